What follows belongs to an exercise in optimizing a design on an open flow for small area and a short achievable clock period; a production flow would make more cautious choices.
Where RTL was checked, it was by simulation tests only, not by an equivalence proof against the original.
Order is by start time. A run may have started before the one above it ended, and the first run may already hold edits.
Not every run is shown, and edits may drop behaviour that the tests do not exercise.
Function not checked in runs 2, 3, 10, 15, 18 to 20, 22, 23 and 27 to 30: the RTL went through the layout flow alone.
The clock cells of runs 6 to 30 come from the design's own scripts or RTL, not from TritonCTS.
No driver is modelled on the clock port, so clock power and skew are understated where the tree is cut down; a real chip needs a root buffer or a tree.
Power figures rest on the tool's default switching activity, not on a simulated workload.

<file path="config.mk">
export PLATFORM = sky130hd
export DESIGN_NAME = alu4_top
export DESIGN_NICKNAME = alu4_top
export VERILOG_FILES = /design/flow/design.v
export SDC_FILE = /design/flow/constraint.sdc
export NUM_CORES = 4
export LEC_CHECK = 0
export CAP_MARGIN = 20
export CORE_MARGIN = 2
export CORE_UTILIZATION = 20
export SLEW_MARGIN = 20
</file>
<file path="constraint.sdc">
create_clock -name core_clock -period 5.0 [get_ports {clk}]
set_input_delay 1.0000 -clock core_clock [delete_from_list [all_inputs] [get_ports {clk}]]
set_output_delay 1.0000 -clock core_clock [all_outputs]
set_load 0.01 [all_outputs]
</file>
<file path="design.v">
module alu4_top (
  input  wire        clk,
  input  wire [13:0] i,
  output wire [7:0]  o
);
  reg  [13:0] a_q;
  reg  [7:0]  y_q;
  wire [7:0]  y_c;
  alu4 u_alu4 (
    .i_0_(a_q[0]),
    .i_1_(a_q[1]),
    .i_2_(a_q[2]),
    .i_3_(a_q[3]),
    .i_4_(a_q[4]),
    .i_5_(a_q[5]),
    .i_6_(a_q[6]),
    .i_7_(a_q[7]),
    .i_8_(a_q[8]),
    .i_9_(a_q[9]),
    .i_10_(a_q[10]),
    .i_11_(a_q[11]),
    .i_12_(a_q[12]),
    .i_13_(a_q[13]),
    .o_0_(y_c[0]),
    .o_1_(y_c[1]),
    .o_2_(y_c[2]),
    .o_3_(y_c[3]),
    .o_4_(y_c[4]),
    .o_5_(y_c[5]),
    .o_6_(y_c[6]),
    .o_7_(y_c[7])
  );
  always @(posedge clk) begin
    a_q <= i;
    y_q <= y_c;
  end
  assign o = y_q;
endmodule

module alu4 (
	i_9_, i_10_, i_7_, i_8_, i_5_, i_6_, i_3_, i_13_, 
	i_4_, i_12_, i_1_, i_11_, i_2_, i_0_, o_1_, o_2_, o_0_, o_7_, 
	o_5_, o_6_, o_3_, o_4_);
input i_9_;
input i_10_;
input i_7_;
input i_8_;
input i_5_;
input i_6_;
input i_3_;
input i_13_;
input i_4_;
input i_12_;
input i_1_;
input i_11_;
input i_2_;
input i_0_;
output o_1_;
output o_2_;
output o_0_;
output o_7_;
output o_5_;
output o_6_;
output o_3_;
output o_4_;
wire n_n637;
wire n_n860;
wire n_n861;
wire wire8;
wire wire21;
wire wire23;
wire wire414;
wire n_n877;
wire n_n876;
wire n_n878;
wire n_n874;
wire wire18;
wire wire55;
wire wire126;
wire wire278;
wire wire283;
wire wire327;
wire wire343;
wire wire348;
wire wire386;
wire n_n1240;
wire n_n1241;
wire n_n1221;
wire n_n1236;
wire n_n1222;
wire n_n1121;
wire n_n1120;
wire n_n1108;
wire n_n1189;
wire n_n1187;
wire n_n658;
wire n_n741;
wire n_n566;
wire n_n764;
wire n_n701;
wire wire323;
wire wire325;
wire wire326;
wire n_n970;
wire n_n972;
wire n_n978;
wire n_n976;
wire n_n962;
wire n_n955;
wire n_n957;
wire n_n816;
wire n_n853;
wire n_n779;
wire n_n795;
wire wire17;
wire wire33;
wire wire35;
wire wire37;
wire wire68;
wire wire288;
wire wire313;
wire wire322;
wire wire336;
wire wire420;
wire n_n833;
wire n_n538;
wire n_n850;
wire n_n498;
wire n_n838;
wire n_n835;
wire n_n748;
wire n_n725;
wire wire341;
wire n_n665;
wire wire425;
wire wire337;
wire wire430;
wire n_n1245;
wire wire435;
wire wire434;
wire n_n716;
wire n_n849;
wire n_n36;
wire wire438;
wire n_n545;
wire n_n675;
wire wire29;
wire wire289;
wire wire443;
wire wire442;
wire n_n570;
wire n_n787;
wire n_n769;
wire n_n819;
wire n_n273;
wire wire381;
wire wire12;
wire wire377;
wire n_n847;
wire wire27;
wire n_n581;
wire wire264;
wire n_n638;
wire wire15;
wire n_n814;
wire n_n541;
wire wire28;
wire n_n746;
wire wire333;
wire n_n830;
wire n_n453;
wire n_n761;
wire n_n213;
wire n_n421;
wire n_n415;
wire wire344;
wire n_n369;
wire wire25;
wire n_n358;
wire wire14;
wire n_n412;
wire wire279;
wire n_n773;
wire n_n844;
wire wire13;
wire n_n639;
wire wire286;
wire n_n185;
wire n_n432;
wire n_n826;
wire n_n183;
wire wire96;
wire n_n818;
wire n_n153;
wire n_n316;
wire n_n197;
wire n_n843;
wire n_n699;
wire wire293;
wire n_n678;
wire n_n671;
wire wire26;
wire n_n176;
wire n_n712;
wire n_n751;
wire wire265;
wire n_n719;
wire wire31;
wire n_n687;
wire wire34;
wire n_n827;
wire n_n685;
wire wire309;
wire wire267;
wire n_n683;
wire n_n275;
wire n_n792;
wire n_n35;
wire wire69;
wire wire70;
wire wire106;
wire wire450;
wire n_n1261;
wire wire454;
wire wire453;
wire n_n1248;
wire n_n752;
wire wire307;
wire n_n635;
wire n_n592;
wire n_n832;
wire n_n852;
wire n_n1243;
wire n_n609;
wire wire465;
wire n_n598;
wire n_n575;
wire wire19;
wire wire9;
wire n_n672;
wire n_n810;
wire wire32;
wire wire370;
wire wire371;
wire wire295;
wire wire301;
wire wire346;
wire wire11;
wire n_n633;
wire n_n653;
wire n_n526;
wire n_n534;
wire n_n242;
wire n_n656;
wire n_n194;
wire n_n346;
wire n_n842;
wire wire281;
wire n_n791;
wire n_n755;
wire n_n846;
wire n_n1258;
wire n_n670;
wire wire113;
wire n_n756;
wire n_n550;
wire n_n732;
wire wire284;
wire wire483;
wire wire482;
wire wire118;
wire wire487;
wire wire486;
wire wire485;
wire n_n1126;
wire wire22;
wire wire38;
wire wire297;
wire n_n1127;
wire wire493;
wire wire491;
wire n_n1112;
wire wire268;
wire n_n274;
wire n_n837;
wire n_n240;
wire wire330;
wire n_n771;
wire n_n606;
wire n_n813;
wire wire290;
wire wire308;
wire wire318;
wire wire494;
wire wire360;
wire wire497;
wire n_n1250;
wire wire294;
wire wire296;
wire wire502;
wire wire501;
wire wire272;
wire wire298;
wire wire311;
wire wire363;
wire n_n1129;
wire wire104;
wire wire270;
wire wire379;
wire wire507;
wire n_n1123;
wire n_n623;
wire wire181;
wire wire364;
wire wire512;
wire wire516;
wire wire513;
wire wire300;
wire wire269;
wire n_n822;
wire n_n840;
wire n_n631;
wire n_n710;
wire n_n729;
wire wire519;
wire wire518;
wire wire517;
wire n_n1256;
wire n_n735;
wire wire523;
wire wire521;
wire n_n1231;
wire wire350;
wire wire529;
wire wire16;
wire wire533;
wire wire536;
wire wire277;
wire n_n597;
wire n_n651;
wire n_n1255;
wire wire405;
wire wire545;
wire wire544;
wire wire543;
wire n_n1253;
wire wire120;
wire n_n1229;
wire wire553;
wire wire552;
wire n_n1128;
wire wire30;
wire wire352;
wire wire557;
wire wire338;
wire wire560;
wire wire558;
wire n_n1000;
wire wire565;
wire wire564;
wire n_n503;
wire wire73;
wire wire121;
wire wire571;
wire n_n1233;
wire wire574;
wire n_n624;
wire wire20;
wire wire579;
wire wire578;
wire n_n619;
wire wire583;
wire wire581;
wire n_n1234;
wire wire591;
wire n_n851;
wire wire594;
wire wire593;
wire wire123;
wire wire276;
wire wire291;
wire wire354;
wire wire596;
wire n_n277;
wire wire115;
wire wire410;
wire wire604;
wire wire606;
wire n_n1264;
wire n_n1265;
wire wire292;
wire wire340;
wire wire359;
wire wire402;
wire wire612;
wire n_n1191;
wire n_n1185;
wire wire351;
wire wire369;
wire wire617;
wire wire616;
wire wire314;
wire wire365;
wire wire619;
wire n_n612;
wire wire275;
wire wire626;
wire wire628;
wire n_n768;
wire wire632;
wire wire639;
wire wire638;
wire wire637;
wire wire41;
wire wire382;
wire wire641;
wire wire324;
wire n_n910;
wire wire648;
wire wire299;
wire wire316;
wire wire376;
wire wire395;
wire wire36;
wire wire304;
wire wire384;
wire wire385;
wire wire347;
wire wire356;
wire wire655;
wire n_n991;
wire wire660;
wire n_n879;
wire wire287;
wire wire388;
wire n_n881;
wire wire668;
wire wire667;
wire wire666;
wire wire669;
wire wire671;
wire wire406;
wire wire676;
wire wire403;
wire wire334;
wire wire380;
wire wire686;
wire wire685;
wire n_n993;
wire n_n913;
wire wire696;
wire n_n906;
wire wire397;
wire wire701;
wire wire700;
wire wire321;
wire wire704;
wire wire703;
wire wire706;
wire wire705;
wire wire708;
wire n_n987;
wire wire366;
wire wire717;
wire wire716;
wire n_n965;
wire n_n981;
wire n_n984;
wire n_n983;
wire wire725;
wire wire724;
wire wire723;
wire wire374;
wire n_n986;
wire wire24;
wire wire735;
wire wire737;
wire wire736;
wire wire342;
wire wire738;
wire wire744;
wire wire747;
wire wire746;
wire wire751;
wire wire752;
wire wire263;
wire wire762;
wire wire761;
wire wire54;
wire wire10;
wire wire42;
wire wire51;
wire wire317;
wire wire319;
wire wire329;
wire wire335;
wire wire375;
wire wire393;
wire wire424;
wire wire423;
wire wire427;
wire wire426;
wire wire429;
wire wire428;
wire wire436;
wire wire440;
wire wire439;
wire wire447;
wire wire451;
wire wire452;
wire wire459;
wire wire469;
wire wire468;
wire wire479;
wire wire484;
wire wire503;
wire wire515;
wire wire520;
wire wire525;
wire wire524;
wire wire530;
wire wire531;
wire wire541;
wire wire546;
wire wire551;
wire wire562;
wire wire561;
wire wire569;
wire wire573;
wire wire572;
wire wire576;
wire wire584;
wire wire615;
wire wire622;
wire wire633;
wire wire636;
wire wire635;
wire wire644;
wire wire643;
wire wire646;
wire wire649;
wire wire653;
wire wire657;
wire wire673;
wire wire677;
wire wire680;
wire wire683;
wire wire684;
wire wire689;
wire wire698;
wire wire707;
wire wire712;
wire wire719;
wire wire718;
wire wire726;
wire wire728;
wire wire734;
wire wire741;
wire wire763;
wire wire40;
wire wire50;
wire wire52;
wire wire57;
wire wire59;
wire wire60;
wire wire62;
wire wire63;
wire wire64;
wire wire65;
wire wire80;
wire wire81;
wire wire82;
wire wire83;
wire wire84;
wire wire86;
wire wire89;
wire wire95;
wire wire97;
wire wire98;
wire wire103;
wire wire107;
wire wire112;
wire wire127;
wire wire128;
wire wire129;
wire wire130;
wire wire136;
wire wire139;
wire wire141;
wire wire142;
wire wire143;
wire wire144;
wire wire145;
wire wire150;
wire wire154;
wire wire156;
wire wire163;
wire wire166;
wire wire170;
wire wire171;
wire wire172;
wire wire176;
wire wire180;
wire wire182;
wire wire190;
wire wire192;
wire wire194;
wire wire198;
wire wire200;
wire wire201;
wire wire206;
wire wire207;
wire wire208;
wire wire212;
wire wire213;
wire wire215;
wire wire222;
wire wire223;
wire wire224;
wire wire225;
wire wire230;
wire wire231;
wire wire235;
wire wire236;
wire wire237;
wire wire238;
wire wire241;
wire wire245;
wire wire246;
wire wire247;
wire wire249;
wire wire252;
wire wire253;
wire wire255;
wire wire256;
wire wire258;
wire wire362;
wire wire373;
wire wire411;
wire wire768;
wire wire769;
wire wire772;
wire wire773;
wire wire777;
wire wire779;
wire wire784;
wire wire785;
wire wire788;
wire wire790;
wire wire791;
wire wire795;
wire wire798;
wire wire800;
wire wire801;
wire wire802;
wire wire808;
wire wire809;
wire wire814;
wire wire824;
wire wire825;
wire wire834;
wire wire835;
wire wire836;
wire wire837;
wire wire840;
wire wire841;
wire wire842;
wire wire843;
wire wire844;
wire wire845;
wire wire846;
wire wire850;
wire wire852;
wire wire853;
wire wire854;
wire wire855;
wire wire856;
wire wire857;
wire wire859;
wire wire863;
wire wire864;
wire wire879;
wire wire881;
wire wire882;
wire wire883;
wire wire884;
wire wire885;
wire wire887;
wire wire891;
wire wire895;
wire wire896;
wire wire901;
wire wire903;
wire wire905;
wire wire907;
wire wire909;
wire wire912;
wire wire917;
wire wire925;
wire wire927;
wire wire931;
wire wire932;
wire wire934;
wire wire937;
wire wire939;
wire wire947;
wire wire948;
wire wire949;
wire wire951;
wire wire954;
wire wire957;
wire wire958;
wire wire960;
wire wire961;
wire wire962;
wire wire970;
wire wire971;
wire wire972;
wire wire979;
wire wire981;
wire wire987;
wire wire988;
wire wire993;
wire wire995;
wire wire1003;
wire wire1005;
wire wire1009;
wire wire1011;
wire wire1012;
wire wire1017;
wire wire1019;
wire wire1021;
wire wire1023;
wire wire1024;
wire wire1026;
wire wire1027;
wire wire1030;
wire wire1033;
wire wire1040;
wire wire1041;
wire wire1042;
wire wire1043;
wire wire1044;
wire wire1047;
wire wire1064;
wire wire1067;
wire wire1074;
wire wire1076;
wire wire1082;
wire wire1083;
wire wire1087;
wire wire1089;
wire wire1092;
wire wire1093;
wire wire1094;
wire wire1096;
wire wire1097;
wire wire1103;
wire wire1108;
wire wire1109;
wire wire1110;
wire wire1115;
wire wire1116;
wire wire1117;
wire wire1119;
wire wire1121;
wire wire1122;
wire wire1123;
wire wire1130;
wire wire1132;
wire wire1133;
wire wire1134;
wire wire1135;
wire wire1139;
wire wire1143;
wire wire1152;
wire wire1154;
wire wire1156;
wire wire1160;
wire wire1162;
wire wire1165;
wire wire1166;
wire wire1168;
wire wire1169;
wire wire1171;
wire wire1173;
wire wire1175;
wire wire1180;
wire wire1181;
wire wire1182;
wire wire1183;
wire wire1186;
wire wire1194;
wire wire1195;
wire wire1196;
wire wire1198;
wire wire1199;
wire wire1200;
wire wire1202;
wire wire1203;
wire wire1204;
wire wire1213;
wire wire1214;
wire wire1215;
wire wire1216;
wire wire1217;
wire wire1218;
wire wire1221;
wire wire1228;
wire wire1229;
wire wire1230;
wire wire1234;
wire wire1235;
wire wire1239;
wire wire1245;
wire wire1246;
wire wire1247;
wire wire1248;
wire wire1249;
wire wire1250;
wire wire1252;
wire wire1255;
wire wire1263;
wire wire1266;
wire wire1267;
wire wire1272;
wire wire1274;
wire wire1277;
wire wire1279;
wire wire1283;
wire wire1290;
wire wire1293;
wire wire1294;
wire wire1295;
wire wire1296;
wire wire1297;
wire wire1298;
wire wire1299;
wire wire1300;
wire wire1301;
wire wire1302;
wire wire1307;
wire wire1308;
wire wire1314;
wire wire1315;
wire wire1316;
wire wire1317;
wire wire1321;
wire wire1324;
wire wire1326;
wire wire1327;
wire wire1328;
wire wire1329;
wire wire1331;
wire wire1332;
wire wire1333;
wire wire1334;
wire wire1336;
wire wire1337;
wire wire1338;
wire wire1339;
wire wire1340;
wire wire1341;
wire wire1343;
wire wire1344;
wire wire1346;
wire wire1348;
wire wire1350;
wire wire1351;
wire wire1352;
wire wire1353;
wire wire1354;
wire wire1355;
wire wire1361;
wire wire1362;
wire wire1363;
wire wire1366;
wire wire1372;
wire wire1373;
wire wire1375;
wire wire1376;
wire wire1377;
wire wire1383;
wire wire1385;
wire wire1388;
wire wire1390;
wire wire1391;
wire wire1392;
wire wire1393;
wire wire1394;
wire wire1396;
wire wire1397;
wire wire1400;
wire wire1402;
wire wire1403;
wire wire1406;
wire wire1408;
wire wire1409;
wire wire1410;
wire wire1412;
wire wire1414;
wire wire1416;
wire wire1418;
wire wire1419;
wire wire1423;
wire wire1425;
wire wire1432;
wire wire1433;
wire wire1436;
wire wire1437;
wire wire1438;
wire wire1440;
wire wire1441;
wire wire1444;
wire wire1446;
wire wire1447;
wire wire1450;
wire wire1453;
wire wire1454;
wire wire1462;
wire wire1463;
wire wire1464;
wire wire1466;
wire wire1472;
wire wire1474;
wire wire1480;
wire wire1481;
wire wire1488;
wire wire1490;
wire wire1493;
wire wire1500;
wire wire1501;
wire wire1502;
wire wire1503;
wire wire1504;
wire wire1506;
wire wire1511;
wire wire1517;
wire wire1524;
wire wire1525;
wire wire1526;
wire wire1527;
wire wire1528;
wire wire1529;
wire wire1530;
wire wire1534;
wire wire1535;
wire wire1537;
wire wire1538;
wire wire1539;
wire wire1542;
wire wire1543;
wire wire1547;
wire wire1552;
wire wire1553;
wire wire1554;
wire wire1555;
wire wire1558;
wire wire1562;
wire wire1563;
wire wire1564;
wire wire1565;
wire wire1569;
wire wire1571;
wire wire1572;
wire wire1574;
wire wire1575;
wire wire1582;
wire wire1583;
wire wire1584;
wire wire1585;
wire wire1587;
wire wire1588;
wire wire1596;
wire wire1603;
wire wire1605;
wire wire1609;
wire wire1610;
wire wire1611;
wire wire1612;
wire wire1613;
wire wire1614;
wire wire1620;
wire wire1624;
wire wire1629;
wire wire1630;
wire wire1634;
wire wire1635;
wire wire1637;
wire wire1639;
wire wire1640;
wire wire1643;
wire wire1644;
wire wire1647;
wire wire1648;
wire wire1652;
wire wire1656;
wire wire1661;
wire wire1663;
wire wire1669;
wire wire1672;
wire wire1673;
wire wire1675;
wire wire1679;
wire wire1681;
wire wire1684;
wire wire1685;
wire wire1686;
wire wire1689;
wire wire1691;
wire wire1692;
wire wire1694;
wire wire1699;
wire wire1702;
wire wire1703;
wire wire1704;
wire wire1705;
wire wire1708;
wire wire1709;
wire wire1712;
wire wire1713;
wire wire1720;
wire wire1721;
wire wire1722;
wire wire1723;
wire wire1724;
wire wire1725;
wire wire1726;
wire wire1729;
wire wire1732;
wire wire1740;
wire wire1741;
wire wire1744;
wire wire1746;
wire wire1748;
wire wire1750;
wire wire1756;
wire wire1763;
wire wire1764;
wire wire1765;
wire wire1766;
wire wire1767;
wire wire1768;
wire wire1770;
wire wire1776;
wire wire1778;
wire wire1779;
wire wire1780;
wire wire1781;
wire wire1789;
wire wire1792;
wire wire1794;
wire wire1796;
wire wire1797;
wire wire1798;
wire wire1799;
wire wire1803;
wire wire1804;
wire wire1805;
wire wire1806;
wire wire1808;
wire wire1810;
wire wire1814;
wire wire1816;
wire wire1817;
wire wire1820;
wire wire1821;
wire wire1823;
wire wire1825;
wire wire1829;
wire wire1832;
wire wire1833;
wire wire1838;
wire wire1839;
wire wire1841;
wire wire1844;
wire wire1845;
wire wire1848;
wire wire1849;
wire wire1850;
wire wire1852;
wire wire1853;
wire wire1856;
wire wire1857;
wire wire1861;
wire wire1863;
wire wire1867;
wire wire1869;
wire wire6473;
wire wire6474;
wire wire6475;
wire wire6478;
wire wire6479;
wire wire6485;
wire wire6488;
wire wire6491;
wire wire6493;
wire wire6494;
wire wire6495;
wire wire6496;
wire wire6499;
wire wire6500;
wire wire6501;
wire wire6504;
wire wire6506;
wire wire6507;
wire wire6509;
wire wire6510;
wire wire6512;
wire wire6515;
wire wire6516;
wire wire6517;
wire wire6520;
wire wire6522;
wire wire6523;
wire wire6524;
wire wire6526;
wire wire6527;
wire wire6528;
wire wire6530;
wire wire6536;
wire wire6537;
wire wire6538;
wire wire6549;
wire wire6550;
wire wire6551;
wire wire6553;
wire wire6554;
wire wire6555;
wire wire6557;
wire wire6558;
wire wire6559;
wire wire6561;
wire wire6562;
wire wire6563;
wire wire6567;
wire wire6573;
wire wire6575;
wire wire6577;
wire wire6578;
wire wire6579;
wire wire6582;
wire wire6584;
wire wire6585;
wire wire6587;
wire wire6588;
wire wire6589;
wire wire6591;
wire wire6593;
wire wire6594;
wire wire6595;
wire wire6598;
wire wire6600;
wire wire6603;
wire wire6604;
wire wire6605;
wire wire6615;
wire wire6616;
wire wire6618;
wire wire6620;
wire wire6621;
wire wire6622;
wire wire6623;
wire wire6624;
wire wire6627;
wire wire6628;
wire wire6629;
wire wire6630;
wire wire6631;
wire wire6632;
wire wire6633;
wire wire6636;
wire wire6637;
wire wire6638;
wire wire6640;
wire wire6642;
wire wire6643;
wire wire6644;
wire wire6645;
wire wire6647;
wire wire6651;
wire wire6653;
wire wire6654;
wire wire6658;
wire wire6660;
wire wire6661;
wire wire6665;
wire wire6667;
wire wire6669;
wire wire6670;
wire wire6672;
wire wire6673;
wire wire6674;
wire wire6675;
wire wire6678;
wire wire6683;
wire wire6686;
wire wire6687;
wire wire6688;
wire wire6693;
wire wire6694;
wire wire6698;
wire wire6702;
wire wire6704;
wire wire6708;
wire wire6709;
wire wire6712;
wire wire6713;
wire wire6714;
wire wire6715;
wire wire6719;
wire wire6725;
wire wire6730;
wire wire6731;
wire wire6735;
wire wire6737;
wire wire6745;
wire wire6748;
wire wire6749;
wire wire6750;
wire wire6752;
wire wire6755;
wire wire6756;
wire wire6757;
wire wire6759;
wire wire6762;
wire wire6763;
wire wire6764;
wire wire6766;
wire wire6770;
wire wire6771;
wire wire6772;
wire wire6773;
wire wire6775;
wire wire6776;
wire wire6777;
wire wire6780;
wire wire6782;
wire wire6785;
wire wire6787;
wire wire6788;
wire wire6789;
wire wire6791;
wire wire6794;
wire wire6799;
wire wire6803;
wire wire6805;
wire wire6806;
wire wire6807;
wire wire6811;
wire wire6812;
wire wire6814;
wire wire6816;
wire wire6819;
wire wire6820;
wire wire6821;
wire wire6823;
wire wire6824;
wire wire6825;
wire wire6827;
wire wire6828;
wire wire6831;
wire wire6834;
wire wire6835;
wire wire6837;
wire wire6838;
wire wire6840;
wire wire6842;
wire wire6843;
wire wire6846;
wire wire6848;
wire wire6850;
wire wire6852;
wire wire6853;
wire wire6854;
wire wire6857;
wire wire6858;
wire wire6860;
wire wire6864;
wire wire6865;
wire wire6868;
wire wire6869;
wire wire6870;
wire wire6871;
wire wire6872;
wire wire6873;
wire wire6875;
wire wire6876;
wire wire6879;
wire wire6884;
wire wire6885;
wire wire6886;
wire wire6887;
wire wire6888;
wire wire6890;
wire wire6893;
wire wire6894;
wire wire6896;
wire wire6897;
wire wire6899;
wire wire6900;
wire wire6901;
wire wire6902;
wire wire6904;
wire wire6905;
wire wire6906;
wire wire6908;
wire wire6911;
wire wire6913;
wire wire6914;
wire wire6915;
wire wire6916;
wire wire6918;
wire wire6919;
wire wire6920;
wire wire6921;
wire wire6922;
wire wire6923;
wire wire6924;
wire wire6925;
wire wire6926;
wire wire6929;
wire wire6930;
wire wire6931;
wire wire6934;
wire wire6937;
wire wire6938;
wire wire6941;
wire wire6942;
wire wire6943;
wire wire6944;
wire wire6945;
wire wire6946;
wire wire6949;
wire wire6950;
wire wire6952;
wire wire6954;
wire wire6955;
wire wire6956;
wire wire6958;
wire wire6959;
wire wire6961;
wire wire6963;
wire wire6964;
wire wire6965;
wire wire6966;
wire wire6967;
wire wire6968;
wire wire6969;
wire wire6970;
wire wire6972;
wire wire6973;
wire wire6975;
wire wire6976;
wire wire6978;
wire wire6979;
wire wire6982;
wire wire6983;
wire wire6984;
wire wire6985;
wire wire6987;
wire wire6991;
wire wire6992;
wire wire6994;
wire wire6995;
wire wire6996;
wire wire6997;
wire wire6999;
wire wire7001;
wire wire7003;
wire wire7004;
wire wire7005;
wire wire7007;
wire wire7008;
wire wire7009;
wire wire7010;
wire wire7011;
wire wire7013;
wire wire7015;
wire wire7017;
wire wire7018;
wire wire7019;
wire wire7021;
wire wire7022;
wire wire7023;
wire wire7024;
wire wire7027;
wire wire7028;
wire wire7029;
wire wire7030;
wire wire7032;
wire wire7033;
wire wire7035;
wire wire7037;
wire wire7038;
wire wire7039;
wire wire7040;
wire wire7041;
wire wire7042;
wire wire7043;
wire wire7045;
wire wire7046;
wire wire7047;
wire wire7050;
wire wire7051;
wire wire7054;
wire wire7057;
wire wire7058;
wire wire7059;
wire wire7060;
wire wire7062;
wire wire7063;
wire wire7065;
wire wire7066;
wire wire7067;
wire wire7068;
wire wire7070;
wire wire7071;
wire wire7074;
wire wire7076;
wire wire7077;
wire wire7078;
wire wire7079;
wire wire7080;
wire wire7082;
wire wire7083;
wire wire7084;
wire wire7085;
wire wire7086;
wire wire7087;
wire wire7088;
wire wire7091;
wire wire7092;
wire wire7093;
wire wire7094;
wire wire7100;
wire wire7102;
wire wire7104;
wire wire7105;
wire wire7107;
wire wire7108;
wire wire7109;
wire wire7110;
wire wire7111;
wire wire7113;
wire wire7114;
wire wire7115;
wire wire7117;
wire wire7118;
wire wire7119;
wire wire7121;
wire wire7122;
wire wire7126;
wire wire7127;
wire wire7128;
wire wire7129;
wire wire7130;
wire wire7132;
wire wire7133;
wire wire7134;
wire wire7136;
wire wire7138;
wire wire7140;
wire wire7144;
wire wire7146;
wire wire7149;
wire wire7151;
wire wire7155;
wire wire7157;
wire wire7161;
wire wire7163;
wire wire7164;
wire wire7165;
wire wire7167;
wire wire7168;
wire wire7174;
wire wire7175;
wire wire7177;
wire wire7178;
wire wire7181;
wire wire7182;
wire wire7183;
wire wire7184;
wire wire7185;
wire wire7188;
wire wire7190;
wire wire7191;
wire wire7194;
wire wire7196;
wire wire7199;
wire wire7200;
wire wire7202;
wire wire7203;
wire wire7205;
wire wire7208;
wire wire7211;
wire wire7214;
wire wire7215;
wire wire7218;
wire wire7219;
wire wire7222;
wire wire7223;
wire wire7226;
wire wire7227;
wire wire7228;
wire wire7229;
wire wire7231;
wire wire7232;
wire wire7233;
wire wire7234;
wire wire7235;
wire wire7237;
wire wire7239;
wire wire7241;
wire wire7244;
wire wire7246;
wire wire7248;
wire wire7249;
wire wire7250;
wire wire7251;
wire wire7253;
wire wire7254;
wire wire7255;
wire wire7257;
wire wire7260;
wire wire7261;
wire wire7262;
wire wire7263;
wire wire7264;
wire wire7266;
wire wire7267;
wire wire7268;
wire wire7269;
wire wire7271;
wire wire7272;
wire wire7273;
wire wire7275;
wire wire7277;
wire wire7278;
wire wire7279;
wire wire7280;
wire wire7282;
wire wire7286;
wire wire7287;
wire wire7288;
wire wire7289;
wire wire7292;
wire wire7293;
wire wire7294;
wire wire7295;
wire wire7296;
wire wire7297;
wire wire7300;
wire wire7302;
wire wire7303;
wire wire7304;
wire wire7307;
wire wire7308;
wire wire7309;
wire wire7310;
wire wire7311;
wire wire7312;
wire wire7313;
wire wire7314;
wire wire7317;
wire wire7318;
wire wire7319;
wire wire7321;
wire wire7322;
wire wire7324;
wire wire7325;
wire wire7326;
wire wire7327;
wire wire7329;
wire wire7335;
wire wire7336;
wire wire7337;
wire wire7338;
wire wire7339;
assign o_1_ = ( n_n860 ) | ( n_n861 ) | ( wire1852 ) | ( wire6485 ) ;
 assign o_2_ = ( n_n874 ) | ( wire1789 ) | ( wire6528 ) | ( wire6530 ) ;
 assign o_0_ = ( wire6536 ) | ( wire6537 ) | ( wire6538 ) ;
 assign o_7_ = ( n_n1221 ) | ( n_n1222 ) | ( wire6827 ) | ( wire6828 ) ;
 assign o_5_ = ( wire6937 ) | ( wire6938 ) | ( wire6949 ) | ( wire6950 ) ;
 assign o_6_ = ( n_n1185 ) | ( wire6975 ) | ( wire7001 ) ;
 assign o_3_ = ( n_n906 ) | ( wire7065 ) | ( wire7076 ) ;
 assign o_4_ = ( n_n955 ) | ( wire7337 ) | ( wire7338 ) | ( wire7339 ) ;
 assign n_n637 = ( i_13_  &  (~ i_11_) ) ;
 assign n_n860 = ( wire1867 ) | ( wire1869 ) | ( wire6474 ) | ( wire6475 ) ;
 assign n_n861 = ( wire1861 ) | ( wire6479 ) | ( (~ i_3_)  &  wire747 ) ;
 assign wire8 = ( i_9_  &  i_10_ ) ;
 assign wire21 = ( i_3_  &  (~ i_4_) ) ;
 assign wire23 = ( (~ i_8_)  &  (~ i_3_) ) ;
 assign wire414 = ( i_9_  &  i_10_ ) | ( i_9_  &  i_8_ ) | ( i_10_  &  (~ i_8_) ) ;
 assign n_n877 = ( wire1841 ) | ( wire6491 ) | ( (~ i_5_)  &  wire648 ) ;
 assign n_n876 = ( wire1832 ) | ( wire1833 ) | ( wire6495 ) | ( wire6496 ) ;
 assign n_n878 = ( wire1823 ) | ( wire1825 ) | ( wire6500 ) | ( wire6501 ) ;
 assign n_n874 = ( n_n879 ) | ( n_n881 ) | ( wire6520 ) ;
 assign wire18 = ( i_9_  &  i_8_ ) ;
 assign wire55 = ( i_3_ ) | ( i_2_ ) ;
 assign wire126 = ( i_10_  &  (~ i_8_)  &  i_3_ ) ;
 assign wire278 = ( i_10_  &  (~ i_8_) ) ;
 assign wire283 = ( i_9_  &  i_1_ ) ;
 assign wire327 = ( (~ i_6_)  &  i_3_  &  i_2_  &  i_0_ ) ;
 assign wire343 = ( i_9_  &  i_5_  &  i_0_ ) ;
 assign wire348 = ( i_10_  &  (~ i_5_)  &  i_0_ ) ;
 assign wire386 = ( i_9_  &  i_7_  &  i_2_ ) ;
 assign n_n1240 = ( wire6615 ) | ( wire6616 ) | ( wire284  &  wire483 ) ;
 assign n_n1241 = ( wire6627 ) | ( wire344  &  wire502  &  wire6594 ) ;
 assign n_n1221 = ( n_n1248 ) | ( n_n1229 ) | ( wire1547 ) | ( wire6704 ) ;
 assign n_n1236 = ( wire1535 ) | ( wire1537 ) | ( wire6715 ) ;
 assign n_n1222 = ( n_n1261 ) | ( n_n1231 ) | ( n_n1233 ) | ( wire6791 ) ;
 assign n_n1121 = ( wire1375 ) | ( wire1376 ) | ( wire6834 ) ;
 assign n_n1120 = ( wire1362 ) | ( wire1363 ) | ( wire1366 ) | ( wire6840 ) ;
 assign n_n1108 = ( wire1186 ) | ( wire1195 ) | ( wire6941 ) | ( wire6946 ) ;
 assign n_n1189 = ( wire6956 ) | ( wire14  &  wire6954 ) | ( wire14  &  wire6955 ) ;
 assign n_n1187 = ( wire1096 ) | ( wire1097 ) | ( wire6997 ) ;
 assign n_n658 = ( i_5_  &  i_6_  &  (~ i_3_) ) ;
 assign n_n741 = ( (~ i_9_)  &  (~ i_10_)  &  (~ i_11_) ) ;
 assign n_n566 = ( (~ i_9_)  &  (~ i_10_)  &  (~ i_12_) ) ;
 assign n_n764 = ( (~ i_9_)  &  i_7_  &  i_8_ ) ;
 assign n_n701 = ( (~ i_10_)  &  (~ i_12_)  &  (~ i_11_) ) ;
 assign wire323 = ( (~ i_5_)  &  (~ i_1_) ) ;
 assign wire325 = ( i_6_  &  (~ i_1_) ) ;
 assign wire326 = ( (~ i_6_)  &  (~ i_1_) ) ;
 assign n_n970 = ( wire947 ) | ( wire949 ) | ( wire7088 ) ;
 assign n_n972 = ( wire937 ) | ( i_0_  &  wire939 ) | ( i_0_  &  wire7093 ) ;
 assign n_n978 = ( wire925 ) | ( wire7102 ) | ( wire20  &  wire578 ) ;
 assign n_n976 = ( wire881 ) | ( wire882 ) | ( wire883 ) | ( wire884 ) ;
 assign n_n962 = ( n_n984 ) | ( n_n983 ) | ( wire7167 ) | ( wire7168 ) ;
 assign n_n955 = ( n_n965 ) | ( wire7232 ) | ( wire7233 ) | ( wire7244 ) ;
 assign n_n957 = ( wire40 ) | ( wire50 ) | ( wire52 ) | ( wire7329 ) ;
 assign n_n816 = ( (~ i_10_)  &  (~ i_13_)  &  i_11_ ) ;
 assign n_n853 = ( (~ i_13_)  &  i_12_  &  i_11_ ) ;
 assign n_n779 = ( i_4_  &  (~ i_1_)  &  (~ i_2_) ) ;
 assign n_n795 = ( (~ i_9_)  &  (~ i_7_)  &  (~ i_8_) ) ;
 assign wire17 = ( (~ i_13_)  &  i_4_  &  i_12_  &  i_11_ ) ;
 assign wire33 = ( i_1_  &  i_2_ ) ;
 assign wire35 = ( (~ i_5_)  &  i_4_ ) ;
 assign wire37 = ( (~ i_10_)  &  (~ i_13_)  &  i_4_  &  i_12_ ) ;
 assign wire68 = ( (~ i_10_)  &  (~ i_8_)  &  wire17  &  n_n835 ) ;
 assign wire288 = ( (~ i_8_)  &  (~ i_5_) ) ;
 assign wire313 = ( (~ i_10_)  &  (~ i_13_)  &  i_12_  &  i_11_ ) ;
 assign wire322 = ( (~ i_9_)  &  i_8_  &  i_5_  &  i_6_ ) ;
 assign wire336 = ( (~ i_10_)  &  (~ i_8_)  &  (~ i_6_)  &  (~ i_2_) ) ;
 assign wire420 = ( (~ i_6_)  &  (~ i_2_)  &  i_0_ ) | ( (~ i_1_)  &  (~ i_2_)  &  i_0_ ) ;
 assign n_n833 = ( i_1_  &  (~ i_2_)  &  i_0_ ) ;
 assign n_n538 = ( i_5_  &  i_3_  &  (~ i_4_) ) ;
 assign n_n850 = ( (~ i_7_)  &  (~ i_8_)  &  i_6_ ) ;
 assign n_n498 = ( i_10_  &  (~ i_13_)  &  i_12_  &  (~ i_11_) ) ;
 assign n_n838 = ( (~ i_1_)  &  (~ i_2_)  &  i_0_ ) ;
 assign n_n835 = ( (~ i_1_)  &  (~ i_2_)  &  (~ i_0_) ) ;
 assign n_n748 = ( (~ i_7_)  &  i_8_  &  i_6_ ) ;
 assign n_n725 = ( (~ i_10_)  &  (~ i_13_)  &  i_12_  &  (~ i_11_) ) ;
 assign wire341 = ( i_9_  &  (~ i_5_)  &  i_3_  &  (~ i_4_) ) ;
 assign n_n665 = ( i_13_  &  (~ i_12_) ) ;
 assign wire425 = ( wire1756 ) | ( wire6555 ) | ( i_7_  &  wire427 ) ;
 assign wire337 = ( i_9_  &  i_10_  &  wire6557 ) ;
 assign wire430 = ( wire1746 ) | ( n_n609  &  wire6561 ) | ( n_n609  &  wire6562 ) ;
 assign n_n1245 = ( wire1744 ) | ( i_13_  &  (~ i_12_)  &  wire430 ) ;
 assign wire435 = ( n_n619  &  wire376 ) | ( n_n623  &  wire436 ) ;
 assign wire434 = ( n_n833  &  n_n633 ) | ( n_n830  &  n_n631 ) ;
 assign n_n716 = ( (~ i_13_)  &  i_12_  &  (~ i_11_) ) ;
 assign n_n849 = ( (~ i_10_)  &  (~ i_13_)  &  i_12_ ) ;
 assign n_n36 = ( (~ i_8_)  &  i_11_ ) ;
 assign wire438 = ( n_n779  &  wire309 ) | ( n_n685  &  wire439 ) ;
 assign n_n545 = ( (~ i_13_)  &  (~ i_12_)  &  i_11_ ) ;
 assign n_n675 = ( (~ i_3_)  &  (~ i_1_)  &  (~ i_2_) ) ;
 assign wire29 = ( i_7_  &  (~ i_2_) ) ;
 assign wire289 = ( (~ i_8_)  &  i_6_ ) ;
 assign wire443 = ( n_n675  &  wire295 ) | ( n_n792  &  wire6837 ) ;
 assign wire442 = ( n_n779  &  wire289 ) | ( n_n685  &  wire269 ) ;
 assign n_n570 = ( (~ i_13_)  &  (~ i_12_) ) ;
 assign n_n787 = ( (~ i_13_)  &  i_11_ ) ;
 assign n_n769 = ( (~ i_9_)  &  i_8_  &  i_6_ ) ;
 assign n_n819 = ( (~ i_9_)  &  i_7_  &  i_6_ ) ;
 assign n_n273 = ( (~ i_3_)  &  i_1_  &  (~ i_2_) ) ;
 assign wire381 = ( (~ i_13_)  &  (~ i_12_)  &  (~ i_11_) ) ;
 assign wire12 = ( i_5_  &  i_6_ ) ;
 assign wire377 = ( (~ i_1_)  &  (~ i_0_) ) ;
 assign n_n847 = ( (~ i_1_)  &  i_2_  &  (~ i_0_) ) ;
 assign wire27 = ( (~ i_7_)  &  (~ i_8_) ) ;
 assign n_n581 = ( i_9_  &  (~ i_7_)  &  (~ i_8_) ) ;
 assign wire264 = ( i_1_  &  i_0_ ) ;
 assign n_n638 = ( i_9_  &  i_7_  &  i_8_ ) ;
 assign wire15 = ( i_3_  &  i_1_ ) ;
 assign n_n814 = ( i_3_  &  i_1_  &  i_2_ ) ;
 assign n_n541 = ( (~ i_5_)  &  i_3_  &  (~ i_4_) ) ;
 assign wire28 = ( (~ i_7_)  &  (~ i_6_) ) ;
 assign n_n746 = ( (~ i_7_)  &  i_8_  &  (~ i_6_) ) ;
 assign wire333 = ( i_1_  &  (~ i_0_) ) ;
 assign n_n830 = ( i_1_  &  (~ i_2_)  &  (~ i_0_) ) ;
 assign n_n453 = ( i_10_  &  (~ i_11_) ) ;
 assign n_n761 = ( (~ i_13_)  &  i_12_ ) ;
 assign n_n213 = ( i_10_  &  i_11_ ) ;
 assign n_n421 = ( i_9_  &  i_10_  &  i_11_ ) ;
 assign n_n415 = ( i_10_  &  i_12_  &  i_11_ ) ;
 assign wire344 = ( (~ i_9_)  &  (~ i_10_) ) ;
 assign n_n369 = ( i_3_  &  (~ i_4_)  &  i_1_ ) ;
 assign wire25 = ( i_9_  &  i_7_ ) ;
 assign n_n358 = ( i_9_  &  i_7_  &  i_6_ ) ;
 assign wire14 = ( (~ i_4_)  &  i_2_ ) ;
 assign n_n412 = ( i_3_  &  (~ i_4_)  &  i_2_ ) ;
 assign wire279 = ( (~ i_10_)  &  (~ i_6_) ) ;
 assign n_n773 = ( (~ i_10_)  &  (~ i_8_)  &  (~ i_6_) ) ;
 assign n_n844 = ( i_1_  &  i_2_  &  i_0_ ) ;
 assign wire13 = ( i_5_  &  (~ i_6_) ) ;
 assign n_n639 = ( i_5_  &  (~ i_6_)  &  i_3_ ) ;
 assign wire286 = ( i_7_  &  i_8_ ) ;
 assign n_n185 = ( i_7_  &  i_8_  &  (~ i_5_) ) ;
 assign n_n432 = ( i_9_  &  i_10_  &  i_12_ ) ;
 assign n_n826 = ( i_3_  &  i_1_  &  i_0_ ) ;
 assign n_n183 = ( i_9_  &  i_12_ ) ;
 assign wire96 = ( (~ i_3_) ) | ( (~ i_2_) ) ;
 assign n_n818 = ( i_3_  &  i_2_  &  i_0_ ) ;
 assign n_n153 = ( i_3_  &  (~ i_4_)  &  i_0_ ) ;
 assign n_n316 = ( i_12_  &  (~ i_11_) ) ;
 assign n_n197 = ( i_9_  &  i_11_ ) ;
 assign n_n843 = ( (~ i_7_)  &  (~ i_8_)  &  (~ i_6_) ) ;
 assign n_n699 = ( (~ i_10_)  &  (~ i_7_)  &  (~ i_6_) ) ;
 assign wire293 = ( (~ i_3_)  &  i_4_ ) ;
 assign n_n678 = ( (~ i_3_)  &  i_4_  &  (~ i_0_) ) ;
 assign n_n671 = ( (~ i_3_)  &  (~ i_2_)  &  (~ i_0_) ) ;
 assign wire26 = ( (~ i_5_)  &  i_6_ ) ;
 assign n_n176 = ( i_8_  &  (~ i_5_)  &  i_6_ ) ;
 assign n_n712 = ( i_5_  &  (~ i_3_)  &  i_4_ ) ;
 assign n_n751 = ( (~ i_9_)  &  (~ i_13_) ) ;
 assign wire265 = ( (~ i_1_)  &  (~ i_2_) ) ;
 assign n_n719 = ( (~ i_9_)  &  (~ i_13_)  &  (~ i_11_) ) ;
 assign wire31 = ( (~ i_3_)  &  (~ i_1_) ) ;
 assign n_n687 = ( (~ i_3_)  &  (~ i_1_)  &  i_0_ ) ;
 assign wire34 = ( i_7_  &  i_5_ ) ;
 assign n_n827 = ( (~ i_9_)  &  i_7_  &  i_5_ ) ;
 assign n_n685 = ( (~ i_3_)  &  i_4_  &  (~ i_1_) ) ;
 assign wire309 = ( (~ i_9_)  &  i_8_ ) ;
 assign wire267 = ( (~ i_9_)  &  i_7_ ) ;
 assign n_n683 = ( (~ i_3_)  &  (~ i_1_)  &  (~ i_0_) ) ;
 assign n_n275 = ( (~ i_9_)  &  i_7_  &  (~ i_8_) ) ;
 assign n_n792 = ( (~ i_10_)  &  (~ i_7_)  &  (~ i_8_) ) ;
 assign n_n35 = ( i_8_  &  i_12_ ) ;
 assign wire69 = ( (~ i_6_)  &  (~ i_0_)  &  wire17  &  n_n792 ) ;
 assign wire70 = ( (~ i_5_)  &  (~ i_6_)  &  n_n792  &  wire370 ) ;
 assign wire106 = ( n_n853  &  n_n792  &  n_n791 ) ;
 assign wire450 = ( n_n853  &  wire6735 ) | ( i_4_  &  wire323  &  n_n853 ) ;
 assign n_n1261 = ( wire1511 ) | ( wire6737 ) | ( n_n792  &  wire450 ) ;
 assign wire454 = ( wire1652 ) | ( n_n637  &  wire1656 ) | ( n_n637  &  wire6633 ) ;
 assign wire453 = ( i_0_  &  n_n639  &  wire265 ) | ( (~ i_0_)  &  wire265  &  n_n635 ) ;
 assign n_n1248 = ( wire1647 ) | ( wire1648 ) | ( n_n638  &  wire454 ) ;
 assign n_n752 = ( i_7_  &  i_8_  &  i_6_ ) ;
 assign wire307 = ( i_9_  &  i_5_  &  i_3_  &  (~ i_4_) ) ;
 assign n_n635 = ( (~ i_5_)  &  (~ i_6_)  &  i_3_ ) ;
 assign n_n592 = ( i_10_  &  (~ i_7_)  &  (~ i_8_) ) ;
 assign n_n832 = ( i_7_  &  (~ i_8_)  &  (~ i_6_) ) ;
 assign n_n852 = ( (~ i_1_)  &  i_2_  &  i_0_ ) ;
 assign n_n1243 = ( wire6587 ) | ( n_n665  &  wire1712 ) | ( n_n665  &  wire1713 ) ;
 assign n_n609 = ( i_10_  &  (~ i_8_)  &  (~ i_11_) ) ;
 assign wire465 = ( wire388 ) | ( wire42 ) | ( wire6591 ) ;
 assign n_n598 = ( (~ i_6_)  &  i_2_  &  i_0_ ) ;
 assign n_n575 = ( (~ i_10_)  &  (~ i_13_)  &  (~ i_12_) ) ;
 assign wire19 = ( i_8_  &  (~ i_3_) ) ;
 assign wire9 = ( (~ i_9_)  &  i_4_ ) ;
 assign n_n672 = ( (~ i_3_)  &  i_4_  &  (~ i_2_) ) ;
 assign n_n810 = ( (~ i_9_)  &  i_6_  &  i_4_ ) ;
 assign wire32 = ( (~ i_13_)  &  i_1_ ) ;
 assign wire370 = ( (~ i_13_)  &  i_4_  &  i_11_ ) ;
 assign wire371 = ( (~ i_13_)  &  i_4_  &  i_1_ ) ;
 assign wire295 = ( (~ i_13_)  &  i_4_  &  i_12_ ) ;
 assign wire301 = ( (~ i_13_)  &  (~ i_12_)  &  i_11_  &  (~ i_2_) ) ;
 assign wire346 = ( (~ i_9_)  &  (~ i_3_)  &  i_4_  &  (~ i_2_) ) ;
 assign wire11 = ( (~ i_5_)  &  (~ i_6_) ) ;
 assign n_n633 = ( i_5_  &  i_6_  &  i_3_ ) ;
 assign n_n653 = ( (~ i_5_)  &  (~ i_6_)  &  (~ i_3_) ) ;
 assign n_n526 = ( (~ i_12_)  &  (~ i_11_) ) ;
 assign n_n534 = ( i_3_  &  (~ i_1_)  &  i_2_ ) ;
 assign n_n242 = ( (~ i_10_)  &  (~ i_7_)  &  (~ i_11_) ) ;
 assign n_n656 = ( i_10_  &  (~ i_7_)  &  (~ i_11_) ) ;
 assign n_n194 = ( i_9_  &  i_7_  &  i_11_ ) ;
 assign n_n346 = ( (~ i_4_)  &  i_1_  &  i_2_ ) ;
 assign n_n842 = ( (~ i_10_)  &  (~ i_13_) ) ;
 assign wire281 = ( i_4_  &  (~ i_1_) ) ;
 assign n_n791 = ( i_4_  &  (~ i_1_)  &  (~ i_0_) ) ;
 assign n_n755 = ( (~ i_9_)  &  (~ i_13_)  &  i_11_ ) ;
 assign n_n846 = ( i_5_  &  i_3_  &  i_4_ ) ;
 assign n_n1258 = ( wire1503 ) | ( wire1504 ) | ( wire6745 ) ;
 assign n_n670 = ( (~ i_3_)  &  (~ i_2_)  &  i_0_ ) ;
 assign wire113 = ( wire17  &  wire6669 ) ;
 assign n_n756 = ( i_7_  &  i_8_  &  (~ i_6_) ) ;
 assign n_n550 = ( (~ i_9_)  &  (~ i_13_)  &  (~ i_12_) ) ;
 assign n_n732 = ( i_5_  &  (~ i_3_)  &  (~ i_4_) ) ;
 assign wire284 = ( (~ i_9_)  &  (~ i_13_)  &  (~ i_12_)  &  i_11_ ) ;
 assign wire483 = ( wire1679 ) | ( wire1681 ) | ( n_n748  &  wire484 ) ;
 assign wire482 = ( n_n752  &  n_n575 ) | ( n_n756  &  n_n729 ) ;
 assign wire118 = ( i_13_  &  (~ i_12_)  &  (~ i_11_) ) ;
 assign wire487 = ( i_9_  &  i_13_  &  (~ i_12_) ) | ( i_9_  &  i_13_  &  i_1_ ) ;
 assign wire486 = ( i_9_  &  i_10_  &  i_13_ ) | ( i_10_  &  (~ i_6_)  &  i_13_ ) ;
 assign wire485 = ( i_10_  &  (~ i_6_) ) | ( (~ i_6_)  &  (~ i_1_) ) ;
 assign n_n1126 = ( wire6871 ) | ( wire6872 ) | ( wire6873 ) ;
 assign wire22 = ( (~ i_4_)  &  i_1_ ) ;
 assign wire38 = ( i_9_ ) | ( (~ i_1_) ) ;
 assign wire297 = ( (~ i_4_)  &  (~ i_12_)  &  i_11_ ) ;
 assign n_n1127 = ( wire1293 ) | ( wire1294 ) | ( wire1295 ) | ( wire1296 ) ;
 assign wire493 = ( i_10_  &  (~ i_7_)  &  i_6_ ) | ( i_10_  &  (~ i_7_)  &  (~ i_11_) ) ;
 assign wire491 = ( n_n748  &  wire342 ) | ( n_n183  &  wire393 ) ;
 assign n_n1112 = ( n_n1126 ) | ( n_n1127 ) | ( wire1283 ) | ( wire6890 ) ;
 assign wire268 = ( i_7_  &  (~ i_6_) ) ;
 assign n_n274 = ( (~ i_13_)  &  (~ i_11_) ) ;
 assign n_n837 = ( i_7_  &  (~ i_8_)  &  i_6_ ) ;
 assign n_n240 = ( (~ i_10_)  &  (~ i_7_)  &  i_8_ ) ;
 assign wire330 = ( i_4_  &  (~ i_2_) ) ;
 assign n_n771 = ( i_4_  &  (~ i_2_)  &  (~ i_0_) ) ;
 assign n_n606 = ( (~ i_5_)  &  (~ i_6_)  &  (~ i_2_) ) ;
 assign n_n813 = ( (~ i_9_)  &  i_5_  &  i_4_ ) ;
 assign wire290 = ( (~ i_6_)  &  i_0_ ) ;
 assign wire308 = ( i_9_  &  i_13_  &  (~ i_12_) ) ;
 assign wire318 = ( (~ i_9_)  &  i_8_  &  i_4_ ) ;
 assign wire494 = ( wire33  &  n_n768 ) | ( n_n769  &  wire6748 ) ;
 assign wire360 = ( i_10_  &  (~ i_5_)  &  (~ i_11_) ) ;
 assign wire497 = ( wire1637 ) | ( n_n665  &  wire1643 ) | ( n_n665  &  wire6640 ) ;
 assign n_n1250 = ( wire1634 ) | ( wire1635 ) | ( (~ i_11_)  &  wire497 ) ;
 assign wire294 = ( (~ i_10_)  &  (~ i_13_)  &  (~ i_12_)  &  i_11_ ) ;
 assign wire296 = ( (~ i_4_)  &  i_1_  &  i_2_  &  i_0_ ) ;
 assign wire502 = ( wire1669 ) | ( wire6624 ) | ( (~ i_7_)  &  wire503 ) ;
 assign wire501 = ( (~ i_5_)  &  n_n847  &  wire277 ) | ( i_5_  &  n_n852  &  wire277 ) ;
 assign wire272 = ( i_3_  &  (~ i_4_)  &  i_1_  &  i_2_ ) ;
 assign wire298 = ( i_3_  &  (~ i_4_)  &  (~ i_1_)  &  i_2_ ) ;
 assign wire311 = ( i_10_  &  (~ i_6_) ) ;
 assign wire363 = ( i_10_  &  (~ i_6_)  &  (~ i_11_) ) ;
 assign n_n1129 = ( wire6896 ) | ( i_6_  &  wire1274 ) | ( i_6_  &  wire6893 ) ;
 assign wire104 = ( i_9_  &  i_10_  &  i_12_  &  i_11_ ) ;
 assign wire270 = ( i_9_  &  i_8_  &  i_12_ ) ;
 assign wire379 = ( i_3_  &  i_1_  &  i_11_ ) ;
 assign wire507 = ( i_10_  &  (~ i_8_)  &  i_6_ ) | ( i_10_  &  (~ i_8_)  &  (~ i_11_) ) ;
 assign n_n1123 = ( wire6905 ) | ( (~ i_6_)  &  wire1263 ) | ( (~ i_6_)  &  wire6902 ) ;
 assign n_n623 = ( i_9_  &  i_8_  &  (~ i_11_) ) ;
 assign wire181 = ( (~ i_6_) ) | ( (~ i_12_) ) ;
 assign wire364 = ( i_10_  &  (~ i_7_)  &  (~ i_8_)  &  (~ i_6_) ) ;
 assign wire512 = ( i_3_  &  (~ i_12_)  &  i_2_ ) | ( i_3_  &  i_1_  &  i_2_ ) ;
 assign wire516 = ( (~ i_6_)  &  (~ i_11_) ) | ( (~ i_12_)  &  (~ i_11_) ) ;
 assign wire513 = ( (~ i_12_)  &  i_2_ ) | ( i_1_  &  i_2_ ) ;
 assign wire300 = ( (~ i_1_)  &  i_0_ ) ;
 assign wire269 = ( (~ i_7_)  &  i_6_ ) ;
 assign n_n822 = ( (~ i_10_)  &  i_12_  &  i_11_ ) ;
 assign n_n840 = ( i_1_  &  i_2_  &  (~ i_0_) ) ;
 assign n_n631 = ( (~ i_5_)  &  i_6_  &  i_3_ ) ;
 assign n_n710 = ( (~ i_5_)  &  (~ i_3_)  &  i_4_ ) ;
 assign n_n729 = ( (~ i_10_)  &  (~ i_13_)  &  (~ i_11_) ) ;
 assign wire519 = ( wire1629 ) | ( wire1630 ) | ( n_n725  &  wire520 ) ;
 assign wire518 = ( n_n837  &  wire277 ) | ( wire22  &  wire6644 ) ;
 assign wire517 = ( n_n843  &  n_n735 ) | ( n_n795  &  wire6642 ) ;
 assign n_n1256 = ( wire1624 ) | ( wire6651 ) | ( n_n732  &  wire519 ) ;
 assign n_n735 = ( (~ i_5_)  &  (~ i_3_)  &  (~ i_4_) ) ;
 assign wire523 = ( n_n746  &  wire525 ) | ( n_n748  &  wire524 ) ;
 assign wire521 = ( (~ i_13_)  &  wire296 ) | ( n_n346  &  wire6756 ) ;
 assign n_n1231 = ( n_n1258 ) | ( wire1490 ) | ( wire6752 ) | ( wire6759 ) ;
 assign wire350 = ( i_7_  &  (~ i_5_)  &  (~ i_6_)  &  (~ i_2_) ) ;
 assign wire529 = ( (~ i_6_)  &  i_0_  &  n_n741 ) | ( i_6_  &  i_0_  &  n_n566 ) ;
 assign wire16 = ( (~ i_5_)  &  i_0_ ) ;
 assign wire533 = ( n_n746  &  n_n575 ) | ( n_n843  &  n_n729 ) ;
 assign wire536 = ( (~ i_8_)  &  (~ i_3_) ) | ( (~ i_7_)  &  (~ i_2_) ) ;
 assign wire277 = ( (~ i_3_)  &  (~ i_4_) ) ;
 assign n_n597 = ( i_10_  &  i_7_  &  (~ i_8_) ) ;
 assign n_n651 = ( i_10_  &  i_7_  &  i_8_ ) ;
 assign n_n1255 = ( wire1609 ) | ( wire1610 ) | ( wire6658 ) ;
 assign wire405 = ( (~ i_13_)  &  i_11_  &  n_n835  &  n_n710 ) ;
 assign wire545 = ( wire1603 ) | ( wire1605 ) | ( wire381  &  wire546 ) ;
 assign wire544 = ( n_n833  &  n_n712 ) | ( n_n830  &  n_n710 ) ;
 assign wire543 = ( n_n847  &  n_n712 ) | ( n_n852  &  n_n710 ) ;
 assign n_n1253 = ( wire6683 ) | ( n_n849  &  wire571 ) ;
 assign wire120 = ( n_n853  &  n_n699  &  n_n678 ) ;
 assign n_n1229 = ( n_n1253 ) | ( wire1584 ) | ( wire6678 ) | ( wire6694 ) ;
 assign wire553 = ( n_n35  &  wire393 ) | ( n_n756  &  wire6922 ) ;
 assign wire552 = ( n_n638  &  (~ wire181) ) | ( n_n619  &  wire6921 ) ;
 assign n_n1128 = ( wire1221 ) | ( wire6926 ) | ( (~ i_4_)  &  wire553 ) ;
 assign wire30 = ( (~ i_7_)  &  (~ i_5_) ) ;
 assign wire352 = ( (~ i_7_)  &  i_2_ ) ;
 assign wire557 = ( n_n844  &  wire30 ) | ( wire7249  &  wire7250 ) ;
 assign wire338 = ( i_10_  &  (~ i_5_)  &  i_12_  &  i_0_ ) ;
 assign wire560 = ( n_n840  &  wire562 ) | ( wire333  &  wire561 ) ;
 assign wire558 = ( i_10_  &  i_1_  &  (~ i_11_) ) | ( i_10_  &  i_1_  &  i_0_ ) ;
 assign n_n1000 = ( wire176 ) | ( wire7255 ) | ( (~ i_12_)  &  wire560 ) ;
 assign wire565 = ( wire375 ) | ( wire170 ) | ( wire171 ) | ( wire172 ) ;
 assign wire564 = ( n_n432  &  wire36 ) | ( wire26  &  wire7257 ) ;
 assign n_n503 = ( (~ i_9_)  &  (~ i_8_)  &  i_6_ ) ;
 assign wire73 = ( (~ i_10_)  &  (~ i_7_)  &  wire17  &  n_n683 ) ;
 assign wire121 = ( (~ i_13_)  &  i_12_  &  n_n835  &  n_n712 ) ;
 assign wire571 = ( n_n712  &  wire573 ) | ( n_n710  &  wire572 ) ;
 assign n_n1233 = ( n_n1264 ) | ( n_n1265 ) | ( wire6782 ) ;
 assign wire574 = ( n_n826  &  wire9 ) | ( (~ wire38)  &  n_n851 ) ;
 assign n_n624 = ( i_5_  &  i_6_  &  (~ i_2_) ) ;
 assign wire20 = ( i_5_  &  i_0_ ) ;
 assign wire579 = ( wire24 ) | ( wire931 ) | ( wire932 ) ;
 assign wire578 = ( n_n752  &  wire24 ) | ( n_n819  &  wire6848 ) ;
 assign n_n619 = ( i_9_  &  i_10_  &  i_8_ ) ;
 assign wire583 = ( wire1418 ) | ( wire1419 ) | ( n_n843  &  wire584 ) ;
 assign wire581 = ( wire1414 ) | ( n_n832  &  wire410 ) | ( n_n832  &  wire1416 ) ;
 assign n_n1234 = ( wire115 ) | ( wire1400 ) | ( wire1402 ) | ( wire6814 ) ;
 assign wire591 = ( i_9_  &  i_7_  &  i_6_ ) | ( i_7_  &  (~ i_5_)  &  i_6_ ) ;
 assign n_n851 = ( (~ i_5_)  &  i_3_  &  i_4_ ) ;
 assign wire594 = ( i_9_  &  i_7_ ) | ( i_7_  &  (~ i_2_) ) ;
 assign wire593 = ( i_9_  &  i_10_ ) | ( i_10_  &  (~ i_7_) ) ;
 assign wire123 = ( (~ i_7_)  &  (~ i_6_)  &  i_3_  &  i_0_ ) ;
 assign wire276 = ( i_5_  &  (~ i_12_) ) ;
 assign wire291 = ( i_3_  &  i_0_ ) ;
 assign wire354 = ( (~ i_7_)  &  (~ i_12_)  &  i_11_ ) ;
 assign wire596 = ( n_n818  &  wire7287 ) | ( n_n415  &  wire7288 ) ;
 assign n_n277 = ( (~ i_9_)  &  (~ i_7_)  &  (~ i_11_) ) ;
 assign wire115 = ( i_1_  &  i_2_  &  i_0_  &  wire6807 ) ;
 assign wire410 = ( (~ i_13_)  &  (~ i_12_)  &  n_n835  &  n_n541 ) ;
 assign wire604 = ( wire1214 ) | ( wire1215 ) | ( wire1216 ) | ( wire1217 ) ;
 assign wire606 = ( wire15  &  n_n827 ) | ( n_n819  &  wire291 ) ;
 assign n_n1264 = ( wire1462 ) | ( wire1463 ) | ( wire1466 ) | ( wire6766 ) ;
 assign n_n1265 = ( wire6773 ) | ( n_n849  &  wire1453 ) | ( n_n849  &  wire1454 ) ;
 assign wire292 = ( i_3_  &  i_1_  &  i_2_  &  i_0_ ) ;
 assign wire340 = ( (~ i_9_)  &  (~ i_10_)  &  (~ i_13_)  &  i_4_ ) ;
 assign wire359 = ( (~ i_5_)  &  i_3_  &  i_1_  &  i_2_ ) ;
 assign wire402 = ( (~ i_9_)  &  (~ i_13_)  &  n_n846  &  n_n822 ) ;
 assign wire612 = ( n_n818  &  n_n810 ) | ( n_n633  &  wire6777 ) ;
 assign n_n1191 = ( wire1132 ) | ( wire1134 ) | ( wire6978 ) | ( wire6979 ) ;
 assign n_n1185 = ( wire1154 ) | ( i_2_  &  wire6965 ) | ( i_2_  &  wire6966 ) ;
 assign wire351 = ( (~ i_9_)  &  i_7_  &  i_4_ ) ;
 assign wire369 = ( (~ i_10_)  &  (~ i_13_)  &  i_4_  &  i_11_ ) ;
 assign wire617 = ( n_n816  &  wire9 ) | ( wire19  &  wire294 ) ;
 assign wire616 = ( n_n761  &  wire351 ) | ( (~ i_11_)  &  n_n761  &  n_n275 ) ;
 assign wire314 = ( i_9_  &  i_10_  &  i_7_ ) ;
 assign wire365 = ( i_3_  &  (~ i_12_) ) ;
 assign wire619 = ( n_n35  &  n_n656 ) | ( wire275  &  wire356 ) ;
 assign n_n612 = ( i_5_  &  i_1_  &  i_2_ ) ;
 assign wire275 = ( (~ i_7_)  &  (~ i_2_) ) ;
 assign wire626 = ( i_10_  &  (~ i_7_)  &  (~ i_11_) ) | ( i_10_  &  (~ i_7_)  &  i_2_ ) ;
 assign wire628 = ( (~ i_8_)  &  wire37 ) | ( (~ i_8_)  &  (~ i_3_)  &  n_n716 ) ;
 assign n_n768 = ( (~ i_9_)  &  i_8_  &  i_5_ ) ;
 assign wire632 = ( n_n566  &  wire19 ) | ( n_n741  &  wire633 ) ;
 assign wire639 = ( wire7129 ) | ( i_5_  &  wire879 ) | ( i_5_  &  wire7128 ) ;
 assign wire638 = ( n_n545  &  wire377 ) | ( n_n755  &  wire7127 ) ;
 assign wire637 = ( n_n185  &  n_n683 ) | ( n_n752  &  wire7126 ) ;
 assign wire41 = ( (~ i_6_)  &  (~ i_3_)  &  (~ i_0_) ) | ( (~ i_3_)  &  (~ i_1_)  &  (~ i_0_) ) ;
 assign wire382 = ( (~ i_10_)  &  (~ i_7_)  &  (~ i_8_)  &  (~ i_11_) ) ;
 assign wire641 = ( (~ i_6_)  &  (~ i_0_)  &  n_n242 ) | ( i_6_  &  (~ i_0_)  &  n_n277 ) ;
 assign wire324 = ( (~ i_5_)  &  (~ i_3_)  &  (~ i_1_) ) ;
 assign n_n910 = ( wire1064 ) | ( wire7019 ) | ( wire382  &  wire324 ) ;
 assign wire648 = ( wire1848 ) | ( wire1849 ) | ( wire33  &  wire649 ) ;
 assign wire299 = ( i_12_  &  i_2_ ) ;
 assign wire316 = ( i_10_  &  (~ i_7_)  &  i_12_ ) ;
 assign wire376 = ( i_7_  &  i_5_  &  i_1_ ) ;
 assign wire395 = ( i_9_  &  i_5_  &  i_6_  &  i_12_ ) ;
 assign wire36 = ( i_6_  &  i_0_ ) ;
 assign wire304 = ( i_10_  &  (~ i_5_)  &  (~ i_6_)  &  i_11_ ) ;
 assign wire384 = ( (~ i_5_)  &  (~ i_6_)  &  i_3_  &  i_2_ ) ;
 assign wire385 = ( (~ i_5_)  &  (~ i_6_)  &  i_2_ ) ;
 assign wire347 = ( i_10_  &  (~ i_5_) ) ;
 assign wire356 = ( i_8_  &  i_12_  &  (~ i_11_) ) ;
 assign wire655 = ( wire777 ) | ( wire7185 ) | ( i_8_  &  wire657 ) ;
 assign n_n991 = ( wire772 ) | ( wire773 ) | ( (~ i_4_)  &  wire655 ) ;
 assign wire660 = ( i_9_  &  i_10_  &  i_11_ ) | ( i_9_  &  i_7_  &  i_11_ ) ;
 assign n_n879 = ( wire1814 ) | ( wire6506 ) | ( wire6507 ) ;
 assign wire287 = ( i_7_  &  i_3_  &  i_1_  &  i_0_ ) ;
 assign wire388 = ( (~ i_7_)  &  (~ i_6_)  &  i_0_ ) ;
 assign n_n881 = ( wire1805 ) | ( wire1806 ) | ( wire1808 ) | ( wire6512 ) ;
 assign wire668 = ( (~ i_5_)  &  (~ i_6_)  &  (~ i_3_) ) | ( (~ i_5_)  &  (~ i_3_)  &  (~ i_1_) ) ;
 assign wire667 = ( n_n779  &  wire288 ) | ( n_n685  &  wire30 ) ;
 assign wire666 = ( n_n699  &  n_n710 ) | ( n_n792  &  wire7066 ) ;
 assign wire669 = ( wire1074 ) | ( n_n658  &  n_n275 ) | ( n_n275  &  wire7013 ) ;
 assign wire671 = ( wire35  &  n_n675 ) | ( n_n672  &  wire11 ) ;
 assign wire406 = ( i_4_  &  (~ i_1_)  &  (~ i_2_)  &  n_n768 ) ;
 assign wire676 = ( wire279  &  n_n671 ) | ( n_n792  &  wire677 ) ;
 assign wire403 = ( (~ i_9_)  &  i_7_  &  i_5_  &  n_n685 ) ;
 assign wire334 = ( i_9_  &  i_12_  &  i_11_ ) ;
 assign wire380 = ( (~ i_11_)  &  (~ i_0_) ) ;
 assign wire686 = ( n_n432  &  n_n176 ) | ( wire12  &  wire270 ) ;
 assign wire685 = ( i_5_  &  wire292 ) | ( i_5_  &  (~ i_12_)  &  n_n814 ) ;
 assign n_n993 = ( wire373 ) | ( wire7191 ) | ( wire18  &  wire685 ) ;
 assign n_n913 = ( wire1011 ) | ( wire1012 ) | ( wire7046 ) | ( wire7047 ) ;
 assign wire696 = ( wire1003 ) | ( wire1005 ) | ( wire7050 ) | ( wire7051 ) ;
 assign n_n906 = ( n_n913 ) | ( wire7054 ) | ( (~ i_12_)  &  wire696 ) ;
 assign wire397 = ( i_9_  &  i_5_  &  (~ i_6_)  &  i_11_ ) ;
 assign wire701 = ( i_9_  &  i_7_  &  i_6_ ) | ( i_9_  &  i_7_  &  i_11_ ) ;
 assign wire700 = ( n_n432  &  n_n826 ) | ( wire380  &  wire7269 ) ;
 assign wire321 = ( i_5_  &  (~ i_0_) ) ;
 assign wire704 = ( i_5_  &  (~ i_6_)  &  i_3_ ) | ( i_5_  &  i_3_  &  i_1_ ) ;
 assign wire703 = ( n_n746  &  wire366 ) | ( n_n826  &  wire7275 ) ;
 assign wire706 = ( i_10_  &  (~ i_5_) ) | ( (~ i_5_)  &  (~ i_0_) ) ;
 assign wire705 = ( wire7294  &  wire7295 ) | ( wire707  &  wire7296 ) ;
 assign wire708 = ( n_n538  &  wire333 ) | ( n_n369  &  wire7178 ) ;
 assign n_n987 = ( wire784 ) | ( wire785 ) | ( wire354  &  wire708 ) ;
 assign wire366 = ( i_5_  &  i_3_  &  i_0_ ) ;
 assign wire717 = ( wire20  &  wire334 ) | ( n_n415  &  wire718 ) ;
 assign wire716 = ( n_n176  &  wire719 ) | ( wire270  &  wire7194 ) ;
 assign n_n965 = ( n_n991 ) | ( n_n993 ) | ( wire256 ) | ( wire7196 ) ;
 assign n_n981 = ( wire857 ) | ( wire7140 ) | ( i_5_  &  wire762 ) ;
 assign n_n984 = ( wire836 ) | ( wire837 ) | ( wire7155 ) ;
 assign n_n983 = ( wire73 ) | ( wire824 ) | ( wire825 ) | ( wire7161 ) ;
 assign wire725 = ( n_n773  &  n_n671 ) | ( n_n835  &  wire726 ) ;
 assign wire724 = ( wire37 ) | ( (~ i_3_)  &  n_n725 ) ;
 assign wire723 = ( wire37  &  n_n671 ) | ( n_n771  &  wire7165 ) ;
 assign wire374 = ( i_9_  &  (~ i_4_)  &  i_11_ ) ;
 assign n_n986 = ( wire246 ) | ( wire247 ) | ( wire249 ) | ( wire7205 ) ;
 assign wire24 = ( (~ i_9_)  &  (~ i_13_)  &  i_4_ ) ;
 assign wire735 = ( wire24 ) | ( wire808 ) | ( wire809 ) ;
 assign wire737 = ( wire395 ) | ( wire397 ) | ( i_6_  &  wire10 ) ;
 assign wire736 = ( wire230 ) | ( wire231 ) | ( wire263  &  wire7219 ) ;
 assign wire342 = ( i_9_  &  (~ i_12_)  &  i_11_ ) ;
 assign wire738 = ( n_n818  &  wire304 ) | ( n_n752  &  wire7226 ) ;
 assign wire744 = ( n_n581  &  wire290 ) | ( i_2_  &  wire288  &  wire290 ) ;
 assign wire747 = ( i_13_  &  (~ i_12_)  &  (~ i_11_) ) | ( (~ i_13_)  &  i_4_  &  i_12_  &  i_11_ ) ;
 assign wire746 = ( i_13_  &  (~ i_12_) ) | ( (~ i_13_)  &  i_4_  &  i_12_ ) ;
 assign wire751 = ( (~ i_5_)  &  i_6_  &  i_3_ ) | ( (~ i_5_)  &  i_3_  &  i_1_ ) ;
 assign wire752 = ( wire80 ) | ( wire81 ) | ( n_n840  &  wire54 ) ;
 assign wire263 = ( i_6_  &  (~ i_0_) ) ;
 assign wire762 = ( wire863 ) | ( wire864 ) | ( n_n716  &  wire763 ) ;
 assign wire761 = ( n_n678  &  wire7132 ) | ( n_n716  &  wire7133 ) ;
 assign wire54 = ( (~ i_5_)  &  (~ i_11_) ) | ( (~ i_12_)  &  (~ i_11_) ) ;
 assign wire10 = ( i_9_  &  i_10_  &  i_12_ ) | ( i_10_  &  (~ i_5_)  &  i_12_ ) ;
 assign wire42 = ( (~ i_5_)  &  i_1_  &  i_2_ ) | ( i_1_  &  i_2_  &  i_0_ ) ;
 assign wire51 = ( n_n769  &  n_n771 ) | ( n_n835  &  wire318 ) ;
 assign wire317 = ( i_8_  &  (~ i_5_)  &  (~ i_6_)  &  (~ i_3_) ) ;
 assign wire319 = ( (~ i_9_)  &  i_8_  &  (~ i_13_)  &  i_4_ ) ;
 assign wire329 = ( (~ i_10_)  &  (~ i_13_)  &  (~ i_12_)  &  (~ i_11_) ) ;
 assign wire335 = ( (~ i_9_)  &  (~ i_13_)  &  (~ i_12_)  &  (~ i_11_) ) ;
 assign wire375 = ( i_5_  &  i_6_  &  (~ i_12_) ) ;
 assign wire393 = ( i_10_  &  i_7_  &  (~ i_6_)  &  (~ i_11_) ) ;
 assign wire424 = ( n_n850  &  n_n751 ) | ( n_n570  &  n_n503 ) ;
 assign wire423 = ( wire329  &  wire6549 ) | ( n_n729  &  wire6550 ) ;
 assign wire427 = ( n_n623  &  wire429 ) | ( n_n619  &  wire428 ) ;
 assign wire426 = ( i_5_  &  i_1_  &  i_2_ ) | ( i_1_  &  i_2_  &  i_0_ ) ;
 assign wire429 = ( i_6_  &  (~ i_0_) ) | ( (~ i_1_)  &  (~ i_0_) ) ;
 assign wire428 = ( i_6_  &  i_0_ ) | ( i_1_  &  i_0_ ) ;
 assign wire436 = ( n_n835 ) | ( n_n624 ) | ( wire1740 ) | ( wire1741 ) ;
 assign wire440 = ( (~ i_9_)  &  i_7_  &  i_8_ ) | ( (~ i_10_)  &  (~ i_7_)  &  (~ i_8_) ) ;
 assign wire439 = ( (~ i_9_)  &  i_7_ ) | ( (~ i_10_)  &  (~ i_7_) ) ;
 assign wire447 = ( i_1_  &  wire335 ) | ( (~ i_13_)  &  i_1_  &  n_n277 ) ;
 assign wire451 = ( n_n816  &  wire264 ) | ( n_n822  &  wire452 ) ;
 assign wire452 = ( i_5_  &  (~ i_6_)  &  (~ i_13_) ) | ( i_5_  &  (~ i_13_)  &  i_1_ ) ;
 assign wire459 = ( wire279  &  wire301 ) | ( n_n852  &  wire329 ) ;
 assign wire469 = ( n_n658  &  n_n844 ) | ( n_n847  &  n_n653 ) ;
 assign wire468 = ( i_5_  &  (~ i_6_)  &  n_n838 ) | ( (~ i_5_)  &  i_6_  &  n_n830 ) ;
 assign wire479 = ( n_n852  &  n_n846 ) | ( n_n847  &  n_n851 ) ;
 assign wire484 = ( i_5_  &  n_n833  &  wire277 ) | ( (~ i_5_)  &  n_n830  &  wire277 ) ;
 assign wire503 = ( wire22  &  wire6622 ) | ( n_n735  &  wire6623 ) ;
 assign wire515 = ( i_6_  &  (~ i_12_) ) | ( (~ i_12_)  &  (~ i_11_) ) ;
 assign wire520 = ( i_6_  &  n_n847  &  wire27 ) | ( (~ i_6_)  &  wire27  &  n_n840 ) ;
 assign wire525 = ( i_0_  &  wire265  &  n_n846 ) | ( (~ i_0_)  &  wire265  &  n_n851 ) ;
 assign wire524 = ( n_n833  &  n_n846 ) | ( n_n830  &  n_n851 ) ;
 assign wire530 = ( wire23  &  n_n729 ) | ( n_n575  &  wire531 ) ;
 assign wire531 = ( i_7_ ) | ( i_8_  &  (~ i_3_) ) ;
 assign wire541 = ( (~ i_5_)  &  n_n833  &  wire277 ) | ( i_5_  &  n_n830  &  wire277 ) ;
 assign wire546 = ( i_5_  &  n_n819  &  wire277 ) | ( (~ i_5_)  &  n_n699  &  wire277 ) ;
 assign wire551 = ( (~ i_5_)  &  i_6_  &  n_n838 ) | ( i_5_  &  (~ i_6_)  &  n_n830 ) ;
 assign wire562 = ( i_10_  &  (~ i_7_)  &  i_5_ ) | ( i_10_  &  (~ i_7_)  &  (~ i_11_) ) ;
 assign wire561 = ( i_10_  &  i_5_  &  (~ i_6_) ) | ( i_10_  &  (~ i_6_)  &  (~ i_11_) ) ;
 assign wire569 = ( n_n795  &  n_n570 ) | ( n_n843  &  n_n751 ) ;
 assign wire573 = ( n_n830  &  n_n756 ) | ( n_n746  &  n_n840 ) ;
 assign wire572 = ( n_n838  &  n_n752 ) | ( n_n833  &  n_n756 ) ;
 assign wire576 = ( i_5_  &  (~ i_6_)  &  i_2_ ) | ( i_5_  &  i_1_  &  i_2_ ) ;
 assign wire584 = ( i_0_  &  wire33  &  n_n541 ) | ( (~ i_0_)  &  wire33  &  wire6803 ) ;
 assign wire615 = ( i_10_  &  i_7_  &  (~ i_8_) ) | ( i_10_  &  (~ i_8_)  &  (~ i_11_) ) ;
 assign wire622 = ( i_2_ ) | ( (~ i_12_)  &  (~ i_11_) ) ;
 assign wire633 = ( (~ i_8_)  &  (~ i_3_) ) | ( (~ i_7_)  &  (~ i_2_) ) ;
 assign wire636 = ( (~ i_10_)  &  (~ i_7_)  &  (~ i_11_) ) | ( (~ i_10_)  &  (~ i_12_)  &  (~ i_11_) ) ;
 assign wire635 = ( (~ i_10_)  &  (~ i_7_)  &  i_8_ ) | ( (~ i_10_)  &  (~ i_7_)  &  (~ i_11_) ) ;
 assign wire644 = ( (~ i_9_)  &  (~ i_8_)  &  i_6_ ) | ( (~ i_10_)  &  (~ i_8_)  &  (~ i_6_) ) ;
 assign wire643 = ( (~ i_7_) ) | ( (~ i_8_)  &  (~ i_3_) ) ;
 assign wire646 = ( i_6_  &  (~ i_3_)  &  (~ i_0_) ) | ( (~ i_3_)  &  (~ i_1_)  &  (~ i_0_) ) ;
 assign wire649 = ( (~ i_8_)  &  i_11_ ) | ( i_9_  &  i_7_  &  i_11_ ) ;
 assign wire653 = ( i_8_  &  i_12_ ) | ( i_10_  &  (~ i_7_)  &  i_12_ ) ;
 assign wire657 = ( i_0_  &  wire33  &  wire10 ) | ( (~ i_0_)  &  wire33  &  wire7184 ) ;
 assign wire673 = ( i_8_  &  (~ i_3_) ) | ( i_7_  &  (~ i_2_) ) ;
 assign wire677 = ( (~ i_5_)  &  (~ i_6_) ) | ( (~ i_6_)  &  (~ i_0_) ) ;
 assign wire680 = ( (~ i_9_)  &  i_7_  &  i_8_ ) | ( (~ i_10_)  &  (~ i_7_)  &  i_8_ ) ;
 assign wire683 = ( n_n814 ) | ( wire1794 ) | ( i_1_  &  wire684 ) ;
 assign wire684 = ( i_9_  &  i_7_  &  i_8_ ) | ( i_9_  &  i_7_  &  i_6_ ) ;
 assign wire689 = ( (~ i_5_)  &  i_0_  &  n_n432 ) | ( (~ i_5_)  &  (~ i_0_)  &  wire7190 ) ;
 assign wire698 = ( (~ i_5_)  &  (~ i_6_)  &  (~ i_3_) ) | ( (~ i_5_)  &  (~ i_3_)  &  (~ i_1_) ) ;
 assign wire707 = ( (~ i_5_)  &  i_0_ ) | ( i_5_  &  (~ i_12_)  &  (~ i_0_) ) ;
 assign wire712 = ( n_n541  &  wire333 ) | ( n_n369  &  wire347 ) ;
 assign wire719 = ( i_10_  &  i_12_  &  (~ i_11_) ) | ( i_10_  &  i_12_  &  i_0_ ) | ( i_12_  &  (~ i_11_)  &  (~ i_0_) ) ;
 assign wire718 = ( i_9_  &  i_0_ ) | ( (~ i_5_)  &  i_0_ ) ;
 assign wire726 = ( (~ i_7_) ) | ( (~ i_8_)  &  (~ i_3_) ) ;
 assign wire728 = ( (~ i_9_)  &  i_4_ ) | ( (~ i_8_)  &  i_4_ ) ;
 assign wire734 = ( n_n819  &  wire381 ) | ( n_n752  &  n_n550 ) ;
 assign wire741 = ( i_9_  &  i_7_  &  i_8_ ) | ( i_7_  &  i_8_  &  (~ i_5_) ) ;
 assign wire763 = ( n_n683  &  n_n792 ) | ( n_n699  &  wire7136 ) ;
 assign wire40 = ( (~ i_10_)  &  (~ i_13_)  &  n_n838  &  wire7322 ) ;
 assign wire50 = ( n_n687  &  wire57 ) | ( n_n687  &  n_n729  &  wire7325 ) ;
 assign wire52 = ( wire16  &  wire59 ) | ( wire16  &  wire60 ) | ( wire16  &  wire7327 ) ;
 assign wire57 = ( (~ i_7_)  &  (~ i_5_)  &  wire1202 ) | ( (~ i_7_)  &  (~ i_5_)  &  wire1203 ) ;
 assign wire59 = ( n_n699  &  wire62 ) | ( n_n699  &  wire63 ) ;
 assign wire60 = ( (~ i_1_)  &  wire329 ) ;
 assign wire62 = ( (~ i_3_)  &  (~ i_13_)  &  (~ i_12_)  &  (~ i_11_) ) ;
 assign wire63 = ( (~ i_13_)  &  (~ i_11_)  &  (~ i_2_) ) ;
 assign wire64 = ( wire82  &  wire7312 ) | ( wire83  &  wire7312 ) ;
 assign wire65 = ( wire338  &  wire7313 ) | ( wire84  &  wire7313 ) ;
 assign wire80 = ( i_5_  &  (~ i_12_)  &  i_1_  &  i_2_ ) ;
 assign wire81 = ( i_5_  &  i_1_  &  i_2_  &  i_0_ ) ;
 assign wire82 = ( i_7_  &  i_12_  &  i_2_ ) ;
 assign wire83 = ( i_8_  &  i_3_  &  i_12_ ) ;
 assign wire84 = ( (~ i_5_)  &  i_12_  &  (~ i_11_)  &  (~ i_0_) ) ;
 assign wire86 = ( i_12_  &  (~ i_11_)  &  n_n597  &  wire751 ) ;
 assign wire89 = ( wire126  &  wire95 ) | ( wire126  &  n_n526  &  n_n840 ) ;
 assign wire95 = ( (~ i_5_)  &  i_1_  &  i_2_  &  i_0_ ) ;
 assign wire97 = ( (~ i_12_)  &  i_2_  &  n_n639  &  wire7304 ) ;
 assign wire98 = ( i_3_  &  i_2_  &  i_0_  &  wire304 ) ;
 assign wire103 = ( i_9_  &  i_10_  &  i_13_  &  i_0_ ) ;
 assign wire107 = ( i_10_  &  (~ i_5_)  &  i_13_  &  i_0_ ) ;
 assign wire112 = ( i_9_  &  i_5_  &  i_13_  &  (~ i_12_) ) ;
 assign wire127 = ( i_5_  &  (~ i_12_)  &  n_n840  &  wire7280 ) ;
 assign wire128 = ( i_10_  &  i_11_  &  n_n826  &  wire7282 ) ;
 assign wire129 = ( n_n316  &  n_n631  &  wire314 ) | ( n_n316  &  n_n631  &  wire136 ) ;
 assign wire130 = ( i_9_  &  i_10_  &  n_n639  &  wire354 ) ;
 assign wire136 = ( i_10_  &  (~ i_8_)  &  i_2_ ) ;
 assign wire139 = ( n_n194  &  wire144 ) | ( n_n194  &  wire145 ) ;
 assign wire141 = ( i_9_  &  i_5_  &  i_13_  &  i_0_ ) ;
 assign wire142 = ( i_5_  &  i_13_  &  (~ i_12_)  &  (~ i_0_) ) ;
 assign wire143 = ( i_13_  &  (~ i_12_)  &  (~ i_11_)  &  (~ i_0_) ) ;
 assign wire144 = ( i_5_  &  (~ i_6_)  &  (~ i_12_)  &  i_2_ ) ;
 assign wire145 = ( i_5_  &  (~ i_6_)  &  i_2_  &  i_0_ ) ;
 assign wire150 = ( (~ i_12_)  &  i_11_  &  n_n639  &  wire7264 ) ;
 assign wire154 = ( wire270  &  wire156 ) | ( n_n826  &  wire34  &  wire270 ) ;
 assign wire156 = ( i_5_  &  i_3_  &  i_11_  &  i_0_ ) ;
 assign wire163 = ( i_9_  &  i_10_  &  i_1_  &  i_0_ ) ;
 assign wire166 = ( i_5_  &  (~ i_6_)  &  (~ i_12_)  &  i_2_ ) ;
 assign wire170 = ( (~ i_5_)  &  i_6_  &  (~ i_11_)  &  (~ i_0_) ) ;
 assign wire171 = ( i_6_  &  (~ i_12_)  &  (~ i_11_)  &  (~ i_0_) ) ;
 assign wire172 = ( i_5_  &  i_6_  &  i_0_ ) ;
 assign wire176 = ( n_n656  &  wire180 ) | ( n_n656  &  wire182 ) ;
 assign wire180 = ( (~ i_5_)  &  i_6_  &  i_12_  &  i_2_ ) ;
 assign wire182 = ( (~ i_5_)  &  i_1_  &  i_2_ ) ;
 assign wire190 = ( i_3_  &  i_0_  &  wire104 ) | ( i_2_  &  i_0_  &  wire104 ) ;
 assign wire192 = ( i_1_  &  wire194 ) | ( i_1_  &  wire1408 ) | ( i_1_  &  wire1409 ) ;
 assign wire194 = ( i_9_  &  i_10_  &  i_5_  &  (~ i_12_) ) ;
 assign wire198 = ( i_9_  &  wire7234  &  wire7235 ) | ( (~ i_0_)  &  wire7234  &  wire7235 ) ;
 assign wire200 = ( (~ i_8_)  &  i_5_  &  n_n598  &  wire374 ) ;
 assign wire201 = ( (~ i_4_)  &  i_1_  &  wire206 ) | ( (~ i_4_)  &  i_1_  &  wire207 ) ;
 assign wire206 = ( i_9_  &  (~ i_7_)  &  (~ i_8_)  &  wire7239 ) ;
 assign wire207 = ( wire27  &  wire208 ) | ( wire27  &  wire841 ) | ( wire27  &  wire842 ) ;
 assign wire208 = ( i_9_  &  i_5_  &  i_11_  &  i_0_ ) ;
 assign wire212 = ( (~ i_6_)  &  (~ i_0_)  &  n_n538  &  wire7223 ) ;
 assign wire213 = ( i_5_  &  (~ i_6_)  &  n_n412  &  wire342 ) ;
 assign wire215 = ( (~ i_4_)  &  i_1_  &  wire222 ) | ( (~ i_4_)  &  i_1_  &  wire7229 ) ;
 assign wire222 = ( i_12_  &  (~ i_11_)  &  wire223 ) | ( i_12_  &  (~ i_11_)  &  wire224 ) ;
 assign wire223 = ( i_10_  &  i_7_  &  i_8_  &  (~ i_5_) ) ;
 assign wire224 = ( i_7_  &  i_8_  &  (~ i_5_)  &  (~ i_0_) ) ;
 assign wire225 = ( (~ i_5_)  &  i_6_  &  n_n412  &  wire7215 ) ;
 assign wire230 = ( i_1_  &  (~ i_11_)  &  i_2_  &  (~ i_0_) ) ;
 assign wire231 = ( i_10_  &  i_1_  &  i_2_  &  i_0_ ) ;
 assign wire235 = ( i_7_  &  i_6_  &  n_n541  &  wire7208 ) ;
 assign wire236 = ( i_10_  &  i_12_  &  n_n153  &  wire591 ) ;
 assign wire237 = ( wire360  &  wire272 ) | ( wire272  &  wire241 ) ;
 assign wire238 = ( i_1_  &  i_2_  &  i_0_  &  wire307 ) ;
 assign wire241 = ( i_9_  &  i_5_  &  (~ i_12_) ) ;
 assign wire245 = ( wire307  &  wire7199 ) | ( wire253  &  wire7199 ) ;
 assign wire246 = ( wire304  &  wire7200 ) | ( wire397  &  wire7200 ) ;
 assign wire247 = ( (~ i_7_)  &  i_5_  &  n_n826  &  wire374 ) ;
 assign wire249 = ( (~ i_8_)  &  i_5_  &  wire252 ) | ( (~ i_8_)  &  i_5_  &  wire7203 ) ;
 assign wire252 = ( i_9_  &  i_11_  &  wire296 ) ;
 assign wire253 = ( i_5_  &  i_3_  &  (~ i_4_)  &  (~ i_0_) ) ;
 assign wire255 = ( i_9_  &  i_12_  &  n_n752  &  wire366 ) ;
 assign wire256 = ( (~ i_4_)  &  i_2_  &  wire716 ) ;
 assign wire258 = ( i_6_  &  i_0_  &  n_n432  &  wire6976 ) ;
 assign wire362 = ( (~ i_11_)  &  (~ i_0_)  &  n_n176  &  wire7188 ) ;
 assign wire373 = ( i_3_  &  wire411 ) | ( i_3_  &  n_n752  &  wire689 ) ;
 assign wire411 = ( n_n840  &  wire768 ) | ( n_n840  &  wire769 ) ;
 assign wire768 = ( i_9_  &  i_8_  &  (~ i_12_)  &  (~ i_11_) ) ;
 assign wire769 = ( i_9_  &  i_8_  &  (~ i_5_)  &  (~ i_11_) ) ;
 assign wire772 = ( i_10_  &  (~ i_5_)  &  n_n346  &  wire356 ) ;
 assign wire773 = ( wire296  &  wire7181 ) ;
 assign wire777 = ( n_n752  &  wire338 ) | ( n_n752  &  wire779 ) ;
 assign wire779 = ( i_9_  &  i_5_  &  i_12_  &  i_0_ ) ;
 assign wire784 = ( (~ i_4_)  &  wire788 ) | ( (~ i_4_)  &  wire287  &  wire10 ) ;
 assign wire785 = ( i_7_  &  wire795 ) | ( i_7_  &  n_n316  &  wire712 ) ;
 assign wire788 = ( n_n826  &  wire790 ) | ( n_n826  &  wire791 ) ;
 assign wire790 = ( i_9_  &  i_7_  &  i_5_  &  i_12_ ) ;
 assign wire791 = ( i_10_  &  (~ i_7_)  &  (~ i_5_)  &  i_11_ ) ;
 assign wire795 = ( i_3_  &  (~ i_4_)  &  i_0_  &  wire395 ) ;
 assign wire798 = ( i_7_  &  i_0_  &  n_n658  &  wire24 ) ;
 assign wire800 = ( (~ i_9_)  &  (~ i_13_)  &  (~ i_11_)  &  wire7175 ) ;
 assign wire801 = ( wire20  &  wire802 ) | ( (~ i_3_)  &  wire20  &  wire734 ) ;
 assign wire802 = ( (~ i_1_)  &  wire335 ) | ( (~ i_1_)  &  wire286  &  wire24 ) ;
 assign wire808 = ( (~ i_9_)  &  i_8_  &  (~ i_13_)  &  (~ i_12_) ) ;
 assign wire809 = ( (~ i_9_)  &  (~ i_8_)  &  (~ i_13_)  &  (~ i_11_) ) ;
 assign wire814 = ( n_n853  &  n_n819  &  n_n678 ) ;
 assign wire824 = ( n_n853  &  wire7157 ) | ( n_n764  &  n_n853  &  n_n791 ) ;
 assign wire825 = ( (~ i_10_)  &  (~ i_6_)  &  wire17  &  n_n671 ) ;
 assign wire834 = ( i_5_  &  (~ i_6_)  &  n_n581  &  wire297 ) ;
 assign wire835 = ( i_6_  &  (~ i_0_)  &  n_n764  &  wire17 ) ;
 assign wire836 = ( n_n853  &  wire51 ) | ( n_n853  &  n_n671  &  n_n810 ) ;
 assign wire837 = ( n_n843  &  wire840 ) | ( n_n843  &  wire20  &  wire374 ) ;
 assign wire840 = ( (~ i_4_)  &  wire841 ) | ( (~ i_4_)  &  wire842 ) ;
 assign wire841 = ( i_5_  &  (~ i_12_)  &  i_11_  &  (~ i_0_) ) ;
 assign wire842 = ( i_10_  &  (~ i_5_)  &  i_11_  &  i_0_ ) ;
 assign wire843 = ( (~ i_5_)  &  (~ i_0_)  &  n_n819  &  wire301 ) ;
 assign wire844 = ( n_n671  &  n_n176  &  wire284 ) ;
 assign wire845 = ( n_n755  &  wire850 ) | ( n_n755  &  wire852 ) | ( n_n755  &  wire7146 ) ;
 assign wire846 = ( i_7_  &  n_n545  &  wire7138 ) ;
 assign wire850 = ( wire35  &  wire853 ) | ( wire35  &  wire854 ) | ( wire35  &  wire855 ) ;
 assign wire852 = ( i_7_  &  i_8_  &  (~ i_5_)  &  n_n791 ) ;
 assign wire853 = ( i_8_  &  (~ i_1_)  &  (~ i_2_)  &  (~ i_0_) ) ;
 assign wire854 = ( i_7_  &  i_8_  &  i_6_  &  (~ i_0_) ) ;
 assign wire855 = ( i_7_  &  (~ i_3_)  &  (~ i_1_)  &  (~ i_0_) ) ;
 assign wire856 = ( (~ i_7_)  &  i_5_  &  wire37  &  n_n683 ) ;
 assign wire857 = ( i_5_  &  (~ i_6_)  &  wire761 ) ;
 assign wire859 = ( i_8_  &  (~ i_3_)  &  n_n545  &  wire7138 ) ;
 assign wire863 = ( wire37  &  wire7134 ) ;
 assign wire864 = ( (~ i_7_)  &  (~ i_8_)  &  n_n849  &  n_n791 ) ;
 assign wire879 = ( i_8_  &  (~ i_3_)  &  n_n550 ) ;
 assign wire881 = ( n_n719  &  n_n837  &  wire7119 ) ;
 assign wire882 = ( (~ i_9_)  &  (~ i_13_)  &  (~ i_12_)  &  wire7121 ) ;
 assign wire883 = ( n_n716  &  wire885 ) | ( n_n716  &  n_n675  &  wire7015 ) ;
 assign wire884 = ( n_n761  &  wire406 ) | ( n_n761  &  wire887 ) | ( n_n761  &  wire7122 ) ;
 assign wire885 = ( i_5_  &  (~ i_3_)  &  (~ i_2_)  &  n_n503 ) ;
 assign wire887 = ( i_5_  &  i_6_  &  wire346 ) | ( i_5_  &  i_6_  &  wire891 ) ;
 assign wire891 = ( (~ i_9_)  &  i_7_  &  i_8_  &  i_4_ ) ;
 assign wire895 = ( (~ i_5_)  &  wire901 ) | ( (~ i_5_)  &  n_n816  &  wire9 ) ;
 assign wire896 = ( (~ i_10_)  &  wire903 ) | ( (~ i_10_)  &  wire301  &  wire317 ) ;
 assign wire901 = ( (~ i_9_)  &  (~ i_10_)  &  wire673  &  wire6594 ) ;
 assign wire903 = ( n_n545  &  wire350 ) | ( n_n545  &  wire905 ) ;
 assign wire905 = ( i_7_  &  (~ i_5_)  &  (~ i_1_)  &  (~ i_2_) ) ;
 assign wire907 = ( (~ i_10_)  &  (~ i_5_)  &  n_n675  &  wire7109 ) ;
 assign wire909 = ( n_n761  &  wire912 ) | ( n_n761  &  wire7110 ) | ( n_n761  &  wire7111 ) ;
 assign wire912 = ( i_4_  &  (~ i_2_)  &  wire322 ) ;
 assign wire917 = ( n_n545  &  n_n240  &  wire668 ) ;
 assign wire925 = ( (~ i_7_)  &  i_5_  &  n_n838  &  wire7094 ) ;
 assign wire927 = ( wire319  &  wire7100 ) | ( wire335  &  wire7100 ) | ( wire934  &  wire7100 ) ;
 assign wire931 = ( (~ i_9_)  &  i_8_  &  (~ i_13_)  &  (~ i_12_) ) ;
 assign wire932 = ( (~ i_9_)  &  (~ i_8_)  &  (~ i_13_)  &  (~ i_11_) ) ;
 assign wire934 = ( (~ i_9_)  &  (~ i_7_)  &  (~ i_13_)  &  (~ i_11_) ) ;
 assign wire937 = ( i_5_  &  n_n741  &  n_n761  &  wire536 ) ;
 assign wire939 = ( (~ i_13_)  &  wire7091 ) | ( (~ i_13_)  &  n_n741  &  wire275 ) ;
 assign wire947 = ( wire954  &  wire7085 ) | ( wire7084  &  wire7085 ) ;
 assign wire948 = ( (~ i_5_)  &  (~ i_6_)  &  n_n670  &  wire7086 ) ;
 assign wire949 = ( n_n575  &  wire951 ) | ( n_n575  &  n_n606  &  wire7087 ) ;
 assign wire951 = ( i_8_  &  (~ i_5_)  &  (~ i_6_)  &  n_n670 ) ;
 assign wire954 = ( i_0_  &  wire957 ) | ( i_0_  &  wire958 ) ;
 assign wire957 = ( (~ i_8_)  &  (~ i_5_)  &  (~ i_6_)  &  (~ i_2_) ) ;
 assign wire958 = ( (~ i_7_)  &  (~ i_5_)  &  (~ i_6_)  &  (~ i_3_) ) ;
 assign wire960 = ( wire350  &  wire7078 ) ;
 assign wire961 = ( n_n838  &  wire7080 ) | ( (~ i_5_)  &  n_n838  &  wire530 ) ;
 assign wire962 = ( (~ i_9_)  &  (~ i_13_)  &  n_n701  &  wire300 ) ;
 assign wire970 = ( (~ i_10_)  &  (~ i_5_)  &  n_n675  &  wire7067 ) ;
 assign wire971 = ( (~ i_9_)  &  i_7_  &  i_8_  &  wire7068 ) ;
 assign wire972 = ( (~ i_9_)  &  wire979 ) | ( (~ i_9_)  &  n_n526  &  n_n624 ) ;
 assign wire979 = ( (~ i_1_)  &  n_n701 ) | ( (~ i_1_)  &  wire375 ) | ( (~ i_1_)  &  wire981 ) ;
 assign wire981 = ( i_5_  &  (~ i_12_)  &  (~ i_11_) ) ;
 assign wire987 = ( n_n653  &  wire382 ) | ( n_n653  &  wire995 ) ;
 assign wire988 = ( (~ i_5_)  &  (~ i_11_)  &  (~ i_0_) ) | ( (~ i_12_)  &  (~ i_11_)  &  (~ i_0_) ) ;
 assign wire993 = ( (~ i_9_)  &  (~ i_3_) ) | ( (~ i_9_)  &  (~ i_2_) ) ;
 assign wire995 = ( (~ i_10_)  &  (~ i_7_)  &  (~ i_12_)  &  (~ i_11_) ) ;
 assign wire1003 = ( i_6_  &  (~ i_1_)  &  (~ i_0_) ) | ( i_6_  &  (~ i_0_)  &  wire1009 ) ;
 assign wire1005 = ( (~ i_10_)  &  i_8_  &  (~ i_6_)  &  n_n671 ) ;
 assign wire1009 = ( (~ i_9_)  &  i_7_  &  i_8_  &  (~ i_3_) ) ;
 assign wire1011 = ( (~ i_11_)  &  wire1017 ) | ( (~ i_11_)  &  n_n658  &  n_n275 ) ;
 assign wire1012 = ( (~ i_12_)  &  wire1019 ) | ( (~ i_12_)  &  wire265  &  n_n827 ) ;
 assign wire1017 = ( i_5_  &  (~ i_3_)  &  (~ i_2_)  &  n_n503 ) ;
 assign wire1019 = ( (~ i_10_)  &  wire350 ) | ( (~ i_10_)  &  wire1021 ) ;
 assign wire1021 = ( i_7_  &  (~ i_5_)  &  (~ i_1_)  &  (~ i_2_) ) ;
 assign wire1023 = ( n_n764  &  wire1026 ) | ( n_n764  &  wire1027 ) ;
 assign wire1024 = ( (~ i_12_)  &  wire1030 ) | ( (~ i_12_)  &  wire7042 ) | ( (~ i_12_)  &  wire7043 ) ;
 assign wire1026 = ( i_5_  &  i_6_  &  i_4_ ) | ( i_6_  &  i_4_  &  (~ i_0_) ) ;
 assign wire1027 = ( i_5_  &  (~ i_3_)  &  (~ i_12_)  &  (~ i_1_) ) ;
 assign wire1030 = ( (~ i_10_)  &  i_8_  &  (~ i_5_)  &  n_n675 ) ;
 assign wire1033 = ( (~ i_12_)  &  wire1040 ) | ( (~ i_12_)  &  wire1041 ) | ( (~ i_12_)  &  wire7035 ) ;
 assign wire1040 = ( (~ i_6_)  &  (~ i_0_)  &  wire1043 ) | ( (~ i_6_)  &  (~ i_0_)  &  wire1044 ) ;
 assign wire1041 = ( (~ i_3_)  &  (~ i_1_)  &  (~ i_0_)  &  wire680 ) ;
 assign wire1042 = ( i_7_  &  (~ i_1_)  &  (~ i_2_)  &  (~ i_0_) ) ;
 assign wire1043 = ( (~ i_10_)  &  i_7_  &  (~ i_2_) ) ;
 assign wire1044 = ( (~ i_10_)  &  (~ i_7_)  &  i_8_  &  (~ i_3_) ) ;
 assign wire1047 = ( (~ i_9_)  &  (~ i_10_)  &  i_4_ ) ;
 assign wire1064 = ( (~ i_11_)  &  wire7017 ) | ( (~ i_11_)  &  wire7018 ) ;
 assign wire1067 = ( (~ i_10_)  &  (~ i_5_)  &  (~ i_6_)  &  (~ i_1_) ) ;
 assign wire1074 = ( (~ i_9_)  &  i_5_  &  (~ i_6_)  &  (~ i_1_) ) ;
 assign wire1076 = ( (~ i_11_)  &  wire7009 ) | ( (~ i_11_)  &  n_n671  &  wire644 ) ;
 assign wire1082 = ( (~ i_6_)  &  (~ i_1_)  &  (~ i_0_) ) ;
 assign wire1083 = ( (~ i_10_)  &  wire1089 ) | ( (~ i_10_)  &  wire7004 ) | ( (~ i_10_)  &  wire7005 ) ;
 assign wire1087 = ( (~ i_5_)  &  i_6_  &  (~ i_12_)  &  (~ i_1_) ) ;
 assign wire1089 = ( (~ i_8_)  &  wire1092 ) | ( (~ i_8_)  &  wire1093 ) ;
 assign wire1092 = ( i_4_  &  (~ i_1_)  &  (~ i_2_)  &  (~ i_0_) ) ;
 assign wire1093 = ( (~ i_5_)  &  i_4_  &  (~ i_1_)  &  (~ i_2_) ) ;
 assign wire1094 = ( (~ i_9_)  &  i_7_  &  i_8_  &  wire6994 ) ;
 assign wire1096 = ( (~ i_7_)  &  wire6996 ) | ( (~ i_7_)  &  wire19  &  wire301 ) ;
 assign wire1097 = ( i_7_  &  wire1103 ) | ( i_7_  &  n_n761  &  n_n672 ) ;
 assign wire1103 = ( i_2_  &  wire319 ) | ( (~ i_3_)  &  i_2_  &  wire335 ) ;
 assign wire1108 = ( wire14  &  wire1115 ) | ( wire14  &  wire1116 ) | ( wire14  &  wire1117 ) ;
 assign wire1109 = ( i_3_  &  wire1119 ) | ( i_3_  &  wire8  &  wire622 ) ;
 assign wire1110 = ( i_3_  &  (~ i_12_)  &  wire314 ) ;
 assign wire1115 = ( i_10_  &  (~ i_7_)  &  i_8_  &  i_12_ ) ;
 assign wire1116 = ( i_9_  &  i_10_  &  (~ i_8_)  &  i_11_ ) ;
 assign wire1117 = ( i_9_  &  i_7_  &  i_8_  &  i_12_ ) ;
 assign wire1119 = ( i_9_  &  i_10_  &  (~ i_7_)  &  (~ i_11_) ) ;
 assign wire1121 = ( i_3_  &  wire1130 ) | ( i_3_  &  wire6983 ) ;
 assign wire1122 = ( i_9_  &  i_10_  &  i_13_  &  i_2_ ) ;
 assign wire1123 = ( (~ i_7_)  &  i_13_  &  (~ i_11_)  &  (~ i_2_) ) ;
 assign wire1130 = ( i_9_  &  i_7_  &  i_8_  &  (~ i_12_) ) ;
 assign wire1132 = ( (~ i_2_)  &  wire118 ) | ( (~ i_2_)  &  wire365  &  wire615 ) ;
 assign wire1133 = ( i_9_  &  i_7_  &  i_13_  &  i_2_ ) ;
 assign wire1134 = ( i_3_  &  i_2_  &  n_n592 ) ;
 assign wire1135 = ( i_7_  &  i_13_  &  (~ i_12_)  &  (~ i_2_) ) ;
 assign wire1139 = ( wire1152  &  wire6967 ) | ( wire23  &  n_n719  &  wire6967 ) ;
 assign wire1143 = ( (~ i_7_)  &  (~ i_8_)  &  wire369 ) ;
 assign wire1152 = ( (~ i_9_)  &  (~ i_3_)  &  (~ i_13_)  &  i_4_ ) ;
 assign wire1154 = ( (~ i_10_)  &  (~ i_13_)  &  i_11_  &  wire6963 ) ;
 assign wire1156 = ( (~ i_13_)  &  wire1160 ) | ( (~ i_13_)  &  n_n566  &  wire19 ) ;
 assign wire1160 = ( (~ i_10_)  &  (~ i_7_)  &  (~ i_8_)  &  i_4_ ) ;
 assign wire1162 = ( (~ i_7_)  &  wire329 ) ;
 assign wire1165 = ( (~ i_8_)  &  (~ i_3_)  &  (~ i_13_)  &  n_n741 ) ;
 assign wire1166 = ( (~ i_9_)  &  (~ i_3_)  &  (~ i_13_)  &  n_n701 ) ;
 assign wire1168 = ( n_n853  &  n_n672 ) | ( n_n853  &  wire1171 ) ;
 assign wire1169 = ( wire21  &  wire1173 ) | ( wire21  &  wire1175 ) | ( wire21  &  wire6959 ) ;
 assign wire1171 = ( (~ i_9_)  &  i_8_  &  i_4_  &  (~ i_2_) ) ;
 assign wire1173 = ( i_9_  &  i_7_  &  (~ i_12_) ) | ( i_7_  &  (~ i_12_)  &  (~ i_2_) ) ;
 assign wire1175 = ( (~ i_12_)  &  (~ i_11_)  &  (~ i_2_) ) ;
 assign wire1180 = ( i_9_  &  i_7_  &  i_12_  &  i_11_ ) ;
 assign wire1181 = ( i_10_  &  (~ i_7_)  &  (~ i_8_)  &  i_11_ ) ;
 assign wire1182 = ( i_9_  &  i_7_  &  (~ i_8_)  &  i_11_ ) ;
 assign wire1183 = ( i_10_  &  (~ i_7_)  &  i_12_  &  i_11_ ) ;
 assign wire1186 = ( (~ i_6_)  &  wire6945 ) | ( (~ i_6_)  &  wire636  &  wire6943 ) ;
 assign wire1194 = ( (~ i_13_)  &  (~ i_11_)  &  n_n273  &  n_n773 ) ;
 assign wire1195 = ( (~ i_6_)  &  wire1198 ) | ( (~ i_6_)  &  wire1199 ) ;
 assign wire1196 = ( wire336  &  wire371 ) | ( wire371  &  wire1348 ) ;
 assign wire1198 = ( n_n792  &  wire371 ) | ( n_n792  &  wire1200 ) ;
 assign wire1199 = ( n_n273  &  wire1202 ) | ( n_n273  &  wire1203 ) ;
 assign wire1200 = ( (~ i_3_)  &  (~ i_13_)  &  i_1_  &  (~ i_11_) ) ;
 assign wire1202 = ( (~ i_10_)  &  i_8_  &  (~ i_13_)  &  (~ i_12_) ) ;
 assign wire1203 = ( (~ i_10_)  &  (~ i_13_)  &  i_4_ ) ;
 assign wire1204 = ( (~ i_6_)  &  (~ i_11_)  &  wire298 ) ;
 assign wire1213 = ( i_12_  &  wire393 ) ;
 assign wire1214 = ( i_9_  &  (~ i_7_)  &  i_6_  &  i_11_ ) ;
 assign wire1215 = ( i_10_  &  i_7_  &  (~ i_6_)  &  i_12_ ) ;
 assign wire1216 = ( i_10_  &  (~ i_7_)  &  (~ i_6_)  &  i_11_ ) ;
 assign wire1217 = ( i_9_  &  i_7_  &  i_6_  &  i_12_ ) ;
 assign wire1218 = ( i_9_  &  i_8_  &  i_12_  &  wire6920 ) ;
 assign wire1221 = ( (~ i_6_)  &  wire1228 ) | ( (~ i_6_)  &  wire6925 ) ;
 assign wire1228 = ( (~ i_4_)  &  i_2_  &  wire1229 ) | ( (~ i_4_)  &  i_2_  &  wire1230 ) ;
 assign wire1229 = ( i_8_  &  i_12_  &  (~ i_1_)  &  (~ i_11_) ) ;
 assign wire1230 = ( i_10_  &  i_8_  &  i_12_  &  (~ i_11_) ) ;
 assign wire1234 = ( i_2_  &  wire1239 ) | ( i_2_  &  wire8  &  wire515 ) ;
 assign wire1235 = ( i_9_  &  i_10_  &  i_1_  &  i_2_ ) ;
 assign wire1239 = ( i_9_  &  i_10_  &  (~ i_6_)  &  (~ i_11_) ) ;
 assign wire1245 = ( (~ i_6_)  &  n_n534  &  n_n623 ) | ( (~ i_12_)  &  n_n534  &  n_n623 ) ;
 assign wire1246 = ( n_n421  &  wire1249 ) | ( n_n421  &  wire1250 ) ;
 assign wire1247 = ( n_n638  &  wire1252 ) | ( n_n638  &  n_n316  &  wire6908 ) ;
 assign wire1248 = ( i_3_  &  i_1_  &  i_11_  &  wire364 ) ;
 assign wire1249 = ( (~ i_7_)  &  i_6_  &  i_3_  &  (~ i_12_) ) ;
 assign wire1250 = ( (~ i_7_)  &  i_3_  &  i_1_ ) ;
 assign wire1252 = ( i_6_  &  i_3_  &  i_12_  &  i_1_ ) ;
 assign wire1255 = ( (~ i_12_)  &  i_11_  &  n_n592  &  wire6897 ) ;
 assign wire1263 = ( (~ i_8_)  &  wire1266 ) | ( (~ i_8_)  &  wire15  &  n_n415 ) ;
 assign wire1266 = ( i_10_  &  i_3_  &  i_1_  &  i_2_ ) ;
 assign wire1267 = ( (~ i_4_)  &  i_1_  &  wire104 ) | ( (~ i_4_)  &  i_1_  &  wire1272 ) ;
 assign wire1272 = ( i_10_  &  (~ i_6_)  &  i_12_  &  i_11_ ) ;
 assign wire1274 = ( i_9_  &  wire272 ) | ( i_9_  &  wire1277 ) ;
 assign wire1277 = ( i_3_  &  (~ i_4_)  &  (~ i_12_)  &  i_2_ ) ;
 assign wire1279 = ( (~ i_12_)  &  (~ i_1_)  &  i_2_  &  wire493 ) ;
 assign wire1283 = ( i_3_  &  i_1_  &  wire1290 ) | ( i_3_  &  i_1_  &  wire6887 ) ;
 assign wire1290 = ( i_9_  &  i_10_  &  i_7_  &  i_12_ ) ;
 assign wire1293 = ( wire6875  &  wire6876 ) ;
 assign wire1294 = ( wire364  &  wire6879 ) | ( wire1301  &  wire6879 ) | ( wire1302  &  wire6879 ) ;
 assign wire1295 = ( wire297  &  wire1297 ) | ( wire297  &  wire1298 ) ;
 assign wire1296 = ( n_n346  &  wire1299 ) | ( n_n346  &  wire1300 ) ;
 assign wire1297 = ( (~ i_7_)  &  (~ i_8_)  &  i_6_  &  (~ i_1_) ) ;
 assign wire1298 = ( i_9_  &  (~ i_7_)  &  (~ i_8_)  &  i_6_ ) ;
 assign wire1299 = ( i_10_  &  (~ i_8_)  &  (~ i_6_)  &  i_11_ ) ;
 assign wire1300 = ( i_9_  &  (~ i_8_)  &  i_6_  &  i_11_ ) ;
 assign wire1301 = ( i_9_  &  i_10_  &  (~ i_7_)  &  (~ i_8_) ) ;
 assign wire1302 = ( i_9_  &  (~ i_7_)  &  (~ i_8_)  &  i_6_ ) ;
 assign wire1307 = ( i_6_  &  i_13_  &  (~ i_12_)  &  (~ i_1_) ) ;
 assign wire1308 = ( i_13_  &  (~ i_12_)  &  (~ i_1_)  &  (~ i_11_) ) ;
 assign wire1314 = ( (~ i_10_)  &  (~ i_3_)  &  n_n545  &  n_n746 ) ;
 assign wire1315 = ( i_6_  &  (~ i_13_)  &  i_12_  &  wire346 ) ;
 assign wire1316 = ( wire301  &  wire6864 ) ;
 assign wire1317 = ( wire295  &  wire1321 ) | ( wire295  &  wire1338 ) | ( wire295  &  wire1339 ) ;
 assign wire1321 = ( (~ i_9_)  &  i_7_  &  i_8_  &  i_6_ ) ;
 assign wire1324 = ( (~ i_9_)  &  (~ i_10_)  &  wire19  &  wire6594 ) ;
 assign wire1326 = ( n_n273  &  wire1331 ) | ( n_n273  &  n_n274  &  n_n503 ) ;
 assign wire1327 = ( i_6_  &  wire1332 ) | ( i_6_  &  wire1333 ) ;
 assign wire1328 = ( (~ i_3_)  &  (~ i_2_)  &  n_n716  &  n_n503 ) ;
 assign wire1329 = ( wire371  &  wire1338 ) | ( wire371  &  wire1339 ) ;
 assign wire1331 = ( (~ i_9_)  &  i_6_  &  (~ i_13_)  &  i_4_ ) ;
 assign wire1332 = ( n_n764  &  wire371 ) | ( n_n764  &  wire1334 ) ;
 assign wire1333 = ( n_n716  &  wire1336 ) | ( n_n716  &  wire1337 ) ;
 assign wire1334 = ( (~ i_3_)  &  (~ i_13_)  &  (~ i_12_)  &  i_1_ ) ;
 assign wire1336 = ( (~ i_9_)  &  (~ i_7_)  &  (~ i_2_) ) ;
 assign wire1337 = ( (~ i_9_)  &  i_7_  &  (~ i_8_)  &  (~ i_3_) ) ;
 assign wire1338 = ( (~ i_9_)  &  i_7_  &  i_6_  &  (~ i_3_) ) ;
 assign wire1339 = ( (~ i_9_)  &  i_8_  &  i_6_  &  (~ i_2_) ) ;
 assign wire1340 = ( (~ i_9_)  &  (~ i_13_)  &  n_n701  &  wire6852 ) ;
 assign wire1341 = ( (~ i_13_)  &  i_12_  &  n_n741  &  wire6853 ) ;
 assign wire1343 = ( wire336  &  wire370 ) | ( wire370  &  wire1346 ) | ( wire370  &  wire1348 ) ;
 assign wire1344 = ( i_7_  &  (~ i_2_)  &  n_n566  &  wire32 ) ;
 assign wire1346 = ( (~ i_10_)  &  (~ i_7_)  &  (~ i_8_)  &  (~ i_6_) ) ;
 assign wire1348 = ( (~ i_10_)  &  (~ i_7_)  &  (~ i_6_)  &  (~ i_3_) ) ;
 assign wire1350 = ( wire1361  &  wire6843 ) | ( wire6842  &  wire6843 ) ;
 assign wire1351 = ( (~ i_3_)  &  i_1_  &  n_n819  &  wire381 ) ;
 assign wire1352 = ( (~ i_13_)  &  (~ i_12_)  &  n_n769  &  n_n273 ) ;
 assign wire1353 = ( i_6_  &  wire1355 ) | ( i_6_  &  (~ i_2_)  &  wire447 ) ;
 assign wire1354 = ( i_1_  &  n_n819  &  wire6848 ) ;
 assign wire1355 = ( (~ i_9_)  &  i_7_  &  (~ i_8_)  &  wire6846 ) ;
 assign wire1361 = ( (~ i_3_)  &  i_4_  &  (~ i_1_)  &  (~ i_2_) ) ;
 assign wire1362 = ( (~ i_13_)  &  (~ i_12_)  &  i_11_  &  wire6835 ) ;
 assign wire1363 = ( (~ i_8_)  &  i_6_  &  n_n716  &  n_n675 ) ;
 assign wire1366 = ( (~ i_6_)  &  wire1372 ) | ( (~ i_6_)  &  n_n675  &  wire6838 ) ;
 assign wire1372 = ( n_n764  &  wire1373 ) | ( n_n764  &  n_n545  &  wire31 ) ;
 assign wire1373 = ( (~ i_13_)  &  i_4_  &  (~ i_1_)  &  i_11_ ) ;
 assign wire1375 = ( wire1383  &  wire6831 ) | ( wire31  &  n_n792  &  wire6831 ) ;
 assign wire1376 = ( (~ i_8_)  &  i_11_  &  n_n779  &  n_n849 ) ;
 assign wire1377 = ( wire17  &  n_n675 ) | ( (~ i_1_)  &  wire17  &  wire440 ) ;
 assign wire1383 = ( (~ i_7_)  &  (~ i_1_)  &  (~ i_2_) ) ;
 assign wire1385 = ( i_9_  &  i_10_  &  wire6820 ) | ( i_9_  &  i_10_  &  wire6821 ) ;
 assign wire1388 = ( n_n665  &  wire287 ) | ( n_n665  &  wire1393 ) | ( n_n665  &  wire1394 ) ;
 assign wire1390 = ( i_13_  &  wire292 ) ;
 assign wire1391 = ( (~ i_5_)  &  i_3_  &  (~ i_4_)  &  wire6816 ) ;
 assign wire1392 = ( (~ i_6_)  &  n_n538  &  n_n716 ) ;
 assign wire1393 = ( i_5_  &  i_6_  &  i_3_  &  i_2_ ) ;
 assign wire1394 = ( i_5_  &  i_3_  &  i_1_  &  i_2_ ) ;
 assign wire1396 = ( (~ i_7_)  &  n_n826 ) | ( (~ i_7_)  &  n_n635 ) ;
 assign wire1397 = ( (~ i_7_)  &  (~ i_5_)  &  i_3_  &  i_1_ ) ;
 assign wire1400 = ( n_n498  &  n_n835  &  wire307  &  wire269 ) ;
 assign wire1402 = ( i_9_  &  i_10_  &  wire1406 ) | ( i_9_  &  i_10_  &  wire6812 ) ;
 assign wire1403 = ( wire272  &  wire1408 ) | ( wire272  &  wire1409 ) ;
 assign wire1406 = ( i_13_  &  (~ i_11_)  &  wire327 ) | ( i_13_  &  (~ i_11_)  &  wire384 ) ;
 assign wire1408 = ( i_9_  &  i_10_  &  (~ i_5_)  &  (~ i_11_) ) ;
 assign wire1409 = ( i_9_  &  i_10_  &  (~ i_12_)  &  (~ i_11_) ) ;
 assign wire1410 = ( n_n592  &  wire272  &  wire6794 ) ;
 assign wire1412 = ( i_10_  &  wire583 ) ;
 assign wire1414 = ( n_n541  &  n_n830  &  n_n550  &  n_n837 ) ;
 assign wire1416 = ( n_n538  &  n_n838  &  n_n550 ) ;
 assign wire1418 = ( n_n538  &  n_n850  &  n_n716  &  wire6799 ) ;
 assign wire1419 = ( n_n833  &  n_n538  &  n_n550  &  n_n837 ) ;
 assign wire1423 = ( n_n795  &  n_n822  &  wire6785 ) ;
 assign wire1425 = ( (~ i_8_)  &  wire1432 ) | ( (~ i_8_)  &  wire1433 ) ;
 assign wire1432 = ( n_n822  &  wire24  &  wire576 ) ;
 assign wire1433 = ( n_n816  &  wire9  &  wire42 ) | ( n_n816  &  wire9  &  wire6788 ) ;
 assign wire1436 = ( n_n751  &  n_n846  &  n_n822  &  wire6775 ) ;
 assign wire1437 = ( (~ i_9_)  &  i_4_  &  wire313  &  wire6776 ) ;
 assign wire1438 = ( (~ i_7_)  &  (~ i_6_)  &  wire402 ) | ( (~ i_7_)  &  (~ i_6_)  &  wire1444 ) ;
 assign wire1440 = ( (~ i_9_)  &  i_4_  &  n_n816  &  wire359 ) ;
 assign wire1441 = ( wire292  &  wire340 ) ;
 assign wire1444 = ( n_n816  &  wire1446 ) | ( n_n816  &  wire1447 ) ;
 assign wire1446 = ( (~ i_9_)  &  i_3_  &  i_4_  &  i_0_ ) ;
 assign wire1447 = ( (~ i_9_)  &  (~ i_5_)  &  i_3_  &  i_4_ ) ;
 assign wire1450 = ( n_n844  &  n_n843  &  n_n842  &  n_n851 ) ;
 assign wire1453 = ( n_n851  &  wire6770 ) | ( n_n833  &  n_n832  &  n_n851 ) ;
 assign wire1454 = ( n_n846  &  wire6771 ) | ( n_n846  &  wire6772 ) ;
 assign wire1462 = ( (~ i_9_)  &  i_4_  &  wire313  &  wire6762 ) ;
 assign wire1463 = ( n_n822  &  wire24  &  wire6763 ) ;
 assign wire1464 = ( wire327  &  n_n816  &  wire9 ) | ( n_n816  &  wire9  &  wire384 ) ;
 assign wire1466 = ( n_n849  &  wire6764 ) | ( n_n849  &  wire9  &  wire287 ) ;
 assign wire1472 = ( n_n850  &  n_n725  &  n_n852  &  n_n735 ) ;
 assign wire1474 = ( (~ i_8_)  &  (~ i_3_)  &  n_n741  &  wire521 ) ;
 assign wire1480 = ( (~ i_8_)  &  i_6_  &  (~ i_3_)  &  i_0_ ) ;
 assign wire1481 = ( (~ i_8_)  &  i_5_  &  i_6_  &  (~ i_3_) ) ;
 assign wire1488 = ( n_n849  &  n_n844  &  wire318 ) ;
 assign wire1490 = ( n_n764  &  wire1493 ) | ( n_n764  &  wire6749 ) | ( n_n764  &  wire6750 ) ;
 assign wire1493 = ( i_5_  &  (~ i_1_)  &  wire17 ) | ( i_5_  &  i_1_  &  wire37 ) ;
 assign wire1500 = ( n_n844  &  n_n751  &  n_n752  &  n_n846 ) ;
 assign wire1501 = ( (~ i_2_)  &  wire17  &  wire322 ) ;
 assign wire1502 = ( i_1_  &  i_0_  &  n_n764  &  wire37 ) ;
 assign wire1503 = ( n_n755  &  wire1506 ) | ( n_n755  &  n_n756  &  wire479 ) ;
 assign wire1504 = ( n_n853  &  wire51 ) | ( n_n853  &  n_n779  &  n_n768 ) ;
 assign wire1506 = ( n_n752  &  n_n840  &  n_n851 ) ;
 assign wire1511 = ( n_n795  &  wire1517 ) | ( i_4_  &  n_n795  &  wire451 ) ;
 assign wire1517 = ( (~ i_6_)  &  i_0_  &  wire369 ) ;
 assign wire1524 = ( n_n816  &  n_n795  &  wire6719 ) ;
 assign wire1525 = ( (~ i_8_)  &  wire420  &  n_n822  &  wire24 ) ;
 assign wire1526 = ( (~ i_5_)  &  wire17  &  wire336 ) ;
 assign wire1527 = ( i_2_  &  wire37  &  wire322 ) ;
 assign wire1528 = ( (~ i_8_)  &  (~ i_5_)  &  n_n779  &  wire313 ) ;
 assign wire1529 = ( (~ i_9_)  &  i_4_  &  wire313  &  wire6725 ) ;
 assign wire1530 = ( n_n853  &  n_n773  &  n_n771 ) ;
 assign wire1534 = ( n_n795  &  n_n498  &  wire13  &  wire298 ) ;
 assign wire1535 = ( wire1543  &  wire6709 ) | ( n_n453  &  wire569  &  wire6709 ) ;
 assign wire1537 = ( i_13_  &  (~ i_12_)  &  wire1542 ) | ( i_13_  &  (~ i_12_)  &  wire6714 ) ;
 assign wire1538 = ( n_n850  &  n_n570  &  n_n541  &  n_n213 ) ;
 assign wire1539 = ( n_n538  &  n_n498  &  n_n843 ) ;
 assign wire1542 = ( i_5_  &  i_6_  &  i_3_  &  wire314 ) ;
 assign wire1543 = ( (~ i_9_)  &  (~ i_13_)  &  (~ i_12_)  &  wire6708 ) ;
 assign wire1547 = ( i_13_  &  (~ i_12_)  &  wire1555 ) | ( i_13_  &  (~ i_12_)  &  wire6702 ) ;
 assign wire1552 = ( i_7_  &  i_8_  &  n_n658  &  n_n835 ) ;
 assign wire1553 = ( n_n833  &  n_n653  &  n_n651 ) ;
 assign wire1554 = ( n_n656  &  wire41 ) | ( n_n656  &  wire6698 ) ;
 assign wire1555 = ( (~ i_3_)  &  wire1558 ) | ( (~ i_3_)  &  n_n651  &  wire551 ) ;
 assign wire1558 = ( i_10_  &  i_5_  &  n_n746  &  n_n840 ) ;
 assign wire1562 = ( (~ i_9_)  &  i_7_  &  wire313  &  n_n685 ) ;
 assign wire1563 = ( n_n822  &  wire24  &  wire6686 ) ;
 assign wire1564 = ( n_n853  &  wire403 ) | ( n_n853  &  wire6687 ) | ( n_n853  &  wire6688 ) ;
 assign wire1565 = ( (~ i_10_)  &  (~ i_5_)  &  wire17  &  n_n675 ) ;
 assign wire1569 = ( n_n822  &  wire24  &  wire1574 ) | ( n_n822  &  wire24  &  wire1575 ) ;
 assign wire1571 = ( (~ i_7_)  &  (~ i_5_)  &  wire313  &  n_n685 ) ;
 assign wire1572 = ( n_n835  &  n_n761  &  n_n712  &  n_n752 ) ;
 assign wire1574 = ( (~ i_7_)  &  (~ i_6_)  &  (~ i_3_)  &  i_0_ ) ;
 assign wire1575 = ( (~ i_7_)  &  (~ i_3_)  &  (~ i_1_)  &  i_0_ ) ;
 assign wire1582 = ( wire1587  &  wire6670 ) | ( wire1588  &  wire6670 ) ;
 assign wire1583 = ( n_n822  &  wire24  &  wire6672 ) ;
 assign wire1584 = ( n_n853  &  wire6674 ) | ( n_n853  &  wire6675 ) ;
 assign wire1585 = ( (~ i_10_)  &  (~ i_6_)  &  wire17  &  n_n671 ) ;
 assign wire1587 = ( (~ i_5_)  &  (~ i_6_)  &  (~ i_3_)  &  (~ i_2_) ) ;
 assign wire1588 = ( (~ i_6_)  &  (~ i_3_)  &  (~ i_2_)  &  (~ i_0_) ) ;
 assign wire1596 = ( n_n835  &  n_n787  &  n_n843  &  n_n710 ) ;
 assign wire1603 = ( n_n849  &  n_n746  &  n_n710 ) ;
 assign wire1605 = ( (~ i_9_)  &  (~ i_13_)  &  n_n701  &  wire277 ) ;
 assign wire1609 = ( n_n837  &  wire1612 ) | ( n_n837  &  wire1613 ) ;
 assign wire1610 = ( n_n832  &  wire1614 ) | ( n_n725  &  n_n832  &  wire541 ) ;
 assign wire1611 = ( n_n835  &  n_n716  &  n_n732  &  n_n837 ) ;
 assign wire1612 = ( n_n838  &  n_n725  &  n_n735 ) ;
 assign wire1613 = ( n_n755  &  n_n840  &  n_n710 ) ;
 assign wire1614 = ( n_n847  &  n_n755  &  n_n710 ) ;
 assign wire1620 = ( (~ i_1_)  &  (~ i_2_)  &  i_0_  &  n_n843 ) ;
 assign wire1624 = ( (~ i_9_)  &  n_n716  &  n_n732  &  n_n837 ) ;
 assign wire1629 = ( (~ i_13_)  &  i_12_  &  n_n741  &  wire6647 ) ;
 assign wire1630 = ( n_n844  &  n_n719  &  n_n837 ) ;
 assign wire1634 = ( i_13_  &  (~ i_12_)  &  n_n675  &  wire360 ) ;
 assign wire1635 = ( i_13_  &  (~ i_12_)  &  (~ i_11_)  &  wire6636 ) ;
 assign wire1637 = ( wire308  &  wire1639 ) | ( wire308  &  wire1640 ) ;
 assign wire1639 = ( i_6_  &  (~ i_3_)  &  (~ i_2_)  &  (~ i_0_) ) ;
 assign wire1640 = ( i_5_  &  i_6_  &  (~ i_3_)  &  (~ i_2_) ) ;
 assign wire1643 = ( n_n658  &  wire25 ) | ( wire25  &  n_n683 ) | ( wire25  &  wire1644 ) ;
 assign wire1644 = ( i_5_  &  (~ i_3_)  &  (~ i_1_) ) ;
 assign wire1647 = ( wire6630  &  wire6631 ) | ( n_n844  &  wire317  &  wire6631 ) ;
 assign wire1648 = ( i_9_  &  i_8_  &  wire453  &  wire6563 ) ;
 assign wire1652 = ( i_5_  &  i_6_  &  i_3_  &  wire6632 ) ;
 assign wire1656 = ( (~ i_1_)  &  i_2_  &  (~ i_0_)  &  n_n635 ) ;
 assign wire1661 = ( (~ i_13_)  &  n_n566  &  wire19  &  wire296 ) ;
 assign wire1663 = ( n_n746  &  wire294  &  n_n735 ) ;
 assign wire1669 = ( (~ i_4_)  &  i_2_  &  wire317 ) ;
 assign wire1672 = ( n_n716  &  n_n847  &  wire307  &  n_n756 ) ;
 assign wire1673 = ( n_n844  &  n_n752  &  n_n550  &  n_n732 ) ;
 assign wire1675 = ( n_n835  &  n_n545  &  n_n746  &  n_n735 ) ;
 assign wire1679 = ( n_n838  &  n_n746  &  n_n732 ) ;
 assign wire1681 = ( n_n752  &  n_n840  &  n_n735 ) ;
 assign wire1684 = ( wire344  &  n_n598  &  wire6594  &  wire6595 ) ;
 assign wire1685 = ( n_n746  &  n_n844  &  n_n575  &  n_n735 ) ;
 assign wire1686 = ( i_13_  &  (~ i_11_)  &  wire1692 ) | ( i_13_  &  (~ i_11_)  &  wire6603 ) ;
 assign wire1689 = ( n_n358  &  n_n840  &  wire6598 ) ;
 assign wire1691 = ( (~ i_7_)  &  (~ i_8_)  &  n_n835  &  n_n653 ) ;
 assign wire1692 = ( n_n581  &  wire1694 ) | ( (~ i_3_)  &  n_n581  &  wire468 ) ;
 assign wire1694 = ( i_5_  &  i_6_  &  (~ i_3_)  &  n_n833 ) ;
 assign wire1699 = ( wire1704  &  wire6588 ) | ( wire1705  &  wire6588 ) ;
 assign wire1702 = ( i_10_  &  (~ i_8_)  &  (~ i_11_)  &  wire6589 ) ;
 assign wire1703 = ( n_n830  &  n_n639  &  n_n597 ) ;
 assign wire1704 = ( i_13_  &  (~ i_12_)  &  (~ i_1_)  &  (~ i_0_) ) ;
 assign wire1705 = ( (~ i_5_)  &  (~ i_6_)  &  i_13_ ) ;
 assign wire1708 = ( n_n832  &  n_n852  &  wire6578  &  wire6579 ) ;
 assign wire1709 = ( n_n635  &  n_n592  &  wire6582 ) ;
 assign wire1712 = ( n_n597  &  wire6584 ) | ( n_n833  &  n_n635  &  n_n597 ) ;
 assign wire1713 = ( n_n592  &  wire6585 ) | ( n_n847  &  n_n592  &  n_n633 ) ;
 assign wire1720 = ( (~ i_11_)  &  wire341  &  n_n752  &  n_n840 ) ;
 assign wire1721 = ( n_n844  &  n_n752  &  wire307 ) ;
 assign wire1722 = ( i_9_  &  i_11_  &  wire1724 ) | ( i_9_  &  i_11_  &  wire1725 ) ;
 assign wire1723 = ( n_n638  &  wire6575 ) | ( n_n638  &  n_n541  &  wire459 ) ;
 assign wire1724 = ( n_n570  &  n_n847  &  n_n541  &  n_n752 ) ;
 assign wire1725 = ( n_n835  &  n_n570  &  n_n541  &  n_n756 ) ;
 assign wire1726 = ( (~ i_5_)  &  i_6_  &  wire294  &  wire298 ) ;
 assign wire1729 = ( i_6_  &  n_n840  &  wire6573 ) ;
 assign wire1732 = ( i_9_  &  i_8_  &  wire434  &  wire6563 ) ;
 assign wire1740 = ( i_5_  &  (~ i_1_)  &  (~ i_2_) ) ;
 assign wire1741 = ( i_6_  &  (~ i_2_)  &  (~ i_0_) ) ;
 assign wire1744 = ( i_9_  &  i_10_  &  wire6557  &  wire6558 ) ;
 assign wire1746 = ( i_5_  &  i_6_  &  wire6559 ) | ( i_6_  &  i_0_  &  wire6559 ) ;
 assign wire1748 = ( (~ i_6_)  &  (~ i_2_)  &  (~ i_0_) ) ;
 assign wire1750 = ( (~ i_7_)  &  (~ i_6_)  &  (~ i_0_) ) ;
 assign wire1756 = ( i_9_  &  i_10_  &  i_8_  &  wire426 ) ;
 assign wire1763 = ( n_n838  &  n_n748  &  n_n725  &  wire341 ) ;
 assign wire1764 = ( n_n538  &  n_n850  &  n_n498  &  n_n835 ) ;
 assign wire1765 = ( i_9_  &  wire1767 ) | ( i_9_  &  wire1768 ) ;
 assign wire1766 = ( n_n833  &  wire6551 ) | ( n_n833  &  n_n541  &  wire423 ) ;
 assign wire1767 = ( n_n538  &  n_n725  &  n_n746  &  n_n830 ) ;
 assign wire1768 = ( n_n538  &  n_n835  &  n_n748  &  n_n716 ) ;
 assign wire1770 = ( wire341  &  n_n575  &  n_n756 ) ;
 assign wire1776 = ( i_9_  &  i_10_  &  i_1_ ) | ( i_10_  &  (~ i_6_)  &  i_1_ ) ;
 assign wire1778 = ( i_10_  &  (~ i_7_)  &  i_2_ ) ;
 assign wire1779 = ( i_9_  &  i_6_  &  i_1_ ) ;
 assign wire1780 = ( i_9_  &  i_10_  &  i_3_ ) | ( i_9_  &  i_10_  &  i_2_ ) ;
 assign wire1781 = ( i_9_  &  i_8_  &  i_3_ ) ;
 assign wire1789 = ( i_5_  &  wire1792 ) | ( i_5_  &  i_12_  &  wire683 ) ;
 assign wire1792 = ( i_9_  &  i_10_  &  i_12_  &  i_1_ ) ;
 assign wire1794 = ( i_9_  &  i_7_  &  i_6_  &  i_2_ ) ;
 assign wire1796 = ( (~ i_7_)  &  wire1803 ) | ( (~ i_7_)  &  wire1804 ) ;
 assign wire1797 = ( n_n844  &  wire6515 ) | ( n_n844  &  wire6516 ) ;
 assign wire1798 = ( i_10_  &  (~ i_6_)  &  i_1_  &  i_0_ ) ;
 assign wire1799 = ( i_8_  &  i_12_  &  i_11_  &  wire6509 ) ;
 assign wire1803 = ( (~ i_8_)  &  i_1_  &  i_11_  &  i_0_ ) ;
 assign wire1804 = ( i_3_  &  i_1_  &  i_11_  &  i_0_ ) ;
 assign wire1805 = ( n_n598  &  wire1810 ) | ( n_n598  &  wire6510 ) ;
 assign wire1806 = ( i_12_  &  i_11_ ) | ( i_11_  &  wire327 ) | ( i_11_  &  wire123 ) ;
 assign wire1808 = ( i_12_  &  wire287 ) ;
 assign wire1810 = ( i_10_  &  (~ i_7_)  &  i_11_ ) ;
 assign wire1814 = ( (~ i_7_)  &  wire1820 ) | ( (~ i_7_)  &  wire1821 ) ;
 assign wire1816 = ( i_9_  &  i_6_  &  i_1_  &  i_0_ ) ;
 assign wire1817 = ( i_9_  &  i_10_  &  i_0_ ) ;
 assign wire1820 = ( (~ i_8_)  &  (~ i_5_)  &  (~ i_6_)  &  i_11_ ) ;
 assign wire1821 = ( (~ i_5_)  &  (~ i_6_)  &  i_3_  &  i_11_ ) ;
 assign wire1823 = ( wire36  &  wire1829 ) | ( i_2_  &  wire36  &  wire653 ) ;
 assign wire1825 = ( i_11_  &  wire384 ) ;
 assign wire1829 = ( i_7_  &  i_8_  &  i_12_ ) | ( i_7_  &  i_3_  &  i_12_ ) ;
 assign wire1832 = ( wire316  &  wire6494 ) | ( wire6493  &  wire6494 ) ;
 assign wire1833 = ( i_7_  &  wire1838 ) | ( i_7_  &  wire1839 ) ;
 assign wire1838 = ( i_8_  &  i_5_  &  i_6_  &  i_12_ ) ;
 assign wire1839 = ( i_5_  &  i_6_  &  i_3_  &  i_12_ ) ;
 assign wire1841 = ( wire379  &  wire30 ) | ( wire30  &  wire1844 ) | ( wire30  &  wire1845 ) ;
 assign wire1844 = ( i_10_  &  i_1_  &  i_11_  &  i_2_ ) ;
 assign wire1845 = ( (~ i_8_)  &  i_1_  &  i_11_ ) ;
 assign wire1848 = ( i_9_  &  i_10_  &  i_1_  &  i_11_ ) ;
 assign wire1849 = ( i_3_  &  i_1_  &  i_11_  &  i_2_ ) ;
 assign wire1850 = ( i_9_  &  i_10_  &  i_3_  &  i_13_ ) ;
 assign wire1852 = ( (~ i_4_)  &  n_n609 ) | ( (~ i_4_)  &  wire1856 ) | ( (~ i_4_)  &  wire1857 ) ;
 assign wire1853 = ( (~ i_8_)  &  (~ i_3_)  &  i_13_  &  (~ i_11_) ) ;
 assign wire1856 = ( i_9_  &  i_8_  &  (~ i_12_) ) | ( i_8_  &  (~ i_3_)  &  (~ i_12_) ) ;
 assign wire1857 = ( i_9_  &  i_10_  &  (~ i_12_)  &  (~ i_11_) ) ;
 assign wire1861 = ( i_13_  &  wire1863 ) | ( i_13_  &  wire6478 ) ;
 assign wire1863 = ( i_9_  &  i_8_  &  i_3_ ) ;
 assign wire1867 = ( i_3_  &  wire319 ) | ( i_3_  &  n_n842  &  wire728 ) ;
 assign wire1869 = ( (~ i_8_)  &  wire369 ) ;
 assign wire6473 = ( (~ i_8_)  &  (~ i_11_) ) | ( (~ i_12_)  &  (~ i_11_) ) ;
 assign wire6474 = ( wire23  &  wire370 ) | ( wire277  &  wire6473 ) ;
 assign wire6475 = ( wire313  &  wire9 ) | ( i_8_  &  n_n761  &  wire9 ) ;
 assign wire6478 = ( i_10_  &  (~ i_8_)  &  i_3_ ) | ( i_10_  &  (~ i_8_)  &  (~ i_11_) ) ;
 assign wire6479 = ( n_n453  &  wire308 ) | ( wire19  &  wire746 ) ;
 assign wire6485 = ( wire1850 ) | ( wire1853 ) | ( wire21  &  wire414 ) ;
 assign wire6488 = ( i_9_  &  i_1_  &  i_11_ ) ;
 assign wire6491 = ( n_n35  &  n_n612 ) | ( wire26  &  wire6488 ) ;
 assign wire6493 = ( i_8_  &  i_12_ ) | ( i_9_  &  i_10_  &  i_12_ ) ;
 assign wire6494 = ( i_5_  &  i_6_  &  i_2_ ) ;
 assign wire6495 = ( i_1_  &  wire395 ) | ( i_1_  &  wire34  &  n_n35 ) ;
 assign wire6496 = ( n_n633  &  wire299 ) | ( n_n612  &  wire316 ) ;
 assign wire6499 = ( i_12_  &  i_2_  &  i_0_ ) ;
 assign wire6500 = ( n_n36  &  wire385 ) | ( n_n358  &  wire6499 ) ;
 assign wire6501 = ( n_n818  &  (~ wire181) ) | ( i_1_  &  wire304 ) ;
 assign wire6504 = ( i_9_  &  i_5_  &  i_0_ ) | ( i_10_  &  (~ i_5_)  &  i_0_ ) ;
 assign wire6506 = ( wire6504 ) | ( (~ i_7_)  &  i_2_  &  wire304 ) ;
 assign wire6507 = ( wire1816 ) | ( wire1817 ) | ( wire385  &  wire660 ) ;
 assign wire6509 = ( i_7_  &  i_1_  &  i_0_ ) ;
 assign wire6510 = ( (~ i_8_)  &  i_11_ ) | ( i_9_  &  i_7_  &  i_11_ ) ;
 assign wire6512 = ( n_n36  &  wire388 ) | ( n_n35  &  wire6509 ) ;
 assign wire6515 = ( i_10_  &  (~ i_7_) ) | ( (~ i_8_)  &  i_11_ ) ;
 assign wire6516 = ( i_9_  &  i_7_ ) | ( i_8_  &  i_12_ ) ;
 assign wire6517 = ( wire292 ) | ( wire1798 ) ;
 assign wire6520 = ( wire1796 ) | ( wire1797 ) | ( wire1799 ) | ( wire6517 ) ;
 assign wire6522 = ( i_7_  &  i_5_  &  i_3_  &  i_1_ ) ;
 assign wire6523 = ( i_5_  &  (~ i_6_)  &  i_1_ ) ;
 assign wire6524 = ( i_9_  &  i_7_  &  i_12_ ) ;
 assign wire6526 = ( i_12_  &  wire6522 ) | ( i_10_  &  i_12_  &  wire6523 ) ;
 assign wire6527 = ( wire376  &  wire334 ) | ( n_n612  &  wire6524 ) ;
 assign wire6528 = ( wire6527 ) | ( wire6526 ) ;
 assign wire6530 = ( n_n877 ) | ( n_n876 ) | ( n_n878 ) ;
 assign wire6536 = ( wire126 ) | ( wire343 ) | ( wire1776 ) ;
 assign wire6537 = ( wire348 ) | ( wire386 ) | ( wire1778 ) | ( wire1779 ) ;
 assign wire6538 = ( wire1780 ) | ( wire1781 ) | ( wire278  &  wire327 ) ;
 assign wire6549 = ( i_9_  &  i_8_  &  (~ i_6_) ) ;
 assign wire6550 = ( i_9_  &  (~ i_7_)  &  i_8_  &  (~ i_6_) ) ;
 assign wire6551 = ( wire1770 ) | ( n_n538  &  n_n453  &  wire424 ) ;
 assign wire6553 = ( wire1763 ) | ( wire1764 ) | ( wire1765 ) ;
 assign wire6554 = ( i_7_  &  i_5_  &  (~ i_1_) ) ;
 assign wire6555 = ( wire12  &  n_n638 ) | ( n_n623  &  wire6554 ) ;
 assign wire6557 = ( (~ i_8_)  &  i_13_  &  (~ i_11_) ) ;
 assign wire6558 = ( (~ i_7_)  &  (~ i_5_)  &  i_1_ ) | ( (~ i_7_)  &  i_1_  &  i_0_ ) ;
 assign wire6559 = ( i_9_  &  i_10_  &  i_8_  &  i_2_ ) ;
 assign wire6561 = ( wire1748 ) | ( (~ i_5_)  &  (~ i_1_)  &  (~ i_2_) ) ;
 assign wire6562 = ( n_n835 ) | ( n_n606 ) | ( wire1750 ) ;
 assign wire6563 = ( (~ i_7_)  &  i_13_  &  (~ i_11_) ) ;
 assign wire6567 = ( wire1732 ) | ( n_n665  &  wire425 ) | ( n_n665  &  wire435 ) ;
 assign wire6573 = ( i_3_  &  (~ i_4_)  &  (~ i_12_)  &  (~ i_11_) ) ;
 assign wire6575 = ( wire1726 ) | ( wire1729 ) | ( wire272  &  wire375 ) ;
 assign wire6577 = ( wire1720 ) | ( wire1721 ) | ( wire1722 ) ;
 assign wire6578 = ( i_5_  &  i_9_ ) ;
 assign wire6579 = ( (~ i_3_)  &  i_13_  &  (~ i_11_) ) ;
 assign wire6582 = ( i_13_  &  i_1_  &  i_2_  &  i_0_ ) ;
 assign wire6584 = ( (~ i_0_)  &  wire265  &  n_n633 ) | ( i_0_  &  wire265  &  n_n631 ) ;
 assign wire6585 = ( n_n639  &  n_n840 ) | ( n_n852  &  n_n631 ) ;
 assign wire6587 = ( wire1708 ) | ( wire1709 ) | ( n_n453  &  wire308 ) ;
 assign wire6588 = ( i_10_  &  (~ i_7_)  &  (~ i_8_)  &  (~ i_11_) ) ;
 assign wire6589 = ( (~ i_7_)  &  (~ i_5_)  &  (~ i_1_) ) ;
 assign wire6591 = ( (~ i_5_)  &  (~ i_6_)  &  i_2_ ) | ( (~ i_6_)  &  i_2_  &  i_0_ ) ;
 assign wire6593 = ( wire1699 ) | ( n_n665  &  wire1702 ) | ( n_n665  &  wire1703 ) ;
 assign wire6594 = ( (~ i_13_)  &  (~ i_12_)  &  i_11_ ) ;
 assign wire6595 = ( i_8_  &  (~ i_3_)  &  (~ i_4_) ) ;
 assign wire6598 = ( (~ i_8_)  &  (~ i_5_)  &  (~ i_3_) ) ;
 assign wire6600 = ( i_9_  &  i_7_  &  (~ i_8_) ) ;
 assign wire6603 = ( wire1689 ) | ( wire1691 ) | ( wire469  &  wire6600 ) ;
 assign wire6604 = ( wire1685 ) | ( wire1684 ) ;
 assign wire6605 = ( wire6593 ) | ( wire6604 ) | ( wire337  &  wire465 ) ;
 assign wire6615 = ( wire1675 ) | ( wire1673 ) ;
 assign wire6616 = ( wire1672 ) | ( wire341  &  n_n852  &  wire482 ) ;
 assign wire6618 = ( i_7_  &  i_8_  &  (~ i_6_)  &  wire284 ) ;
 assign wire6620 = ( (~ i_3_)  &  (~ i_4_)  &  i_0_ ) ;
 assign wire6621 = ( i_8_  &  (~ i_5_)  &  (~ i_3_) ) ;
 assign wire6622 = ( i_8_  &  (~ i_3_)  &  i_0_ ) ;
 assign wire6623 = ( i_1_  &  i_8_ ) ;
 assign wire6624 = ( n_n746  &  wire6620 ) | ( n_n346  &  wire6621 ) ;
 assign wire6627 = ( wire1661 ) | ( wire1663 ) | ( wire501  &  wire6618 ) ;
 assign wire6628 = ( i_8_  &  (~ i_5_)  &  i_6_  &  (~ i_3_) ) ;
 assign wire6629 = ( i_8_  &  i_5_  &  i_6_  &  (~ i_3_) ) ;
 assign wire6630 = ( n_n852  &  wire6628 ) | ( n_n847  &  wire6629 ) ;
 assign wire6631 = ( i_10_  &  (~ i_7_)  &  i_13_  &  (~ i_12_) ) ;
 assign wire6632 = ( i_13_  &  i_1_  &  i_2_  &  i_0_ ) ;
 assign wire6633 = ( n_n639  &  n_n852 ) | ( n_n840  &  n_n631 ) ;
 assign wire6636 = ( (~ i_3_)  &  (~ i_1_)  &  (~ i_2_)  &  (~ i_0_) ) ;
 assign wire6637 = ( i_5_  &  i_9_ ) ;
 assign wire6638 = ( (~ i_0_)  &  (~ i_3_) ) ;
 assign wire6640 = ( n_n675  &  wire6637 ) | ( n_n358  &  wire6638 ) ;
 assign wire6642 = ( (~ i_6_)  &  (~ i_3_)  &  (~ i_4_) ) ;
 assign wire6643 = ( (~ i_10_)  &  (~ i_13_)  &  (~ i_11_)  &  n_n844 ) ;
 assign wire6644 = ( i_7_  &  (~ i_8_)  &  (~ i_3_) ) ;
 assign wire6645 = ( (~ i_13_)  &  i_12_  &  i_0_  &  n_n741 ) ;
 assign wire6647 = ( i_7_  &  (~ i_8_)  &  i_1_ ) ;
 assign wire6651 = ( wire517  &  wire6643 ) | ( wire518  &  wire6645 ) ;
 assign wire6653 = ( n_n832  &  n_n852 ) | ( n_n844  &  n_n837 ) ;
 assign wire6654 = ( (~ i_9_)  &  (~ i_13_)  &  i_11_  &  n_n712 ) ;
 assign wire6658 = ( wire1611 ) | ( wire1620  &  wire6654 ) | ( wire6653  &  wire6654 ) ;
 assign wire6660 = ( (~ i_10_)  &  (~ i_13_)  &  i_12_  &  n_n748 ) ;
 assign wire6661 = ( (~ i_9_)  &  (~ i_13_)  &  i_11_  &  n_n850 ) ;
 assign wire6665 = ( wire543  &  wire6660 ) | ( wire544  &  wire6661 ) ;
 assign wire6667 = ( wire1596 ) | ( wire6665 ) | ( n_n844  &  wire545 ) ;
 assign wire6669 = ( (~ i_3_)  &  (~ i_1_)  &  (~ i_2_)  &  (~ i_0_) ) ;
 assign wire6670 = ( i_10_  &  i_13_  &  (~ i_12_)  &  (~ i_11_) ) ;
 assign wire6672 = ( (~ i_6_)  &  (~ i_3_)  &  (~ i_2_)  &  i_0_ ) ;
 assign wire6673 = ( (~ i_10_)  &  (~ i_5_)  &  (~ i_6_) ) ;
 assign wire6674 = ( n_n671  &  n_n810 ) | ( n_n675  &  n_n813 ) ;
 assign wire6675 = ( n_n672  &  wire6673 ) | ( (~ i_9_)  &  wire12  &  n_n672 ) ;
 assign wire6678 = ( wire113 ) | ( wire1582 ) | ( wire1583 ) | ( wire1585 ) ;
 assign wire6683 = ( wire73 ) | ( wire1569 ) | ( wire1571 ) | ( wire1572 ) ;
 assign wire6686 = ( (~ i_3_)  &  (~ i_1_)  &  (~ i_2_)  &  i_0_ ) ;
 assign wire6687 = ( n_n819  &  n_n678 ) | ( n_n819  &  n_n712 ) ;
 assign wire6688 = ( n_n699  &  n_n710 ) | ( n_n683  &  wire351 ) ;
 assign wire6693 = ( wire120 ) | ( wire1562 ) | ( wire1563 ) | ( wire1565 ) ;
 assign wire6694 = ( wire1564 ) | ( wire6693 ) ;
 assign wire6698 = ( (~ i_5_)  &  (~ i_6_)  &  (~ i_3_) ) | ( (~ i_5_)  &  (~ i_3_)  &  (~ i_1_) ) ;
 assign wire6702 = ( wire1552 ) | ( wire1553 ) | ( wire1554 ) ;
 assign wire6704 = ( n_n1250 ) | ( n_n1256 ) | ( n_n1255 ) | ( wire6667 ) ;
 assign wire6708 = ( i_10_  &  (~ i_7_)  &  (~ i_8_)  &  i_6_ ) ;
 assign wire6709 = ( (~ i_1_)  &  i_2_  &  i_0_  &  n_n538 ) ;
 assign wire6712 = ( i_10_  &  i_3_  &  i_0_ ) ;
 assign wire6713 = ( i_9_  &  i_10_  &  i_3_  &  i_1_ ) ;
 assign wire6714 = ( n_n358  &  wire6712 ) | ( wire34  &  wire6713 ) ;
 assign wire6715 = ( wire1534 ) | ( n_n847  &  wire1538 ) | ( n_n847  &  wire1539 ) ;
 assign wire6719 = ( (~ i_5_)  &  i_4_  &  i_1_ ) ;
 assign wire6725 = ( i_8_  &  i_1_  &  i_2_ ) ;
 assign wire6730 = ( wire68 ) | ( wire1524 ) | ( wire1528 ) | ( wire1530 ) ;
 assign wire6731 = ( wire1525 ) | ( wire1526 ) | ( wire1527 ) | ( wire1529 ) ;
 assign wire6735 = ( (~ i_9_)  &  i_4_  &  i_1_ ) ;
 assign wire6737 = ( wire69 ) | ( wire70 ) | ( wire106 ) ;
 assign wire6745 = ( wire1500 ) | ( wire1501 ) | ( wire1502 ) ;
 assign wire6748 = ( i_0_  &  i_2_ ) ;
 assign wire6749 = ( wire12  &  wire295 ) | ( n_n853  &  n_n791 ) ;
 assign wire6750 = ( i_6_  &  (~ i_0_)  &  wire17 ) | ( i_6_  &  i_0_  &  wire37 ) ;
 assign wire6752 = ( wire1488 ) | ( wire37  &  wire494 ) ;
 assign wire6755 = ( (~ i_13_)  &  i_12_  &  n_n741  &  wire14 ) ;
 assign wire6756 = ( i_5_  &  (~ i_13_)  &  i_12_ ) ;
 assign wire6757 = ( wire1472 ) | ( wire1480  &  wire6755 ) | ( wire1481  &  wire6755 ) ;
 assign wire6759 = ( wire1474 ) | ( wire6757 ) | ( n_n755  &  wire523 ) ;
 assign wire6762 = ( i_7_  &  i_6_  &  i_3_ ) ;
 assign wire6763 = ( i_5_  &  (~ i_6_)  &  i_3_  &  i_2_ ) ;
 assign wire6764 = ( n_n819  &  n_n846 ) | ( n_n814  &  n_n813 ) ;
 assign wire6766 = ( wire1464 ) | ( wire37  &  wire606 ) ;
 assign wire6770 = ( n_n850  &  n_n852 ) | ( n_n838  &  n_n837 ) ;
 assign wire6771 = ( n_n835  &  n_n837 ) | ( n_n843  &  n_n840 ) ;
 assign wire6772 = ( n_n850  &  n_n847 ) | ( n_n830  &  n_n832 ) ;
 assign wire6773 = ( wire1450 ) | ( (~ i_9_)  &  i_4_  &  wire313 ) ;
 assign wire6775 = ( i_1_  &  (~ i_7_) ) ;
 assign wire6776 = ( i_6_  &  i_3_  &  i_2_ ) ;
 assign wire6777 = ( (~ i_9_)  &  i_4_  &  i_2_ ) ;
 assign wire6780 = ( wire1440 ) | ( wire1441 ) | ( n_n849  &  wire612 ) ;
 assign wire6782 = ( wire1436 ) | ( wire1437 ) | ( wire1438 ) | ( wire6780 ) ;
 assign wire6785 = ( (~ i_13_)  &  i_4_  &  (~ i_1_)  &  i_0_ ) ;
 assign wire6787 = ( (~ i_10_)  &  (~ i_7_)  &  (~ i_13_)  &  i_11_ ) ;
 assign wire6788 = ( (~ i_5_)  &  (~ i_6_)  &  i_2_ ) | ( (~ i_6_)  &  i_2_  &  i_0_ ) ;
 assign wire6789 = ( wire1423 ) | ( wire574  &  wire6787 ) ;
 assign wire6791 = ( wire1425 ) | ( wire6730 ) | ( wire6731 ) | ( wire6789 ) ;
 assign wire6794 = ( (~ i_5_)  &  (~ i_6_)  &  (~ i_11_) ) ;
 assign wire6799 = ( (~ i_2_)  &  (~ i_9_) ) ;
 assign wire6803 = ( i_5_  &  i_3_  &  (~ i_4_)  &  (~ i_12_) ) ;
 assign wire6805 = ( wire1410 ) | ( wire364  &  n_n840  &  wire6573 ) ;
 assign wire6806 = ( wire6805 ) | ( i_10_  &  i_11_  &  wire581 ) ;
 assign wire6807 = ( i_9_  &  i_10_  &  i_3_  &  (~ i_4_) ) ;
 assign wire6811 = ( i_6_  &  i_13_  &  (~ i_12_) ) ;
 assign wire6812 = ( wire272  &  wire276 ) | ( n_n818  &  wire6811 ) ;
 assign wire6814 = ( wire1403 ) | ( n_n421  &  wire268  &  wire410 ) ;
 assign wire6816 = ( i_6_  &  (~ i_13_)  &  (~ i_12_)  &  i_11_ ) ;
 assign wire6819 = ( wire123 ) | ( wire359 ) | ( wire1397 ) ;
 assign wire6820 = ( wire1390 ) | ( n_n847  &  wire1391 ) | ( n_n847  &  wire1392 ) ;
 assign wire6821 = ( wire1388 ) | ( n_n637  &  wire1396 ) | ( n_n637  &  wire6819 ) ;
 assign wire6823 = ( wire1723 ) | ( wire1766 ) | ( wire6553 ) | ( wire6577 ) ;
 assign wire6824 = ( n_n1240 ) | ( n_n1241 ) | ( n_n1236 ) ;
 assign wire6825 = ( n_n1245 ) | ( wire1412 ) | ( wire6567 ) | ( wire6806 ) ;
 assign wire6827 = ( n_n1243 ) | ( wire1686 ) | ( wire6605 ) | ( wire6824 ) ;
 assign wire6828 = ( n_n1234 ) | ( wire1385 ) | ( wire6823 ) | ( wire6825 ) ;
 assign wire6831 = ( i_6_  &  (~ i_13_)  &  i_12_  &  (~ i_11_) ) ;
 assign wire6834 = ( wire1377 ) | ( n_n853  &  wire438 ) ;
 assign wire6835 = ( i_7_  &  (~ i_6_)  &  (~ i_1_)  &  (~ i_2_) ) ;
 assign wire6837 = ( (~ i_13_)  &  i_4_  &  i_12_  &  (~ i_1_) ) ;
 assign wire6838 = ( i_8_  &  (~ i_13_)  &  (~ i_12_)  &  i_11_ ) ;
 assign wire6840 = ( i_6_  &  wire443 ) | ( n_n849  &  wire442 ) ;
 assign wire6842 = ( n_n779  &  wire309 ) | ( n_n685  &  wire267 ) ;
 assign wire6843 = ( (~ i_6_)  &  (~ i_13_)  &  i_11_ ) ;
 assign wire6846 = ( (~ i_3_)  &  (~ i_13_)  &  i_1_  &  (~ i_11_) ) ;
 assign wire6848 = ( (~ i_13_)  &  (~ i_12_)  &  (~ i_2_) ) ;
 assign wire6850 = ( wire1351 ) | ( wire1352 ) | ( wire1354 ) ;
 assign wire6852 = ( (~ i_3_)  &  i_1_ ) | ( i_1_  &  (~ i_2_) ) ;
 assign wire6853 = ( (~ i_8_)  &  i_6_  &  (~ i_3_) ) ;
 assign wire6854 = ( (~ i_10_)  &  (~ i_6_)  &  (~ i_13_)  &  i_11_ ) ;
 assign wire6857 = ( wire1340 ) | ( wire1344 ) | ( n_n849  &  n_n810 ) ;
 assign wire6858 = ( wire1341 ) | ( wire1343 ) | ( n_n672  &  wire6854 ) ;
 assign wire6860 = ( wire1326 ) | ( wire1328 ) | ( wire1329 ) ;
 assign wire6864 = ( (~ i_10_)  &  i_8_  &  (~ i_6_)  &  (~ i_3_) ) ;
 assign wire6865 = ( n_n816  &  wire9 ) | ( wire29  &  wire294 ) ;
 assign wire6868 = ( wire1317 ) | ( (~ i_6_)  &  wire1324 ) | ( (~ i_6_)  &  wire6865 ) ;
 assign wire6869 = ( wire1314 ) | ( wire1315 ) | ( wire1316 ) | ( wire6868 ) ;
 assign wire6870 = ( wire1327 ) | ( wire6857 ) | ( wire6858 ) | ( wire6860 ) ;
 assign wire6871 = ( wire1307 ) | ( i_10_  &  (~ i_11_)  &  wire308 ) ;
 assign wire6872 = ( wire1308 ) | ( i_13_  &  (~ i_11_)  &  wire485 ) ;
 assign wire6873 = ( i_6_  &  wire487 ) | ( i_1_  &  wire486 ) ;
 assign wire6875 = ( (~ i_8_)  &  i_6_  &  (~ i_4_)  &  i_2_ ) ;
 assign wire6876 = ( i_9_  &  (~ i_12_)  &  i_11_ ) | ( (~ i_12_)  &  (~ i_1_)  &  i_11_ ) ;
 assign wire6879 = ( (~ i_4_)  &  i_1_  &  i_11_ ) ;
 assign wire6884 = ( i_10_  &  i_1_  &  i_2_ ) ;
 assign wire6885 = ( i_2_  &  (~ i_6_) ) ;
 assign wire6886 = ( i_10_  &  (~ i_6_)  &  i_12_ ) ;
 assign wire6887 = ( n_n748  &  n_n197 ) | ( n_n638  &  wire6886 ) ;
 assign wire6888 = ( wire28  &  wire6884 ) | ( n_n656  &  wire6885 ) ;
 assign wire6890 = ( wire1279 ) | ( wire6888 ) | ( i_3_  &  wire491 ) ;
 assign wire6893 = ( (~ i_12_)  &  wire298 ) | ( wire22  &  wire334 ) ;
 assign wire6894 = ( wire272  &  wire311 ) | ( n_n412  &  wire363 ) ;
 assign wire6896 = ( wire1267 ) | ( wire6894 ) | ( n_n526  &  wire298 ) ;
 assign wire6897 = ( i_6_  &  i_3_  &  (~ i_1_) ) ;
 assign wire6899 = ( i_3_  &  (~ i_12_)  &  (~ i_1_)  &  i_2_ ) ;
 assign wire6900 = ( i_9_  &  i_8_  &  i_6_  &  i_12_ ) ;
 assign wire6901 = ( i_3_  &  i_12_  &  i_1_ ) ;
 assign wire6902 = ( (~ wire96)  &  n_n609 ) | ( n_n597  &  wire6901 ) ;
 assign wire6904 = ( wire15  &  wire104 ) | ( i_11_  &  wire15  &  wire6900 ) ;
 assign wire6905 = ( wire1255 ) | ( wire6904 ) | ( wire507  &  wire6899 ) ;
 assign wire6906 = ( i_9_  &  i_8_  &  i_6_ ) ;
 assign wire6908 = ( (~ i_6_)  &  i_3_  &  (~ i_1_) ) ;
 assign wire6911 = ( wire1245 ) | ( wire1247 ) | ( wire512  &  wire6906 ) ;
 assign wire6913 = ( i_7_  &  (~ i_6_)  &  i_3_  &  i_12_ ) ;
 assign wire6914 = ( i_9_  &  i_7_  &  (~ i_1_)  &  i_2_ ) ;
 assign wire6915 = ( wire1235 ) | ( n_n609  &  wire6913 ) ;
 assign wire6916 = ( n_n358  &  wire513 ) | ( wire516  &  wire6914 ) ;
 assign wire6918 = ( wire1234 ) | ( wire6915 ) | ( wire6916 ) ;
 assign wire6919 = ( wire1246 ) | ( wire1248 ) | ( wire6911 ) | ( wire6918 ) ;
 assign wire6920 = ( i_6_  &  (~ i_4_)  &  i_1_  &  i_2_ ) ;
 assign wire6921 = ( i_12_  &  i_7_ ) ;
 assign wire6922 = ( i_12_  &  (~ i_1_)  &  (~ i_11_) ) ;
 assign wire6923 = ( (~ i_4_)  &  i_12_  &  i_1_ ) ;
 assign wire6924 = ( i_10_  &  i_8_  &  i_12_ ) ;
 assign wire6925 = ( n_n651  &  wire6923 ) | ( n_n346  &  wire6924 ) ;
 assign wire6926 = ( wire1218 ) | ( (~ i_4_)  &  i_1_  &  wire552 ) ;
 assign wire6929 = ( i_9_  &  (~ i_12_)  &  i_11_ ) | ( (~ i_12_)  &  (~ i_1_)  &  i_11_ ) ;
 assign wire6930 = ( i_12_  &  (~ i_1_)  &  (~ i_11_) ) ;
 assign wire6931 = ( (~ i_7_)  &  i_6_  &  wire6929 ) | ( i_7_  &  (~ i_6_)  &  wire6930 ) ;
 assign wire6934 = ( wire1204 ) | ( wire21  &  wire1213 ) | ( wire21  &  wire6931 ) ;
 assign wire6937 = ( n_n1112 ) | ( wire6934 ) | ( n_n369  &  wire604 ) ;
 assign wire6938 = ( n_n1129 ) | ( n_n1123 ) | ( n_n1128 ) | ( wire6919 ) ;
 assign wire6941 = ( wire1194 ) | ( wire1196 ) | ( wire313  &  wire9 ) ;
 assign wire6942 = ( (~ i_3_)  &  (~ i_13_)  &  (~ i_12_)  &  i_1_ ) ;
 assign wire6943 = ( (~ i_13_)  &  i_1_  &  (~ i_2_) ) ;
 assign wire6944 = ( i_7_  &  i_1_  &  (~ i_2_) ) ;
 assign wire6945 = ( wire635  &  wire6942 ) | ( n_n575  &  wire6944 ) ;
 assign wire6946 = ( i_1_  &  wire340 ) | ( (~ i_13_)  &  i_1_  &  wire632 ) ;
 assign wire6949 = ( n_n1108 ) | ( wire1350 ) | ( wire1353 ) | ( wire6850 ) ;
 assign wire6950 = ( n_n1121 ) | ( n_n1120 ) | ( wire6869 ) | ( wire6870 ) ;
 assign wire6952 = ( (~ i_8_)  &  (~ i_4_)  &  (~ i_12_)  &  i_11_ ) ;
 assign wire6954 = ( wire1182 ) | ( wire1180 ) ;
 assign wire6955 = ( wire104 ) | ( wire1181 ) | ( wire1183 ) ;
 assign wire6956 = ( n_n412  &  wire593 ) | ( wire594  &  wire6952 ) ;
 assign wire6958 = ( (~ i_8_)  &  (~ i_13_)  &  i_4_  &  (~ i_2_) ) ;
 assign wire6959 = ( i_10_  &  (~ i_7_)  &  (~ i_11_) ) | ( (~ i_7_)  &  (~ i_11_)  &  (~ i_2_) ) ;
 assign wire6961 = ( wire25  &  n_n412 ) | ( n_n822  &  wire6958 ) ;
 assign wire6963 = ( (~ i_7_)  &  (~ i_3_)  &  i_4_ ) ;
 assign wire6964 = ( n_n792  &  n_n274 ) | ( n_n570  &  n_n240 ) ;
 assign wire6965 = ( wire340 ) | ( wire1165 ) | ( wire1166 ) ;
 assign wire6966 = ( wire1156 ) | ( (~ i_3_)  &  wire1162 ) | ( (~ i_3_)  &  wire6964 ) ;
 assign wire6967 = ( i_2_  &  i_7_ ) ;
 assign wire6968 = ( (~ i_10_)  &  (~ i_3_)  &  (~ i_13_)  &  i_4_ ) ;
 assign wire6969 = ( n_n849  &  wire351 ) | ( wire352  &  wire6968 ) ;
 assign wire6970 = ( wire313  &  wire9 ) | ( n_n764  &  wire295 ) ;
 assign wire6972 = ( wire1139 ) | ( (~ i_3_)  &  wire616 ) ;
 assign wire6973 = ( wire6970 ) | ( (~ i_7_)  &  wire617 ) ;
 assign wire6975 = ( wire1143 ) | ( wire6969 ) | ( wire6972 ) | ( wire6973 ) ;
 assign wire6976 = ( i_8_  &  (~ i_4_)  &  i_2_ ) ;
 assign wire6978 = ( wire1135 ) | ( n_n432  &  wire6976 ) ;
 assign wire6979 = ( wire1133 ) | ( (~ i_8_)  &  i_3_  &  n_n656 ) ;
 assign wire6982 = ( i_9_  &  i_8_  &  (~ i_2_) ) ;
 assign wire6983 = ( n_n623  &  wire275 ) | ( n_n526  &  wire6982 ) ;
 assign wire6984 = ( wire1123 ) | ( i_10_  &  (~ i_11_)  &  wire308 ) ;
 assign wire6985 = ( wire1122 ) | ( i_3_  &  i_2_  &  n_n638 ) ;
 assign wire6987 = ( wire6984 ) | ( wire6985 ) | ( i_13_  &  wire626 ) ;
 assign wire6991 = ( n_n1191 ) | ( wire1110 ) | ( (~ i_4_)  &  wire619 ) ;
 assign wire6992 = ( wire1108 ) | ( wire1109 ) | ( wire1121 ) | ( wire6987 ) ;
 assign wire6994 = ( (~ i_3_)  &  (~ i_13_)  &  (~ i_12_)  &  i_2_ ) ;
 assign wire6995 = ( i_8_  &  i_4_  &  (~ i_2_) ) ;
 assign wire6996 = ( n_n787  &  n_n672 ) | ( n_n755  &  wire6995 ) ;
 assign wire6997 = ( wire1094 ) | ( i_7_  &  (~ i_2_)  &  wire628 ) ;
 assign wire6999 = ( n_n1189 ) | ( wire1168 ) | ( wire1169 ) | ( wire6961 ) ;
 assign wire7001 = ( n_n1187 ) | ( wire6991 ) | ( wire6992 ) | ( wire6999 ) ;
 assign wire7003 = ( i_4_  &  (~ i_7_) ) ;
 assign wire7004 = ( wire1087 ) | ( (~ i_7_)  &  (~ i_5_)  &  n_n685 ) ;
 assign wire7005 = ( wire35  &  n_n675 ) | ( n_n683  &  wire7003 ) ;
 assign wire7007 = ( n_n835  &  wire293 ) | ( n_n675  &  n_n813 ) ;
 assign wire7008 = ( wire7007 ) | ( n_n792  &  n_n791 ) ;
 assign wire7009 = ( wire1082 ) | ( n_n835  &  wire643 ) ;
 assign wire7010 = ( wire41  &  wire382 ) | ( (~ i_2_)  &  wire641 ) ;
 assign wire7011 = ( i_5_  &  (~ i_1_)  &  (~ i_2_) ) ;
 assign wire7013 = ( i_5_  &  (~ i_3_)  &  (~ i_1_) ) ;
 assign wire7015 = ( (~ i_9_)  &  (~ i_8_)  &  i_5_ ) ;
 assign wire7017 = ( wire1067 ) | ( n_n675  &  wire7015 ) ;
 assign wire7018 = ( wire1074 ) | ( n_n275  &  wire646 ) | ( n_n275  &  wire7013 ) ;
 assign wire7019 = ( (~ i_5_)  &  wire265  &  n_n242 ) | ( i_5_  &  wire265  &  n_n277 ) ;
 assign wire7021 = ( n_n819  &  n_n678 ) | ( n_n671  &  n_n810 ) ;
 assign wire7022 = ( n_n819  &  n_n712 ) | ( n_n779  &  n_n768 ) ;
 assign wire7023 = ( n_n769  &  n_n771 ) | ( n_n835  &  wire318 ) ;
 assign wire7024 = ( wire12  &  wire346 ) | ( n_n764  &  n_n791 ) ;
 assign wire7027 = ( wire7021 ) | ( wire7024 ) | ( wire322  &  wire330 ) ;
 assign wire7028 = ( wire1047 ) | ( n_n773  &  n_n771 ) ;
 assign wire7029 = ( n_n699  &  n_n710 ) | ( n_n672  &  wire6673 ) ;
 assign wire7030 = ( wire35  &  wire336 ) | ( n_n699  &  n_n678 ) ;
 assign wire7032 = ( wire7030 ) | ( i_4_  &  wire676 ) ;
 assign wire7033 = ( i_5_  &  i_4_  &  (~ i_1_) ) ;
 assign wire7035 = ( wire1042 ) | ( (~ i_2_)  &  (~ i_0_)  &  n_n819 ) ;
 assign wire7037 = ( n_n683  &  wire351 ) | ( n_n764  &  wire7033 ) ;
 assign wire7038 = ( wire7037 ) | ( n_n827  &  n_n685 ) ;
 assign wire7039 = ( wire7022 ) | ( wire7023 ) | ( wire7027 ) | ( wire7038 ) ;
 assign wire7040 = ( wire1033 ) | ( wire7028 ) | ( wire7029 ) | ( wire7032 ) ;
 assign wire7041 = ( (~ i_2_)  &  (~ i_10_) ) ;
 assign wire7042 = ( wire267  &  n_n624 ) | ( n_n675  &  n_n768 ) ;
 assign wire7043 = ( (~ wire55)  &  wire322 ) | ( wire317  &  wire7041 ) ;
 assign wire7045 = ( wire1023 ) | ( i_7_  &  (~ i_2_)  &  n_n566 ) ;
 assign wire7046 = ( n_n741  &  wire275 ) | ( (~ i_8_)  &  (~ i_3_)  &  n_n741 ) ;
 assign wire7047 = ( n_n242  &  n_n606 ) | ( n_n624  &  n_n277 ) ;
 assign wire7050 = ( wire321 ) | ( i_8_  &  (~ i_3_)  &  n_n835 ) ;
 assign wire7051 = ( n_n769  &  n_n671 ) | ( n_n240  &  wire698 ) ;
 assign wire7054 = ( wire1024 ) | ( wire7045 ) | ( n_n566  &  wire19 ) ;
 assign wire7057 = ( (~ i_5_)  &  (~ i_3_)  &  (~ i_11_)  &  (~ i_2_) ) ;
 assign wire7058 = ( (~ i_9_)  &  i_7_  &  (~ i_12_)  &  (~ i_11_) ) ;
 assign wire7059 = ( n_n773  &  wire7057 ) | ( n_n658  &  wire7058 ) ;
 assign wire7060 = ( wire988 ) | ( n_n701  &  n_n606 ) | ( n_n701  &  wire993 ) ;
 assign wire7062 = ( wire987 ) | ( wire7059 ) | ( wire7060 ) ;
 assign wire7063 = ( wire1076 ) | ( wire7010 ) | ( wire7062 ) ;
 assign wire7065 = ( n_n910 ) | ( wire7039 ) | ( wire7040 ) | ( wire7063 ) ;
 assign wire7066 = ( (~ i_5_)  &  i_4_  &  (~ i_1_) ) ;
 assign wire7067 = ( (~ i_11_)  &  (~ i_8_) ) ;
 assign wire7068 = ( i_5_  &  i_6_  &  (~ i_3_)  &  (~ i_12_) ) ;
 assign wire7070 = ( n_n741  &  wire326 ) | ( n_n792  &  wire7066 ) ;
 assign wire7071 = ( n_n701  &  wire323 ) | ( n_n566  &  wire325 ) ;
 assign wire7074 = ( wire970 ) | ( wire971 ) | ( wire7070 ) | ( wire7071 ) ;
 assign wire7076 = ( wire972 ) | ( wire1083 ) | ( wire7008 ) | ( wire7074 ) ;
 assign wire7077 = ( (~ i_1_)  &  (~ i_13_) ) ;
 assign wire7078 = ( (~ i_10_)  &  (~ i_13_)  &  (~ i_12_)  &  i_0_ ) ;
 assign wire7079 = ( (~ i_10_)  &  (~ i_13_)  &  (~ i_11_) ) ;
 assign wire7080 = ( n_n842  &  n_n710 ) | ( wire30  &  wire7079 ) ;
 assign wire7082 = ( wire960 ) | ( wire962 ) | ( wire529  &  wire7077 ) ;
 assign wire7083 = ( (~ i_5_)  &  (~ i_3_)  &  i_0_ ) ;
 assign wire7084 = ( wire11  &  n_n670 ) | ( n_n843  &  wire16 ) ;
 assign wire7085 = ( (~ i_10_)  &  (~ i_13_)  &  i_4_ ) ;
 assign wire7086 = ( (~ i_10_)  &  (~ i_8_)  &  (~ i_13_)  &  (~ i_11_) ) ;
 assign wire7087 = ( i_0_  &  (~ i_11_) ) ;
 assign wire7088 = ( wire948 ) | ( wire533  &  wire7083 ) ;
 assign wire7091 = ( n_n566  &  wire19 ) | ( i_7_  &  (~ i_2_)  &  n_n566 ) ;
 assign wire7092 = ( wire340 ) | ( (~ i_2_)  &  n_n701  &  n_n751 ) ;
 assign wire7093 = ( wire1165 ) | ( wire1166 ) | ( wire7092 ) ;
 assign wire7094 = ( (~ i_9_)  &  (~ i_13_)  &  (~ i_11_) ) ;
 assign wire7100 = ( i_5_  &  i_6_  &  (~ i_2_)  &  i_0_ ) ;
 assign wire7102 = ( wire927 ) | ( wire12  &  n_n670  &  wire579 ) ;
 assign wire7104 = ( (~ i_5_)  &  i_6_  &  (~ i_1_) ) ;
 assign wire7105 = ( n_n849  &  n_n813 ) | ( wire294  &  wire7104 ) ;
 assign wire7107 = ( wire7105 ) | ( (~ i_13_)  &  i_11_  &  wire666 ) ;
 assign wire7108 = ( wire70 ) | ( wire917 ) | ( n_n816  &  wire667 ) ;
 assign wire7109 = ( i_8_  &  (~ i_13_)  &  (~ i_12_)  &  i_11_ ) ;
 assign wire7110 = ( n_n819  &  n_n712 ) | ( n_n764  &  wire7033 ) ;
 assign wire7111 = ( n_n827  &  n_n685 ) | ( n_n624  &  n_n277 ) ;
 assign wire7113 = ( wire907 ) | ( n_n716  &  wire669 ) ;
 assign wire7114 = ( (~ i_5_)  &  (~ i_13_)  &  i_4_  &  i_11_ ) ;
 assign wire7115 = ( n_n816  &  wire671 ) | ( wire336  &  wire7114 ) ;
 assign wire7117 = ( wire896 ) | ( wire7107 ) | ( wire7108 ) ;
 assign wire7118 = ( wire895 ) | ( wire909 ) | ( wire7113 ) | ( wire7115 ) ;
 assign wire7119 = ( i_5_  &  (~ i_3_)  &  i_0_ ) ;
 assign wire7121 = ( i_5_  &  i_6_  &  (~ i_1_)  &  i_0_ ) ;
 assign wire7122 = ( n_n675  &  n_n813 ) | ( n_n277  &  wire7011 ) ;
 assign wire7126 = ( (~ i_5_)  &  (~ i_3_)  &  (~ i_0_) ) ;
 assign wire7127 = ( i_7_  &  (~ i_3_)  &  i_4_  &  (~ i_0_) ) ;
 assign wire7128 = ( wire319 ) | ( (~ i_8_)  &  (~ i_3_)  &  n_n719 ) ;
 assign wire7129 = ( n_n712  &  n_n751 ) | ( n_n570  &  n_n827 ) ;
 assign wire7130 = ( wire26  &  wire638 ) | ( wire284  &  wire637 ) ;
 assign wire7132 = ( (~ i_10_)  &  (~ i_7_)  &  (~ i_13_)  &  i_12_ ) ;
 assign wire7133 = ( (~ i_0_)  &  (~ i_1_) ) ;
 assign wire7134 = ( (~ i_8_)  &  (~ i_1_)  &  (~ i_2_)  &  (~ i_0_) ) ;
 assign wire7136 = ( (~ i_0_)  &  (~ i_2_) ) ;
 assign wire7138 = ( (~ i_5_)  &  (~ i_1_)  &  (~ i_2_)  &  (~ i_0_) ) ;
 assign wire7140 = ( wire405 ) | ( wire856 ) | ( wire859 ) ;
 assign wire7144 = ( (~ i_5_)  &  i_6_  &  i_4_ ) ;
 assign wire7146 = ( n_n176  &  n_n771 ) | ( n_n671  &  wire7144 ) ;
 assign wire7149 = ( wire843 ) | ( wire844 ) | ( wire846 ) ;
 assign wire7151 = ( wire845 ) | ( wire7130 ) | ( n_n838  &  wire639 ) ;
 assign wire7155 = ( wire834 ) | ( wire835 ) | ( wire17  &  wire6669 ) ;
 assign wire7157 = ( n_n773  &  n_n771 ) | ( n_n683  &  wire351 ) ;
 assign wire7161 = ( wire68 ) | ( wire69 ) | ( wire106 ) | ( wire120 ) ;
 assign wire7163 = ( i_5_  &  (~ i_0_)  &  n_n843 ) ;
 assign wire7164 = ( i_5_  &  (~ i_13_)  &  i_12_  &  (~ i_11_) ) ;
 assign wire7165 = ( (~ i_10_)  &  (~ i_8_)  &  (~ i_13_)  &  i_12_ ) ;
 assign wire7167 = ( wire121 ) | ( wire814 ) | ( wire725  &  wire7164 ) ;
 assign wire7168 = ( wire13  &  wire723 ) | ( wire724  &  wire7163 ) ;
 assign wire7174 = ( i_7_  &  i_5_  &  n_n687 ) ;
 assign wire7175 = ( i_5_  &  (~ i_6_)  &  (~ i_1_)  &  i_0_ ) ;
 assign wire7177 = ( wire798 ) | ( wire800 ) | ( wire735  &  wire7174 ) ;
 assign wire7178 = ( i_5_  &  i_9_ ) ;
 assign wire7181 = ( i_9_  &  i_8_  &  i_5_  &  i_12_ ) ;
 assign wire7182 = ( i_10_  &  i_6_  &  i_12_  &  i_0_ ) ;
 assign wire7183 = ( (~ i_5_)  &  i_6_  &  i_12_  &  (~ i_11_) ) ;
 assign wire7184 = ( (~ i_5_)  &  i_12_  &  (~ i_11_) ) ;
 assign wire7185 = ( n_n638  &  wire7182 ) | ( n_n651  &  wire7183 ) ;
 assign wire7188 = ( i_9_  &  i_3_  &  i_12_  &  i_2_ ) ;
 assign wire7190 = ( i_9_  &  i_12_  &  (~ i_11_) ) ;
 assign wire7191 = ( wire362 ) | ( n_n818  &  wire686 ) ;
 assign wire7194 = ( i_5_  &  i_6_  &  i_0_ ) ;
 assign wire7196 = ( wire255 ) | ( wire258 ) | ( (~ i_4_)  &  wire717 ) ;
 assign wire7199 = ( (~ i_7_)  &  (~ i_6_)  &  (~ i_12_)  &  i_11_ ) ;
 assign wire7200 = ( (~ i_7_)  &  i_3_  &  (~ i_4_)  &  i_0_ ) ;
 assign wire7202 = ( i_10_  &  (~ i_8_)  &  (~ i_5_)  &  i_11_ ) ;
 assign wire7203 = ( wire297  &  n_n840 ) | ( n_n346  &  wire342 ) ;
 assign wire7205 = ( wire245 ) | ( wire296  &  wire7202 ) ;
 assign wire7208 = ( i_10_  &  i_12_  &  (~ i_11_) ) | ( i_12_  &  (~ i_11_)  &  (~ i_0_) ) ;
 assign wire7211 = ( n_n840  &  wire6573 ) | ( n_n840  &  wire6803 ) ;
 assign wire7214 = ( wire235 ) | ( wire236 ) | ( wire7211 ) ;
 assign wire7215 = ( i_10_  &  i_12_  &  (~ i_11_) ) ;
 assign wire7218 = ( i_3_  &  (~ i_4_)  &  i_2_  &  i_0_ ) ;
 assign wire7219 = ( i_12_  &  (~ i_11_)  &  i_2_ ) ;
 assign wire7222 = ( wire115 ) | ( wire225 ) | ( wire737  &  wire7218 ) ;
 assign wire7223 = ( (~ i_12_)  &  i_11_  &  i_2_ ) ;
 assign wire7226 = ( (~ i_5_)  &  i_12_  &  (~ i_11_)  &  (~ i_0_) ) ;
 assign wire7227 = ( i_10_  &  i_12_  &  i_0_ ) ;
 assign wire7228 = ( i_7_  &  i_5_  &  i_0_ ) ;
 assign wire7229 = ( wire741  &  wire7227 ) | ( wire270  &  wire7228 ) ;
 assign wire7231 = ( wire212 ) | ( wire213 ) | ( (~ i_4_)  &  wire738 ) ;
 assign wire7232 = ( wire237 ) | ( wire238 ) | ( wire7214 ) | ( wire7231 ) ;
 assign wire7233 = ( wire215 ) | ( wire7222 ) | ( n_n541  &  wire736 ) ;
 assign wire7234 = ( (~ i_8_)  &  (~ i_4_)  &  i_2_ ) ;
 assign wire7235 = ( i_5_  &  (~ i_6_)  &  (~ i_12_)  &  i_11_ ) ;
 assign wire7237 = ( i_10_  &  (~ i_4_)  &  i_11_ ) ;
 assign wire7239 = ( i_5_  &  (~ i_12_)  &  i_11_ ) ;
 assign wire7241 = ( wire198 ) | ( wire200 ) | ( wire744  &  wire7237 ) ;
 assign wire7244 = ( n_n987 ) | ( n_n986 ) | ( wire201 ) | ( wire7241 ) ;
 assign wire7246 = ( (~ i_7_)  &  (~ i_5_)  &  i_2_  &  i_0_ ) ;
 assign wire7248 = ( i_10_  &  (~ i_7_)  &  (~ i_5_)  &  i_11_ ) ;
 assign wire7249 = ( (~ i_12_)  &  i_11_  &  (~ i_0_) ) ;
 assign wire7250 = ( (~ i_7_)  &  i_5_  &  (~ i_6_)  &  i_2_ ) ;
 assign wire7251 = ( n_n415  &  wire7246 ) | ( n_n598  &  wire7248 ) ;
 assign wire7253 = ( wire190 ) | ( wire7251 ) | ( i_10_  &  wire557 ) ;
 assign wire7254 = ( (~ i_7_)  &  i_6_  &  i_2_ ) ;
 assign wire7255 = ( wire11  &  wire558 ) | ( wire338  &  wire7254 ) ;
 assign wire7257 = ( i_9_  &  i_10_  &  i_12_  &  (~ i_11_) ) ;
 assign wire7260 = ( wire163 ) | ( n_n421  &  n_n598 ) | ( n_n421  &  wire166 ) ;
 assign wire7261 = ( wire283  &  wire565 ) | ( i_2_  &  wire564 ) ;
 assign wire7262 = ( wire7261 ) | ( wire7260 ) ;
 assign wire7263 = ( n_n1000 ) | ( wire192 ) | ( wire7253 ) ;
 assign wire7264 = ( i_9_  &  i_8_  &  i_2_ ) ;
 assign wire7266 = ( i_5_  &  i_12_  &  i_2_  &  i_0_ ) ;
 assign wire7267 = ( i_8_  &  i_3_  &  i_2_  &  i_0_ ) ;
 assign wire7268 = ( i_9_  &  i_10_  &  i_8_  &  (~ i_5_) ) ;
 assign wire7269 = ( i_9_  &  i_3_  &  i_12_  &  i_1_ ) ;
 assign wire7271 = ( wire397  &  wire7267 ) | ( wire292  &  wire7268 ) ;
 assign wire7272 = ( wire154 ) | ( n_n185  &  wire700 ) ;
 assign wire7273 = ( wire150 ) | ( wire7271 ) | ( wire701  &  wire7266 ) ;
 assign wire7275 = ( (~ i_7_)  &  i_8_  &  i_5_ ) ;
 assign wire7277 = ( wire143 ) | ( wire18  &  wire354  &  wire704 ) ;
 assign wire7278 = ( wire139 ) | ( wire141 ) | ( wire142 ) ;
 assign wire7279 = ( wire7277 ) | ( i_9_  &  i_11_  &  wire703 ) ;
 assign wire7280 = ( i_10_  &  (~ i_8_)  &  i_3_ ) ;
 assign wire7282 = ( (~ i_7_)  &  (~ i_8_)  &  (~ i_5_) ) ;
 assign wire7286 = ( i_10_  &  i_3_  &  i_12_  &  i_0_ ) ;
 assign wire7287 = ( i_10_  &  (~ i_5_)  &  i_6_  &  i_12_ ) ;
 assign wire7288 = ( (~ i_5_)  &  i_3_  &  i_0_ ) ;
 assign wire7289 = ( n_n421  &  wire123 ) | ( n_n358  &  wire7286 ) ;
 assign wire7292 = ( wire7289 ) | ( (~ i_8_)  &  wire596 ) ;
 assign wire7293 = ( wire127 ) | ( wire128 ) | ( wire129 ) | ( wire130 ) ;
 assign wire7294 = ( (~ i_7_)  &  (~ i_8_)  &  (~ i_0_) ) ;
 assign wire7295 = ( i_5_  &  i_3_  &  (~ i_12_)  &  i_1_ ) ;
 assign wire7296 = ( (~ i_7_)  &  (~ i_8_)  &  (~ i_6_)  &  i_3_ ) ;
 assign wire7297 = ( n_n453  &  wire308 ) | ( n_n637  &  wire706 ) ;
 assign wire7300 = ( wire103 ) | ( wire107 ) | ( wire112 ) | ( wire7297 ) ;
 assign wire7302 = ( i_7_  &  (~ i_8_)  &  i_6_  &  i_3_ ) ;
 assign wire7303 = ( i_10_  &  (~ i_8_)  &  (~ i_5_)  &  i_12_ ) ;
 assign wire7304 = ( i_10_  &  i_11_  &  (~ i_0_) ) ;
 assign wire7307 = ( n_n609  &  wire359 ) | ( wire287  &  wire7303 ) ;
 assign wire7308 = ( wire86 ) | ( wire89 ) | ( wire338  &  wire7302 ) ;
 assign wire7309 = ( wire7307 ) | ( (~ i_8_)  &  wire97 ) | ( (~ i_8_)  &  wire98 ) ;
 assign wire7310 = ( wire7292 ) | ( wire7293 ) | ( wire7308 ) ;
 assign wire7311 = ( wire7300 ) | ( wire7309 ) | ( n_n213  &  wire705 ) ;
 assign wire7312 = ( i_9_  &  i_10_  &  i_11_  &  i_0_ ) ;
 assign wire7313 = ( i_9_  &  i_7_  &  i_6_  &  i_2_ ) ;
 assign wire7314 = ( (~ i_5_)  &  i_1_  &  i_2_  &  i_0_ ) ;
 assign wire7317 = ( wire64 ) | ( wire65 ) | ( wire314  &  wire7314 ) ;
 assign wire7318 = ( wire7317 ) | ( i_9_  &  i_7_  &  wire752 ) ;
 assign wire7319 = ( wire7272 ) | ( wire7273 ) | ( wire7278 ) | ( wire7279 ) ;
 assign wire7321 = ( wire7262 ) | ( wire7263 ) | ( wire7310 ) | ( wire7311 ) ;
 assign wire7322 = ( (~ i_8_)  &  (~ i_5_)  &  i_4_ ) ;
 assign wire7324 = ( (~ i_5_)  &  (~ i_6_)  &  (~ i_1_)  &  i_0_ ) ;
 assign wire7325 = ( (~ i_7_)  &  (~ i_8_)  &  (~ i_5_) ) ;
 assign wire7326 = ( (~ i_10_)  &  (~ i_7_)  &  (~ i_8_)  &  (~ i_13_) ) ;
 assign wire7327 = ( wire325  &  n_n575 ) | ( wire281  &  wire7326 ) ;
 assign wire7329 = ( wire313  &  wire9 ) | ( n_n729  &  wire7324 ) ;
 assign wire7335 = ( n_n970 ) | ( n_n957 ) | ( wire961 ) | ( wire7082 ) ;
 assign wire7336 = ( n_n978 ) | ( n_n976 ) | ( wire7117 ) | ( wire7118 ) ;
 assign wire7337 = ( n_n972 ) | ( n_n962 ) | ( wire801 ) | ( wire7177 ) ;
 assign wire7338 = ( n_n981 ) | ( wire7149 ) | ( wire7151 ) | ( wire7335 ) ;
 assign wire7339 = ( wire7318 ) | ( wire7319 ) | ( wire7321 ) | ( wire7336 ) ;
endmodule
</file>
<file path="run.sh">
#!/bin/bash
# synth_recipe.tcl (not shown) runs the flow's synth.tcl, then flattens the netlist and writes it again
# the make line also repeats each setting of config.mk as NAME=value (left out here)
make -C /OpenROAD-flow-scripts/flow DESIGN_CONFIG=/design/flow/config.mk WORK_HOME=/design/flow/orfs CLKGATE_MAP_FILE= SYNTH_SCRIPT=/design/flow/synth_recipe.tcl finish
</file>
==> metrics.cfg, run 1 <==
[outcome]
status=finished clean

[worst_hold_path]
hold_path.class=reg2reg
hold_start=a_q[8]

[pwr]
p_clk_frac=0.189
internal-power_w=0.000598
switching_share=0.596
pwr-share-seq=0.184
power_density_nw_per_um2=158
p_sw_w=0.000884
power_w=0.00148
peakVddDrop_uv=109
p_leak_nw=2.79
p_comb_frac=0.627

[placement]
pre_cts_ws_ns=1.40
gp_congestion=1.19
hpwlAfterDp_um=58500
port_buffers=22

[synthesis]
synth_area_um2=8300
async_flop_share=0
synth_warnings=1
syn_inst=1286
synth_area_per_cell_um2=6.45
syn-num-nets=1301
synth_edf_count=0
ys_types=95
yosys-top-cells-area=dfxtp_1 5.3%, a21oi_1 4.9%, buf_2 4.7%
synth_area_leader_cell=dfxtp_1
synth-seq-cells=22
ys_dominant_reg_cell=dfxtp_1
synth_commonest_cells=99 x nand2_1, 85 x nor2_1, 82 x a21oi_1, 78 x buf_2
yosysMostFrequentCell=nand2_1
synth_top_cell_area_share=0.0531
ys_seq_area_frac=0.0531

[global_routing]
grt_max_degree=74
grtUsageMet2=0.515
use_met3=0.195
grt_pass1_wl_um=114000
grt_pass1_vias=13000
grt_util_all_layers=0.377
antenna_found_initial=14
grt-busiest-layer=met2
gr-total-overflow=0
met1_usage=0.443

[clock_tree]
clkSinkCount=22
post_cts_buffers=0
ctsResizeCount=0
cts_hold_buf=0
cts.path.max_buffers=2
clkLatencyLatePin_ns=0.31
htree_levels=1
clock-root-buffer=clkbuf_16
tritoncts.num_buffers=3
cts_tree=done
clk_pin_slew_ns=0.10

[detailed_routing]
vias_per_cell=7.75
drt-initial-drc-count=2799
antenna_left=0
via_count=13900
routed_wl_um=84400
firstDrtPassIters=9
routedWlPerCell_um=46.9
drc_errors=0

[run]
maxCapViolCount=0

[final_layout]
nNetsFinal=1272
num-fill-cells=4733
fin_util=0.229
drive_gt1_frac=0.152
area_delta_synth_final_pct=13.0

[timing]
fin_crit_ns=4.15
setup_viol=0
final.setup.tns_ns=0
rsz0062_at_grt=false
drv_slew=0
worstMarginPinSlew_ns=1.18
skew_ns=0.0214
hold_violations=0
fmax_mhz=241
slew-limit-headroom=0.207
setup_ws_ns=0.846
period_share=0.831

[setup_path]
r2r-end=y_q[4]
r2r-start=a_q[2]
crit_end=y_q[4]
cp_max_fo=33
worstPathRequired_ns=5.18
reg2reg_slack_ns=0.85
worstPathArrival_ns=4.34
crit_start=a_q[2]
start_kind=flip-flop
rr_worst_depth=10
cp-end-kind=flip-flop
crit_type=reg2reg

[floorplan]
fp.dieH_um=208
fp.coreArea_um2=40900
ios=23
initial_core_util=0.203
die_w_um=208
dieArea_um2=43100
rows=74

power groups by stage:
stage,registers [W],logic (W),clock network [W]
3_5_place_dp,0.000270,0.000831,0
3_3_place_gp,0.000272,0.000864,0
4_1_cts,0.000266,0.000834,0.000291
2_1_floorplan,0.000208,0.000469,0
5_1_grt,0.000270,0.000909,0.000290
6_report,0.000273,0.000929,0.000280
cells by family after synthesis:
| logic type | count (synthesis) | share of synthesized area |
|---|---|---|
| buffers and inverters | 188 | 0.132 |
| multiplexers | 4 | 0.00498 |
| AO/OA/AOI/OAI | 444 | 0.381 |
| flip-flops | 22 | 0.0531 |
| AND/OR/NAND/NOR | 621 | 0.422 |
| XOR/XNOR | 7 | 0.00829 |
per-stage QoR:
| step | hold WS [ns] | std cells | instance area (um^2) |
|---|---|---|---|
| 2_1_floorplan | 0.743 | 1286 | 8300 |
| 3_3_place_gp | 0.896 | 1781 | 9170 |
| 3_5_place_dp | 0.811 | 1783 | 9210 |
| 4_1_cts | 0.838 | 1787 | 9320 |
| 5_1_grt | 0.940 | 1788 | 9350 |
| 6_report | 0.880 | 1798 | 9380 |
flip-flops by register name, summed over array words and instances (netlist names):
name  flops
a_q      14
y_q       8
final cells by class:
| class | instances | area [um^2] | share of cell area |
|---|---|---|---|
| Clock inverter | 1 | 30.0 | 0.00320 |
| Clock buffer | 3 | 75.1 | 0.00801 |
| Timing Repair Buffer | 139 | 1180 | 0.126 |
| Sequential cell | 22 | 470 | 0.0502 |
| Multi-Input combinational cell | 1076 | 6870 | 0.733 |
| Tap cell | 532 | 666 | 0.0710 |
| Antenna cell | 10 | 25.0 | 0.00267 |
| Inverter | 15 | 56.3 | 0.00600 |
how the worst min path moves through the flow:
stage | end | cells after the start
2_1_floorplan | y_q[2] | 5
3_3_place_gp | y_q[4] | 5
3_5_place_dp | y_q[4] | 5
4_1_cts | y_q[4] | 5
5_1_grt | y_q[4] | 5
6_report | y_q[4] | 5
per-layer routing:
metal  wire, um  up-vias
met5        206        -
met4       8670       16
met3      13200      596
met2      32100     1643
met1      30200     6630
li1           -     5050
critical path, cell delays in order, from the launching register on:
cell and delay, ns:
dfxtp_4 0.64, buf_4 0.38, nor2b_2 0.22, buf_4 0.23, o21ai_1 0.79, nor2_1 0.09, nor4_1 0.89, buf_4 0.24
nand4_1 0.10, nor3_1 0.30, nand4_1 0.12
cells in the final DEF, fill, tap and decap left out, types with 10 or more instances in the layout:
master | synthesis | routed
nor3_1 | 52 | 49
nor2_1 | 85 | 84
nand3_1 | 60 | 60
nor4_1 | 53 | 52
nor2b_1 | 40 | 34
o2111ai_1 | 24 | 24
o22ai_1 | 37 | 37
a32oi_1 | 20 | 20
o211ai_1 | 14 | 14
clkdlybuf4s50_1 | 0 | 22
nand2b_1 | 32 | 32
inv_1 | 11 | 11
o21ai_0 | 58 | 58
a21oi_1 | 82 | 82
a31oi_1 | 17 | 17
buf_4 | 17 | 108
or2_2 | 17 | 17
a22oi_1 | 21 | 21
nor3b_1 | 10 | 10
nand4_1 | 60 | 60
diode_2 | 0 | 10
and3_1 | 14 | 14
a2111oi_0 | 18 | 17
o32ai_1 | 23 | 23
a211oi_1 | 19 | 19
nand2_1 | 99 | 99
and2_1 | 15 | 15
==> run 2, diff against run 1 <==
==> design.v (replaced) <==
module alu4_top (
  input  wire        clk,
  input  wire [13:0] i,
  output wire [7:0]  o
);
  reg  [13:0] a_q;
  reg  [7:0]  y_q;
  wire [7:0]  y_c;
  alu4 u_alu4 (
    .i_0_(a_q[0]),
    .i_1_(a_q[1]),
    .i_2_(a_q[2]),
    .i_3_(a_q[3]),
    .i_4_(a_q[4]),
    .i_5_(a_q[5]),
    .i_6_(a_q[6]),
    .i_7_(a_q[7]),
    .i_8_(a_q[8]),
    .i_9_(a_q[9]),
    .i_10_(a_q[10]),
    .i_11_(a_q[11]),
    .i_12_(a_q[12]),
    .i_13_(a_q[13]),
    .o_0_(y_c[0]),
    .o_1_(y_c[1]),
    .o_2_(y_c[2]),
    .o_3_(y_c[3]),
    .o_4_(y_c[4]),
    .o_5_(y_c[5]),
    .o_6_(y_c[6]),
    .o_7_(y_c[7])
  );
  always @(posedge clk) begin
    a_q <= i;
    y_q <= y_c;
  end
  assign o = y_q;
endmodule

module alu4 ( 
    i_9_, i_10_, i_7_, i_8_, i_5_, i_6_, i_3_, i_13_, i_4_, i_12_, i_1_, i_11_,
    i_2_, i_0_,
    o_1_, o_2_, o_0_, o_7_, o_5_, o_6_, o_3_, o_4_  );
  input  i_9_, i_10_, i_7_, i_8_, i_5_, i_6_, i_3_, i_13_, i_4_, i_12_,
    i_1_, i_11_, i_2_, i_0_;
  output o_1_, o_2_, o_0_, o_7_, o_5_, o_6_, o_3_, o_4_;
  wire new_n23, new_n24, new_n25, new_n26, new_n27, new_n28, new_n29,
    new_n30, new_n31, new_n32, new_n33, new_n34, new_n36, new_n37, new_n38,
    new_n39, new_n40, new_n41, new_n42, new_n43, new_n44, new_n45, new_n46,
    new_n47, new_n48, new_n49, new_n50, new_n51, new_n52, new_n53, new_n54,
    new_n55, new_n56, new_n57, new_n58, new_n59, new_n60, new_n61, new_n62,
    new_n63, new_n64, new_n66, new_n68, new_n69, new_n70, new_n71, new_n72,
    new_n73, new_n74, new_n75, new_n76, new_n77, new_n78, new_n79, new_n80,
    new_n82, new_n84, new_n86, new_n87, new_n89;
  assign new_n23 = ~i_9_ & i_8_;
  assign new_n24 = ~i_10_ & ~i_8_;
  assign new_n25 = i_3_ & ~new_n24;
  assign new_n26 = ~new_n23 & new_n25;
  assign new_n27 = i_8_ & i_12_;
  assign new_n28 = ~i_8_ & i_11_;
  assign new_n29 = ~i_3_ & ~new_n28;
  assign new_n30 = ~new_n27 & new_n29;
  assign new_n31 = ~new_n26 & ~new_n30;
  assign new_n32 = ~i_13_ & i_4_;
  assign new_n33 = ~new_n31 & new_n32;
  assign new_n34 = new_n31 & ~new_n32;
  assign o_1_ = ~new_n33 & ~new_n34;
  assign new_n36 = ~i_9_ & i_5_;
  assign new_n37 = ~i_10_ & ~i_5_;
  assign new_n38 = i_0_ & ~new_n37;
  assign new_n39 = ~new_n36 & new_n38;
  assign new_n40 = ~i_9_ & i_6_;
  assign new_n41 = ~i_10_ & ~i_6_;
  assign new_n42 = i_1_ & ~new_n41;
  assign new_n43 = ~new_n40 & new_n42;
  assign new_n44 = ~new_n39 & ~new_n43;
  assign new_n45 = ~i_9_ & i_7_;
  assign new_n46 = ~i_10_ & ~i_7_;
  assign new_n47 = i_2_ & ~new_n46;
  assign new_n48 = ~new_n45 & new_n47;
  assign new_n49 = new_n30 & ~new_n48;
  assign new_n50 = i_7_ & i_12_;
  assign new_n51 = ~i_7_ & i_11_;
  assign new_n52 = ~i_2_ & ~new_n51;
  assign new_n53 = ~new_n50 & new_n52;
  assign new_n54 = i_6_ & i_12_;
  assign new_n55 = ~i_6_ & i_11_;
  assign new_n56 = ~i_1_ & ~new_n55;
  assign new_n57 = ~new_n54 & new_n56;
  assign new_n58 = ~new_n53 & ~new_n57;
  assign new_n59 = ~new_n49 & new_n58;
  assign new_n60 = new_n44 & ~new_n59;
  assign new_n61 = i_5_ & i_12_;
  assign new_n62 = ~i_5_ & i_11_;
  assign new_n63 = ~i_0_ & ~new_n62;
  assign new_n64 = ~new_n61 & new_n63;
  assign o_2_ = ~new_n60 & ~new_n64;
  assign new_n66 = ~new_n26 & ~new_n48;
  assign o_0_ = ~new_n44 | ~new_n66;
  assign new_n68 = ~new_n39 & ~new_n64;
  assign new_n69 = ~new_n43 & ~new_n57;
  assign new_n70 = ~new_n48 & ~new_n53;
  assign new_n71 = ~i_13_ & ~new_n26;
  assign new_n72 = ~new_n34 & new_n71;
  assign new_n73 = new_n70 & ~new_n72;
  assign new_n74 = ~i_13_ & ~new_n48;
  assign new_n75 = ~new_n73 & new_n74;
  assign new_n76 = new_n69 & ~new_n75;
  assign new_n77 = ~i_13_ & ~new_n43;
  assign new_n78 = ~new_n76 & new_n77;
  assign new_n79 = new_n68 & ~new_n78;
  assign new_n80 = ~new_n68 & new_n78;
  assign o_4_ = ~new_n79 & ~new_n80;
  assign new_n82 = ~new_n69 & new_n75;
  assign o_5_ = ~new_n76 & ~new_n82;
  assign new_n84 = ~new_n70 & new_n72;
  assign o_6_ = ~new_n73 & ~new_n84;
  assign new_n86 = o_1_ & o_6_;
  assign new_n87 = o_5_ & new_n86;
  assign o_7_ = o_4_ & new_n87;
  assign new_n89 = i_4_ & ~o_0_;
  assign o_3_ = ~o_2_ | new_n89;
endmodule
==> run 2 against run 1 <==
Compared with the run above: largest cell class is now registers; sequential power is 27% lower; fmax is 71% higher; critical path type unchanged; wire length is 98% lower; combinational power is 93% lower.
==> metrics.cfg, run 2 <==
[final_layout]
num_antenna_cells=0  ; -10
largest_reg_flops=14  ; unchanged
area_delta_synth_final_pct=45.2
fin_util=0.306  ; +0.0769
drive_gt1_frac=0.124  ; -0.0285
top_register=a_q
layout_common_cells=22 x dfxtp_1, 22 x clkdlybuf4s50_1, 4 x nand2_1, 4 x nor2_1
final_cell_area_um2=1130  ; -88%
num-fill-cells=390  ; -92%
nNetsFinal=108  ; -92%
reg_top3=a_q x14, y_q x8

[detailed_routing]
routed_wl_um=1420  ; -98%
firstDrtPassIters=5  ; -4
drc_errors=0  ; unchanged
antenna_left=0  ; unchanged
drt-initial-drc-count=17  ; -99%
vias_per_cell=3.91  ; -50%
via_count=536  ; -96%
routedWlPerCell_um=10.4  ; -78%

[setup_path]
r2r-start=a_q[12]
crit_type=reg2reg
start_kind=flip-flop
worstPathArrival_ns=2.64  ; -1.70 ns
rr_worst_depth=12  ; +2
reg2reg_slack_ns=2.57  ; +1.72 ns
r2r-end=y_q[7]
worstPathRequired_ns=5.21  ; +0.03 ns
cp_max_fo=5  ; -85%
cp-end-kind=flip-flop

[floorplan]
die_w_um=66.3  ; -68%
fp.dieH_um=66.3  ; -68%
fp.coreArea_um2=3690  ; -91%
ios=23  ; unchanged
rows=22  ; -70%
dieArea_um2=4400  ; -90%
initial_core_util=0.211  ; +0.00786

[synthesis]
synth_top_cell_area_share=0.567  ; +0.514
synth-seq-cells=22  ; unchanged
ys_seq_area_frac=0.567  ; +0.514
yosys-top-cells-area=dfxtp_1 57%, ha_1 4.8%, mux2_2 4.3%
yosysMostFrequentCell=dfxtp_1
synth_area_um2=777  ; -91%
ys_types=24  ; -75%
async_flop_share=0  ; unchanged
synth_edf_count=0  ; unchanged
synth_area_leader_cell=dfxtp_1
synth_area_per_cell_um2=12.3  ; +91%
syn-num-nets=81  ; -94%
synth_commonest_cells=22 x dfxtp_1, 4 x nand2_1, 4 x nor2_1
syn_inst=63  ; -95%
synth_warnings=1  ; unchanged
ys_dominant_reg_cell=dfxtp_1

[placement]
port_buffers=22  ; unchanged
gp_congestion=0.817  ; -31%
hpwlAfterDp_um=1110  ; -98%
placed_area_um2=1060  ; -89%

[global_routing]
grt_max_degree=14  ; -81%
antenna_found_initial=0  ; -14
gr-total-overflow=0  ; unchanged
grt_pass1_vias=536  ; -96%
grt_util_all_layers=0.0718  ; -0.305
grt_pass1_wl_um=2310  ; -98%

[pwr]
power_density_nw_per_um2=376  ; +140%
p_leak_nw=0.444  ; -84%
peakVddDrop_uv=186  ; +71%

[clock_tree]
clkSinkCount=22  ; unchanged
tritoncts.num_buffers=3  ; unchanged
ctsResizeCount=0  ; unchanged
clk_pin_slew_ns=0.08  ; -0.02 ns
cts_tree=done
clock-root-buffer=clkbuf_8
post_cts_buffers=0  ; unchanged
cts_hold_buf=0  ; unchanged
htree_levels=1  ; unchanged
clkLatencyLatePin_ns=0.26  ; -0.05 ns
cts.path.max_buffers=2  ; unchanged

[timing]
fmax_mhz=411  ; +71%
setup_viol=0  ; unchanged
rsz0062_at_grt=false
fin_crit_ns=2.43  ; -1.72 ns
slew-limit-headroom=0.760  ; +0.553
final.setup.tns_ns=0  ; unchanged
skew_ns=0.00681  ; -0.0146 ns
worstMarginPinSlew_ns=0.355  ; -0.828 ns
period_share=0.486  ; -0.344
drv_slew=0  ; unchanged
hold_violations=0  ; unchanged

[worst_hold_path]
hold_path.class=reg2reg
min_path_cells=2  ; -3
hold_start=a_q[4]
min_to=y_q[3]

[outcome]
status=finished clean

[run]
maxCapViolCount=0  ; unchanged

run 2: kinds of logic after synthesis:
group                      Yosys count  synth area share
DFF                                 22             0.567
and+or+nand+nor                     18             0.122
AOI/OAI and AO/OA                    9             0.121
muxes                                8             0.121
adders and majority gates            3            0.0483
buffers and inverters                2           0.00967
xor gates and xnor gates             1            0.0113
run 2: worst max-delay path by stage:
stage / endpoint / start / slack, ns
2_1_floorplan: y_q[7] / a_q[8] / 2.75
3_3_place_gp: y_q[7] / a_q[12] / 2.62
3_5_place_dp: y_q[7] / a_q[12] / 2.56
4_1_cts: y_q[7] / a_q[12] / 2.53
5_1_grt: y_q[7] / a_q[12] / 2.38
6_report: y_q[7] / a_q[12] / 2.57
run 2: power by group:
part / internal [W] / switching [W] / leakage [nW]
Combinational: 0.0000411 / 0.0000227 / 0.223
Clock: 0.000107 / 0.0000537 / 0.0357
Sequential: 0.000191 / 0.00000915 / 0.185
Total: 0.000339 / 0.0000856 / 0.444
run 2: layout make-up:
| type | count | area [um^2] | area share |
|---|---|---|---|
| Sequential cell | 22 | 440 | 0.390 |
| Multi-Input combinational cell | 39 | 329 | 0.292 |
| Timing Repair Buffer | 22 | 220 | 0.195 |
| Tap cell | 48 | 60.1 | 0.0532 |
| Clock buffer | 3 | 41.3 | 0.0366 |
| Clock inverter | 1 | 30.0 | 0.0266 |
| Inverter | 2 | 7.51 | 0.00665 |
run 2: metrics by stage:
step	worst slack [ns]	hold slack (ns)	power, W	std cells
global placement	2.62	0.505	0.000268	133
floorplan	2.75	0.465	0.000233	63
detailed placement	2.56	0.508	0.000269	133
global route	2.38	0.555	0.000445	137
finish	2.57	0.524	0.000424	137
CTS	2.53	0.529	0.000431	137
run 2: worst max-delay path: stages, from the launching register on:
cell and delay (ns):
dfxtp_1 0.35, and2_1 0.19, nor3_1 0.18, nor2_1 0.08
ha_1 0.19, or3_1 0.35, ha_1 0.18, nor2_1 0.08
nand2_1 0.06, ha_1 0.19, a211oi_2 0.16, xnor2_1 0.16
and4_1 0.20
run 2: routing by layer:
metal / wire (um) / part of all wire / GRT usage / up-vias
li1: - / - / - / 273
met1: 677 / 0.48 / 0.0840 / 236
met2: 600 / 0.42 / 0.114 / 25
met3: 136 / 0.096 / 0.0409 / 2
met4: 6 / 0.0042 / 0.0153 / 0
met5: 0 / 0 / 0 / -
==> run 3, diff against run 2 <==
==> design.v (replaced) <==
module alu4_top (
  input  wire        clk,
  input  wire [13:0] i,
  output wire [7:0]  o
);
  reg  [13:0] a_q;
  reg  [7:0]  y_q;
  wire [7:0]  y_c;
  alu4 u_alu4 (
    .i_0_(a_q[0]),
    .i_1_(a_q[1]),
    .i_2_(a_q[2]),
    .i_3_(a_q[3]),
    .i_4_(a_q[4]),
    .i_5_(a_q[5]),
    .i_6_(a_q[6]),
    .i_7_(a_q[7]),
    .i_8_(a_q[8]),
    .i_9_(a_q[9]),
    .i_10_(a_q[10]),
    .i_11_(a_q[11]),
    .i_12_(a_q[12]),
    .i_13_(a_q[13]),
    .o_0_(y_c[0]),
    .o_1_(y_c[1]),
    .o_2_(y_c[2]),
    .o_3_(y_c[3]),
    .o_4_(y_c[4]),
    .o_5_(y_c[5]),
    .o_6_(y_c[6]),
    .o_7_(y_c[7])
  );
  always @(posedge clk) begin
    a_q <= i;
    y_q <= y_c;
  end
  assign o = y_q;
endmodule

module alu4 (
	i_9_, i_10_, i_7_, i_8_, i_5_, i_6_, i_3_, i_13_,
	i_4_, i_12_, i_1_, i_11_, i_2_, i_0_, o_1_, o_2_, o_0_, o_7_,
	o_5_, o_6_, o_3_, o_4_);
input i_9_;
input i_10_;
input i_7_;
input i_8_;
input i_5_;
input i_6_;
input i_3_;
input i_13_;
input i_4_;
input i_12_;
input i_1_;
input i_11_;
input i_2_;
input i_0_;
output o_1_;
output o_2_;
output o_0_;
output o_7_;
output o_5_;
output o_6_;
output o_3_;
output o_4_;
wire [3:0] a = {i_3_, i_2_, i_1_, i_0_};
wire [3:0] b = {i_8_, i_7_, i_6_, i_5_};
wire m = i_13_;
wire cn = i_4_;
wire [3:0] g, p, h;
genvar k;
generate
  for (k = 0; k < 4; k = k + 1) begin : gp
    assign g[k] = a[k] & (b[k] ? i_9_ : i_10_);
    assign p[k] = a[k] | (b[k] ? i_12_ : i_11_);
    assign h[k] = p[k] & ~g[k];
  end
endgenerate
wire c3 = ~cn;
wire c2 = g[3] | (p[3] & c3);
wire c1 = g[2] | (p[2] & g[3]) | (p[2] & p[3] & c3);
wire c0 = g[1] | (p[1] & g[2]) | (p[1] & p[2] & g[3]) | (p[1] & p[2] & p[3] & c3);
wire co = g[0] | (p[0] & g[1]) | (p[0] & p[1] & g[2]) | (p[0] & p[1] & p[2] & g[3])
        | (p[0] & p[1] & p[2] & p[3] & c3);
wire f3 = ~(h[3] ^ (~m & ~c3));
wire f2 = ~(h[2] ^ (~m & ~c2));
wire f1 = ~(h[1] ^ (~m & ~c1));
wire f0 = ~(h[0] ^ (~m & ~c0));
assign o_1_ = f3;
assign o_6_ = f2;
assign o_5_ = f1;
assign o_4_ = f0;
assign o_7_ = f0 & f1 & f2 & f3;
assign o_0_ = g[0] | g[1] | g[2] | g[3];
assign o_2_ = p[0] & (g[0] | g[1] | (p[1] & p[2] & (p[3] | g[2])));
assign o_3_ = ~co;
endmodule
==> flow/run.sh (new file) <==
#!/bin/bash
# Standard ORFS layout, with port buffers of a chosen cell.
export BUFFER_PORTS_ARGS="-buffer_cell sky130_fd_sc_hd__buf_1"
bash standard.sh > standard.log 2>&1
==> standard.sh (new file) <==
#!/bin/bash
# synth_recipe.tcl (not shown) runs the flow's synth.tcl, then flattens the netlist and writes it again
# the make line also repeats each setting of config.mk as NAME=value (left out here)
make -C /OpenROAD-flow-scripts/flow DESIGN_CONFIG=/design/flow/config.mk WORK_HOME=/design/flow/orfs CLKGATE_MAP_FILE= SYNTH_SCRIPT=/design/flow/synth_recipe.tcl "${@:-finish}"
removed: run.sh
==> run 3 against run 2 <==
Compared with the run above: sequential share of layout area increased by 2.9 points; global-route usage is 0.40 points lower; synthesized cell count increased by 16%; critical path type is now reg2out; largest power group unchanged.
==> metrics.cfg, run 3 <==
[global_routing]
grt_max_degree=13  ; -1
gr-total-overflow=0  ; unchanged
grt_util_all_layers=0.0677  ; -0.00404
grt_pass1_vias=615  ; +15%
antenna_found_initial=0  ; unchanged
grt_pass1_wl_um=2620  ; +13%

[setup_path]
cp.depth=1  ; -11
worstPathArrival_ns=0.73  ; -1.91 ns
cp-end-kind=output pin
path_delay_family=flip-flops
worstPathCellList=buf_1
rr_worst_depth=5  ; -7
worst-path-buf-inv=1  ; +1
cp_max_fo=1  ; -4
start_kind=flip-flop
worstPathRequired_ns=4.00  ; -1.21 ns
crit_slowest_cell=dfxtp_1
cpPeakStageDelay_ns=0.32  ; -0.03 ns
crit_type=reg2out

[detailed_routing]
met3WireLength_um=105  ; -23%
antenna_left=0  ; unchanged
firstDrtPassIters=4  ; -1
met1_length_um=718  ; +6.1%
wl_met2_um=640  ; +6.7%
routed_wl_um=1500  ; +5.8%
routedWlPerCell_um=10.1  ; -2.7%
drc_errors=0  ; unchanged
vias_per_cell=3.93  ; +0.52%
via_count=586  ; +9.3%
drt-initial-drc-count=6  ; -11
top_layer=met4

[clock_tree]
clock-root-buffer=clkbuf_8
clkSinkCount=22  ; unchanged
clkLatencyLatePin_ns=0.26  ; about the same
clk_pin_slew_ns=0.08  ; about the same
cts_hold_buf=0  ; unchanged
cts_tree=done
post_cts_buffers=0  ; unchanged
cts.path.max_buffers=2  ; unchanged
htree_levels=1  ; unchanged
tritoncts.num_buffers=3  ; unchanged
ctsResizeCount=0  ; unchanged

[final_layout]
fin_util=0.259  ; -0.0473
top_register=a_q
drive_gt1_frac=0.202  ; +0.0784
reg_top3=a_q x14, y_q x8
layout_common_cells=22 x dfxtp_1, 22 x buf_1, 6 x nor2_1
largest_reg_flops=14  ; unchanged
nNetsFinal=115  ; +6.5%
stdcell_count=149  ; +8.8%
area_delta_synth_final_pct=23.6
num_antenna_cells=0  ; unchanged

[floorplan]
die_w_um=69.2  ; +4.3%
ios=23  ; unchanged
initial_core_util=0.209  ; -0.00128
dieArea_um2=4790  ; +8.8%
fp.dieH_um=69.2  ; +4.3%
fp.coreArea_um2=4060  ; +10%
rows=23  ; +4.5%

[placement]
port_buffers=22  ; unchanged
dpl.cell_count=145  ; +9.0%
gp_congestion=0.843  ; +3.1%
hpwlAfterDp_um=1170  ; +5.2%
pre_cts_ws_ns=3.37  ; +0.814 ns

[synthesis]
ys_dominant_reg_cell=dfxtp_1
synth_commonest_cells=22 x dfxtp_1, 6 x nor2_1
synth_area_um2=850  ; +9.3%
synth_top_cell_area_share=0.518  ; -0.0484
synth_area_per_cell_um2=11.6  ; -5.6%
synth_area_leader_cell=dfxtp_1
syn-num-nets=88  ; +8.6%
syn_inst=73  ; +16%
yosysMostFrequentCell=dfxtp_1
yosys-top-cells-area=dfxtp_1 52%, mux2_2 5.3%, mux2_4 5.3%
synth-seq-cells=22  ; unchanged
async_flop_share=0  ; unchanged
ys_seq_area_frac=0.518  ; -0.0484
ys_types=27  ; +13%
synth_edf_count=0  ; unchanged
synth_warnings=1  ; unchanged

[pwr]
p_leak_nw=0.423  ; -4.7%
peakVddDrop_uv=68.7  ; -63%
power_density_nw_per_um2=364  ; -3.1%

[timing]
rsz0062_at_grt=false
final.setup.tns_ns=0  ; unchanged
skew_ns=0.00513  ; -0.00168 ns
setup_viol=0  ; unchanged
hold_violations=0  ; unchanged
drv_slew=0  ; unchanged
worstMarginPinSlew_ns=0.428  ; +0.0733 ns
fmax_mhz=578  ; +41%
fin_crit_ns=1.73  ; -0.701 ns
slew-limit-headroom=0.706  ; -0.0533
period_share=0.346  ; -0.140
setup_ws_ns=3.27  ; +0.701 ns

[worst_hold_path]
hold_path.class=reg2reg
min_path_cells=2  ; unchanged

[run]
maxCapViolCount=0  ; unchanged

[outcome]
status=finished clean

==> run 3: changes by cell type after synthesis, sizes merged, moves of 3 or more <==
| cell | before | now |
|---|---|---|
| nand2b | 3 | 0 |
| ha | 3 | 0 |
| o21bai | 0 | 3 |
| a21oi | 1 | 4 |
==> run 3: worst reg2reg max path, delay by kind of cell, from the launching register on <==
| family | cells | cell delay, ns |
|---|---|---|
| AOI/OAI and AO/OA | 3 | 0.61 |
| muxes | 1 | 0.37 |
| xor gates and xnor gates | 1 | 0.16 |
| DFF | 1 | 0.42 |
==> run 3: cells by family after synthesis <==
kind of cell,count (synthesis),synth area share
compound gates,15,0.165
xor+xnor,3,0.0309
buf+inv,4,0.0177
flops,22,0.518
mux,9,0.130
simple gates,20,0.138
==> run 3: path summary, 6_finish.rpt <==
path / startpoint / end / slack [ns]
hold reg to reg: a_q[0] / y_q[2] / 0.58
hold / removal: a_q[0] / y_q[2] / 0.58
setup / recovery: y_q[2] / o[2] / 3.27
setup reg to reg: a_q[7] / y_q[7] / 3.33
==> run 3: metal layers <==
metal,up-vias,GRT usage
met5,-,0
met4,0,0.0392
met3,5,0.0276
met2,19,0.100
met1,259,0.0821
li1,303,-
==> run 3: area by class of cell <==
cell class	instances	area, um^2
Fill cell	438	3010
Sequential cell	22	440
Timing Repair Buffer	22	82.6
Inverter	4	15.0
Tap cell	50	62.6
Multi-Input combinational cell	47	394
Clock buffer	4	55.1
==> run 3: power breakdown <==
group          internal (W)  switching [W]
registers          0.000191     0.00000903
logic             0.0000273      0.0000290
clock network     0.0000702      0.0000566
==> run 3: per-stage QoR <==
stage / instance area (um^2) / hold slack [ns] / power, W
CTS: 1050 / 0.584 / 0.000387
finish: 1050 / 0.581 / 0.000383
floorplan: 850 / 0.521 / 0.000244
global route: 1050 / 0.637 / 0.000401
global placement: 995 / 0.566 / 0.000260
detailed placement: 995 / 0.565 / 0.000260
==> run 4, diff against run 3 <==
==> design.v (replaced) <==
module alu4_top (
  input  wire        clk,
  input  wire [13:0] i,
  output wire [7:0]  o
);
  reg  [13:0] a_q;
  reg  [7:0]  y_q;
  wire [7:0]  y_c;
  alu4 u_alu4 (
    .i_0_(a_q[0]),
    .i_1_(a_q[1]),
    .i_2_(a_q[2]),
    .i_3_(a_q[3]),
    .i_4_(a_q[4]),
    .i_5_(a_q[5]),
    .i_6_(a_q[6]),
    .i_7_(a_q[7]),
    .i_8_(a_q[8]),
    .i_9_(a_q[9]),
    .i_10_(a_q[10]),
    .i_11_(a_q[11]),
    .i_12_(a_q[12]),
    .i_13_(a_q[13]),
    .o_0_(y_c[0]),
    .o_1_(y_c[1]),
    .o_2_(y_c[2]),
    .o_3_(y_c[3]),
    .o_4_(y_c[4]),
    .o_5_(y_c[5]),
    .o_6_(y_c[6]),
    .o_7_(y_c[7])
  );
  always @(posedge clk) begin
    a_q <= i;
    y_q <= y_c;
  end
  assign o = y_q;
endmodule

module alu4 (
	i_9_, i_10_, i_7_, i_8_, i_5_, i_6_, i_3_, i_13_,
	i_4_, i_12_, i_1_, i_11_, i_2_, i_0_, o_1_, o_2_, o_0_, o_7_,
	o_5_, o_6_, o_3_, o_4_);
input i_9_;
input i_10_;
input i_7_;
input i_8_;
input i_5_;
input i_6_;
input i_3_;
input i_13_;
input i_4_;
input i_12_;
input i_1_;
input i_11_;
input i_2_;
input i_0_;
output o_1_;
output o_2_;
output o_0_;
output o_7_;
output o_5_;
output o_6_;
output o_3_;
output o_4_;
wire new_n23;
wire new_n24;
wire new_n25;
wire new_n26;
wire new_n27;
wire new_n28;
wire new_n29;
wire new_n30;
wire new_n32;
wire new_n33;
wire new_n34;
wire new_n35;
wire new_n36;
wire new_n37;
wire new_n38;
wire new_n39;
wire new_n40;
wire new_n41;
wire new_n42;
wire new_n43;
wire new_n45;
wire new_n47;
wire new_n48;
wire new_n49;
wire new_n50;
wire new_n51;
wire new_n52;
wire new_n53;
wire new_n54;
wire new_n55;
wire new_n56;
wire new_n57;
wire new_n58;
wire new_n59;
wire new_n60;
  g_inv g00 (.A(i_8_), .Y(new_n23));
  g_o221a g01 (.A1(i_10_), .A2(i_8_), .B1(i_9_), .B2(new_n23), .C1(i_3_), .X(new_n24));
  g_a221oi g02 (.A1(new_n23), .A2(i_11_), .B1(i_8_), .B2(i_12_), .C1(i_3_), .Y(new_n25));
  g_nor2 g03 (.A(new_n24), .B(new_n25), .Y(new_n26));
  g_inv g04 (.A(i_4_), .Y(new_n27));
  g_or2 g05 (.A(i_13_), .B(new_n27), .X(new_n28));
  g_nand2 g06 (.A(new_n26), .B(new_n28), .Y(new_n29));
  g_o21ai g07 (.A1(new_n26), .A2(new_n28), .B1(new_n29), .Y(new_n30));
  g_inv g08 (.A(new_n30), .Y(o_1_));
  g_inv g09 (.A(i_5_), .Y(new_n32));
  g_a221oi g10 (.A1(new_n32), .A2(i_11_), .B1(i_5_), .B2(i_12_), .C1(i_0_), .Y(new_n33));
  g_o221a g11 (.A1(i_10_), .A2(i_5_), .B1(i_9_), .B2(new_n32), .C1(i_0_), .X(new_n34));
  g_inv g12 (.A(i_6_), .Y(new_n35));
  g_o221a g13 (.A1(i_10_), .A2(i_6_), .B1(i_9_), .B2(new_n35), .C1(i_1_), .X(new_n36));
  g_or2 g14 (.A(new_n34), .B(new_n36), .X(new_n37));
  g_inv g15 (.A(i_7_), .Y(new_n38));
  g_o221ai g16 (.A1(i_10_), .A2(i_7_), .B1(i_9_), .B2(new_n38), .C1(i_2_), .Y(new_n39));
  g_a221oi g17 (.A1(new_n38), .A2(i_11_), .B1(i_7_), .B2(i_12_), .C1(i_2_), .Y(new_n40));
  g_a221oi g18 (.A1(new_n35), .A2(i_11_), .B1(i_6_), .B2(i_12_), .C1(i_1_), .Y(new_n41));
  g_a211oi g19 (.A1(new_n25), .A2(new_n39), .B1(new_n40), .C1(new_n41), .Y(new_n42));
  g_nor2 g20 (.A(new_n37), .B(new_n42), .Y(new_n43));
  g_nor2 g21 (.A(new_n33), .B(new_n43), .Y(o_2_));
  g_inv g22 (.A(new_n39), .Y(new_n45));
  g_or3 g23 (.A(new_n37), .B(new_n45), .C(new_n24), .X(o_0_));
  g_nor2 g24 (.A(new_n45), .B(new_n40), .Y(new_n47));
  g_nor2 g25 (.A(i_13_), .B(new_n24), .Y(new_n48));
  g_nand2 g26 (.A(new_n29), .B(new_n48), .Y(new_n49));
  g_nand2 g27 (.A(new_n47), .B(new_n49), .Y(new_n50));
  g_o21ai g28 (.A1(new_n47), .A2(new_n49), .B1(new_n50), .Y(new_n51));
  g_nor2 g29 (.A(new_n36), .B(new_n41), .Y(new_n52));
  g_nor2 g30 (.A(i_13_), .B(new_n45), .Y(new_n53));
  g_nand2 g31 (.A(new_n50), .B(new_n53), .Y(new_n54));
  g_nand2 g32 (.A(new_n52), .B(new_n54), .Y(new_n55));
  g_o21ai g33 (.A1(new_n52), .A2(new_n54), .B1(new_n55), .Y(new_n56));
  g_nor2 g34 (.A(new_n33), .B(new_n34), .Y(new_n57));
  g_nor2 g35 (.A(i_13_), .B(new_n36), .Y(new_n58));
  g_nand2 g36 (.A(new_n55), .B(new_n58), .Y(new_n59));
  g_nor2 g37 (.A(new_n57), .B(new_n59), .Y(new_n60));
  g_a21oi g38 (.A1(new_n57), .A2(new_n59), .B1(new_n60), .Y(o_4_));
  g_nor4b g39 (.A(new_n30), .B(new_n51), .C(new_n56), .D_N(o_4_), .Y(o_7_));
  g_inv g40 (.A(new_n56), .Y(o_5_));
  g_inv g41 (.A(new_n51), .Y(o_6_));
  g_o21ai g42 (.A1(new_n27), .A2(o_0_), .B1(o_2_), .Y(o_3_));
endmodule
module g_a211oi (A1, A2, B1, C1, Y);
  input A1;
  input A2;
  input B1;
  input C1;
  output Y;
  assign Y = (~A1&~B1&~C1) | (~A2&~B1&~C1);
endmodule
module g_a21oi (A1, A2, B1, Y);
  input A1;
  input A2;
  input B1;
  output Y;
  assign Y = (~A1&~B1) | (~A2&~B1);
endmodule
module g_a221oi (A1, A2, B1, B2, C1, Y);
  input A1;
  input A2;
  input B1;
  input B2;
  input C1;
  output Y;
  assign Y = (~A1&~B1&~C1) | (~A1&~B2&~C1) | (~A2&~B1&~C1) | (~A2&~B2&~C1);
endmodule
module g_inv (A, Y);
  input A;
  output Y;
  assign Y = (~A);
endmodule
module g_nand2 (A, B, Y);
  input A;
  input B;
  output Y;
  assign Y = (~A) | (~B);
endmodule
module g_nor2 (A, B, Y);
  input A;
  input B;
  output Y;
  assign Y = (~A&~B);
endmodule
module g_nor4b (A, B, C, D_N, Y);
  input A;
  input B;
  input C;
  input D_N;
  output Y;
  assign Y = (~A&~B&~C&D_N);
endmodule
module g_o21ai (A1, A2, B1, Y);
  input A1;
  input A2;
  input B1;
  output Y;
  assign Y = (~A1&~A2) | (~B1);
endmodule
module g_o221a (A1, A2, B1, B2, C1, X);
  input A1;
  input A2;
  input B1;
  input B2;
  input C1;
  output X;
  assign X = (A1&B1&C1) | (A2&B1&C1) | (A1&B2&C1) | (A2&B2&C1);
endmodule
module g_o221ai (A1, A2, B1, B2, C1, Y);
  input A1;
  input A2;
  input B1;
  input B2;
  input C1;
  output Y;
  assign Y = (~B1&~B2) | (~A1&~A2) | (~C1);
endmodule
module g_or2 (A, B, X);
  input A;
  input B;
  output X;
  assign X = (A) | (B);
endmodule
module g_or3 (A, B, C, X);
  input A;
  input B;
  input C;
  output X;
  assign X = (A) | (B) | (C);
endmodule
--- a/config.mk
+++ b/config.mk
@@ -9,3 +9,5 @@
 export CORE_MARGIN = 2
 export CORE_UTILIZATION = 20
 export SLEW_MARGIN = 20
+export SYNTH_HIERARCHICAL = 1
+export SYNTH_MINIMUM_KEEP_SIZE = 0
==> run 4 against run 3 <==
Compared with the run above: still clean on timing, DRC and antenna; sequential share of layout area grew 8.0 points; clock power shrank 42%; worst hold slack lost 0.11 ns; cell area shrank 16%; combinational power shrank 28%; setup slack lost 0.054 ns; critical path depth grew 11; clock skew grew 0.0062 ns; largest cell class unchanged; largest power group unchanged; highest routed layer unchanged.
==> metrics.cfg, run 4 <==
[floorplan]
ios=23  ; unchanged
rows=21  ; -8.7%
dieArea_um2=4090  ; -15%
initial_core_util=0.212  ; +0.00251
fp.dieH_um=63.9  ; -7.6%
die_w_um=63.9  ; -7.6%
fp.coreArea_um2=3390  ; -16%

[final_layout]
stdcell_count=136  ; -8.7%
top_register=a_q
largest_reg_flops=14  ; unchanged
num-fill-cells=373  ; -15%
area_delta_synth_final_pct=22.6
nNetsFinal=107  ; -7.0%
layout_common_cells=22 x dfxtp_1, 22 x buf_1, 10 x nor2_1
drive_gt1_frac=0.122  ; -0.0798
num_antenna_cells=0  ; unchanged
reg_top3=a_q x14, y_q x8

[global_routing]
met1_usage=0.0745  ; -0.00763
grtUsageMet2=0.0924  ; -0.00798
grt-busiest-layer=met2
use_met3=0.0458  ; +0.0182
grt_pass1_vias=470  ; -24%
grt_pass1_wl_um=1970  ; -25%
grt_max_degree=12  ; -1
antenna_found_initial=0  ; unchanged
gr-total-overflow=0  ; unchanged
grt_util_all_layers=0.0637  ; -0.00406

[timing]
slew-limit-headroom=0.803  ; +0.0971
rsz0062_at_grt=false
fin_crit_ns=1.78  ; +0.0543 ns
period_share=0.357  ; +0.0109
skew_ns=0.0113  ; +0.00621 ns
setup_ws_ns=3.22  ; -0.0543 ns
drv_slew=0  ; unchanged
setup_viol=0  ; unchanged
worstMarginPinSlew_ns=0.295  ; -0.133 ns
fmax_mhz=560  ; -3.0%
hold_violations=0  ; unchanged
final.setup.tns_ns=0  ; unchanged
fin_hold_ws_ns=0.468  ; -0.113 ns

[setup_path]
cp-end-kind=flip-flop
reg2reg_slack_ns=3.22  ; -0.11 ns
worstPathCellList=inv_1 -> a221oi_2 -> nor2_1 -> nand2_1 -> nand2_1 -> nand2_1 -> nand2_1 -> nand2_1 -> nand2_1 -> nor2_1 -> a21oi_2 -> nor4b_2
cpPeakStageDelay_ns=0.38  ; +0.06 ns
crit_type=reg2reg
start_kind=flip-flop
crit_slowest_cell=dfxtp_1
worstPathRequired_ns=5.20  ; +1.20 ns
crit_start=a_q[8]
cp_max_fo=3  ; +2
worstPathArrival_ns=1.98  ; +1.25 ns
r2r-end=y_q[7]
crit_end=y_q[7]
rr_worst_depth=12  ; +7
cpMostUsedCell=nand2_1
r2r-start=a_q[8]

[synthesis]
synth-seq-cells=22  ; unchanged
syn_inst=65  ; -11%
synth_warnings=7  ; +6
synth_commonest_cells=22 x dfxtp_1, 10 x nor2_1, 9 x inv_1, 6 x nand2_1
synth_area_per_cell_um2=11.0  ; -5.1%
ys_types=13  ; -52%
synth_area_leader_cell=dfxtp_1
ys_seq_area_frac=0.613  ; +0.0948
async_flop_share=0  ; unchanged
syn-num-nets=80  ; -9.1%
synth_top_cell_area_share=0.613  ; +0.0948
yosysMostFrequentCell=dfxtp_1
synth_edf_count=0  ; unchanged
synth_area_um2=718  ; -15%
ys_dominant_reg_cell=dfxtp_1
yosys-top-cells-area=dfxtp_1 61%, a221oi_2 8.4%, nor2_1 5.2%

[detailed_routing]
drc_errors=0  ; unchanged
routed_wl_um=1210  ; -20%
routedWlPerCell_um=8.88  ; -12%
antenna_left=0  ; unchanged
firstDrtPassIters=2  ; -2
vias_per_cell=3.80  ; -3.3%
drt-initial-drc-count=7  ; +1
via_count=517  ; -12%

[clock_tree]
clkLatencyLatePin_ns=0.30  ; +0.04 ns
clock-root-buffer=clkbuf_4
clk_pin_slew_ns=0.11  ; +0.03 ns
htree_levels=1  ; unchanged
cts_tree=done
cts.path.max_buffers=2  ; unchanged
post_cts_buffers=0  ; unchanged
tritoncts.num_buffers=3  ; unchanged
clkSinkCount=22  ; unchanged
ctsResizeCount=0  ; unchanged
cts_hold_buf=0  ; unchanged

[outcome]
status=finished clean

[worst_hold_path]
hold_path.class=reg2reg

[placement]
pre_cts_ws_ns=3.25  ; -0.125 ns
hpwlAfterDp_um=1000  ; -14%
dpl.cell_count=133  ; -8.3%
gp_congestion=0.712  ; -16%
port_buffers=22  ; unchanged

[pwr]
p_leak_nw=0.352  ; -17%
power_w=0.000312  ; -18%
power_density_nw_per_um2=354  ; -2.8%
peakVddDrop_uv=143  ; +110%

[run]
maxCapViolCount=0  ; unchanged

==> run 4: cell count changes after synthesis, sizes merged, moves of 4 or more <==
cell / previous run / this run
mux2: 7 / 0
inv: 4 / 9
a221oi: 0 / 4
nor2: 6 / 10
==> run 4: area by class of cell <==
type,instances,area [um^2],area share
tap,46,57.6,0.0653
inverter,9,33.8,0.0384
clock buffer,3,22.5,0.0256
timing repair buffer,22,82.6,0.0937
multi-input combinational,34,244,0.277
sequential,22,440,0.500
==> run 4: Yosys stat by module, one instance, submodules excluded, excerpt <==
module	cell area, um^2	times used	cells
g_or2	6.26	2	1
alu4_top	440	1	22
g_nor4b	15.0	1	1
g_nand2	3.75	6	1
g_o221ai	15.0	1	1
g_a211oi	12.5	1	1
g_or3	6.26	1	1
g_inv	3.75	9	1
g_a221oi	15.0	4	1
g_nor2	3.75	10	1
g_a21oi	8.76	1	1
g_o221a	11.3	3	1
g_o21ai	5.00	4	1
==> run 4: logic make-up after synthesis <==
kind of cell,Yosys count,share of synthesized area
buffers and inverters,9,0.0470
AO/OA/AOI/OAI,14,0.209
AND/OR/NAND/NOR,20,0.131
flip-flops,22,0.613
==> run 4: critical path: cells and delay by family, from the launching register on <==
kind / cells / cell delay, ns
flip-flops: 1 / 0.38
buffers and inverters: 1 / 0.08
AND/OR/NAND/NOR: 9 / 0.85
AO/OA/AOI/OAI: 2 / 0.37
==> run 4: metrics by stage <==
step           utilization  instance area, um^2
2_1_floorplan            -                  718
3_3_place_gp         0.253                  858
3_5_place_dp         0.253                  858
4_1_cts              0.260                  881
5_1_grt              0.260                  881
6_report             0.260                  881
==> run 4: worst min path at each step <==
stage	start	end	slack, ns	cells after the start
after global placement	a_q[4]	y_q[3]	0.44	2
final	a_q[4]	y_q[3]	0.47	2
after global routing	a_q[4]	y_q[3]	0.50	2
after CTS	a_q[4]	y_q[3]	0.47	2
after floorplan	a_q[4]	y_q[3]	0.42	2
after detailed placement	a_q[4]	y_q[3]	0.45	2
==> run 4: metal layers <==
layer / part of all wire / up-vias
met5: 0 / -
met4: 0.0083 / 0
met3: 0.10 / 2
met2: 0.42 / 21
met1: 0.46 / 223
li1: - / 271
==> run 4: power breakdown <==
part / switching (W) / internal, W / total (W)
Clock: 0.0000459 / 0.0000281 / 0.0000740
Sequential: 0.00000766 / 0.000190 / 0.000197
Combinational: 0.0000236 / 0.0000172 / 0.0000407
==> run 5, diff against run 4 <==
--- a/config.mk
+++ b/config.mk
@@ -7,7 +7,10 @@
 export LEC_CHECK = 0
 export CAP_MARGIN = 20
 export CORE_MARGIN = 2
-export CORE_UTILIZATION = 20
+export CORE_UTILIZATION = 40
+export CTS_BUF_LIST = sky130_fd_sc_hd__clkbuf_16
+export CTS_CLUSTER_DIAMETER = 200
+export CTS_CLUSTER_SIZE = 30
 export SLEW_MARGIN = 20
 export SYNTH_HIERARCHICAL = 1
 export SYNTH_MINIMUM_KEEP_SIZE = 0
==> run 5 against run 4 <==
Compared with the run above: still clean on timing, DRC and antenna; clock skew is 0.0097 ns lower; synthesized cell count stayed put; combinational power is 2% lower; critical path type unchanged; largest cell class unchanged.
==> metrics.cfg, run 5 <==
[global_routing]
grt_pass1_vias=451  ; -4.0%
grt_pass1_wl_um=1750  ; -12%
grt_util_all_layers=0.127  ; +0.0636
antenna_found_initial=0  ; unchanged
gr-total-overflow=0  ; unchanged
grt_max_degree=13  ; +1

[detailed_routing]
routed_wl_um=1050  ; -13%
drc_errors=0  ; unchanged
via_count=503  ; -2.7%
drt-initial-drc-count=9  ; +2
antenna_left=0  ; unchanged
vias_per_cell=4.34  ; +14%
routedWlPerCell_um=9.03  ; +1.6%
firstDrtPassIters=4  ; +2

[synthesis]
synth-seq-cells=22  ; unchanged
yosysMostFrequentCell=dfxtp_1
synthSimpleGateAreaFrac=0.131  ; unchanged
ys_dominant_reg_cell=dfxtp_1
synth_xor_xnor_area_share=0  ; unchanged
synth_commonest_cells=22 x dfxtp_1, 10 x nor2_1, 9 x inv_1, 6 x nand2_1
syn_inst=65  ; unchanged
synthAdderAreaFrac=0  ; unchanged
synth_edf_count=0  ; unchanged
yosys-top-cells-area=dfxtp_1 61%, a221oi_2 8.4%, nor2_1 5.2%
synth_top_cell_area_share=0.613  ; unchanged
synth_area_per_cell_um2=11.0  ; unchanged
syn-num-nets=80  ; unchanged
muxShareOfSynthArea=0  ; unchanged
async_flop_share=0  ; unchanged
synth_compound_gate_area_share=0.209  ; unchanged
synth_area_leader_cell=dfxtp_1
synth_top_family_by_area=compound AO/OA/AOI/OAI gates
synth_warnings=7  ; unchanged
ys_types=13  ; unchanged
synth_area_um2=718  ; unchanged
ys_seq_area_frac=0.613  ; unchanged

[placement]
gp_congestion=0.766  ; +7.6%
hpwlAfterDp_um=838  ; -16%
port_buffers=22  ; unchanged

[setup_path]
cpMostUsedCell=nand2_1
cpPeakStageDelay_ns=0.36  ; -0.02 ns
cp-end-kind=flip-flop
worst-path-buf-inv=1  ; unchanged
worstPathRequired_ns=5.13  ; -0.07 ns
crit_type=reg2reg
path_delay_family=simple AND/OR/NAND/NOR gates
start_kind=flip-flop
cp_max_fo=3  ; unchanged
crit_slowest_cell=dfxtp_1
worstPathArrival_ns=1.89  ; -0.09 ns
worstPathCellList=inv_1 -> a221oi_2 -> nor2_1 -> nand2_1 -> nand2_1 -> nand2_1 -> nand2_1 -> nand2_1 -> nand2_1 -> nor2_1 -> a21oi_2 -> nor4b_2

[clock_tree]
ctsResizeCount=0  ; unchanged
post_cts_buffers=0  ; unchanged
clkSinkCount=22  ; unchanged
clk_pin_slew_ns=0.05  ; -0.06 ns
tritoncts.num_buffers=3  ; unchanged
cts.path.max_buffers=2  ; unchanged
clkLatencyLatePin_ns=0.25  ; -0.05 ns
clock-root-buffer=clkbuf_16
htree_levels=1  ; unchanged
cts_hold_buf=0  ; unchanged
cts_tree=done

[timing]
drv_slew=0  ; unchanged
final.setup.tns_ns=0  ; unchanged
period_share=0.353  ; -0.00434
setup_viol=0  ; unchanged
skew_ns=0.00164  ; -0.00969 ns
fin_hold_ws_ns=0.448  ; -0.0205 ns
slew-limit-headroom=0.814  ; +0.0101
fin_crit_ns=1.76  ; -0.0217 ns
worstMarginPinSlew_ns=0.280  ; -0.0152 ns
fmax_mhz=567  ; +1.2%
hold_violations=0  ; unchanged
rsz0062_at_grt=false

[worst_hold_path]
hold_path.class=reg2reg

[final_layout]
largest_reg_flops=14  ; unchanged
top_register=a_q
final-seq-area_um2=440  ; unchanged
num_antenna_cells=0  ; unchanged
num-fill-cells=166  ; -55%
multi_input_area_um2=244  ; unchanged
drive_gt1_frac=0.121  ; -0.00134
area_delta_synth_final_pct=26.8
layout_common_cells=22 x dfxtp_1, 22 x buf_1, 10 x nor2_1
reg_top3=a_q x14, y_q x8
nNetsFinal=107  ; unchanged

[pwr]
p_leak_nw=0.376  ; +7.0%
power_w=0.000398  ; +27%
peakVddDrop_uv=232  ; +62%
power_density_nw_per_um2=437  ; +23%

[floorplan]
ios=23  ; unchanged
die_w_um=46.4  ; -27%
fp.dieH_um=46.4  ; -27%
fp.coreArea_um2=1710  ; -50%
initial_core_util=0.421  ; +0.209
rows=15  ; -29%
dieArea_um2=2150  ; -47%

[outcome]
status=finished clean

[run]
maxCapViolCount=0  ; unchanged

run 5: cell types whose count changed in the layout (fill, tap and decap cells not counted):
cell / previous run / this run
clkbuf_16: 0 / 3
clkbuf_4: 3 / 0
clkinv_1: 0 / 1
run 5: worst paths after layout:
| kind | from | to | slack, ns | cells after the start |
|---|---|---|---|---|
| max | a_q[8] | y_q[7] | 3.24 | 12 |
| min | a_q[4] | y_q[3] | 0.45 | 2 |
| max reg2reg | a_q[8] | y_q[7] | 3.24 | 12 |
| min reg2reg | a_q[4] | y_q[3] | 0.45 | 2 |
run 5: cells by family after synthesis:
group,after synthesis
flip-flops,22
AND/OR/NAND/NOR,20
AO/OA/AOI/OAI,14
buffers and inverters,9
run 5: stage by stage:
stage           util  area, um^2  cells  worst slack, ns
4_1_cts        0.533         911    116             3.23
2_1_floorplan      -         718     65             3.39
3_3_place_gp   0.487         832    112             3.31
6_report       0.533         911    116             3.24
3_5_place_dp   0.487         832    112             3.24
5_1_grt        0.533         911    116             3.01
run 5: routing by layer:
metal / up-vias / routed length, um / track usage
met5: - / 0 / 0
met4: 0 / 53 / 0.137
met3: 5 / 80 / 0.0471
met2: 18 / 445 / 0.183
met1: 205 / 468 / 0.134
li1: 275 / - / -
run 5: power breakdown:
group	internal, W	total (W)	leakage (nW)	switching [W]
Combinational	0.0000171	0.0000398	0.152	0.0000226
Clock	0.000106	0.000160	0.0385	0.0000540
Sequential	0.000190	0.000198	0.185	0.00000761
Total	0.000314	0.000398	0.376	0.0000842
run 5: worst min-delay path, cell delays in order, from the launching register on:
cell	delay, ns
dfxtp_1	0.29
inv_1	0.06
o21ai_1	0.05
run 5: Yosys stat by module (local to each module, per instance), a selection:
module / cell area, um^2 / flip-flops and latches / cells inside
g_a211oi: 12.5 / 0 / 1
g_a221oi: 15.0 / 0 / 1
g_nand2: 3.75 / 0 / 1
g_o21ai: 5.00 / 0 / 1
g_nor4b: 15.0 / 0 / 1
g_or3: 6.26 / 0 / 1
g_a21oi: 8.76 / 0 / 1
g_inv: 3.75 / 0 / 1
g_o221ai: 15.0 / 0 / 1
g_o221a: 11.3 / 0 / 1
alu4_top: 440 / 22 / 22
g_nor2: 3.75 / 0 / 1
g_or2: 6.26 / 0 / 1
run 5: area by class of cell:
| cell class | instances | area share |
|---|---|---|
| multi-input cells | 34 | 0.268 |
| clock inverters | 1 | 0.00412 |
| well taps | 25 | 0.0343 |
| flip-flops and latches | 22 | 0.484 |
| clock buffers | 3 | 0.0824 |
| inverters | 9 | 0.0371 |
| repair buffers | 22 | 0.0907 |
==> run 6, diff against run 5 <==
==> flow/run.sh (replaced) <==
#!/bin/bash
# Standard ORFS layout with buf_1 port buffers, except clock tree synthesis:
# the clock reaches all registers through a single clock buffer (clk_tree.tcl).
set -e
export BUFFER_PORTS_ARGS="-buffer_cell sky130_fd_sc_hd__buf_1"
bash standard.sh place > standard_place.log 2>&1
RES=$(pwd)/orfs/results/$FLOW_PLATFORM/alu4_top/base
export RES
openroad -no_init -exit flow/clk_tree.tcl > clk_tree.log 2>&1
bash standard.sh > standard_finish.log 2>&1
==> flow/clk_tree.tcl (new file) <==
# Clock tree: one clkbuf_16 between the clock port and every register clock pin,
# placed at the centre of the registers, then legalised.
set plat $::env(FLOW_HOME)/platforms/$::env(FLOW_PLATFORM)
read_liberty $plat/lib/sky130_fd_sc_hd__tt_025C_1v80.lib
read_db $::env(RES)/3_place.odb
read_sdc $::env(RES)/3_place.sdc
set block [ord::get_db_block]
set clknet [$block findNet clk]
set master [[ord::get_db] findMaster sky130_fd_sc_hd__clkbuf_16]
set buf [odb::dbInst_create $block $master clkbuf_root]
set leaf [odb::dbNet_create $block clknet_root]
$leaf setSigType CLOCK
$clknet setSigType CLOCK
set sx 0; set sy 0; set n 0
foreach it [$clknet getITerms] {
  set inst [$it getInst]
  set loc [$inst getLocation]
  set sx [expr {$sx + [lindex $loc 0]}]; set sy [expr {$sy + [lindex $loc 1]}]; incr n
  set mt [$it getMTerm]
  $it disconnect
  $it connect $leaf
}
puts "moved $n clock sinks to clknet_root"
[$buf findITerm A] connect $clknet
[$buf findITerm X] connect $leaf
$buf setLocation [expr {$sx / $n}] [expr {$sy / $n}]
$buf setPlacementStatus PLACED
global_connect
set_propagated_clock [all_clocks]
detailed_placement
check_placement -verbose
source $plat/setRC.tcl
estimate_parasitics -placement
report_clock_skew
report_checks -path_delay min_max
write_db $::env(RES)/4_1_cts.odb
write_sdc -no_timestamp $::env(RES)/4_cts.sdc
--- a/config.mk
+++ b/config.mk
@@ -7,10 +7,7 @@
 export LEC_CHECK = 0
 export CAP_MARGIN = 20
 export CORE_MARGIN = 2
-export CORE_UTILIZATION = 40
-export CTS_BUF_LIST = sky130_fd_sc_hd__clkbuf_16
-export CTS_CLUSTER_DIAMETER = 200
-export CTS_CLUSTER_SIZE = 30
+export CORE_UTILIZATION = 20
 export SLEW_MARGIN = 20
 export SYNTH_HIERARCHICAL = 1
 export SYNTH_MINIMUM_KEEP_SIZE = 0
==> run 6 against run 5 <==
Compared with the run above: synthesized area unchanged; via count unchanged; clock skew about the same; sequential power about the same; global-route usage shrank 7.2 points; first-iteration DRC count decreased by 11%; register-to-register slack worse by 0.03 ns; combinational power rose by 2%; clock power shrank 52%.
==> metrics.cfg, run 6 <==
[detailed_routing]
routedWlPerCell_um=8.78  ; -2.8%
routed_wl_um=1180  ; +12%
drc_errors=0  ; unchanged
drt-initial-drc-count=8  ; -1
via_count=503  ; unchanged
antenna_left=0  ; unchanged
vias_per_cell=3.75  ; -13%
firstDrtPassIters=2  ; -2

[synthesis]
ys_types=13  ; unchanged
syn-num-nets=80  ; unchanged
synth_area_leader_cell=dfxtp_1
async_flop_share=0  ; unchanged
synth-seq-cells=22  ; unchanged
syn_inst=65  ; unchanged
yosysMostFrequentCell=dfxtp_1
yosys-top-cells-area=dfxtp_1 61%, a221oi_2 8.4%, nor2_1 5.2%
synth_area_um2=718  ; unchanged
synth_area_per_cell_um2=11.0  ; unchanged
ys_seq_area_frac=0.613  ; unchanged
synth_commonest_cells=22 x dfxtp_1, 10 x nor2_1, 9 x inv_1, 6 x nand2_1
synth_warnings=7  ; unchanged
synth_edf_count=0  ; unchanged
synth_top_cell_area_share=0.613  ; unchanged
ys_dominant_reg_cell=dfxtp_1

[placement]
gp_congestion=0.712  ; -7.1%
hpwlAfterDp_um=1000  ; +20%
port_buffers=22  ; unchanged

[global_routing]
grt_util_all_layers=0.0551  ; -0.0721
grt_pass1_wl_um=1930  ; +11%
gr-total-overflow=0  ; unchanged
antenna_found_initial=0  ; unchanged
grt_pass1_vias=454  ; +0.67%
grt_max_degree=23  ; +10

[floorplan]
die_w_um=63.9  ; +38%
ios=23  ; unchanged
initial_core_util=0.212  ; -0.209
fp.dieH_um=63.9  ; +38%
fp.coreArea_um2=3390  ; +98%
dieArea_um2=4090  ; +90%
rows=21  ; +6

[final_layout]
fin_util=0.261  ; -0.273
num_antenna_cells=0  ; unchanged
num-fill-cells=376  ; +130%
multi_input_area_um2=244  ; unchanged
area_delta_synth_final_pct=23.0
drive_gt1_frac=0.102  ; -0.0186
nNetsFinal=105  ; -1.9%
largest_reg_flops=14  ; unchanged
reg_top3=a_q x14, y_q x8
final-seq-area_um2=440  ; unchanged
layout_common_cells=22 x dfxtp_1, 22 x buf_1, 10 x nor2_1
top_register=a_q

[setup_path]
cp-end-kind=flip-flop
start_kind=flip-flop
reg2reg_slack_ns=3.21  ; -0.03 ns
rr_worst_depth=12  ; unchanged
crit_type=reg2reg
r2r-end=y_q[7]
cp_max_fo=3  ; unchanged
r2r-start=a_q[8]
worstPathRequired_ns=5.03  ; -0.10 ns
worstPathArrival_ns=1.82  ; -0.07 ns

[pwr]
pwr-share-seq=0.628  ; +0.131
peakVddDrop_uv=155  ; -33%
p_leak_nw=0.350  ; -7.0%
switching_share=0.226  ; +0.0142
p_sw_w=0.0000710  ; -16%
power_density_nw_per_um2=355  ; -19%
power_w=0.000314  ; -21%
p_comb_frac=0.129  ; +0.029
internal-power_w=0.000243  ; -22%
p_clk_frac=0.243  ; -0.160

[worst_hold_path]
hold_start=a_q[4]
hold_path.class=reg2reg
min_to=y_q[3]
min_path_cells=2  ; unchanged

[timing]
period_share=0.358  ; +0.00578
fin_hold_ws_ns=0.462  ; +0.0140 ns
hold_violations=0  ; unchanged
fin_crit_ns=1.79  ; +0.0289 ns
setup_viol=0  ; unchanged
worstMarginPinSlew_ns=0.295  ; +0.0153 ns
rsz0062_at_grt=false
final.setup.tns_ns=0  ; unchanged
slew-limit-headroom=0.803  ; -0.0102
fmax_mhz=558  ; -1.6%
skew_ns=0.00140  ; -0.000240 ns
drv_slew=0  ; unchanged

[outcome]
status=finished clean

[clock_tree]
clk_pin_slew_ns=0.08  ; +0.03 ns
clkLatencyLatePin_ns=0.14  ; -0.11 ns

[run]
maxCapViolCount=0  ; unchanged

## run 6: logic make-up (layout without fill, tap and decap cells)
family | count (synthesis) | after routing | synth area share
AOI/OAI and AO/OA | 14 | 14 | 0.209
buffers and inverters | 9 | 32 | 0.0470
DFF | 22 | 22 | 0.613
and+or+nand+nor | 20 | 20 | 0.131
## run 6: cell type report
type	count	share of cell area
sequential	22	0.499
multi-input combinational	34	0.276
timing repair buffer	22	0.0935
tap	46	0.0652
inverter	9	0.0382
buffer	1	0.0283
## run 6: power by group through the flow
stage	Sequential, W	Combinational [W]	Clock, W
floorplan	0.000205	0.0000228	0
global placement	0.000201	0.0000401	0
detailed placement	0.000202	0.0000408	0
global route	0.000199	0.0000458	0.0000872
finish	0.000197	0.0000406	0.0000762
## run 6: worst max-delay path: stages (launching register included)
cell and delay (ns):
dfxtp_1 0.38, inv_1 0.08, a221oi_2 0.33, nor2_1 0.11, nand2_1 0.09, nand2_1 0.08
nand2_1 0.07, nand2_1 0.06, nand2_1 0.07, nand2_1 0.08, nor2_1 0.13, a21oi_2 0.04
nor4b_2 0.16
## run 6: worst max path at each step
| stage | startpoint | endpoint | slack, ns | cells past startpoint |
|---|---|---|---|---|
| 2_1_floorplan | a_q[8] | y_q[7] | 3.39 | 12 |
| 3_3_place_gp | a_q[8] | y_q[7] | 3.32 | 12 |
| 3_5_place_dp | a_q[8] | y_q[7] | 3.25 | 12 |
| 5_1_grt | a_q[8] | y_q[7] | 3.06 | 12 |
| 6_report | a_q[8] | y_q[7] | 3.21 | 12 |
## run 6: modules after synthesis, one instance, submodules excluded, excerpt
module    copies in the design  flops+latches
g_or3                        1              0
g_a211oi                     1              0
g_a21oi                      1              0
g_a221oi                     4              0
alu4_top                     1             22
g_nand2                      6              0
g_o21ai                      4              0
g_o221ai                     1              0
g_nor2                      10              0
g_or2                        2              0
g_nor4b                      1              0
## run 6: stage by stage
stage / instance area (um^2) / setup slack, ns / instances
2_1_floorplan: 718 / 3.39 / 65
3_3_place_gp: 858 / 3.32 / 133
3_5_place_dp: 858 / 3.25 / 133
5_1_grt: 883 / 3.06 / 134
6_report: 883 / 3.21 / 134
## run 6: layer usage
metal  GRT usage  up-vias  wire [um]
li1            -      269          -
met1      0.0756      214        561
met2      0.0898       18        493
met3      0.0123        2        103
met4     0.00815        0         17
met5           0        -          0
==> run 7, diff against run 6 <==
--- a/config.mk
+++ b/config.mk
@@ -8,6 +8,7 @@
 export CAP_MARGIN = 20
 export CORE_MARGIN = 2
 export CORE_UTILIZATION = 20
+export SETUP_SLACK_MARGIN = 3.3
 export SLEW_MARGIN = 20
 export SYNTH_HIERARCHICAL = 1
 export SYNTH_MINIMUM_KEEP_SIZE = 0
==> run 7 against run 6 <==
Compared with the run above: still clean on timing, DRC and antenna; combinational power grew 15%; die area is the same; sequential power is essentially flat; fmax increased by 9.1%; critical path type unchanged; critical endpoint unchanged.
==> metrics.cfg, run 7 <==
[outcome]
status=finished clean

[setup_path]
cp_max_fo=3  ; unchanged
crit_type=reg2reg
worstPathRequired_ns=5.06  ; +0.03 ns
worstPathArrival_ns=1.71  ; -0.11 ns
r2r-start=a_q[8]
start_kind=flip-flop
r2r-end=y_q[7]
cpMostUsedCell=nand2_1
worstPathCellList=inv_2 -> o221a_1 -> nor2_2 -> nand2_1 -> nand2_1 -> nand2_1 -> nand2_1 -> nand2_2 -> nand2_2 -> nor2_2 -> a21oi_2 -> nor4b_4
reg2reg_slack_ns=3.36  ; +0.15 ns
crit_slowest_cell=dfxtp_2
cp-end-kind=flip-flop
rr_worst_depth=12  ; unchanged
cpPeakStageDelay_ns=0.36  ; -0.02 ns

[floorplan]
rows=21  ; unchanged
initial_core_util=0.212  ; unchanged
dieArea_um2=4090  ; unchanged
fp.dieH_um=63.9  ; unchanged
fp.coreArea_um2=3390  ; unchanged
ios=23  ; unchanged
die_w_um=63.9  ; unchanged

[synthesis]
synth-seq-cells=22  ; unchanged
syn-num-nets=80  ; unchanged
ys_types=13  ; unchanged
synth_area_leader_cell=dfxtp_1
ys_dominant_reg_cell=dfxtp_1
synth_edf_count=0  ; unchanged
synth_commonest_cells=22 x dfxtp_1, 10 x nor2_1, 9 x inv_1, 6 x nand2_1
syn_inst=65  ; unchanged
yosysMostFrequentCell=dfxtp_1
synth_top_cell_area_share=0.613  ; unchanged
synth_area_per_cell_um2=11.0  ; unchanged
yosys-top-cells-area=dfxtp_1 61%, a221oi_2 8.4%, nor2_1 5.2%
synth_area_um2=718  ; unchanged
synth_warnings=7  ; unchanged
ys_seq_area_frac=0.613  ; unchanged
async_flop_share=0  ; unchanged

[timing]
period_share=0.329  ; -0.0298
fin_hold_ws_ns=0.461  ; -0.000191 ns
slew-limit-headroom=0.791  ; -0.0129
rsz0062_at_grt=true
worstMarginPinSlew_ns=0.312  ; +0.0172 ns
fin_crit_ns=1.64  ; -0.149 ns
setup_viol=0  ; unchanged
final.setup.tns_ns=0  ; unchanged
hold_violations=0  ; unchanged
drv_slew=0  ; unchanged
fmax_mhz=609  ; +9.1%
skew_ns=0.00136  ; -0.0000354 ns

[placement]
port_buffers=22  ; unchanged
gp_congestion=0.712  ; unchanged
hpwlAfterDp_um=1000  ; unchanged
dpl.cell_count=133  ; unchanged

[final_layout]
stdcell_count=136  ; +1.5%
drive_gt1_frac=0.233  ; +0.131
largest_reg_flops=14  ; unchanged
final-seq-area_um2=444  ; +0.85%
top_register=a_q
multi_input_area_um2=268  ; +9.7%
num-fill-cells=371  ; -1.3%
num_antenna_cells=0  ; unchanged
area_delta_synth_final_pct=28.9
final_common_cell=buf_1
reg_top3=a_q x14, y_q x8
nNetsFinal=107  ; +1.9%
layout_common_cells=22 x buf_1, 19 x dfxtp_1, 8 x inv_1

[global_routing]
antenna_found_initial=0  ; unchanged
grt_pass1_vias=454  ; unchanged
grt_pass1_wl_um=1930  ; unchanged
gr-total-overflow=0  ; unchanged
grt_util_all_layers=0.0551  ; unchanged
grt_max_degree=23  ; unchanged

[worst_hold_path]
hold_start=a_q[4]
hold_path.class=reg2reg
min_to=y_q[3]
min_path_cells=2  ; unchanged

[detailed_routing]
antenna_left=0  ; unchanged
routedWlPerCell_um=8.80  ; +0.29%
routed_wl_um=1200  ; +1.8%
drc_errors=0  ; unchanged
vias_per_cell=3.83  ; +2.1%
firstDrtPassIters=4  ; +2
drt-initial-drc-count=5  ; -3
via_count=521  ; +3.6%

[pwr]
p_leak_nw=0.365  ; +4.4%
peakVddDrop_uv=156  ; +0.83%
power_density_nw_per_um2=346  ; -2.7%

[clock_tree]
clk_pin_slew_ns=0.08  ; about the same
clkLatencyLatePin_ns=0.14  ; about the same

[run]
maxCapViolCount=0  ; unchanged

## run 7: worst max path at each step
stage                 from      to  cells past startpoint
finish              a_q[8]  y_q[7]                     12
global route        a_q[8]  y_q[7]                     12
detailed placement  a_q[8]  y_q[7]                     12
global placement    a_q[8]  y_q[7]                     12
floorplan           a_q[8]  y_q[7]                     12
## run 7: final cells by class
| class | instances | area share |
|---|---|---|
| buffer | 1 | 0.0270 |
| inverter | 9 | 0.0365 |
| multi-input combinational | 34 | 0.289 |
| sequential | 22 | 0.480 |
| tap | 46 | 0.0622 |
| timing repair buffer | 24 | 0.105 |
## run 7: logic make-up (layout without fill, tap and decap cells)
group                  count (synthesis)  in the layout  share of synthesized area
and+or+nand+nor                       20             20                      0.131
DFF                                   22             22                      0.613
buffers and inverters                  9             34                     0.0470
AOI/OAI and AO/OA                     14             14                      0.209
## run 7: stage by stage
step	worst slack (ns)	power, W	utilization	cell area [um^2]
5_1_grt	3.25	0.000339	0.273	926
3_5_place_dp	3.25	0.000243	0.253	858
3_3_place_gp	3.32	0.000241	0.253	858
2_1_floorplan	3.39	0.000228	-	718
6_report	3.36	0.000320	0.273	926
## run 7: power by group
part / switching [W] / leakage (nW) / internal (W)
Sequential: 0.00000781 / 0.185 / 0.000190
Clock: 0.0000397 / 0.0123 / 0.0000363
Combinational: 0.0000263 / 0.168 / 0.0000203
## run 7: critical path, delay by kind of cell (launching register included)
kind | cells | cell delay (ns)
buffers and inverters | 1 | 0.04
and+or+nand+nor | 9 | 0.80
AOI/OAI and AO/OA | 2 | 0.35
DFF | 1 | 0.36
## run 7: per-module statistics from Yosys, one instance, submodules excluded, excerpt
module    cells  flops+latches  times used  cell area, um^2
g_a221oi      1              0           4             15.0
g_o21ai       1              0           4             5.00
g_nor2        1              0          10             3.75
g_nand2       1              0           6             3.75
g_o221ai      1              0           1             15.0
g_or2         1              0           2             6.26
alu4_top     22             22           1              440
## run 7: routing by layer
metal	wire length, um	GRT usage	up-vias
met5	0	0	-
li1	-	-	274
met4	17	0.00815	0
met2	524	0.0898	18
met1	552	0.0756	227
met3	103	0.0123	2
==> run 8, diff against run 7 <==
--- a/config.mk
+++ b/config.mk
@@ -8,7 +8,7 @@
 export CAP_MARGIN = 20
 export CORE_MARGIN = 2
 export CORE_UTILIZATION = 20
-export SETUP_SLACK_MARGIN = 3.3
+export SETUP_SLACK_MARGIN = 3.45
 export SLEW_MARGIN = 20
 export SYNTH_HIERARCHICAL = 1
 export SYNTH_MINIMUM_KEEP_SIZE = 0
==> run 8 against run 7 <==
Compared with the run above: critical path type unchanged; cell area grew 8.4%; total power grew 3.7%; sequential share of layout area shrank 2.7 points; utilization grew 2.3 points; fmax shrank 2.3%; first-iteration DRC count grew to 2.8 times the previous value; setup slack lost 0.038 ns; cell count grew 1.5%; critical endpoint unchanged; still clean on timing, DRC and antenna; clock skew grew 0.00051 ns; worst hold slack lost 0.00056 ns; clock power shrank 2%; sequential power is essentially flat.
==> metrics.cfg, run 8 <==
[final_layout]
layout_common_cells=14 x buf_1, 13 x dfxtp_1, 8 x inv_1, 8 x dfxtp_2, 7 x nor2_1
num_antenna_cells=0  ; unchanged
final_cell_area_um2=1000  ; +8.4%
reg_top3=a_q x14, y_q x8
nNetsFinal=109  ; +1.9%
stdcell_count=138  ; +1.5%
drive_gt1_frac=0.435  ; +0.201
final_common_cell=buf_1
area_delta_synth_final_pct=39.7
largest_reg_flops=14  ; unchanged
top_register=a_q

[detailed_routing]
firstDrtPassIters=4  ; unchanged
antenna_left=0  ; unchanged
vias_per_cell=3.83  ; about the same
drt-initial-drc-count=14  ; +9
routed_wl_um=1310  ; +9.8%
via_count=529  ; +1.5%
drc_errors=0  ; unchanged
routedWlPerCell_um=9.52  ; +8.2%

[placement]
port_buffers=22  ; unchanged
hpwlAfterDp_um=964  ; -3.8%
gp_congestion=0.750  ; +5.5%
placed_area_um2=860  ; +0.15%
dpl.cell_count=133  ; unchanged

[global_routing]
gr-total-overflow=0  ; unchanged
grt_pass1_vias=449  ; -1.1%
antenna_found_initial=0  ; unchanged
grt_pass1_wl_um=1970  ; +1.8%
grt_max_degree=23  ; unchanged
grt_util_all_layers=0.0553  ; +0.000123

[synthesis]
yosysMostFrequentCell=dfxtp_1
synth-seq-cells=22  ; unchanged
synth_edf_count=0  ; unchanged
syn-num-nets=80  ; unchanged
synth_commonest_cells=22 x dfxtp_1, 10 x nor2_1, 9 x inv_1, 6 x nand2_1
syn_inst=65  ; unchanged
synth_area_um2=718  ; unchanged
synth_area_leader_cell=dfxtp_1
synth_area_per_cell_um2=11.0  ; unchanged
ys_dominant_reg_cell=dfxtp_1
ys_types=13  ; unchanged
ys_seq_area_frac=0.613  ; unchanged
async_flop_share=0  ; unchanged
synth_top_cell_area_share=0.613  ; unchanged
synth_warnings=7  ; unchanged
yosys-top-cells-area=dfxtp_1 61%, a221oi_2 8.4%, nor2_1 5.2%

[setup_path]
crit_type=reg2reg
worstPathArrival_ns=1.75  ; +0.04 ns
rr_worst_depth=11  ; -1
r2r-start=a_q[8]
cpMostUsedCell=nand2_2
path_delay_family=simple AND/OR/NAND/NOR gates
worstPathRequired_ns=5.06  ; about the same
worst-path-buf-inv=2  ; +1
cpPeakStageDelay_ns=0.38  ; +0.02 ns
cp-end-kind=flip-flop
crit_slowest_cell=dfxtp_4
worstPathCellList=inv_4 -> o221a_1 -> buf_4 -> nor2_2 -> nand2_2 -> nand2_2 -> nand2_2 -> nand2_2 -> nand2_2 -> a21oi_2 -> nor4b_4
reg2reg_slack_ns=3.32  ; -0.04 ns
r2r-end=y_q[7]
cp_max_fo=3  ; unchanged
start_kind=flip-flop

[worst_hold_path]
min_to=y_q[3]
hold_path.class=reg2reg
min_path_cells=2  ; unchanged
hold_start=a_q[4]

[floorplan]
ios=23  ; unchanged
fp.coreArea_um2=3390  ; unchanged
initial_core_util=0.212  ; unchanged
rows=21  ; unchanged
die_w_um=63.9  ; unchanged
dieArea_um2=4090  ; unchanged
fp.dieH_um=63.9  ; unchanged

[pwr]
peakVddDrop_uv=138  ; -12%
p_leak_nw=0.408  ; +12%
power_density_nw_per_um2=331  ; -4.3%

[timing]
fin_crit_ns=1.68  ; +0.0382 ns
skew_ns=0.00187  ; +0.000507 ns
setup_viol=0  ; unchanged
rsz0062_at_grt=true
period_share=0.336  ; +0.00764
hold_violations=0  ; unchanged
fmax_mhz=595  ; -2.3%
worstMarginPinSlew_ns=0.323  ; +0.0113 ns
slew-limit-headroom=0.784  ; -0.00611
final.setup.tns_ns=0  ; unchanged
drv_slew=0  ; unchanged

[outcome]
status=finished clean

[run]
maxCapViolCount=0  ; unchanged

[clock_tree]
clk_pin_slew_ns=0.08  ; about the same
clkLatencyLatePin_ns=0.14  ; about the same

run 8: changes by cell type in the layout (fill, tap and decap cells not counted), moves of 2 or more:
| cell | delta |
|---|---|
| buf_1 | -8 |
| buf_2 | +4 |
| buf_4 | +2 |
| buf_6 | +3 |
| dfxtp_1 | -6 |
| dfxtp_2 | +5 |
| nand2_1 | -3 |
| nand2_2 | +3 |
run 8: cells by family (layout without fill, tap and decap cells):
| family | Yosys count | count (layout) | share of synthesized area |
|---|---|---|---|
| AO/OA/AOI/OAI | 14 | 14 | 0.209 |
| flip-flops | 22 | 22 | 0.613 |
| buffers and inverters | 9 | 36 | 0.0470 |
| AND/OR/NAND/NOR | 20 | 20 | 0.131 |
run 8: power breakdown:
part | switching [W] | internal, W
registers | 0.00000937 | 0.000191
clock network | 0.0000385 | 0.0000363
logic | 0.0000280 | 0.0000294
total | 0.0000759 | 0.000256
run 8: modules after synthesis, one instance, submodules excluded, excerpt:
module,cells inside,times used,area [um^2],flops+latches
g_a211oi,1,1,12.5,0
g_a21oi,1,1,8.76,0
g_a221oi,1,4,15.0,0
g_inv,1,9,3.75,0
g_nor4b,1,1,15.0,0
g_o21ai,1,4,5.00,0
g_o221a,1,3,11.3,0
g_o221ai,1,1,15.0,0
g_or2,1,2,6.26,0
g_or3,1,1,6.26,0
run 8: how the worst max path moves through the flow:
| stage | startpoint | end | slack (ns) | cells past startpoint |
|---|---|---|---|---|
| 2_1_floorplan | a_q[8] | y_q[7] | 3.45 | 12 |
| 3_3_place_gp | a_q[10] | y_q[7] | 3.33 | 11 |
| 3_5_place_dp | a_q[10] | y_q[7] | 3.31 | 11 |
| 5_1_grt | a_q[7] | y_q[7] | 3.21 | 11 |
| 6_report | a_q[8] | y_q[7] | 3.32 | 11 |
run 8: stage by stage:
step | hold WS, ns | util | total power, W | setup slack, ns
2_1_floorplan | 0.420 | - | 0.000228 | 3.45
6_report | 0.461 | 0.296 | 0.000332 | 3.32
3_5_place_dp | 0.444 | 0.254 | 0.000242 | 3.31
5_1_grt | 0.494 | 0.296 | 0.000353 | 3.21
3_3_place_gp | 0.450 | 0.254 | 0.000241 | 3.33
run 8: worst min-delay path: stages, from the launching register on:
cell,delay [ns]
dfxtp_1,0.31
inv_1,0.06
o21ai_1,0.05
run 8: area by class of cell:
type / count / area [um^2]
Inverter: 9 / 36.3
Buffer: 1 / 25.0
Sequential cell: 22 / 454
Timing Repair Buffer: 26 / 141
Fill cell: 355 / 2390
Tap cell: 46 / 57.6
Multi-Input combinational cell: 34 / 289
run 8: metal layers:
metal | GRT usage | wire, um | vias to the layer above
met1 | 0.0837 | 609 | 233
met5 | 0 | 0 | -
met2 | 0.0885 | 607 | 21
li1 | - | - | 275
met3 | 0.00704 | 97 | 0
met4 | 0 | 0 | 0
--- run 9: outline of the changes from run 8 ---
design.v: 231 -> 268 lines; modules unchanged: 8
  alu4: edited, 105 -> 121 lines, not shown
  g_a211o: new, 8 lines, not shown
  g_and2: new, 6 lines
  g_nand3b: new, 7 lines, not shown
  g_nand4: new, 8 lines, not shown
  g_nor3: new, 7 lines, not shown
  g_o211ai: new, 8 lines, not shown
  g_o21bai: new, 7 lines, not shown
  g_xnor2: new, 6 lines, not shown
  g_xor2: new, 6 lines
  removed: g_a221oi, g_nor4b, g_o221a, g_o221ai, g_or3
==> module g_and2 as of run 9 <==
module g_and2 (A, B, X);
  input A;
  input B;
  output X;
  assign X = (A&B);
endmodule
==> module g_xor2 as of run 9 <==
module g_xor2 (A, B, X);
  input A;
  input B;
  output X;
  assign X = (A&~B) | (~A&B);
endmodule
--- a/config.mk
+++ b/config.mk
@@ -8,7 +8,6 @@
 export CAP_MARGIN = 20
 export CORE_MARGIN = 2
 export CORE_UTILIZATION = 20
-export SETUP_SLACK_MARGIN = 3.45
 export SLEW_MARGIN = 20
 export SYNTH_HIERARCHICAL = 1
 export SYNTH_MINIMUM_KEEP_SIZE = 0
==> run 9 against run 8 <==
Compared with the run above: cell count rose by 4.3%; setup slack improved by 0.073 ns; largest power group unchanged; via count down 0.76%; cell area shrank 8.6%; still clean; clock skew is essentially flat; highest routed layer unchanged; sequential share of layout area rose by 2.8 points; utilization down 4.4 points; worst hold slack better by 0.14 ns.
==> metrics.cfg, run 9 <==
[timing]
period_share=0.322  ; -0.0145
worstMarginPinSlew_ns=0.296  ; -0.0275 ns
drv_slew=0  ; unchanged
hold_violations=0  ; unchanged
skew_ns=0.00174  ; -0.000130 ns
slew-limit-headroom=0.802  ; +0.0180
final.setup.tns_ns=0  ; unchanged
setup_ws_ns=3.39  ; +0.0726 ns
fin_hold_ws_ns=0.599  ; +0.138 ns
fin_crit_ns=1.61  ; -0.0726 ns
fmax_mhz=622  ; +4.5%
rsz0062_at_grt=false
setup_viol=0  ; unchanged

[synthesis]
synthSimpleGateAreaFrac=0.142  ; +0.0112
synth_top_cell_area_share=0.588  ; -0.0256
yosysMostFrequentCell=dfxtp_1
ys_types=17  ; +4
synth_xor_xnor_area_share=0.0351  ; +0.0351
ys_dominant_reg_cell=dfxtp_1
synth_edf_count=0  ; unchanged
synthAdderAreaFrac=0  ; unchanged
synth_compound_gate_area_share=0.205  ; -0.00372
syn-num-nets=88  ; +10%
synth-seq-cells=22  ; unchanged
async_flop_share=0  ; unchanged
synth_warnings=7  ; unchanged
synth_area_um2=749  ; +4.4%
synth_top_family_by_area=compound AO/OA/AOI/OAI gates
synth_area_per_cell_um2=10.3  ; -7.1%
yosys-top-cells-area=dfxtp_1 59%, a21oi_2 9.3%, nor2_1 5.0%
ys_seq_area_frac=0.588  ; -0.0256
synth_area_leader_cell=dfxtp_1
synth_commonest_cells=22 x dfxtp_1, 10 x nor2_1, 8 x a21oi_2, 7 x nand2_1
syn_inst=73  ; +12%
muxShareOfSynthArea=0  ; unchanged

[global_routing]
grt-busiest-layer=met2
antenna_found_initial=0  ; unchanged
grt_pass1_wl_um=1820  ; -7.4%
gr-total-overflow=0  ; unchanged
grt_max_degree=23  ; unchanged
grt_pass1_vias=439  ; -2.2%
use_met3=0.00856  ; +0.00152
grtUsageMet2=0.0829  ; -0.00563
grt_util_all_layers=0.0510  ; -0.00431
met1_usage=0.0742  ; -0.00946

[setup_path]
start_kind=flip-flop
cp_max_fo=1  ; -2
path_delay_family=flip-flops
cp-end-kind=output pin
cpPeakStageDelay_ns=0.31  ; -0.07 ns
worstPathArrival_ns=0.61  ; -1.14 ns
crit_type=reg2out
worstPathRequired_ns=4.00  ; -1.06 ns
worst-path-buf-inv=1  ; -1
crit_slowest_cell=dfxtp_1
worstPathCellList=buf_1

[run]
maxCapViolCount=0  ; unchanged

[final_layout]
final-seq-area_um2=440  ; -3.0%
num-fill-cells=397  ; +12%
drive_gt1_frac=0.135  ; -0.299
area_delta_synth_final_pct=22.4
top_register=a_q
multi_input_area_um2=287  ; -0.87%
reg_top3=a_q x14, y_q x8
fin_util=0.252  ; -0.0436
layout_common_cells=22 x dfxtp_1, 22 x buf_1, 10 x nor2_1
num_antenna_cells=0  ; unchanged
largest_reg_flops=14  ; unchanged
stdcell_count=144  ; +4.3%
nNetsFinal=113  ; +3.7%

[detailed_routing]
routedWlPerCell_um=8.42  ; -12%
via_count=525  ; -0.76%
routed_wl_um=1210  ; -7.8%
drt-initial-drc-count=11  ; -3
firstDrtPassIters=4  ; unchanged
vias_per_cell=3.65  ; -4.9%
antenna_left=0  ; unchanged
drc_errors=0  ; unchanged

[floorplan]
dieArea_um2=4250  ; +4.1%
fp.dieH_um=65.2  ; +2.0%
initial_core_util=0.206  ; -0.00562
rows=22  ; +4.8%
die_w_um=65.2  ; +2.0%
ios=23  ; unchanged
fp.coreArea_um2=3630  ; +7.2%

[placement]
pre_cts_ws_ns=3.48  ; +0.163 ns
dpl.cell_count=143  ; +7.5%
gp_congestion=0.771  ; +2.7%
port_buffers=22  ; unchanged

[pwr]
p_sw_w=0.0000718  ; -5.5%
p_comb_frac=0.142  ; -0.031
switching_share=0.226  ; -0.00245
pwr-share-seq=0.624  ; +0.022
internal-power_w=0.000246  ; -4.1%
peakVddDrop_uv=158  ; +15%
power_density_nw_per_um2=346  ; +4.6%
p_leak_nw=0.352  ; -14%
p_clk_frac=0.234  ; +0.009

[outcome]
status=finished clean

[worst_hold_path]
hold_path.class=reg2reg

[clock_tree]
clk_pin_slew_ns=0.08  ; about the same
clkLatencyLatePin_ns=0.14  ; about the same

[run 9: area by class of cell]
class | instances | area share
sequential | 22 | 0.480
buffer | 1 | 0.0273
timing repair buffer | 22 | 0.0900
tap | 48 | 0.0655
inverter | 6 | 0.0246
multi-input combinational | 45 | 0.312
[run 9: Yosys stat by module, one instance, submodules excluded, excerpt]
module    flops+latches  times used  cells
g_a21oi               0           8      1
g_and2                0           1      1
g_nor3                0           1      1
g_o211ai              0           1      1
g_o21ai               0           6      1
g_or2                 0           2      1
[run 9: metrics by stage]
| stage | power [W] | area, um^2 |
|---|---|---|
| after floorplan | 0.000233 | 749 |
| after global placement | 0.000247 | 892 |
| after detailed placement | 0.000248 | 892 |
| after global routing | 0.000336 | 917 |
| final | 0.000317 | 917 |
[run 9: power groups by stage]
| stage | Sequential [W] | Clock (W) | Combinational, W |
|---|---|---|---|
| final | 0.000198 | 0.0000742 | 0.0000452 |
| after global routing | 0.000200 | 0.0000849 | 0.0000511 |
| after detailed placement | 0.000202 | 0 | 0.0000457 |
| after global placement | 0.000202 | 0 | 0.0000453 |
| after floorplan | 0.000206 | 0 | 0.0000266 |
[run 9: kinds of logic after synthesis]
group	Yosys count
compound gates	19
xor+xnor	3
buf+inv	6
flops	22
simple gates	23
[run 9: worst paths after layout]
check	start	cells past startpoint	slack (ns)	end
setup reg to reg	a_q[12]	7	3.47	y_q[5]
setup / recovery	y_q[2]	1	3.39	o[2]
hold / removal	a_q[4]	3	0.60	y_q[1]
hold reg to reg	a_q[4]	3	0.60	y_q[1]
[run 9: worst reg2reg max path, cell delays in order, from the launching register on]
cell and delay, ns:
dfxtp_1 0.47, a21oi_2 0.09, o21ai_1 0.15, nand2_1 0.12
a21oi_2 0.14, nor3_2 0.05, or2_1 0.24, and2_1 0.15
[run 9: layer usage]
metal  part of all wire  up-vias
met5                  0        -
met4                  0        0
met3              0.091        0
met2               0.40       19
met1               0.51      218
li1                   -      288
==> run 10, diff against run 9 <==
==> design.v (replaced) <==
module alu4_top (
  input  wire        clk,
  input  wire [13:0] i,
  output wire [7:0]  o
);
  reg  [13:0] a_q;
  reg  [7:0]  y_q;
  wire [7:0]  y_c;
  alu4 u_alu4 (
    .i_0_(a_q[0]),
    .i_1_(a_q[1]),
    .i_2_(a_q[2]),
    .i_3_(a_q[3]),
    .i_4_(a_q[4]),
    .i_5_(a_q[5]),
    .i_6_(a_q[6]),
    .i_7_(a_q[7]),
    .i_8_(a_q[8]),
    .i_9_(a_q[9]),
    .i_10_(a_q[10]),
    .i_11_(a_q[11]),
    .i_12_(a_q[12]),
    .i_13_(a_q[13]),
    .o_0_(y_c[0]),
    .o_1_(y_c[1]),
    .o_2_(y_c[2]),
    .o_3_(y_c[3]),
    .o_4_(y_c[4]),
    .o_5_(y_c[5]),
    .o_6_(y_c[6]),
    .o_7_(y_c[7])
  );
  always @(posedge clk) begin
    a_q <= i;
    y_q <= y_c;
  end
  assign o = y_q;
endmodule

module alu4 (
	i_9_, i_10_, i_7_, i_8_, i_5_, i_6_, i_3_, i_13_,
	i_4_, i_12_, i_1_, i_11_, i_2_, i_0_, o_1_, o_2_, o_0_, o_7_,
	o_5_, o_6_, o_3_, o_4_);
input i_9_;
input i_10_;
input i_7_;
input i_8_;
input i_5_;
input i_6_;
input i_3_;
input i_13_;
input i_4_;
input i_12_;
input i_1_;
input i_11_;
input i_2_;
input i_0_;
output o_1_;
output o_2_;
output o_0_;
output o_7_;
output o_5_;
output o_6_;
output o_3_;
output o_4_;
wire new_n23;
wire new_n24;
wire new_n25;
wire new_n26;
wire new_n27;
wire new_n28;
wire new_n29;
wire new_n30;
wire new_n31;
wire new_n32;
wire new_n34;
wire new_n35;
wire new_n36;
wire new_n37;
wire new_n38;
wire new_n39;
wire new_n40;
wire new_n41;
wire new_n42;
wire new_n43;
wire new_n44;
wire new_n45;
wire new_n46;
wire new_n47;
wire new_n48;
wire new_n49;
wire new_n50;
wire new_n51;
wire new_n52;
wire new_n53;
wire new_n54;
wire new_n55;
wire new_n58;
wire new_n59;
wire new_n60;
wire new_n61;
wire new_n62;
wire new_n63;
wire new_n64;
wire new_n65;
wire new_n66;
wire new_n67;
wire new_n68;
wire new_n69;
wire new_n71;
wire new_n72;
wire new_n74;
wire new_n76;
  g_inv g00 (.A(i_4_), .Y(new_n23));
  g_nor2 g01 (.A(i_13_), .B(new_n23), .Y(new_n24));
  g_inv g02 (.A(i_9_), .Y(new_n25));
  g_o21ai g03 (.A1(i_10_), .A2(i_8_), .B1(i_3_), .Y(new_n26));
  g_a21oi g04 (.A1(new_n25), .A2(i_8_), .B1(new_n26), .Y(new_n27));
  g_inv g05 (.A(new_n27), .Y(new_n28));
  g_inv g06 (.A(i_11_), .Y(new_n29));
  g_a21oi g07 (.A1(i_8_), .A2(i_12_), .B1(i_3_), .Y(new_n30));
  g_o21ai g08 (.A1(i_8_), .A2(new_n29), .B1(new_n30), .Y(new_n31));
  g_nand2 g09 (.A(new_n28), .B(new_n31), .Y(new_n32));
  g_xor2 g10 (.A(new_n24), .B(new_n32), .X(o_1_));
  g_inv g11 (.A(i_7_), .Y(new_n34));
  g_inv g12 (.A(i_10_), .Y(new_n35));
  g_nand2 g13 (.A(new_n35), .B(new_n34), .Y(new_n36));
  g_o211ai g14 (.A1(i_9_), .A2(new_n34), .B1(i_2_), .C1(new_n36), .Y(new_n37));
  g_inv g15 (.A(new_n37), .Y(new_n38));
  g_a21oi g16 (.A1(i_6_), .A2(i_12_), .B1(i_1_), .Y(new_n39));
  g_o21ai g17 (.A1(i_6_), .A2(new_n29), .B1(new_n39), .Y(new_n40));
  g_a21oi g18 (.A1(i_7_), .A2(i_12_), .B1(i_2_), .Y(new_n41));
  g_o21ai g19 (.A1(i_7_), .A2(new_n29), .B1(new_n41), .Y(new_n42));
  g_and2 g20 (.A(new_n40), .B(new_n42), .X(new_n43));
  g_o21ai g21 (.A1(new_n31), .A2(new_n38), .B1(new_n43), .Y(new_n44));
  g_inv g22 (.A(i_6_), .Y(new_n45));
  g_nand2 g23 (.A(new_n35), .B(new_n45), .Y(new_n46));
  g_o211ai g24 (.A1(i_9_), .A2(new_n45), .B1(i_1_), .C1(new_n46), .Y(new_n47));
  g_inv g25 (.A(new_n47), .Y(new_n48));
  g_inv g26 (.A(i_0_), .Y(new_n49));
  g_nor2 g27 (.A(i_10_), .B(i_5_), .Y(new_n50));
  g_and2 g28 (.A(new_n25), .B(i_5_), .X(new_n51));
  g_nor3 g29 (.A(new_n49), .B(new_n50), .C(new_n51), .Y(new_n52));
  g_nor2 g30 (.A(new_n48), .B(new_n52), .Y(new_n53));
  g_a21oi g31 (.A1(i_5_), .A2(i_12_), .B1(i_0_), .Y(new_n54));
  g_o21ai g32 (.A1(i_5_), .A2(new_n29), .B1(new_n54), .Y(new_n55));
  g_a21boi g33 (.A1(new_n44), .A2(new_n53), .B1_N(new_n55), .Y(o_2_));
  g_nand3 g34 (.A(new_n53), .B(new_n28), .C(new_n37), .Y(o_0_));
  g_inv g35 (.A(new_n52), .Y(new_n58));
  g_nand2 g36 (.A(new_n58), .B(new_n55), .Y(new_n59));
  g_a21oi g37 (.A1(new_n31), .A2(new_n23), .B1(new_n27), .Y(new_n60));
  g_inv g38 (.A(new_n60), .Y(new_n61));
  g_nand2 g39 (.A(new_n61), .B(new_n43), .Y(new_n62));
  g_inv g40 (.A(i_13_), .Y(new_n63));
  g_a21oi g41 (.A1(new_n38), .A2(new_n40), .B1(new_n48), .Y(new_n64));
  g_nand3 g42 (.A(new_n62), .B(new_n63), .C(new_n64), .Y(new_n65));
  g_xor2 g43 (.A(new_n59), .B(new_n65), .X(new_n66));
  g_nand2 g44 (.A(new_n47), .B(new_n40), .Y(new_n67));
  g_nand2 g45 (.A(new_n61), .B(new_n42), .Y(new_n68));
  g_nand3 g46 (.A(new_n68), .B(new_n63), .C(new_n37), .Y(new_n69));
  g_xnor2 g47 (.A(new_n67), .B(new_n69), .Y(o_5_));
  g_nand2 g48 (.A(new_n37), .B(new_n42), .Y(new_n71));
  g_nand2 g49 (.A(new_n60), .B(new_n63), .Y(new_n72));
  g_xnor2 g50 (.A(new_n71), .B(new_n72), .Y(o_6_));
  g_nand3 g51 (.A(o_5_), .B(o_1_), .C(o_6_), .Y(new_n74));
  g_nor2 g52 (.A(new_n66), .B(new_n74), .Y(o_7_));
  g_nand3 g53 (.A(new_n62), .B(new_n58), .C(new_n64), .Y(new_n76));
  g_nand2 g54 (.A(new_n76), .B(new_n55), .Y(o_3_));
  g_inv g55 (.A(new_n66), .Y(o_4_));
endmodule
module g_a21boi (A1, A2, B1_N, Y);
  input A1;
  input A2;
  input B1_N;
  output Y;
  assign Y = (~A1&B1_N) | (~A2&B1_N);
endmodule
module g_a21oi (A1, A2, B1, Y);
  input A1;
  input A2;
  input B1;
  output Y;
  assign Y = (~A1&~B1) | (~A2&~B1);
endmodule
module g_and2 (A, B, X);
  input A;
  input B;
  output X;
  assign X = (A&B);
endmodule
module g_inv (A, Y);
  input A;
  output Y;
  assign Y = (~A);
endmodule
module g_nand2 (A, B, Y);
  input A;
  input B;
  output Y;
  assign Y = (~A) | (~B);
endmodule
module g_nand3 (A, B, C, Y);
  input A;
  input B;
  input C;
  output Y;
  assign Y = (~A) | (~B) | (~C);
endmodule
module g_nor2 (A, B, Y);
  input A;
  input B;
  output Y;
  assign Y = (~A&~B);
endmodule
module g_nor3 (A, B, C, Y);
  input A;
  input B;
  input C;
  output Y;
  assign Y = (~A&~B&~C);
endmodule
module g_o211ai (A1, A2, B1, C1, Y);
  input A1;
  input A2;
  input B1;
  input C1;
  output Y;
  assign Y = (~A1&~A2) | (~B1) | (~C1);
endmodule
module g_o21ai (A1, A2, B1, Y);
  input A1;
  input A2;
  input B1;
  output Y;
  assign Y = (~A1&~A2) | (~B1);
endmodule
module g_xnor2 (A, B, Y);
  input A;
  input B;
  output Y;
  assign Y = (~A&~B) | (A&B);
endmodule
module g_xor2 (A, B, X);
  input A;
  input B;
  output X;
  assign X = (A&~B) | (~A&B);
endmodule
==> run 10 against run 9 <==
Compared with the run above: clock power is 3.9% higher; still clean on timing, DRC and antenna; worst hold slack worse by 0.043 ns; synthesized area is 0.83% higher; sequential share of layout area is 0.33 points lower; critical path depth stayed put; largest cell class unchanged.
==> metrics.cfg, run 10 <==
[synthesis]
synth_top_cell_area_share=0.583  ; -0.00486
synthSimpleGateAreaFrac=0.132  ; -0.00945
syn_inst=78  ; +6.8%
synth_area_per_cell_um2=9.69  ; -5.6%
synth_commonest_cells=22 x dfxtp_1, 14 x inv_1, 10 x nand2_1, 7 x a21oi_2, 6 x o21ai_1
ys_seq_area_frac=0.583  ; -0.00486
synth_xor_xnor_area_share=0.0464  ; +0.0113
synthAdderAreaFrac=0  ; unchanged
ys_types=13  ; -4
ys_dominant_reg_cell=dfxtp_1
synth_compound_gate_area_share=0.169  ; -0.0365
synth_warnings=7  ; unchanged
synth-seq-cells=22  ; unchanged
synth_area_um2=756  ; +0.83%
yosysMostFrequentCell=dfxtp_1
synth_edf_count=0  ; unchanged
yosys-top-cells-area=dfxtp_1 58%, a21oi_2 8.1%, inv_1 7.0%
synth_top_family_by_area=compound AO/OA/AOI/OAI gates
async_flop_share=0  ; unchanged
syn-num-nets=93  ; +5.7%
synth_area_leader_cell=dfxtp_1
muxShareOfSynthArea=0  ; unchanged

[global_routing]
antenna_found_initial=0  ; unchanged
gr-total-overflow=0  ; unchanged
grtUsageMet2=0.106  ; +0.0230
grt_max_degree=23  ; unchanged
grt-busiest-layer=met2
grt_pass1_wl_um=2060  ; +13%
grt_util_all_layers=0.0575  ; +0.00651
use_met3=0.0103  ; +0.00171
grt_pass1_vias=505  ; +15%
met1_usage=0.0721  ; -0.00212

[final_layout]
nNetsFinal=118  ; +4.4%
drive_gt1_frac=0.119  ; -0.0166
area_delta_synth_final_pct=22.2
reg_top3=a_q x14, y_q x8
layout_common_cells=22 x dfxtp_1, 22 x buf_1, 14 x inv_1
multi_input_area_um2=263  ; -8.3%
largest_reg_flops=14  ; unchanged
top_register=a_q
fin_util=0.254  ; +0.00172
num_antenna_cells=0  ; unchanged
num-fill-cells=413  ; +4.0%
stdcell_count=149  ; +3.5%
final-seq-area_um2=440  ; unchanged

[floorplan]
dieArea_um2=4290  ; +0.78%
rows=22  ; unchanged
fp.coreArea_um2=3630  ; unchanged
ios=23  ; unchanged
fp.dieH_um=65.5  ; +0.39%
initial_core_util=0.208  ; +0.00172
die_w_um=65.5  ; +0.39%

[setup_path]
worst-path-buf-inv=1  ; unchanged
worstPathCellList=buf_1
cpPeakStageDelay_ns=0.32  ; about the same
path_delay_family=flip-flops
worstPathArrival_ns=0.61  ; about the same
cp-end-kind=output pin
worstPathRequired_ns=4.00  ; about the same
crit_slowest_cell=dfxtp_1
start_kind=flip-flop
crit_type=reg2out
cp_max_fo=1  ; unchanged

[timing]
rsz0062_at_grt=false
fmax_mhz=622  ; +0.11%
drv_slew=0  ; unchanged
setup_viol=0  ; unchanged
setup_ws_ns=3.39  ; +0.00178 ns
skew_ns=0.00263  ; +0.000889 ns
worstMarginPinSlew_ns=0.276  ; -0.0198 ns
hold_violations=0  ; unchanged
period_share=0.321  ; -0.000356
slew-limit-headroom=0.815  ; +0.0123
fin_crit_ns=1.61  ; -0.00178 ns
final.setup.tns_ns=0  ; unchanged

[detailed_routing]
drt-initial-drc-count=28  ; +17
routedWlPerCell_um=8.62  ; +2.5%
via_count=552  ; +5.1%
vias_per_cell=3.70  ; +1.6%
antenna_left=0  ; unchanged
firstDrtPassIters=4  ; unchanged
drc_errors=0  ; unchanged
routed_wl_um=1290  ; +6.0%

[placement]
hpwlAfterDp_um=1100
pre_cts_ws_ns=3.47  ; -0.00103 ns
dpl.cell_count=148  ; +3.5%
gp_congestion=0.716  ; -7.1%
port_buffers=22  ; unchanged

[outcome]
status=finished clean

[worst_hold_path]
hold_path.class=reg2reg

[pwr]
power_w=0.000321  ; +1.1%
power_density_nw_per_um2=347  ; +0.37%
p_leak_nw=0.396  ; +12%
peakVddDrop_uv=148  ; -6.4%

[clock_tree]
clk_pin_slew_ns=0.08  ; about the same
clkLatencyLatePin_ns=0.15  ; about the same

[run]
maxCapViolCount=0  ; unchanged

## run 10: cell count changes in the layout (fill, tap and decap cells not counted), sizes merged, moves of 2 or more
cell | before | now
a211oi | 2 | 0
inv | 6 | 14
nand2 | 7 | 10
nand3 | 0 | 5
nor2 | 10 | 4
or2 | 2 | 0
## run 10: cell type report
type	instances	share of cell area
Sequential cell	22	0.477
Multi-Input combinational cell	42	0.285
Timing Repair Buffer	22	0.0894
Tap cell	48	0.0650
Inverter	14	0.0569
Buffer	1	0.0271
## run 10: worst paths after layout
check / start / endpoint / slack (ns) / cells past startpoint
max: y_q[0] / o[0] / 3.39 / 1
max reg2reg: a_q[12] / y_q[7] / 3.46 / 9
min reg2reg: a_q[13] / y_q[1] / 0.56 / 2
min: a_q[13] / y_q[1] / 0.56 / 2
## run 10: metal layers
| metal | routed length (um) | up-vias |
|---|---|---|
| li1 | - | 291 |
| met1 | 605 | 235 |
| met2 | 554 | 24 |
| met3 | 112 | 2 |
| met4 | 12 | 0 |
| met5 | 0 | - |
## run 10: logic make-up (layout without fill, tap and decap cells)
logic type	Yosys count	after routing
XOR/XNOR	4	4
AO/OA/AOI/OAI	16	16
flip-flops	22	22
AND/OR/NAND/NOR	22	22
buffers and inverters	14	37
## run 10: per-module statistics from Yosys, one instance, submodules excluded, excerpt
module / copies in the design / cells / flip-flops and latches / area [um^2]
g_xnor2: 2 / 1 / 0 / 8.76
g_o21ai: 6 / 1 / 0 / 5.00
alu4_top: 1 / 22 / 22 / 440
g_nor3: 1 / 1 / 0 / 10.0
g_o211ai: 2 / 1 / 0 / 12.5
g_a21oi: 7 / 1 / 0 / 8.76
g_nand2: 10 / 1 / 0 / 3.75
g_xor2: 2 / 1 / 0 / 8.76
g_a21boi: 1 / 1 / 0 / 11.3
g_nor2: 4 / 1 / 0 / 3.75
g_nand3: 5 / 1 / 0 / 5.00
g_inv: 14 / 1 / 0 / 3.75
g_and2: 2 / 1 / 0 / 6.26
## run 10: power breakdown
part	switching (W)	internal, W
clock network	0.0000407	0.0000364
registers	0.00000698	0.000191
logic	0.0000276	0.0000186
total	0.0000753	0.000246
## run 10: metrics by stage
step,hold WS (ns),instance area (um^2)
6_report,0.556,923
3_3_place_gp,0.553,898
5_1_grt,0.623,923
3_5_place_dp,0.556,898
2_1_floorplan,0.512,756
==> run 11, diff against run 10 <==
==> design.v: back to that of run 9 <==
--- a/flow/run.sh
+++ b/flow/run.sh
@@ -3,6 +3,7 @@
 # the clock reaches all registers through a single clock buffer (clk_tree.tcl).
 set -e
 export BUFFER_PORTS_ARGS="-buffer_cell sky130_fd_sc_hd__buf_1"
+export PRE_FLOORPLAN_TCL=$(pwd)/flow/downsize.tcl
 bash standard.sh place > standard_place.log 2>&1
 RES=$(pwd)/orfs/results/$FLOW_PLATFORM/alu4_top/base
 export RES
==> flow/downsize.tcl (new file) <==
# Before floorplanning: put every combinational cell that synthesis upsized
# back to its drive-1 variant (timing repair later upsizes where it must).
set n 0
foreach inst [[ord::get_db_block] getInsts] {
  set m [[$inst getMaster] getName]
  if {[regexp {^(sky130_fd_sc_hd__[a-z0-9]+)_([0-9]+)$} $m -> base drive] && $drive > 1 && ![string match *df* $base]} {
    set small [[ord::get_db] findMaster ${base}_1]
    if {$small ne "NULL"} {
      $inst swapMaster $small
      incr n
    }
  }
}
puts "downsize: $n cells set to drive 1"
==> run 11 against run 10 <==
Compared with the run above: largest power group unchanged; still clean; sequential share of layout area is 3.2 points higher; critical endpoint is now o[2]; via count down 8.0%; global-route usage about the same; worst hold slack better by 0.033 ns; largest cell class unchanged.
==> metrics.cfg, run 11 <==
[outcome]
status=finished clean

[final_layout]
num_antenna_cells=0  ; unchanged
num-fill-cells=380  ; -8.0%
nNetsFinal=113  ; -4.2%
fin_util=0.259  ; +0.00496
drive_gt1_frac=0.0104  ; -0.108
largest_reg_flops=14  ; unchanged
top_register=a_q
layout_common_cells=22 x dfxtp_1, 22 x buf_1, 10 x nor2_1
reg_top3=a_q x14, y_q x8

[timing]
period_share=0.321  ; -0.000464
slew-limit-headroom=0.756  ; -0.0585
hold_violations=0  ; unchanged
drv_slew=0  ; unchanged
worstMarginPinSlew_ns=0.366  ; +0.0896 ns
fin_crit_ns=1.60  ; -0.00232 ns
fmax_mhz=623  ; +0.14%
skew_ns=0.00158  ; -0.00105 ns
final.setup.tns_ns=0  ; unchanged
rsz0062_at_grt=false
setup_viol=0  ; unchanged

[setup_path]
reg2reg_slack_ns=3.52  ; +0.06 ns
path_delay_family=flip-flops
rr_worst_depth=9  ; unchanged
start_kind=flip-flop
worst-path-buf-inv=1  ; unchanged
r2r-start=a_q[11]
worstPathRequired_ns=4.00  ; about the same
cp-end-kind=output pin
cp.depth=1  ; unchanged
cp_max_fo=1  ; unchanged
crit_end=o[2]
crit_slowest_cell=dfxtp_1
worstPathCellList=buf_1
cpPeakStageDelay_ns=0.32  ; about the same
crit_type=reg2out
crit_start=y_q[2]
worstPathArrival_ns=0.60  ; about the same
r2r-end=y_q[7]

[pwr]
pwr-share-seq=0.630  ; +0.014
p_leak_nw=0.345  ; -13%
switching_share=0.220  ; -0.0147
power_density_nw_per_um2=361  ; +4.0%
internal-power_w=0.000244  ; -0.73%
p_comb_frac=0.133  ; -0.011
p_clk_frac=0.237  ; -0.003
peakVddDrop_uv=120  ; -19%
p_sw_w=0.0000687  ; -8.7%

[floorplan]
ios=23  ; unchanged
fp.dieH_um=63.1  ; -3.6%
die_w_um=63.1  ; -3.6%
rows=21  ; -4.5%
fp.coreArea_um2=3340  ; -8.2%
initial_core_util=0.210  ; +0.00161
dieArea_um2=3990  ; -7.0%

[global_routing]
grt_pass1_vias=479  ; -5.1%
grt_max_degree=23  ; unchanged
antenna_found_initial=0  ; unchanged
grt_pass1_wl_um=2010  ; -2.4%
grt_util_all_layers=0.0578  ; +0.000338
gr-total-overflow=0  ; unchanged

[detailed_routing]
drc_errors=0  ; unchanged
drt-initial-drc-count=8  ; -71%
firstDrtPassIters=4  ; unchanged
vias_per_cell=3.58  ; -3.4%
routedWlPerCell_um=8.15  ; -5.4%
via_count=508  ; -8.0%
routed_wl_um=1160  ; -9.9%
antenna_left=0  ; unchanged

[run]
maxCapViolCount=0  ; unchanged

[synthesis]
synth_warnings=7  ; unchanged
syn_inst=73  ; -6.4%
syn-num-nets=88  ; -5.4%

[clock_tree]
clk_pin_slew_ns=0.08  ; about the same
clkLatencyLatePin_ns=0.14  ; about the same

[worst_hold_path]
hold_path.class=reg2reg

[placement]
gp_congestion=0.889  ; +24%
hpwlAfterDp_um=992  ; -10%
port_buffers=22  ; unchanged

run 11: cell type report:
| type | instances | area, um^2 | area share |
|---|---|---|---|
| Sequential cell | 22 | 440 | 0.509 |
| Multi-Input combinational cell | 45 | 236 | 0.274 |
| Tap cell | 46 | 57.6 | 0.0666 |
| Timing Repair Buffer | 22 | 82.6 | 0.0955 |
| Buffer | 1 | 25.0 | 0.0289 |
| Inverter | 6 | 22.5 | 0.0260 |
run 11: through the flow:
step	hold WS [ns]	instance area, um^2	total power [W]	worst slack (ns)	instances
after floorplan	0.533	699	0.000228	3.64	73
after global placement	0.586	840	0.000242	3.57	141
after detailed placement	0.588	840	0.000243	3.53	141
after global routing	0.658	865	0.000330	3.34	142
final	0.590	865	0.000312	3.40	142
run 11: worst min-delay path by stage:
stage / to / startpoint / depth (start not counted)
after global placement: y_q[1] / a_q[13] / 2
final: y_q[1] / a_q[13] / 2
after floorplan: y_q[3] / a_q[0] / 3
after detailed placement: y_q[1] / a_q[13] / 2
after global routing: y_q[3] / a_q[0] / 3
run 11: power groups by stage:
stage,combinational [W],sequential [W],clock [W]
floorplan,0.0000226,0.000205,0
finish,0.0000416,0.000197,0.0000741
detailed placement,0.0000418,0.000201,0
global route,0.0000477,0.000199,0.0000837
global placement,0.0000412,0.000201,0
run 11: per-layer routing:
metal | up-vias | track usage | share of wire
met5 | - | 0 | 0
met4 | 0 | 0 | 0
met3 | 0 | 0.0107 | 0.087
met2 | 19 | 0.0904 | 0.37
met1 | 201 | 0.0875 | 0.54
li1 | 288 | - | -
==> run 12, diff against run 11 <==
--- a/flow/run.sh
+++ b/flow/run.sh
@@ -7,5 +7,7 @@
 bash standard.sh place > standard_place.log 2>&1
 RES=$(pwd)/orfs/results/$FLOW_PLATFORM/alu4_top/base
 export RES
+export CLKBUF=sky130_fd_sc_hd__clkbuf_16
+export OUTBUF=sky130_fd_sc_hd__buf_2
 openroad -no_init -exit flow/clk_tree.tcl > clk_tree.log 2>&1
 bash standard.sh > standard_finish.log 2>&1
--- a/flow/clk_tree.tcl
+++ b/flow/clk_tree.tcl
@@ -1,4 +1,5 @@
-# Clock tree: one clkbuf_16 between the clock port and every register clock pin,
+# Output port buffers set to $OUTBUF (if given).
+# Clock tree: one $CLKBUF between the clock port and every register clock pin,
 # placed at the centre of the registers, then legalised.
 set plat $::env(FLOW_HOME)/platforms/$::env(FLOW_PLATFORM)
 read_liberty $plat/lib/sky130_fd_sc_hd__tt_025C_1v80.lib
@@ -6,7 +7,15 @@
 read_sdc $::env(RES)/3_place.sdc
 set block [ord::get_db_block]
 set clknet [$block findNet clk]
-set master [[ord::get_db] findMaster sky130_fd_sc_hd__clkbuf_16]
+set master [[ord::get_db] findMaster $::env(CLKBUF)]
+if {[info exists ::env(OUTBUF)]} {
+  set ob [[ord::get_db] findMaster $::env(OUTBUF)]
+  foreach bt [$block getBTerms] {
+    if {[$bt getIoType] ne "OUTPUT"} continue
+    set drv [[$bt getNet] getFirstOutput]
+    if {$drv ne "NULL"} { [$drv getInst] swapMaster $ob; puts "output buffer [[$drv getInst] getName] -> $::env(OUTBUF)" }
+  }
+}
 set buf [odb::dbInst_create $block $master clkbuf_root]
 set leaf [odb::dbNet_create $block clknet_root]
 $leaf setSigType CLOCK
==> run 12 against run 11 <==
Compared with the run above: sequential power barely moved; synthesized cell count unchanged; still clean on timing, DRC and antenna; flip-flop and latch count unchanged; die area is the same; setup slack better by 0.026 ns; clock skew is the same; fmax is 1.6% higher; utilization up 0.30 points; cell area grew 1.2%; sequential share of layout area fell by 0.58 points; critical path type unchanged.
==> metrics.cfg, run 12 <==
[global_routing]
met1_usage=0.0875  ; unchanged
antenna_found_initial=0  ; unchanged
gr-total-overflow=0  ; unchanged
grt_pass1_vias=479  ; unchanged
grt-busiest-layer=met2
grt_max_degree=23  ; unchanged
use_met3=0.0107  ; unchanged
grt_util_all_layers=0.0578  ; unchanged
grtUsageMet2=0.0904  ; unchanged
grt_pass1_wl_um=2010  ; unchanged

[timing]
setup_ws_ns=3.42  ; +0.0258 ns
rsz0062_at_grt=false
drv_slew=0  ; unchanged
setup_viol=0  ; unchanged
fin_crit_ns=1.58  ; -0.0258 ns
period_share=0.316  ; -0.00516
final.setup.tns_ns=0  ; unchanged
worstMarginPinSlew_ns=0.365  ; -0.000859 ns
hold_violations=0  ; unchanged
skew_ns=0.00158  ; unchanged
fin_hold_ws_ns=0.590  ; unchanged
fmax_mhz=633  ; +1.6%
slew-limit-headroom=0.757  ; about the same

[setup_path]
worst-path-buf-inv=1  ; unchanged
rr_worst_depth=9  ; unchanged
crit_type=reg2out
cp.depth=1  ; unchanged
reg2reg_slack_ns=3.52  ; about the same
cp-end-kind=output pin
worstPathRequired_ns=4.00  ; about the same
r2r-end=y_q[7]
cp_max_fo=1  ; unchanged
worstPathCellList=buf_2
start_kind=flip-flop
crit_slowest_cell=dfxtp_1
cpPeakStageDelay_ns=0.32  ; about the same
worstPathArrival_ns=0.58  ; -0.02 ns
path_delay_family=flip-flops
r2r-start=a_q[11]

[detailed_routing]
drc_errors=0  ; unchanged
firstDrtPassIters=4  ; unchanged
drt-initial-drc-count=8  ; unchanged
antenna_left=0  ; unchanged
routed_wl_um=1160  ; -0.17%
routedWlPerCell_um=8.14  ; -0.17%
vias_per_cell=3.58  ; +0.20%
via_count=509  ; +0.20%

[final_layout]
stdcell_count=142  ; unchanged
reg_top3=a_q x14, y_q x8
drive_gt1_frac=0.0938  ; +0.0833
final_cell_area_um2=875  ; +1.2%
nNetsFinal=113  ; unchanged
top_register=a_q
layout_common_cells=22 x dfxtp_1, 14 x buf_1, 10 x nor2_1
num_antenna_cells=0  ; unchanged
largest_reg_flops=14  ; unchanged
final_common_cell=dfxtp_1

[pwr]
peakVddDrop_uv=120  ; about the same
internal-power_w=0.000246  ; +0.97%
switching_share=0.218  ; -0.00240
pwr-share-seq=0.624  ; -0.006
p_sw_w=0.0000684  ; -0.44%
p_clk_frac=0.236  ; about the same
p_comb_frac=0.140  ; +0.007
p_leak_nw=0.368  ; +6.6%
power_density_nw_per_um2=360  ; -0.50%

[placement]
pre_cts_ws_ns=3.53  ; unchanged
hpwlAfterDp_um=992  ; unchanged
gp_congestion=0.889  ; unchanged
dpl.cell_count=141  ; unchanged
port_buffers=22  ; unchanged
placed_area_um2=840  ; unchanged

[run]
maxCapViolCount=0  ; unchanged

[synthesis]
syn_inst=73  ; unchanged
syn-num-nets=88  ; unchanged
synth_warnings=7  ; unchanged

[floorplan]
fp.coreArea_um2=3340  ; unchanged
die_w_um=63.1  ; unchanged
dieArea_um2=3990  ; unchanged
fp.dieH_um=63.1  ; unchanged
initial_core_util=0.210  ; unchanged
ios=23  ; unchanged
rows=21  ; unchanged

[worst_hold_path]
min_path_cells=2  ; unchanged
hold_path.class=reg2reg
min_to=y_q[1]
hold_start=a_q[13]

[outcome]
status=finished clean

[clock_tree]
clkLatencyLatePin_ns=0.14  ; about the same
clk_pin_slew_ns=0.08  ; about the same

run 12: area by class of cell:
class	instances	area, um^2
multi-input combinational	45	236
buffer	1	25.0
fill	376	2460
timing repair buffer	22	92.6
tap	46	57.6
inverter	6	22.5
sequential	22	440
run 12: through the flow:
step	total power, W	utilization
after floorplan	0.000228	-
after global placement	0.000242	0.252
after detailed placement	0.000243	0.252
after global routing	0.000332	0.262
final	0.000315	0.262
run 12: how the worst max path moves through the flow:
stage	endpoint	start
final	o[2]	y_q[2]
after global placement	o[7]	y_q[7]
after global routing	y_q[7]	a_q[11]
after detailed placement	y_q[7]	a_q[11]
after floorplan	y_q[7]	a_q[11]
run 12: power by group through the flow:
stage,Clock (W),Combinational [W],Sequential (W)
after floorplan,0,0.0000226,0.000205
after global placement,0,0.0000412,0.000201
after detailed placement,0,0.0000418,0.000201
after global routing,0.0000837,0.0000501,0.000198
final,0.0000741,0.0000441,0.000196
run 12: metal layers:
layer / up-vias / wire (um)
li1: 288 / -
met1: 202 / 623
met5: - / 0
met4: 0 / 0
met3: 0 / 103
met2: 19 / 429
run 12: worst register-to-register path: stages (launching register included):
cell and delay, ns:
dfxtp_1 0.30, inv_1 0.10, nor2_1 0.06, a211oi_1 0.34, nor2_1 0.09, nand2_1 0.08, nand2_1 0.06, nor2_1 0.13
xnor2_1 0.15, nor2_1 0.07
==> run 13, diff against run 12 <==
--- a/flow/run.sh
+++ b/flow/run.sh
@@ -7,7 +7,7 @@
 bash standard.sh place > standard_place.log 2>&1
 RES=$(pwd)/orfs/results/$FLOW_PLATFORM/alu4_top/base
 export RES
-export CLKBUF=sky130_fd_sc_hd__clkbuf_16
+export CLKBUF=sky130_fd_sc_hd__clkbuf_8
 export OUTBUF=sky130_fd_sc_hd__buf_2
 openroad -no_init -exit flow/clk_tree.tcl > clk_tree.log 2>&1
 bash standard.sh > standard_finish.log 2>&1
==> run 13 against run 12 <==
Compared with the run above: via count grew 1.2%; sequential share of layout area increased by 0.66 points; still clean on timing, DRC and antenna; first-iteration DRC count down 38%; clock power fell by about 20%; fmax down 2.7%; register-to-register slack got worse by 0.03 ns; sequential power about the same; synthesized cell count did not move; wire length grew 3.3%; worst hold slack better by 0.0074 ns.
==> metrics.cfg, run 13 <==
[outcome]
status=finished clean

[placement]
port_buffers=22  ; unchanged
gp_congestion=0.889  ; unchanged
hpwlAfterDp_um=992  ; unchanged
dpl.cell_count=141  ; unchanged

[timing]
setup_viol=0  ; unchanged
worstMarginPinSlew_ns=0.375  ; +0.00993 ns
rsz0062_at_grt=false
skew_ns=0.000649  ; -0.000933 ns
fin_crit_ns=1.62  ; +0.0443 ns
fmax_mhz=616  ; -2.7%
period_share=0.325  ; +0.00887
fin_hold_ws_ns=0.597  ; +0.00739 ns
drv_slew=0  ; unchanged
hold_violations=0  ; unchanged
final.setup.tns_ns=0  ; unchanged
slew-limit-headroom=0.749  ; -0.00813

[setup_path]
worstPathRequired_ns=4.00  ; about the same
cpPeakStageDelay_ns=0.33  ; about the same
worstPathArrival_ns=0.62  ; +0.04 ns
crit_slowest_cell=dfxtp_1
crit_type=reg2out
worstPathCellList=buf_2
cp_max_fo=1  ; unchanged
worst-path-buf-inv=1  ; unchanged
cp-end-kind=output pin
path_delay_family=flip-flops
start_kind=flip-flop

[final_layout]
largest_reg_flops=14  ; unchanged
drive_gt1_frac=0.0938  ; unchanged
nNetsFinal=113  ; unchanged
reg_top3=a_q x14, y_q x8
top_register=a_q
stdcell_count=142  ; unchanged
final_common_cell=dfxtp_1
num_antenna_cells=0  ; unchanged
layout_common_cells=22 x dfxtp_1, 14 x buf_1, 10 x nor2_1

[detailed_routing]
drt-initial-drc-count=5  ; -3
routedWlPerCell_um=8.41  ; +3.3%
routed_wl_um=1190  ; +3.3%
via_count=515  ; +1.2%
antenna_left=0  ; unchanged
firstDrtPassIters=4  ; unchanged
drc_errors=0  ; unchanged
vias_per_cell=3.63  ; +1.2%

[global_routing]
grt_pass1_wl_um=2080  ; +3.8%
grt_pass1_vias=487  ; +1.7%
grt_max_degree=23  ; unchanged
grt_util_all_layers=0.0604  ; +0.00264
gr-total-overflow=0  ; unchanged
antenna_found_initial=0  ; unchanged

[pwr]
power_w=0.000300  ; -4.6%
peakVddDrop_uv=150  ; +25%
power_density_nw_per_um2=347  ; -3.4%
p_leak_nw=0.363  ; -1.4%

[worst_hold_path]
hold_path.class=reg2reg

[floorplan]
dieArea_um2=3990  ; unchanged
fp.coreArea_um2=3340  ; unchanged
ios=23  ; unchanged
die_w_um=63.1  ; unchanged
rows=21  ; unchanged
initial_core_util=0.210  ; unchanged
fp.dieH_um=63.1  ; unchanged

[clock_tree]
clk_pin_slew_ns=0.12  ; +0.04 ns
clkLatencyLatePin_ns=0.17  ; +0.03 ns

[synthesis]
syn-num-nets=88  ; unchanged
syn_inst=73  ; unchanged
synth_warnings=7  ; unchanged

[run]
maxCapViolCount=0  ; unchanged

## run 13: area by class of cell
cell class / instances / area, um^2
fillers: 378 / 2470
well taps: 46 / 57.6
multi-input cells: 45 / 236
repair buffers: 22 / 92.6
plain buffers: 1 / 13.8
inverters: 6 / 22.5
flip-flops and latches: 22 / 440
## run 13: final timing paths
check | endpoint | slack, ns | depth (start not counted) | start
worst max register to register | y_q[7] | 3.49 | 9 | a_q[11]
worst min register to register | y_q[1] | 0.60 | 2 | a_q[13]
worst min-delay path | y_q[1] | 0.60 | 2 | a_q[13]
worst max-delay path | o[2] | 3.38 | 1 | y_q[2]
## run 13: power by group
group / total (W) / switching, W / internal [W]
Clock: 0.0000594 / 0.0000406 / 0.0000188
Combinational: 0.0000441 / 0.0000245 / 0.0000196
Sequential: 0.000197 / 0.00000621 / 0.000190
Total: 0.000300 / 0.0000712 / 0.000229
## run 13: stage by stage
step	setup slack [ns]	cell area, um^2	util
after floorplan	3.64	699	-
after global placement	3.57	840	0.252
after detailed placement	3.53	840	0.252
after global routing	3.32	863	0.259
final	3.38	863	0.259
## run 13: routing by layer
layer / up-vias / routed length, um / global-route usage
met5: - / 0 / 0
met4: 0 / 10 / 0.00556
met3: 2 / 101 / 0.0107
met2: 19 / 457 / 0.0957
met1: 207 / 624 / 0.0886
li1: 287 / - / -
==> run 14, diff against run 13 <==
--- a/flow/run.sh
+++ b/flow/run.sh
@@ -7,7 +7,7 @@
 bash standard.sh place > standard_place.log 2>&1
 RES=$(pwd)/orfs/results/$FLOW_PLATFORM/alu4_top/base
 export RES
-export CLKBUF=sky130_fd_sc_hd__clkbuf_8
+export CLKBUF=sky130_fd_sc_hd__buf_12
 export OUTBUF=sky130_fd_sc_hd__buf_2
 openroad -no_init -exit flow/clk_tree.tcl > clk_tree.log 2>&1
 bash standard.sh > standard_finish.log 2>&1
==> run 14 against run 13 <==
Compared with the run above: setup slack gained 0.068 ns; still clean; combinational power is essentially flat; global-route usage shrank 0.23 points; cell area grew 0.72%; synthesized cell count is the same; sequential share of layout area shrank 0.37 points.
==> metrics.cfg, run 14 <==
[timing]
skew_ns=0.00149  ; +0.000845 ns
period_share=0.311  ; -0.0136
slew-limit-headroom=0.755  ; +0.00672
drv_slew=0  ; unchanged
worstMarginPinSlew_ns=0.367  ; -0.00782 ns
fin_crit_ns=1.56  ; -0.0680 ns
setup_viol=0  ; unchanged
setup_ws_ns=3.44  ; +0.0680 ns
rsz0062_at_grt=false
hold_violations=0  ; unchanged
fmax_mhz=643  ; +4.4%
final.setup.tns_ns=0  ; unchanged

[placement]
port_buffers=22  ; unchanged
dpl.cell_count=141  ; unchanged
pre_cts_ws_ns=3.53  ; unchanged
hpwlAfterDp_um=992  ; unchanged
gp_congestion=0.889  ; unchanged
placed_area_um2=840  ; unchanged

[final_layout]
nNetsFinal=113  ; unchanged
final_cell_area_um2=870  ; +0.72%
layout_common_cells=22 x dfxtp_1, 14 x buf_1, 10 x nor2_1
top_register=a_q
reg_top3=a_q x14, y_q x8
num_antenna_cells=0  ; unchanged
final_common_cell=dfxtp_1
drive_gt1_frac=0.0938  ; unchanged
largest_reg_flops=14  ; unchanged
stdcell_count=142  ; unchanged
fin_util=0.261  ; +0.00187

[detailed_routing]
vias_per_cell=3.61  ; -0.39%
antenna_left=0  ; unchanged
routedWlPerCell_um=8.24  ; -2.0%
routed_wl_um=1170  ; -2.0%
firstDrtPassIters=3  ; -1
drt-initial-drc-count=7  ; +2
drc_errors=0  ; unchanged
via_count=513  ; -0.39%

[worst_hold_path]
min_path_cells=2  ; unchanged
hold_start=a_q[13]
min_to=y_q[1]
hold_path.class=reg2reg

[global_routing]
grt_max_degree=23  ; unchanged
grt_pass1_wl_um=2020  ; -3.0%
gr-total-overflow=0  ; unchanged
grt_pass1_vias=482  ; -1.0%
grt_util_all_layers=0.0582  ; -0.00227
antenna_found_initial=0  ; unchanged

[setup_path]
crit_type=reg2out
cp-end-kind=output pin
worstPathCellList=buf_2
worst-path-buf-inv=1  ; unchanged
reg2reg_slack_ns=3.52  ; +0.03 ns
r2r-end=y_q[7]
start_kind=flip-flop
cpPeakStageDelay_ns=0.32  ; about the same
r2r-start=a_q[11]
worstPathArrival_ns=0.56  ; -0.06 ns
path_delay_family=flip-flops
cp_max_fo=1  ; unchanged
crit_slowest_cell=dfxtp_1
worstPathRequired_ns=4.00  ; about the same
rr_worst_depth=9  ; unchanged

[floorplan]
die_w_um=63.1  ; unchanged
fp.dieH_um=63.1  ; unchanged
fp.coreArea_um2=3340  ; unchanged
initial_core_util=0.210  ; unchanged
dieArea_um2=3990  ; unchanged
rows=21  ; unchanged
ios=23  ; unchanged

[synthesis]
syn_inst=73  ; unchanged
syn-num-nets=88  ; unchanged
synth_warnings=7  ; unchanged

[run]
maxCapViolCount=0  ; unchanged

[pwr]
peakVddDrop_uv=175  ; +17%
p_leak_nw=0.365  ; +0.61%
power_density_nw_per_um2=359  ; +3.2%

[clock_tree]
clkLatencyLatePin_ns=0.12  ; -0.05 ns
clk_pin_slew_ns=0.08  ; -0.04 ns

[outcome]
status=finished clean

==> run 14: per-layer routing <==
layer  wire [um]  global-route usage  vias to the layer above
li1            -                   -                      287
met1         620              0.0875                      207
met2         450              0.0904                       19
met3         100              0.0107                        0
met4           0             0.00278                        0
met5           0                   0                        -
==> run 14: where the power goes <==
part	switching (W)	total, W	internal, W
Combinational	0.0000244	0.0000440	0.0000196
Clock	0.0000385	0.0000710	0.0000325
Sequential	0.00000621	0.000197	0.000191
Total	0.0000691	0.000312	0.000243
==> run 14: final cells by class <==
class                      count  area [um^2]
inverter                       6         22.5
fill                         377         2470
sequential                    22          440
buffer                         1         20.0
timing repair buffer          22         92.6
tap                           46         57.6
multi-input combinational     45          236
==> run 14: stage by stage <==
stage,power [W],hold WS (ns)
final,0.000312,0.591
after global routing,0.000328,0.658
after detailed placement,0.000243,0.588
after global placement,0.000242,0.586
after floorplan,0.000228,0.533
==> run 14: worst reg2reg max path: cells and delay by family (launching register included) <==
kind / cells / cell delay [ns]
buffers and inverters: 1 / 0.10
AOI/OAI and AO/OA: 1 / 0.34
DFF: 1 / 0.30
and+or+nand+nor: 6 / 0.49
xor gates and xnor gates: 1 / 0.15
==> run 14: worst max path at each step <==
stage,start,cells after the start,end
after global placement,y_q[7],1,o[7]
after floorplan,a_q[11],9,y_q[7]
after global routing,a_q[11],8,y_q[7]
final,y_q[2],1,o[2]
after detailed placement,a_q[11],9,y_q[7]
--- run 15: outline of the changes from run 14 ---
design.v: 268 -> 260 lines; modules unchanged: 12
  alu4: edited, 121 -> 119 lines, not shown
  g_a31o: new, 8 lines
  g_a31oi: new, 8 lines, not shown
  g_and2b: new, 6 lines
  g_nand3: new, 7 lines
  removed: g_a211o, g_nand3b, g_nor3, g_o21bai, g_xnor2
==> module g_a31o as of run 15 <==
module g_a31o (A1, A2, A3, B1, X);
  input A1;
  input A2;
  input A3;
  input B1;
  output X;
  assign X = (A1&A2&A3) | (B1);
endmodule
==> module g_and2b as of run 15 <==
module g_and2b (A_N, B, X);
  input A_N;
  input B;
  output X;
  assign X = (~A_N&B);
endmodule
==> module g_nand3 as of run 15 <==
module g_nand3 (A, B, C, Y);
  input A;
  input B;
  input C;
  output Y;
  assign Y = (~A) | (~B) | (~C);
endmodule
==> run 15 against run 14 <==
Compared with the run above: register-to-register slack got worse by 0.14 ns; cell count fell by 0.70%; critical path depth rose by 9; total power fell by 1.3%; flip-flop and latch count is the same; clock skew is 0.0015 ns higher; first-iteration DRC count unchanged; die area fell by 1.3%; sequential share of layout area up 0.59 points; highest routed layer unchanged.
==> metrics.cfg, run 15 <==
[outcome]
status=finished clean

[timing]
fin_crit_ns=1.62  ; +0.0642 ns
final.setup.tns_ns=0  ; unchanged
setup_viol=0  ; unchanged
worstMarginPinSlew_ns=0.296  ; -0.0704 ns
period_share=0.324  ; +0.0128
fmax_mhz=618  ; -4.0%
rsz0062_at_grt=false
slew-limit-headroom=0.801  ; +0.0461
skew_ns=0.00299  ; +0.00150 ns
hold_violations=0  ; unchanged
drv_slew=0  ; unchanged

[detailed_routing]
firstDrtPassIters=4  ; +1
routed_wl_um=1140  ; -2.6%
vias_per_cell=3.62  ; +0.12%
drt-initial-drc-count=7  ; unchanged
routedWlPerCell_um=8.08  ; -2.0%
antenna_left=0  ; unchanged
drc_errors=0  ; unchanged
via_count=510  ; -0.58%

[floorplan]
fp.dieH_um=62.7  ; -0.67%
initial_core_util=0.208  ; -0.00136
ios=23  ; unchanged
rows=21  ; unchanged
die_w_um=62.7  ; -0.67%
dieArea_um2=3930  ; -1.3%
fp.coreArea_um2=3310  ; -0.79%

[global_routing]
use_met3=0.0162  ; +0.00550
grt-busiest-layer=met2
grt_pass1_vias=475  ; -1.5%
grt_max_degree=23  ; unchanged
grtUsageMet2=0.0833  ; -0.00709
met1_usage=0.0805  ; -0.00695
antenna_found_initial=0  ; unchanged
grt_util_all_layers=0.0545  ; -0.00370
grt_pass1_wl_um=1910  ; -5.4%
gr-total-overflow=0  ; unchanged

[pwr]
internal-power_w=0.000240  ; -1.1%
p_sw_w=0.0000676  ; -2.2%
p_clk_frac=0.231  ; +0.003
peakVddDrop_uv=123  ; -30%
power_density_nw_per_um2=358  ; -0.15%
switching_share=0.220  ; -0.00196
p_comb_frac=0.134  ; -0.007
pwr-share-seq=0.635  ; +0.004
p_leak_nw=0.356  ; -2.5%

[setup_path]
start_kind=flip-flop
rr_worst_depth=10  ; +1
worstPathArrival_ns=1.67  ; +1.11 ns
cp-end-kind=flip-flop
cp_max_fo=4  ; +3
crit_type=reg2reg
r2r-end=y_q[7]
worstPathRequired_ns=5.05  ; +1.05 ns
r2r-start=a_q[9]
reg2reg_slack_ns=3.38  ; -0.14 ns

[worst_hold_path]
hold_start=a_q[4]
hold_path.class=reg2reg
min_to=y_q[3]
min_path_cells=2  ; unchanged

[clock_tree]
clkLatencyLatePin_ns=0.12  ; about the same
clk_pin_slew_ns=0.08  ; about the same

[final_layout]
final-seq-area_um2=440  ; unchanged
top_register=a_q
num_antenna_cells=0  ; unchanged
final_common_cell=dfxtp_1
nNetsFinal=112  ; -0.88%
reg_top3=a_q x14, y_q x8
stdcell_count=141  ; -0.70%
drive_gt1_frac=0.0947  ; +0.000987
layout_common_cells=22 x dfxtp_1, 14 x buf_1, 8 x nand2_1, 8 x a21oi_1, 8 x buf_2
multi_input_area_um2=223  ; -5.8%
num-fill-cells=378  ; +0.27%
largest_reg_flops=14  ; unchanged

[placement]
port_buffers=22  ; unchanged
gp_congestion=0.863  ; -2.9%
dpl.cell_count=140  ; -0.71%
hpwlAfterDp_um=959  ; -3.4%

[synthesis]
syn_inst=72  ; -1.4%
syn-num-nets=87  ; -1.1%
synth_warnings=7  ; unchanged

[run]
maxCapViolCount=0  ; unchanged

run 15: final cells by class:
class                           instances  area share
Timing Repair Buffer                   22       0.108
Tap cell                               46      0.0670
Inverter                                7      0.0306
Buffer                                  1      0.0233
Sequential cell                        22       0.512
Multi-Input combinational cell         43       0.259
run 15: worst max-delay path by stage:
stage,from,end,slack (ns),cells after the start
after floorplan,a_q[8],y_q[7],3.56,8
after global placement,a_q[10],y_q[7],3.49,8
after detailed placement,a_q[9],y_q[7],3.41,10
after global routing,a_q[9],y_q[7],3.21,10
final,a_q[9],y_q[7],3.38,10
run 15: layer usage:
metal,vias up,part of all wire
li1,287,-
met1,203,0.50
met2,20,0.40
met3,0,0.096
met4,0,0
met5,-,0
run 15: power groups by stage:
stage | clock network [W] | logic [W] | registers [W]
after floorplan | 0 | 0.0000206 | 0.000204
after global placement | 0 | 0.0000383 | 0.000200
after detailed placement | 0 | 0.0000390 | 0.000200
after global routing | 0.0000815 | 0.0000467 | 0.000197
final | 0.0000711 | 0.0000412 | 0.000195
run 15: worst max-delay path, stage by stage (launching register included):
cell	delay (ns)
dfxtp_1	0.30
inv_1	0.11
nand2_1	0.07
o211ai_1	0.16
nand3_1	0.14
nand3_1	0.14
nand2_1	0.06
nand3_1	0.10
nand2_1	0.10
a31o_1	0.24
a21oi_1	0.12
run 15: metrics by stage:
step,setup slack [ns],hold WS [ns],util,cell area [um^2],total power (W)
floorplan,3.56,0.422,-,689,0.000224
global placement,3.49,0.442,0.251,830,0.000238
detailed placement,3.41,0.443,0.251,830,0.000239
global route,3.21,0.496,0.260,860,0.000325
finish,3.38,0.447,0.260,860,0.000308
==> run 16, diff against run 15 <==
==> design.v: back to that of run 9 <==
==> flow/run.sh (replaced) <==
#!/bin/bash
# Standard ORFS layout (standard.sh) with these changes:
#  - port buffers are buf_1 (input) and buf_2 (output) instead of the delay cell
#    buffer_ports picks by default;
#  - before floorplanning, combinational cells that synthesis upsized are put back
#    to drive 1 (downsize.tcl); timing repair may upsize them again;
#  - clock tree synthesis is replaced by one buf_12 between the clock port and all
#    22 register clock pins (clk_tree.tcl), so every register sees the same clock.
# Each tool's output goes to its own log file here.
set -e
export BUFFER_PORTS_ARGS="-buffer_cell sky130_fd_sc_hd__buf_1"
export PRE_FLOORPLAN_TCL=$(pwd)/flow/downsize.tcl
bash standard.sh place > standard_place.log 2>&1
export RES=$(pwd)/orfs/results/$FLOW_PLATFORM/alu4_top/base
export CLKBUF=sky130_fd_sc_hd__buf_12
export OUTBUF=sky130_fd_sc_hd__buf_2
openroad -no_init -exit flow/clk_tree.tcl > clk_tree.log 2>&1
bash standard.sh > standard_finish.log 2>&1
==> run 16 against run 15 <==
Compared with the run above: first-iteration DRC count unchanged; flip-flop and latch count unchanged; die area increased by 1.4%; cell count increased by 0.71%; wire length increased by 2.7%; sequential power about the same; critical path depth decreased by 9; cell area increased by 1.2%; sequential share of layout area decreased by 0.59 points; setup slack improved by 0.064 ns; clock power about the same; via count increased by 0.59%.
==> metrics.cfg, run 16 <==
[pwr]
p_leak_nw=0.365  ; +2.6%
power_density_nw_per_um2=359  ; +0.15%
peakVddDrop_uv=175  ; +42%

[final_layout]
reg_top3=a_q x14, y_q x8
final_common_cell=dfxtp_1
multi_input_area_um2=236  ; +6.2%
num_antenna_cells=0  ; unchanged
nNetsFinal=113  ; +0.89%
drive_gt1_frac=0.0938  ; -0.000987
layout_common_cells=22 x dfxtp_1, 14 x buf_1, 10 x nor2_1
top_register=a_q
largest_reg_flops=14  ; unchanged
stdcell_count=142  ; +0.71%
final-seq-area_um2=440  ; unchanged
num-fill-cells=377  ; -0.26%

[floorplan]
dieArea_um2=3990  ; +1.4%
initial_core_util=0.210  ; +0.00136
ios=23  ; unchanged
fp.coreArea_um2=3340  ; +0.79%
die_w_um=63.1  ; +0.68%
rows=21  ; unchanged
fp.dieH_um=63.1  ; +0.68%

[run]
maxCapViolCount=0  ; unchanged

[timing]
final.setup.tns_ns=0  ; unchanged
fmax_mhz=643  ; +4.1%
drv_slew=0  ; unchanged
fin_crit_ns=1.56  ; -0.0642 ns
rsz0062_at_grt=false
setup_viol=0  ; unchanged
slew-limit-headroom=0.755  ; -0.0461
skew_ns=0.00149  ; -0.00150 ns
period_share=0.311  ; -0.0128
worstMarginPinSlew_ns=0.367  ; +0.0704 ns
hold_violations=0  ; unchanged

[setup_path]
worstPathArrival_ns=0.56  ; -1.11 ns
path_delay_family=flip-flops
cpPeakStageDelay_ns=0.32  ; +0.02 ns
start_kind=flip-flop
worstPathCellList=buf_2
worstPathRequired_ns=4.00  ; -1.05 ns
worst-path-buf-inv=1  ; unchanged
crit_slowest_cell=dfxtp_1
cp_max_fo=1  ; -3
rr_worst_depth=9  ; -1
cp.depth=1  ; -9
cp-end-kind=output pin
crit_type=reg2out

[synthesis]
synth_warnings=7  ; unchanged
syn-num-nets=88  ; +1.1%
syn_inst=73  ; +1.4%

[worst_hold_path]
hold_path.class=reg2reg
min_path_cells=2  ; unchanged

[clock_tree]
clkLatencyLatePin_ns=0.12  ; about the same
clk_pin_slew_ns=0.08  ; about the same

[global_routing]
grt_max_degree=23  ; unchanged
grt_pass1_wl_um=2020  ; +5.8%
grt_util_all_layers=0.0582  ; +0.00370
antenna_found_initial=0  ; unchanged
grt_pass1_vias=482  ; +1.5%
gr-total-overflow=0  ; unchanged

[placement]
gp_congestion=0.889  ; +3.0%
dpl.cell_count=141  ; +0.71%
hpwlAfterDp_um=992  ; +3.5%
port_buffers=22  ; unchanged

[outcome]
status=finished clean

[detailed_routing]
via_count=513  ; +0.59%
antenna_left=0  ; unchanged
firstDrtPassIters=3  ; -1
routed_wl_um=1170  ; +2.7%
drt-initial-drc-count=7  ; unchanged
vias_per_cell=3.61  ; -0.12%
drc_errors=0  ; unchanged
routedWlPerCell_um=8.24  ; +2.0%

==> run 16: power by group <==
group          switching [W]  internal [W]
clock              0.0000385     0.0000325
sequential        0.00000621      0.000191
combinational      0.0000244     0.0000196
==> run 16: final timing paths <==
kind | slack [ns] | end | from
setup reg to reg | 3.52 | y_q[7] | a_q[11]
hold reg to reg | 0.59 | y_q[1] | a_q[13]
hold / removal | 0.59 | y_q[1] | a_q[13]
setup / recovery | 3.44 | o[2] | y_q[2]
==> run 16: worst min-delay path, delay by kind of cell (launching register included) <==
family	cells	cell delay [ns]
XOR/XNOR	1	0.09
AND/OR/NAND/NOR	1	0.11
flip-flops	1	0.34
==> run 16: final cells by class <==
type,count,share of cell area
Sequential cell,22,0.506
Multi-Input combinational cell,45,0.272
Timing Repair Buffer,22,0.106
Tap cell,46,0.0662
Inverter,6,0.0259
Buffer,1,0.0230
==> run 16: per-layer routing <==
layer	up-vias	wire, um	track usage
li1	287	-	-
met1	207	620	0.0875
met2	19	450	0.0904
met3	0	100	0.0107
met4	0	0	0.00278
met5	-	0	0
==> run 16: through the flow <==
step           setup WS, ns  instance area [um^2]  hold slack [ns]  power (W)  utilization
2_1_floorplan          3.64                   699            0.533   0.000228            -
3_3_place_gp           3.57                   840            0.586   0.000242        0.252
3_5_place_dp           3.53                   840            0.588   0.000243        0.252
5_1_grt                3.36                   870            0.658   0.000328        0.261
6_report               3.44                   870            0.591   0.000312        0.261
==> run 17, diff against run 16 <==
--- a/config.mk
+++ b/config.mk
@@ -7,7 +7,7 @@
 export LEC_CHECK = 0
 export CAP_MARGIN = 20
 export CORE_MARGIN = 2
-export CORE_UTILIZATION = 20
+export CORE_UTILIZATION = 50
 export SLEW_MARGIN = 20
 export SYNTH_HIERARCHICAL = 1
 export SYNTH_MINIMUM_KEEP_SIZE = 0
==> run 17 against run 16 <==
Compared with the run above: die area decreased by 57%; still clean; clock skew increased by 0.0014 ns; sequential power barely moved; largest cell class unchanged; clock power increased by 2%; global-route usage rose by 5.0 points; worst hold slack worse by 0.0050 ns; setup slack improved by 0.011 ns.
==> metrics.cfg, run 17 <==
[setup_path]
crit_type=reg2out
crit_start=y_q[0]
cpPeakStageDelay_ns=0.30  ; -0.02 ns
cp.depth=1  ; unchanged
cp_max_fo=1  ; unchanged
crit_slowest_cell=dfxtp_1
worstPathArrival_ns=0.54  ; -0.02 ns
worstPathCellList=buf_2
worstPathRequired_ns=4.00  ; about the same
reg2reg_slack_ns=3.52  ; about the same
r2r-start=a_q[11]
worst-path-buf-inv=1  ; unchanged
rr_worst_depth=9  ; unchanged
path_delay_family=flip-flops
r2r-end=y_q[7]
cp-end-kind=output pin
start_kind=flip-flop
crit_end=o[0]

[timing]
period_share=0.309  ; -0.00213
setup_viol=0  ; unchanged
final.setup.tns_ns=0  ; unchanged
rsz0062_at_grt=false
fmax_mhz=647  ; +0.69%
skew_ns=0.00291  ; +0.00142 ns
drv_slew=0  ; unchanged
worstMarginPinSlew_ns=0.341  ; -0.0263 ns
hold_violations=0  ; unchanged
slew-limit-headroom=0.772  ; +0.0161
fin_crit_ns=1.54  ; -0.0106 ns

[global_routing]
gr-total-overflow=0  ; unchanged
grt_pass1_vias=454  ; -5.8%
grt_util_all_layers=0.108  ; +0.0502
grt_pass1_wl_um=1610  ; -20%
antenna_found_initial=0  ; unchanged
grt_max_degree=23  ; unchanged

[worst_hold_path]
min_path_cells=3  ; +1
hold_path.class=reg2reg

[placement]
gp_congestion=0.826  ; -7.2%
port_buffers=22  ; unchanged
placed_area_um2=801  ; -4.6%
hpwlAfterDp_um=772  ; -22%

[floorplan]
rows=13  ; -38%
die_w_um=41.4  ; -34%
fp.coreArea_um2=1300  ; -61%
dieArea_um2=1710  ; -57%
fp.dieH_um=41.4  ; -34%
ios=23  ; unchanged
initial_core_util=0.538  ; +0.328

[final_layout]
layout_common_cells=22 x dfxtp_1, 14 x buf_1, 10 x nor2_1
num_antenna_cells=0  ; unchanged
nNetsFinal=113  ; unchanged
final_cell_area_um2=831  ; -4.5%
largest_reg_flops=14  ; unchanged
multi_input_area_um2=236  ; unchanged
final_common_cell=dfxtp_1
final-seq-area_um2=440  ; unchanged
num-fill-cells=134  ; -64%
drive_gt1_frac=0.0938  ; unchanged
top_register=a_q
reg_top3=a_q x14, y_q x8

[detailed_routing]
vias_per_cell=4.87  ; +35%
via_count=541  ; +5.5%
drt-initial-drc-count=0  ; -7
drc_errors=0  ; unchanged
antenna_left=0  ; unchanged
routedWlPerCell_um=8.55  ; +3.8%
firstDrtPassIters=1  ; -2
routed_wl_um=949  ; -19%

[clock_tree]
clkLatencyLatePin_ns=0.12  ; about the same
clk_pin_slew_ns=0.08  ; about the same

[pwr]
power_w=0.000311  ; -0.21%
peakVddDrop_uv=287  ; +64%
power_density_nw_per_um2=374  ; +4.4%
p_leak_nw=0.365  ; unchanged

[synthesis]
syn-num-nets=88  ; unchanged
syn_inst=73  ; unchanged
synth_warnings=7  ; unchanged

[run]
maxCapViolCount=0  ; unchanged

[outcome]
status=finished clean

run 17: report_power, final:
| part | leakage, nW | switching, W | total (W) | internal (W) |
|---|---|---|---|---|
| registers | 0.185 | 0.00000574 | 0.000196 | 0.000190 |
| logic | 0.170 | 0.0000229 | 0.0000425 | 0.0000196 |
| clock network | 0.00940 | 0.0000399 | 0.0000724 | 0.0000325 |
run 17: per-stage QoR:
| step | util | hold slack [ns] | setup slack, ns | instances |
|---|---|---|---|---|
| 2_1_floorplan | - | 0.533 | 3.64 | 73 |
| 3_3_place_gp | 0.615 | 0.576 | 3.55 | 110 |
| 3_5_place_dp | 0.615 | 0.570 | 3.52 | 110 |
| 5_1_grt | 0.638 | 0.634 | 3.32 | 111 |
| 6_report | 0.638 | 0.586 | 3.46 | 111 |
run 17: final cells by class:
cell class                      count  share of cell area
Tap cell                           15              0.0226
Timing Repair Buffer               22               0.111
Multi-Input combinational cell     45               0.285
Buffer                              1              0.0241
Sequential cell                    22               0.530
Inverter                            6              0.0271
run 17: how the worst min path moves through the flow:
stage	startpoint	to	slack, ns
2_1_floorplan	a_q[0]	y_q[3]	0.53
3_3_place_gp	a_q[0]	y_q[3]	0.58
3_5_place_dp	a_q[0]	y_q[3]	0.57
5_1_grt	a_q[4]	y_q[1]	0.63
6_report	a_q[0]	y_q[3]	0.59
run 17: metal layers:
metal,global-route usage,routed length (um)
met5,0,0
met4,0.0129,13
met3,0.00870,57
met2,0.225,454
met1,0.118,423
==> run 18, diff against run 17 <==
==> design.v (replaced) <==
module alu4_top (
  input  wire        clk,
  input  wire [13:0] i,
  output wire [7:0]  o
);
  reg  [13:0] a_q;
  reg  [7:0]  y_q;
  wire [7:0]  y_c;
  alu4 u_alu4 (
    .i_0_(a_q[0]),
    .i_1_(a_q[1]),
    .i_2_(a_q[2]),
    .i_3_(a_q[3]),
    .i_4_(a_q[4]),
    .i_5_(a_q[5]),
    .i_6_(a_q[6]),
    .i_7_(a_q[7]),
    .i_8_(a_q[8]),
    .i_9_(a_q[9]),
    .i_10_(a_q[10]),
    .i_11_(a_q[11]),
    .i_12_(a_q[12]),
    .i_13_(a_q[13]),
    .o_0_(y_c[0]),
    .o_1_(y_c[1]),
    .o_2_(y_c[2]),
    .o_3_(y_c[3]),
    .o_4_(y_c[4]),
    .o_5_(y_c[5]),
    .o_6_(y_c[6]),
    .o_7_(y_c[7])
  );
  always @(posedge clk) begin
    a_q <= i;
    y_q <= y_c;
  end
  assign o = y_q;
endmodule

module alu4 (
	i_9_, i_10_, i_7_, i_8_, i_5_, i_6_, i_3_, i_13_,
	i_4_, i_12_, i_1_, i_11_, i_2_, i_0_, o_1_, o_2_, o_0_, o_7_,
	o_5_, o_6_, o_3_, o_4_);
input i_9_;
input i_10_;
input i_7_;
input i_8_;
input i_5_;
input i_6_;
input i_3_;
input i_13_;
input i_4_;
input i_12_;
input i_1_;
input i_11_;
input i_2_;
input i_0_;
output o_1_;
output o_2_;
output o_0_;
output o_7_;
output o_5_;
output o_6_;
output o_3_;
output o_4_;
wire new_n23;
wire new_n24;
wire new_n25;
wire new_n26;
wire new_n27;
wire new_n28;
wire new_n29;
wire new_n30;
wire new_n31;
wire new_n33;
wire new_n34;
wire new_n35;
wire new_n36;
wire new_n37;
wire new_n38;
wire new_n39;
wire new_n40;
wire new_n41;
wire new_n42;
wire new_n43;
wire new_n44;
wire new_n45;
wire new_n46;
wire new_n47;
wire new_n48;
wire new_n49;
wire new_n50;
wire new_n52;
wire new_n54;
wire new_n55;
wire new_n56;
wire new_n57;
wire new_n58;
wire new_n59;
wire new_n60;
wire new_n61;
wire new_n62;
wire new_n63;
wire new_n64;
wire new_n65;
wire new_n67;
wire new_n68;
wire new_n70;
wire new_n72;
  g_inv g00 (.A(i_4_), .Y(new_n23));
  g_nor2 g01 (.A(i_13_), .B(new_n23), .Y(new_n24));
  g_inv g02 (.A(i_9_), .Y(new_n25));
  g_nand2 g03 (.A(new_n25), .B(i_8_), .Y(new_n26));
  g_o211ai g04 (.A1(i_10_), .A2(i_8_), .B1(i_3_), .C1(new_n26), .Y(new_n27));
  g_inv g05 (.A(i_11_), .Y(new_n28));
  g_a21oi g06 (.A1(i_8_), .A2(i_12_), .B1(i_3_), .Y(new_n29));
  g_o21ai g07 (.A1(i_8_), .A2(new_n28), .B1(new_n29), .Y(new_n30));
  g_nand2 g08 (.A(new_n27), .B(new_n30), .Y(new_n31));
  g_xor2 g09 (.A(new_n24), .B(new_n31), .X(o_1_));
  g_o21ai g10 (.A1(i_10_), .A2(i_5_), .B1(i_0_), .Y(new_n33));
  g_a21oi g11 (.A1(new_n25), .A2(i_5_), .B1(new_n33), .Y(new_n34));
  g_inv g12 (.A(i_6_), .Y(new_n35));
  g_o21a g13 (.A1(i_10_), .A2(i_6_), .B1(i_1_), .X(new_n36));
  g_o21ai g14 (.A1(i_9_), .A2(new_n35), .B1(new_n36), .Y(new_n37));
  g_inv g15 (.A(new_n37), .Y(new_n38));
  g_nor2 g16 (.A(new_n34), .B(new_n38), .Y(new_n39));
  g_o21ai g17 (.A1(i_10_), .A2(i_7_), .B1(i_2_), .Y(new_n40));
  g_a21oi g18 (.A1(new_n25), .A2(i_7_), .B1(new_n40), .Y(new_n41));
  g_a21oi g19 (.A1(i_6_), .A2(i_12_), .B1(i_1_), .Y(new_n42));
  g_o21ai g20 (.A1(i_6_), .A2(new_n28), .B1(new_n42), .Y(new_n43));
  g_a21oi g21 (.A1(i_7_), .A2(i_12_), .B1(i_2_), .Y(new_n44));
  g_o21ai g22 (.A1(i_7_), .A2(new_n28), .B1(new_n44), .Y(new_n45));
  g_o211ai g23 (.A1(new_n30), .A2(new_n41), .B1(new_n43), .C1(new_n45), .Y(new_n46));
  g_nand2 g24 (.A(i_5_), .B(i_12_), .Y(new_n47));
  g_inv g25 (.A(new_n47), .Y(new_n48));
  g_nor2 g26 (.A(i_5_), .B(new_n28), .Y(new_n49));
  g_nor3 g27 (.A(i_0_), .B(new_n48), .C(new_n49), .Y(new_n50));
  g_a21oi g28 (.A1(new_n39), .A2(new_n46), .B1(new_n50), .Y(o_2_));
  g_inv g29 (.A(new_n41), .Y(new_n52));
  g_nand3 g30 (.A(new_n39), .B(new_n27), .C(new_n52), .Y(o_0_));
  g_nand2 g31 (.A(new_n30), .B(new_n23), .Y(new_n54));
  g_nand2 g32 (.A(new_n54), .B(new_n27), .Y(new_n55));
  g_nand2 g33 (.A(new_n55), .B(new_n45), .Y(new_n56));
  g_nand2 g34 (.A(new_n56), .B(new_n52), .Y(new_n57));
  g_nand2 g35 (.A(new_n57), .B(new_n43), .Y(new_n58));
  g_inv g36 (.A(i_13_), .Y(new_n59));
  g_nor2 g37 (.A(new_n34), .B(new_n50), .Y(new_n60));
  g_nand4 g38 (.A(new_n58), .B(new_n59), .C(new_n37), .D(new_n60), .Y(new_n61));
  g_nand2 g39 (.A(new_n58), .B(new_n37), .Y(new_n62));
  g_o22ai g40 (.A1(new_n50), .A2(new_n34), .B1(i_13_), .B2(new_n62), .Y(new_n63));
  g_nand2 g41 (.A(new_n37), .B(new_n43), .Y(new_n64));
  g_nand3 g42 (.A(new_n56), .B(new_n59), .C(new_n52), .Y(new_n65));
  g_xnor2 g43 (.A(new_n64), .B(new_n65), .Y(o_5_));
  g_nand2 g44 (.A(new_n52), .B(new_n45), .Y(new_n67));
  g_nor2 g45 (.A(i_13_), .B(new_n55), .Y(new_n68));
  g_xor2 g46 (.A(new_n67), .B(new_n68), .X(o_6_));
  g_nand3 g47 (.A(o_5_), .B(o_1_), .C(o_6_), .Y(new_n70));
  g_a21oi g48 (.A1(new_n61), .A2(new_n63), .B1(new_n70), .Y(o_7_));
  g_inv g49 (.A(new_n50), .Y(new_n72));
  g_a21oi g50 (.A1(new_n62), .A2(new_n72), .B1(new_n34), .Y(o_3_));
  g_nand2 g51 (.A(new_n63), .B(new_n61), .Y(o_4_));
endmodule
module g_a21oi (A1, A2, B1, Y);
  input A1;
  input A2;
  input B1;
  output Y;
  assign Y = (~A1&~B1) | (~A2&~B1);
endmodule
module g_inv (A, Y);
  input A;
  output Y;
  assign Y = (~A);
endmodule
module g_nand2 (A, B, Y);
  input A;
  input B;
  output Y;
  assign Y = (~A) | (~B);
endmodule
module g_nand3 (A, B, C, Y);
  input A;
  input B;
  input C;
  output Y;
  assign Y = (~A) | (~B) | (~C);
endmodule
module g_nand4 (A, B, C, D, Y);
  input A;
  input B;
  input C;
  input D;
  output Y;
  assign Y = (~A) | (~B) | (~C) | (~D);
endmodule
module g_nor2 (A, B, Y);
  input A;
  input B;
  output Y;
  assign Y = (~A&~B);
endmodule
module g_nor3 (A, B, C, Y);
  input A;
  input B;
  input C;
  output Y;
  assign Y = (~A&~B&~C);
endmodule
module g_o211ai (A1, A2, B1, C1, Y);
  input A1;
  input A2;
  input B1;
  input C1;
  output Y;
  assign Y = (~A1&~A2) | (~B1) | (~C1);
endmodule
module g_o21a (A1, A2, B1, X);
  input A1;
  input A2;
  input B1;
  output X;
  assign X = (A1&B1) | (A2&B1);
endmodule
module g_o21ai (A1, A2, B1, Y);
  input A1;
  input A2;
  input B1;
  output Y;
  assign Y = (~A1&~A2) | (~B1);
endmodule
module g_o22ai (A1, A2, B1, B2, Y);
  input A1;
  input A2;
  input B1;
  input B2;
  output Y;
  assign Y = (~B1&~B2) | (~A1&~A2);
endmodule
module g_xnor2 (A, B, Y);
  input A;
  input B;
  output Y;
  assign Y = (~A&~B) | (A&B);
endmodule
module g_xor2 (A, B, X);
  input A;
  input B;
  output X;
  assign X = (A&~B) | (~A&B);
endmodule
==> run 18 against run 17 <==
Compared with the run above: still clean; global-route usage grew 1.7 points; cell area shrank 1.2%; wire length grew 3.0%; clock skew shrank 0.0016 ns; setup slack gained 0.0024 ns; first-iteration DRC count grew 3; sequential share of layout area grew 0.65 points; critical path depth is the same; largest power group unchanged.
==> metrics.cfg, run 18 <==
[global_routing]
grt-busiest-layer=met2
grt_pass1_wl_um=1480  ; -8.6%
grt_util_all_layers=0.125  ; +0.0168
grtUsageMet2=0.242  ; +0.0172
use_met3=0.0109  ; +0.00217
gr-total-overflow=0  ; unchanged
grt_pass1_vias=385  ; -15%
antenna_found_initial=0  ; unchanged
grt_max_degree=23  ; unchanged
met1_usage=0.151  ; +0.0320

[synthesis]
synth_warnings=7  ; unchanged
syn-num-nets=89  ; +1.1%
syn_inst=74  ; +1.4%

[setup_path]
worst-path-buf-inv=1  ; unchanged
cp_max_fo=1  ; unchanged
cpPeakStageDelay_ns=0.30  ; about the same
crit_type=reg2out
worstPathRequired_ns=4.00  ; about the same
crit_slowest_cell=dfxtp_1
worstPathCellList=buf_2
cp-end-kind=output pin
worstPathArrival_ns=0.54  ; about the same
start_kind=flip-flop
path_delay_family=flip-flops

[timing]
skew_ns=0.00127  ; -0.00164 ns
fmax_mhz=648  ; +0.16%
setup_ws_ns=3.46  ; +0.00243 ns
hold_violations=0  ; unchanged
setup_viol=0  ; unchanged
slew-limit-headroom=0.715  ; -0.0562
period_share=0.308  ; -0.000486
drv_slew=0  ; unchanged
worstMarginPinSlew_ns=0.424  ; +0.0831 ns
rsz0062_at_grt=false
fin_crit_ns=1.54  ; -0.00243 ns
final.setup.tns_ns=0  ; unchanged

[final_layout]
drive_gt1_frac=0.0928  ; -0.000966
num-fill-cells=118  ; -12%
stdcell_count=112  ; +0.90%
reg_top3=a_q x14, y_q x8
top_register=a_q
num_antenna_cells=0  ; unchanged
nNetsFinal=114  ; +0.88%
layout_common_cells=22 x dfxtp_1, 14 x buf_1, 12 x nand2_1
largest_reg_flops=14  ; unchanged
final_common_cell=dfxtp_1
final_cell_area_um2=821  ; -1.2%

[floorplan]
ios=23  ; unchanged
dieArea_um2=1690  ; -1.3%
fp.dieH_um=41.1  ; -0.65%
die_w_um=41.1  ; -0.65%
fp.coreArea_um2=1300  ; unchanged
initial_core_util=0.530  ; -0.00769
rows=13  ; unchanged

[run]
maxCapViolCount=0  ; unchanged

[placement]
dpl.cell_count=111  ; +0.91%
pre_cts_ws_ns=3.55  ; +0.0377 ns
gp_congestion=0.790  ; -4.3%
placed_area_um2=791  ; -1.3%
port_buffers=22  ; unchanged
hpwlAfterDp_um=796  ; +3.1%

[pwr]
peakVddDrop_uv=248  ; -14%
power_density_nw_per_um2=375  ; about the same
p_leak_nw=0.387  ; +6.0%

[clock_tree]
clkLatencyLatePin_ns=0.12  ; about the same
clk_pin_slew_ns=0.08  ; about the same

[worst_hold_path]
hold_path.class=reg2reg

[outcome]
status=finished clean

[detailed_routing]
via_count=525  ; -3.0%
drc_errors=0  ; unchanged
antenna_left=0  ; unchanged
routed_wl_um=977  ; +3.0%
routedWlPerCell_um=8.72  ; +2.0%
firstDrtPassIters=4  ; +3
vias_per_cell=4.69  ; -3.8%
drt-initial-drc-count=3  ; +3

run 18: power breakdown:
| part | internal, W | switching [W] | total, W |
|---|---|---|---|
| combinational | 0.0000180 | 0.0000231 | 0.0000411 |
| clock | 0.0000325 | 0.0000378 | 0.0000703 |
| sequential | 0.000190 | 0.00000570 | 0.000196 |
| total | 0.000241 | 0.0000666 | 0.000307 |
run 18: routing by layer:
layer / wire (um) / vias up
met3: 54 / 2
met4: 12 / 0
met1: 432 / 215
met2: 477 / 18
li1: - / 290
met5: 0 / -
run 18: through the flow:
stage | utilization | hold slack, ns | power (W)
global route | 0.631 | 0.594 | 0.000323
floorplan | - | 0.501 | 0.000226
detailed placement | 0.608 | 0.554 | 0.000239
finish | 0.631 | 0.569 | 0.000307
global placement | 0.608 | 0.544 | 0.000239
run 18: final timing paths:
path | start | to | slack [ns] | depth (start not counted)
worst max-delay path | y_q[1] | o[1] | 3.46 | 1
worst min-delay path | a_q[0] | y_q[2] | 0.57 | 2
worst max register to register | a_q[12] | y_q[7] | 3.54 | 10
worst min register to register | a_q[0] | y_q[2] | 0.57 | 2
run 18: area by class of cell:
type | count | area [um^2] | share of cell area
Buffer | 1 | 20.0 | 0.0244
Sequential cell | 22 | 440 | 0.537
Tap cell | 15 | 18.8 | 0.0229
Inverter | 9 | 33.8 | 0.0412
Multi-Input combinational cell | 43 | 215 | 0.262
Timing Repair Buffer | 22 | 92.6 | 0.113
run 18: worst register-to-register path, delay by kind of cell (launching register included):
family           cells  cell delay [ns]
AO/OA/AOI/OAI        4             0.55
flip-flops           1             0.35
AND/OR/NAND/NOR      6             0.45
==> run 19, diff against run 18 <==
==> design.v (replaced) <==
module alu4_top (
  input  wire        clk,
  input  wire [13:0] i,
  output wire [7:0]  o
);
  reg  [13:0] a_q;
  reg  [7:0]  y_q;
  wire [7:0]  y_c;
  alu4 u_alu4 (
    .i_0_(a_q[0]),
    .i_1_(a_q[1]),
    .i_2_(a_q[2]),
    .i_3_(a_q[3]),
    .i_4_(a_q[4]),
    .i_5_(a_q[5]),
    .i_6_(a_q[6]),
    .i_7_(a_q[7]),
    .i_8_(a_q[8]),
    .i_9_(a_q[9]),
    .i_10_(a_q[10]),
    .i_11_(a_q[11]),
    .i_12_(a_q[12]),
    .i_13_(a_q[13]),
    .o_0_(y_c[0]),
    .o_1_(y_c[1]),
    .o_2_(y_c[2]),
    .o_3_(y_c[3]),
    .o_4_(y_c[4]),
    .o_5_(y_c[5]),
    .o_6_(y_c[6]),
    .o_7_(y_c[7])
  );
  always @(posedge clk) begin
    a_q <= i;
    y_q <= y_c;
  end
  assign o = y_q;
endmodule

module alu4 (
	i_9_, i_10_, i_7_, i_8_, i_5_, i_6_, i_3_, i_13_,
	i_4_, i_12_, i_1_, i_11_, i_2_, i_0_, o_1_, o_2_, o_0_, o_7_,
	o_5_, o_6_, o_3_, o_4_);
input i_9_;
input i_10_;
input i_7_;
input i_8_;
input i_5_;
input i_6_;
input i_3_;
input i_13_;
input i_4_;
input i_12_;
input i_1_;
input i_11_;
input i_2_;
input i_0_;
output o_1_;
output o_2_;
output o_0_;
output o_7_;
output o_5_;
output o_6_;
output o_3_;
output o_4_;
wire new_n23;
wire new_n24;
wire new_n25;
wire new_n26;
wire new_n27;
wire new_n28;
wire new_n29;
wire new_n30;
wire new_n31;
wire new_n33;
wire new_n34;
wire new_n35;
wire new_n36;
wire new_n37;
wire new_n38;
wire new_n39;
wire new_n40;
wire new_n41;
wire new_n42;
wire new_n43;
wire new_n44;
wire new_n45;
wire new_n46;
wire new_n47;
wire new_n48;
wire new_n49;
wire new_n51;
wire new_n53;
wire new_n54;
wire new_n55;
wire new_n56;
wire new_n57;
wire new_n58;
wire new_n59;
wire new_n60;
wire new_n61;
wire new_n62;
wire new_n64;
wire new_n65;
wire new_n67;
  g_inv g00 (.A(i_13_), .Y(new_n23));
  g_nand2 g01 (.A(new_n23), .B(i_4_), .Y(new_n24));
  g_inv g02 (.A(i_9_), .Y(new_n25));
  g_nand2 g03 (.A(new_n25), .B(i_8_), .Y(new_n26));
  g_o211ai g04 (.A1(i_10_), .A2(i_8_), .B1(i_3_), .C1(new_n26), .Y(new_n27));
  g_inv g05 (.A(i_11_), .Y(new_n28));
  g_a21oi g06 (.A1(i_8_), .A2(i_12_), .B1(i_3_), .Y(new_n29));
  g_o21ai g07 (.A1(i_8_), .A2(new_n28), .B1(new_n29), .Y(new_n30));
  g_nand2 g08 (.A(new_n27), .B(new_n30), .Y(new_n31));
  g_xnor2 g09 (.A(new_n24), .B(new_n31), .Y(o_1_));
  g_o21ai g10 (.A1(i_10_), .A2(i_7_), .B1(i_2_), .Y(new_n33));
  g_a21oi g11 (.A1(new_n25), .A2(i_7_), .B1(new_n33), .Y(new_n34));
  g_a21oi g12 (.A1(i_7_), .A2(i_12_), .B1(i_2_), .Y(new_n35));
  g_o21ai g13 (.A1(i_7_), .A2(new_n28), .B1(new_n35), .Y(new_n36));
  g_inv g14 (.A(i_1_), .Y(new_n37));
  g_nand2 g15 (.A(i_6_), .B(i_12_), .Y(new_n38));
  g_o211ai g16 (.A1(i_6_), .A2(new_n28), .B1(new_n37), .C1(new_n38), .Y(new_n39));
  g_o211ai g17 (.A1(new_n30), .A2(new_n34), .B1(new_n36), .C1(new_n39), .Y(new_n40));
  g_o21ai g18 (.A1(i_10_), .A2(i_6_), .B1(i_1_), .Y(new_n41));
  g_a21oi g19 (.A1(new_n25), .A2(i_6_), .B1(new_n41), .Y(new_n42));
  g_o21ai g20 (.A1(i_10_), .A2(i_5_), .B1(i_0_), .Y(new_n43));
  g_a21oi g21 (.A1(new_n25), .A2(i_5_), .B1(new_n43), .Y(new_n44));
  g_nor2 g22 (.A(new_n42), .B(new_n44), .Y(new_n45));
  g_inv g23 (.A(i_0_), .Y(new_n46));
  g_nand2 g24 (.A(i_5_), .B(i_12_), .Y(new_n47));
  g_o211ai g25 (.A1(i_5_), .A2(new_n28), .B1(new_n46), .C1(new_n47), .Y(new_n48));
  g_inv g26 (.A(new_n48), .Y(new_n49));
  g_a21oi g27 (.A1(new_n40), .A2(new_n45), .B1(new_n49), .Y(o_2_));
  g_nor2 g28 (.A(new_n34), .B(new_n42), .Y(new_n51));
  g_nand3b g29 (.A_N(new_n44), .B(new_n51), .C(new_n27), .Y(o_0_));
  g_nand2 g30 (.A(new_n27), .B(i_4_), .Y(new_n53));
  g_nand3 g31 (.A(new_n53), .B(new_n30), .C(new_n36), .Y(new_n54));
  g_inv g32 (.A(new_n39), .Y(new_n55));
  g_a21oi g33 (.A1(new_n54), .A2(new_n51), .B1(new_n55), .Y(new_n56));
  g_nor2 g34 (.A(new_n44), .B(new_n49), .Y(new_n57));
  g_o21a g35 (.A1(i_13_), .A2(new_n56), .B1(new_n57), .X(new_n58));
  g_nor3 g36 (.A(i_13_), .B(new_n57), .C(new_n56), .Y(new_n59));
  g_nor2 g37 (.A(new_n42), .B(new_n55), .Y(new_n60));
  g_inv g38 (.A(new_n34), .Y(new_n61));
  g_nand3 g39 (.A(new_n54), .B(new_n23), .C(new_n61), .Y(new_n62));
  g_xor2 g40 (.A(new_n60), .B(new_n62), .X(o_5_));
  g_nand2 g41 (.A(new_n61), .B(new_n36), .Y(new_n64));
  g_a21oi g42 (.A1(new_n53), .A2(new_n30), .B1(i_13_), .Y(new_n65));
  g_xor2 g43 (.A(new_n64), .B(new_n65), .X(o_6_));
  g_nand3 g44 (.A(o_5_), .B(o_1_), .C(o_6_), .Y(new_n67));
  g_nor3 g45 (.A(new_n58), .B(new_n59), .C(new_n67), .Y(o_7_));
  g_o21ai g46 (.A1(new_n44), .A2(new_n56), .B1(new_n48), .Y(o_3_));
  g_nor2 g47 (.A(new_n59), .B(new_n58), .Y(o_4_));
endmodule
module g_a21oi (A1, A2, B1, Y);
  input A1;
  input A2;
  input B1;
  output Y;
  assign Y = (~A1&~B1) | (~A2&~B1);
endmodule
module g_inv (A, Y);
  input A;
  output Y;
  assign Y = (~A);
endmodule
module g_nand2 (A, B, Y);
  input A;
  input B;
  output Y;
  assign Y = (~A) | (~B);
endmodule
module g_nand3 (A, B, C, Y);
  input A;
  input B;
  input C;
  output Y;
  assign Y = (~A) | (~B) | (~C);
endmodule
module g_nand3b (A_N, B, C, Y);
  input A_N;
  input B;
  input C;
  output Y;
  assign Y = (A_N) | (~B) | (~C);
endmodule
module g_nor2 (A, B, Y);
  input A;
  input B;
  output Y;
  assign Y = (~A&~B);
endmodule
module g_nor3 (A, B, C, Y);
  input A;
  input B;
  input C;
  output Y;
  assign Y = (~A&~B&~C);
endmodule
module g_o211ai (A1, A2, B1, C1, Y);
  input A1;
  input A2;
  input B1;
  input C1;
  output Y;
  assign Y = (~A1&~A2) | (~B1) | (~C1);
endmodule
module g_o21a (A1, A2, B1, X);
  input A1;
  input A2;
  input B1;
  output X;
  assign X = (A1&B1) | (A2&B1);
endmodule
module g_o21ai (A1, A2, B1, Y);
  input A1;
  input A2;
  input B1;
  output Y;
  assign Y = (~A1&~A2) | (~B1);
endmodule
module g_xnor2 (A, B, Y);
  input A;
  input B;
  output Y;
  assign Y = (~A&~B) | (A&B);
endmodule
module g_xor2 (A, B, X);
  input A;
  input B;
  output X;
  assign X = (A&~B) | (~A&B);
endmodule
==> run 19 against run 18 <==
Compared with the run above: critical path depth did not move; synthesized cell count fell by 5.4%; wire length rose by 5.0%; total power rose by 0.46%; first-iteration DRC count rose by 130%; largest power group unchanged; still clean; via count fell by 3.4%; largest cell class unchanged; fmax fell by 0.17%; utilization rose by 0.21 points.
==> metrics.cfg, run 19 <==
[setup_path]
crit_type=reg2out
worstPathRequired_ns=4.00  ; about the same
worstPathCellList=buf_2
r2r-start=a_q[9]
cp_max_fo=1  ; unchanged
cpPeakStageDelay_ns=0.31  ; about the same
cp-end-kind=output pin
crit_slowest_cell=dfxtp_1
worstPathArrival_ns=0.54  ; about the same
start_kind=flip-flop
crit_start=y_q[2]
worst-path-buf-inv=1  ; unchanged
path_delay_family=flip-flops

[synthesis]
syn-num-nets=85  ; -4.5%
synth_warnings=7  ; unchanged
syn_inst=70  ; -5.4%

[global_routing]
grt_util_all_layers=0.137  ; +0.0119
gr-total-overflow=0  ; unchanged
antenna_found_initial=0  ; unchanged
grt_max_degree=23  ; unchanged
grt_pass1_wl_um=1590  ; +7.5%
grt_pass1_vias=403  ; +4.7%

[outcome]
status=finished clean

[floorplan]
dieArea_um2=1680  ; -0.97%
die_w_um=40.9  ; -0.49%
rows=13  ; unchanged
initial_core_util=0.531  ; +0.000864
fp.coreArea_um2=1280  ; -1.3%
fp.dieH_um=40.9  ; -0.49%
ios=23  ; unchanged

[pwr]
p_clk_frac=0.231  ; +0.002
pwr-share-seq=0.636  ; -0.002
p_sw_w=0.0000678  ; +1.7%
power_density_nw_per_um2=380  ; +1.4%
switching_share=0.219  ; +0.00269
peakVddDrop_uv=261  ; +5.4%
p_leak_nw=0.363  ; -6.2%
internal-power_w=0.000241  ; +0.11%
p_comb_frac=0.133  ; about the same

[timing]
drv_slew=0  ; unchanged
hold_violations=0  ; unchanged
rsz0062_at_grt=false
worstMarginPinSlew_ns=0.283  ; -0.141 ns
fin_hold_ws_ns=0.509  ; -0.0598 ns
fin_crit_ns=1.54  ; +0.00270 ns
final.setup.tns_ns=0  ; unchanged
fmax_mhz=647  ; -0.17%
period_share=0.309  ; +0.000540
slew-limit-headroom=0.810  ; +0.0947
setup_viol=0  ; unchanged
skew_ns=0.00104  ; -0.000230 ns

[worst_hold_path]
hold_start=a_q[4]
hold_path.class=reg2reg

[detailed_routing]
vias_per_cell=4.69  ; +0.15%
drt-initial-drc-count=7  ; +4
routed_wl_um=1030  ; +5.0%
firstDrtPassIters=4  ; unchanged
via_count=507  ; -3.4%
antenna_left=0  ; unchanged
drc_errors=0  ; unchanged
routedWlPerCell_um=9.50  ; +8.9%

[final_layout]
nNetsFinal=110  ; -3.5%
layout_common_cells=22 x dfxtp_1, 14 x buf_1, 8 x inv_1, 8 x a21oi_1, 8 x buf_2
drive_gt1_frac=0.0968  ; +0.00399
top_register=a_q
reg_top3=a_q x14, y_q x8
num_antenna_cells=0  ; unchanged
largest_reg_flops=14  ; unchanged
final_common_cell=dfxtp_1

[placement]
hpwlAfterDp_um=844  ; +6.1%
gp_congestion=0.762  ; -3.6%
port_buffers=22  ; unchanged

[run]
maxCapViolCount=0  ; unchanged

[clock_tree]
clkLatencyLatePin_ns=0.12  ; about the same
clk_pin_slew_ns=0.08  ; about the same

## run 19: through the flow
| step | instances | power (W) | setup slack (ns) | util | area [um^2] |
|---|---|---|---|---|---|
| floorplan | 70 | 0.000225 | 3.67 | - | 682 |
| global route | 108 | 0.000325 | 3.39 | 0.633 | 813 |
| detailed placement | 107 | 0.000240 | 3.54 | 0.610 | 783 |
| global placement | 107 | 0.000239 | 3.54 | 0.610 | 783 |
| finish | 108 | 0.000309 | 3.46 | 0.633 | 813 |
## run 19: cell type report
| class | instances | area [um^2] |
|---|---|---|
| Buffer | 1 | 20.0 |
| Fill cell | 113 | 472 |
| Inverter | 8 | 30.0 |
| Multi-Input combinational cell | 40 | 211 |
| Sequential cell | 22 | 440 |
| Tap cell | 15 | 18.8 |
| Timing Repair Buffer | 22 | 92.6 |
## run 19: final timing paths
path / end / slack (ns) / cells after the start
min: y_q[1] / 0.51 / 2
max: o[2] / 3.46 / 1
min reg2reg: y_q[1] / 0.51 / 2
max reg2reg: y_q[7] / 3.53 / 8
## run 19: power groups by stage
stage                     combinational [W]  clock (W)  sequential [W]
after floorplan                   0.0000207          0        0.000205
after detailed placement          0.0000391          0        0.000201
after global placement            0.0000385          0        0.000200
after global routing              0.0000471  0.0000794        0.000199
final                             0.0000412  0.0000714        0.000196
## run 19: per-layer routing
layer,track usage,share of wire
met5,0,0
met4,0.0167,0.016
met3,0.0109,0.064
met2,0.246,0.46
met1,0.181,0.45
==> run 20, diff against run 19 <==
==> design.v (replaced) <==
module alu4_top (
  input  wire        clk,
  input  wire [13:0] i,
  output wire [7:0]  o
);
  reg  [13:0] a_q;
  reg  [7:0]  y_q;
  wire [7:0]  y_c;
  alu4 u_alu4 (
    .i_0_(a_q[0]),
    .i_1_(a_q[1]),
    .i_2_(a_q[2]),
    .i_3_(a_q[3]),
    .i_4_(a_q[4]),
    .i_5_(a_q[5]),
    .i_6_(a_q[6]),
    .i_7_(a_q[7]),
    .i_8_(a_q[8]),
    .i_9_(a_q[9]),
    .i_10_(a_q[10]),
    .i_11_(a_q[11]),
    .i_12_(a_q[12]),
    .i_13_(a_q[13]),
    .o_0_(y_c[0]),
    .o_1_(y_c[1]),
    .o_2_(y_c[2]),
    .o_3_(y_c[3]),
    .o_4_(y_c[4]),
    .o_5_(y_c[5]),
    .o_6_(y_c[6]),
    .o_7_(y_c[7])
  );
  always @(posedge clk) begin
    a_q <= i;
    y_q <= y_c;
  end
  assign o = y_q;
endmodule

module alu4 (
	i_9_, i_10_, i_7_, i_8_, i_5_, i_6_, i_3_, i_13_,
	i_4_, i_12_, i_1_, i_11_, i_2_, i_0_, o_1_, o_2_, o_0_, o_7_,
	o_5_, o_6_, o_3_, o_4_);
input i_9_;
input i_10_;
input i_7_;
input i_8_;
input i_5_;
input i_6_;
input i_3_;
input i_13_;
input i_4_;
input i_12_;
input i_1_;
input i_11_;
input i_2_;
input i_0_;
output o_1_;
output o_2_;
output o_0_;
output o_7_;
output o_5_;
output o_6_;
output o_3_;
output o_4_;
wire new_n23;
wire new_n24;
wire new_n25;
wire new_n26;
wire new_n27;
wire new_n28;
wire new_n29;
wire new_n30;
wire new_n31;
wire new_n33;
wire new_n34;
wire new_n35;
wire new_n36;
wire new_n37;
wire new_n38;
wire new_n39;
wire new_n40;
wire new_n41;
wire new_n42;
wire new_n43;
wire new_n44;
wire new_n45;
wire new_n46;
wire new_n47;
wire new_n48;
wire new_n49;
wire new_n51;
wire new_n52;
wire new_n54;
wire new_n55;
wire new_n56;
wire new_n57;
wire new_n58;
wire new_n59;
wire new_n60;
wire new_n61;
wire new_n62;
wire new_n64;
wire new_n65;
wire new_n66;
wire new_n67;
wire new_n71;
  g_inv g00 (.A(i_4_), .Y(new_n23));
  g_nor2 g01 (.A(i_13_), .B(new_n23), .Y(new_n24));
  g_inv g02 (.A(i_9_), .Y(new_n25));
  g_nand2 g03 (.A(new_n25), .B(i_8_), .Y(new_n26));
  g_o211ai g04 (.A1(i_10_), .A2(i_8_), .B1(i_3_), .C1(new_n26), .Y(new_n27));
  g_inv g05 (.A(i_11_), .Y(new_n28));
  g_a21oi g06 (.A1(i_8_), .A2(i_12_), .B1(i_3_), .Y(new_n29));
  g_o21ai g07 (.A1(i_8_), .A2(new_n28), .B1(new_n29), .Y(new_n30));
  g_nand2 g08 (.A(new_n27), .B(new_n30), .Y(new_n31));
  g_xor2 g09 (.A(new_n24), .B(new_n31), .X(o_1_));
  g_nand2 g10 (.A(i_6_), .B(i_12_), .Y(new_n33));
  g_inv g11 (.A(new_n33), .Y(new_n34));
  g_nor2 g12 (.A(i_6_), .B(new_n28), .Y(new_n35));
  g_nor3 g13 (.A(i_1_), .B(new_n34), .C(new_n35), .Y(new_n36));
  g_inv g14 (.A(new_n36), .Y(new_n37));
  g_a21oi g15 (.A1(i_5_), .A2(i_12_), .B1(i_0_), .Y(new_n38));
  g_o21ai g16 (.A1(i_5_), .A2(new_n28), .B1(new_n38), .Y(new_n39));
  g_nand2 g17 (.A(new_n37), .B(new_n39), .Y(new_n40));
  g_a21oi g18 (.A1(i_7_), .A2(i_12_), .B1(i_2_), .Y(new_n41));
  g_o21ai g19 (.A1(i_7_), .A2(new_n28), .B1(new_n41), .Y(new_n42));
  g_o21ai g20 (.A1(i_10_), .A2(i_6_), .B1(i_1_), .Y(new_n43));
  g_a21oi g21 (.A1(new_n25), .A2(i_6_), .B1(new_n43), .Y(new_n44));
  g_o21ai g22 (.A1(i_10_), .A2(i_7_), .B1(i_2_), .Y(new_n45));
  g_a21oi g23 (.A1(new_n25), .A2(i_7_), .B1(new_n45), .Y(new_n46));
  g_a211oi g24 (.A1(new_n30), .A2(new_n42), .B1(new_n44), .C1(new_n46), .Y(new_n47));
  g_nand2 g25 (.A(new_n25), .B(i_5_), .Y(new_n48));
  g_o211ai g26 (.A1(i_10_), .A2(i_5_), .B1(i_0_), .C1(new_n48), .Y(new_n49));
  g_o21ai g27 (.A1(new_n40), .A2(new_n47), .B1(new_n49), .Y(o_2_));
  g_inv g28 (.A(new_n44), .Y(new_n51));
  g_inv g29 (.A(new_n46), .Y(new_n52));
  g_nand4 g30 (.A(new_n51), .B(new_n52), .C(new_n27), .D(new_n49), .Y(o_0_));
  g_nor2 g31 (.A(new_n44), .B(new_n36), .Y(new_n54));
  g_nand2 g32 (.A(new_n30), .B(new_n23), .Y(new_n55));
  g_nand2 g33 (.A(new_n55), .B(new_n27), .Y(new_n56));
  g_nand2 g34 (.A(new_n56), .B(new_n42), .Y(new_n57));
  g_inv g35 (.A(i_13_), .Y(new_n58));
  g_nand3 g36 (.A(new_n57), .B(new_n58), .C(new_n52), .Y(new_n59));
  g_xnor2 g37 (.A(new_n54), .B(new_n59), .Y(new_n60));
  g_nand2 g38 (.A(new_n52), .B(new_n42), .Y(new_n61));
  g_nor2 g39 (.A(i_13_), .B(new_n56), .Y(new_n62));
  g_xor2 g40 (.A(new_n61), .B(new_n62), .X(o_6_));
  g_nand2 g41 (.A(new_n49), .B(new_n39), .Y(new_n64));
  g_nand2 g42 (.A(new_n51), .B(new_n58), .Y(new_n65));
  g_xnor2 g43 (.A(new_n64), .B(new_n65), .Y(new_n66));
  g_nand3 g44 (.A(o_6_), .B(o_1_), .C(new_n66), .Y(new_n67));
  g_nor2 g45 (.A(new_n60), .B(new_n67), .Y(o_7_));
  g_inv g46 (.A(new_n60), .Y(o_5_));
  g_o21ai g47 (.A1(new_n23), .A2(o_0_), .B1(o_2_), .Y(o_3_));
  g_a21oi g48 (.A1(new_n59), .A2(new_n54), .B1(new_n66), .Y(new_n71));
  g_a41oi g49 (.A1(new_n49), .A2(new_n39), .A3(new_n59), .A4(new_n54), .B1(new_n71), .Y(o_4_));
endmodule
module g_a211oi (A1, A2, B1, C1, Y);
  input A1;
  input A2;
  input B1;
  input C1;
  output Y;
  assign Y = (~A1&~B1&~C1) | (~A2&~B1&~C1);
endmodule
module g_a21oi (A1, A2, B1, Y);
  input A1;
  input A2;
  input B1;
  output Y;
  assign Y = (~A1&~B1) | (~A2&~B1);
endmodule
module g_a41oi (A1, A2, A3, A4, B1, Y);
  input A1;
  input A2;
  input A3;
  input A4;
  input B1;
  output Y;
  assign Y = (~A1&~B1) | (~A2&~B1) | (~A3&~B1) | (~A4&~B1);
endmodule
module g_inv (A, Y);
  input A;
  output Y;
  assign Y = (~A);
endmodule
module g_nand2 (A, B, Y);
  input A;
  input B;
  output Y;
  assign Y = (~A) | (~B);
endmodule
module g_nand3 (A, B, C, Y);
  input A;
  input B;
  input C;
  output Y;
  assign Y = (~A) | (~B) | (~C);
endmodule
module g_nand4 (A, B, C, D, Y);
  input A;
  input B;
  input C;
  input D;
  output Y;
  assign Y = (~A) | (~B) | (~C) | (~D);
endmodule
module g_nor2 (A, B, Y);
  input A;
  input B;
  output Y;
  assign Y = (~A&~B);
endmodule
module g_nor3 (A, B, C, Y);
  input A;
  input B;
  input C;
  output Y;
  assign Y = (~A&~B&~C);
endmodule
module g_o211ai (A1, A2, B1, C1, Y);
  input A1;
  input A2;
  input B1;
  input C1;
  output Y;
  assign Y = (~A1&~A2) | (~B1) | (~C1);
endmodule
module g_o21ai (A1, A2, B1, Y);
  input A1;
  input A2;
  input B1;
  output Y;
  assign Y = (~A1&~A2) | (~B1);
endmodule
module g_xnor2 (A, B, Y);
  input A;
  input B;
  output Y;
  assign Y = (~A&~B) | (A&B);
endmodule
module g_xor2 (A, B, X);
  input A;
  input B;
  output X;
  assign X = (A&~B) | (~A&B);
endmodule
==> run 20 against run 19 <==
Compared with the run above: cell count increased by 1.9%; global-route usage decreased by 1.0 points; critical path type unchanged; combinational power increased by 4%; first-iteration DRC count decreased by 43%; wire length decreased by 5.5%; register-to-register slack improved by 0.11 ns; utilization increased by 0.39 points; still clean on timing, DRC and antenna; critical path depth unchanged; setup slack got worse by 0.013 ns.
==> metrics.cfg, run 20 <==
[setup_path]
cp-end-kind=output pin
path_delay_family=flip-flops
reg2reg_slack_ns=3.64  ; +0.11 ns
crit_type=reg2out
crit_slowest_cell=dfxtp_1
worstPathArrival_ns=0.56  ; +0.02 ns
worstPathCellList=buf_2
cp_max_fo=1  ; unchanged
start_kind=flip-flop
worstPathRequired_ns=4.00  ; about the same
cpPeakStageDelay_ns=0.32  ; about the same
worst-path-buf-inv=1  ; unchanged

[placement]
hpwlAfterDp_um=799  ; -5.3%
gp_congestion=0.802  ; +5.3%
port_buffers=22  ; unchanged

[timing]
setup_viol=0  ; unchanged
rsz0062_at_grt=false
hold_violations=0  ; unchanged
fin_hold_ws_ns=0.499  ; -0.00955 ns
drv_slew=0  ; unchanged
period_share=0.312  ; +0.00261
worstMarginPinSlew_ns=0.301  ; +0.0177 ns
slew-limit-headroom=0.799  ; -0.0114
skew_ns=0.00349  ; +0.00245 ns
fmax_mhz=642  ; -0.84%
final.setup.tns_ns=0  ; unchanged
fin_crit_ns=1.56  ; +0.0131 ns

[outcome]
status=finished clean

[floorplan]
fp.dieH_um=41.1  ; +0.33%
ios=23  ; unchanged
dieArea_um2=1690  ; +0.66%
die_w_um=41.1  ; +0.33%
fp.coreArea_um2=1280  ; unchanged
rows=13  ; unchanged
initial_core_util=0.535  ; +0.00389

[clock_tree]
clk_pin_slew_ns=0.08  ; about the same
clkLatencyLatePin_ns=0.12  ; about the same

[synthesis]
syn_inst=72  ; +2.9%
syn-num-nets=87  ; +2.4%
synth_warnings=7  ; unchanged

[final_layout]
final_common_cell=dfxtp_1
nNetsFinal=112  ; +1.8%
layout_common_cells=22 x dfxtp_1, 14 x buf_1, 11 x nand2_1
num-fill-cells=123  ; +8.8%
multi_input_area_um2=213  ; +0.59%
top_register=a_q
drive_gt1_frac=0.0947  ; -0.00204
final-seq-area_um2=440  ; unchanged
largest_reg_flops=14  ; unchanged
reg_top3=a_q x14, y_q x8
num_antenna_cells=0  ; unchanged
fin_util=0.637  ; +0.00389

[worst_hold_path]
hold_path.class=reg2reg

[run]
maxCapViolCount=0  ; unchanged

[pwr]
p_clk_frac=0.231  ; about the same
power_density_nw_per_um2=381  ; +0.22%
peakVddDrop_uv=242  ; -7.5%
switching_share=0.222  ; +0.00227
p_leak_nw=0.375  ; +3.2%
pwr-share-seq=0.631  ; -0.005
p_sw_w=0.0000691  ; +1.9%
p_comb_frac=0.137  ; +0.004
internal-power_w=0.000242  ; +0.55%

[detailed_routing]
via_count=503  ; -0.79%
antenna_left=0  ; unchanged
drc_errors=0  ; unchanged
vias_per_cell=4.57  ; -2.6%
routed_wl_um=970  ; -5.5%
routedWlPerCell_um=8.82  ; -7.2%
drt-initial-drc-count=4  ; -3
firstDrtPassIters=4  ; unchanged

[global_routing]
grt_pass1_wl_um=1500  ; -5.2%
grt_pass1_vias=407  ; +0.99%
grt_util_all_layers=0.127  ; -0.0103
antenna_found_initial=0  ; unchanged
gr-total-overflow=0  ; unchanged
grt_max_degree=23  ; unchanged

## run 20: worst paths after layout
kind,start,endpoint,cells past startpoint
setup / recovery,y_q[1],o[1],1
hold reg to reg,a_q[4],y_q[3],2
setup reg to reg,a_q[12],y_q[7],8
hold / removal,a_q[4],y_q[3],2
## run 20: power groups by stage
stage	sequential, W	combinational [W]	clock [W]
finish	0.000197	0.0000428	0.0000720
global route	0.000199	0.0000494	0.0000803
detailed placement	0.000201	0.0000408	0
global placement	0.000201	0.0000403	0
floorplan	0.000205	0.0000220	0
## run 20: through the flow
step,total power [W],setup WS [ns],cell area [um^2],instances
floorplan,0.000227,3.67,687,72
global placement,0.000241,3.57,788,109
detailed placement,0.000242,3.56,788,109
global route,0.000329,3.39,818,110
finish,0.000311,3.44,818,110
## run 20: per-layer routing
| layer | GRT usage | vias to the layer above | wire [um] |
|---|---|---|---|
| li1 | - | 281 | - |
| met1 | 0.153 | 204 | 425 |
| met2 | 0.246 | 16 | 476 |
| met3 | 0.0109 | 2 | 61 |
| met4 | 0.00833 | 0 | 6 |
| met5 | 0 | - | 0 |
## run 20: area by class of cell
cell class / instances / share of cell area
flip-flops and latches: 22 / 0.538
multi-input cells: 41 / 0.260
repair buffers: 22 / 0.113
inverters: 9 / 0.0413
plain buffers: 1 / 0.0245
well taps: 15 / 0.0229
## run 20: tightest hold or removal path, cell delays in order (launching register included)
cell	delay, ns
dfxtp_1	0.30
inv_1	0.09
o21ai_1	0.07
==> run 21, diff against run 20 <==
==> design.v (replaced) <==
module alu4_top (
  input  wire        clk,
  input  wire [13:0] i,
  output wire [7:0]  o
);
  reg  [13:0] a_q;
  reg  [7:0]  y_q;
  wire [7:0]  y_c;
  alu4 u_alu4 (
    .i_0_(a_q[0]),
    .i_1_(a_q[1]),
    .i_2_(a_q[2]),
    .i_3_(a_q[3]),
    .i_4_(a_q[4]),
    .i_5_(a_q[5]),
    .i_6_(a_q[6]),
    .i_7_(a_q[7]),
    .i_8_(a_q[8]),
    .i_9_(a_q[9]),
    .i_10_(a_q[10]),
    .i_11_(a_q[11]),
    .i_12_(a_q[12]),
    .i_13_(a_q[13]),
    .o_0_(y_c[0]),
    .o_1_(y_c[1]),
    .o_2_(y_c[2]),
    .o_3_(y_c[3]),
    .o_4_(y_c[4]),
    .o_5_(y_c[5]),
    .o_6_(y_c[6]),
    .o_7_(y_c[7])
  );
  always @(posedge clk) begin
    a_q <= i;
    y_q <= y_c;
  end
  assign o = y_q;
endmodule

module alu4 (
	i_9_, i_10_, i_7_, i_8_, i_5_, i_6_, i_3_, i_13_,
	i_4_, i_12_, i_1_, i_11_, i_2_, i_0_, o_1_, o_2_, o_0_, o_7_,
	o_5_, o_6_, o_3_, o_4_);
input i_9_;
input i_10_;
input i_7_;
input i_8_;
input i_5_;
input i_6_;
input i_3_;
input i_13_;
input i_4_;
input i_12_;
input i_1_;
input i_11_;
input i_2_;
input i_0_;
output o_1_;
output o_2_;
output o_0_;
output o_7_;
output o_5_;
output o_6_;
output o_3_;
output o_4_;
wire new_n23;
wire new_n24;
wire new_n25;
wire new_n26;
wire new_n27;
wire new_n28;
wire new_n29;
wire new_n30;
wire new_n31;
wire new_n33;
wire new_n34;
wire new_n35;
wire new_n36;
wire new_n37;
wire new_n38;
wire new_n39;
wire new_n40;
wire new_n41;
wire new_n42;
wire new_n43;
wire new_n44;
wire new_n45;
wire new_n46;
wire new_n48;
wire new_n50;
wire new_n51;
wire new_n52;
wire new_n53;
wire new_n54;
wire new_n55;
wire new_n56;
wire new_n57;
wire new_n58;
wire new_n59;
wire new_n60;
wire new_n62;
wire new_n63;
wire new_n64;
wire new_n66;
  g_inv g00 (.A(i_13_), .Y(new_n23));
  g_nand2 g01 (.A(new_n23), .B(i_4_), .Y(new_n24));
  g_inv g02 (.A(i_9_), .Y(new_n25));
  g_nand2 g03 (.A(new_n25), .B(i_8_), .Y(new_n26));
  g_o211ai g04 (.A1(i_10_), .A2(i_8_), .B1(i_3_), .C1(new_n26), .Y(new_n27));
  g_inv g05 (.A(i_11_), .Y(new_n28));
  g_a21oi g06 (.A1(i_8_), .A2(i_12_), .B1(i_3_), .Y(new_n29));
  g_o21ai g07 (.A1(i_8_), .A2(new_n28), .B1(new_n29), .Y(new_n30));
  g_nand2 g08 (.A(new_n27), .B(new_n30), .Y(new_n31));
  g_xnor2 g09 (.A(new_n24), .B(new_n31), .Y(o_1_));
  g_o21ai g10 (.A1(i_10_), .A2(i_7_), .B1(i_2_), .Y(new_n33));
  g_a21oi g11 (.A1(new_n25), .A2(i_7_), .B1(new_n33), .Y(new_n34));
  g_a21oi g12 (.A1(i_6_), .A2(i_12_), .B1(i_1_), .Y(new_n35));
  g_o21ai g13 (.A1(i_6_), .A2(new_n28), .B1(new_n35), .Y(new_n36));
  g_a21oi g14 (.A1(i_7_), .A2(i_12_), .B1(i_2_), .Y(new_n37));
  g_o21ai g15 (.A1(i_7_), .A2(new_n28), .B1(new_n37), .Y(new_n38));
  g_o211ai g16 (.A1(new_n30), .A2(new_n34), .B1(new_n36), .C1(new_n38), .Y(new_n39));
  g_o21ai g17 (.A1(i_10_), .A2(i_5_), .B1(i_0_), .Y(new_n40));
  g_a21oi g18 (.A1(new_n25), .A2(i_5_), .B1(new_n40), .Y(new_n41));
  g_o21ai g19 (.A1(i_10_), .A2(i_6_), .B1(i_1_), .Y(new_n42));
  g_a21oi g20 (.A1(new_n25), .A2(i_6_), .B1(new_n42), .Y(new_n43));
  g_nor2 g21 (.A(new_n41), .B(new_n43), .Y(new_n44));
  g_a21oi g22 (.A1(i_5_), .A2(i_12_), .B1(i_0_), .Y(new_n45));
  g_o21ai g23 (.A1(i_5_), .A2(new_n28), .B1(new_n45), .Y(new_n46));
  g_a21boi g24 (.A1(new_n39), .A2(new_n44), .B1_N(new_n46), .Y(o_2_));
  g_inv g25 (.A(new_n34), .Y(new_n48));
  g_nand3 g26 (.A(new_n44), .B(new_n27), .C(new_n48), .Y(o_0_));
  g_inv g27 (.A(new_n41), .Y(new_n50));
  g_nand2 g28 (.A(new_n50), .B(new_n46), .Y(new_n51));
  g_nand2 g29 (.A(new_n27), .B(i_4_), .Y(new_n52));
  g_nand3 g30 (.A(new_n52), .B(new_n30), .C(new_n38), .Y(new_n53));
  g_nor2 g31 (.A(new_n34), .B(new_n43), .Y(new_n54));
  g_inv g32 (.A(new_n36), .Y(new_n55));
  g_a21oi g33 (.A1(new_n53), .A2(new_n54), .B1(new_n55), .Y(new_n56));
  g_nor2 g34 (.A(i_13_), .B(new_n56), .Y(new_n57));
  g_nor2 g35 (.A(new_n51), .B(new_n57), .Y(new_n58));
  g_nor2 g36 (.A(new_n43), .B(new_n55), .Y(new_n59));
  g_nand3 g37 (.A(new_n53), .B(new_n23), .C(new_n48), .Y(new_n60));
  g_xor2 g38 (.A(new_n59), .B(new_n60), .X(o_5_));
  g_nand2 g39 (.A(new_n57), .B(new_n51), .Y(new_n62));
  g_nand2 g40 (.A(new_n48), .B(new_n38), .Y(new_n63));
  g_a21oi g41 (.A1(new_n52), .A2(new_n30), .B1(i_13_), .Y(new_n64));
  g_xor2 g42 (.A(new_n63), .B(new_n64), .X(o_6_));
  g_nand4 g43 (.A(o_5_), .B(o_1_), .C(new_n62), .D(o_6_), .Y(new_n66));
  g_nor2 g44 (.A(new_n58), .B(new_n66), .Y(o_7_));
  g_o21ai g45 (.A1(new_n41), .A2(new_n56), .B1(new_n46), .Y(o_3_));
  g_and2b g46 (.A_N(new_n58), .B(new_n62), .X(o_4_));
endmodule
module g_a21boi (A1, A2, B1_N, Y);
  input A1;
  input A2;
  input B1_N;
  output Y;
  assign Y = (~A1&B1_N) | (~A2&B1_N);
endmodule
module g_a21oi (A1, A2, B1, Y);
  input A1;
  input A2;
  input B1;
  output Y;
  assign Y = (~A1&~B1) | (~A2&~B1);
endmodule
module g_and2b (A_N, B, X);
  input A_N;
  input B;
  output X;
  assign X = (~A_N&B);
endmodule
module g_inv (A, Y);
  input A;
  output Y;
  assign Y = (~A);
endmodule
module g_nand2 (A, B, Y);
  input A;
  input B;
  output Y;
  assign Y = (~A) | (~B);
endmodule
module g_nand3 (A, B, C, Y);
  input A;
  input B;
  input C;
  output Y;
  assign Y = (~A) | (~B) | (~C);
endmodule
module g_nand4 (A, B, C, D, Y);
  input A;
  input B;
  input C;
  input D;
  output Y;
  assign Y = (~A) | (~B) | (~C) | (~D);
endmodule
module g_nor2 (A, B, Y);
  input A;
  input B;
  output Y;
  assign Y = (~A&~B);
endmodule
module g_o211ai (A1, A2, B1, C1, Y);
  input A1;
  input A2;
  input B1;
  input C1;
  output Y;
  assign Y = (~A1&~A2) | (~B1) | (~C1);
endmodule
module g_o21ai (A1, A2, B1, Y);
  input A1;
  input A2;
  input B1;
  output Y;
  assign Y = (~A1&~A2) | (~B1);
endmodule
module g_xnor2 (A, B, Y);
  input A;
  input B;
  output Y;
  assign Y = (~A&~B) | (A&B);
endmodule
module g_xor2 (A, B, X);
  input A;
  input B;
  output X;
  assign X = (A&~B) | (~A&B);
endmodule
--- a/config.mk
+++ b/config.mk
@@ -8,6 +8,7 @@
 export CAP_MARGIN = 20
 export CORE_MARGIN = 2
 export CORE_UTILIZATION = 50
+export SETUP_SLACK_MARGIN = 3.42
 export SLEW_MARGIN = 20
 export SYNTH_HIERARCHICAL = 1
 export SYNTH_MINIMUM_KEEP_SIZE = 0
==> run 21 against run 20 <==
Compared with the run above: worst hold slack got worse by 0.0068 ns; critical path type unchanged; flip-flop and latch count did not move; combinational power grew 14%; die area down 1.8%; critical path depth stayed put; clock power about the same; largest power group unchanged; fmax is 0.57% higher; still clean on timing, DRC and antenna; sequential power hardly changed; global-route usage is 0.86 points higher.
==> metrics.cfg, run 21 <==
[outcome]
status=finished clean

[pwr]
p_leak_nw=0.365  ; -2.5%
peakVddDrop_uv=267  ; +10%
power_density_nw_per_um2=375  ; -1.4%

[floorplan]
dieArea_um2=1660  ; -1.8%
fp.coreArea_um2=1280  ; unchanged
fp.dieH_um=40.7  ; -0.91%
ios=23  ; unchanged
rows=13  ; unchanged
die_w_um=40.7  ; -0.91%
initial_core_util=0.524  ; -0.0107

[final_layout]
num_antenna_cells=0  ; unchanged
num-fill-cells=115  ; -6.5%
final_common_cell=dfxtp_1
top_register=a_q
reg_top3=a_q x14, y_q x8
layout_common_cells=16 x dfxtp_1, 14 x buf_1, 8 x a21oi_1, 8 x o21ai_1, 7 x nand2_1
stdcell_count=107  ; -2.7%
largest_reg_flops=14  ; unchanged
nNetsFinal=109  ; -2.7%
fin_util=0.664  ; +0.0273
drive_gt1_frac=0.185  ; +0.0900

[clock_tree]
clkLatencyLatePin_ns=0.12  ; about the same
clk_pin_slew_ns=0.08  ; about the same

[timing]
setup_ws_ns=3.45  ; +0.00878 ns
fin_crit_ns=1.55  ; -0.00878 ns
drv_slew=0  ; unchanged
skew_ns=0.000511  ; -0.00298 ns
slew-limit-headroom=0.786  ; -0.0129
rsz0062_at_grt=true
final.setup.tns_ns=0  ; unchanged
worstMarginPinSlew_ns=0.320  ; +0.0193 ns
setup_viol=0  ; unchanged
period_share=0.310  ; -0.00176
hold_violations=0  ; unchanged
fmax_mhz=646  ; +0.57%

[setup_path]
cp.depth=1  ; unchanged
path_delay_family=flip-flops
crit_end=o[4]
worst-path-buf-inv=1  ; unchanged
cp-end-kind=output pin
rr_worst_depth=7  ; -1
r2r-end=y_q[7]
worstPathArrival_ns=0.55  ; about the same
reg2reg_slack_ns=3.48  ; -0.16 ns
cp_max_fo=1  ; unchanged
crit_start=y_q[4]
crit_type=reg2out
worstPathCellList=buf_6
worstPathRequired_ns=4.00  ; about the same
cpPeakStageDelay_ns=0.32  ; about the same
r2r-start=a_q[8]
crit_slowest_cell=dfxtp_2
start_kind=flip-flop

[global_routing]
grt_pass1_vias=409  ; +0.49%
antenna_found_initial=0  ; unchanged
grt_util_all_layers=0.135  ; +0.00862
grt_max_degree=23  ; unchanged
grt_pass1_wl_um=1540  ; +2.3%
gr-total-overflow=0  ; unchanged

[worst_hold_path]
hold_path.class=reg2reg
min_path_cells=2  ; unchanged

[placement]
pre_cts_ws_ns=3.51  ; -0.0466 ns
dpl.cell_count=106  ; -2.8%
hpwlAfterDp_um=840  ; +5.1%
port_buffers=22  ; unchanged
gp_congestion=0.817  ; +1.8%

[synthesis]
syn_inst=69  ; -4.2%
synth_warnings=7  ; unchanged
syn-num-nets=84  ; -3.4%

[detailed_routing]
vias_per_cell=4.78  ; +4.4%
via_count=511  ; +1.6%
drc_errors=0  ; unchanged
firstDrtPassIters=4  ; unchanged
routed_wl_um=1060  ; +9.2%
antenna_left=0  ; unchanged
routedWlPerCell_um=9.90  ; +12%
drt-initial-drc-count=6  ; +2

[run]
maxCapViolCount=0  ; unchanged

## run 21: cell types whose count changed in the layout (fill, tap and decap cells not counted), moves of 2 or more
cell | before | now
buf_2 | 8 | 2
buf_6 | 0 | 6
dfxtp_1 | 22 | 16
dfxtp_2 | 0 | 6
inv_1 | 9 | 5
nand2_1 | 11 | 7
a21oi_1 | 6 | 8
## run 21: worst min-delay path, stage by stage (launching register included)
cell and delay [ns]:
dfxtp_1 0.31, nand2_1 0.06, xnor2_1 0.07
## run 21: metal layers
| metal | up-vias | global-route usage | routed length [um] |
|---|---|---|---|
| li1 | 279 | - | - |
| met1 | 213 | 0.147 | 439 |
| met2 | 19 | 0.286 | 557 |
| met3 | 0 | 0.0109 | 61 |
| met4 | 0 | 0.00833 | 0 |
| met5 | - | 0 | 0 |
## run 21: layout make-up
type,instances,area [um^2],share of cell area
Inverter,6,22.5,0.0264
Tap cell,15,18.8,0.0220
Sequential cell,22,448,0.525
Timing Repair Buffer,22,130,0.152
Multi-Input combinational cell,41,214,0.251
Buffer,1,20.0,0.0235
## run 21: through the flow
step                      instance area, um^2  hold WS, ns  power (W)
after detailed placement                  774        0.489   0.000239
after global routing                      853        0.516   0.000336
final                                     853        0.492   0.000320
after global placement                    774        0.488   0.000238
after floorplan                           673        0.470   0.000225
## run 21: report_power, final
group | internal (W) | leakage, nW | switching, W
sequential | 0.000192 | 0.185 | 0.00000730
combinational | 0.0000253 | 0.171 | 0.0000234
clock | 0.0000325 | 0.00940 | 0.0000398
total | 0.000250 | 0.365 | 0.0000705
## run 21: how the worst min path moves through the flow
| stage | start | end | slack [ns] |
|---|---|---|---|
| after global placement | a_q[4] | y_q[1] | 0.49 |
| after floorplan | a_q[4] | y_q[1] | 0.47 |
| final | a_q[4] | y_q[1] | 0.49 |
| after global routing | a_q[4] | y_q[1] | 0.52 |
| after detailed placement | a_q[4] | y_q[1] | 0.49 |
--- run 22: outline of the changes from run 21 ---
design.v: 231 -> 245 lines; modules unchanged: 10
  alu4: edited, 113 -> 113 lines, not shown
  g_a211oi: new, 8 lines, not shown
  g_nor3: new, 7 lines
  g_o21a: new, 7 lines
  g_o21bai: new, 7 lines, not shown
  g_or2: new, 6 lines
  removed: g_a21boi, g_and2b, g_nand4
==> module g_nor3 as of run 22 <==
module g_nor3 (A, B, C, Y);
  input A;
  input B;
  input C;
  output Y;
  assign Y = (~A&~B&~C);
endmodule
==> module g_o21a as of run 22 <==
module g_o21a (A1, A2, B1, X);
  input A1;
  input A2;
  input B1;
  output X;
  assign X = (A1&B1) | (A2&B1);
endmodule
==> module g_or2 as of run 22 <==
module g_or2 (A, B, X);
  input A;
  input B;
  output X;
  assign X = (A) | (B);
endmodule
--- a/config.mk
+++ b/config.mk
@@ -8,7 +8,6 @@
 export CAP_MARGIN = 20
 export CORE_MARGIN = 2
 export CORE_UTILIZATION = 50
-export SETUP_SLACK_MARGIN = 3.42
 export SLEW_MARGIN = 20
 export SYNTH_HIERARCHICAL = 1
 export SYNTH_MINIMUM_KEEP_SIZE = 0
==> run 22 against run 21 <==
Compared with the run above: register-to-register slack improved by 0.07 ns; combinational power is 15% lower; sequential share of layout area increased by 1.9 points; cell area is 5.1% lower; critical endpoint is now o[0]; utilization shrank 3.4 points; synthesized cell count unchanged; clock skew barely moved; critical path depth is the same; clock power rose by 0.6%; global-route usage up 0.61 points.
==> metrics.cfg, run 22 <==
[synthesis]
syn_inst=69  ; unchanged
synth_warnings=7  ; unchanged
syn-num-nets=84  ; unchanged

[floorplan]
ios=23  ; unchanged
die_w_um=40.8  ; +0.33%
dieArea_um2=1670  ; +0.66%
fp.coreArea_um2=1280  ; unchanged
fp.dieH_um=40.8  ; +0.33%
initial_core_util=0.528  ; +0.00389
rows=13  ; unchanged

[setup_path]
path_delay_family=flip-flops
worstPathCellList=buf_2
cp.depth=1  ; unchanged
crit_start=y_q[0]
worstPathRequired_ns=4.00  ; about the same
worstPathArrival_ns=0.55  ; about the same
r2r-end=y_q[7]
worst-path-buf-inv=1  ; unchanged
rr_worst_depth=7  ; unchanged
crit_slowest_cell=dfxtp_1
cp_max_fo=1  ; unchanged
cp-end-kind=output pin
r2r-start=a_q[10]
cpPeakStageDelay_ns=0.31  ; about the same
start_kind=flip-flop
reg2reg_slack_ns=3.55  ; +0.07 ns
crit_type=reg2out

[final_layout]
nNetsFinal=109  ; unchanged
reg_top3=a_q x14, y_q x8
final_common_cell=dfxtp_1
final-seq-area_um2=440  ; -1.7%
layout_common_cells=22 x dfxtp_1, 14 x buf_1, 8 x a21oi_1, 8 x nor2_1, 8 x buf_2
num_antenna_cells=0  ; unchanged
top_register=a_q
num-fill-cells=114  ; -0.87%
final_cell_area_um2=810  ; -5.1%
multi_input_area_um2=219  ; +2.3%
drive_gt1_frac=0.0978  ; -0.0870
largest_reg_flops=14  ; unchanged

[timing]
fin_hold_ws_ns=0.509  ; +0.0165 ns
fin_crit_ns=1.55  ; -0.00101 ns
period_share=0.310  ; about the same
fmax_mhz=646  ; about the same
drv_slew=0  ; unchanged
rsz0062_at_grt=false
skew_ns=0.000977  ; +0.000466 ns
slew-limit-headroom=0.757  ; -0.0283
hold_violations=0  ; unchanged
setup_ws_ns=3.45  ; +0.00101 ns
final.setup.tns_ns=0  ; unchanged
worstMarginPinSlew_ns=0.362  ; +0.0417 ns
setup_viol=0  ; unchanged

[global_routing]
antenna_found_initial=0  ; unchanged
grt_pass1_vias=407  ; -0.49%
grt_max_degree=23  ; unchanged
gr-total-overflow=0  ; unchanged
grt_util_all_layers=0.141  ; +0.00608
grt_pass1_wl_um=1660  ; +8.1%

[pwr]
p_leak_nw=0.347  ; -5.2%
peakVddDrop_uv=280  ; +5.1%
power_density_nw_per_um2=384  ; +2.3%

[clock_tree]
clk_pin_slew_ns=0.08  ; about the same
clkLatencyLatePin_ns=0.12  ; about the same

[placement]
port_buffers=22  ; unchanged
pre_cts_ws_ns=3.57  ; +0.0538 ns
placed_area_um2=779  ; +0.65%
hpwlAfterDp_um=854  ; +1.7%
gp_congestion=0.756  ; -7.4%

[detailed_routing]
drt-initial-drc-count=3  ; -3
routed_wl_um=1050  ; -0.94%
firstDrtPassIters=4  ; unchanged
antenna_left=0  ; unchanged
vias_per_cell=4.64  ; -2.7%
via_count=497  ; -2.7%
routedWlPerCell_um=9.80  ; -0.94%
drc_errors=0  ; unchanged

[worst_hold_path]
min_path_cells=2  ; unchanged
hold_start=a_q[4]
min_to=y_q[1]
hold_path.class=reg2reg

[run]
maxCapViolCount=0  ; unchanged

[outcome]
status=finished clean

[run 22: how the worst max path moves through the flow]
stage | end
floorplan | o[0]
global placement | o[1]
detailed placement | o[3]
global route | y_q[7]
finish | o[0]
[run 22: power by group]
| part | switching [W] | internal (W) | total (W) |
|---|---|---|---|
| combinational | 0.0000229 | 0.0000186 | 0.0000415 |
| sequential | 0.00000594 | 0.000191 | 0.000197 |
| clock | 0.0000402 | 0.0000325 | 0.0000727 |
[run 22: metal layers]
metal	wire length, um	vias to the layer above	GRT usage
met5	0	-	0
met4	14	0	0.0167
met3	63	2	0.0109
met2	506	17	0.258
met1	465	200	0.183
li1	-	278	-
[run 22: cell type report]
type / count / area share
flip-flops and latches: 22 / 0.544
multi-input cells: 42 / 0.270
repair buffers: 22 / 0.114
plain buffers: 1 / 0.0247
inverters: 5 / 0.0232
well taps: 15 / 0.0232
[run 22: through the flow]
stage          cells   util  power [W]
2_1_floorplan     69      -   0.000226
3_3_place_gp     106  0.607   0.000239
3_5_place_dp     106  0.607   0.000240
5_1_grt          107  0.630   0.000328
6_report         107  0.630   0.000311
[run 22: tightest hold or removal path, delay by kind of cell (launching register included)]
family        cells  cell delay, ns
simple gates      1            0.07
xor+xnor          1            0.07
flops             1            0.32
==> run 23, diff against run 22 <==
--- a/config.mk
+++ b/config.mk
@@ -6,8 +6,8 @@
 export NUM_CORES = 4
 export LEC_CHECK = 0
 export CAP_MARGIN = 20
-export CORE_MARGIN = 2
-export CORE_UTILIZATION = 50
+export CORE_AREA = 2 2 61 61
+export DIE_AREA = 0 0 63 63
 export SLEW_MARGIN = 20
 export SYNTH_HIERARCHICAL = 1
 export SYNTH_MINIMUM_KEEP_SIZE = 0
==> run 23 against run 22 <==
Compared with the run above: largest cell class unchanged; total power is 0.22% higher; combinational power rose by 3%; wire length grew 9.9%; setup slack got worse by 0.0017 ns; register-to-register slack worse by 0.02 ns; fmax is 0.11% lower; highest routed layer is now met3.
==> metrics.cfg, run 23 <==
[timing]
rsz0062_at_grt=false
fin_crit_ns=1.55  ; +0.00172 ns
final.setup.tns_ns=0  ; unchanged
setup_viol=0  ; unchanged
skew_ns=0.00190  ; +0.000925 ns
slew-limit-headroom=0.739  ; -0.0186
period_share=0.310  ; +0.000344
drv_slew=0  ; unchanged
worstMarginPinSlew_ns=0.389  ; +0.0277 ns
fin_hold_ws_ns=0.506  ; -0.00282 ns
fmax_mhz=645  ; -0.11%
hold_violations=0  ; unchanged

[setup_path]
path_delay_family=flip-flops
worstPathCellList=buf_2
crit_slowest_cell=dfxtp_1
start_kind=flip-flop
cp_max_fo=1  ; unchanged
cp-end-kind=output pin
crit_type=reg2out
rr_worst_depth=8  ; +1
cpPeakStageDelay_ns=0.31  ; about the same
worstPathArrival_ns=0.55  ; about the same
worst-path-buf-inv=1  ; unchanged
cp.depth=1  ; unchanged
worstPathRequired_ns=4.00  ; about the same

[clock_tree]
clk_pin_slew_ns=0.08  ; about the same
clkLatencyLatePin_ns=0.12  ; about the same

[worst_hold_path]
hold_path.class=reg2reg
min_path_cells=2  ; unchanged

[final_layout]
layout_common_cells=22 x dfxtp_1, 14 x buf_1, 8 x a21oi_1, 8 x nor2_1, 8 x buf_2
multi_input_area_um2=219  ; unchanged
final_common_cell=dfxtp_1
reg_top3=a_q x14, y_q x8
top_register=a_q
nNetsFinal=109  ; unchanged
largest_reg_flops=14  ; unchanged
num_antenna_cells=0  ; unchanged
final-seq-area_um2=440  ; unchanged
num-fill-cells=378  ; +230%
drive_gt1_frac=0.0978  ; unchanged

[global_routing]
grt_max_degree=23  ; unchanged
grt_util_all_layers=0.0537  ; -0.0877
grt_pass1_vias=463  ; +14%
antenna_found_initial=0  ; unchanged
grt_pass1_wl_um=1870  ; +12%
gr-total-overflow=0  ; unchanged

[pwr]
power_density_nw_per_um2=367  ; -4.4%
peakVddDrop_uv=162  ; -42%
p_leak_nw=0.347  ; unchanged

[detailed_routing]
routed_wl_um=1150  ; +9.9%
drc_errors=0  ; unchanged
routedWlPerCell_um=8.36  ; -15%
vias_per_cell=3.63  ; -22%
met1_length_um=572  ; +23%
firstDrtPassIters=4  ; unchanged
top_layer=met3
drt-initial-drc-count=11  ; +8
wl_met2_um=480  ; -5.1%
antenna_left=0  ; unchanged
met3WireLength_um=100  ; +59%
via_count=501  ; +0.80%

[floorplan]
fp.coreArea_um2=3340  ; +160%
rows=21  ; +8
ios=23  ; unchanged
die_w_um=63  ; +54%
fp.dieH_um=63  ; +54%
initial_core_util=0.203  ; -0.325
dieArea_um2=3970  ; +140%

[outcome]
status=finished clean

[placement]
port_buffers=22  ; unchanged
gp_congestion=0.793  ; +4.8%
hpwlAfterDp_um=958  ; +12%

[run]
maxCapViolCount=0  ; unchanged

[synthesis]
synth_warnings=7  ; unchanged
syn_inst=69  ; unchanged
syn-num-nets=84  ; unchanged

-- run 23: cell counts in the layout (fill, tap and decap cells not counted) --
No cell type changed its count.
-- run 23: path summary, 6_finish.rpt --
check,start,to,slack (ns)
min,a_q[4],y_q[1],0.51
max reg2reg,a_q[10],y_q[7],3.53
min reg2reg,a_q[4],y_q[1],0.51
max,y_q[4],o[4],3.45
-- run 23: stage by stage --
stage               cell area, um^2  std cells  power [W]  setup slack, ns   util
floorplan                       678         69   0.000226             3.67      -
global placement                818        137   0.000240             3.56  0.245
detailed placement              818        137   0.000241             3.55  0.245
global route                    848        138   0.000325             3.36  0.254
finish                          848        138   0.000311             3.45  0.254
-- run 23: tightest hold or removal path, cell delays in order (launching register included) --
cell	delay (ns)
dfxtp_1	0.32
nand2_1	0.06
xnor2_1	0.08
-- run 23: power breakdown --
part / switching [W] / internal, W
sequential: 0.00000581 / 0.000191
clock: 0.0000398 / 0.0000325
combinational: 0.0000241 / 0.0000187
-- run 23: metal layers --
layer  track usage  vias to the layer above
li1              -                      278
met1        0.0763                      202
met2        0.0904                       21
met3       0.00721                        0
met4       0.00278                        0
met5             0                        -
-- run 23: cell type report --
class,count,area share
multi-input combinational,42,0.258
inverter,5,0.0221
buffer,1,0.0236
timing repair buffer,22,0.109
tap,46,0.0678
sequential,22,0.519
==> run 24, diff against run 23 <==
==> design.v: back to that of run 21 <==
==> run 24 against run 23 <==
Compared with the run above: via count grew 0.20%; first-iteration DRC count down 55%; global-route usage rose by 0.72 points; sequential share of layout area grew 0.31 points; synthesized cell count did not move; largest power group unchanged; clock power shrank 3%; wire length is 1.3% lower; cell count stayed put; critical path type unchanged.
==> metrics.cfg, run 24 <==
[setup_path]
worstPathCellList=buf_2
path_delay_family=flip-flops
r2r-start=a_q[11]
reg2reg_slack_ns=3.54  ; about the same
crit_slowest_cell=dfxtp_1
cpPeakStageDelay_ns=0.32  ; about the same
start_kind=flip-flop
r2r-end=y_q[7]
cp-end-kind=output pin
worst-path-buf-inv=1  ; unchanged
worstPathArrival_ns=0.55  ; about the same
rr_worst_depth=8  ; unchanged
cp_max_fo=1  ; unchanged
worstPathRequired_ns=4.00  ; about the same
cp.depth=1  ; unchanged
crit_type=reg2out

[timing]
period_share=0.311  ; +0.000590
worstMarginPinSlew_ns=0.316  ; -0.0737 ns
drv_slew=0  ; unchanged
hold_violations=0  ; unchanged
fin_hold_ws_ns=0.503  ; -0.00330 ns
fin_crit_ns=1.55  ; +0.00295 ns
skew_ns=0.00116  ; -0.000744 ns
setup_viol=0  ; unchanged
rsz0062_at_grt=false
fmax_mhz=644  ; -0.19%
final.setup.tns_ns=0  ; unchanged
slew-limit-headroom=0.788  ; +0.0493

[clock_tree]
clkLatencyLatePin_ns=0.12  ; about the same
clk_pin_slew_ns=0.08  ; about the same

[floorplan]
fp.dieH_um=63  ; unchanged
initial_core_util=0.202  ; -0.00150
ios=23  ; unchanged
dieArea_um2=3970  ; unchanged
fp.coreArea_um2=3340  ; unchanged
die_w_um=63  ; unchanged
rows=21  ; unchanged

[pwr]
power_w=0.000308  ; -1.2%
p_leak_nw=0.354  ; +2.1%
peakVddDrop_uv=160  ; -1.3%
power_density_nw_per_um2=365  ; -0.58%

[final_layout]
num_antenna_cells=0  ; unchanged
reg_top3=a_q x14, y_q x8
final_common_cell=dfxtp_1
nNetsFinal=109  ; unchanged
stdcell_count=138  ; unchanged
final_cell_area_um2=843  ; -0.59%
largest_reg_flops=14  ; unchanged
top_register=a_q
drive_gt1_frac=0.0978  ; unchanged
layout_common_cells=22 x dfxtp_1, 14 x buf_1, 9 x a21oi_1

[detailed_routing]
routedWlPerCell_um=8.25  ; -1.3%
firstDrtPassIters=3  ; -1
drt-initial-drc-count=5  ; -6
drc_errors=0  ; unchanged
routed_wl_um=1140  ; -1.3%
antenna_left=0  ; unchanged
via_count=502  ; +0.20%
vias_per_cell=3.64  ; +0.20%

[placement]
placed_area_um2=813  ; -0.61%
gp_congestion=0.770  ; -2.9%
port_buffers=22  ; unchanged
hpwlAfterDp_um=978  ; +2.1%
dpl.cell_count=137  ; unchanged

[global_routing]
grt_pass1_wl_um=2080  ; +11%
grt_pass1_vias=480  ; +3.7%
antenna_found_initial=0  ; unchanged
grt_util_all_layers=0.0609  ; +0.00721
grt_max_degree=23  ; unchanged
gr-total-overflow=0  ; unchanged

[worst_hold_path]
hold_path.class=reg2reg
hold_start=a_q[4]
min_to=y_q[1]
min_path_cells=2  ; unchanged

[run]
maxCapViolCount=0  ; unchanged

[outcome]
status=finished clean

[synthesis]
syn-num-nets=84  ; unchanged
synth_warnings=7  ; unchanged
syn_inst=69  ; unchanged

==> run 24: how the worst max path moves through the flow <==
stage	startpoint	endpoint
detailed placement	a_q[11]	y_q[7]
global route	a_q[11]	y_q[7]
global placement	y_q[2]	o[2]
floorplan	y_q[0]	o[0]
finish	y_q[0]	o[0]
==> run 24: routing by layer <==
layer	wire, um	global-route usage	up-vias
li1	-	-	279
met1	554	0.0842	202
met2	447	0.101	19
met3	118	0.0108	2
met4	18	0.00833	0
met5	0	0	-
==> run 24: metrics by stage <==
step | worst slack, ns | utilization
3_3_place_gp | 3.57 | 0.244
6_report | 3.45 | 0.253
5_1_grt | 3.31 | 0.253
3_5_place_dp | 3.56 | 0.244
2_1_floorplan | 3.67 | -
==> run 24: area by class of cell <==
| class | instances | area [um^2] |
|---|---|---|
| Sequential cell | 22 | 440 |
| Multi-Input combinational cell | 41 | 210 |
| Timing Repair Buffer | 22 | 92.6 |
| Fill cell | 378 | 2490 |
| Buffer | 1 | 20.0 |
| Inverter | 6 | 22.5 |
| Tap cell | 46 | 57.6 |
==> run 24: report_power, final <==
group          switching (W)  internal, W
Combinational      0.0000233    0.0000178
Clock              0.0000379    0.0000325
Sequential        0.00000579     0.000191
==> run 25, diff against run 24 <==
--- a/config.mk
+++ b/config.mk
@@ -8,6 +8,7 @@
 export CAP_MARGIN = 20
 export CORE_AREA = 2 2 61 61
 export DIE_AREA = 0 0 63 63
+export GPL_TIMING_DRIVEN = 1
 export SLEW_MARGIN = 20
 export SYNTH_HIERARCHICAL = 1
 export SYNTH_MINIMUM_KEEP_SIZE = 0
==> run 25 against run 24 <==
Compared with the run above: synthesized cell count stayed put; fmax stayed put; combinational power hardly changed; sequential share of layout area stayed put; global-route usage stayed put; first-iteration DRC count stayed put; register-to-register slack hardly changed; clock power hardly changed; wire length stayed put; critical path depth stayed put; critical path type unchanged; largest cell class unchanged.
==> metrics.cfg, run 25 <==
[floorplan]
initial_core_util=0.202  ; unchanged
fp.dieH_um=63  ; unchanged
die_w_um=63  ; unchanged
ios=23  ; unchanged
rows=21  ; unchanged
dieArea_um2=3970  ; unchanged
fp.coreArea_um2=3340  ; unchanged

[setup_path]
cpPeakStageDelay_ns=0.32  ; about the same
worstPathCellList=buf_2
worst-path-buf-inv=1  ; unchanged
crit_type=reg2out
worstPathArrival_ns=0.55  ; about the same
worstPathRequired_ns=4.00  ; about the same
rr_worst_depth=8  ; unchanged
crit_slowest_cell=dfxtp_1
reg2reg_slack_ns=3.54  ; about the same
crit_start=y_q[0]
r2r-end=y_q[7]
cp_max_fo=1  ; unchanged
r2r-start=a_q[11]
cp-end-kind=output pin
path_delay_family=flip-flops
start_kind=flip-flop

[pwr]
peakVddDrop_uv=160  ; unchanged
p_clk_frac=0.229  ; about the same
pwr-share-seq=0.638  ; about the same
p_leak_nw=0.354  ; unchanged
p_comb_frac=0.133  ; about the same
power_w=0.000308  ; unchanged
internal-power_w=0.000241  ; unchanged
p_sw_w=0.0000669  ; unchanged
power_density_nw_per_um2=365  ; unchanged
switching_share=0.217  ; unchanged

[global_routing]
antenna_found_initial=0  ; unchanged
grt_pass1_vias=480  ; unchanged
grt_max_degree=23  ; unchanged
grt_util_all_layers=0.0609  ; unchanged
grt_pass1_wl_um=2080  ; unchanged
gr-total-overflow=0  ; unchanged

[final_layout]
nNetsFinal=109  ; unchanged
num_antenna_cells=0  ; unchanged
drive_gt1_frac=0.0978  ; unchanged
layout_common_cells=22 x dfxtp_1, 14 x buf_1, 9 x a21oi_1
stdcell_count=138  ; unchanged
top_register=a_q
largest_reg_flops=14  ; unchanged
final_common_cell=dfxtp_1
reg_top3=a_q x14, y_q x8
num-fill-cells=378  ; unchanged

[detailed_routing]
drc_errors=0  ; unchanged
vias_per_cell=3.64  ; unchanged
via_count=502  ; unchanged
firstDrtPassIters=3  ; unchanged
routedWlPerCell_um=8.25  ; unchanged
antenna_left=0  ; unchanged
drt-initial-drc-count=5  ; unchanged
routed_wl_um=1140  ; unchanged

[timing]
fin_crit_ns=1.55  ; unchanged
period_share=0.311  ; unchanged
setup_viol=0  ; unchanged
setup_ws_ns=3.45  ; unchanged
drv_slew=0  ; unchanged
fmax_mhz=644  ; unchanged
worstMarginPinSlew_ns=0.316  ; unchanged
hold_violations=0  ; unchanged
slew-limit-headroom=0.788  ; unchanged
final.setup.tns_ns=0  ; unchanged
rsz0062_at_grt=false
skew_ns=0.00116  ; unchanged

[run]
maxCapViolCount=0  ; unchanged

[worst_hold_path]
hold_start=a_q[4]
min_to=y_q[1]
hold_path.class=reg2reg
min_path_cells=2  ; unchanged

[clock_tree]
clkLatencyLatePin_ns=0.12  ; about the same
clk_pin_slew_ns=0.08  ; about the same

[placement]
pre_cts_ws_ns=3.56  ; unchanged
hpwlAfterDp_um=978  ; unchanged
port_buffers=22  ; unchanged
gp_congestion=0.770  ; unchanged
dpl.cell_count=137  ; unchanged

[synthesis]
synth_warnings=7  ; unchanged
syn-num-nets=84  ; unchanged
syn_inst=69  ; unchanged

[outcome]
status=finished clean

-- run 25: through the flow --
| step | area [um^2] | util | hold slack [ns] |
|---|---|---|---|
| finish | 843 | 0.253 | 0.503 |
| global route | 843 | 0.253 | 0.535 |
| detailed placement | 813 | 0.244 | 0.495 |
| global placement | 813 | 0.244 | 0.498 |
| floorplan | 673 | - | 0.470 |
-- run 25: worst max path at each step --
| stage | end | depth (start not counted) |
|---|---|---|
| floorplan | o[0] | 0 |
| global placement | o[2] | 1 |
| detailed placement | y_q[7] | 8 |
| global route | y_q[7] | 8 |
| finish | o[0] | 1 |
-- run 25: area by class of cell --
| type | instances | area [um^2] | area share |
|---|---|---|---|
| Buffer | 1 | 20.0 | 0.0237 |
| Timing Repair Buffer | 22 | 92.6 | 0.110 |
| Multi-Input combinational cell | 41 | 210 | 0.249 |
| Tap cell | 46 | 57.6 | 0.0682 |
| Inverter | 6 | 22.5 | 0.0267 |
| Sequential cell | 22 | 440 | 0.522 |
-- run 25: tightest hold or removal path, stage by stage, from the launching register on --
cell,delay (ns)
dfxtp_1,0.31
nand2_1,0.06
xnor2_1,0.07
-- run 25: routing by layer --
metal | vias up | part of all wire | track usage
li1 | 279 | - | -
met1 | 202 | 0.49 | 0.0842
met2 | 19 | 0.39 | 0.101
met3 | 2 | 0.10 | 0.0108
met4 | 0 | 0.016 | 0.00833
met5 | - | 0 | 0
-- run 25: power by group through the flow --
stage	combinational (W)	clock (W)	sequential [W]
after floorplan	0.0000202	0	0.000205
after global placement	0.0000386	0	0.000200
after detailed placement	0.0000390	0	0.000201
after global routing	0.0000466	0.0000805	0.000199
final	0.0000410	0.0000704	0.000196
==> run 26, diff against run 25 <==
--- a/config.mk
+++ b/config.mk
@@ -8,7 +8,7 @@
 export CAP_MARGIN = 20
 export CORE_AREA = 2 2 61 61
 export DIE_AREA = 0 0 63 63
-export GPL_TIMING_DRIVEN = 1
+export PLACE_DENSITY = 0.85
 export SLEW_MARGIN = 20
 export SYNTH_HIERARCHICAL = 1
 export SYNTH_MINIMUM_KEEP_SIZE = 0
==> run 26 against run 25 <==
Compared with the run above: still clean on timing, DRC and antenna; wire length fell by 3.0%; via count fell by 1.0%; register-to-register slack improved by 0.05 ns; first-iteration DRC count did not move; sequential share of layout area did not move; clock power barely moved; flip-flop and latch count did not move; global-route usage fell by 0.91 points; utilization did not move.
==> metrics.cfg, run 26 <==
[timing]
worstMarginPinSlew_ns=0.310  ; -0.00561 ns
setup_viol=0  ; unchanged
period_share=0.310  ; -0.000364
rsz0062_at_grt=false
skew_ns=0.00161  ; +0.000448 ns
slew-limit-headroom=0.793  ; +0.00515
fin_crit_ns=1.55  ; -0.00182 ns
final.setup.tns_ns=0  ; unchanged
fin_hold_ws_ns=0.503  ; +0.000448 ns
drv_slew=0  ; unchanged
fmax_mhz=645  ; +0.12%
hold_violations=0  ; unchanged

[pwr]
internal-power_w=0.000241  ; about the same
pwr-share-seq=0.638  ; about the same
p_leak_nw=0.354  ; unchanged
p_clk_frac=0.229  ; about the same
power_density_nw_per_um2=365  ; about the same
switching_share=0.217  ; -0.000614
p_comb_frac=0.133  ; about the same
p_sw_w=0.0000667  ; -0.38%
peakVddDrop_uv=178  ; +12%

[floorplan]
fp.dieH_um=63  ; unchanged
rows=21  ; unchanged
dieArea_um2=3970  ; unchanged
die_w_um=63  ; unchanged
fp.coreArea_um2=3340  ; unchanged
initial_core_util=0.202  ; unchanged
ios=23  ; unchanged

[global_routing]
antenna_found_initial=0  ; unchanged
grt_pass1_wl_um=1750  ; -16%
grt_max_degree=23  ; unchanged
gr-total-overflow=0  ; unchanged
grt_util_all_layers=0.0518  ; -0.00910
grt_pass1_vias=398  ; -17%

[final_layout]
reg_top3=a_q x14, y_q x8
stdcell_count=138  ; unchanged
drive_gt1_frac=0.0978  ; unchanged
num-fill-cells=374  ; -1.1%
final_common_cell=dfxtp_1
largest_reg_flops=14  ; unchanged
nNetsFinal=109  ; unchanged
top_register=a_q
layout_common_cells=22 x dfxtp_1, 14 x buf_1, 9 x a21oi_1
num_antenna_cells=0  ; unchanged

[setup_path]
path_delay_family=flip-flops
cpPeakStageDelay_ns=0.32  ; about the same
cp_max_fo=1  ; unchanged
crit_type=reg2out
crit_slowest_cell=dfxtp_1
cp-end-kind=output pin
worstPathCellList=buf_2
start_kind=flip-flop
worst-path-buf-inv=1  ; unchanged
worstPathRequired_ns=4.00  ; about the same
worstPathArrival_ns=0.55  ; about the same

[synthesis]
syn-num-nets=84  ; unchanged
syn_inst=69  ; unchanged
synth_warnings=7  ; unchanged

[detailed_routing]
routed_wl_um=1100  ; -3.0%
antenna_left=0  ; unchanged
drt-initial-drc-count=5  ; unchanged
vias_per_cell=3.60  ; -1.0%
firstDrtPassIters=4  ; +1
via_count=497  ; -1.0%
routedWlPerCell_um=8.00  ; -3.0%
drc_errors=0  ; unchanged

[placement]
dpl.cell_count=137  ; unchanged
port_buffers=22  ; unchanged
hpwlAfterDp_um=927  ; -5.2%
gp_congestion=0.841  ; +9.3%

[worst_hold_path]
hold_path.class=reg2reg

[clock_tree]
clk_pin_slew_ns=0.08  ; about the same
clkLatencyLatePin_ns=0.12  ; about the same

[run]
maxCapViolCount=0  ; unchanged

[outcome]
status=finished clean

run 26: worst paths after layout:
path	slack, ns	depth (start not counted)	from	endpoint
max reg2reg	3.59	8	a_q[11]	y_q[7]
max	3.45	1	y_q[0]	o[0]
min reg2reg	0.50	2	a_q[4]	y_q[1]
min	0.50	2	a_q[4]	y_q[1]
run 26: layout make-up:
type | instances | area, um^2 | share of cell area
inverters | 6 | 22.5 | 0.0267
repair buffers | 22 | 92.6 | 0.110
well taps | 46 | 57.6 | 0.0682
multi-input cells | 41 | 210 | 0.249
plain buffers | 1 | 20.0 | 0.0237
flip-flops and latches | 22 | 440 | 0.522
run 26: worst reg2reg max path: stages, from the launching register on:
cell,delay [ns]
dfxtp_1,0.31
inv_1,0.07
o21ai_1,0.28
nand3_1,0.14
a21oi_1,0.20
nor2_1,0.09
nand2_1,0.08
nand4_1,0.09
nor2_1,0.10
run 26: stage by stage:
step / area (um^2) / total power (W) / worst slack (ns) / util
2_1_floorplan: 673 / 0.000225 / 3.67 / -
3_3_place_gp: 813 / 0.000239 / 3.55 / 0.244
6_report: 843 / 0.000308 / 3.45 / 0.253
5_1_grt: 843 / 0.000326 / 3.40 / 0.253
3_5_place_dp: 813 / 0.000239 / 3.55 / 0.244
run 26: power by group through the flow:
stage	logic (W)	clock network [W]	registers, W
2_1_floorplan	0.0000202	0	0.000205
3_3_place_gp	0.0000382	0	0.000200
5_1_grt	0.0000461	0.0000826	0.000198
3_5_place_dp	0.0000386	0	0.000201
6_report	0.0000408	0.0000705	0.000196
run 26: per-layer routing:
metal | GRT usage | share of wire
met1 | 0.0785 | 0.48
met5 | 0 | 0
met3 | 0.00721 | 0.076
met4 | 0.00278 | 0
met2 | 0.0811 | 0.44
--- run 27: outline of the changes from run 26 ---
design.v: 231 -> 252 lines; modules unchanged: 11
  alu4: edited, 113 -> 109 lines, shown in part
  g_a211oi: new, 8 lines, not shown
  g_a31oi: new, 8 lines, not shown
  g_o21bai: new, 7 lines
  g_o22ai: new, 8 lines, not shown
  g_or4: new, 8 lines
  removed: g_and2b, g_nand4
==> module alu4, changes in run 27, first 23 of 101 lines <==
@@ -47,8 +47,8 @@
 wire new_n44;
 wire new_n45;
 wire new_n46;
-wire new_n48;
-wire new_n50;
+wire new_n47;
+wire new_n49;
 wire new_n51;
 wire new_n52;
 wire new_n53;
@@ -57,14 +57,12 @@
 wire new_n56;
 wire new_n57;
 wire new_n58;
-wire new_n59;
 wire new_n60;
+wire new_n61;
 wire new_n62;
-wire new_n63;
 wire new_n64;
-wire new_n66;
-  g_inv g00 (.A(i_13_), .Y(new_n23));
==> module g_o21bai as of run 27 <==
module g_o21bai (A1, A2, B1_N, Y);
  input A1;
  input A2;
  input B1_N;
  output Y;
  assign Y = (~A1&~A2) | (B1_N);
endmodule
==> module g_or4 as of run 27 <==
module g_or4 (A, B, C, D, X);
  input A;
  input B;
  input C;
  input D;
  output X;
  assign X = (A) | (B) | (C) | (D);
endmodule
--- a/config.mk
+++ b/config.mk
@@ -8,7 +8,6 @@
 export CAP_MARGIN = 20
 export CORE_AREA = 2 2 61 61
 export DIE_AREA = 0 0 63 63
-export PLACE_DENSITY = 0.85
 export SLEW_MARGIN = 20
 export SYNTH_HIERARCHICAL = 1
 export SYNTH_MINIMUM_KEEP_SIZE = 0
==> run 27 against run 26 <==
Compared with the run above: setup slack got worse by 0.083 ns; register-to-register slack worse by 0.22 ns; global-route usage rose by 0.26 points; critical endpoint is now y_q[7]; highest routed layer unchanged.
==> metrics.cfg, run 27 <==
[detailed_routing]
via_count=493  ; -0.80%
firstDrtPassIters=4  ; unchanged
routed_wl_um=1130  ; +1.9%
drc_errors=0  ; unchanged
vias_per_cell=3.63  ; +0.65%
drt-initial-drc-count=10  ; +5
antenna_left=0  ; unchanged
routedWlPerCell_um=8.27  ; +3.4%

[setup_path]
worstPathRequired_ns=5.06  ; +1.06 ns
start_kind=flip-flop
crit_slowest_cell=or4_1
cpPeakStageDelay_ns=0.49  ; +0.17 ns
path_delay_family=simple AND/OR/NAND/NOR gates
worstPathArrival_ns=1.69  ; +1.14 ns
worst-path-buf-inv=1  ; unchanged
crit_type=reg2reg
worstPathCellList=inv_1 -> nand2_1 -> o211ai_1 -> nand2_1 -> nand3_1 -> a21boi_1 -> or4_1 -> a21oi_1
cp-end-kind=flip-flop
cpMostUsedCell=nand2_1
cp_max_fo=4  ; +3

[run]
maxCapViolCount=0  ; unchanged

[timing]
hold_violations=0  ; unchanged
drv_slew=0  ; unchanged
skew_ns=0.00394  ; +0.00233 ns
fmax_mhz=612  ; -5.1%
rsz0062_at_grt=false
final.setup.tns_ns=0  ; unchanged
setup_ws_ns=3.37  ; -0.0829 ns
worstMarginPinSlew_ns=0.403  ; +0.0930 ns
fin_hold_ws_ns=0.592  ; +0.0886 ns
fin_crit_ns=1.63  ; +0.0829 ns
slew-limit-headroom=0.730  ; -0.0636
setup_viol=0  ; unchanged
period_share=0.327  ; +0.0166

[floorplan]
ios=23  ; unchanged
fp.dieH_um=63  ; unchanged
die_w_um=63  ; unchanged
fp.coreArea_um2=3340  ; unchanged
dieArea_um2=3970  ; unchanged
rows=21  ; unchanged
initial_core_util=0.202  ; unchanged

[final_layout]
layout_common_cells=22 x dfxtp_1, 14 x buf_1, 8 x a21oi_1, 8 x buf_2, 7 x nand2_1
multi_input_area_um2=210  ; unchanged
top_register=a_q
stdcell_count=136  ; -1.4%
largest_reg_flops=14  ; unchanged
fin_util=0.253  ; unchanged
drive_gt1_frac=0.100  ; +0.00217
final_common_cell=dfxtp_1
final-seq-area_um2=440  ; unchanged
nNetsFinal=107  ; -1.8%
reg_top3=a_q x14, y_q x8
num-fill-cells=379  ; +1.3%
num_antenna_cells=0  ; unchanged

[placement]
hpwlAfterDp_um=949  ; +2.3%
port_buffers=22  ; unchanged
dpl.cell_count=135  ; -1.5%
pre_cts_ws_ns=3.39  ; -0.162 ns
gp_congestion=0.884  ; +5.1%

[worst_hold_path]
hold_path.class=reg2reg

[pwr]
power_density_nw_per_um2=366  ; +0.32%
p_leak_nw=0.352  ; -0.52%
peakVddDrop_uv=162  ; -8.8%

[outcome]
status=finished clean

[global_routing]
grt_pass1_vias=458  ; +15%
gr-total-overflow=0  ; unchanged
grt_pass1_wl_um=1880  ; +7.5%
antenna_found_initial=0  ; unchanged
grt_max_degree=23  ; unchanged
grt_util_all_layers=0.0545  ; +0.00265

[clock_tree]
clkLatencyLatePin_ns=0.12  ; about the same
clk_pin_slew_ns=0.08  ; about the same

[synthesis]
syn-num-nets=82  ; -2.4%
synth_warnings=7  ; unchanged
syn_inst=67  ; -2.9%

run 27: worst paths after layout:
check             startpoint     end  slack, ns  depth (start not counted)
setup reg to reg      a_q[9]  y_q[7]       3.37                          8
hold reg to reg       a_q[3]  y_q[0]       0.59                          2
hold / removal        a_q[3]  y_q[0]       0.59                          2
setup / recovery      a_q[9]  y_q[7]       3.37                          8
run 27: cell type report:
cell class | instances | share of cell area
Inverter | 6 | 0.0267
Multi-Input combinational cell | 39 | 0.249
Sequential cell | 22 | 0.522
Buffer | 1 | 0.0237
Timing Repair Buffer | 22 | 0.110
Tap cell | 46 | 0.0682
run 27: power breakdown:
group          internal (W)  switching, W  leakage (nW)
logic             0.0000177     0.0000229         0.157
clock network     0.0000325     0.0000390       0.00940
registers          0.000190    0.00000600         0.185
total              0.000241     0.0000678         0.352
run 27: stage by stage:
step | area, um^2 | power, W
2_1_floorplan | 673 | 0.000224
6_report | 843 | 0.000309
5_1_grt | 843 | 0.000325
3_3_place_gp | 813 | 0.000239
3_5_place_dp | 813 | 0.000239
run 27: layer usage:
layer | GRT usage | vias to the layer above | share of wire
li1 | - | 276 | -
met1 | 0.0796 | 190 | 0.51
met2 | 0.0878 | 27 | 0.40
met3 | 0.00901 | 0 | 0.091
met4 | 0.00278 | 0 | 0
met5 | 0 | - | 0
run 27: tightest hold or removal path, stage by stage, from the launching register on:
cell	delay (ns)
dfxtp_1	0.32
o211ai_1	0.12
nand3_1	0.10
==> run 28, diff against run 27 <==
==> design.v (replaced) <==
module alu4_top (
  input  wire        clk,
  input  wire [13:0] i,
  output wire [7:0]  o
);
  reg  [13:0] a_q;
  reg  [7:0]  y_q;
  wire [7:0]  y_c;
  alu4 u_alu4 (
    .i_0_(a_q[0]),
    .i_1_(a_q[1]),
    .i_2_(a_q[2]),
    .i_3_(a_q[3]),
    .i_4_(a_q[4]),
    .i_5_(a_q[5]),
    .i_6_(a_q[6]),
    .i_7_(a_q[7]),
    .i_8_(a_q[8]),
    .i_9_(a_q[9]),
    .i_10_(a_q[10]),
    .i_11_(a_q[11]),
    .i_12_(a_q[12]),
    .i_13_(a_q[13]),
    .o_0_(y_c[0]),
    .o_1_(y_c[1]),
    .o_2_(y_c[2]),
    .o_3_(y_c[3]),
    .o_4_(y_c[4]),
    .o_5_(y_c[5]),
    .o_6_(y_c[6]),
    .o_7_(y_c[7])
  );
  always @(posedge clk) begin
    a_q <= i;
    y_q <= y_c;
  end
  assign o = y_q;
endmodule

module alu4 (
	i_9_, i_10_, i_7_, i_8_, i_5_, i_6_, i_3_, i_13_,
	i_4_, i_12_, i_1_, i_11_, i_2_, i_0_, o_1_, o_2_, o_0_, o_7_,
	o_5_, o_6_, o_3_, o_4_);
input i_9_;
input i_10_;
input i_7_;
input i_8_;
input i_5_;
input i_6_;
input i_3_;
input i_13_;
input i_4_;
input i_12_;
input i_1_;
input i_11_;
input i_2_;
input i_0_;
output o_1_;
output o_2_;
output o_0_;
output o_7_;
output o_5_;
output o_6_;
output o_3_;
output o_4_;
wire new_n23;
wire new_n24;
wire new_n25;
wire new_n26;
wire new_n27;
wire new_n28;
wire new_n29;
wire new_n30;
wire new_n31;
wire new_n33;
wire new_n34;
wire new_n35;
wire new_n36;
wire new_n37;
wire new_n38;
wire new_n39;
wire new_n40;
wire new_n41;
wire new_n42;
wire new_n43;
wire new_n44;
wire new_n45;
wire new_n46;
wire new_n47;
wire new_n48;
wire new_n51;
wire new_n52;
wire new_n53;
wire new_n54;
wire new_n55;
wire new_n56;
wire new_n57;
wire new_n58;
wire new_n59;
wire new_n60;
wire new_n62;
wire new_n63;
wire new_n65;
wire new_n67;
  g_inv g00 (.A(i_4_), .Y(new_n23));
  g_nor2 g01 (.A(i_13_), .B(new_n23), .Y(new_n24));
  g_inv g02 (.A(i_9_), .Y(new_n25));
  g_nand2 g03 (.A(new_n25), .B(i_8_), .Y(new_n26));
  g_o211ai g04 (.A1(i_10_), .A2(i_8_), .B1(i_3_), .C1(new_n26), .Y(new_n27));
  g_inv g05 (.A(i_11_), .Y(new_n28));
  g_a21oi g06 (.A1(i_8_), .A2(i_12_), .B1(i_3_), .Y(new_n29));
  g_o21ai g07 (.A1(i_8_), .A2(new_n28), .B1(new_n29), .Y(new_n30));
  g_nand2 g08 (.A(new_n27), .B(new_n30), .Y(new_n31));
  g_xor2 g09 (.A(new_n24), .B(new_n31), .X(o_1_));
  g_nor2 g10 (.A(i_7_), .B(new_n28), .Y(new_n33));
  g_a211o g11 (.A1(i_7_), .A2(i_12_), .B1(i_2_), .C1(new_n33), .X(new_n34));
  g_nand2 g12 (.A(new_n34), .B(new_n30), .Y(new_n35));
  g_o21ai g13 (.A1(i_10_), .A2(i_7_), .B1(i_2_), .Y(new_n36));
  g_a21oi g14 (.A1(new_n25), .A2(i_7_), .B1(new_n36), .Y(new_n37));
  g_inv g15 (.A(new_n37), .Y(new_n38));
  g_nor2 g16 (.A(i_6_), .B(new_n28), .Y(new_n39));
  g_a211oi g17 (.A1(i_6_), .A2(i_12_), .B1(i_1_), .C1(new_n39), .Y(new_n40));
  g_a21o g18 (.A1(new_n35), .A2(new_n38), .B1(new_n40), .X(new_n41));
  g_o21ai g19 (.A1(i_10_), .A2(i_6_), .B1(i_1_), .Y(new_n42));
  g_a21oi g20 (.A1(new_n25), .A2(i_6_), .B1(new_n42), .Y(new_n43));
  g_o21ai g21 (.A1(i_10_), .A2(i_5_), .B1(i_0_), .Y(new_n44));
  g_a21oi g22 (.A1(new_n25), .A2(i_5_), .B1(new_n44), .Y(new_n45));
  g_nor2 g23 (.A(new_n43), .B(new_n45), .Y(new_n46));
  g_nor2 g24 (.A(i_5_), .B(new_n28), .Y(new_n47));
  g_a211oi g25 (.A1(i_5_), .A2(i_12_), .B1(i_0_), .C1(new_n47), .Y(new_n48));
  g_a21oi g26 (.A1(new_n41), .A2(new_n46), .B1(new_n48), .Y(o_2_));
  g_nand3 g27 (.A(new_n46), .B(new_n27), .C(new_n38), .Y(o_0_));
  g_nand2 g28 (.A(new_n30), .B(new_n23), .Y(new_n51));
  g_nand2 g29 (.A(new_n51), .B(new_n27), .Y(new_n52));
  g_nand2 g30 (.A(new_n52), .B(new_n34), .Y(new_n53));
  g_a21oi g31 (.A1(new_n53), .A2(new_n38), .B1(new_n40), .Y(new_n54));
  g_nor2 g32 (.A(new_n45), .B(new_n48), .Y(new_n55));
  g_o31a g33 (.A1(i_13_), .A2(new_n43), .A3(new_n54), .B1(new_n55), .X(new_n56));
  g_nor4 g34 (.A(i_13_), .B(new_n43), .C(new_n55), .D(new_n54), .Y(new_n57));
  g_nor2 g35 (.A(new_n43), .B(new_n40), .Y(new_n58));
  g_nor2 g36 (.A(i_13_), .B(new_n37), .Y(new_n59));
  g_nand2 g37 (.A(new_n53), .B(new_n59), .Y(new_n60));
  g_xor2 g38 (.A(new_n58), .B(new_n60), .X(o_5_));
  g_nand2 g39 (.A(new_n34), .B(new_n38), .Y(new_n62));
  g_nor2 g40 (.A(i_13_), .B(new_n52), .Y(new_n63));
  g_xor2 g41 (.A(new_n62), .B(new_n63), .X(o_6_));
  g_nand3 g42 (.A(o_5_), .B(o_1_), .C(o_6_), .Y(new_n65));
  g_nor3 g43 (.A(new_n56), .B(new_n57), .C(new_n65), .Y(o_7_));
  g_inv g44 (.A(new_n46), .Y(new_n67));
  g_o21bai g45 (.A1(new_n67), .A2(new_n54), .B1_N(new_n48), .Y(o_3_));
  g_nor2 g46 (.A(new_n57), .B(new_n56), .Y(o_4_));
endmodule
module g_a211o (A1, A2, B1, C1, X);
  input A1;
  input A2;
  input B1;
  input C1;
  output X;
  assign X = (A1&A2) | (B1) | (C1);
endmodule
module g_a211oi (A1, A2, B1, C1, Y);
  input A1;
  input A2;
  input B1;
  input C1;
  output Y;
  assign Y = (~A1&~B1&~C1) | (~A2&~B1&~C1);
endmodule
module g_a21o (A1, A2, B1, X);
  input A1;
  input A2;
  input B1;
  output X;
  assign X = (A1&A2) | (B1);
endmodule
module g_a21oi (A1, A2, B1, Y);
  input A1;
  input A2;
  input B1;
  output Y;
  assign Y = (~A1&~B1) | (~A2&~B1);
endmodule
module g_inv (A, Y);
  input A;
  output Y;
  assign Y = (~A);
endmodule
module g_nand2 (A, B, Y);
  input A;
  input B;
  output Y;
  assign Y = (~A) | (~B);
endmodule
module g_nand3 (A, B, C, Y);
  input A;
  input B;
  input C;
  output Y;
  assign Y = (~A) | (~B) | (~C);
endmodule
module g_nor2 (A, B, Y);
  input A;
  input B;
  output Y;
  assign Y = (~A&~B);
endmodule
module g_nor3 (A, B, C, Y);
  input A;
  input B;
  input C;
  output Y;
  assign Y = (~A&~B&~C);
endmodule
module g_nor4 (A, B, C, D, Y);
  input A;
  input B;
  input C;
  input D;
  output Y;
  assign Y = (~A&~B&~C&~D);
endmodule
module g_o211ai (A1, A2, B1, C1, Y);
  input A1;
  input A2;
  input B1;
  input C1;
  output Y;
  assign Y = (~A1&~A2) | (~B1) | (~C1);
endmodule
module g_o21ai (A1, A2, B1, Y);
  input A1;
  input A2;
  input B1;
  output Y;
  assign Y = (~A1&~A2) | (~B1);
endmodule
module g_o21bai (A1, A2, B1_N, Y);
  input A1;
  input A2;
  input B1_N;
  output Y;
  assign Y = (~A1&~A2) | (B1_N);
endmodule
module g_o31a (A1, A2, A3, B1, X);
  input A1;
  input A2;
  input A3;
  input B1;
  output X;
  assign X = (A1&B1) | (A2&B1) | (A3&B1);
endmodule
module g_xor2 (A, B, X);
  input A;
  input B;
  output X;
  assign X = (A&~B) | (~A&B);
endmodule
==> run 28 against run 27 <==
Compared with the run above: clock skew fell by 0.0029 ns; wire length shrank 1.7%; first-iteration DRC count is 30% lower; cell area grew 0.74%; clock power is 2% higher; synthesized cell count rose by 3.0%; global-route usage rose by 0.22 points; cell count rose by 1.5%; worst hold slack worse by 0.060 ns; critical path type is now reg2out; utilization rose by 0.19 points; critical path depth shrank 7; fmax is 4.9% higher.
==> metrics.cfg, run 28 <==
[detailed_routing]
routedWlPerCell_um=8.01  ; -3.1%
via_count=494  ; +0.20%
drc_errors=0  ; unchanged
vias_per_cell=3.58  ; -1.2%
antenna_left=0  ; unchanged
firstDrtPassIters=3  ; -1
drt-initial-drc-count=7  ; -3
routed_wl_um=1110  ; -1.7%

[global_routing]
gr-total-overflow=0  ; unchanged
grt_max_degree=23  ; unchanged
grt_util_all_layers=0.0567  ; +0.00223
grt_pass1_vias=447  ; -2.4%
antenna_found_initial=0  ; unchanged
grt_pass1_wl_um=1970  ; +5.2%

[setup_path]
path_delay_family=flip-flops
reg2reg_slack_ns=3.47  ; +0.10 ns
cpPeakStageDelay_ns=0.31  ; -0.18 ns
worst-path-buf-inv=1  ; unchanged
start_kind=flip-flop
r2r-end=y_q[7]
cp-end-kind=output pin
worstPathCellList=buf_2
crit_slowest_cell=dfxtp_1
rr_worst_depth=6  ; -2
worstPathArrival_ns=0.56  ; -1.13 ns
r2r-start=a_q[11]
crit_type=reg2out
cp_max_fo=1  ; -3
crit_start=y_q[3]
worstPathRequired_ns=4.00  ; -1.06 ns

[final_layout]
multi_input_area_um2=220  ; +4.8%
reg_top3=a_q x14, y_q x8
stdcell_count=138  ; +1.5%
final_common_cell=dfxtp_1
top_register=a_q
largest_reg_flops=14  ; unchanged
drive_gt1_frac=0.0978  ; -0.00217
nNetsFinal=109  ; +1.9%
layout_common_cells=22 x dfxtp_1, 14 x buf_1, 10 x nor2_1
num_antenna_cells=0  ; unchanged
final-seq-area_um2=440  ; unchanged
num-fill-cells=388  ; +2.4%

[worst_hold_path]
min_path_cells=2  ; unchanged
min_to=y_q[2]
hold_path.class=reg2reg
hold_start=a_q[0]

[run]
maxCapViolCount=0  ; unchanged

[timing]
fin_crit_ns=1.56  ; -0.0756 ns
worstMarginPinSlew_ns=0.381  ; -0.0224 ns
drv_slew=0  ; unchanged
period_share=0.312  ; -0.0151
fmax_mhz=642  ; +4.9%
skew_ns=0.00108  ; -0.00286 ns
final.setup.tns_ns=0  ; unchanged
setup_viol=0  ; unchanged
rsz0062_at_grt=false
hold_violations=0  ; unchanged
fin_hold_ws_ns=0.532  ; -0.0597 ns
slew-limit-headroom=0.745  ; +0.0150

[placement]
dpl.cell_count=137  ; +1.5%
gp_congestion=0.827  ; -6.4%
port_buffers=22  ; unchanged
hpwlAfterDp_um=920  ; -3.0%

[pwr]
p_leak_nw=0.366  ; +3.9%
power_density_nw_per_um2=366  ; about the same
peakVddDrop_uv=159  ; -2.2%

[floorplan]
fp.dieH_um=63  ; unchanged
fp.coreArea_um2=3340  ; unchanged
rows=21  ; unchanged
ios=23  ; unchanged
initial_core_util=0.204  ; +0.00187
dieArea_um2=3970  ; unchanged
die_w_um=63  ; unchanged

[outcome]
status=finished clean

[synthesis]
syn_inst=69  ; +3.0%
syn-num-nets=84  ; +2.4%
synth_warnings=7  ; unchanged

[clock_tree]
clk_pin_slew_ns=0.08  ; about the same
clkLatencyLatePin_ns=0.12  ; about the same

==> run 28: routing by layer <==
metal / GRT usage / wire length, um
met4: 0.00556 / 13
met1: 0.0806 / 592
met5: 0 / 0
met2: 0.0931 / 412
met3: 0.00901 / 87
==> run 28: where the power goes <==
| part | switching [W] | internal, W | total, W |
|---|---|---|---|
| registers | 0.00000593 | 0.000190 | 0.000196 |
| clock network | 0.0000406 | 0.0000325 | 0.0000731 |
| logic | 0.0000233 | 0.0000181 | 0.0000414 |
| total | 0.0000698 | 0.000241 | 0.000311 |
==> run 28: per-stage QoR <==
stage                     power (W)  area [um^2]  utilization  setup slack (ns)
after global placement     0.000240          820        0.246              3.54
final                      0.000311          850        0.255              3.44
after global routing       0.000326          850        0.255              3.18
after floorplan            0.000225          679            -              3.64
after detailed placement   0.000240          820        0.246              3.51
==> run 28: cell type report <==
type                       count  share of cell area
inverter                       5              0.0221
tap                           46              0.0677
buffer                         1              0.0236
multi-input combinational     42               0.259
sequential                    22               0.518
timing repair buffer          22               0.109
==> run 28: how the worst max path moves through the flow <==
stage | to | cells after the start
6_report | o[3] | 1
5_1_grt | y_q[7] | 8
3_5_place_dp | y_q[7] | 6
3_3_place_gp | y_q[7] | 8
2_1_floorplan | y_q[7] | 7
--- run 29: outline of the changes from run 28 ---
design.v: 257 -> 236 lines; modules unchanged: 7
  alu4: edited, 113 -> 97 lines, not shown
  g_a21boi: new, 7 lines, not shown
  g_a221oi: new, 9 lines, not shown
  g_a31oi: new, 8 lines, not shown
  g_and4: new, 8 lines, not shown
  g_nand2b: new, 6 lines, not shown
  g_nand4: new, 8 lines, not shown
  g_nor2b: new, 6 lines, not shown
  and 1 more new or edited module, 0 of them shown
  removed: g_a211oi, g_a21o, g_nand3, g_nor3, g_nor4, g_o211ai, g_o21bai, g_o31a and 1 more
--- a/flow/run.sh
+++ b/flow/run.sh
@@ -14,5 +14,6 @@
 export RES=$(pwd)/orfs/results/$FLOW_PLATFORM/alu4_top/base
 export CLKBUF=sky130_fd_sc_hd__buf_12
 export OUTBUF=sky130_fd_sc_hd__buf_2
+export REG_MARGIN=${REG_MARGIN:-3.47}
 openroad -no_init -exit flow/clk_tree.tcl > clk_tree.log 2>&1
 bash standard.sh > standard_finish.log 2>&1
--- a/flow/clk_tree.tcl
+++ b/flow/clk_tree.tcl
@@ -42,5 +42,16 @@
 estimate_parasitics -placement
 report_clock_skew
 report_checks -path_delay min_max
+write_sdc -no_timestamp $::env(RES)/4_cts.sdc
+if {[info exists ::env(REG_MARGIN)]} {
+  # Speed up register-to-register paths only (the port paths are set by the
+  # fixed port delays); the SDC written above is unchanged.
+  set_false_path -from [all_inputs]
+  set_false_path -to [all_outputs]
+  repair_timing -setup -setup_margin $::env(REG_MARGIN) -verbose
+  detailed_placement
+  check_placement -verbose
+  estimate_parasitics -placement
+  report_checks -path_delay max
+}
 write_db $::env(RES)/4_1_cts.odb
-write_sdc -no_timestamp $::env(RES)/4_cts.sdc
==> run 29 against run 28 <==
Compared with the run above: wire length rose by 16%; worst hold slack better by 0.033 ns; flip-flop and latch count unchanged; combinational power grew 12%; global-route usage up 0.23 points; utilization rose by 1.4 points; cell count fell by 2.2%; critical path type is now reg2reg; sequential share of layout area decreased by 2.5 points.
==> metrics.cfg, run 29 <==
[outcome]
status=finished clean

[detailed_routing]
antenna_left=0  ; unchanged
routed_wl_um=1280  ; +16%
drt-initial-drc-count=4  ; -3
via_count=537  ; +8.7%
drc_errors=0  ; unchanged
routedWlPerCell_um=9.48  ; +18%
vias_per_cell=3.98  ; +11%
firstDrtPassIters=2  ; -1

[pwr]
p_leak_nw=0.376  ; +2.8%
peakVddDrop_uv=127  ; -20%
power_density_nw_per_um2=354  ; -3.2%

[setup_path]
worstPathRequired_ns=5.07  ; +1.07 ns
cp_max_fo=3  ; +2
start_kind=flip-flop
crit_type=reg2reg
rr_worst_depth=9  ; +3
cp-end-kind=flip-flop
worstPathArrival_ns=1.77  ; +1.21 ns

[floorplan]
die_w_um=63  ; unchanged
initial_core_util=0.199  ; -0.00450
ios=23  ; unchanged
fp.coreArea_um2=3340  ; unchanged
fp.dieH_um=63  ; unchanged
dieArea_um2=3970  ; unchanged
rows=21  ; unchanged

[global_routing]
grt_max_degree=23  ; unchanged
grt_pass1_wl_um=2030  ; +2.8%
antenna_found_initial=0  ; unchanged
grt_pass1_vias=502  ; +12%
grt_util_all_layers=0.0590  ; +0.00231
gr-total-overflow=0  ; unchanged

[final_layout]
drive_gt1_frac=0.236  ; +0.138
final_common_cell=dfxtp_1
top_register=a_q
num-fill-cells=371  ; -4.4%
num_antenna_cells=0  ; unchanged
largest_reg_flops=14  ; unchanged
fin_util=0.268  ; +0.0139
nNetsFinal=106  ; -2.8%
layout_common_cells=21 x dfxtp_1, 14 x buf_1, 8 x buf_2
reg_top3=a_q x14, y_q x8

[synthesis]
syn_inst=61  ; -12%
synth_warnings=7  ; unchanged
syn-num-nets=76  ; -9.5%

[clock_tree]
clkLatencyLatePin_ns=0.12  ; about the same
clk_pin_slew_ns=0.08  ; about the same

[worst_hold_path]
hold_path.class=reg2reg
min_path_cells=2  ; unchanged

[run]
maxCapViolCount=0  ; unchanged

[placement]
hpwlAfterDp_um=1010  ; +9.8%
port_buffers=22  ; unchanged
gp_congestion=0.809  ; -2.2%

[timing]
drv_slew=0  ; unchanged
worstMarginPinSlew_ns=0.517  ; +0.136 ns
final.setup.tns_ns=0  ; unchanged
setup_viol=0  ; unchanged
rsz0062_at_grt=false
period_share=0.341  ; +0.0293
slew-limit-headroom=0.655  ; -0.0893
hold_violations=0  ; unchanged
fmax_mhz=587  ; -8.6%
skew_ns=0.00221  ; +0.00114 ns
fin_crit_ns=1.70  ; +0.146 ns

-- run 29: changes by cell type in the layout (fill, tap and decap cells not counted), sizes merged, moves of 4 or more --
cell,delta
a221oi,+4
buf,+5
nand2,-7
o221ai,+4
-- run 29: worst max-delay path: stages, from the launching register on --
cell      delay [ns]
dfxtp_2         0.36
inv_2           0.05
a221oi_2        0.29
o21ai_1         0.12
buf_4           0.15
buf_4           0.12
nor2_2          0.11
nor2_1          0.05
a21oi_1         0.17
and4_1          0.22
-- run 29: through the flow --
| stage | worst slack, ns | instances | hold WS, ns | total power, W | cell area [um^2] |
|---|---|---|---|---|---|
| 6_report | 3.30 | 135 | 0.565 | 0.000317 | 896 |
| 5_1_grt | 3.11 | 135 | 0.596 | 0.000332 | 896 |
| 3_5_place_dp | 3.13 | 129 | 0.539 | 0.000237 | 805 |
| 3_3_place_gp | 3.19 | 129 | 0.554 | 0.000235 | 805 |
| 2_1_floorplan | 3.34 | 61 | 0.507 | 0.000222 | 664 |
-- run 29: area by class of cell --
type / count / area, um^2 / share of cell area
plain buffers: 1 / 20.0 / 0.0223
inverters: 7 / 26.3 / 0.0293
multi-input cells: 32 / 220 / 0.246
flip-flops and latches: 22 / 442 / 0.493
well taps: 46 / 57.6 / 0.0642
repair buffers: 27 / 130 / 0.145
-- run 29: worst paths after layout --
| path | startpoint | end | slack [ns] |
|---|---|---|---|
| worst max-delay path | a_q[8] | y_q[7] | 3.30 |
| worst min-delay path | a_q[0] | y_q[2] | 0.57 |
| worst max register to register | a_q[8] | y_q[7] | 3.30 |
| worst min register to register | a_q[0] | y_q[2] | 0.57 |
-- run 29: layer usage --
layer | global-route usage | vias up | part of all wire
li1 | - | 278 | -
met1 | 0.0741 | 245 | 0.45
met2 | 0.110 | 14 | 0.49
met3 | 0.00901 | 0 | 0.059
met4 | 0.00278 | 0 | 0
met5 | 0 | - | 0
-- run 29: power breakdown --
part	total (W)	leakage (nW)	switching (W)	internal, W
registers	0.000197	0.185	0.00000726	0.000190
logic	0.0000465	0.181	0.0000236	0.0000229
clock network	0.0000739	0.00940	0.0000414	0.0000325
total	0.000317	0.376	0.0000723	0.000245
--- run 30: outline of the changes from run 29 ---
design.v: 236 -> 238 lines; modules unchanged: 6
  alu4: edited, 97 -> 113 lines, not shown
  g_a211oi: new, 8 lines, not shown
  g_a21o: new, 7 lines, not shown
  g_and2: new, 6 lines, not shown
  g_nand3: new, 7 lines, not shown
  g_nor3: new, 7 lines, not shown
  g_o211ai: new, 8 lines, not shown
  g_xnor2: new, 6 lines, not shown
  and 1 more new or edited module, 0 of them shown
  removed: g_a211o, g_a21boi, g_a221oi, g_a31oi, g_and4, g_nand2b, g_nand4, g_nor2b and 1 more
--- a/flow/run.sh
+++ b/flow/run.sh
@@ -14,6 +14,5 @@
 export RES=$(pwd)/orfs/results/$FLOW_PLATFORM/alu4_top/base
 export CLKBUF=sky130_fd_sc_hd__buf_12
 export OUTBUF=sky130_fd_sc_hd__buf_2
-export REG_MARGIN=${REG_MARGIN:-3.47}
 openroad -no_init -exit flow/clk_tree.tcl > clk_tree.log 2>&1
 bash standard.sh > standard_finish.log 2>&1
--- a/flow/clk_tree.tcl
+++ b/flow/clk_tree.tcl
@@ -42,16 +42,5 @@
 estimate_parasitics -placement
 report_clock_skew
 report_checks -path_delay min_max
+write_db $::env(RES)/4_1_cts.odb
 write_sdc -no_timestamp $::env(RES)/4_cts.sdc
-if {[info exists ::env(REG_MARGIN)]} {
-  # Speed up register-to-register paths only (the port paths are set by the
-  # fixed port delays); the SDC written above is unchanged.
-  set_false_path -from [all_inputs]
-  set_false_path -to [all_outputs]
-  repair_timing -setup -setup_margin $::env(REG_MARGIN) -verbose
-  detailed_placement
-  check_placement -verbose
-  estimate_parasitics -placement
-  report_checks -path_delay max
-}
-write_db $::env(RES)/4_1_cts.odb
==> run 30 against run 29 <==
Compared with the run above: critical path depth down 8; flip-flop and latch count unchanged; critical endpoint is now o[2]; global-route usage shrank 0.11 points; combinational power is 9.9% lower; largest cell class unchanged; clock power down 5.1%.
==> metrics.cfg, run 30 <==
[global_routing]
grt_pass1_wl_um=1930  ; -5.1%
gr-total-overflow=0  ; unchanged
antenna_found_initial=0  ; unchanged
grt_util_all_layers=0.0579  ; -0.00114
grt_pass1_vias=466  ; -7.2%
grt_max_degree=23  ; unchanged

[final_layout]
top_register=a_q
num_antenna_cells=0  ; unchanged
reg_top3=a_q x14, y_q x8
nNetsFinal=109  ; +2.8%
layout_common_cells=22 x dfxtp_1, 14 x buf_1, 8 x nand2_1, 8 x a21oi_1, 8 x buf_2
final_common_cell=dfxtp_1
fin_util=0.253  ; -0.0154
largest_reg_flops=14  ; unchanged
num-fill-cells=386  ; +4.0%
drive_gt1_frac=0.0978  ; -0.138

[detailed_routing]
routedWlPerCell_um=8.12  ; -14%
drt-initial-drc-count=7  ; +3
drc_errors=0  ; unchanged
antenna_left=0  ; unchanged
vias_per_cell=3.59  ; -9.6%
via_count=496  ; -7.6%
routed_wl_um=1120  ; -13%
top_layer=met3
met3WireLength_um=89  ; +17%
firstDrtPassIters=4  ; +2
met1_length_um=499  ; -13%
wl_met2_um=531  ; -16%

[setup_path]
cp_max_fo=1  ; -2
worst-path-buf-inv=1  ; -2
worstPathCellList=buf_2
crit_slowest_cell=dfxtp_1
crit_type=reg2out
worstPathArrival_ns=0.55  ; -1.22 ns
path_delay_family=flip-flops
start_kind=flip-flop
worstPathRequired_ns=4.00  ; -1.07 ns
cp-end-kind=output pin
cpPeakStageDelay_ns=0.32  ; -0.04 ns

[timing]
setup_ws_ns=3.45  ; +0.153 ns
worstMarginPinSlew_ns=0.359  ; -0.158 ns
rsz0062_at_grt=false
period_share=0.310  ; -0.0305
drv_slew=0  ; unchanged
hold_violations=0  ; unchanged
skew_ns=0.00114  ; -0.00108 ns
setup_viol=0  ; unchanged
fmax_mhz=644  ; +9.8%
slew-limit-headroom=0.759  ; +0.104
fin_crit_ns=1.55  ; -0.153 ns
final.setup.tns_ns=0  ; unchanged

[synthesis]
syn_inst=69  ; +13%
syn-num-nets=84  ; +11%
synth_warnings=7  ; unchanged

[floorplan]
ios=23  ; unchanged
die_w_um=63  ; unchanged
fp.coreArea_um2=3340  ; unchanged
dieArea_um2=3970  ; unchanged
initial_core_util=0.202  ; +0.00300
fp.dieH_um=63  ; unchanged
rows=21  ; unchanged

[pwr]
power_w=0.000308  ; -2.8%
power_density_nw_per_um2=365  ; +3.1%
peakVddDrop_uv=157  ; +23%
p_leak_nw=0.356  ; -5.2%

[clock_tree]
clk_pin_slew_ns=0.08  ; about the same
clkLatencyLatePin_ns=0.12  ; about the same

[placement]
pre_cts_ws_ns=3.55  ; +0.419 ns
hpwlAfterDp_um=934  ; -7.5%
gp_congestion=0.838  ; +3.6%
port_buffers=22  ; unchanged

[outcome]
status=finished clean

[run]
maxCapViolCount=0  ; unchanged

[worst_hold_path]
hold_path.class=reg2reg

run 30: path summary, 6_finish.rpt:
kind | startpoint | endpoint | slack, ns | cells after the start
worst max-delay path | y_q[2] | o[2] | 3.45 | 1
worst min-delay path | a_q[4] | y_q[1] | 0.51 | 2
worst max register to register | a_q[10] | y_q[7] | 3.55 | 8
worst min register to register | a_q[4] | y_q[1] | 0.51 | 2
run 30: area by class of cell:
class | count | area, um^2 | area share
Buffer | 1 | 20.0 | 0.0237
Inverter | 6 | 22.5 | 0.0267
Multi-Input combinational cell | 41 | 211 | 0.250
Sequential cell | 22 | 440 | 0.521
Tap cell | 46 | 57.6 | 0.0681
Timing Repair Buffer | 22 | 92.6 | 0.110
run 30: tightest hold or removal path, delay by kind of cell (launching register included):
family | cells | cell delay, ns
flops | 1 | 0.32
simple gates | 1 | 0.07
xor+xnor | 1 | 0.07
run 30: routing by layer:
| layer | up-vias | GRT usage |
|---|---|---|
| met1 | 204 | 0.0741 |
| met5 | - | 0 |
| met2 | 16 | 0.109 |
| met4 | 0 | 0 |
| met3 | 0 | 0.00721 |
| li1 | 276 | - |
run 30: report_power, final:
| part | total [W] | switching, W | internal (W) |
|---|---|---|---|
| sequential | 0.000196 | 0.00000576 | 0.000191 |
| combinational | 0.0000419 | 0.0000235 | 0.0000184 |
| clock | 0.0000701 | 0.0000376 | 0.0000325 |
| total | 0.000308 | 0.0000668 | 0.000242 |
run 30: per-stage QoR:
| stage | cells | hold slack, ns | cell area [um^2] |
|---|---|---|---|
| global placement | 137 | 0.495 | 815 |
| global route | 138 | 0.568 | 845 |
| detailed placement | 137 | 0.506 | 815 |
| floorplan | 69 | 0.470 | 674 |
| finish | 138 | 0.509 | 845 |

==> separate check: timing with driven ports <==
The results above use ideal ports. As a check the final layouts listed here were re-extracted and re-timed, cells and wires unchanged.
Step 1, drivers: a clkbuf_16 drives clk and a buf_2 each remaining input, both assumed.
Step 2, shift: input delay + t, output delay - t, t = (earliest + latest rising clock arrival at the registers) / 2. This alone moves slack from input paths to output paths.
Slacks: no drivers / after step 1 / after step 2; pairs: no drivers / after step 1.
run	shift t [ns]	setup slack, ns	hold slack, ns
run 1	0.345	0.846 / 0.846 / 0.846	0.880 / 0.880 / 0.880
run 2	0.280	2.569 / 2.569 / 2.569	0.524 / 0.524 / 0.524
run 3	0.283	3.270 / 3.247 / 3.335	0.581 / 0.581 / 0.581
run 4	0.316	3.215 / 3.206 / 3.215	0.468 / 0.468 / 0.468
run 5	0.277	3.237 / 3.237 / 3.237	0.448 / 0.448 / 0.448
run 6	0.173	3.208 / 3.208 / 3.208	0.462 / 0.462 / 0.462
run 7	0.173	3.357 / 3.357 / 3.357	0.461 / 0.461 / 0.461
run 8	0.169	3.319 / 3.319 / 3.319	0.461 / 0.461 / 0.461
run 9	0.168	3.391 / 3.365 / 3.473	0.599 / 0.599 / 0.599
run 10	0.174	3.393 / 3.363 / 3.461	0.556 / 0.556 / 0.556
run 11	0.166	3.395 / 3.371 / 3.519	0.590 / 0.590 / 0.590
run 12	0.166	3.421 / 3.396 / 3.517	0.590 / 0.590 / 0.590
run 13	0.192	3.377 / 3.355 / 3.495	0.597 / 0.597 / 0.597
run 14	0.144	3.445 / 3.417 / 3.517	0.591 / 0.591 / 0.591
run 15	0.144	3.381 / 3.381 / 3.381	0.447 / 0.447 / 0.447
run 16	0.144	3.445 / 3.417 / 3.517	0.591 / 0.591 / 0.591
run 17	0.148	3.455 / 3.426 / 3.520	0.586 / 0.586 / 0.586
run 18	0.145	3.458 / 3.428 / 3.537	0.569 / 0.569 / 0.569
run 19	0.147	3.455 / 3.425 / 3.527	0.509 / 0.509 / 0.509
run 20	0.145	3.442 / 3.415 / 3.560	0.499 / 0.499 / 0.499
run 21	0.145	3.451 / 3.424 / 3.476	0.492 / 0.492 / 0.492
run 22	0.148	3.452 / 3.422 / 3.552	0.509 / 0.509 / 0.509
run 23	0.145	3.450 / 3.423 / 3.527	0.506 / 0.506 / 0.506
run 24	0.148	3.447 / 3.414 / 3.539	0.503 / 0.503 / 0.503
run 25	0.148	3.447 / 3.414 / 3.539	0.503 / 0.503 / 0.503
run 26	0.144	3.449 / 3.421 / 3.565	0.503 / 0.503 / 0.503
run 27	0.145	3.366 / 3.366 / 3.366	0.592 / 0.592 / 0.592
run 28	0.148	3.442 / 3.412 / 3.473	0.532 / 0.532 / 0.532
run 29	0.146	3.295 / 3.295 / 3.295	0.565 / 0.565 / 0.565
run 30	0.142	3.448 / 3.420 / 3.551	0.509 / 0.509 / 0.509
After both steps every run listed still meets setup and hold.
